From an optimization exercise on the open Yosys and OpenROAD flow, aimed at small area and a short achievable clock period; shortcuts taken in it are not production practice.
Where RTL was checked, it was by simulation tests only, not by an equivalence proof against the original.
Runs are listed by start time; runs that overlapped did not see each other's results, and the first one shown may already differ from the original design.
Some runs may be left out. An edit can pass the tests and still lose a function that they never use.
For runs 3 to 11, 14, 15, 21, 22, 26 to 29, 32, 33, 39, 45, 48 and 53, only the layout was checked, not whether the RTL still works.

==> flow/design.v <==
module PE#(
    parameter d_width = 32,
    parameter a_width = 8,
    parameter iact_size =  5,
    parameter kernel_size = 3
)
(
    input start,
    input clk, rst_n,
    input [d_width -1 : 0] weight,
    input [d_width -1 : 0] iact,
    output reg load_weight,
    output reg load_iact,
    output reg done,
    output reg [d_width -1 : 0] pe_out
);
    reg [2:0] state, next_state;
    parameter S0 = 3'd0;
    parameter S1 = 3'd1;
    parameter S2 = 3'd2;
    parameter S3 = 3'd3;
    parameter S4 = 3'd4;
    reg [d_width -1 : 0] buffer_iact [0:4];
    reg [d_width -1 : 0] buffer_weight[0:4];
    reg [d_width -1 : 0] buffer_out[0:2];
    reg [2:0] cnt_load_iact, cnt_load_weight;
    reg [2:0] cnt_com_iact, cnt_com_weight, index_out;
    integer i;
    always@(posedge clk, negedge rst_n) begin
        if(!rst_n) begin
            state <= S0;
            cnt_com_iact <= 0;
            cnt_com_weight <= 0;
            cnt_load_iact <= 0;
            cnt_load_weight <= 0;
            index_out <= 0;
            load_iact <= 0;
            load_weight <= 0;
            done <= 0;
            pe_out <= 0;
            for (i = 0; i < 3; i = i + 1) begin
              buffer_out[i] <= 0;
            end
        end
        else begin
            case(state) 
                S0: begin 
                    done <= 0;
                    if(start) state <= S1;
                    else state <= S0;
                    cnt_com_iact <= 0;
                    cnt_com_weight <= 0;
                    cnt_load_iact <= 0;
                    cnt_load_weight <= 0;
                    index_out <= 0;
                    load_iact <= 0;
                    load_weight <= 0;
                    pe_out <= 0;
                    for (i = 0; i < 3; i = i + 1) begin
                        buffer_out[i] <= 0;
                    end
                end
                S1: begin
                    if(cnt_load_iact < iact_size) begin
                        buffer_iact[cnt_load_iact] <= iact;
                        cnt_load_iact <= cnt_load_iact + 1;
                        state <= S1;
                    end
                    else begin
                        state <= S2;
                        load_iact <= 1;
                        cnt_load_iact <= 0;
                    end
                end
                S2: begin
                    if(cnt_load_weight < kernel_size) begin
                        buffer_weight[cnt_load_weight] <= weight;
                        cnt_load_weight <= cnt_load_weight + 1;
                        state <= S2;
                    end
                    else begin
                        state <= S3;
                        load_weight <= 1;
                        cnt_load_weight <= 0;
                    end
                end
                S3: begin
                    if(cnt_com_weight < kernel_size) begin
                        buffer_out[index_out] <= buffer_out[index_out] + buffer_iact[cnt_com_iact] * buffer_weight[cnt_com_weight];                        
                        cnt_com_iact <= cnt_com_iact + 1;
                        cnt_com_weight <= cnt_com_weight +1;
                        state <= S3;
                        done <= 0;
                    end
                    else begin
                        if(index_out < (iact_size - kernel_size + 1)) begin
                            index_out <= index_out + 1;
                            cnt_com_weight <= 0;
                            cnt_com_iact <= index_out + 1;
                            done <= 1;
                            pe_out <= buffer_out[index_out];
                            state <= S3;
                        end
                        else begin
                            cnt_com_iact <= 0;
                            cnt_com_weight <= 0;
                            index_out <= 0;
                            state <= S4;
                        end
                    end
                end
                S4: begin 
                    state <= S0;
                end
                default: state <= S0;
            endcase
        end
    end
endmodule
==> flow/run.sh <==
#!/bin/bash
# synth_recipe.tcl (not shown) runs the flow's synth.tcl, then flattens the netlist and writes it again
# the make line also repeats each setting of config.mk as NAME=value (left out here)
make -C /OpenROAD-flow-scripts/flow DESIGN_CONFIG=/design/flow/config.mk WORK_HOME=/design/flow/orfs CLKGATE_MAP_FILE= SYNTH_SCRIPT=/design/flow/synth_recipe.tcl finish
==> flow/config.mk <==
export PLATFORM = sky130hd
export DESIGN_NAME = PE
export DESIGN_NICKNAME = PE
export VERILOG_FILES = /design/flow/design.v
export SDC_FILE = /design/flow/constraint.sdc
export NUM_CORES = 4
export LEC_CHECK = 0
export CAP_MARGIN = 20
export CORE_MARGIN = 2
export CORE_UTILIZATION = 40
export SLEW_MARGIN = 20
==> flow/constraint.sdc <==
create_clock -name core_clock -period 10.0 [get_ports {clk}]
set_input_delay 2.0000 -clock core_clock [delete_from_list [all_inputs] [get_ports {clk}]]
set_output_delay 2.0000 -clock core_clock [all_outputs]
set_load 0.01 [all_outputs]
==> summary.txt, run 1 <==
Run status
  • Status: no timing/DRC/antenna violations

Critical path
  • Worst Reg2Reg Path Length in Cells: 34
  • Worst setup EP type: flip-flop
  • R2r endpoint: buffer_out[1][31]$_DFFE_PN0P_
  • Crit-path max FO: 25
  • Reg2reg start: cnt_com_iact[0]$_DFFE_PN0N_
  • Worst R2R Setup Slack: 710 ps
  • Critical path's largest stage delay: 670 ps
  • Startpoint Class: flip-flop
  • CP arrival: 9770 ps
  • Critical Path RT: 10,480 ps
  • Worst path slowest cell: o21bai_4
  • Setup CP Type: reg2reg

STA
  • Final period util: 92.9%
  • Fin Setup TNS: 0 ps
  • Slew HR: 29.9%
  • Clock skew: 55.5 ps
  • Hold Vio Cnt, Final: 0
  • Unrepaired setup endpoints after global routing: false
  • Final min period: 9290 ps
  • Maximum clock rate: 0.108 GHz
  • Max-slew violations: 0
  • Worst-Margin Slew: 1050 ps
  • Setup violators final: 0

Cells and area
  • Most frequent cells in the layout: 532 x inv_1, 438 x fa_1, 436 x nor2_1
  • Synthesis-to-finish area growth: 13.2%
  • Multi-input logic area: 0.0194 mm2
  • Finished Layout Cells: 4,648
  • Design area: 0.0397 mm2
  • Area of all sequential standard cells: 0.0133 mm2
  • ANT cells: 0
  • Most common cell after layout, fill and taps aside: inv_1
  • Layout net count: 4,107
  • Fin util: 45.7%
  • Fillers: 8,164
  • Share of cells above drive strength 1: 9.25%

Min path
  • Worst Hold Depth: 2
  • Min-delay worst type: reg2reg
  • Worst Hold End: buffer_out[1][4]$_DFFE_PN0P_
  • Worst Hold Launch: buffer_out[1][4]$_DFFE_PN0P_

Route
  • Routed WL per cell: 20.1 um
  • Drt total wl: 93,200 um
  • DR vias/cell: 5.10
  • Initial DRC count: 1,644
  • Routed via count: 23,700
  • Initial DRT Pass Iterations: 7
  • Routed Antenna Nets: 0
  • DRC viols: 0

Logic synthesis
  • Yosys Warn Count: 4
  • Synthesized area: 0.0351 mm2
  • Cells after synthesis: 3,288
  • Seq/Total Area, Yosys: 38.0%
  • Avg Synthesized Cell Area: 10.7 um2
  • Main synth FF type: edfxtp_1
  • Async set-reset flop share out of synthesis: 31.8%
  • Post-synth EDFFs: 320
  • Synth unique cells: 61
  • Number of synthesized register bits: 469

CTS
  • Post-CTS Setup Bufs: 0
  • Clock Latency Late Sink: 620 ps
  • CTS clock-pin slew for the worst setup and hold paths: 60 ps
  • CTS tree: yes
  • Clk buf depth: 3
  • H-tree levels: 2
  • Root Driver: clkbuf_16
  • Cts hold-fix bufs: 0
  • CTS Buf Count: 50
  • Post-CTS Resized: 0
  • Clk sinks: 469

GRT
  • Initial antenna violation count: 1
  • Number of global-route vias before repair: 24,300
  • First-pass GRT wire length: 143,000 um
  • Largest net degree at the start of global routing: 84
  • GRT Total Usage: 21.0%
  • GRT overflow: 0

Floorplan
  • I/O Pins: 102
  • Die span in x: 300 um
  • Die area: 0.0901 mm2
  • Die Height: 300 um
  • Row count: 108
  • Initial core utilization: 40.4%
  • CORE AREA: 0.0869 mm2

Place
  • DP Wirelength: 70,100 um
  • IO buf count: 101
  • Placed cell count: 4,557
  • Post-placement cell area: 0.0381 mm2
  • Gpl congestion: 0.880

Flow run
  • Max Cap Viol: 0
[worst max-delay path: cells and delay by family (launching register included)]
family / cells / cell delay [ps]
fa+ha+maj: 10 / 4100
compound gates: 10 / 2830
buf+inv: 10 / 1200
flops: 1 / 430
xor+xnor: 1 / 280
simple gates: 3 / 260
[registers in the layout (all words and copies together), names as in the netlist, 32 cells and up]
name / cells
buffer_iact: 160
pe_out: 32
buffer_out: 96
buffer_weight: 160
[cell usage after synthesis (3+ instances only)]
| master | instances | area, um2 |
|---|---|---|
| and3_1 | 3 | 18.8 |
| a21oi_1 | 61 | 305 |
| a31o_2 | 8 | 70.1 |
| o211ai_1 | 3 | 22.5 |
| ha_1 | 147 | 1840 |
| and2_1 | 4 | 25.0 |
| a21o_1 | 10 | 75.1 |
| xor2_1 | 18 | 158 |
| nor2b_1 | 9 | 56.3 |
| buf_2 | 16 | 80.1 |
| mux2i_1 | 42 | 420 |
| nand2_1 | 267 | 1000 |
| mux2i_2 | 3 | 41.3 |
| nor3_1 | 6 | 30.0 |
| clkbuf_1 | 128 | 480 |
| o21a_1 | 4 | 30.0 |
| fa_1 | 438 | 8770 |
| mux2_2 | 11 | 124 |
| nand2b_1 | 33 | 206 |
| or3_1 | 6 | 37.5 |
| a22oi_1 | 84 | 631 |
| buf_4 | 4 | 30.0 |
| o21ai_1 | 6 | 30.0 |
| dfrtp_1 | 149 | 3730 |
| a31oi_1 | 7 | 43.8 |
| nor2_1 | 440 | 1650 |
| a22o_1 | 22 | 193 |
| nand4_1 | 42 | 263 |
| or2_2 | 76 | 475 |
| buf_6 | 6 | 67.6 |
| o31ai_1 | 15 | 113 |
| nand3b_1 | 80 | 601 |
| xnor2_1 | 63 | 552 |
| edfxtp_1 | 320 | 9610 |
| buf_1 | 10 | 37.5 |
| nand3_1 | 56 | 280 |
| inv_1 | 532 | 2000 |
| o21ai_0 | 123 | 616 |
| a31oi_2 | 3 | 37.5 |
| o21bai_1 | 5 | 37.5 |
[stage by stage]
step | setup WS [ps] | hold WS, ps
3_5_place_dp | 622 | 467
2_1_floorplan | 1240 | 449
5_1_grt | 103 | 502
6_report | 709 | 477
3_3_place_gp | 674 | 461
4_1_cts | 570 | 480
[layer usage]
layer	track usage, %	wire length [um]
met3	3.55	5590
met1	26.4	37000
met4	10.5	5070
met2	35.2	45500
met5	0	0
[final cells by class]
class | count | share of cell area [%]
repair buffers | 216 | 4.76
flip-flops and latches | 469 | 33.6
well taps | 1155 | 3.64
clock buffers | 68 | 3.50
inverters | 532 | 5.03
multi-input cells | 2186 | 48.9
clock inverters | 22 | 0.554
[cells by family after synthesis]
family | after synthesis | synth area share, %
and+or+nand+nor | 1029 | 13.4
AOI/OAI and AO/OA | 369 | 6.82
DFF | 469 | 38.0
buffers and inverters | 696 | 7.68
other | 1 | 0.0107
xor gates and xnor gates | 83 | 2.15
adders and majority gates | 585 | 30.2
muxes | 56 | 1.67
[how the worst max path moves through the flow]
| stage | endpoint | from | slack, ps |
|---|---|---|---|
| 2_1_floorplan | buffer_out[1][31]$_DFFE_PN0P_ | cnt_com_weight[2]$_DFFE_PN0N_ | 1240 |
| 6_report | buffer_out[1][31]$_DFFE_PN0P_ | cnt_com_iact[0]$_DFFE_PN0N_ | 710 |
| 3_5_place_dp | buffer_out[1][31]$_DFFE_PN0P_ | cnt_com_iact[0]$_DFFE_PN0N_ | 620 |
| 3_3_place_gp | buffer_out[1][31]$_DFFE_PN0P_ | cnt_com_iact[0]$_DFFE_PN0N_ | 670 |
| 4_1_cts | buffer_out[1][31]$_DFFE_PN0P_ | cnt_com_iact[0]$_DFFE_PN0N_ | 570 |
| 5_1_grt | buffer_out[1][31]$_DFFE_PN0P_ | cnt_com_iact[0]$_DFFE_PN0N_ | 100 |
Power of run 1 is not shown: default switching activity piles up to over one toggle a cycle in this logic, so the estimate is an artifact.
--- run 2: outline of the changes from run 1 ---
flow/design.v: 119 -> 991 lines; modules unchanged: 0
  PE: edited, 119 -> 991 lines, shown in part
==> module PE as of run 2, first 51 of 991 lines <==
module PE#(
    parameter d_width = 32,
    parameter a_width = 8,
    parameter iact_size =  5,
    parameter kernel_size = 3
)
(
    input start,
    input clk, rst_n,
    input [d_width -1 : 0] weight,
    input [d_width -1 : 0] iact,
    output reg load_weight,
    output reg load_iact,
    output reg done,
    output reg [d_width -1 : 0] pe_out
);
    reg [4:0] cnt;
    wire [4:0] nc = (cnt == 5'd0) ? (start ? 5'd1 : 5'd0) :
                    (cnt == 5'd27) ? 5'd0 : cnt + 5'd1;
    always @(posedge clk or negedge rst_n)
        if (!rst_n) cnt <= 5'd0;
        else cnt <= nc;
    reg ld_i;    
    reg ld_w;    
    reg clr;     
    reg tap4;    
    reg hold;    
    reg outp;    
    always @(posedge clk or negedge rst_n)
        if (!rst_n) begin
            ld_i <= 1'b0; ld_w <= 1'b0; clr <= 1'b0; tap4 <= 1'b0; hold <= 1'b0; outp <= 1'b0;
        end else begin
            ld_i <= (nc >= 5'd1) && (nc <= 5'd5);
            ld_w <= (nc >= 5'd7) && (nc <= 5'd9);
            clr  <= (nc == 5'd10) || (nc == 5'd15) || (nc == 5'd19);
            tap4 <= (nc == 5'd14) || (nc == 5'd18) || (nc == 5'd19) || (nc == 5'd20);
            hold <= (nc == 5'd12);
            outp <= (nc == 5'd14) || (nc == 5'd18) || (nc == 5'd22);
        end
    reg [31:0] r0, r1, r2, r3, r4;
    reg [31:0] w0, w1, w2;
    reg [31:0] a;           
    always @(posedge clk) begin
        r0 <= r1; r1 <= r2; r2 <= r3; r3 <= r4; r4 <= ld_i ? iact : r0;
        w0 <= w1; w1 <= w2; w2 <= ld_w ? weight : w0;
        a <= tap4 ? r0 : r2;
    end
    wire [32:0] bx = {w1, 1'b0};
    reg [15:0] one, two, neg;
    integer k;
    always @(posedge clk)
==> run 2 against run 1 <==
Against the previous run: still clean; via count shrank 27%; design area shrank 24%; synthesized area shrank 24%; largest cell class unchanged.
==> summary.txt, run 2 <==
Run status
  • Status: no timing/DRC/antenna violations

Place
  • Post-placement cell area: 0.0285 mm2
  • IO buf count: 101
  • Dpl ws: 5780 ps
  • Gpl congestion: 0.899
  • Placed cell count: 3,277
  • DP Wirelength: 46,000 um

GRT
  • Number of global-route vias before repair: 18,500
  • GRT overflow: 0
  • First-pass GRT wire length: 105,000 um
  • Largest net degree at the start of global routing: 55
  • GRT Total Usage: 19.1%
  • Initial antenna violation count: 0

Cells and area
  • Layout net count: 2,892
  • Share of cells above drive strength 1: 9.81%
  • Finished Layout Cells: 3,371
  • Most frequent cells in the layout: 426 x dfxtp_1, 296 x inv_1, 284 x fa_1
  • Most common cell after layout, fill and taps aside: dfxtp_1
  • Design area: 0.0302 mm2
  • Fillers: 6,039
  • ANT cells: 0
  • Synthesis-to-finish area growth: 13.0%

Route
  • DR vias/cell: 5.11
  • Drt total wl: 65,000 um
  • Routed Antenna Nets: 0
  • DRC viols: 0
  • Routed via count: 17,200
  • Initial DRC count: 1,177
  • Initial DRT Pass Iterations: 7
  • Routed WL per cell: 19.3 um

STA
  • Final worst slack: 5790 ps
  • Fin Setup TNS: 0 ps
  • Final period util: 42.1%
  • Slew HR: 23.9%
  • Clock skew: 44.8 ps
  • Setup violators final: 0
  • Unrepaired setup endpoints after global routing: false
  • Hold Vio Cnt, Final: 0
  • Final min period: 4210 ps
  • Max-slew violations: 0
  • Worst-Margin Slew: 1140 ps
  • Maximum clock rate: 0.237 GHz

Critical path
  • Worst path top cell family by delay: adder cells
  • Worst Reg2Reg Path Length in Cells: 9
  • Worst path cell trace: buf_4, nor2b_1, fa_1, inv_1, fa_1, fa_1, fa_1, inv_1, fa_1
  • R2r endpoint: acc0_c[15]$_DFF_P_
  • CP Buf/Inv Count: 3
  • CP arrival: 4690 ps
  • Setup CP Type: reg2reg
  • Startpoint Class: flip-flop
  • Reg2reg start: clr$_DFF_PN0_
  • Worst R2R Setup Slack: 5790 ps
  • Critical Path RT: 10,480 ps
  • Top cell by count, worst path: fa_1
  • CP startpoint: clr$_DFF_PN0_
  • Crit-path max FO: 54
  • Worst path slowest cell: dfrtp_2
  • Critical path's largest stage delay: 780 ps
  • Worst setup EP type: flip-flop
  • WP depth: 9

Floorplan
  • CORE AREA: 0.0660 mm2
  • Die area: 0.0690 mm2
  • Die Height: 263 um
  • Die span in x: 263 um
  • Initial core utilization: 40.6%
  • I/O Pins: 102
  • Row count: 94

Logic synthesis
  • Number of synthesized register bits: 476
  • Synthesized area: 0.0268 mm2
  • Synth unique cells: 52
  • List of most frequent post-synthesis cells: 430 x dfxtp_1, 296 x inv_1, 284 x fa_1, 257 x a22oi_1, 171 x xnor2_1
  • Yosys Warn Count: 1
  • Post-synth EDFFs: 0
  • Synth area leader: dfxtp_1
  • Seq/Total Area, Yosys: 36.5%
  • Main synth FF type: dfxtp_1
  • Top-area cell type share of the netlist area: 32.2%
  • Count leader, synth: dfxtp_1
  • Avg Synthesized Cell Area: 10.9 um2
  • Top cells by area, synth: dfxtp_1 32%, fa_1 21%, a22oi_1 7.2%, xnor2_1 5.6%, xor2_1 5.3%
  • Async set-reset flop share out of synthesis: 9.66%
  • Cells after synthesis: 2,449

Min path
  • Worst Hold Depth: 0
  • Min-delay worst type: reg2reg
  • Worst Hold End: r0[16]$_DFF_P_
  • Worst Hold Launch: r1[16]$_DFF_P_

CTS
  • CTS tree: yes
  • H-tree levels: 2
  • Cts hold-fix bufs: 0
  • Clock Latency Late Sink: 620 ps
  • Post-CTS Setup Bufs: 0
  • Clk sinks: 476
  • Clk buf depth: 3
  • CTS Buf Count: 50
  • Root Driver: clkbuf_16
  • Post-CTS Resized: 0
  • CTS clock-pin slew for the worst setup and hold paths: 60 ps

Flow run
  • Max Cap Viol: 0
==> run 2: cell count changes in the layout (fill, tap and decap cells not counted), moves of 108 or more <==
| cell | change |
|---|---|
| nor2_1 | -359 |
| xor2_1 | +145 |
| a22oi_1 | +173 |
| dfxtp_1 | +426 |
| fa_1 | -154 |
| xnor2_1 | +108 |
| inv_1 | -236 |
| nand2_1 | -214 |
| edfxtp_1 | -320 |
==> run 2: worst max path at each step <==
stage	endpoint	slack [ps]
finish	acc0_c[15]$_DFF_P_	5790
global placement	acc0_c[15]$_DFF_P_	5820
global route	acc0_c[15]$_DFF_P_	5540
CTS	acc0_c[15]$_DFF_P_	5730
detailed placement	acc0_c[15]$_DFF_P_	5780
floorplan	acc0_c[17]$_DFF_P_	6110
==> run 2: metal layers <==
layer  GRT usage [%]  up-vias  wire, um
li1                -     7948         -
met1            26.6     8631     29100
met2            30.8      552     30200
met3            3.19       94      4230
met4            5.50        0      1430
met5               0        -         0
==> run 2: cells by family (layout without fill, tap and decap cells) <==
kind of cell	count (synthesis)	count (layout)	synth area share, %
simple gates	309	309	6.17
fa+ha+maj	360	360	24.8
buf+inv	470	528	6.62
xor+xnor	334	334	10.9
mux	120	120	4.95
flops	476	476	36.5
compound gates	380	380	10.1
==> run 2: per-stage QoR <==
step / hold WS (ps) / util, %
6_report: 320 / 45.8
5_1_grt: 319 / 45.8
4_1_cts: 317 / 45.8
3_5_place_dp: 312 / 43.1
3_3_place_gp: 310 / 43.1
2_1_floorplan: 310 / -
==> run 2: layout make-up <==
type | instances | area, um2 | area share, %
timing repair buffer | 136 | 1270 | 4.20
inverter | 298 | 1120 | 3.70
clock inverter | 30 | 387 | 1.28
sequential | 476 | 9770 | 32.3
tap | 864 | 1080 | 3.58
multi-input combinational | 1503 | 15200 | 50.4
clock buffer | 64 | 1380 | 4.58
Power of run 2 is left out for the same reason.
==> run 3: too many edits to list; what changed since run 2 <==
flow/design.v: 991 -> 1041 lines; modules unchanged: 0
  PE: edited, 991 -> 1041 lines, shown in part
==> module PE as of run 3, first 51 of 1041 lines <==
module PE#(
    parameter d_width = 32,
    parameter a_width = 8,
    parameter iact_size =  5,
    parameter kernel_size = 3
)
(
    input start,
    input clk, rst_n,
    input [d_width -1 : 0] weight,
    input [d_width -1 : 0] iact,
    output reg load_weight,
    output reg load_iact,
    output reg done,
    output reg [d_width -1 : 0] pe_out
);
    reg [4:0] cnt;
    wire [4:0] nc = (cnt == 5'd0) ? (start ? 5'd1 : 5'd0) :
                    (cnt == 5'd27) ? 5'd0 : cnt + 5'd1;
    always @(posedge clk or negedge rst_n)
        if (!rst_n) cnt <= 5'd0;
        else cnt <= nc;
    reg ld_i;    
    reg ld_w;    
    reg clr;     
    reg tap4;    
    reg hold;    
    reg outp;    
    always @(posedge clk or negedge rst_n)
        if (!rst_n) begin
            ld_i <= 1'b0; ld_w <= 1'b0; clr <= 1'b0; tap4 <= 1'b0; hold <= 1'b0; outp <= 1'b0;
        end else begin
            ld_i <= (nc >= 5'd1) && (nc <= 5'd5);
            ld_w <= (nc >= 5'd7) && (nc <= 5'd9);
            clr  <= (nc == 5'd9) || (nc == 5'd14) || (nc == 5'd18);
            tap4 <= (nc == 5'd14) || (nc == 5'd18) || (nc == 5'd19) || (nc == 5'd20);
            hold <= (nc == 5'd12);
            outp <= (nc == 5'd14) || (nc == 5'd18) || (nc == 5'd22);
        end
    reg [31:0] r0, r1, r2, r3, r4;
    reg [31:0] w0, w1, w2;
    reg [31:0] a;           
    always @(posedge clk) begin
        r0 <= r1; r1 <= r2; r2 <= r3; r3 <= r4; r4 <= ld_i ? iact : r0;
        w0 <= w1; w1 <= w2; w2 <= ld_w ? weight : w0;
        a <= tap4 ? r0 : r2;
    end
    wire [32:0] bx = {w1, 1'b0};
    reg [15:0] one, two, neg;
    integer k;
    always @(posedge clk)
==> run 3 against run 2 <==
Against the previous run: register-to-register slack improved by 320 ps; sequential share of layout area about the same; global-route usage fell by 0.15 points; flip-flop and latch count rose by 35; core utilization shrank 0.47 points; still clean on timing, DRC and antenna; clock skew fell by 7.4 ps.
==> summary.txt, run 3 <==
STA
  • Maximum clock rate: 0.257 GHz
  • Clock skew: 37.4 ps
  • Final worst slack: 6110 ps
  • Setup violators final: 0
  • Final min period: 3890 ps
  • Slew HR: 23.3%
  • Hold slack: 317 ps
  • Final period util: 38.9%
  • Worst-Margin Slew: 1150 ps
  • Hold Vio Cnt, Final: 0
  • Fin Setup TNS: 0 ps
  • Max-slew violations: 0
  • Unrepaired setup endpoints after global routing: false

Logic synthesis
  • List of most frequent post-synthesis cells: 465 x dfxtp_1, 397 x inv_1, 315 x fa_1, 256 x a22oi_1, 181 x xnor2_1
  • Post-synth EDFFs: 0
  • Avg Synthesized Cell Area: 10.7 um2
  • Yosys Warn Count: 1
  • Top cells by area, synth: dfxtp_1 32%, fa_1 22%, a22oi_1 6.7%, xnor2_1 5.5%, inv_1 5.2%
  • Synth area leader: dfxtp_1
  • Seq/Total Area, Yosys: 36.4%
  • Cells after synthesis: 2,684
  • Count leader, synth: dfxtp_1
  • Main synth FF type: dfxtp_1
  • Synthesized area: 0.0288 mm2
  • Synth unique cells: 55
  • Top-area cell type share of the netlist area: 32.4%
  • Number of synthesized register bits: 511
  • Async set-reset flop share out of synthesis: 9.00%

GRT
  • First-pass GRT wire length: 112,000 um
  • Largest net degree at the start of global routing: 68
  • GRT overflow: 0
  • Number of global-route vias before repair: 20,100
  • Initial antenna violation count: 0
  • GRT Total Usage: 19.0%

CTS
  • Clk buf depth: 3
  • H-tree levels: 2
  • Post-CTS Setup Bufs: 0
  • Cts hold-fix bufs: 0
  • Clk sinks: 511
  • Post-CTS Resized: 0
  • CTS tree: yes
  • Clock Latency Late Sink: 630 ps
  • CTS clock-pin slew for the worst setup and hold paths: 70 ps
  • Root Driver: clkbuf_16
  • CTS Buf Count: 54

Cells and area
  • ANT cells: 0
  • Layout net count: 3,161
  • Design area: 0.0324 mm2
  • Most common cell after layout, fill and taps aside: dfxtp_1
  • Multi-input logic area: 0.0161 mm2
  • Most frequent cells in the layout: 461 x dfxtp_1, 397 x inv_1, 315 x fa_1
  • Fillers: 6,603
  • Finished Layout Cells: 3,688
  • Fin util: 45.4%
  • Share of cells above drive strength 1: 8.47%
  • Synthesis-to-finish area growth: 12.5%
  • Area of all sequential standard cells: 0.0105 mm2

Route
  • DRC viols: 0
  • Routed via count: 18,400
  • Routed WL per cell: 18.5 um
  • Initial DRT Pass Iterations: 6
  • Routed Antenna Nets: 0
  • Drt total wl: 68,200 um
  • DR vias/cell: 4.99
  • Initial DRC count: 1,156

Floorplan
  • CORE AREA: 0.0714 mm2
  • Initial core utilization: 40.3%
  • Die Height: 272 um
  • I/O Pins: 102
  • Die area: 0.0741 mm2
  • Row count: 98
  • Die span in x: 272 um

Min path
  • Worst Hold Launch: r4[8]$_DFF_P_
  • Min-delay worst type: reg2reg
  • Worst Hold Depth: 0
  • Worst Hold End: r3[8]$_DFF_P_

Critical path
  • Setup CP Type: reg2reg
  • Worst setup EP type: flip-flop
  • Worst Reg2Reg Path Length in Cells: 15
  • Top cell by count, worst path: inv_1
  • CP arrival: 4360 ps
  • Startpoint Class: flip-flop
  • Worst path cell trace: inv_1, fa_1, inv_1, fa_1, inv_1, fa_1, inv_1, ha_1, a21oi_1, o21ai_0, a211oi_1, o21ai_0, a21o_1, nor4b_1, nor3_1
  • Worst R2R Setup Slack: 6110 ps
  • Worst path slowest cell: fa_1
  • Critical Path RT: 10,470 ps
  • R2r endpoint: pe_out[30]$_DFFE_PN0P_
  • Reg2reg start: acc1_c[23]$_SDFF_PP0_
  • Critical path's largest stage delay: 540 ps
  • Crit-path max FO: 6

Place
  • DP Wirelength: 48,800 um
  • Gpl congestion: 0.875
  • IO buf count: 101
  • Placed cell count: 3,591
  • Post-placement cell area: 0.0306 mm2
  • Dpl ws: 6120 ps

Flow run
  • Max Cap Viol: 0

Run status
  • Status: no timing/DRC/antenna violations
run 3: cell count changes after synthesis, moves of 26 or more:
cell	delta
fa_1	+31
nand2b_1	-69
nor2b_1	+104
nor2_1	+26
inv_1	+101
dfxtp_1	+35
run 3: worst max-delay path, delay by kind of cell, from the launching register on:
family                     cells  cell delay (ps)
adders and majority gates      4             1930
AOI/OAI and AO/OA              5              930
and+or+nand+nor                2              340
DFF                            1              320
buffers and inverters          4              250
run 3: worst max-delay path by stage:
stage,startpoint,to,slack (ps),depth (start not counted)
finish,acc1_c[23]$_SDFF_PP0_,pe_out[30]$_DFFE_PN0P_,6110,15
global route,acc1_c[23]$_SDFF_PP0_,pe_out[30]$_DFFE_PN0P_,5770,15
CTS,acc1_c[23]$_SDFF_PP0_,pe_out[30]$_DFFE_PN0P_,6090,15
detailed placement,acc1_c[23]$_SDFF_PP0_,pe_out[30]$_DFFE_PN0P_,6120,15
global placement,acc1_c[23]$_SDFF_PP0_,pe_out[30]$_DFFE_PN0P_,6120,15
floorplan,neg[6]$_DFF_P_,acc1_c[20]$_SDFF_PP0_,6400,9
run 3: cells by family after synthesis:
| kind of cell | share of synthesized area [%] |
|---|---|
| flops | 36.4 |
| mux | 4.38 |
| compound gates | 9.35 |
| simple gates | 6.67 |
| xor+xnor | 10.2 |
| fa+ha+maj | 25.5 |
| buf+inv | 7.53 |
run 3: routing by layer:
| layer | share of wire (%) | track usage (%) | vias up |
|---|---|---|---|
| li1 | - | - | 8527 |
| met1 | 44 | 25.6 | 9222 |
| met2 | 47 | 31.1 | 546 |
| met3 | 6.6 | 3.53 | 115 |
| met4 | 2.5 | 5.74 | 0 |
| met5 | 0 | 0 | - |
run 3: final cells by class:
type,instances,area share [%]
multi-input cells,1597,49.9
well taps,950,3.67
inverters,399,4.63
clock inverters,24,0.947
repair buffers,134,3.88
clock buffers,73,4.65
flip-flops and latches,511,32.3
Power of run 3 is left out for the same reason.
==> run 4: too many edits to list; what changed since run 3 <==
flow/design.v: 1041 -> 997 lines; modules unchanged: 0
  PE: edited, 1041 -> 997 lines, shown in part
==> module PE, changes in run 4, first 25 of 1327 lines <==
@@ -198,4 +198,64 @@
     wire pp4_30 = ((one[4] & a[22]) | (two[4] & a[21])) ^ neg[4];
     wire pp4_31 = ((one[4] & a[23]) | (two[4] & a[22])) ^ neg[4];
+    wire pp5_10 = ((one[5] & a[0]) | (two[5] & 1'b0)) ^ neg[5];
+    wire pp5_11 = ((one[5] & a[1]) | (two[5] & a[0])) ^ neg[5];
+    wire pp5_12 = ((one[5] & a[2]) | (two[5] & a[1])) ^ neg[5];
+    wire pp5_13 = ((one[5] & a[3]) | (two[5] & a[2])) ^ neg[5];
+    wire pp5_14 = ((one[5] & a[4]) | (two[5] & a[3])) ^ neg[5];
+    wire pp5_15 = ((one[5] & a[5]) | (two[5] & a[4])) ^ neg[5];
+    wire pp5_16 = ((one[5] & a[6]) | (two[5] & a[5])) ^ neg[5];
+    wire pp5_17 = ((one[5] & a[7]) | (two[5] & a[6])) ^ neg[5];
+    wire pp5_18 = ((one[5] & a[8]) | (two[5] & a[7])) ^ neg[5];
+    wire pp5_19 = ((one[5] & a[9]) | (two[5] & a[8])) ^ neg[5];
+    wire pp5_20 = ((one[5] & a[10]) | (two[5] & a[9])) ^ neg[5];
+    wire pp5_21 = ((one[5] & a[11]) | (two[5] & a[10])) ^ neg[5];
+    wire pp5_22 = ((one[5] & a[12]) | (two[5] & a[11])) ^ neg[5];
+    wire pp5_23 = ((one[5] & a[13]) | (two[5] & a[12])) ^ neg[5];
+    wire pp5_24 = ((one[5] & a[14]) | (two[5] & a[13])) ^ neg[5];
+    wire pp5_25 = ((one[5] & a[15]) | (two[5] & a[14])) ^ neg[5];
+    wire pp5_26 = ((one[5] & a[16]) | (two[5] & a[15])) ^ neg[5];
+    wire pp5_27 = ((one[5] & a[17]) | (two[5] & a[16])) ^ neg[5];
+    wire pp5_28 = ((one[5] & a[18]) | (two[5] & a[17])) ^ neg[5];
+    wire pp5_29 = ((one[5] & a[19]) | (two[5] & a[18])) ^ neg[5];
+    wire pp5_30 = ((one[5] & a[20]) | (two[5] & a[19])) ^ neg[5];
+    wire pp5_31 = ((one[5] & a[21]) | (two[5] & a[20])) ^ neg[5];
==> run 4 against run 3 <==
Against the previous run: clock skew rose by 38 ps; synthesized cell count fell by 8.9%; core utilization increased by 0.43 points; die area shrank 6.9%; synthesized area down 7.0%; final cell count down 8.7%; global-route usage increased by 0.19 points; still clean on timing, DRC and antenna; design area down 6.7%; first-iteration DRC count increased by 18%.
==> summary.txt, run 4 <==
Run status
  • Status: no timing/DRC/antenna violations

GRT
  • GRT overflow: 0
  • First-pass GRT wire length: 106,000 um
  • Largest net degree at the start of global routing: 83
  • GRT Total Usage: 19.2%
  • Number of global-route vias before repair: 18,900
  • Initial antenna violation count: 0

Floorplan
  • I/O Pins: 102
  • Die Height: 263 um
  • Die area: 0.0690 mm2
  • CORE AREA: 0.0660 mm2
  • Initial core utilization: 40.6%
  • Row count: 94
  • Die span in x: 263 um

Route
  • Routed WL per cell: 19.2 um
  • DR vias/cell: 5.10
  • Routed via count: 17,200
  • Initial DRC count: 1,366
  • Initial DRT Pass Iterations: 7
  • Drt total wl: 64,800 um
  • Routed Antenna Nets: 0
  • DRC viols: 0

CTS
  • Root Driver: clkbuf_16
  • CTS clock-pin slew for the worst setup and hold paths: 70 ps
  • H-tree levels: 2
  • Post-CTS Resized: 0
  • Clk sinks: 476
  • CTS Buf Count: 50
  • Post-CTS Setup Bufs: 0
  • CTS tree: yes
  • Clock Latency Late Sink: 620 ps
  • Cts hold-fix bufs: 0
  • Clk buf depth: 3

Critical path
  • Setup CP Type: reg2reg
  • R2r endpoint: acc0_c[18]$_SDFF_PP0_
  • Worst Reg2Reg Path Length in Cells: 11
  • Reg2reg start: a[15]$_DFF_P_
  • Critical Path RT: 10,400 ps
  • Worst setup EP type: flip-flop
  • Crit-path max FO: 17
  • Startpoint Class: flip-flop
  • Worst R2R Setup Slack: 5890 ps
  • CP arrival: 4520 ps

Logic synthesis
  • Post-synthesis compound-gate area fraction: 10.2%
  • Avg Synthesized Cell Area: 10.9 um2
  • Seq/Total Area, Yosys: 36.5%
  • Post-Synth Adder-Cell Area: 24.8%
  • XOR/XNOR Fraction of Synth Area: 10.7%
  • Top cells by area, synth: dfxtp_1 32%, fa_1 21%, a22oi_1 7.2%, xnor2_1 6.3%, xor2_1 4.5%
  • Post-synth EDFFs: 0
  • Number of synthesized register bits: 476
  • Yosys Warn Count: 1
  • Combinational family with the most area after synthesis: adder cells
  • Async set-reset flop share out of synthesis: 9.66%
  • Synth area leader: dfxtp_1
  • Cells after synthesis: 2,446
  • Count leader, synth: dfxtp_1
  • Synth unique cells: 60
  • Simple-Gate Fraction of Synth Area: 6.14%
  • Mux cell area share after synthesis: 4.79%
  • List of most frequent post-synthesis cells: 430 x dfxtp_1, 317 x inv_1, 284 x fa_1, 257 x a22oi_1, 191 x xnor2_1
  • Synthesized area: 0.0268 mm2
  • Main synth FF type: dfxtp_1
  • Top-area cell type share of the netlist area: 32.2%

STA
  • Setup violators final: 0
  • Hold slack: 318 ps
  • Slew HR: 30.1%
  • Unrepaired setup endpoints after global routing: false
  • Max-slew violations: 0
  • Fin Setup TNS: 0 ps
  • Final min period: 4110 ps
  • Hold Vio Cnt, Final: 0
  • Maximum clock rate: 0.243 GHz
  • Final period util: 41.1%
  • Clock skew: 75.3 ps
  • Worst-Margin Slew: 1050 ps

Cells and area
  • Fillers: 6,036
  • Fin util: 45.8%
  • Synthesis-to-finish area growth: 12.9%
  • Most common cell after layout, fill and taps aside: dfxtp_1
  • ANT cells: 0
  • Share of cells above drive strength 1: 10.1%
  • Most frequent cells in the layout: 425 x dfxtp_1, 317 x inv_1, 284 x fa_1
  • Layout net count: 2,893

Min path
  • Min-delay worst type: reg2reg
  • Worst Hold Depth: 0
  • Worst Hold End: r0[19]$_DFF_P_
  • Worst Hold Launch: r1[19]$_DFF_P_

Place
  • IO buf count: 101
  • DP Wirelength: 45,400 um
  • Gpl congestion: 0.846

Flow run
  • Max Cap Viol: 0
## run 4: logic make-up after synthesis
logic type,after synthesis
AO/OA/AOI/OAI,384
XOR/XNOR,327
adder cells (fa/ha/maj),360
buffers and inverters,490
flip-flops,476
multiplexers,116
AND/OR/NAND/NOR,293
## run 4: routing by layer
layer | vias up | part of all wire [%] | track usage, % | wire length, um
met5 | - | 0 | 0 | 0
met4 | 0 | 2.6 | 6.06 | 1660
met3 | 123 | 6.3 | 3.63 | 4110
met2 | 606 | 46 | 31.2 | 30000
met1 | 8540 | 45 | 25.9 | 29000
li1 | 7922 | - | - | -
## run 4: how the worst max path moves through the flow
stage	to	slack [ps]	from	cells after the start
after CTS	acc0_c[18]$_SDFF_PP0_	5710	two[2]$_DFF_P_	11
after floorplan	acc0_c[17]$_SDFF_PP0_	6150	neg[1]$_DFF_P_	13
after detailed placement	acc0_c[18]$_SDFF_PP0_	5780	two[2]$_DFF_P_	11
after global routing	acc0_c[18]$_SDFF_PP0_	5670	a[15]$_DFF_P_	11
final	acc0_c[18]$_SDFF_PP0_	5890	a[15]$_DFF_P_	11
after global placement	acc0_c[18]$_SDFF_PP0_	5870	two[2]$_DFF_P_	11
## run 4: worst max-delay path, stage by stage (launching register included)
cell,delay (ps)
dfxtp_1,900
a22oi_1,320
xor2_1,260
fa_1,510
fa_1,420
inv_1,90
fa_1,170
inv_1,60
fa_1,530
inv_1,60
fa_1,450
nor2b_1,130
## run 4: area by class of cell
type / instances / area, um2 / area share, %
multi-input cells: 1480 / 15200 / 50.2
flip-flops and latches: 476 / 9770 / 32.3
clock buffers: 64 / 1400 / 4.62
repair buffers: 139 / 1290 / 4.28
inverters: 319 / 1200 / 3.96
well taps: 864 / 1080 / 3.58
clock inverters: 26 / 320 / 1.06
## run 4: per-stage QoR
stage                     setup WS [ps]  area, um2  std cells
final                              5890      30200       3368
after global routing               5670      30200       3368
after CTS                          5710      30200       3368
after detailed placement           5780      28500       3278
after global placement             5870      28500       3278
after floorplan                    6150      26800       2446
Power of run 4 is left out for the same reason.
==> run 5: changes to the inputs <==
--- a/flow/config.mk
+++ b/flow/config.mk
@@ -9,3 +9,4 @@
 export CORE_MARGIN = 2
 export CORE_UTILIZATION = 40
+export CTS_BUF_LIST = sky130_fd_sc_hd__clkbuf_8
 export SLEW_MARGIN = 20
==> run 5 against run 4 <==
Against the previous run: die area unchanged; synthesized area unchanged; worst hold slack got worse by 20 ps; clock skew decreased by 42 ps; routed wire length increased by 0.48%; flip-flop and latch count unchanged; register-to-register slack improved by 30 ps; setup slack improved by 34 ps; clock-buffer cell count increased by 40; critical endpoint unchanged.
==> summary.txt, run 5 <==
Route
  • Initial DRC count: 1,294
  • DR vias/cell: 5.09
  • DRC viols: 0
  • Drt total wl: 65,100 um
  • Met2 routed WL: 29,800 um
  • Routed via count: 17,500
  • Routed WL per cell: 19.0 um
  • Top layer used by detailed routing: met4
  • Met1 WL: 28,700 um
  • Routed Antenna Nets: 0
  • Met3 WL post-DR: 4730 um
  • Initial DRT Pass Iterations: 6

Logic synthesis
  • Avg Synthesized Cell Area: 10.9 um2
  • XOR/XNOR Fraction of Synth Area: 10.7%
  • Synth area leader: dfxtp_1
  • Main synth FF type: dfxtp_1
  • Count leader, synth: dfxtp_1
  • Post-Synth Adder-Cell Area: 24.8%
  • Seq/Total Area, Yosys: 36.5%
  • Synthesized area: 0.0268 mm2
  • Top cells by area, synth: dfxtp_1 32%, fa_1 21%, a22oi_1 7.2%, xnor2_1 6.3%, xor2_1 4.5%
  • Post-synth EDFFs: 0
  • Mux cell area share after synthesis: 4.79%
  • List of most frequent post-synthesis cells: 430 x dfxtp_1, 317 x inv_1, 284 x fa_1, 257 x a22oi_1, 191 x xnor2_1
  • Top-area cell type share of the netlist area: 32.2%
  • Cells after synthesis: 2,446
  • Combinational family with the most area after synthesis: adder cells
  • Yosys Warn Count: 1
  • Number of synthesized register bits: 476
  • Simple-Gate Fraction of Synth Area: 6.14%
  • Synth unique cells: 60
  • Async set-reset flop share out of synthesis: 9.66%
  • Post-synthesis compound-gate area fraction: 10.2%

Floorplan
  • Die area: 0.0690 mm2
  • I/O Pins: 102
  • Row count: 94
  • Initial core utilization: 40.6%
  • CORE AREA: 0.0660 mm2
  • Die span in x: 263 um
  • Die Height: 263 um

Critical path
  • Startpoint Class: flip-flop
  • Setup CP Type: reg2reg
  • CP arrival: 4610 ps
  • Crit-path max FO: 17
  • Worst setup EP type: flip-flop
  • Critical Path RT: 10,530 ps

Cells and area
  • Share of cells above drive strength 1: 11.3%
  • Fin util: 45.9%
  • Synthesis-to-finish area growth: 13.1%
  • Most common cell after layout, fill and taps aside: dfxtp_1
  • Finished Layout Cells: 3,426
  • Most frequent cells in the layout: 425 x dfxtp_1, 343 x inv_1, 284 x fa_1
  • Layout net count: 2,925

STA
  • Clock skew: 33.3 ps
  • Slew HR: 31.3%
  • Final period util: 40.8%
  • Hold slack: 298 ps
  • Fin Setup TNS: 0 ps
  • Final min period: 4080 ps
  • Worst-Margin Slew: 1030 ps
  • Maximum clock rate: 0.245 GHz
  • Hold Vio Cnt, Final: 0
  • Unrepaired setup endpoints after global routing: false
  • Setup violators final: 0
  • Max-slew violations: 0

CTS
  • Root Driver: clkbuf_8
  • H-tree levels: 3
  • Post-CTS Setup Bufs: 0
  • CTS Buf Count: 82
  • Cts hold-fix bufs: 0
  • CTS clock-pin slew for the worst setup and hold paths: 60 ps
  • Post-CTS Resized: 0
  • Clk buf depth: 3
  • CTS tree: yes
  • Clock Latency Late Sink: 710 ps
  • Clk sinks: 476

Flow run
  • Max Cap Viol: 0

Place
  • DP Wirelength: 45,400 um
  • Placed cell count: 3,278
  • IO buf count: 101
  • Gpl congestion: 0.846

GRT
  • GRT overflow: 0
  • GRT Total Usage: 19.5%
  • First-pass GRT wire length: 107,000 um
  • Largest net degree at the start of global routing: 83
  • Number of global-route vias before repair: 19,200
  • Initial antenna violation count: 1

Min path
  • Min-delay worst type: reg2reg

Run status
  • Status: no timing/DRC/antenna violations
run 5: path summary, 6_finish.rpt:
check | from | to | slack (ps) | cells past startpoint
max | a[15]$_DFF_P_ | acc0_c[18]$_SDFF_PP0_ | 5920 | 11
min | r1[6]$_DFF_P_ | r0[6]$_DFF_P_ | 300 | 0
max reg2reg | a[15]$_DFF_P_ | acc0_c[18]$_SDFF_PP0_ | 5920 | 11
min reg2reg | r1[6]$_DFF_P_ | r0[6]$_DFF_P_ | 300 | 0
max in group asynchronous | rst_n | pe_out[19]$_DFFE_PN0P_ | 8290 | 1
min in group asynchronous | rst_n | ld_w$_DFF_PN0_ | 1300 | 1
run 5: cells by family after synthesis:
| kind of cell | count (synthesis) |
|---|---|
| AOI/OAI and AO/OA | 384 |
| xor gates and xnor gates | 327 |
| DFF | 476 |
| muxes | 116 |
| buffers and inverters | 490 |
| and+or+nand+nor | 293 |
| adders and majority gates | 360 |
run 5: final cells by class:
| class | count | area (um2) |
|---|---|---|
| flip-flops and latches | 476 | 9770 |
| multi-input cells | 1480 | 15200 |
| well taps | 864 | 1080 |
| diodes | 2 | 5.00 |
| fillers | 6053 | 35700 |
| clock inverters | 42 | 345 |
| inverters | 319 | 1200 |
| clock buffers | 104 | 1430 |
| repair buffers | 139 | 1290 |
run 5: worst max-delay path, stage by stage (launching register included):
cell and delay, ps:
dfxtp_1 910, a22oi_1 320, xor2_1 260, fa_1 510, fa_1 420, inv_1 90, fa_1 170, inv_1 60
fa_1 530, inv_1 60, fa_1 450, nor2b_1 130
run 5: through the flow:
step                      instance area (um2)  setup WS [ps]
after floorplan                         26800           6150
after detailed placement                28500           5780
after CTS                               30300           5760
after global routing                    30300           5740
final                                   30300           5920
after global placement                  28500           5870
run 5: per-layer routing:
| layer | track usage, % | vias to the layer above |
|---|---|---|
| met5 | 0 | - |
| met4 | 7.30 | 0 |
| met3 | 4.04 | 142 |
| met2 | 31.4 | 645 |
| met1 | 25.9 | 8655 |
| li1 | - | 8011 |
Power of run 5 is left out for the same reason.
==> run 6: changes to the inputs <==
--- a/flow/config.mk
+++ b/flow/config.mk
@@ -8,5 +8,5 @@
 export CAP_MARGIN = 20
 export CORE_MARGIN = 2
-export CORE_UTILIZATION = 40
-export CTS_BUF_LIST = sky130_fd_sc_hd__clkbuf_8
+export CORE_UTILIZATION = 60
+export CTS_BUF_LIST = sky130_fd_sc_hd__clkbuf_4
 export SLEW_MARGIN = 20
==> run 6 against run 5 <==
Against the previous run: still clean on timing, DRC and antenna; global-route usage is 9.1 points higher; worst hold slack better by 10 ps; die area is 33% lower.
==> summary.txt, run 6 <==
Critical path
  • CP startpoint: a[13]$_DFF_P_
  • Startpoint Class: flip-flop
  • Setup crit end: acc0_c[22]$_SDFF_PP0_
  • Top cell by count, worst path: fa_1
  • Worst Reg2Reg Path Length in Cells: 11
  • Crit-path max FO: 19
  • WP depth: 11
  • CP arrival: 4770 ps
  • Critical path's largest stage delay: 940 ps
  • Setup CP Type: reg2reg
  • Worst path cell trace: a22oi_1, xor2_1, fa_1, fa_1, inv_1, fa_1, inv_1, fa_1, inv_1, fa_1, nor2b_1
  • CP Buf/Inv Count: 3
  • R2r endpoint: acc0_c[22]$_SDFF_PP0_
  • Worst setup EP type: flip-flop
  • Worst path top cell family by delay: adder cells
  • Worst R2R Setup Slack: 5960 ps
  • Reg2reg start: a[13]$_DFF_P_
  • Critical Path RT: 10,730 ps
  • Worst path slowest cell: dfxtp_1

Cells and area
  • Share of cells above drive strength 1: 13.4%
  • Most common cell after layout, fill and taps aside: dfxtp_1
  • Multi-input logic area: 0.0152 mm2
  • Fillers: 3,560
  • Area of all sequential standard cells: 0.00977 mm2
  • Layout net count: 2,962
  • Synthesis-to-finish area growth: 11.1%
  • Most frequent cells in the layout: 427 x dfxtp_1, 317 x inv_1, 284 x fa_1

Place
  • DP Wirelength: 44,000 um
  • Gpl congestion: 0.900
  • IO buf count: 101

Logic synthesis
  • Cells after synthesis: 2,446
  • Number of synthesized register bits: 476
  • Synth unique cells: 60
  • Seq/Total Area, Yosys: 36.5%
  • Synth area leader: dfxtp_1
  • Avg Synthesized Cell Area: 10.9 um2
  • Main synth FF type: dfxtp_1
  • Async set-reset flop share out of synthesis: 9.66%
  • Yosys Warn Count: 1
  • Synthesized area: 0.0268 mm2
  • Post-synth EDFFs: 0
  • List of most frequent post-synthesis cells: 430 x dfxtp_1, 317 x inv_1, 284 x fa_1, 257 x a22oi_1, 191 x xnor2_1
  • Top cells by area, synth: dfxtp_1 32%, fa_1 21%, a22oi_1 7.2%, xnor2_1 6.3%, xor2_1 4.5%
  • Top-area cell type share of the netlist area: 32.2%
  • Count leader, synth: dfxtp_1

STA
  • Unrepaired setup endpoints after global routing: false
  • Slew HR: 25.7%
  • Final min period: 4040 ps
  • Final period util: 40.4%
  • Hold Vio Cnt, Final: 0
  • Max-slew violations: 0
  • Maximum clock rate: 0.248 GHz
  • Worst-Margin Slew: 1110 ps
  • Setup violators final: 0
  • Fin Setup TNS: 0 ps
  • Clock skew: 45.5 ps

Floorplan
  • Die area: 0.0463 mm2
  • Die span in x: 215 um
  • I/O Pins: 102
  • Initial core utilization: 60.7%
  • Die Height: 215 um
  • CORE AREA: 0.0441 mm2
  • Row count: 77

CTS
  • CTS tree: yes
  • Post-CTS Resized: 0
  • CTS clock-pin slew for the worst setup and hold paths: 70 ps
  • Root Driver: clkbuf_4
  • H-tree levels: 3
  • Clock Latency Late Sink: 890 ps
  • CTS Buf Count: 119
  • Cts hold-fix bufs: 0
  • Clk sinks: 476
  • Clk buf depth: 3
  • Post-CTS Setup Bufs: 0

Min path
  • Min-delay worst type: reg2reg
  • Worst Hold Depth: 0
  • Worst Hold End: r3[2]$_DFF_P_
  • Worst Hold Launch: r4[2]$_DFF_P_

Route
  • DRC viols: 0
  • Routed Antenna Nets: 0
  • DR vias/cell: 5.52
  • Drt total wl: 63,600 um
  • Initial DRT Pass Iterations: 7
  • Routed via count: 17,800
  • Initial DRC count: 1,207
  • Routed WL per cell: 19.7 um

GRT
  • Initial antenna violation count: 2
  • GRT Total Usage: 28.6%
  • Largest net degree at the start of global routing: 93
  • First-pass GRT wire length: 103,000 um
  • GRT overflow: 0
  • Number of global-route vias before repair: 19,000

Flow run
  • Max Cap Viol: 0

Run status
  • Status: no timing/DRC/antenna violations
## run 6: changes by cell type in the layout (fill, tap and decap cells not counted), sizes merged
| cell | delta |
|---|---|
| clkinv | +42 |
| diode | +2 |
| clkinvlp | +1 |
| clkbuf | +62 |
| inv | -27 |
| bufinv | -1 |
## run 6: final cells by class
cell class / instances / share of cell area [%]
diodes: 4 / 0.0337
clock inverters: 57 / 1.08
well taps: 592 / 2.49
flip-flops and latches: 476 / 32.8
clock buffers: 166 / 4.19
repair buffers: 139 / 4.35
inverters: 319 / 4.03
multi-input cells: 1480 / 51.0
## run 6: metal layers
layer / vias to the layer above / GRT usage, % / part of all wire [%]
li1: 8149 / - / -
met1: 8801 / 38.0 / 42
met2: 733 / 44.5 / 46
met3: 154 / 7.39 / 8.0
met4: 0 / 12.3 / 3.7
met5: - / 0 / 0
## run 6: logic make-up (layout without fill, tap and decap cells)
group,count (synthesis),in the layout,share of synthesized area (%)
buf+inv,490,681,6.89
fa+ha+maj,360,360,24.8
flops,476,476,36.5
xor+xnor,327,327,10.7
compound gates,384,384,10.2
other cells,0,4,0
simple gates,293,293,6.14
mux,116,116,4.79
## run 6: through the flow
stage / instances / hold slack, ps / util, % / instance area [um2] / worst slack (ps)
final: 3233 / 308 / 67.4 / 29700 / 5960
after global routing: 3233 / 319 / 67.4 / 29700 / 5750
after CTS: 3229 / 320 / 67.4 / 29700 / 6020
after detailed placement: 3006 / 312 / 63.8 / 28200 / 6030
after global placement: 3006 / 310 / 63.8 / 28200 / 6090
after floorplan: 2446 / 310 / - / 26800 / 6150
Power of run 6 is left out for the same reason.
## Run 7: large edit since run 6, in outline
flow/design.v: 997 -> 1006 lines; modules unchanged: 0
  PE: edited, 997 -> 1006 lines, shown in part
==> module PE, changes in run 7, first 33 of 418 lines <==
@@ -41,13 +41,16 @@
     reg [31:0] w0, w1, w2;
     reg [31:0] a;           
+    reg [15:0] an;          
     always @(posedge clk) begin
         r0 <= r1; r1 <= r2; r2 <= r3; r3 <= r4; r4 <= ld_i ? iact : r0;
         w0 <= w1; w1 <= w2; w2 <= ld_w ? weight : w0;
         a <= tap4 ? r0 : r2;
+        an <= ~(tap4 ? r0[15:0] : r2[15:0]);
     end
     wire [32:0] bx = {w1, 1'b0};
     reg [15:0] one, two, neg;
+    reg [7:0] onen, twon, negn;
     integer k;
-    always @(posedge clk)
+    always @(posedge clk) begin
         for (k = 0; k < 16; k = k + 1) begin
             one[k] <= ~hold & (bx[2*k+1] ^ bx[2*k]);
@@ -55,4 +58,10 @@
             neg[k] <= ~hold & bx[2*k+2] & ~(bx[2*k+1] & bx[2*k]);
         end
+        for (k = 0; k < 8; k = k + 1) begin
+            onen[k] <= ~(~hold & (bx[2*k+1] ^ bx[2*k]));
+            twon[k] <= ~(~hold & ((bx[2*k+2] & ~bx[2*k+1] & ~bx[2*k]) | (~bx[2*k+2] & bx[2*k+1] & bx[2*k])));
+            negn[k] <= ~(~hold & bx[2*k+2] & ~(bx[2*k+1] & bx[2*k]));
+        end
+    end
     reg [31:0] acc0_s, acc0_c;
     wire [31:0] f0_s = acc0_s;
@@ -74,20 +83,20 @@
     wire pp0_14 = ((one[0] & a[14]) | (two[0] & a[13])) ^ neg[0];
     wire pp0_15 = ((one[0] & a[15]) | (two[0] & a[14])) ^ neg[0];
-    wire pp0_16 = ((one[0] & a[16]) | (two[0] & a[15])) ^ neg[0];
--- a/flow/config.mk
+++ b/flow/config.mk
@@ -9,4 +9,6 @@
 export CORE_MARGIN = 2
 export CORE_UTILIZATION = 60
-export CTS_BUF_LIST = sky130_fd_sc_hd__clkbuf_4
+export CTS_BUF_LIST = sky130_fd_sc_hd__clkbuf_16
+export CTS_CLUSTER_DIAMETER = 60
+export CTS_CLUSTER_SIZE = 30
 export SLEW_MARGIN = 20
==> run 7 against run 6 <==
Against the previous run: final cell count down 1.8%; die area increased by 3.2%; non-clock buffer count fell by 30; critical path depth stayed put; flip-flop and latch count up 40; fmax rose by 5.8%; clock-buffer cell count shrank 128; critical path type unchanged; largest cell class unchanged.
==> summary.txt, run 7 <==
Run status
  • Status: no timing/DRC/antenna violations

STA
  • Slew HR: 27.7%
  • Final period util: 38.2%
  • Setup violators final: 0
  • Final min period: 3820 ps
  • Max-slew violations: 0
  • Unrepaired setup endpoints after global routing: false
  • Fin Setup TNS: 0 ps
  • Hold slack: 321 ps
  • Hold Vio Cnt, Final: 0

Place
  • DP Wirelength: 47,800 um
  • Dpl ws: 6180 ps
  • Gpl congestion: 0.902

Logic synthesis
  • Synth unique cells: 64
  • XOR/XNOR Fraction of Synth Area: 10.4%
  • Synth area leader: dfxtp_1
  • Main synth FF type: dfxtp_1
  • Post-synth EDFFs: 0
  • Post-synthesis compound-gate area fraction: 9.03%
  • Synthesized area: 0.0276 mm2
  • Mux cell area share after synthesis: 4.67%
  • Count leader, synth: dfxtp_1
  • Top-area cell type share of the netlist area: 34.0%
  • Combinational family with the most area after synthesis: adder cells
  • Top cells by area, synth: dfxtp_1 34%, fa_1 21%, xnor2_1 5.7%, inv_1 5.3%, xor2_1 4.8%

Cells and area
  • ANT cells: 0
  • Most common cell after layout, fill and taps aside: dfxtp_1
  • Fillers: 3,686
  • Layout net count: 2,975
  • Most frequent cells in the layout: 470 x dfxtp_1, 392 x inv_1, 284 x fa_1
  • Share of cells above drive strength 1: 7.15%

Critical path
  • CP Buf/Inv Count: 3
  • Worst setup EP type: flip-flop
  • CP arrival: 4250 ps
  • CP startpoint: a[8]$_DFF_P_
  • WP depth: 11
  • Crit-path max FO: 16
  • Setup CP Type: reg2reg
  • Worst Reg2Reg Path Length in Cells: 11
  • Worst path cell trace: a22oi_1, xor2_1, fa_1, fa_1, inv_1, fa_1, inv_1, fa_1, inv_1, fa_1, nor2b_1
  • Top cell by count, worst path: fa_1
  • Startpoint Class: flip-flop
  • R2r endpoint: acc0_c[17]$_SDFF_PP0_
  • Critical path's largest stage delay: 810 ps
  • Worst R2R Setup Slack: 6180 ps
  • Setup crit end: acc0_c[17]$_SDFF_PP0_

GRT
  • GRT Total Usage: 26.6%
  • Largest net degree at the start of global routing: 67
  • GRT overflow: 0

Floorplan
  • CORE AREA: 0.0455 mm2
  • Die span in x: 219 um
  • Die area: 0.0478 mm2
  • Row count: 78
  • Die Height: 219 um

Min path
  • Worst Hold Launch: r3[2]$_DFF_P_

Route
  • Routed Antenna Nets: 0
  • Routed via count: 17,300
  • Drt total wl: 61,500 um
  • Routed WL per cell: 19.4 um
  • DR vias/cell: 5.46
  • Initial DRT Pass Iterations: 6
  • DRC viols: 0
  • Initial DRC count: 1,289

CTS
  • CTS Buf Count: 37
  • Clock Latency Late Sink: 600 ps
  • Root Driver: clkbuf_16
  • Post-CTS Resized: 0
  • Clk sinks: 516
  • CTS tree: yes
  • CTS clock-pin slew for the worst setup and hold paths: 110 ps
  • Clk buf depth: 3
==> run 7: changes by cell type in the layout (fill, tap and decap cells not counted), sizes merged, moves of 13 or more <==
cell,change
a21o,+16
clkbuf,-128
xor2,+14
o22ai,+163
buf,-30
inv,+85
a22oi,-166
nor2b,-13
mux2,-17
mux2i,+20
clkinv,-35
dfxtp,+40
nand2b,+19
nor2,+13
==> run 7: cell families (layout without fill, tap and decap cells) <==
kind of cell	after synthesis	count (layout)
buffers and inverters	551	572
DFF	516	516
AOI/OAI and AO/OA	373	373
adders and majority gates	360	360
xor gates and xnor gates	329	329
and+or+nand+nor	306	306
muxes	119	119
==> run 7: worst min-delay path by stage <==
stage                endpoint  slack (ps)
3_5_place_dp   r2[16]$_DFF_P_         310
4_1_cts        w1[27]$_DFF_P_         330
3_3_place_gp   r2[18]$_DFF_P_         310
5_1_grt        r0[13]$_DFF_P_         320
6_report        r2[2]$_DFF_P_         320
2_1_floorplan   r0[0]$_DFF_P_         310
==> run 7: through the flow <==
step	cells	util (%)
floorplan	2554	-
global placement	3109	63.4
detailed placement	3109	63.4
CTS	3175	66.4
global route	3175	66.4
finish	3175	66.4
==> run 7: area by class of cell <==
cell class	count	area [um2]	share of cell area [%]
clock buffer	38	951	3.15
sequential	516	10600	35.0
multi-input combinational	1487	15000	49.6
timing repair buffer	109	1070	3.54
inverter	397	1490	4.94
tap	600	751	2.49
clock inverter	28	388	1.28
==> run 7: worst register-to-register path, delay by kind of cell, from the launching register on <==
kind                       cells  cell delay, ps
adders and majority gates      5            2130
DFF                            1             810
xor gates and xnor gates       1             200
buffers and inverters          3             200
AOI/OAI and AO/OA              1             180
and+or+nand+nor                1             140
==> run 7: layer usage <==
metal / global-route usage, % / wire (um) / vias to the layer above
li1: - / - / 8128
met4: 10.2 / 2390 / 0
met3: 3.20 / 2850 / 119
met1: 37.7 / 27800 / 8590
met5: 0 / 0 / -
met2: 42.0 / 28400 / 509
Power of run 7 is left out for the same reason.
==> run 8: changes to the inputs <==
--- a/flow/config.mk
+++ b/flow/config.mk
@@ -9,6 +9,3 @@
 export CORE_MARGIN = 2
 export CORE_UTILIZATION = 60
-export CTS_BUF_LIST = sky130_fd_sc_hd__clkbuf_16
-export CTS_CLUSTER_DIAMETER = 60
-export CTS_CLUSTER_SIZE = 30
 export SLEW_MARGIN = 20
==> run 8 against run 7 <==
Against the previous run: still clean on timing, DRC and antenna; synthesized cell count did not move; register-to-register slack barely moved; synthesized area did not move; routed wire length rose by 2.0%; global-route usage rose by 0.44 points; die area did not move; critical path depth fell by 1; clock-buffer cell count rose by 27.
==> summary.txt, run 8 <==
CTS
  • Clk sinks: 516
  • H-tree levels: 2
  • Cts hold-fix bufs: 0
  • Clk buf depth: 3
  • CTS clock-pin slew for the worst setup and hold paths: 70 ps
  • Post-CTS Setup Bufs: 0
  • Root Driver: clkbuf_16
  • CTS tree: yes
  • Clock Latency Late Sink: 610 ps
  • CTS Buf Count: 52
  • Post-CTS Resized: 0

Route
  • Initial DRC count: 1,416
  • Initial DRT Pass Iterations: 6
  • Routed via count: 17,400
  • Drt total wl: 62,700 um
  • Routed Antenna Nets: 0
  • DRC viols: 0
  • DR vias/cell: 5.45
  • Routed WL per cell: 19.6 um

STA
  • Final period util: 38.1%
  • Hold Vio Cnt, Final: 0
  • Unrepaired setup endpoints after global routing: false
  • Maximum clock rate: 0.262 GHz
  • Final min period: 3810 ps
  • Slew HR: 27.6%
  • Fin Setup TNS: 0 ps
  • Worst-Margin Slew: 1080 ps
  • Setup violators final: 0
  • Max-slew violations: 0
  • Clock skew: 18.0 ps

Logic synthesis
  • Synth area leader: dfxtp_1
  • Top-area cell type share of the netlist area: 34.0%
  • Synth unique cells: 64
  • Number of synthesized register bits: 516
  • List of most frequent post-synthesis cells: 470 x dfxtp_1, 390 x inv_1, 284 x fa_1, 179 x xnor2_1, 164 x o22ai_1
  • Async set-reset flop share out of synthesis: 8.91%
  • Post-synth EDFFs: 0
  • Yosys Warn Count: 1
  • Count leader, synth: dfxtp_1
  • Avg Synthesized Cell Area: 10.8 um2
  • Cells after synthesis: 2,554
  • Seq/Total Area, Yosys: 38.2%
  • Top cells by area, synth: dfxtp_1 34%, fa_1 21%, xnor2_1 5.7%, inv_1 5.3%, xor2_1 4.8%
  • Main synth FF type: dfxtp_1
  • Synthesized area: 0.0276 mm2

Critical path
  • Worst path cell trace: xor2_1, fa_1, fa_1, inv_1, fa_1, inv_1, fa_1, inv_1, fa_1, nor2b_1
  • CP arrival: 4280 ps
  • Setup CP Type: reg2reg
  • Reg2reg start: neg[1]$_DFF_P_
  • Crit-path max FO: 16
  • Critical path's largest stage delay: 1000 ps
  • Startpoint Class: flip-flop
  • Worst path top cell family by delay: adder cells
  • WP depth: 10
  • Worst setup EP type: flip-flop
  • Worst path slowest cell: dfxtp_1
  • CP startpoint: neg[1]$_DFF_P_
  • Worst Reg2Reg Path Length in Cells: 10
  • Critical Path RT: 10,470 ps
  • Top cell by count, worst path: fa_1
  • CP Buf/Inv Count: 3

Place
  • Post-placement cell area: 0.0289 mm2
  • IO buf count: 101
  • DP Wirelength: 47,800 um
  • Gpl congestion: 0.902

GRT
  • Number of global-route vias before repair: 18,100
  • Largest net degree at the start of global routing: 67
  • GRT overflow: 0
  • First-pass GRT wire length: 100,000 um
  • Initial antenna violation count: 0
  • GRT Total Usage: 27.1%

Floorplan
  • CORE AREA: 0.0455 mm2
  • Row count: 78
  • Die Height: 219 um
  • I/O Pins: 102
  • Initial core utilization: 60.8%
  • Die area: 0.0478 mm2
  • Die span in x: 219 um

Flow run
  • Max Cap Viol: 0

Cells and area
  • Most common cell after layout, fill and taps aside: dfxtp_1
  • Most frequent cells in the layout: 470 x dfxtp_1, 390 x inv_1, 284 x fa_1
  • Share of cells above drive strength 1: 7.85%
  • Synthesis-to-finish area growth: 10.7%
  • Layout net count: 2,990
  • Design area: 0.0306 mm2
  • ANT cells: 0

Run status
  • Status: no timing/DRC/antenna violations

Min path
  • Min-delay worst type: reg2reg
  • Worst Hold Launch: r3[2]$_DFF_P_
  • Worst Hold Depth: 0
==> run 8: cell count changes in the layout (fill, tap and decap cells not counted), sizes merged <==
cell | before | now
inv | 408 | 392
clkbuf | 38 | 65
clkinvlp | 1 | 6
bufinv | 1 | 4
clkinv | 15 | 21
==> run 8: cells by family after synthesis <==
family          share of synthesized area, %
fa+ha+maj                               24.0
simple gates                            6.07
flops                                   38.2
compound gates                          9.03
mux                                     4.67
buf+inv                                 7.61
xor+xnor                                10.4
==> run 8: per-layer routing <==
metal	global-route usage [%]	wire, um
met5	0	0
met3	3.81	3080
met1	37.9	28200
met2	43.3	29400
met4	9.17	2000
==> run 8: per-stage QoR <==
stage | hold slack, ps | setup slack, ps | std cells | util [%]
2_1_floorplan | 310 | 6350 | 2554 | -
3_3_place_gp | 310 | 6250 | 3109 | 63.4
3_5_place_dp | 312 | 6180 | 3109 | 63.4
4_1_cts | 315 | 6170 | 3200 | 67.3
5_1_grt | 320 | 5940 | 3200 | 67.3
6_report | 320 | 6190 | 3200 | 67.3
==> run 8: path summary, 6_finish.rpt <==
kind	to	slack [ps]
worst max-delay path	acc0_c[17]$_SDFF_PP0_	6190
worst max register to register	acc0_c[17]$_SDFF_PP0_	6190
max in group asynchronous	outp$_DFF_PN0_	8190
min in group asynchronous	load_weight$_DFFE_PN0P_	1400
worst min register to register	r2[2]$_DFF_P_	320
worst min-delay path	r2[2]$_DFF_P_	320
==> run 8: area by class of cell <==
class / instances / area, um2
Sequential cell: 516 / 10600
Multi-Input combinational cell: 1487 / 15000
Inverter: 397 / 1490
Clock buffer: 65 / 1430
Fill cell: 3626 / 14900
Tap cell: 600 / 751
Clock inverter: 26 / 310
Timing Repair Buffer: 109 / 1070
Power of run 8 is left out for the same reason.
--- run 9: outline of the changes from run 8 ---
flow/design.v: 1006 -> 1222 lines; modules unchanged: 0
  PE: edited, 1006 -> 1222 lines, shown in part
==> module PE as of run 9, first 43 of 1222 lines <==
module PE#(
    parameter d_width = 32,
    parameter a_width = 8,
    parameter iact_size =  5,
    parameter kernel_size = 3
)
(
    input start,
    input clk, rst_n,
    input [d_width -1 : 0] weight,
    input [d_width -1 : 0] iact,
    output reg load_weight,
    output reg load_iact,
    output reg done,
    output reg [d_width -1 : 0] pe_out
);
    reg [4:0] cnt;
    wire [4:0] nc = (cnt == 5'd0) ? (start ? 5'd1 : 5'd0) :
                    (cnt == 5'd27) ? 5'd0 : cnt + 5'd1;
    always @(posedge clk or negedge rst_n)
        if (!rst_n) cnt <= 5'd0;
        else cnt <= nc;
    reg ld_i;    
    reg ld_w;    
    reg clr;     
    reg tap4;    
    reg hold;    
    reg outp;    
    always @(posedge clk or negedge rst_n)
        if (!rst_n) begin
            ld_i <= 1'b0; ld_w <= 1'b0; clr <= 1'b0; tap4 <= 1'b0; hold <= 1'b0; outp <= 1'b0;
        end else begin
            ld_i <= (nc >= 5'd1) && (nc <= 5'd5);
            ld_w <= (nc >= 5'd7) && (nc <= 5'd9);
            clr  <= (nc == 5'd9) || (nc == 5'd14) || (nc == 5'd18);
            tap4 <= (nc == 5'd14) || (nc == 5'd18) || (nc == 5'd19) || (nc == 5'd20);
            hold <= (nc == 5'd12);
            outp <= (nc == 5'd14) || (nc == 5'd18) || (nc == 5'd22);
        end
    reg [31:0] r0, r1, r2, r3, r4;
    reg [31:0] w0, w1, w2;
    reg [31:0] a;           
    reg [15:0] an;          
--- a/flow/config.mk
+++ b/flow/config.mk
@@ -9,3 +9,6 @@
 export CORE_MARGIN = 2
 export CORE_UTILIZATION = 60
+export CTS_BUF_LIST = sky130_fd_sc_hd__clkbuf_16
+export CTS_CLUSTER_DIAMETER = 60
+export CTS_CLUSTER_SIZE = 30
 export SLEW_MARGIN = 20
==> run 9 against run 8 <==
Against the previous run: still clean on timing, DRC and antenna; sequential share of layout area is 0.52 points lower; register-to-register slack better by 20 ps; routed wire length rose by 7.0%; clock skew up 14 ps; die area down 2.4%; critical endpoint is now pe_out[30]$_DFFE_PN0P_; highest routed layer unchanged.
==> summary.txt, run 9 <==
Run status
  • Status: no timing/DRC/antenna violations

CTS
  • Root Driver: clkbuf_16
  • H-tree levels: 2
  • CTS tree: yes
  • CTS Buf Count: 37
  • CTS clock-pin slew for the worst setup and hold paths: 100 ps
  • Post-CTS Resized: 0
  • Clock Latency Late Sink: 600 ps
  • Clk sinks: 485
  • Cts hold-fix bufs: 0
  • Clk buf depth: 3
  • Post-CTS Setup Bufs: 0

STA
  • Fin Setup TNS: 0 ps
  • Final min period: 3790 ps
  • Unrepaired setup endpoints after global routing: false
  • Slew HR: 27.0%
  • Maximum clock rate: 0.264 GHz
  • Hold Vio Cnt, Final: 0
  • Final period util: 37.9%
  • Clock skew: 31.7 ps
  • Setup violators final: 0
  • Max-slew violations: 0
  • Worst-Margin Slew: 1090 ps

Cells and area
  • Most frequent cells in the layout: 481 x xnor2_1, 438 x dfxtp_1, 228 x xor2_1
  • Fin util: 66.0%
  • ANT cells: 0
  • Synthesis-to-finish area growth: 8.46%
  • Layout net count: 2,836
  • Share of cells above drive strength 1: 8.75%
  • Most common cell after layout, fill and taps aside: xnor2_1

Flow run
  • Max Cap Viol: 0

Critical path
  • Setup crit end: pe_out[30]$_DFFE_PN0P_
  • Worst path slowest cell: a221o_1
  • Reg2reg start: acc0_s[2]$_SDFF_PP0_
  • Critical path's largest stage delay: 440 ps
  • Worst path cell trace: ha_1, a21o_1, a21oi_1, o21ai_1, a31o_2, a31oi_1, o21ai_1, a221o_1, a21oi_1, o31a_1, o21ai_0, xnor2_1, a21oi_1
  • Top cell by count, worst path: a21oi_1
  • Critical Path RT: 10,420 ps
  • CP arrival: 4210 ps
  • Setup CP Type: reg2reg
  • R2r endpoint: pe_out[30]$_DFFE_PN0P_
  • Worst setup EP type: flip-flop
  • Startpoint Class: flip-flop
  • Worst R2R Setup Slack: 6210 ps
  • Crit-path max FO: 5
  • CP startpoint: acc0_s[2]$_SDFF_PP0_
  • Worst Reg2Reg Path Length in Cells: 13

Route
  • Routed WL per cell: 20.1 um
  • Routed via count: 19,100
  • DR vias/cell: 5.72
  • DRC viols: 0
  • Initial DRC count: 1,523
  • Drt total wl: 67,200 um
  • Routed Antenna Nets: 0
  • Initial DRT Pass Iterations: 5

Floorplan
  • Die area: 0.0466 mm2
  • Initial core utilization: 60.8%
  • Row count: 77
  • Die span in x: 216 um
  • CORE AREA: 0.0443 mm2
  • Die Height: 216 um
  • I/O Pins: 102

Logic synthesis
  • Seq/Total Area, Yosys: 36.9%
  • Post-synth EDFFs: 0
  • Cells after synthesis: 2,739
  • Number of synthesized register bits: 485
  • Synth unique cells: 64
  • Synth area leader: dfxtp_1
  • Count leader, synth: xnor2_1
  • Top cells by area, synth: dfxtp_1 33%, xnor2_1 16%, xor2_1 7.4%, maj3_1 5.4%, dfrtp_1 4.3%
  • List of most frequent post-synthesis cells: 481 x xnor2_1, 439 x dfxtp_1, 228 x xor2_1, 184 x nor2_1, 158 x o22ai_1
  • Synthesized area: 0.0270 mm2
  • Async set-reset flop share out of synthesis: 9.48%
  • Main synth FF type: dfxtp_1
  • Top-area cell type share of the netlist area: 32.6%
  • Yosys Warn Count: 1
  • Avg Synthesized Cell Area: 9.84 um2

Min path
  • Worst Hold End: r2[1]$_DFF_P_
  • Worst Hold Depth: 0
  • Worst Hold Launch: r3[1]$_DFF_P_
  • Min-delay worst type: reg2reg

Place
  • IO buf count: 101
  • Gpl congestion: 0.975
  • DP Wirelength: 51,800 um

GRT
  • GRT overflow: 0
  • Initial antenna violation count: 0
  • Largest net degree at the start of global routing: 64
  • Number of global-route vias before repair: 18,500
  • GRT Total Usage: 28.7%
  • First-pass GRT wire length: 105,000 um
run 9: cell types whose count changed after synthesis, sizes merged, moves of 26 or more:
cell    change
a21oi      +40
buf        +55
clkbuf     -36
dfxtp      -31
fa        -283
inv       -272
maj3      +169
nand2      +69
nor2      +114
nor2b      -73
xnor2     +309
xnor3      +26
xor2       +78
run 9: through the flow:
stage                     std cells  worst slack (ps)  hold slack (ps)  cell area [um2]
after floorplan                2739              6800              310            27000
after global placement         3268              6260              310            28000
after detailed placement       3268              6160              312            28000
after CTS                      3336              6130              326            29200
after global routing           3336              5980              330            29200
final                          3336              6210              319            29200
run 9: cell type report:
type / count / area [um2]
repair buffers: 110 / 1080
flip-flops and latches: 485 / 9940
multi-input cells: 1961 / 15800
inverters: 120 / 453
well taps: 592 / 741
clock inverters: 31 / 337
clock buffers: 37 / 926
fillers: 3655 / 15100
run 9: worst max-delay path, delay by kind of cell, from the launching register on:
| kind | cells | cell delay [ps] |
|---|---|---|
| XOR/XNOR | 1 | 220 |
| AO/OA/AOI/OAI | 11 | 2660 |
| flip-flops | 1 | 350 |
| adder cells (fa/ha/maj) | 1 | 390 |
run 9: logic make-up (layout without fill, tap and decap cells):
group | after synthesis | in the layout | synth area share [%]
AOI/OAI and AO/OA | 442 | 442 | 10.6
xor gates and xnor gates | 753 | 753 | 26.6
adders and majority gates | 223 | 223 | 8.92
buffers and inverters | 293 | 298 | 4.68
DFF | 485 | 485 | 36.9
muxes | 142 | 142 | 5.66
and+or+nand+nor | 401 | 401 | 6.67
run 9: layer usage:
layer	vias up	global-route usage, %	wire [um]
met3	161	5.88	4440
met4	0	10.5	2590
met2	617	45.4	30100
li1	9179	-	-
met1	9124	38.8	30100
met5	-	0	0
Power of run 9 is left out for the same reason.
==> run 10: too many edits to list; what changed since run 9 <==
flow/design.v: 1222 -> 1572 lines; modules unchanged: 0
  PE: edited, 1222 -> 1572 lines, shown in part
==> module PE as of run 10, first 43 of 1572 lines <==
module PE#(
    parameter d_width = 32,
    parameter a_width = 8,
    parameter iact_size =  5,
    parameter kernel_size = 3
)
(
    input start,
    input clk, rst_n,
    input [d_width -1 : 0] weight,
    input [d_width -1 : 0] iact,
    output reg load_weight,
    output reg load_iact,
    output reg done,
    output reg [d_width -1 : 0] pe_out
);
    reg [4:0] cnt;
    wire [4:0] nc = (cnt == 5'd0) ? (start ? 5'd1 : 5'd0) :
                    (cnt == 5'd27) ? 5'd0 : cnt + 5'd1;
    always @(posedge clk or negedge rst_n)
        if (!rst_n) cnt <= 5'd0;
        else cnt <= nc;
    reg ld_i;    
    reg ld_w;    
    reg clr;     
    reg tap4;    
    reg hold;    
    reg outp;    
    always @(posedge clk or negedge rst_n)
        if (!rst_n) begin
            ld_i <= 1'b0; ld_w <= 1'b0; clr <= 1'b0; tap4 <= 1'b0; hold <= 1'b0; outp <= 1'b0;
        end else begin
            ld_i <= (nc >= 5'd1) && (nc <= 5'd5);
            ld_w <= (nc >= 5'd7) && (nc <= 5'd9);
            clr  <= (nc == 5'd9) || (nc == 5'd14) || (nc == 5'd18);
            tap4 <= (nc == 5'd14) || (nc == 5'd18) || (nc == 5'd19) || (nc == 5'd20);
            hold <= (nc == 5'd12);
            outp <= (nc == 5'd14) || (nc == 5'd18) || (nc == 5'd22);
        end
    reg [31:0] r0, r1, r2, r3, r4;
    reg [31:0] w0, w1, w2;
    reg [31:0] a;           
    reg [15:0] an;          
--- a/flow/config.mk
+++ b/flow/config.mk
@@ -8,5 +8,5 @@
 export CAP_MARGIN = 20
 export CORE_MARGIN = 2
-export CORE_UTILIZATION = 60
+export CORE_UTILIZATION = 80
 export CTS_BUF_LIST = sky130_fd_sc_hd__clkbuf_16
 export CTS_CLUSTER_DIAMETER = 60
==> run 10 against run 9 <==
Against the previous run: worst hold slack improved by 10 ps; via count rose by 14%; first-iteration DRC count rose by 55%; setup slack got worse by 33 ps.
==> summary.txt, run 10 <==
Run status
  • Status: no timing/DRC/antenna violations

Logic synthesis
  • Yosys Warn Count: 1
  • List of most frequent post-synthesis cells: 517 x xnor2_1, 470 x dfxtp_1, 260 x xor2_1, 216 x nor2_1, 175 x maj3_1
  • Top cells by area, synth: dfxtp_1 33%, xnor2_1 16%, xor2_1 8.0%, maj3_1 6.2%, dfrtp_1 4.1%
  • Synth area leader: dfxtp_1
  • Seq/Total Area, Yosys: 37.3%
  • Synth unique cells: 68
  • Cells after synthesis: 2,912
  • Main synth FF type: dfxtp_1
  • Async set-reset flop share out of synthesis: 8.91%
  • Synthesized area: 0.0283 mm2
  • Avg Synthesized Cell Area: 9.72 um2
  • Top-area cell type share of the netlist area: 33.3%
  • Number of synthesized register bits: 516
  • Count leader, synth: xnor2_1
  • Post-synth EDFFs: 0

Place
  • Dpl ws: 6380 ps
  • IO buf count: 101
  • Gpl congestion: 0.965
  • DP Wirelength: 52,900 um

STA
  • Final min period: 3820 ps
  • Final period util: 38.2%
  • Maximum clock rate: 0.262 GHz
  • Setup violators final: 0
  • Max-slew violations: 0
  • Final worst slack: 6180 ps
  • Worst-Margin Slew: 1060 ps
  • Fin Setup TNS: 0 ps
  • Hold Vio Cnt, Final: 0
  • Hold slack: 330 ps
  • Unrepaired setup endpoints after global routing: false
  • Slew HR: 29.0%
  • Clock skew: 53.2 ps

Critical path
  • Worst path slowest cell: xnor2_1
  • Worst path top cell family by delay: XOR/XNOR gates
  • Worst setup EP type: flip-flop
  • Startpoint Class: flip-flop
  • Crit-path max FO: 3
  • Worst path cell trace: xnor2_1, xnor3_1, xor2_1, xnor2_1, xnor2_1, xnor2_1, xnor2_1, xnor2_1, ha_1, a21oi_1, nor2_1
  • CP Buf/Inv Count: 0
  • Top cell by count, worst path: xnor2_1
  • Setup CP Type: reg2reg
  • Critical Path RT: 10,470 ps
  • Critical path's largest stage delay: 660 ps
  • CP arrival: 4290 ps

Cells and area
  • ANT cells: 0
  • Clk_buf instances: 36
  • Count of non-CTS buffers in the layout: 110
  • Most common cell after layout, fill and taps aside: xnor2_1
  • Share of cells above drive strength 1: 6.02%
  • Layout net count: 3,031
  • Clock network area share: 3.89%
  • Most frequent cells in the layout: 517 x xnor2_1, 470 x dfxtp_1, 260 x xor2_1
  • Seq/total area: 34.6%
  • Dominant kind of cell: multi-input combinational cells
  • Fillers: 1,733
  • Synthesis-to-finish area growth: 7.76%
  • Data buffer area share: 3.53%
  • Area of all sequential standard cells: 0.0106 mm2
  • Multi-input logic area: 0.0165 mm2
  • Multi-input logic portion of the cell area: 54.2%
  • Multi-input gates: 2,091
  • Seq_cells: 516
  • Fin util: 87.8%
  • Invs w/o clock: 148

GRT
  • Number of global-route vias before repair: 21,900
  • Initial antenna violation count: 0
  • GRT overflow: 0
  • GRT Total Usage: 41.7%
  • Largest net degree at the start of global routing: 55
  • First-pass GRT wire length: 119,000 um

Route
  • Met2 routed WL: 36,100 um
  • Initial DRC count: 2,359
  • DR vias/cell: 6.45
  • Routed via count: 21,800
  • DRC viols: 0
  • Met1 WL: 29,500 um
  • Routed Antenna Nets: 0
  • Top layer used by detailed routing: met4
  • Drt total wl: 76,700 um
  • Initial DRT Pass Iterations: 9
  • Routed WL per cell: 22.7 um
  • Met3 WL post-DR: 7140 um

CTS
  • Clock Latency Late Sink: 610 ps
  • Cts hold-fix bufs: 0
  • Post-CTS Resized: 0
  • H-tree levels: 2
  • CTS Buf Count: 34
  • CTS clock-pin slew for the worst setup and hold paths: 110 ps
  • Root Driver: clkbuf_16
  • Clk sinks: 516
  • CTS tree: yes
  • Post-CTS Setup Bufs: 0
  • Clk buf depth: 3

Flow run
  • Max Cap Viol: 0

Floorplan
  • Die Height: 192 um
  • Die span in x: 192 um
  • I/O Pins: 102
  • Die area: 0.0369 mm2
  • TAP cells: 455
  • CORE AREA: 0.0347 mm2
  • Row count: 68
  • Initial core utilization: 81.5%

Min path
  • Min-delay worst type: reg2reg
-- run 10: kinds of logic (layout without fill, tap and decap cells) --
kind of cell | after synthesis | in the layout | share of synthesized area, %
fa+ha+maj | 239 | 239 | 9.10
buf+inv | 305 | 318 | 4.25
compound gates | 452 | 452 | 10.3
simple gates | 455 | 455 | 7.24
flops | 516 | 516 | 37.3
mux | 136 | 136 | 5.18
xor+xnor | 809 | 809 | 26.6
-- run 10: through the flow --
| step | std cells | cell area [um2] |
|---|---|---|
| 3_3_place_gp | 3320 | 29300 |
| 4_1_cts | 3380 | 30500 |
| 2_1_floorplan | 2912 | 28300 |
| 3_5_place_dp | 3320 | 29300 |
| 5_1_grt | 3380 | 30500 |
| 6_report | 3380 | 30500 |
-- run 10: worst register-to-register path, cell delays in order, from the launching register on --
cell,delay (ps)
dfxtp_1,390
xnor2_1,660
xnor3_1,540
xor2_1,300
xnor2_1,230
xnor2_1,140
xnor2_1,180
xnor2_1,480
xnor2_1,140
ha_1,260
a21oi_1,280
nor2_1,90
-- run 10: worst paths after layout --
path                            slack, ps  cells past startpoint                  start                endpoint
worst max-delay path                 6180                     11  acc0_c[29]$_SDFF_PP0_   acc0_c[30]$_SDFF_PP0_
worst min-delay path                  330                      0         r3[10]$_DFF_P_          r2[10]$_DFF_P_
worst max register to register       6180                     11  acc0_c[29]$_SDFF_PP0_   acc0_c[30]$_SDFF_PP0_
worst min register to register        330                      0         r3[10]$_DFF_P_          r2[10]$_DFF_P_
max in group asynchronous            8150                      1                  rst_n  pe_out[27]$_DFFE_PN0P_
min in group asynchronous            1400                      1                  rst_n          outp$_DFF_PN0_
-- run 10: per-layer routing --
layer	track usage (%)	vias to the layer above
li1	-	9736
met1	52.4	10300
met2	69.9	1378
met3	6.92	333
met4	20.0	0
met5	0	-
Power of run 10 is left out for the same reason.
--- run 11: outline of the changes from run 10 ---
flow/design.v: 1572 -> 1376 lines; modules unchanged: 0
  PE: edited, 1572 -> 1376 lines, not shown
==> run 11 against run 10 <==
Against the previous run: clock-buffer cell count down 7; core utilization up 0.12 points; critical path depth up 1; critical endpoint is now pe_out[17]$_DFFE_PN0P_; sequential share of layout area down 0.077 points.
==> summary.txt, run 11 <==
GRT
  • Initial antenna violation count: 2
  • Largest net degree at the start of global routing: 64
  • GRT overflow: 0
  • Number of global-route vias before repair: 20,900
  • First-pass GRT wire length: 120,000 um

Cells and area
  • Most frequent cells in the layout: 462 x xnor2_1, 439 x dfxtp_1, 237 x xor2_1
  • Layout net count: 2,794
  • Design area: 0.0288 mm2
  • Most common cell after layout, fill and taps aside: xnor2_1
  • Synthesis-to-finish area growth: 7.46%

Logic synthesis
  • Top-area cell type share of the netlist area: 32.8%
  • Cells after synthesis: 2,690
  • Combinational family with the most area after synthesis: XOR/XNOR gates
  • Simple-Gate Fraction of Synth Area: 6.50%
  • Synth area leader: dfxtp_1
  • Post-Synth Adder-Cell Area: 9.08%
  • Seq/Total Area, Yosys: 37.1%
  • Synth unique cells: 57
  • List of most frequent post-synthesis cells: 462 x xnor2_1, 439 x dfxtp_1, 237 x xor2_1, 177 x nor2_1, 165 x o22ai_1
  • Yosys Warn Count: 1
  • Top cells by area, synth: dfxtp_1 33%, xnor2_1 15%, xor2_1 7.8%, maj3_1 5.8%, dfrtp_1 4.3%
  • XOR/XNOR Fraction of Synth Area: 26.9%
  • Post-synth EDFFs: 0
  • Async set-reset flop share out of synthesis: 9.48%
  • Number of synthesized register bits: 485
  • Post-synthesis compound-gate area fraction: 10.1%

CTS
  • Cts hold-fix bufs: 0
  • Clk buf depth: 3
  • CTS Buf Count: 29
  • CTS clock-pin slew for the worst setup and hold paths: 120 ps
  • Root Driver: clkbuf_16
  • Post-CTS Setup Bufs: 0
  • Clock Latency Late Sink: 650 ps
  • CTS tree: yes

Floorplan
  • Row count: 66
  • Initial core utilization: 81.8%
  • Die span in x: 187 um
  • Die Height: 187 um
  • Die area: 0.0349 mm2
  • I/O Pins: 102

STA
  • Slew HR: 18.4%
  • Final worst slack: 5900 ps
  • Setup violators final: 0
  • Maximum clock rate: 0.244 GHz
  • Unrepaired setup endpoints after global routing: false
  • Hold slack: 324 ps
  • Fin Setup TNS: 0 ps
  • Final min period: 4100 ps
  • Max-slew violations: 0

Route
  • Initial DRT Pass Iterations: 7
  • Met1 WL: 28,400 um
  • Routed Antenna Nets: 0
  • DRC viols: 0
  • Top layer used by detailed routing: met5
  • Routed WL per cell: 24.8 um
  • Routed via count: 20,800
  • Met3 WL post-DR: 8080 um
  • Initial DRC count: 2,758

Critical path
  • Setup CP Type: reg2reg
  • R2r endpoint: pe_out[17]$_DFFE_PN0P_
  • Worst setup EP type: flip-flop
  • Critical Path RT: 10,490 ps

Place
  • Dpl ws: 6220 ps
  • IO buf count: 101
  • DP Wirelength: 52,800 um
  • Gpl congestion: 1.03

Run status
  • Status: no timing/DRC/antenna violations

Min path
  • Worst Hold Launch: r3[1]$_DFF_P_
  • Min-delay worst type: reg2reg
  • Worst Hold End: r2[1]$_DFF_P_

Flow run
  • Max Cap Viol: 0
-- run 11: cell types whose count changed in the layout (fill, tap and decap cells not counted), moves of 21 or more --
| cell | delta |
|---|---|
| a21oi_1 | -27 |
| dfxtp_1 | -31 |
| inv_1 | -24 |
| maj3_1 | -21 |
| nor2_1 | -40 |
| xnor2_1 | -55 |
| xor2_1 | -23 |
-- run 11: worst max path at each step --
stage	from	endpoint	slack, ps	depth (start not counted)
4_1_cts	acc0_s[2]$_SDFF_PP0_	pe_out[17]$_DFFE_PN0P_	6100	12
3_3_place_gp	neg[9]$_DFF_P_	acc0_s[28]$_SDFF_PP0_	6250	10
2_1_floorplan	acc0_s[28]$_SDFF_PP0_	acc0_s[31]$_SDFF_PP0_	6690	14
6_report	acc0_s[2]$_SDFF_PP0_	pe_out[17]$_DFFE_PN0P_	5900	12
3_5_place_dp	neg[9]$_DFF_P_	acc0_s[28]$_SDFF_PP0_	6220	10
5_1_grt	acc0_s[2]$_SDFF_PP0_	pe_out[17]$_DFFE_PN0P_	5790	12
-- run 11: through the flow --
| step | std cells | utilization (%) |
|---|---|---|
| finish | 3132 | 87.9 |
| global route | 3132 | 87.9 |
| CTS | 3132 | 87.9 |
| detailed placement | 3081 | 84.5 |
| global placement | 3081 | 84.5 |
| floorplan | 2690 | - |
-- run 11: routing by layer --
layer / vias to the layer above / track usage (%)
met3: 408 / 7.67
met1: 9827 / 53.5
li1: 8964 / -
met4: 4 / 24.9
met2: 1563 / 72.1
met5: - / 0
-- run 11: final cells by class --
type | instances | area [um2]
multi-input combinational | 1911 | 15600
inverter | 132 | 495
fill | 1551 | 3940
timing repair buffer | 111 | 1080
sequential | 485 | 9940
clock buffer | 29 | 726
tap | 442 | 553
clock inverter | 22 | 388
-- run 11: critical path, stage by stage, from the launching register on --
cell,delay (ps)
dfxtp_1,360
ha_1,390
a21o_1,230
a21oi_1,290
o21bai_1,100
a21o_1,210
a21oi_1,300
o21ai_0,310
a21oi_1,630
inv_1,180
fa_1,440
xnor2_1,140
a211oi_1,380
Power of run 11 is left out for the same reason.
==> run 12: too many edits to list; what changed since run 11 <==
flow/design.v: 1376 -> 1418 lines; modules unchanged: 0
  PE: edited, 1376 -> 1418 lines, shown in part
==> module PE as of run 12, first 43 of 1418 lines <==
module PE#(
    parameter d_width = 32,
    parameter a_width = 8,
    parameter iact_size =  5,
    parameter kernel_size = 3
)
(
    input start,
    input clk, rst_n,
    input [d_width -1 : 0] weight,
    input [d_width -1 : 0] iact,
    output reg load_weight,
    output reg load_iact,
    output reg done,
    output reg [d_width -1 : 0] pe_out
);
    reg [4:0] cnt;
    wire [4:0] nc = (cnt == 5'd0) ? (start ? 5'd1 : 5'd0) :
                    (cnt == 5'd27) ? 5'd0 : cnt + 5'd1;
    always @(posedge clk or negedge rst_n)
        if (!rst_n) cnt <= 5'd0;
        else cnt <= nc;
    reg ld_i;    
    reg ld_w;    
    reg clr;     
    reg tap4;    
    reg hold;    
    reg outp;    
    always @(posedge clk or negedge rst_n)
        if (!rst_n) begin
            ld_i <= 1'b0; ld_w <= 1'b0; clr <= 1'b0; tap4 <= 1'b0; hold <= 1'b0; outp <= 1'b0;
        end else begin
            ld_i <= (nc >= 5'd1) && (nc <= 5'd5);
            ld_w <= (nc >= 5'd7) && (nc <= 5'd9);
            clr  <= (nc == 5'd9) || (nc == 5'd14) || (nc == 5'd18);
            tap4 <= (nc == 5'd14) || (nc == 5'd18) || (nc == 5'd19) || (nc == 5'd20);
            hold <= (nc == 5'd12);
            outp <= (nc == 5'd14) || (nc == 5'd18) || (nc == 5'd22);
        end
    reg [31:0] r0, r1, r2, r3, r4;
    reg [31:0] w0, w1, w2;
    reg [31:0] a;           
    reg [15:0] an;          
--- a/flow/config.mk
+++ b/flow/config.mk
@@ -8,5 +8,5 @@
 export CAP_MARGIN = 20
 export CORE_MARGIN = 2
-export CORE_UTILIZATION = 80
+export CORE_UTILIZATION = 60
 export CTS_BUF_LIST = sky130_fd_sc_hd__clkbuf_16
 export CTS_CLUSTER_DIAMETER = 60
==> run 12 against run 11 <==
Against the previous run: first-iteration DRC count fell by 49%; global-route usage fell by 15 points; largest cell class unchanged; highest routed layer is now met4; design area rose by 8.5%; fmax rose by 17%; sequential share of layout area fell by 0.72 points; final cell count rose by 15%.
==> summary.txt, run 12 <==
Cells and area
  • Count of non-CTS buffers in the layout: 115
  • ANT cells: 0
  • Most frequent cells in the layout: 510 x xnor2_1, 469 x dfxtp_1, 265 x xor2_1
  • Fin util: 65.8%
  • Design area: 0.0312 mm2
  • Finished Layout Cells: 3,610
  • Data buffer area share: 3.57%
  • Seq/total area: 33.8%
  • Synthesis-to-finish area growth: 8.98%
  • Clock network area share: 4.45%
  • Fillers: 3,899

STA
  • Unrepaired setup endpoints after global routing: false
  • Slew HR: 30.5%
  • Fin Setup TNS: 0 ps
  • Worst-Margin Slew: 1040 ps
  • Max-slew violations: 0
  • Setup violators final: 0
  • Final worst slack: 6500 ps
  • Maximum clock rate: 0.285 GHz
  • Final min period: 3500 ps
  • Hold Vio Cnt, Final: 0

CTS
  • H-tree levels: 2
  • CTS clock-pin slew for the worst setup and hold paths: 100 ps
  • CTS Buf Count: 39
  • Root Driver: clkbuf_16
  • Cts hold-fix bufs: 0

Logic synthesis
  • Combinational family with the most area after synthesis: XOR/XNOR gates
  • Synth unique cells: 67
  • Top cells by area, synth: dfxtp_1 33%, xnor2_1 16%, xor2_1 8.1%, maj3_1 6.1%, dfrtp_1 4.0%
  • Top-area cell type share of the netlist area: 32.8%
  • XOR/XNOR Fraction of Synth Area: 26.3%
  • Yosys Warn Count: 1
  • Mux cell area share after synthesis: 4.98%
  • Number of synthesized register bits: 516
  • Post-Synth Adder-Cell Area: 8.80%
  • List of most frequent post-synthesis cells: 510 x xnor2_1, 470 x dfxtp_1, 265 x xor2_1, 211 x nor2_1, 175 x maj3_1

Critical path
  • Startpoint Class: flip-flop
  • Worst R2R Setup Slack: 6520 ps
  • Worst setup EP type: primary output
  • Crit-path max FO: 3
  • Setup CP Type: reg2out
  • CP arrival: 1500 ps
  • Worst Reg2Reg Path Length in Cells: 11
  • R2r endpoint: acc0_s[18]$_SDFF_PP0_
  • Critical path's largest stage delay: 550 ps
  • Critical Path RT: 8000 ps
  • CP Buf/Inv Count: 1

GRT
  • Largest net degree at the start of global routing: 80
  • Number of global-route vias before repair: 20,000
  • Initial antenna violation count: 2
  • GRT overflow: 0
  • GRT Total Usage: 28.4%
  • First-pass GRT wire length: 111,000 um

Place
  • Placed cell count: 3,540
  • Dpl ws: 6640 ps

Run status
  • Status: no timing/DRC/antenna violations

Route
  • Drt total wl: 71,400 um
  • DR vias/cell: 5.66
  • Initial DRT Pass Iterations: 6
  • Initial DRC count: 1,396
  • Routed WL per cell: 19.8 um
  • Routed via count: 20,500

Floorplan
  • Die area: 0.0495 mm2
  • I/O Pins: 102
  • Die span in x: 222 um
  • CORE AREA: 0.0474 mm2
  • Die Height: 222 um
  • Initial core utilization: 60.4%

Min path
  • Min-delay worst type: reg2reg
  • Worst Hold Launch: r1[21]$_DFF_P_

Flow run
  • Max Cap Viol: 0
==> run 12: cell types whose count changed in the layout (fill, tap and decap cells not counted), moves of 12 or more <==
cell / delta
xnor2_1: +48
a21oi_1: +46
nor2_1: +34
dfxtp_1: +30
inv_1: +29
xor2_1: +28
maj3_1: +21
o21a_1: +14
inv_2: -13
nand2_1: +13
nor2b_1: +13
maj3_2: -12
==> run 12: how the worst max path moves through the flow <==
stage,start,endpoint,slack [ps],cells after the start
2_1_floorplan,acc0_s[18]$_SDFF_PP0_,pe_out[31]$_DFFE_PN0P_,7060,12
3_3_place_gp,acc0_s[18]$_SDFF_PP0_,pe_out[31]$_DFFE_PN0P_,6690,12
3_5_place_dp,acc0_s[18]$_SDFF_PP0_,pe_out[31]$_DFFE_PN0P_,6640,12
4_1_cts,pe_out[2]$_DFFE_PN0P_,pe_out[2],6470,1
5_1_grt,a[15]$_DFF_P_,acc0_s[18]$_SDFF_PP0_,6300,11
6_report,load_weight$_DFFE_PN0P_,load_weight,6500,1
==> run 12: cell families (layout without fill, tap and decap cells) <==
family                     Yosys count  after routing
buffers and inverters              321            338
adders and majority gates          236            236
AOI/OAI and AO/OA                  498            498
DFF                                516            516
and+or+nand+nor                    467            467
muxes                              132            132
xor gates and xnor gates           808            808
==> run 12: worst register-to-register path: stages, from the launching register on <==
cell     delay (ps)
dfxtp_1         330
inv_1           370
o22ai_1         210
xor2_1          230
maj3_1          410
o21ai_0         290
xor2_1          220
xnor2_1         180
xnor3_1         480
xor2_1          160
ha_1            280
nor2b_1         130
==> run 12: routing by layer <==
| metal | share of wire [%] | track usage (%) | vias to the layer above |
|---|---|---|---|
| li1 | - | - | 9988 |
| met2 | 45 | 45.7 | 584 |
| met1 | 45 | 38.4 | 9741 |
| met4 | 3.9 | 11.8 | 0 |
| met3 | 5.9 | 4.21 | 137 |
| met5 | 0 | 0 | - |
Power of run 12 is left out for the same reason.
==> run 13: changes to the inputs <==
==> flow/flow/run.sh (new file) <==
#!/bin/bash
# Layout flow: the standard layout (standard.sh) with two changes:
#  - the port buffers are buf_2 cells instead of the cell buffer_ports picks;
#  - timing repair aims at 6.9 ns of setup slack at the 10 ns clock.
set -euo pipefail
cat >> config.mk <<'EOC'
export BUFFER_PORTS_ARGS = -buffer_cell sky130_fd_sc_hd__buf_2
export SETUP_SLACK_MARGIN = 6.9
EOC
bash standard.sh > standard.log 2>&1
==> flow/standard.sh (new file) <==
#!/bin/bash
# synth_recipe.tcl (not shown) runs the flow's synth.tcl, then flattens the netlist and writes it again
# the make line also repeats each setting of config.mk as NAME=value (left out here)
make -C /OpenROAD-flow-scripts/flow DESIGN_CONFIG=/design/flow/config.mk WORK_HOME=/design/flow/orfs CLKGATE_MAP_FILE= SYNTH_SCRIPT=/design/flow/synth_recipe.tcl "${@:-finish}"
--- a/flow/config.mk
+++ b/flow/config.mk
@@ -13,2 +13,4 @@
 export CTS_CLUSTER_SIZE = 30
 export SLEW_MARGIN = 20
+export BUFFER_PORTS_ARGS = -buffer_cell sky130_fd_sc_hd__buf_2
+export SETUP_SLACK_MARGIN = 6.9
removed: flow/run.sh
==> run 13 against run 12 <==
Against the previous run: synthesized cell count unchanged; via count up 4.6%; still clean; flip-flop and latch count unchanged; setup slack better by 300 ps; routed wire length up 4.8%; critical path type is now reg2reg; global-route usage up 0.33 points.
==> summary.txt, run 13 <==
STA
  • Setup violators final: 0
  • Unrepaired setup endpoints after global routing: true
  • Hold slack: 326 ps
  • Clock skew: 59.2 ps
  • Hold Vio Cnt, Final: 0
  • Maximum clock rate: 0.313 GHz
  • Max-slew violations: 0
  • Final min period: 3200 ps
  • Fin Setup TNS: 0 ps
  • Slew HR: 35.5%
  • Worst-Margin Slew: 968 ps
  • Final period util: 32.0%

GRT
  • Number of global-route vias before repair: 20,200
  • GRT Total Usage: 28.8%
  • First-pass GRT wire length: 112,000 um
  • Largest net degree at the start of global routing: 80
  • GRT overflow: 0
  • Initial antenna violation count: 1

Critical path
  • Worst path slowest cell: xnor3_2
  • Setup CP Type: reg2reg
  • CP arrival: 3620 ps
  • Worst Reg2Reg Path Length in Cells: 12
  • Crit-path max FO: 5
  • Worst path top cell family by delay: XOR/XNOR gates
  • Critical Path RT: 10,420 ps
  • Worst setup EP type: flip-flop
  • Reg2reg start: a[15]$_DFF_P_
  • Critical path's largest stage delay: 450 ps
  • CP Buf/Inv Count: 2
  • Worst path cell trace: buf_4, clkinvlp_4, o22ai_1, xor2_1, xnor3_2, xnor2_2, xnor2_2, xor2_1, xnor2_1, xor2_1, ha_1, nor2b_1
  • Worst R2R Setup Slack: 6800 ps
  • R2r endpoint: acc0_s[19]$_SDFF_PP0_
  • Top cell by count, worst path: xor2_1
  • Startpoint Class: flip-flop

Cells and area
  • Share of cells above drive strength 1: 21.2%
  • Most frequent cells in the layout: 458 x xnor2_1, 403 x dfxtp_1, 238 x xor2_1
  • Most common cell after layout, fill and taps aside: xnor2_1
  • Multi-input logic area: 0.0178 mm2
  • Layout net count: 3,214
  • Fillers: 3,685
  • Synthesis-to-finish area growth: 14.8%
  • Finished Layout Cells: 3,729
  • ANT cells: 0
  • Design area: 0.0329 mm2
  • Area of all sequential standard cells: 0.0107 mm2

Run status
  • Status: no timing/DRC/antenna violations

Place
  • Gpl congestion: 0.927
  • Post-placement cell area: 0.0293 mm2
  • Placed cell count: 3,543
  • IO buf count: 101
  • DP Wirelength: 53,700 um

Min path
  • Worst Hold Launch: w2[0]$_DFF_P_
  • Min-delay worst type: reg2reg
  • Worst Hold Depth: 0
  • Worst Hold End: w1[0]$_DFF_P_

CTS
  • Root Driver: clkbuf_16
  • CTS tree: yes
  • CTS clock-pin slew for the worst setup and hold paths: 110 ps
  • CTS Buf Count: 39
  • Clock Latency Late Sink: 610 ps
  • Cts hold-fix bufs: 0
  • Clk sinks: 516
  • H-tree levels: 2
  • Clk buf depth: 3

Route
  • Routed Antenna Nets: 0
  • Initial DRC count: 1,550
  • Routed WL per cell: 20.0 um
  • Drt total wl: 74,800 um
  • Initial DRT Pass Iterations: 6
  • DRC viols: 0
  • Routed via count: 21,400
  • DR vias/cell: 5.74

Floorplan
  • I/O Pins: 102
  • Initial core utilization: 60.4%
  • CORE AREA: 0.0474 mm2
  • Die Height: 222 um
  • Row count: 80
  • Die area: 0.0495 mm2
  • Die span in x: 222 um

Logic synthesis
  • Cells after synthesis: 2,978
  • List of most frequent post-synthesis cells: 510 x xnor2_1, 470 x dfxtp_1, 265 x xor2_1, 211 x nor2_1, 175 x maj3_1
  • Synth unique cells: 67
  • Post-synth EDFFs: 0
  • Avg Synthesized Cell Area: 9.62 um2
  • Async set-reset flop share out of synthesis: 8.91%
  • Synth area leader: dfxtp_1
  • Synthesized area: 0.0286 mm2
  • Top cells by area, synth: dfxtp_1 33%, xnor2_1 16%, xor2_1 8.1%, maj3_1 6.1%, dfrtp_1 4.0%
  • Seq/Total Area, Yosys: 36.9%
  • Top-area cell type share of the netlist area: 32.8%
  • Count leader, synth: xnor2_1
  • Main synth FF type: dfxtp_1
  • Yosys Warn Count: 1
  • Number of synthesized register bits: 516

Flow run
  • Max Cap Viol: 0
[run 13: how the worst max path moves through the flow]
stage	cells after the start	slack, ps	startpoint	to
final	12	6800	a[15]$_DFF_P_	acc0_s[19]$_SDFF_PP0_
after global routing	12	6740	a[15]$_DFF_P_	acc0_s[19]$_SDFF_PP0_
after CTS	10	6860	one[3]$_DFF_P_	acc0_s[18]$_SDFF_PP0_
after detailed placement	11	6650	a[8]$_DFF_P_	acc0_s[21]$_SDFF_PP0_
after global placement	12	6680	acc0_s[18]$_SDFF_PP0_	pe_out[30]$_DFFE_PN0P_
after floorplan	12	7060	acc0_s[18]$_SDFF_PP0_	pe_out[31]$_DFFE_PN0P_
[run 13: area by class of cell]
| type | instances | area share [%] |
|---|---|---|
| repair inverters | 2 | 0.0381 |
| clock inverters | 27 | 1.12 |
| repair buffers | 234 | 4.77 |
| multi-input cells | 2141 | 54.2 |
| flip-flops and latches | 516 | 32.5 |
| inverters | 153 | 1.89 |
| well taps | 615 | 2.34 |
| clock buffers | 41 | 3.12 |
[run 13: metrics by stage]
step | worst slack, ps | util (%)
floorplan | 7060 | -
detailed placement | 6650 | 61.8
global route | 6740 | 69.3
global placement | 6680 | 61.8
finish | 6800 | 69.3
CTS | 6860 | 66.3
[run 13: kinds of logic (layout without fill, tap and decap cells)]
group	count (synthesis)	count (layout)	synth area share [%]
AND/OR/NAND/NOR	467	467	7.40
XOR/XNOR	808	808	26.3
flip-flops	516	516	36.9
AO/OA/AOI/OAI	498	498	11.2
multiplexers	132	132	4.98
adder cells (fa/ha/maj)	236	236	8.80
buffers and inverters	321	457	4.48
[run 13: per-layer routing]
metal	wire length, um	track usage (%)	vias to the layer above
li1	-	-	10200
met1	32800	39.0	10200
met2	32900	45.0	822
met3	5000	4.35	187
met4	4060	13.9	0
met5	0	0	-
[run 13: timing repair]
action	4_1_cts	5_1_grt
buffers inserted	53	63
pin swaps	26	89
resized for setup	102	193
setup endpoints to repair	65	70
cloned	1	1
Power of run 13 is left out for the same reason.
--- run 14: outline of the changes from run 13 ---
flow/design.v: 1418 -> 1572 lines; modules unchanged: 0
  PE: edited, 1418 -> 1572 lines, shown in part
==> module PE, changes in run 14, first 29 of 522 lines <==
@@ -41,14 +41,14 @@
     reg [31:0] w0, w1, w2;
     reg [31:0] a;           
-    reg [15:0] an;          
+    reg [31:0] an;          
     always @(posedge clk) begin
         r0 <= r1; r1 <= r2; r2 <= r3; r3 <= r4; r4 <= ld_i ? iact : r0;
         w0 <= w1; w1 <= w2; w2 <= ld_w ? weight : w0;
         a <= tap4 ? r0 : r2;
-        an <= ~(tap4 ? r0[15:0] : r2[15:0]);
+        an <= ~(tap4 ? r0 : r2);
     end
     wire [32:0] bx = {w1, 1'b0};
     reg [15:0] one, two, neg;
-    reg [7:0] onen, twon, negn;
+    reg [11:0] onen, twon, negn;
     integer k;
     always @(posedge clk) begin
@@ -58,5 +58,5 @@
             neg[k] <= ~hold & bx[2*k+2] & ~(bx[2*k+1] & bx[2*k]);
         end
-        for (k = 0; k < 8; k = k + 1) begin
+        for (k = 0; k < 12; k = k + 1) begin
             onen[k] <= ~(~hold & (bx[2*k+1] ^ bx[2*k]));
             twon[k] <= ~(~hold & ((bx[2*k+2] & ~bx[2*k+1] & ~bx[2*k]) | (~bx[2*k+2] & bx[2*k+1] & bx[2*k])));
@@ -99,34 +99,34 @@
     wire pp0_30 = ((~onen[0] & a[30]) | (~twon[0] & a[29])) ^ ~negn[0];
     wire pp0_31 = ((~onen[0] & a[31]) | (~twon[0] & a[30])) ^ ~negn[0];
-    wire pp1_2 = ((one[1] & a[0]) | (two[1] & 1'b0)) ^ neg[1];
==> flow/flow/run.sh (replaced) <==
#!/bin/bash
# Layout flow: the standard layout (standard.sh), with the port buffers
# made as buf_2 cells instead of the cell buffer_ports picks by default.
set -euo pipefail
cat >> config.mk <<'EOC'
export BUFFER_PORTS_ARGS = -buffer_cell sky130_fd_sc_hd__buf_2
EOC
bash standard.sh > standard.log 2>&1
--- a/flow/config.mk
+++ b/flow/config.mk
@@ -14,3 +14,2 @@
 export SLEW_MARGIN = 20
 export BUFFER_PORTS_ARGS = -buffer_cell sky130_fd_sc_hd__buf_2
-export SETUP_SLACK_MARGIN = 6.9
==> run 14 against run 13 <==
Against the previous run: design area down 5.4%; synthesized cell count decreased by 1.6%; still clean; final cell count down 3.9%; worst hold slack is essentially flat; routed wire length grew 0.35%; clock skew shrank 15 ps; first-iteration DRC count is 2.9% higher; non-clock buffer count is 121 lower; core utilization down 4.1 points.
==> summary.txt, run 14 <==
Run status
  • Status: no timing/DRC/antenna violations

CTS
  • Clock Latency Late Sink: 610 ps
  • Clk buf depth: 3
  • Clk sinks: 542
  • Post-CTS Resized: 0
  • Cts hold-fix bufs: 0
  • CTS clock-pin slew for the worst setup and hold paths: 100 ps
  • Post-CTS Setup Bufs: 0
  • CTS tree: yes
  • Root Driver: clkbuf_16
  • H-tree levels: 2
  • CTS Buf Count: 39

STA
  • Worst-Margin Slew: 1170 ps
  • Fin Setup TNS: 0 ps
  • Max-slew violations: 0
  • Setup violators final: 0
  • Hold Vio Cnt, Final: 0
  • Final min period: 3570 ps
  • Clock skew: 43.9 ps
  • Final period util: 35.7%
  • Maximum clock rate: 0.280 GHz
  • Unrepaired setup endpoints after global routing: false
  • Slew HR: 22.1%
  • Final worst slack: 6430 ps

Min path
  • Worst Hold Depth: 0
  • Min-delay worst type: reg2reg

Route
  • Top layer used by detailed routing: met4
  • Met3 WL post-DR: 5590 um
  • Drt total wl: 75,000 um
  • Initial DRT Pass Iterations: 6
  • DRC viols: 0
  • Initial DRC count: 1,595
  • Routed via count: 20,500
  • DR vias/cell: 5.71
  • Met1 WL: 34,600 um
  • Routed Antenna Nets: 0
  • Routed WL per cell: 20.9 um
  • Met2 routed WL: 32,500 um

GRT
  • Initial antenna violation count: 1
  • Largest net degree at the start of global routing: 52
  • Met2 Usage GRT: 46.5%
  • GRT overflow: 0
  • Number of global-route vias before repair: 20,000
  • GRT Total Usage: 29.9%
  • Met1 Track Usage GR: 41.8%
  • First-pass GRT wire length: 116,000 um
  • Met3 Use GR: 5.46%
  • Most used routing layer: met2

Logic synthesis
  • Yosys Warn Count: 1
  • Async set-reset flop share out of synthesis: 8.49%
  • Avg Synthesized Cell Area: 9.90 um2
  • Number of synthesized register bits: 542
  • Synthesized area: 0.0290 mm2
  • Seq/Total Area, Yosys: 38.2%
  • Post-synth EDFFs: 0
  • Cells after synthesis: 2,930
  • Main synth FF type: dfxtp_1
  • List of most frequent post-synthesis cells: 496 x dfxtp_1, 483 x xnor2_1, 278 x xor2_1, 192 x nor2_1, 181 x o22ai_1
  • Top cells by area, synth: dfxtp_1 34%, xnor2_1 15%, xor2_1 8.4%, maj3_1 6.2%, dfrtp_1 4.0%
  • Count leader, synth: dfxtp_1
  • Top-area cell type share of the netlist area: 34.2%
  • Synth area leader: dfxtp_1
  • Synth unique cells: 74

Floorplan
  • I/O Pins: 102
  • CORE AREA: 0.0477 mm2
  • Initial core utilization: 60.7%
  • Die area: 0.0501 mm2
  • Die span in x: 224 um
  • Die Height: 224 um
  • Row count: 80

Critical path
  • R2r endpoint: acc0_s[25]$_SDFF_PP0_
  • Crit-path max FO: 11
  • Setup CP Type: reg2reg
  • Startpoint Class: flip-flop
  • Worst Reg2Reg Path Length in Cells: 11
  • Worst R2R Setup Slack: 6430 ps
  • CP arrival: 4010 ps
  • Reg2reg start: twon[0]$_DFF_P_
  • Critical Path RT: 10,440 ps
  • Worst setup EP type: flip-flop
  • Setup crit end: acc0_s[25]$_SDFF_PP0_
  • CP startpoint: twon[0]$_DFF_P_

Cells and area
  • Synthesis-to-finish area growth: 7.22%
  • Most common cell after layout, fill and taps aside: dfxtp_1
  • Share of cells above drive strength 1: 10.3%
  • Most frequent cells in the layout: 496 x dfxtp_1, 483 x xnor2_1, 278 x xor2_1
  • ANT cells: 0
  • Layout net count: 3,072

Flow run
  • Max Cap Viol: 0

Place
  • Dpl ws: 6480 ps
  • DP Wirelength: 56,700 um
  • IO buf count: 101
  • Gpl congestion: 0.977
run 14: cells by family (layout without fill, tap and decap cells):
family / count (synthesis) / count (layout) / share of synthesized area, %
XOR/XNOR: 804 / 804 / 26.3
flip-flops: 542 / 542 / 38.2
AO/OA/AOI/OAI: 452 / 452 / 10.1
AND/OR/NAND/NOR: 420 / 420 / 6.64
buffers and inverters: 331 / 371 / 4.65
adder cells (fa/ha/maj): 247 / 247 / 9.18
multiplexers: 134 / 134 / 4.91
run 14: worst min-delay path by stage:
stage	to	slack, ps	startpoint
6_report	w1[4]$_DFF_P_	330	w2[4]$_DFF_P_
5_1_grt	r3[28]$_DFF_P_	340	r4[28]$_DFF_P_
4_1_cts	w1[4]$_DFF_P_	330	w2[4]$_DFF_P_
3_5_place_dp	r2[14]$_DFF_P_	310	r3[14]$_DFF_P_
3_3_place_gp	w1[22]$_DFF_P_	310	w2[22]$_DFF_P_
2_1_floorplan	r0[0]$_DFF_P_	310	r1[0]$_DFF_P_
run 14: cell type report:
class | count | area (um2)
multi-input cells | 2057 | 16600
well taps | 615 | 769
clock buffers | 41 | 1030
inverters | 189 | 712
flip-flops and latches | 542 | 11100
clock inverters | 28 | 330
fillers | 3930 | 16600
repair buffers | 113 | 598
run 14: worst max-delay path, cell delays in order (launching register included):
cell and delay, ps:
dfxtp_1 560, inv_2 130, a22oi_1 430, xnor2_1 170, maj3_1 460, maj3_1 420
xor2_1 200, xnor2_1 260, xnor2_1 190, xor2_1 200, ha_1 260, nor2b_1 120
run 14: per-stage QoR:
step	hold slack (ps)	cells	area [um2]	util (%)
3_3_place_gp	310	3516	29700	62.3
5_1_grt	340	3585	31100	65.1
4_1_cts	325	3585	31100	65.1
2_1_floorplan	310	2930	29000	-
6_report	327	3585	31100	65.1
3_5_place_dp	312	3516	29700	62.3
Power of run 14 is left out for the same reason.
==> run 15: changes to the inputs <==
--- a/flow/config.mk
+++ b/flow/config.mk
@@ -6,4 +6,5 @@
 export NUM_CORES = 4
 export LEC_CHECK = 0
+export ABC_AREA = 1
 export CAP_MARGIN = 20
 export CORE_MARGIN = 2
==> run 15 against run 14 <==
Against the previous run: still clean on timing, DRC and antenna; non-clock buffer count decreased by 1; register-to-register slack improved by 150 ps; synthesized area increased by 11%; via count increased by 51%; global-route usage increased by 4.1 points; setup slack improved by 150 ps; critical path type unchanged.
==> summary.txt, run 15 <==
GRT
  • Largest net degree at the start of global routing: 65
  • GRT overflow: 0
  • Initial antenna violation count: 3
  • Number of global-route vias before repair: 26,800
  • GRT Total Usage: 34.0%
  • First-pass GRT wire length: 147,000 um

CTS
  • Cts hold-fix bufs: 0
  • Root Driver: clkbuf_16
  • CTS tree: yes
  • Post-CTS Resized: 0
  • Clk sinks: 542
  • Clk buf depth: 3
  • CTS clock-pin slew for the worst setup and hold paths: 100 ps
  • Post-CTS Setup Bufs: 0
  • CTS Buf Count: 39
  • H-tree levels: 2
  • Clock Latency Late Sink: 610 ps

Logic synthesis
  • Avg Synthesized Cell Area: 6.46 um2
  • Top cells by area, synth: dfxtp_1 31%, nand2_1 22%, nand3_1 7.9%, inv_1 7.6%, xor2_1 6.5%
  • Count leader, synth: nand2_1
  • Number of synthesized register bits: 542
  • List of most frequent post-synthesis cells: 1,926 x nand2_1, 653 x inv_1, 507 x nand3_1, 496 x dfxtp_1, 239 x xor2_1
  • Yosys Warn Count: 1
  • Main synth FF type: dfxtp_1
  • Synth unique cells: 54
  • Async set-reset flop share out of synthesis: 8.49%
  • Cells after synthesis: 4,996
  • Top-area cell type share of the netlist area: 30.8%
  • Synthesized area: 0.0323 mm2
  • Post-synth EDFFs: 0
  • Synth area leader: dfxtp_1
  • Seq/Total Area, Yosys: 34.3%

Min path
  • Worst Hold Depth: 0
  • Worst Hold Launch: r4[19]$_DFF_P_
  • Worst Hold End: r3[19]$_DFF_P_
  • Min-delay worst type: reg2reg

Place
  • IO buf count: 101
  • DP Wirelength: 75,800 um
  • Gpl congestion: 1.00
  • Dpl ws: 6690 ps
  • Post-placement cell area: 0.0332 mm2

Cells and area
  • Most frequent cells in the layout: 1,926 x nand2_1, 652 x inv_1, 507 x nand3_1
  • Synthesis-to-finish area growth: 7.21%
  • Most common cell after layout, fill and taps aside: nand2_1
  • Layout net count: 5,167
  • Design area: 0.0346 mm2
  • Share of cells above drive strength 1: 6.14%
  • Fin util: 64.7%

Floorplan
  • Row count: 85
  • Initial core utilization: 60.3%
  • Die span in x: 236 um
  • Die area: 0.0557 mm2
  • I/O Pins: 102
  • Die Height: 236 um
  • CORE AREA: 0.0535 mm2

Route
  • Routed Antenna Nets: 0
  • Routed via count: 30,800
  • DRC viols: 0
  • Initial DRT Pass Iterations: 7
  • Routed WL per cell: 16.6 um
  • Initial DRC count: 3,087
  • DR vias/cell: 5.35
  • Drt total wl: 95,700 um

Flow run
  • Max Cap Viol: 0

STA
  • Final period util: 34.2%
  • Setup violators final: 0
  • Clock skew: 29.1 ps
  • Maximum clock rate: 0.293 GHz
  • Worst-Margin Slew: 1020 ps
  • Fin Setup TNS: 0 ps
  • Max-slew violations: 0
  • Unrepaired setup endpoints after global routing: false
  • Final min period: 3420 ps
  • Hold Vio Cnt, Final: 0
  • Slew HR: 31.1%
  • Final worst slack: 6580 ps

Critical path
  • Reg2reg start: negn[4]$_DFF_P_
  • Worst R2R Setup Slack: 6580 ps
  • CP arrival: 3870 ps
  • Startpoint Class: flip-flop
  • Critical Path RT: 10,450 ps
  • Setup CP Type: reg2reg
  • Worst Reg2Reg Path Length in Cells: 16
  • Crit-path max FO: 16
  • Worst setup EP type: flip-flop
  • R2r endpoint: acc0_s[25]$_SDFF_PP0_

Run status
  • Status: no timing/DRC/antenna violations
[run 15: worst max path at each step]
stage / from / end / slack [ps]
floorplan: start / ld_w$_DFF_PN0_ / 7270
global placement: neg[2]$_DFF_P_ / acc0_c[17]$_SDFF_PP0_ / 6730
detailed placement: neg[2]$_DFF_P_ / acc0_c[17]$_SDFF_PP0_ / 6690
CTS: neg[2]$_DFF_P_ / acc0_c[17]$_SDFF_PP0_ / 6660
global route: neg[2]$_DFF_P_ / acc0_c[17]$_SDFF_PP0_ / 6280
finish: negn[4]$_DFF_P_ / acc0_s[25]$_SDFF_PP0_ / 6580
[run 15: area by class of cell]
| class | count | area (um2) |
|---|---|---|
| fill | 5106 | 18900 |
| multi-input combinational | 3643 | 18000 |
| sequential | 542 | 11100 |
| inverter | 699 | 2630 |
| clock buffer | 41 | 1030 |
| tap | 696 | 871 |
| timing repair buffer | 112 | 588 |
| clock inverter | 27 | 392 |
| antenna | 1 | 2.50 |
[run 15: kinds of logic (layout without fill, tap and decap cells)]
family,after synthesis,after routing,synth area share (%)
adder cells (fa/ha/maj),65,65,2.57
other,0,1,0
flip-flops,542,542,34.3
buffers and inverters,811,879,9.86
AND/OR/NAND/NOR,2751,2751,35.0
XOR/XNOR,281,281,7.69
multiplexers,34,34,1.18
AO/OA/AOI/OAI,512,512,9.33
[run 15: through the flow]
step                std cells  hold slack, ps
global placement         5692             310
floorplan                4996             310
finish                   5761             322
CTS                      5760             325
global route             5760             323
detailed placement       5692             312
[run 15: critical path, cell delays in order (launching register included)]
cell and delay, ps:
dfxtp_1 780, inv_1 530, xor2_1 280, nand2_1 100, a21boi_0 450, nand2_1 190
nand3b_1 160, nand2_1 90, inv_1 60, nand2_1 60, nand2_1 50, nand2_1 60
nand2_1 60, inv_1 40, ha_1 280, inv_1 50, nor2_1 30
[run 15: metal layers]
metal,GRT usage [%],wire length [um]
met4,11.1,3320
met3,5.82,10500
met5,0,26
met2,48.4,37400
met1,51.4,44500
Power of run 15 is left out for the same reason.
==> run 16: changes to the inputs <==
==> flow/design.v: back to that of run 12 <==
--- a/flow/config.mk
+++ b/flow/config.mk
@@ -6,5 +6,4 @@
 export NUM_CORES = 4
 export LEC_CHECK = 0
-export ABC_AREA = 1
 export CAP_MARGIN = 20
 export CORE_MARGIN = 2
==> run 16 against run 15 <==
Against the previous run: final cell count down 37%; clock skew up 35 ps; global-route usage down 5.6 points; register-to-register slack about the same; synthesized cell count down 40%; critical path depth down 5; flip-flop and latch count down 26; routed wire length down 26%; setup slack worse by 6.5 ps; design area down 11%.
==> summary.txt, run 16 <==
Critical path
  • Startpoint Class: flip-flop
  • Crit-path max FO: 16
  • Setup CP Type: reg2reg
  • Worst setup EP type: flip-flop
  • Critical Path RT: 10,410 ps
  • CP arrival: 3840 ps

Route
  • Routed via count: 20,500
  • Initial DRC count: 1,460
  • DRC viols: 0
  • Routed WL per cell: 19.7 um
  • Drt total wl: 71,100 um
  • Initial DRT Pass Iterations: 6
  • DR vias/cell: 5.67
  • Routed Antenna Nets: 0

Cells and area
  • Fillers: 3,960
  • Multi-input logic area: 0.0168 mm2
  • Synthesis-to-finish area growth: 7.32%
  • Fin util: 64.8%
  • Area of all sequential standard cells: 0.0106 mm2
  • Most common cell after layout, fill and taps aside: xnor2_1
  • Share of cells above drive strength 1: 9.88%
  • Most frequent cells in the layout: 510 x xnor2_1, 470 x dfxtp_1, 265 x xor2_1
  • ANT cells: 0
  • Layout net count: 3,096

STA
  • Final period util: 34.2%
  • Clock skew: 63.7 ps
  • Maximum clock rate: 0.292 GHz
  • Setup violators final: 0
  • Fin Setup TNS: 0 ps
  • Hold Vio Cnt, Final: 0
  • Final min period: 3420 ps
  • Worst-Margin Slew: 1030 ps
  • Slew HR: 31.4%
  • Unrepaired setup endpoints after global routing: false
  • Max-slew violations: 0

Place
  • Gpl congestion: 0.927
  • IO buf count: 101
  • DP Wirelength: 53,700 um

GRT
  • Number of global-route vias before repair: 19,800
  • Most used routing layer: met2
  • Met1 Track Usage GR: 39.0%
  • First-pass GRT wire length: 111,000 um
  • Largest net degree at the start of global routing: 80
  • Met3 Use GR: 3.91%
  • GRT overflow: 0
  • Met2 Usage GRT: 43.8%
  • Initial antenna violation count: 0
  • GRT Total Usage: 28.3%

Logic synthesis
  • Number of synthesized register bits: 516
  • XOR/XNOR Fraction of Synth Area: 26.3%
  • Count leader, synth: xnor2_1
  • Synth unique cells: 67
  • Main synth FF type: dfxtp_1
  • Post-synth EDFFs: 0
  • Avg Synthesized Cell Area: 9.62 um2
  • Cells after synthesis: 2,978
  • Synthesized area: 0.0286 mm2
  • List of most frequent post-synthesis cells: 510 x xnor2_1, 470 x dfxtp_1, 265 x xor2_1, 211 x nor2_1, 175 x maj3_1
  • Combinational family with the most area after synthesis: XOR/XNOR gates
  • Seq/Total Area, Yosys: 36.9%
  • Post-synthesis compound-gate area fraction: 11.2%
  • Synth area leader: dfxtp_1
  • Async set-reset flop share out of synthesis: 8.91%
  • Yosys Warn Count: 1
  • Mux cell area share after synthesis: 4.98%
  • Top-area cell type share of the netlist area: 32.8%
  • Simple-Gate Fraction of Synth Area: 7.40%
  • Top cells by area, synth: dfxtp_1 33%, xnor2_1 16%, xor2_1 8.1%, maj3_1 6.1%, dfrtp_1 4.0%
  • Post-Synth Adder-Cell Area: 8.80%

CTS
  • Post-CTS Setup Bufs: 0
  • Post-CTS Resized: 0
  • CTS tree: yes
  • Clk buf depth: 3
  • CTS clock-pin slew for the worst setup and hold paths: 100 ps
  • CTS Buf Count: 39
  • Root Driver: clkbuf_16
  • Clk sinks: 516
  • Clock Latency Late Sink: 620 ps
  • H-tree levels: 2
  • Cts hold-fix bufs: 0

Floorplan
  • Die area: 0.0495 mm2
  • Initial core utilization: 60.4%
  • I/O Pins: 102
  • CORE AREA: 0.0474 mm2
  • Row count: 80
  • Die span in x: 222 um
  • Die Height: 222 um

Min path
  • Min-delay worst type: reg2reg

Run status
  • Status: no timing/DRC/antenna violations

Flow run
  • Max Cap Viol: 0
## run 16: metrics by stage
step / instances / setup slack [ps] / cell area, um2 / hold slack [ps]
finish: 3611 / 6580 / 30700 / 326
global route: 3611 / 6340 / 30700 / 339
CTS: 3611 / 6600 / 30700 / 332
detailed placement: 3543 / 6650 / 29300 / 312
global placement: 3543 / 6680 / 29300 / 310
floorplan: 2978 / 7060 / 28600 / 310
## run 16: metal layers
metal	wire length [um]	vias up
met5	0	-
met4	3470	0
met3	3810	132
met2	30900	616
met1	32900	9740
li1	-	9989
## run 16: layout make-up
type | count | area share, %
clock buffer | 41 | 3.34
sequential | 516 | 34.4
multi-input combinational | 2141 | 54.7
timing repair buffer | 118 | 2.07
inverter | 153 | 1.87
tap | 615 | 2.50
clock inverter | 27 | 1.20
## run 16: path summary, 6_finish.rpt
path,from,endpoint,slack (ps),cells past startpoint
worst max register to register,a[7]$_DFF_P_,acc0_s[21]$_SDFF_PP0_,6580,11
min in group asynchronous,rst_n,done$_DFF_PN0_,1430,1
max in group asynchronous,rst_n,outp$_DFF_PN0_,8170,1
worst min register to register,w2[0]$_DFF_P_,w1[0]$_DFF_P_,330,0
worst min-delay path,w2[0]$_DFF_P_,w1[0]$_DFF_P_,330,0
worst max-delay path,a[7]$_DFF_P_,acc0_s[21]$_SDFF_PP0_,6580,11
## run 16: cells by family after synthesis
group	count (synthesis)
xor+xnor	808
flops	516
compound gates	498
simple gates	467
buf+inv	321
fa+ha+maj	236
mux	132
## run 16: critical path, cell delays in order (launching register included)
cell     delay [ps]
dfxtp_1         870
a22oi_1         190
xnor2_1         330
xor2_1          130
xnor2_1         290
nor2_1           60
o21ai_0         390
xor2_1          150
xnor2_1         280
xnor2_1         160
ha_1            250
nor2b_1         120
Power of run 16 is left out for the same reason.
==> run 17: changes to the inputs <==
==> flow/flow/run.sh (replaced) <==
#!/bin/bash
# Layout flow: the standard layout (standard.sh) with two changes:
#  - the port buffers are buf_2 cells instead of the cell buffer_ports picks;
#  - timing repair aims at 6.6 ns of setup slack at the 10 ns clock.
set -euo pipefail
cat >> config.mk <<'EOC'
export BUFFER_PORTS_ARGS = -buffer_cell sky130_fd_sc_hd__buf_2
export SETUP_SLACK_MARGIN = 6.6
EOC
bash standard.sh > standard.log 2>&1
--- a/flow/config.mk
+++ b/flow/config.mk
@@ -14,2 +14,3 @@
 export SLEW_MARGIN = 20
 export BUFFER_PORTS_ARGS = -buffer_cell sky130_fd_sc_hd__buf_2
+export SETUP_SLACK_MARGIN = 6.6
==> run 17 against run 16 <==
Against the previous run: global-route usage about the same; first-iteration DRC count grew 1.4%; flip-flop and latch count unchanged; register-to-register slack gained 120 ps; sequential share of layout area down 0.24 points; highest routed layer unchanged; clock-buffer cell count is the same; synthesized cell count did not move; critical path depth is 2 lower; non-clock buffer count rose by 18; synthesized area unchanged; routed wire length grew 0.55%; final cell count grew 0.53%.
==> summary.txt, run 17 <==
Critical path
  • Worst setup EP type: flip-flop
  • CP Buf/Inv Count: 0
  • Critical path's largest stage delay: 760 ps
  • Setup CP Type: reg2reg
  • Worst path cell trace: a22oi_1, xnor2_1, maj3_1, xor2_1, xnor2_1, xnor3_1, xor2_1, ha_1, nor2b_1
  • Worst path slowest cell: dfxtp_1
  • Crit-path max FO: 12
  • CP arrival: 3730 ps
  • Startpoint Class: flip-flop
  • Worst path top cell family by delay: XOR/XNOR gates
  • Critical Path RT: 10,420 ps

Min path
  • Min-delay worst type: reg2reg

STA
  • Fin Setup TNS: 0 ps
  • Final min period: 3300 ps
  • Hold Vio Cnt, Final: 0
  • Worst-Margin Slew: 1000 ps
  • Max-slew violations: 0
  • Final worst slack: 6700 ps
  • Setup violators final: 0
  • Final period util: 33.0%
  • Unrepaired setup endpoints after global routing: true
  • Clock skew: 63.3 ps
  • Maximum clock rate: 0.303 GHz
  • Slew HR: 33.2%

Run status
  • Status: no timing/DRC/antenna violations

Cells and area
  • Count of non-CTS buffers in the layout: 136
  • Clock network area share: 4.50%
  • Synthesis-to-finish area growth: 8.27%
  • Multi-input logic area: 0.0169 mm2
  • Clk_buf instances: 41
  • ANT cells: 0
  • Invs w/o clock: 154
  • Area of all sequential standard cells: 0.0106 mm2
  • Dominant kind of cell: multi-input combinational cells
  • Seq_cells: 516
  • Multi-input logic portion of the cell area: 54.4%
  • Fillers: 3,946
  • Share of cells above drive strength 1: 11.6%
  • Most frequent cells in the layout: 506 x xnor2_1, 455 x dfxtp_1, 265 x xor2_1
  • Data buffer area share: 2.53%
  • Most common cell after layout, fill and taps aside: xnor2_1
  • Layout net count: 3,115
  • Multi-input gates: 2,141
  • Fin util: 65.4%
  • Seq/total area: 34.1%

GRT
  • Number of global-route vias before repair: 19,800
  • GRT overflow: 0
  • GRT Total Usage: 28.3%
  • Largest net degree at the start of global routing: 80
  • Initial antenna violation count: 0
  • First-pass GRT wire length: 111,000 um

Route
  • Initial DRT Pass Iterations: 8
  • DRC viols: 0
  • Initial DRC count: 1,480
  • DR vias/cell: 5.69
  • Routed via count: 20,700
  • Drt total wl: 71,500 um
  • Routed WL per cell: 19.7 um
  • Routed Antenna Nets: 0

CTS
  • Clock Latency Late Sink: 620 ps
  • H-tree levels: 2
  • Clk buf depth: 3
  • Root Driver: clkbuf_16
  • CTS clock-pin slew for the worst setup and hold paths: 100 ps
  • CTS Buf Count: 39
  • Clk sinks: 516
  • CTS tree: yes

Logic synthesis
  • Synthesized area: 0.0286 mm2
  • Count leader, synth: xnor2_1
  • Avg Synthesized Cell Area: 9.62 um2
  • Number of synthesized register bits: 516
  • Post-synth EDFFs: 0
  • Top cells by area, synth: dfxtp_1 33%, xnor2_1 16%, xor2_1 8.1%, maj3_1 6.1%, dfrtp_1 4.0%
  • List of most frequent post-synthesis cells: 510 x xnor2_1, 470 x dfxtp_1, 265 x xor2_1, 211 x nor2_1, 175 x maj3_1
  • Synth unique cells: 67
  • Main synth FF type: dfxtp_1
  • Async set-reset flop share out of synthesis: 8.91%
  • Top-area cell type share of the netlist area: 32.8%
  • Synth area leader: dfxtp_1
  • Yosys Warn Count: 1
  • Cells after synthesis: 2,978
  • Seq/Total Area, Yosys: 36.9%

Floorplan
  • Initial core utilization: 60.4%
  • Row count: 80
  • Die span in x: 222 um
  • TAP cells: 615
  • I/O Pins: 102
  • CORE AREA: 0.0474 mm2
  • Die Height: 222 um
  • Die area: 0.0495 mm2

Place
  • Dpl ws: 6650 ps
  • Gpl congestion: 0.927
  • DP Wirelength: 53,700 um
  • IO buf count: 101

Flow run
  • Max Cap Viol: 0
-- run 17: cell counts after synthesis --
No cell type changed its count.
-- run 17: final timing paths --
| path | from | end | slack (ps) | depth (start not counted) |
|---|---|---|---|---|
| worst max register to register | one[4]$_DFF_P_ | acc0_s[18]$_SDFF_PP0_ | 6700 | 9 |
| min in group asynchronous | rst_n | done$_DFF_PN0_ | 1420 | 1 |
| worst max-delay path | one[4]$_DFF_P_ | acc0_s[18]$_SDFF_PP0_ | 6700 | 9 |
| max in group asynchronous | rst_n | outp$_DFF_PN0_ | 8160 | 1 |
| worst min-delay path | w2[0]$_DFF_P_ | w1[0]$_DFF_P_ | 330 | 0 |
| worst min register to register | w2[0]$_DFF_P_ | w1[0]$_DFF_P_ | 330 | 0 |
-- run 17: what timing repair did --
item | CTS | global route
cloned | 0 | 1
hold buffers | 0 | 0
resized for setup | 1 | 35
buffers inserted | 0 | 18
endpoints found under the setup margin | 1 | 25
pin swaps | 0 | 1
-- run 17: layer usage --
metal  global-route usage [%]  up-vias  routed length (um)
met2                     43.8      681               31100
met1                     39.0     9787               32700
met5                        0        -                   0
met3                     3.91      143                4230
li1                         -    10000                   -
met4                     13.8        0                3530
-- run 17: kinds of logic after synthesis --
family,count (synthesis),share of synthesized area [%]
flops,516,36.9
mux,132,4.98
fa+ha+maj,236,8.80
xor+xnor,808,26.3
simple gates,467,7.40
compound gates,498,11.2
buf+inv,321,4.48
-- run 17: per-stage QoR --
stage | hold slack [ps] | cell area (um2) | instances
6_report | 327 | 31000 | 3630
5_1_grt | 339 | 31000 | 3630
4_1_cts | 332 | 30700 | 3611
3_5_place_dp | 312 | 29300 | 3543
3_3_place_gp | 310 | 29300 | 3543
2_1_floorplan | 310 | 28600 | 2978
-- run 17: worst reg2reg max path: stages, from the launching register on --
cell and delay, ps:
dfxtp_1 760, a22oi_1 230, xnor2_1 210, maj3_1 480, xor2_1 180, xnor2_1 220, xnor3_1 480, xor2_1 160
ha_1 290, nor2b_1 130
Power of run 17 is left out for the same reason.
==> run 18: changes to the inputs <==
==> flow/flow/run.sh (replaced) <==
#!/bin/bash
# Layout flow: the standard layout (standard.sh) with these changes:
#  - the port buffers are buf_2 cells instead of the cell buffer_ports picks;
#  - timing repair aims at 6.8 ns of setup slack at the 10 ns clock, and
#    may only resize cells and swap pins (no buffers, no cloning).
set -euo pipefail
cat >> config.mk <<'EOC'
export BUFFER_PORTS_ARGS = -buffer_cell sky130_fd_sc_hd__buf_2
export SETUP_SLACK_MARGIN = 6.8
export SETUP_MOVE_SEQUENCE = sizeup,swap
EOC
bash standard.sh > standard.log 2>&1
--- a/flow/config.mk
+++ b/flow/config.mk
@@ -14,3 +14,4 @@
 export SLEW_MARGIN = 20
 export BUFFER_PORTS_ARGS = -buffer_cell sky130_fd_sc_hd__buf_2
-export SETUP_SLACK_MARGIN = 6.6
+export SETUP_SLACK_MARGIN = 6.8
+export SETUP_MOVE_SEQUENCE = sizeup,swap
==> run 18 against run 17 <==
Against the previous run: synthesized area is the same; die area is the same; non-clock buffer count shrank 18; design area grew 1.7%; routed wire length grew 0.75%; first-iteration DRC count grew 5.5%; highest routed layer unchanged.
==> summary.txt, run 18 <==
Run status
  • Status: no timing/DRC/antenna violations

Cells and area
  • Share of cells above drive strength 1: 15.4%
  • ANT cells: 0
  • Finished Layout Cells: 3,611
  • Fin util: 66.5%
  • Fillers: 3,852
  • Multi-input logic area: 0.0175 mm2
  • Most frequent cells in the layout: 481 x xnor2_1, 422 x dfxtp_1, 247 x xor2_1
  • Design area: 0.0316 mm2
  • Most common cell after layout, fill and taps aside: xnor2_1
  • Area of all sequential standard cells: 0.0106 mm2
  • Synthesis-to-finish area growth: 10.2%
  • Layout net count: 3,096

CTS
  • CTS tree: yes
  • CTS clock-pin slew for the worst setup and hold paths: 100 ps
  • CTS Buf Count: 39
  • Clk sinks: 516
  • Clock Latency Late Sink: 620 ps
  • Post-CTS Setup Bufs: 0
  • Clk buf depth: 3
  • Root Driver: clkbuf_16
  • H-tree levels: 2
  • Cts hold-fix bufs: 0

Logic synthesis
  • Synth unique cells: 67
  • Cells after synthesis: 2,978
  • Synthesized area: 0.0286 mm2
  • Synth area leader: dfxtp_1
  • Post-synth EDFFs: 0
  • Count leader, synth: xnor2_1
  • Yosys Warn Count: 1
  • Number of synthesized register bits: 516
  • Avg Synthesized Cell Area: 9.62 um2
  • Top-area cell type share of the netlist area: 32.8%
  • Main synth FF type: dfxtp_1
  • Seq/Total Area, Yosys: 36.9%
  • List of most frequent post-synthesis cells: 510 x xnor2_1, 470 x dfxtp_1, 265 x xor2_1, 211 x nor2_1, 175 x maj3_1
  • Top cells by area, synth: dfxtp_1 33%, xnor2_1 16%, xor2_1 8.1%, maj3_1 6.1%, dfrtp_1 4.0%
  • Async set-reset flop share out of synthesis: 8.91%

Critical path
  • Crit-path max FO: 15
  • Setup CP Type: reg2reg
  • Critical path's largest stage delay: 430 ps
  • CP startpoint: a[17]$_DFF_P_
  • Critical Path RT: 10,420 ps
  • Startpoint Class: flip-flop
  • Reg2reg start: a[17]$_DFF_P_
  • Top cell by count, worst path: xnor2_1
  • Worst path cell trace: inv_1, o22ai_2, xnor2_1, maj3_1, maj3_1, xnor2_1, xnor2_1, xnor2_1, xor2_1, ha_1, nor2b_1
  • Worst setup EP type: flip-flop
  • Worst path slowest cell: inv_1
  • CP arrival: 3640 ps

Route
  • DR vias/cell: 5.71
  • DRC viols: 0
  • Initial DRC count: 1,561
  • Routed Antenna Nets: 0
  • Drt total wl: 72,100 um
  • Initial DRT Pass Iterations: 8
  • Routed via count: 20,600
  • Routed WL per cell: 20.0 um

STA
  • Unrepaired setup endpoints after global routing: true
  • Setup violators final: 0
  • Fin Setup TNS: 0 ps
  • Max-slew violations: 0
  • Maximum clock rate: 0.311 GHz
  • Final min period: 3210 ps
  • Hold slack: 327 ps
  • Final period util: 32.1%
  • Clock skew: 57.7 ps
  • Worst-Margin Slew: 1030 ps
  • Hold Vio Cnt, Final: 0
  • Slew HR: 30.9%
  • Final worst slack: 6790 ps

Place
  • Placed cell count: 3,543
  • Dpl ws: 6650 ps
  • Gpl congestion: 0.927
  • IO buf count: 101
  • Post-placement cell area: 0.0293 mm2
  • DP Wirelength: 53,700 um

GRT
  • GRT overflow: 0
  • Largest net degree at the start of global routing: 80
  • Initial antenna violation count: 1
  • Most used routing layer: met2
  • GRT Total Usage: 28.4%
  • Met1 Track Usage GR: 38.8%
  • Met3 Use GR: 4.24%
  • Met2 Usage GRT: 44.1%
  • Number of global-route vias before repair: 19,800
  • First-pass GRT wire length: 111,000 um

Floorplan
  • Initial core utilization: 60.4%
  • CORE AREA: 0.0474 mm2
  • Row count: 80
  • I/O Pins: 102
  • Die span in x: 222 um
  • Die area: 0.0495 mm2
  • Die Height: 222 um

Flow run
  • Max Cap Viol: 0

Min path
  • Min-delay worst type: reg2reg
  • Worst Hold Launch: w2[0]$_DFF_P_
run 18: cell types whose count changed in the layout (fill, tap and decap cells not counted), moves of 6 or more:
cell     change
xnor2_1     -25
o22ai_4      +6
xnor2_2     +23
o22ai_2     +20
xor2_1      -18
buf_4       -17
maj3_2      +14
dfxtp_2     +25
dfxtp_4      +8
maj3_1      -14
o22ai_1     -26
xor2_2      +18
dfxtp_1     -33
run 18: cells by family after synthesis:
kind of cell | share of synthesized area (%)
AOI/OAI and AO/OA | 11.2
xor gates and xnor gates | 26.3
adders and majority gates | 8.80
buffers and inverters | 4.48
DFF | 36.9
muxes | 4.98
and+or+nand+nor | 7.40
run 18: routing by layer:
layer / share of wire (%) / up-vias
li1: - / 9984
met1: 45 / 9785
met2: 44 / 719
met3: 6.4 / 147
met4: 4.9 / 0
met5: 0 / -
run 18: final cells by class:
class	instances	area share [%]
repair buffers	118	2.01
clock inverters	27	1.17
flip-flops and latches	516	33.7
well taps	615	2.44
clock buffers	41	3.25
inverters	153	1.93
multi-input cells	2141	55.5
run 18: timing repair:
action	4_1_cts	5_1_grt
resized for setup	49	139
gates cloned	0	0
pin swaps	7	45
setup endpoints to repair	28	40
run 18: worst paths after layout:
check	endpoint	slack (ps)	cells after the start
setup / recovery	acc0_s[19]$_SDFF_PP0_	6790	11
hold / removal	w1[0]$_DFF_P_	330	0
setup reg to reg	acc0_s[19]$_SDFF_PP0_	6790	11
max in group asynchronous	tap4$_DFF_PN0_	8160	1
min in group asynchronous	done$_DFF_PN0_	1430	1
hold reg to reg	w1[0]$_DFF_P_	330	0
run 18: critical path: cells and delay by family, from the launching register on:
family	cells	cell delay, ps
simple gates	1	130
xor+xnor	5	930
buf+inv	1	430
flops	1	300
compound gates	1	220
fa+ha+maj	3	1030
Power of run 18 is left out for the same reason.
--- run 19: outline of the changes from run 18 ---
flow/design.v: 1418 -> 1572 lines; modules unchanged: 0
  PE: edited, 1418 -> 1572 lines, shown in part
==> module PE, changes in run 19, first 27 of 575 lines <==
@@ -41,14 +41,14 @@
     reg [31:0] w0, w1, w2;
     reg [31:0] a;           
-    reg [15:0] an;          
+    reg [31:0] an;          
     always @(posedge clk) begin
         r0 <= r1; r1 <= r2; r2 <= r3; r3 <= r4; r4 <= ld_i ? iact : r0;
         w0 <= w1; w1 <= w2; w2 <= ld_w ? weight : w0;
         a <= tap4 ? r0 : r2;
-        an <= ~(tap4 ? r0[15:0] : r2[15:0]);
+        an <= ~(tap4 ? r0 : r2);
     end
     wire [32:0] bx = {w1, 1'b0};
     reg [15:0] one, two, neg;
-    reg [7:0] onen, twon, negn;
+    reg [11:0] onen, twon, negn;
     integer k;
     always @(posedge clk) begin
@@ -58,5 +58,5 @@
             neg[k] <= ~hold & bx[2*k+2] & ~(bx[2*k+1] & bx[2*k]);
         end
-        for (k = 0; k < 8; k = k + 1) begin
+        for (k = 0; k < 12; k = k + 1) begin
             onen[k] <= ~(~hold & (bx[2*k+1] ^ bx[2*k]));
             twon[k] <= ~(~hold & ((bx[2*k+2] & ~bx[2*k+1] & ~bx[2*k]) | (~bx[2*k+2] & bx[2*k+1] & bx[2*k])));
@@ -83,20 +83,20 @@
     wire pp0_14 = ((one[0] & a[14]) | (two[0] & a[13])) ^ neg[0];
==> flow/flow/run.sh (replaced) <==
#!/bin/bash
# Layout flow: the standard layout (standard.sh) with two changes:
#  - the port buffers are buf_2 cells instead of the cell buffer_ports picks;
#  - timing repair aims at 6.6 ns of setup slack at the 10 ns clock.
set -euo pipefail
cat >> config.mk <<'EOC'
export BUFFER_PORTS_ARGS = -buffer_cell sky130_fd_sc_hd__buf_2
export SETUP_SLACK_MARGIN = 6.6
EOC
bash standard.sh > standard.log 2>&1
--- a/flow/config.mk
+++ b/flow/config.mk
@@ -14,4 +14,3 @@
 export SLEW_MARGIN = 20
 export BUFFER_PORTS_ARGS = -buffer_cell sky130_fd_sc_hd__buf_2
-export SETUP_SLACK_MARGIN = 6.8
-export SETUP_MOVE_SEQUENCE = sizeup,swap
+export SETUP_SLACK_MARGIN = 6.6
==> run 19 against run 18 <==
Against the previous run: setup slack improved by 25 ps; still clean; non-clock buffer count grew 18; largest cell class unchanged; core utilization fell by 1.3 points; flip-flop and latch count down 40; critical path depth shrank 2; critical path type unchanged; clock-buffer cell count decreased by 2.
==> summary.txt, run 19 <==
GRT
  • Largest net degree at the start of global routing: 94
  • GRT overflow: 0
  • Number of global-route vias before repair: 19,700
  • GRT Total Usage: 28.3%
  • Initial antenna violation count: 0
  • First-pass GRT wire length: 107,000 um

Run status
  • Status: no timing/DRC/antenna violations

Place
  • DP Wirelength: 47,000 um
  • Dpl ws: 6530 ps
  • IO buf count: 101
  • Post-placement cell area: 0.0282 mm2
  • Placed cell count: 3,377
  • Gpl congestion: 0.874

Logic synthesis
  • Main synth FF type: dfxtp_1
  • Number of synthesized register bits: 476
  • Synthesized area: 0.0276 mm2
  • Count leader, synth: xnor2_1
  • Avg Synthesized Cell Area: 9.80 um2
  • List of most frequent post-synthesis cells: 633 x xnor2_1, 430 x dfxtp_1, 248 x a22oi_1, 221 x nor2_1, 159 x maj3_1
  • Async set-reset flop share out of synthesis: 9.66%
  • Yosys Warn Count: 1
  • Seq/Total Area, Yosys: 35.3%
  • Top-area cell type share of the netlist area: 31.1%
  • Post-synth EDFFs: 0
  • Synth area leader: dfxtp_1
  • Synth unique cells: 70
  • Top cells by area, synth: dfxtp_1 31%, xnor2_1 20%, a22oi_1 6.7%, maj3_1 5.8%, xor2_1 5.0%
  • Cells after synthesis: 2,822

CTS
  • CTS tree: yes
  • Clock Latency Late Sink: 590 ps
  • Clk sinks: 476
  • Cts hold-fix bufs: 0
  • H-tree levels: 2
  • Post-CTS Resized: 7
  • CTS clock-pin slew for the worst setup and hold paths: 100 ps
  • CTS Buf Count: 36
  • Clk buf depth: 3
  • Root Driver: clkbuf_16
  • Post-CTS Setup Bufs: 0

STA
  • Final worst slack: 6810 ps
  • Fin Setup TNS: 0 ps
  • Worst-Margin Slew: 1110 ps
  • Setup violators final: 0
  • Maximum clock rate: 0.314 GHz
  • Clock skew: 49.4 ps
  • Hold Vio Cnt, Final: 0
  • Final period util: 31.9%
  • Slew HR: 25.8%
  • Max-slew violations: 0
  • Final min period: 3190 ps
  • Unrepaired setup endpoints after global routing: true

Cells and area
  • Most frequent cells in the layout: 631 x xnor2_1, 407 x dfxtp_1, 248 x a22oi_1
  • ANT cells: 0
  • Share of cells above drive strength 1: 13.5%
  • Layout net count: 2,947
  • Most common cell after layout, fill and taps aside: xnor2_1
  • Fillers: 3,818
  • Synthesis-to-finish area growth: 7.11%
  • Finished Layout Cells: 3,444
  • Design area: 0.0296 mm2

Route
  • DR vias/cell: 5.74
  • Routed WL per cell: 19.6 um
  • Initial DRC count: 1,384
  • Initial DRT Pass Iterations: 6
  • Routed via count: 19,800
  • Routed Antenna Nets: 0
  • DRC viols: 0
  • Drt total wl: 67,600 um

Critical path
  • Setup crit end: acc0_s[26]$_SDFF_PP0_
  • Worst path cell trace: a22oi_1, xnor2_1, xnor3_1, xnor2_1, xnor2_1, xnor2_1, xor2_1, ha_1, nor2b_1
  • Critical Path RT: 10,400 ps
  • Crit-path max FO: 17
  • Setup CP Type: reg2reg
  • Worst Reg2Reg Path Length in Cells: 9
  • Top cell by count, worst path: xnor2_1
  • Worst R2R Setup Slack: 6810 ps
  • CP startpoint: two[7]$_DFF_P_
  • WP depth: 9
  • Critical path's largest stage delay: 920 ps
  • Worst path slowest cell: dfxtp_1
  • CP arrival: 3590 ps
  • Reg2reg start: two[7]$_DFF_P_
  • CP Buf/Inv Count: 0
  • Startpoint Class: flip-flop
  • Worst setup EP type: flip-flop
  • Worst path top cell family by delay: XOR/XNOR gates
  • R2r endpoint: acc0_s[26]$_SDFF_PP0_

Min path
  • Min-delay worst type: reg2reg

Floorplan
  • I/O Pins: 102
  • Row count: 78
  • Die Height: 219 um
  • Initial core utilization: 60.9%
  • CORE AREA: 0.0454 mm2
  • Die area: 0.0478 mm2
  • Die span in x: 219 um

Flow run
  • Max Cap Viol: 0
run 19: changes by cell type after synthesis, sizes merged, moves of 19 or more:
cell / delta
a21oi: -19
a22oi: +161
buf: +63
clkbuf: -52
dfxtp: -40
inv: -104
o22ai: -162
xnor2: +136
xor2: -106
run 19: worst min-delay path by stage:
stage	startpoint	end	slack [ps]	cells after the start
after floorplan	r1[0]$_DFF_P_	r0[0]$_DFF_P_	310	0
after global placement	w2[5]$_DFF_P_	w1[5]$_DFF_P_	310	0
after detailed placement	w2[11]$_DFF_P_	w1[11]$_DFF_P_	310	0
after CTS	r4[16]$_DFF_P_	r3[16]$_DFF_P_	310	0
after global routing	r4[16]$_DFF_P_	r3[16]$_DFF_P_	320	0
final	r4[16]$_DFF_P_	r3[16]$_DFF_P_	300	0
run 19: through the flow:
stage               hold slack [ps]  utilization (%)
floorplan                       310                -
global placement                310             62.2
detailed placement              312             62.2
CTS                             310             65.1
global route                    318             65.3
finish                          301             65.3
run 19: logic make-up (layout without fill, tap and decap cells):
kind of cell / count (synthesis) / in the layout / share of synthesized area, %
AO/OA/AOI/OAI: 452 / 452 / 11.4
flip-flops: 476 / 476 / 35.3
buffers and inverters: 223 / 245 / 3.98
multiplexers: 136 / 136 / 5.37
adder cells (fa/ha/maj): 242 / 242 / 9.50
AND/OR/NAND/NOR: 476 / 476 / 7.62
XOR/XNOR: 817 / 817 / 26.8
run 19: layout make-up:
cell class / count / area, um2 / area share [%]
clock inverters: 26 / 313 / 1.06
well taps: 600 / 751 / 2.54
clock buffers: 39 / 976 / 3.30
inverters: 44 / 165 / 0.558
repair buffers: 136 / 782 / 2.64
multi-input cells: 2123 / 16800 / 56.8
flip-flops and latches: 476 / 9800 / 33.1
run 19: per-layer routing:
metal / share of wire [%] / track usage, % / vias to the layer above
li1: - / - / 9530
met1: 44 / 37.9 / 9496
met2: 46 / 46.9 / 618
met3: 6.3 / 3.22 / 129
met4: 3.2 / 10.6 / 0
met5: 0 / 0 / -
Power of run 19 is left out for the same reason.
==> run 20: changes to the inputs <==
==> flow/flow/run.sh (replaced) <==
#!/bin/bash
# Layout flow: the standard layout (standard.sh) with these changes:
#  - the port buffers are buf_2 cells instead of the cell buffer_ports picks;
#  - timing repair aims at 6.8 ns of setup slack at the 10 ns clock, and
#    may only resize cells and swap pins (no buffers, no cloning).
set -euo pipefail
cat >> config.mk <<'EOC'
export BUFFER_PORTS_ARGS = -buffer_cell sky130_fd_sc_hd__buf_2
export SETUP_SLACK_MARGIN = 6.8
export SETUP_MOVE_SEQUENCE = sizeup,swap
EOC
bash standard.sh > standard.log 2>&1
--- a/flow/config.mk
+++ b/flow/config.mk
@@ -14,3 +14,4 @@
 export SLEW_MARGIN = 20
 export BUFFER_PORTS_ARGS = -buffer_cell sky130_fd_sc_hd__buf_2
-export SETUP_SLACK_MARGIN = 6.6
+export SETUP_SLACK_MARGIN = 6.8
+export SETUP_MOVE_SEQUENCE = sizeup,swap
==> run 20 against run 19 <==
Against the previous run: non-clock buffer count is 2 lower; core utilization grew 0.62 points; critical path depth decreased by 8; routed wire length about the same; setup slack improved by 41 ps; global-route usage about the same; synthesized cell count unchanged; first-iteration DRC count down 1.2%.
==> summary.txt, run 20 <==
Critical path
  • CP Buf/Inv Count: 1
  • Worst path slowest cell: dfrtp_2
  • Crit-path max FO: 2
  • Reg2reg start: neg[2]$_DFF_P_
  • Worst R2R Setup Slack: 6920 ps
  • R2r endpoint: acc0_s[25]$_SDFF_PP0_
  • Setup CP Type: reg2out
  • Startpoint Class: flip-flop
  • CP arrival: 1150 ps
  • Critical Path RT: 8000 ps

STA
  • Max-slew violations: 0
  • Unrepaired setup endpoints after global routing: true
  • Final worst slack: 6850 ps
  • Worst-Margin Slew: 1110 ps
  • Final min period: 3150 ps
  • Slew HR: 26.0%
  • Maximum clock rate: 0.318 GHz
  • Clock skew: 43.9 ps
  • Final period util: 31.5%
  • Fin Setup TNS: 0 ps

Cells and area
  • Most frequent cells in the layout: 617 x xnor2_1, 383 x dfxtp_1, 247 x a22oi_1
  • Area of all sequential standard cells: 0.00986 mm2
  • Multi-input logic area: 0.0170 mm2
  • Finished Layout Cells: 3,442
  • Most common cell after layout, fill and taps aside: xnor2_1

Route
  • Met3 WL post-DR: 3680 um
  • Met1 WL: 30,500 um
  • Met2 routed WL: 31,000 um
  • DRC viols: 0
  • Initial DRT Pass Iterations: 6
  • Drt total wl: 67,600 um

Logic synthesis
  • Cells after synthesis: 2,822
  • List of most frequent post-synthesis cells: 633 x xnor2_1, 430 x dfxtp_1, 248 x a22oi_1, 221 x nor2_1, 159 x maj3_1
  • Top-area cell type share of the netlist area: 31.1%
  • Mux cell area share after synthesis: 5.37%
  • Synthesized area: 0.0276 mm2
  • Post-synth EDFFs: 0
  • Count leader, synth: xnor2_1
  • Simple-Gate Fraction of Synth Area: 7.62%
  • Async set-reset flop share out of synthesis: 9.66%
  • Synth unique cells: 70
  • Combinational family with the most area after synthesis: XOR/XNOR gates
  • Number of synthesized register bits: 476
  • Post-synthesis compound-gate area fraction: 11.4%
  • Main synth FF type: dfxtp_1
  • Yosys Warn Count: 1
  • Post-Synth Adder-Cell Area: 9.50%
  • Seq/Total Area, Yosys: 35.3%
  • Synth area leader: dfxtp_1

GRT
  • First-pass GRT wire length: 107,000 um
  • Largest net degree at the start of global routing: 94
  • GRT Total Usage: 28.3%
  • Met3 Use GR: 3.20%
  • Met1 Track Usage GR: 37.9%
  • GRT overflow: 0

Floorplan
  • Die span in x: 219 um
  • Initial core utilization: 60.9%
  • Die Height: 219 um
  • CORE AREA: 0.0454 mm2
  • Row count: 78

Min path
  • Worst Hold End: r3[16]$_DFF_P_
  • Worst Hold Depth: 0

CTS
  • CTS Buf Count: 36
  • Clk sinks: 476
  • CTS clock-pin slew for the worst setup and hold paths: 100 ps
  • H-tree levels: 2
  • CTS tree: yes

Place
  • IO buf count: 101
  • DP Wirelength: 47,000 um

Flow run
  • Max Cap Viol: 0

Run status
  • Status: no timing/DRC/antenna violations
## run 20: changes by cell type in the layout (fill, tap and decap cells not counted), moves of 3 or more
| cell | delta |
|---|---|
| dfxtp_1 | -24 |
| dfxtp_4 | +15 |
| xnor2_1 | -14 |
| xnor2_2 | +13 |
| buf_4 | -11 |
| dfxtp_2 | +9 |
| buf_6 | +6 |
| xor2_1 | -3 |
| xor2_2 | +3 |
## run 20: worst max-delay path by stage
stage | endpoint | from | depth (start not counted)
detailed placement | pe_out[31]$_DFFE_PN0P_ | acc0_s[20]$_SDFF_PP0_ | 13
global route | pe_out[31]$_DFFE_PN0P_ | acc0_c[20]$_SDFF_PP0_ | 13
floorplan | pe_out[31]$_DFFE_PN0P_ | acc0_s[20]$_SDFF_PP0_ | 13
CTS | pe_out[31]$_DFFE_PN0P_ | acc1_s[20]$_SDFF_PP0_ | 13
global placement | acc0_c[17]$_SDFF_PP0_ | one[3]$_DFF_P_ | 11
finish | pe_out[23] | pe_out[23]$_DFFE_PN0P_ | 1
## run 20: cell families after synthesis
family | Yosys count
xor gates and xnor gates | 817
AOI/OAI and AO/OA | 452
and+or+nand+nor | 476
muxes | 136
buffers and inverters | 223
adders and majority gates | 242
DFF | 476
## run 20: area by class of cell
cell class / count / area share, %
Inverter: 44 / 0.553
Sequential cell: 476 / 33.0
Clock inverter: 26 / 1.05
Tap cell: 600 / 2.51
Clock buffer: 39 / 3.26
Timing Repair Buffer: 134 / 2.75
Multi-Input combinational cell: 2123 / 56.9
## run 20: timing repair
item                       CTS  global route
hold endpoints to repair     0             0
setup endpoints to repair   38            41
pin swaps                    1            22
resized for setup           30            88
buffers inserted             0             0
hold buffers                 0             0
## run 20: per-stage QoR
stage          util [%]  area, um2  hold slack (ps)
2_1_floorplan         -      27600              310
4_1_cts            65.2      29600              310
3_5_place_dp       62.2      28200              312
3_3_place_gp       62.2      28200              310
6_report           65.9      29900              300
5_1_grt            65.9      29900              318
Power of run 20 is left out for the same reason.
==> run 21: changes to the inputs <==
--- a/flow/design.v
+++ b/flow/design.v
@@ -26,15 +26,19 @@
     reg tap4;    
     reg hold;    
+    always @(posedge clk) begin
+        ld_i <= (nc >= 5'd1) && (nc <= 5'd5);
+        ld_w <= (nc >= 5'd7) && (nc <= 5'd9);
+        clr  <= (nc == 5'd9) || (nc == 5'd14) || (nc == 5'd18);
+        tap4 <= (nc == 5'd14) || (nc == 5'd18) || (nc == 5'd19) || (nc == 5'd20);
+        hold <= (nc == 5'd12);
+    end
     reg outp;    
+    reg keep;    
     always @(posedge clk or negedge rst_n)
         if (!rst_n) begin
-            ld_i <= 1'b0; ld_w <= 1'b0; clr <= 1'b0; tap4 <= 1'b0; hold <= 1'b0; outp <= 1'b0;
+            outp <= 1'b0; keep <= 1'b0;
         end else begin
-            ld_i <= (nc >= 5'd1) && (nc <= 5'd5);
-            ld_w <= (nc >= 5'd7) && (nc <= 5'd9);
-            clr  <= (nc == 5'd9) || (nc == 5'd14) || (nc == 5'd18);
-            tap4 <= (nc == 5'd14) || (nc == 5'd18) || (nc == 5'd19) || (nc == 5'd20);
-            hold <= (nc == 5'd12);
             outp <= (nc == 5'd14) || (nc == 5'd18) || (nc == 5'd22);
+            keep <= (nc != 5'd0) && (nc != 5'd14) && (nc != 5'd18) && (nc != 5'd22);
         end
     reg [31:0] r0, r1, r2, r3, r4;
@@ -1562,11 +1566,9 @@
         if (!rst_n) begin
             load_iact <= 1'b0; load_weight <= 1'b0; done <= 1'b0; pe_out <= 32'd0;
-        end else if (cnt == 5'd0) begin
-            load_iact <= 1'b0; load_weight <= 1'b0; done <= 1'b0; pe_out <= 32'd0;
         end else begin
-            if (cnt == 5'd6) load_iact <= 1'b1;
-            if (cnt == 5'd10) load_weight <= 1'b1;
+            load_iact <= (cnt != 5'd0) && (load_iact || cnt == 5'd6);
+            load_weight <= (cnt != 5'd0) && (load_weight || cnt == 5'd10);
             done <= outp;
-            if (outp) pe_out <= sum;
+            pe_out <= ({32{outp}} & sum) | ({32{keep}} & pe_out);
         end
 endmodule
==> run 21 against run 20 <==
Against the previous run: register-to-register slack worse by 170 ps; sequential share of layout area is 0.82 points lower; flip-flop and latch count is 1 higher; critical path depth is 11 higher; core utilization is 0.066 points higher; synthesized area is 0.97% higher; die area is 0.95% higher; non-clock buffer count is 8 higher; first-iteration DRC count is 8.1% higher; final cell count is 1.7% lower; largest cell class unchanged.
==> summary.txt, run 21 <==
Run status
  • Status: no timing/DRC/antenna violations

CTS
  • Root Driver: clkbuf_16
  • H-tree levels: 2
  • Post-CTS Setup Bufs: 0
  • Cts hold-fix bufs: 0
  • Clk buf depth: 3
  • CTS clock-pin slew for the worst setup and hold paths: 90 ps
  • CTS Buf Count: 38
  • CTS tree: yes
  • Clk sinks: 477
  • Clock Latency Late Sink: 610 ps

Cells and area
  • Most common cell after layout, fill and taps aside: xnor2_1
  • ANT cells: 0
  • Finished Layout Cells: 3,382
  • Layout net count: 2,865
  • Fillers: 3,743
  • Synthesis-to-finish area growth: 9.27%
  • Multi-input logic area: 0.0173 mm2
  • Most frequent cells in the layout: 519 x xnor2_1, 403 x dfxtp_1, 244 x a22oi_1
  • Share of cells above drive strength 1: 15.1%
  • Area of all sequential standard cells: 0.00981 mm2
  • Design area: 0.0305 mm2
  • Fin util: 65.9%

Route
  • Met3 WL post-DR: 4740 um
  • Met1 WL: 30,900 um
  • Top layer used by detailed routing: met4
  • DRC viols: 0
  • Drt total wl: 69,500 um
  • Routed WL per cell: 20.6 um
  • Initial DRC count: 1,478
  • Met2 routed WL: 31,400 um
  • Routed Antenna Nets: 0
  • Routed via count: 19,600
  • DR vias/cell: 5.80
  • Initial DRT Pass Iterations: 6

Logic synthesis
  • Count leader, synth: xnor2_1
  • Synth area leader: dfxtp_1
  • Top-area cell type share of the netlist area: 31.2%
  • Post-synth EDFFs: 0
  • Synth unique cells: 65
  • Main synth FF type: dfxtp_1
  • Async set-reset flop share out of synthesis: 8.81%
  • Cells after synthesis: 2,746
  • Synthesized area: 0.0279 mm2
  • Yosys Warn Count: 1
  • Top cells by area, synth: dfxtp_1 31%, xnor2_1 17%, maj3_1 7.0%, a22oi_1 6.7%, xor2_1 4.9%
  • Avg Synthesized Cell Area: 10.2 um2
  • Number of synthesized register bits: 477
  • List of most frequent post-synthesis cells: 539 x xnor2_1, 435 x dfxtp_1, 248 x a22oi_1, 195 x maj3_1, 183 x nor2_1
  • Seq/Total Area, Yosys: 35.0%

GRT
  • Initial antenna violation count: 0
  • Met3 Use GR: 3.74%
  • Most used routing layer: met2
  • GRT Total Usage: 28.9%
  • Met1 Track Usage GR: 39.5%
  • GRT overflow: 0
  • Number of global-route vias before repair: 19,500
  • Met2 Usage GRT: 46.6%
  • Largest net degree at the start of global routing: 79
  • First-pass GRT wire length: 109,000 um

Floorplan
  • CORE AREA: 0.0463 mm2
  • Die area: 0.0483 mm2
  • I/O Pins: 102
  • Die Height: 220 um
  • Initial core utilization: 60.3%
  • Row count: 79
  • Die span in x: 220 um

STA
  • Slew HR: 30.4%
  • Worst-Margin Slew: 1040 ps
  • Unrepaired setup endpoints after global routing: true
  • Maximum clock rate: 0.308 GHz
  • Hold slack: 326 ps
  • Setup violators final: 0
  • Final min period: 3250 ps
  • Max-slew violations: 0
  • Fin Setup TNS: 0 ps
  • Final period util: 32.5%
  • Hold Vio Cnt, Final: 0
  • Final worst slack: 6750 ps
  • Clock skew: 54.0 ps

Critical path
  • Startpoint Class: flip-flop
  • CP arrival: 3700 ps
  • Reg2reg start: acc0_c[19]$_SDFF_PP0_
  • Crit-path max FO: 6
  • CP startpoint: acc0_c[19]$_SDFF_PP0_
  • Worst setup EP type: flip-flop
  • Setup CP Type: reg2reg
  • Critical Path RT: 10,450 ps

Min path
  • Worst Hold Launch: r3[21]$_DFF_P_
  • Min-delay worst type: reg2reg

Place
  • Placed cell count: 3,315
  • DP Wirelength: 47,400 um
  • IO buf count: 101
  • Dpl ws: 6470 ps
  • Gpl congestion: 0.900
  • Post-placement cell area: 0.0286 mm2

Flow run
  • Max Cap Viol: 0
==> run 21: changes by cell type in the layout (fill, tap and decap cells not counted), sizes merged, moves of 8 or more <==
cell / before / now
inv: 53 / 69
xnor3: 5 / 46
xor3: 4 / 33
buf: 134 / 142
o21ai: 38 / 58
maj3: 179 / 214
xnor2: 649 / 543
nor2: 221 / 183
ha: 60 / 47
mux2i: 37 / 12
nor2b: 39 / 25
a21oi: 87 / 69
==> run 21: kinds of logic after synthesis <==
kind of cell	Yosys count	synth area share, %
flip-flops	477	35.0
adder cells (fa/ha/maj)	264	10.1
buffers and inverters	238	3.92
XOR/XNOR	780	28.7
AND/OR/NAND/NOR	418	6.54
AO/OA/AOI/OAI	460	11.5
multiplexers	109	4.34
==> run 21: critical path: stages, from the launching register on <==
cell      delay (ps)
dfxtp_4          380
maj3_2           340
maj3_2           330
ha_4             260
a21o_1           200
a21oi_2          180
o21ai_1          110
a21oi_1          210
or2_4            140
o31a_1           240
a211oi_4         110
or3_1            390
a32o_1           240
==> run 21: area by class of cell <==
cell class | instances | share of cell area (%)
clock inverter | 28 | 1.62
tap | 607 | 2.49
timing repair buffer | 142 | 2.96
inverter | 58 | 0.714
sequential | 477 | 32.2
multi-input combinational | 2031 | 56.8
clock buffer | 39 | 3.20
==> run 21: timing repair <==
item,4_1_cts,5_1_grt
pin swaps,3,7
resized for setup,34,70
endpoints found under the setup margin,36,31
==> run 21: path summary, 6_finish.rpt <==
kind                       cells past startpoint                   end  slack (ps)
max                                           12  pe_out[30]$_DFF_PN0_        6750
min                                            0        r2[21]$_DFF_P_         330
max reg2reg                                   12  pe_out[30]$_DFF_PN0_        6750
min reg2reg                                    0        r2[21]$_DFF_P_         330
max in group asynchronous                      1  pe_out[21]$_DFF_PN0_        7820
min in group asynchronous                      1      cnt[3]$_DFF_PN0_        1550
Power of run 21 is left out for the same reason.
--- run 22: outline of the changes from run 21 ---
flow/design.v: 1574 -> 1378 lines; modules unchanged: 0
  PE: edited, 1574 -> 1378 lines, shown in part
==> module PE, changes in run 22, first 25 of 1892 lines <==
@@ -271,4 +271,76 @@
     wire pp7_30 = ((one[7] & a[16]) | (two[7] & a[15])) ^ neg[7];
     wire pp7_31 = ((one[7] & a[17]) | (two[7] & a[16])) ^ neg[7];
+    wire pp8_16 = ((one[8] & a[0]) | (two[8] & 1'b0)) ^ neg[8];
+    wire pp8_17 = ((one[8] & a[1]) | (two[8] & a[0])) ^ neg[8];
+    wire pp8_18 = ((one[8] & a[2]) | (two[8] & a[1])) ^ neg[8];
+    wire pp8_19 = ((one[8] & a[3]) | (two[8] & a[2])) ^ neg[8];
+    wire pp8_20 = ((one[8] & a[4]) | (two[8] & a[3])) ^ neg[8];
+    wire pp8_21 = ((one[8] & a[5]) | (two[8] & a[4])) ^ neg[8];
+    wire pp8_22 = ((one[8] & a[6]) | (two[8] & a[5])) ^ neg[8];
+    wire pp8_23 = ((one[8] & a[7]) | (two[8] & a[6])) ^ neg[8];
+    wire pp8_24 = ((one[8] & a[8]) | (two[8] & a[7])) ^ neg[8];
+    wire pp8_25 = ((one[8] & a[9]) | (two[8] & a[8])) ^ neg[8];
+    wire pp8_26 = ((one[8] & a[10]) | (two[8] & a[9])) ^ neg[8];
+    wire pp8_27 = ((one[8] & a[11]) | (two[8] & a[10])) ^ neg[8];
+    wire pp8_28 = ((one[8] & a[12]) | (two[8] & a[11])) ^ neg[8];
+    wire pp8_29 = ((one[8] & a[13]) | (two[8] & a[12])) ^ neg[8];
+    wire pp8_30 = ((one[8] & a[14]) | (two[8] & a[13])) ^ neg[8];
+    wire pp8_31 = ((one[8] & a[15]) | (two[8] & a[14])) ^ neg[8];
+    wire pp9_18 = ((one[9] & a[0]) | (two[9] & 1'b0)) ^ neg[9];
+    wire pp9_19 = ((one[9] & a[1]) | (two[9] & a[0])) ^ neg[9];
+    wire pp9_20 = ((one[9] & a[2]) | (two[9] & a[1])) ^ neg[9];
+    wire pp9_21 = ((one[9] & a[3]) | (two[9] & a[2])) ^ neg[9];
+    wire pp9_22 = ((one[9] & a[4]) | (two[9] & a[3])) ^ neg[9];
+    wire pp9_23 = ((one[9] & a[5]) | (two[9] & a[4])) ^ neg[9];
==> run 22 against run 21 <==
Against the previous run: sequential share of layout area is essentially flat; clock-buffer cell count shrank 11; worst hold slack lost 51 ps; register-to-register slack lost 130 ps; critical path type unchanged; via count shrank 5.7%; first-iteration DRC count shrank 22%.
==> summary.txt, run 22 <==
Logic synthesis
  • Number of synthesized register bits: 446
  • Async set-reset flop share out of synthesis: 9.42%
  • Top cells by area, synth: dfxtp_1 31%, xnor2_1 17%, a22oi_1 6.7%, xor2_1 5.2%, maj3_1 4.9%
  • Post-synth EDFFs: 0
  • Top-area cell type share of the netlist area: 30.6%
  • Seq/Total Area, Yosys: 34.6%
  • List of most frequent post-synthesis cells: 524 x xnor2_1, 404 x dfxtp_1, 237 x a22oi_1, 164 x nor2_1, 158 x xor2_1
  • Synthesized area: 0.0264 mm2
  • Main synth FF type: dfxtp_1
  • Yosys Warn Count: 1
  • Synth unique cells: 68
  • Synth area leader: dfxtp_1
  • Avg Synthesized Cell Area: 10.0 um2
  • Cells after synthesis: 2,639
  • Count leader, synth: xnor2_1

Cells and area
  • ANT cells: 0
  • Layout net count: 2,735
  • Fin util: 66.8%
  • Finished Layout Cells: 3,217
  • Most frequent cells in the layout: 483 x xnor2_1, 349 x dfxtp_1, 223 x a22oi_1
  • Synthesis-to-finish area growth: 9.35%
  • Most common cell after layout, fill and taps aside: xnor2_1
  • Design area: 0.0289 mm2
  • Share of cells above drive strength 1: 20.1%

Place
  • Gpl congestion: 0.920
  • IO buf count: 101
  • DP Wirelength: 46,300 um
  • Dpl ws: 5910 ps
  • Post-placement cell area: 0.0268 mm2
  • Placed cell count: 3,166

Critical path
  • Worst path slowest cell: xnor3_2
  • Startpoint Class: flip-flop
  • Top cell by count, worst path: xnor2_2
  • Worst path top cell family by delay: XOR/XNOR gates
  • Worst setup EP type: flip-flop
  • CP Buf/Inv Count: 1
  • Critical Path RT: 10,500 ps
  • Critical path's largest stage delay: 490 ps
  • Crit-path max FO: 28
  • Setup CP Type: reg2reg
  • Worst path cell trace: buf_12, a22oi_2, xnor2_2, xnor3_2, xnor3_2, xor2_2, xnor2_2, and2_4, nor2_2, xnor2_2, xor2_1, ha_2, nor2b_1
  • CP arrival: 3870 ps

STA
  • Final period util: 33.7%
  • Fin Setup TNS: 0 ps
  • Final worst slack: 6630 ps
  • Hold Vio Cnt, Final: 0
  • Slew HR: 44.5%
  • Max-slew violations: 0
  • Worst-Margin Slew: 831 ps
  • Final min period: 3370 ps
  • Clock skew: 61.8 ps
  • Maximum clock rate: 0.296 GHz
  • Setup violators final: 0
  • Hold slack: 274 ps
  • Unrepaired setup endpoints after global routing: true

Route
  • DRC viols: 0
  • Initial DRT Pass Iterations: 6
  • Routed via count: 18,500
  • Routed WL per cell: 19.9 um
  • DR vias/cell: 5.75
  • Initial DRC count: 1,152
  • Routed Antenna Nets: 0
  • Drt total wl: 64,200 um

Floorplan
  • Die Height: 214 um
  • I/O Pins: 102
  • Row count: 76
  • Initial core utilization: 61.0%
  • Die area: 0.0457 mm2
  • Die span in x: 214 um
  • CORE AREA: 0.0433 mm2

CTS
  • H-tree levels: 1
  • Clk sinks: 446
  • Clock Latency Late Sink: 640 ps
  • CTS clock-pin slew for the worst setup and hold paths: 100 ps
  • CTS Buf Count: 28
  • CTS tree: yes
  • Root Driver: clkbuf_16
  • Clk buf depth: 3
  • Cts hold-fix bufs: 0

GRT
  • Number of global-route vias before repair: 18,200
  • GRT overflow: 0
  • Largest net degree at the start of global routing: 64
  • Initial antenna violation count: 0
  • GRT Total Usage: 28.4%
  • First-pass GRT wire length: 101,000 um

Run status
  • Status: no timing/DRC/antenna violations

Flow run
  • Max Cap Viol: 0

Min path
  • Min-delay worst type: reg2reg
-- run 22: cell count changes in the layout (fill, tap and decap cells not counted), sizes merged, moves of 11 or more --
cell,before,now
a21oi,69,87
buf,142,129
clkbuf,39,28
dfxtp,435,404
maj3,214,161
nor2,183,164
o21a,15,3
xnor3,46,35
xor3,33,10
-- run 22: what timing repair did --
action                     4_1_cts  5_1_grt
gates cloned                     0        0
pin swaps                       50       48
resized for setup              209       65
setup endpoints to repair       44       34
buffers inserted                 0        0
-- run 22: cell type report --
cell class                 instances  area [um2]
inverter                          50         188
multi-input combinational       1956       16800
tap                              585         732
clock inverter                    23         298
timing repair buffer             129         898
sequential                       446        9300
fill                            3470       14400
clock buffer                      28         701
-- run 22: logic make-up (layout without fill, tap and decap cells) --
logic type | Yosys count | in the layout | share of synthesized area [%]
adder cells (fa/ha/maj) | 218 | 218 | 9.06
AO/OA/AOI/OAI | 473 | 473 | 12.6
XOR/XNOR | 742 | 742 | 27.4
buffers and inverters | 237 | 230 | 4.64
multiplexers | 119 | 119 | 4.97
AND/OR/NAND/NOR | 404 | 404 | 6.73
flip-flops | 446 | 446 | 34.6
-- run 22: worst paths after layout --
kind | slack [ps] | cells past startpoint | from | endpoint
worst max-delay path | 6630 | 13 | a[4]$_DFF_P_ | acc0_c[29]$_SDFF_PP0_
worst min-delay path | 270 | 0 | r3[5]$_DFF_P_ | r2[5]$_DFF_P_
worst max register to register | 6630 | 13 | a[4]$_DFF_P_ | acc0_c[29]$_SDFF_PP0_
worst min register to register | 270 | 0 | r3[5]$_DFF_P_ | r2[5]$_DFF_P_
max in group asynchronous | 8200 | 1 | rst_n | pe_out[20]$_DFF_PN0_
min in group asynchronous | 1400 | 1 | rst_n | cnt[3]$_DFF_PN0_
-- run 22: routing by layer --
layer	wire, um	global-route usage (%)	vias up	part of all wire [%]
met2	30100	47.6	490	47
met1	28600	37.7	8945	45
met5	0	0	-	0
met3	3020	3.35	130	4.7
li1	-	-	8924	-
met4	2470	10.3	0	3.9
Power of run 22 is left out for the same reason.
==> run 23: changes to the inputs <==
==> flow/design.v: back to that of run 19 <==
==> flow/flow/run.sh (replaced) <==
#!/bin/bash
# Layout flow: the standard layout (standard.sh) with these changes:
#  - the port buffers are buf_2 cells instead of the cell buffer_ports picks;
#  - timing repair aims at 7.0 ns of setup slack at the 10 ns clock, and
#    may only resize cells and swap pins (no buffers, no cloning).
set -euo pipefail
cat >> config.mk <<'EOC'
export BUFFER_PORTS_ARGS = -buffer_cell sky130_fd_sc_hd__buf_2
export SETUP_SLACK_MARGIN = 7.0
export SETUP_MOVE_SEQUENCE = sizeup,swap
EOC
bash standard.sh > standard.log 2>&1
--- a/flow/config.mk
+++ b/flow/config.mk
@@ -14,4 +14,4 @@
 export SLEW_MARGIN = 20
 export BUFFER_PORTS_ARGS = -buffer_cell sky130_fd_sc_hd__buf_2
-export SETUP_SLACK_MARGIN = 6.8
+export SETUP_SLACK_MARGIN = 7.0
 export SETUP_MOVE_SEQUENCE = sizeup,swap
==> run 23 against run 22 <==
Against the previous run: sequential share of layout area is essentially flat; non-clock buffer count grew 6; critical path depth shrank 12; via count grew 7.9%; die area grew 4.6%; global-route usage grew 0.28 points; highest routed layer unchanged; synthesized cell count grew 6.9%; routed wire length grew 6.9%; worst hold slack gained 45 ps; final cell count grew 7.0%.
==> summary.txt, run 23 <==
GRT
  • First-pass GRT wire length: 108,000 um
  • Largest net degree at the start of global routing: 69
  • GRT overflow: 0
  • Initial antenna violation count: 1
  • GRT Total Usage: 28.6%

Route
  • Routed Antenna Nets: 0
  • DRC viols: 0
  • Routed via count: 19,900
  • Initial DRT Pass Iterations: 6
  • DR vias/cell: 5.79
  • Routed WL per cell: 19.9 um
  • Initial DRC count: 1,500
  • Drt total wl: 68,600 um

Place
  • IO buf count: 101
  • Gpl congestion: 0.883
  • Post-placement cell area: 0.0283 mm2
  • Dpl ws: 6490 ps

Logic synthesis
  • Post-synth EDFFs: 0
  • Async set-reset flop share out of synthesis: 9.66%
  • Synth unique cells: 70
  • Avg Synthesized Cell Area: 9.80 um2
  • Cells after synthesis: 2,822
  • Synth area leader: dfxtp_1
  • Count leader, synth: xnor2_1
  • Seq/Total Area, Yosys: 35.3%
  • Yosys Warn Count: 1
  • Number of synthesized register bits: 476
  • Synthesized area: 0.0276 mm2
  • Main synth FF type: dfxtp_1
  • Top-area cell type share of the netlist area: 31.1%
  • List of most frequent post-synthesis cells: 633 x xnor2_1, 430 x dfxtp_1, 248 x a22oi_1, 221 x nor2_1, 159 x maj3_1
  • Top cells by area, synth: dfxtp_1 31%, xnor2_1 20%, a22oi_1 6.7%, maj3_1 5.8%, xor2_1 5.0%

CTS
  • CTS tree: yes
  • CTS clock-pin slew for the worst setup and hold paths: 100 ps
  • H-tree levels: 2
  • Clk buf depth: 3
  • Cts hold-fix bufs: 0
  • Clock Latency Late Sink: 590 ps
  • Root Driver: clkbuf_16
  • Post-CTS Setup Bufs: 0
  • CTS Buf Count: 37
  • Clk sinks: 476

Critical path
  • R2r endpoint: acc0_c[17]$_SDFF_PP0_
  • Setup CP Type: reg2out
  • CP arrival: 1150 ps
  • Reg2reg start: neg[2]$_DFF_P_
  • Critical path's largest stage delay: 440 ps
  • Startpoint Class: flip-flop
  • Crit-path max FO: 2
  • CP Buf/Inv Count: 1
  • Worst setup EP type: primary output
  • Worst path top cell family by delay: flip-flops
  • Critical Path RT: 8000 ps
  • WP depth: 1
  • Worst R2R Setup Slack: 6960 ps
  • Worst path cell trace: buf_6
  • Worst Reg2Reg Path Length in Cells: 8
  • CP startpoint: pe_out[23]$_DFFE_PN0P_
  • Setup crit end: pe_out[23]
  • Worst path slowest cell: dfrtp_2

Cells and area
  • Most common cell after layout, fill and taps aside: xnor2_1
  • Multi-input logic portion of the cell area: 57.3%
  • Clk_buf instances: 38
  • Clock network area share: 4.36%
  • Layout net count: 2,947
  • Dominant kind of cell: multi-input combinational cells
  • Fillers: 3,636
  • Seq_cells: 476
  • Most frequent cells in the layout: 577 x xnor2_1, 377 x dfxtp_1, 235 x a22oi_1
  • Invs w/o clock: 44
  • Share of cells above drive strength 1: 18.5%
  • Seq/total area: 32.2%
  • Multi-input gates: 2,123
  • Area of all sequential standard cells: 0.00989 mm2
  • Design area: 0.0307 mm2
  • ANT cells: 0
  • Synthesis-to-finish area growth: 11.2%
  • Multi-input logic area: 0.0176 mm2
  • Count of non-CTS buffers in the layout: 135
  • Data buffer area share: 3.19%
  • Fin util: 67.8%

STA
  • Final min period: 3150 ps
  • Maximum clock rate: 0.317 GHz
  • Max-slew violations: 0
  • Hold Vio Cnt, Final: 0
  • Clock skew: 31.1 ps
  • Fin Setup TNS: 0 ps
  • Slew HR: 38.4%
  • Unrepaired setup endpoints after global routing: true
  • Worst-Margin Slew: 912 ps
  • Final period util: 31.5%
  • Setup violators final: 0
  • Final worst slack: 6850 ps

Floorplan
  • TAP cells: 600
  • Initial core utilization: 60.9%
  • Die span in x: 219 um
  • Die Height: 219 um
  • Die area: 0.0478 mm2
  • CORE AREA: 0.0454 mm2

Min path
  • Min-delay worst type: reg2reg

Flow run
  • Max Cap Viol: 0

Run status
  • Status: no timing/DRC/antenna violations
-- run 23: changes by cell type in the layout (fill, tap and decap cells not counted), sizes merged, moves of 16 or more --
cell,change
xnor2,+112
nor2,+57
mux2i,+16
maj3,+18
dfxtp,+26
o21ai,-26
xnor3,-30
o21a,+17
-- run 23: how the worst min path moves through the flow --
stage	start	endpoint	slack, ps	cells after the start
3_3_place_gp	w2[4]$_DFF_P_	w1[4]$_DFF_P_	310	0
3_5_place_dp	r3[0]$_DFF_P_	r2[0]$_DFF_P_	310	0
2_1_floorplan	r1[0]$_DFF_P_	r0[0]$_DFF_P_	310	0
4_1_cts	r4[16]$_DFF_P_	r3[16]$_DFF_P_	330	0
6_report	r4[16]$_DFF_P_	r3[16]$_DFF_P_	320	0
5_1_grt	r4[16]$_DFF_P_	r3[16]$_DFF_P_	320	0
-- run 23: stage by stage --
step | hold WS [ps] | instances
final | 319 | 3443
after global routing | 318 | 3443
after CTS | 327 | 3443
after detailed placement | 312 | 3378
after global placement | 310 | 3378
after floorplan | 310 | 2822
-- run 23: kinds of logic after synthesis --
logic type                 count (synthesis)  synth area share (%)
xor gates and xnor gates                 817                  26.8
and+or+nand+nor                          476                  7.62
DFF                                      476                  35.3
AOI/OAI and AO/OA                        452                  11.4
adders and majority gates                242                  9.50
buffers and inverters                    223                  3.98
muxes                                    136                  5.37
-- run 23: repair_timing --
item	CTS	global route
endpoints found under the hold margin	0	0
pin swaps	30	46
endpoints found under the setup margin	86	80
gates resized for setup	133	130
-- run 23: layer usage --
metal / vias to the layer above / part of all wire, % / global-route usage [%]
met5: - / 0 / 0
met4: 0 / 3.2 / 10.7
li1: 9545 / - / -
met1: 9613 / 44 / 38.8
met2: 648 / 47 / 47.0
met3: 137 / 6.1 / 3.28
Power of run 23 is left out for the same reason.
==> run 24: changes to the inputs <==
==> flow/flow/run.sh (replaced) <==
#!/bin/bash
# Layout flow: the standard layout (standard.sh) with these changes:
#  - the port buffers are buf_2 cells instead of the cell buffer_ports picks;
#  - timing repair aims at 6.8 ns of setup slack at the 10 ns clock, and
#    may only resize cells and swap pins (no buffers, no cloning).
set -euo pipefail
cat >> config.mk <<'EOC'
export BUFFER_PORTS_ARGS = -buffer_cell sky130_fd_sc_hd__buf_2
export SETUP_SLACK_MARGIN = 6.8
export SETUP_MOVE_SEQUENCE = sizeup,swap
EOC
bash standard.sh > standard.log 2>&1
--- a/flow/config.mk
+++ b/flow/config.mk
@@ -8,5 +8,5 @@
 export CAP_MARGIN = 20
 export CORE_MARGIN = 2
-export CORE_UTILIZATION = 60
+export CORE_UTILIZATION = 70
 export CTS_BUF_LIST = sky130_fd_sc_hd__clkbuf_16
 export CTS_CLUSTER_DIAMETER = 60
@@ -14,4 +14,4 @@
 export SLEW_MARGIN = 20
 export BUFFER_PORTS_ARGS = -buffer_cell sky130_fd_sc_hd__buf_2
-export SETUP_SLACK_MARGIN = 7.0
+export SETUP_SLACK_MARGIN = 6.8
 export SETUP_MOVE_SEQUENCE = sizeup,swap
==> run 24 against run 23 <==
Against the previous run: critical path depth stayed put; clock-buffer cell count is 6 lower; global-route usage is 4.0 points higher; final cell count is 2.8% lower; sequential share of layout area is 1.1 points higher; register-to-register slack worse by 100 ps; flip-flop and latch count stayed put; die area is 14% lower; critical endpoint is now load_iact.
==> summary.txt, run 24 <==
Logic synthesis
  • Yosys Warn Count: 1
  • Cells after synthesis: 2,822
  • Synthesized area: 0.0276 mm2
  • List of most frequent post-synthesis cells: 633 x xnor2_1, 430 x dfxtp_1, 248 x a22oi_1, 221 x nor2_1, 159 x maj3_1
  • Avg Synthesized Cell Area: 9.80 um2
  • Synth area leader: dfxtp_1
  • Seq/Total Area, Yosys: 35.3%
  • Number of synthesized register bits: 476
  • Top cells by area, synth: dfxtp_1 31%, xnor2_1 20%, a22oi_1 6.7%, maj3_1 5.8%, xor2_1 5.0%
  • Main synth FF type: dfxtp_1
  • Post-synth EDFFs: 0
  • Top-area cell type share of the netlist area: 31.1%
  • Count leader, synth: xnor2_1
  • Async set-reset flop share out of synthesis: 9.66%
  • Synth unique cells: 70

Critical path
  • Startpoint Class: flip-flop
  • CP Buf/Inv Count: 1
  • WP depth: 1
  • CP startpoint: load_iact$_DFFE_PN0P_
  • Worst path slowest cell: dfrtp_1
  • Worst path cell trace: buf_2
  • Worst R2R Setup Slack: 6860 ps
  • Reg2reg start: acc1_s[20]$_SDFF_PP0_
  • Worst path top cell family by delay: flip-flops
  • CP arrival: 1170 ps
  • Worst Reg2Reg Path Length in Cells: 13
  • Critical path's largest stage delay: 410 ps
  • Crit-path max FO: 3
  • R2r endpoint: pe_out[31]$_DFFE_PN0P_
  • Setup crit end: load_iact
  • Setup CP Type: reg2out
  • Critical Path RT: 8000 ps
  • Worst setup EP type: primary output

Flow run
  • Max Cap Viol: 0

Floorplan
  • Die Height: 203 um
  • CORE AREA: 0.0388 mm2
  • Die area: 0.0411 mm2
  • Initial core utilization: 71.2%
  • I/O Pins: 102
  • Row count: 72
  • Die span in x: 203 um

Route
  • Routed Antenna Nets: 0
  • Initial DRT Pass Iterations: 6
  • DRC viols: 0
  • Drt total wl: 66,900 um
  • Routed WL per cell: 20.0 um
  • Routed via count: 20,100
  • DR vias/cell: 6.02
  • Initial DRC count: 1,589

Min path
  • Min-delay worst type: reg2reg
  • Worst Hold Depth: 0
  • Worst Hold Launch: r3[6]$_DFF_P_
  • Worst Hold End: r2[6]$_DFF_P_

GRT
  • First-pass GRT wire length: 108,000 um
  • Largest net degree at the start of global routing: 82
  • GRT Total Usage: 32.6%
  • Number of global-route vias before repair: 20,600
  • GRT overflow: 0
  • Initial antenna violation count: 0

CTS
  • CTS Buf Count: 31
  • Cts hold-fix bufs: 0
  • Clk buf depth: 3
  • Root Driver: clkbuf_16
  • Clock Latency Late Sink: 630 ps
  • H-tree levels: 1
  • Clk sinks: 476
  • CTS tree: yes
  • CTS clock-pin slew for the worst setup and hold paths: 100 ps

Place
  • DP Wirelength: 46,800 um
  • Post-placement cell area: 0.0281 mm2
  • Dpl ws: 6570 ps
  • IO buf count: 101
  • Gpl congestion: 0.916

STA
  • Fin Setup TNS: 0 ps
  • Slew HR: 36.3%
  • Clock skew: 25.0 ps
  • Hold Vio Cnt, Final: 0
  • Hold slack: 322 ps
  • Max-slew violations: 0
  • Final min period: 3170 ps
  • Worst-Margin Slew: 956 ps
  • Final worst slack: 6830 ps
  • Unrepaired setup endpoints after global routing: true
  • Maximum clock rate: 0.316 GHz
  • Setup violators final: 0
  • Final period util: 31.7%

Cells and area
  • Design area: 0.0295 mm2
  • Most frequent cells in the layout: 627 x xnor2_1, 389 x dfxtp_1, 248 x a22oi_1
  • Synthesis-to-finish area growth: 6.86%
  • Layout net count: 2,938
  • Most common cell after layout, fill and taps aside: xnor2_1
  • ANT cells: 0
  • Fillers: 2,768
  • Share of cells above drive strength 1: 14.2%

Run status
  • Status: no timing/DRC/antenna violations
-- run 24: metal layers --
metal  vias to the layer above  track usage (%)  part of all wire [%]
met5                         -                0                     0
met4                         0             13.3                   4.3
met3                       191             4.09                   7.0
met2                       781             55.1                    47
met1                      9668             42.4                    42
li1                       9500                -                     -
-- run 24: cell families (layout without fill, tap and decap cells) --
| group | count (synthesis) | count (layout) | share of synthesized area (%) |
|---|---|---|---|
| XOR/XNOR | 817 | 817 | 26.8 |
| flip-flops | 476 | 476 | 35.3 |
| AND/OR/NAND/NOR | 476 | 476 | 7.62 |
| AO/OA/AOI/OAI | 452 | 452 | 11.4 |
| adder cells (fa/ha/maj) | 242 | 242 | 9.50 |
| buffers and inverters | 223 | 230 | 3.98 |
| multiplexers | 136 | 136 | 5.37 |
-- run 24: timing repair --
| action | CTS | global route |
|---|---|---|
| gates cloned | 0 | 0 |
| buffers inserted | 0 | 0 |
| resized for setup | 26 | 60 |
| pin swaps | 3 | 14 |
| setup endpoints to repair | 35 | 44 |
-- run 24: layout make-up --
type | instances | area, um2 | share of cell area, %
multi-input cells | 2123 | 16900 | 57.2
clock inverters | 22 | 389 | 1.32
clock buffers | 32 | 801 | 2.71
well taps | 518 | 648 | 2.19
flip-flops and latches | 476 | 9840 | 33.3
inverters | 44 | 165 | 0.559
repair buffers | 132 | 802 | 2.71
-- run 24: stage by stage --
step / utilization, % / std cells
global placement: 72.4 / 3293
detailed placement: 72.4 / 3293
finish: 76.1 / 3347
CTS: 75.6 / 3347
global route: 76.1 / 3347
floorplan: - / 2822
-- run 24: worst reg2reg max path: stages (launching register included) --
cell and delay, ps:
dfxtp_2 360, maj3_2 330, xnor2_1 140, xnor2_1 260
ha_4 270, a21o_1 190, a21oi_2 160, o21ai_1 110
a21oi_2 170, a2bb2oi_1 170, o21a_1 220, a21oi_2 100
or4_1 490, nand3_1 110
Power of run 24 is left out for the same reason.
==> run 25: too many edits to list; what changed since run 24 <==
flow/design.v: 1572 -> 1558 lines; modules unchanged: 0
  PE: edited, 1572 -> 1558 lines, shown in part
==> module PE, changes in run 25, first 36 of 450 lines <==
@@ -40,17 +40,13 @@
     reg [31:0] r0, r1, r2, r3, r4;
     reg [31:0] w0, w1, w2;
-    reg [31:0] a;           
-    reg [31:0] an;          
     always @(posedge clk) begin
         r0 <= r1; r1 <= r2; r2 <= r3; r3 <= r4; r4 <= ld_i ? iact : r0;
         w0 <= w1; w1 <= w2; w2 <= ld_w ? weight : w0;
-        a <= tap4 ? r0 : r2;
-        an <= ~(tap4 ? r0 : r2);
     end
-    wire [32:0] bx = {w1, 1'b0};
+    wire [31:0] a = w0;
+    wire [32:0] bx = {tap4 ? r0 : r2, 1'b0};
     reg [15:0] one, two, neg;
-    reg [11:0] onen, twon, negn;
     integer k;
-    always @(posedge clk) begin
+    always @(posedge clk)
         for (k = 0; k < 16; k = k + 1) begin
             one[k] <= ~hold & (bx[2*k+1] ^ bx[2*k]);
@@ -58,13 +54,5 @@
             neg[k] <= ~hold & bx[2*k+2] & ~(bx[2*k+1] & bx[2*k]);
         end
-        for (k = 0; k < 12; k = k + 1) begin
-            onen[k] <= ~(~hold & (bx[2*k+1] ^ bx[2*k]));
-            twon[k] <= ~(~hold & ((bx[2*k+2] & ~bx[2*k+1] & ~bx[2*k]) | (~bx[2*k+2] & bx[2*k+1] & bx[2*k])));
-            negn[k] <= ~(~hold & bx[2*k+2] & ~(bx[2*k+1] & bx[2*k]));
-        end
-    end
     reg [31:0] acc0_s, acc0_c;
-    wire [31:0] f0_s = acc0_s;
-    wire [31:0] f0_c = acc0_c;
     wire pp0_0 = ((one[0] & a[0]) | (two[0] & 1'b0)) ^ neg[0];
     wire pp0_1 = ((one[0] & a[1]) | (two[0] & a[0])) ^ neg[0];
@@ -267,24 +255,24 @@
--- a/flow/config.mk
+++ b/flow/config.mk
@@ -8,5 +8,5 @@
 export CAP_MARGIN = 20
 export CORE_MARGIN = 2
-export CORE_UTILIZATION = 70
+export CORE_UTILIZATION = 60
 export CTS_BUF_LIST = sky130_fd_sc_hd__clkbuf_16
 export CTS_CLUSTER_DIAMETER = 60
==> run 25 against run 24 <==
Against the previous run: still clean; worst hold slack better by 4.5 ps; register-to-register slack worse by 80 ps; non-clock buffer count up 8; critical path type is now reg2reg; critical endpoint is now pe_out[31]$_DFFE_PN0P_; largest cell class unchanged; highest routed layer unchanged.
==> summary.txt, run 25 <==
Critical path
  • Crit-path max FO: 4
  • Worst R2R Setup Slack: 6780 ps
  • Reg2reg start: acc0_c[18]$_SDFF_PP0_
  • Setup CP Type: reg2reg
  • CP arrival: 3720 ps
  • Worst Reg2Reg Path Length in Cells: 14

Logic synthesis
  • Post-synthesis compound-gate area fraction: 11.6%
  • Count leader, synth: xnor2_1
  • Synth unique cells: 61
  • Synthesized area: 0.0267 mm2
  • Cells after synthesis: 2,764
  • Number of synthesized register bits: 444
  • Yosys Warn Count: 1
  • Combinational family with the most area after synthesis: XOR/XNOR gates
  • Post-Synth Adder-Cell Area: 9.90%
  • Top cells by area, synth: dfxtp_1 30%, xnor2_1 22%, a22oi_1 7.1%, maj3_1 6.6%, xor2_1 5.2%
  • Seq/Total Area, Yosys: 34.2%
  • Main synth FF type: dfxtp_1
  • List of most frequent post-synthesis cells: 656 x xnor2_1, 398 x dfxtp_1, 252 x a22oi_1, 181 x nor2_1, 175 x maj3_1
  • Top-area cell type share of the netlist area: 29.9%
  • Simple-Gate Fraction of Synth Area: 7.05%

Route
  • Drt total wl: 66,900 um
  • Routed Antenna Nets: 0
  • Top layer used by detailed routing: met4
  • DR vias/cell: 5.80
  • Met3 WL post-DR: 4720 um
  • DRC viols: 0

Cells and area
  • Most frequent cells in the layout: 628 x xnor2_1, 362 x dfxtp_1, 246 x a22oi_1
  • Clk_buf instances: 31
  • Synthesis-to-finish area growth: 9.74%
  • Fillers: 3,662
  • Invs w/o clock: 60
  • Count of non-CTS buffers in the layout: 140
  • Layout net count: 2,883
  • Fin util: 66.5%
  • Data buffer area share: 3.16%
  • Share of cells above drive strength 1: 14.3%
  • Seq/total area: 31.4%
  • Multi-input gates: 2,076
  • Clock network area share: 4.38%
  • ANT cells: 0
  • Seq_cells: 444
  • Finished Layout Cells: 3,367
  • Dominant kind of cell: multi-input combinational cells

STA
  • Hold Vio Cnt, Final: 0
  • Max-slew violations: 0
  • Final min period: 3220 ps
  • Maximum clock rate: 0.311 GHz
  • Final period util: 32.2%
  • Worst-Margin Slew: 1080 ps
  • Setup violators final: 0
  • Clock skew: 40.4 ps

CTS
  • Root Driver: clkbuf_16
  • H-tree levels: 1
  • CTS tree: yes
  • Post-CTS Setup Bufs: 0
  • Post-CTS Resized: 64
  • Cts hold-fix bufs: 0
  • Clk buf depth: 3

GRT
  • Met1 Track Usage GR: 39.7%
  • Number of global-route vias before repair: 19,300
  • Initial antenna violation count: 0
  • GRT Total Usage: 28.6%
  • Largest net degree at the start of global routing: 65
  • GRT overflow: 0

Floorplan
  • TAP cells: 592
  • Die span in x: 215 um
  • I/O Pins: 102

Flow run
  • Max Cap Viol: 0

Run status
  • Status: no timing/DRC/antenna violations

Min path
  • Min-delay worst type: reg2reg
[run 25: cell types whose count changed in the layout (fill, tap and decap cells not counted), sizes merged, moves of 10 or more]
cell / previous run / this run
dfxtp: 430 / 398
mux2i: 37 / 51
mux2: 99 / 82
nor2: 221 / 181
nor3b: 22 / 7
nor3: 10 / 20
or3: 3 / 16
nand2: 134 / 113
xnor2: 649 / 660
[run 25: cells by family (layout without fill, tap and decap cells)]
group	Yosys count	after routing
AO/OA/AOI/OAI	447	447
XOR/XNOR	827	827
adder cells (fa/ha/maj)	245	245
buffers and inverters	244	255
flip-flops	444	444
multiplexers	133	133
AND/OR/NAND/NOR	424	424
[run 25: worst max-delay path, cell delays in order, from the launching register on]
cell and delay [ps]:
dfxtp_4 380, maj3_2 350, xnor2_2 160, xnor2_2 230, ha_4 250, a21o_1 180
a21o_1 190, a21oi_2 170, o21ai_2 80, a221oi_2 250, a21bo_4 280, a31oi_4 190
o21ai_2 80, xnor2_1 120, a211oi_1 220
[run 25: per-stage QoR]
stage	cell area (um2)	hold WS (ps)	worst slack [ps]
6_report	29300	326	6780
5_1_grt	29300	313	6600
4_1_cts	28900	319	6780
3_5_place_dp	27400	312	6510
3_3_place_gp	27400	310	6540
2_1_floorplan	26700	310	6830
[run 25: how the worst min path moves through the flow]
| stage | startpoint | endpoint | slack [ps] | depth (start not counted) |
|---|---|---|---|---|
| after CTS | w1[27]$_DFF_P_ | w0[27]$_DFF_P_ | 320 | 0 |
| after global placement | w2[1]$_DFF_P_ | w1[1]$_DFF_P_ | 310 | 0 |
| after floorplan | r1[0]$_DFF_P_ | r0[0]$_DFF_P_ | 310 | 0 |
| after detailed placement | r1[5]$_DFF_P_ | r0[5]$_DFF_P_ | 310 | 0 |
| final | r4[25]$_DFF_P_ | r3[25]$_DFF_P_ | 330 | 0 |
| after global routing | w1[27]$_DFF_P_ | w0[27]$_DFF_P_ | 310 | 0 |
Power of run 25 is left out for the same reason.
==> run 26: changes to the inputs <==
--- a/flow/design.v
+++ b/flow/design.v
@@ -27,15 +27,14 @@
     reg hold;    
     reg outp;    
+    always @(posedge clk) begin
+        ld_i <= (nc >= 5'd1) && (nc <= 5'd5);
+        ld_w <= (nc >= 5'd7) && (nc <= 5'd9);
+        clr  <= (nc == 5'd9) || (nc == 5'd14) || (nc == 5'd18);
+        tap4 <= (nc == 5'd14) || (nc == 5'd18) || (nc == 5'd19) || (nc == 5'd20);
+        hold <= (nc == 5'd12);
+    end
     always @(posedge clk or negedge rst_n)
-        if (!rst_n) begin
-            ld_i <= 1'b0; ld_w <= 1'b0; clr <= 1'b0; tap4 <= 1'b0; hold <= 1'b0; outp <= 1'b0;
-        end else begin
-            ld_i <= (nc >= 5'd1) && (nc <= 5'd5);
-            ld_w <= (nc >= 5'd7) && (nc <= 5'd9);
-            clr  <= (nc == 5'd9) || (nc == 5'd14) || (nc == 5'd18);
-            tap4 <= (nc == 5'd14) || (nc == 5'd18) || (nc == 5'd19) || (nc == 5'd20);
-            hold <= (nc == 5'd12);
-            outp <= (nc == 5'd14) || (nc == 5'd18) || (nc == 5'd22);
-        end
+        if (!rst_n) outp <= 1'b0;
+        else outp <= (nc == 5'd14) || (nc == 5'd18) || (nc == 5'd22);
     reg [31:0] r0, r1, r2, r3, r4;
     reg [31:0] w0, w1, w2;
==> run 26 against run 25 <==
Against the previous run: global-route usage is 0.19 points lower; final cell count is 0.24% higher; clock-buffer cell count is 7 higher; design area is 0.74% lower; critical path depth is 5 lower; setup slack worse by 42 ps; worst hold slack worse by 12 ps; synthesized area hardly changed; via count is 0.26% lower; first-iteration DRC count is 5.2% lower; critical endpoint is now acc0_s[28]$_SDFF_PP0_; largest cell class unchanged.
==> summary.txt, run 26 <==
STA
  • Clock skew: 48.9 ps
  • Slew HR: 23.4%
  • Hold slack: 314 ps
  • Hold Vio Cnt, Final: 0
  • Max-slew violations: 0
  • Final min period: 3260 ps
  • Fin Setup TNS: 0 ps
  • Setup violators final: 0
  • Unrepaired setup endpoints after global routing: true
  • Worst-Margin Slew: 1150 ps
  • Maximum clock rate: 0.307 GHz
  • Final period util: 32.6%

Route
  • Routed via count: 19,500
  • Drt total wl: 66,400 um
  • Routed WL per cell: 19.7 um
  • DRC viols: 0
  • Initial DRT Pass Iterations: 6
  • Initial DRC count: 1,337
  • DR vias/cell: 5.77
  • Routed Antenna Nets: 0

Cells and area
  • ANT cells: 0
  • Layout net count: 2,886
  • Most frequent cells in the layout: 634 x xnor2_1, 367 x dfxtp_1, 251 x a22oi_1
  • Fillers: 3,709
  • Multi-input logic area: 0.0168 mm2
  • Finished Layout Cells: 3,375
  • Synthesis-to-finish area growth: 9.03%
  • Most common cell after layout, fill and taps aside: xnor2_1
  • Share of cells above drive strength 1: 13.6%
  • Area of all sequential standard cells: 0.00915 mm2
  • Fin util: 66.0%

CTS
  • CTS tree: yes
  • H-tree levels: 2
  • CTS Buf Count: 36
  • CTS clock-pin slew for the worst setup and hold paths: 100 ps
  • Clk sinks: 444
  • Root Driver: clkbuf_16
  • Post-CTS Setup Bufs: 0
  • Clk buf depth: 3
  • Clock Latency Late Sink: 590 ps

Floorplan
  • Die area: 0.0461 mm2
  • CORE AREA: 0.0440 mm2
  • Die span in x: 215 um
  • Row count: 77
  • I/O Pins: 102
  • Initial core utilization: 60.5%
  • Die Height: 215 um

Critical path
  • Critical path's largest stage delay: 800 ps
  • CP arrival: 3700 ps
  • Setup CP Type: reg2reg
  • Top cell by count, worst path: xnor2_1
  • CP Buf/Inv Count: 0
  • Worst path cell trace: xnor2_1, maj3_1, maj3_1, xnor2_1, xnor2_1, xnor2_1, xor2_1, ha_1, nor2b_1
  • Worst path slowest cell: dfxtp_4
  • Critical Path RT: 10,440 ps
  • Worst setup EP type: flip-flop
  • Reg2reg start: neg[0]$_DFF_P_
  • CP startpoint: neg[0]$_DFF_P_
  • Startpoint Class: flip-flop
  • Worst path top cell family by delay: adder cells
  • Crit-path max FO: 32

Logic synthesis
  • List of most frequent post-synthesis cells: 656 x xnor2_1, 403 x dfxtp_1, 252 x a22oi_1, 181 x nor2_1, 175 x maj3_1
  • Seq/Total Area, Yosys: 34.1%
  • Avg Synthesized Cell Area: 9.64 um2
  • Main synth FF type: dfxtp_1
  • Synth unique cells: 61
  • Cells after synthesis: 2,764
  • Post-synth EDFFs: 0
  • Count leader, synth: xnor2_1
  • Top cells by area, synth: dfxtp_1 30%, xnor2_1 22%, a22oi_1 7.1%, maj3_1 6.6%, xor2_1 5.2%
  • Yosys Warn Count: 1
  • Async set-reset flop share out of synthesis: 9.23%
  • Number of synthesized register bits: 444
  • Top-area cell type share of the netlist area: 30.3%
  • Synthesized area: 0.0267 mm2
  • Synth area leader: dfxtp_1

GRT
  • GRT Total Usage: 28.4%
  • First-pass GRT wire length: 105,000 um
  • Number of global-route vias before repair: 19,400
  • Met3 Use GR: 4.50%
  • GRT overflow: 0
  • Met1 Track Usage GR: 38.7%
  • Largest net degree at the start of global routing: 66
  • Met2 Usage GRT: 45.9%
  • Most used routing layer: met2
  • Initial antenna violation count: 1

Run status
  • Status: no timing/DRC/antenna violations

Flow run
  • Max Cap Viol: 0

Min path
  • Min-delay worst type: reg2reg
  • Worst Hold Launch: r4[9]$_DFF_P_

Place
  • IO buf count: 101
  • Gpl congestion: 0.899
  • DP Wirelength: 46,200 um
  • Placed cell count: 3,310
## run 26: changes by cell type in the layout (fill, tap and decap cells not counted), moves of 4 or more
cell / delta
dfxtp_2: +9
dfxtp_4: -9
a22oi_1: +5
xnor2_1: +6
inv_16: -6
clkbuf_16: +7
xnor2_2: -5
buf_6: -10
inv_1: +5
buf_2: +6
dfxtp_1: +5
a22oi_2: -5
buf_4: +4
## run 26: final timing paths
check | end | slack, ps | depth (start not counted)
max reg2reg | acc0_s[28]$_SDFF_PP0_ | 6740 | 9
max | acc0_s[28]$_SDFF_PP0_ | 6740 | 9
max in group asynchronous | outp$_DFF_PN0_ | 7780 | 1
min | r3[9]$_DFF_P_ | 310 | 0
min in group asynchronous | load_iact$_DFFE_PN0P_ | 1570 | 1
min reg2reg | r3[9]$_DFF_P_ | 310 | 0
## run 26: cell families (layout without fill, tap and decap cells)
logic type	after synthesis	in the layout	synth area share [%]
compound gates	447	447	11.6
mux	133	133	5.38
buf+inv	244	263	4.14
fa+ha+maj	245	245	9.91
flops	444	444	34.1
xor+xnor	827	827	27.8
simple gates	424	424	7.05
## run 26: cell type report
cell class / count / share of cell area, %
clock buffers: 38 / 3.27
inverters: 60 / 0.775
repair buffers: 138 / 2.85
well taps: 592 / 2.55
clock inverters: 27 / 1.26
multi-input cells: 2076 / 57.8
flip-flops and latches: 444 / 31.5
## run 26: per-layer routing
| layer | up-vias | part of all wire (%) |
|---|---|---|
| met2 | 616 | 46 |
| met3 | 137 | 6.6 |
| li1 | 9327 | - |
| met4 | 0 | 2.8 |
| met5 | - | 0 |
| met1 | 9387 | 45 |
## run 26: metrics by stage
step / worst slack (ps) / area (um2)
global placement: 6440 / 27400
floorplan: 6830 / 26700
global route: 6590 / 29100
detailed placement: 6450 / 27400
finish: 6740 / 29100
CTS: 6760 / 28800
## run 26: what timing repair did
item	in CTS	in global routing
gates resized for setup	51	44
hold buffers	0	0
endpoints found under the setup margin	35	40
cloned	0	0
pin swaps	15	12
Power of run 26 is left out for the same reason.
==> run 27: changes to the inputs <==
--- a/flow/design.v
+++ b/flow/design.v
@@ -27,14 +27,15 @@
     reg hold;    
     reg outp;    
-    always @(posedge clk) begin
-        ld_i <= (nc >= 5'd1) && (nc <= 5'd5);
-        ld_w <= (nc >= 5'd7) && (nc <= 5'd9);
-        clr  <= (nc == 5'd9) || (nc == 5'd14) || (nc == 5'd18);
-        tap4 <= (nc == 5'd14) || (nc == 5'd18) || (nc == 5'd19) || (nc == 5'd20);
-        hold <= (nc == 5'd12);
-    end
     always @(posedge clk or negedge rst_n)
-        if (!rst_n) outp <= 1'b0;
-        else outp <= (nc == 5'd14) || (nc == 5'd18) || (nc == 5'd22);
+        if (!rst_n) begin
+            ld_i <= 1'b0; ld_w <= 1'b0; clr <= 1'b0; tap4 <= 1'b0; hold <= 1'b0; outp <= 1'b0;
+        end else begin
+            ld_i <= (nc >= 5'd1) && (nc <= 5'd5);
+            ld_w <= (nc >= 5'd7) && (nc <= 5'd9);
+            clr  <= (nc == 5'd9) || (nc == 5'd14) || (nc == 5'd18);
+            tap4 <= (nc == 5'd14) || (nc == 5'd18) || (nc == 5'd19) || (nc == 5'd20);
+            hold <= (nc == 5'd12);
+            outp <= (nc == 5'd14) || (nc == 5'd18) || (nc == 5'd22);
+        end
     reg [31:0] r0, r1, r2, r3, r4;
     reg [31:0] w0, w1, w2;
@@ -254,10 +255,10 @@
     wire pp7_30 = ((one[7] & a[16]) | (two[7] & a[15])) ^ neg[7];
     wire pp7_31 = ((one[7] & a[17]) | (two[7] & a[16])) ^ neg[7];
-    wire u1 = acc0_s[0] ^ neg[0];
-    wire c2 = u1 ? pp0_0 : acc0_s[0];
-    wire s3 = u1 ^ pp0_0;
+    wire u1 = acc0_s[0] ^ acc0_c[0];
+    wire c2 = u1 ? neg[0] : acc0_s[0];
+    wire s3 = u1 ^ neg[0];
     wire u4 = acc0_s[1] ^ acc0_c[1];
-    wire c5 = u4 ? pp0_1 : acc0_s[1];
-    wire s6 = u4 ^ pp0_1;
+    wire c5 = u4 ? c2 : acc0_s[1];
+    wire s6 = u4 ^ c2;
     wire u7 = acc0_s[2] ^ acc0_c[2];
     wire c8 = u7 ? neg[1] : acc0_s[2];
@@ -848,7 +849,7 @@
     wire [31:0] n0_s, n0_c;
     assign n0_s[0] = s3;
-    assign n0_c[0] = 1'b0;
-    assign n0_s[1] = s6;
-    assign n0_c[1] = c2;
+    assign n0_c[0] = pp0_0;
+    assign n0_s[1] = pp0_1;
+    assign n0_c[1] = s6;
     assign n0_s[2] = c5;
     assign n0_c[2] = s12;
@@ -988,10 +989,10 @@
     wire pp15_30 = ((one[15] & a[0]) | (two[15] & 1'b0)) ^ neg[15];
     wire pp15_31 = ((one[15] & a[1]) | (two[15] & a[0])) ^ neg[15];
-    wire u593 = acc1_s[16] ^ neg[8];
-    wire c594 = u593 ? pp8_16 : acc1_s[16];
-    wire s595 = u593 ^ pp8_16;
+    wire u593 = acc1_s[16] ^ acc1_c[16];
+    wire c594 = u593 ? neg[8] : acc1_s[16];
+    wire s595 = u593 ^ neg[8];
     wire u596 = acc1_s[17] ^ acc1_c[17];
-    wire c597 = u596 ? pp8_17 : acc1_s[17];
-    wire s598 = u596 ^ pp8_17;
+    wire c597 = u596 ? c594 : acc1_s[17];
+    wire s598 = u596 ^ c594;
     wire u599 = acc1_s[18] ^ acc1_c[18];
     wire c600 = u599 ? neg[9] : acc1_s[18];
@@ -1198,7 +1199,7 @@
     wire [31:16] n1_s, n1_c;
     assign n1_s[16] = s595;
-    assign n1_c[16] = 1'b0;
-    assign n1_s[17] = s598;
-    assign n1_c[17] = c594;
+    assign n1_c[16] = pp8_16;
+    assign n1_s[17] = pp8_17;
+    assign n1_c[17] = s598;
     assign n1_s[18] = c597;
     assign n1_c[18] = s604;
@@ -1326,5 +1327,5 @@
     wire [31:0] m_s, m_c;
     assign m_s[0] = acc0_s[0];
-    assign m_c[0] = 1'b0;
+    assign m_c[0] = acc0_c[0];
     assign m_s[1] = acc0_s[1];
     assign m_c[1] = acc0_c[1];
@@ -1357,6 +1358,6 @@
     assign m_s[15] = acc0_s[15];
     assign m_c[15] = acc0_c[15];
-    assign m_s[16] = s803;
-    assign m_c[16] = 1'b0;
+    assign m_s[16] = acc1_c[16];
+    assign m_c[16] = s803;
     assign m_s[17] = s809;
     assign m_c[17] = 1'b0;
@@ -1390,158 +1391,157 @@
     assign m_c[31] = c886;
     wire [31:0] sum_p = m_s ^ m_c;
-    wire [31:0] sum_g = m_s & m_c;
-    wire G892 = sum_g[1] | (sum_p[1] & sum_g[0]);
-    wire G894 = sum_g[3] | (sum_p[3] & sum_g[2]);
+    wire V892 = sum_p[1] ? (m_s[0] & m_c[0]) : m_s[1];
+    wire V894 = sum_p[3] ? m_s[2] : m_s[3];
     wire P895 = sum_p[3] & sum_p[2];
-    wire G896 = sum_g[5] | (sum_p[5] & sum_g[4]);
+    wire V896 = sum_p[5] ? m_s[4] : m_s[5];
     wire P897 = sum_p[5] & sum_p[4];
-    wire G898 = sum_g[7] | (sum_p[7] & sum_g[6]);
+    wire V898 = sum_p[7] ? m_s[6] : m_s[7];
     wire P899 = sum_p[7] & sum_p[6];
-    wire G900 = sum_g[9] | (sum_p[9] & sum_g[8]);
+    wire V900 = sum_p[9] ? m_s[8] : m_s[9];
     wire P901 = sum_p[9] & sum_p[8];
-    wire G902 = sum_g[11] | (sum_p[11] & sum_g[10]);
+    wire V902 = sum_p[11] ? m_s[10] : m_s[11];
     wire P903 = sum_p[11] & sum_p[10];
-    wire G904 = sum_g[13] | (sum_p[13] & sum_g[12]);
+    wire V904 = sum_p[13] ? m_s[12] : m_s[13];
     wire P905 = sum_p[13] & sum_p[12];
-    wire G906 = sum_g[15] | (sum_p[15] & sum_g[14]);
+    wire V906 = sum_p[15] ? m_s[14] : m_s[15];
     wire P907 = sum_p[15] & sum_p[14];
-    wire G908 = sum_g[17] | (sum_p[17] & sum_g[16]);
+    wire V908 = sum_p[17] ? m_s[16] : m_s[17];
     wire P909 = sum_p[17] & sum_p[16];
-    wire G910 = sum_g[19] | (sum_p[19] & sum_g[18]);
+    wire V910 = sum_p[19] ? m_s[18] : m_s[19];
     wire P911 = sum_p[19] & sum_p[18];
-    wire G912 = sum_g[21] | (sum_p[21] & sum_g[20]);
+    wire V912 = sum_p[21] ? m_s[20] : m_s[21];
     wire P913 = sum_p[21] & sum_p[20];
-    wire G914 = sum_g[23] | (sum_p[23] & sum_g[22]);
+    wire V914 = sum_p[23] ? m_s[22] : m_s[23];
     wire P915 = sum_p[23] & sum_p[22];
-    wire G916 = sum_g[25] | (sum_p[25] & sum_g[24]);
+    wire V916 = sum_p[25] ? m_s[24] : m_s[25];
     wire P917 = sum_p[25] & sum_p[24];
-    wire G918 = sum_g[27] | (sum_p[27] & sum_g[26]);
+    wire V918 = sum_p[27] ? m_s[26] : m_s[27];
     wire P919 = sum_p[27] & sum_p[26];
-    wire G920 = sum_g[29] | (sum_p[29] & sum_g[28]);
+    wire V920 = sum_p[29] ? m_s[28] : m_s[29];
     wire P921 = sum_p[29] & sum_p[28];
-    wire G922 = sum_g[2] | (sum_p[2] & G892);
-    wire G924 = G894 | (P895 & G892);
-    wire G926 = sum_g[6] | (sum_p[6] & G896);
+    wire V922 = sum_p[2] ? V892 : m_s[2];
+    wire V924 = P895 ? V892 : V894;
+    wire V926 = sum_p[6] ? V896 : m_s[6];
     wire P927 = sum_p[6] & P897;
-    wire G928 = G898 | (P899 & G896);
+    wire V928 = P899 ? V896 : V898;
     wire P929 = P899 & P897;
-    wire G930 = sum_g[10] | (sum_p[10] & G900);
+    wire V930 = sum_p[10] ? V900 : m_s[10];
     wire P931 = sum_p[10] & P901;
-    wire G932 = G902 | (P903 & G900);
+    wire V932 = P903 ? V900 : V902;
     wire P933 = P903 & P901;
-    wire G934 = sum_g[14] | (sum_p[14] & G904);
+    wire V934 = sum_p[14] ? V904 : m_s[14];
     wire P935 = sum_p[14] & P905;
-    wire G936 = G906 | (P907 & G904);
+    wire V936 = P907 ? V904 : V906;
     wire P937 = P907 & P905;
-    wire G938 = sum_g[18] | (sum_p[18] & G908);
+    wire V938 = sum_p[18] ? V908 : m_s[18];
     wire P939 = sum_p[18] & P909;
-    wire G940 = G910 | (P911 & G908);
+    wire V940 = P911 ? V908 : V910;
     wire P941 = P911 & P909;
-    wire G942 = sum_g[22] | (sum_p[22] & G912);
+    wire V942 = sum_p[22] ? V912 : m_s[22];
     wire P943 = sum_p[22] & P913;
-    wire G944 = G914 | (P915 & G912);
+    wire V944 = P915 ? V912 : V914;
     wire P945 = P915 & P913;
-    wire G946 = sum_g[26] | (sum_p[26] & G916);
+    wire V946 = sum_p[26] ? V916 : m_s[26];
     wire P947 = sum_p[26] & P917;
-    wire G948 = G918 | (P919 & G916);
+    wire V948 = P919 ? V916 : V918;
     wire P949 = P919 & P917;
-    wire G950 = sum_g[30] | (sum_p[30] & G920);
+    wire V950 = sum_p[30] ? V920 : m_s[30];
     wire P951 = sum_p[30] & P921;
-    wire G952 = sum_g[4] | (sum_p[4] & G924);
-    wire G954 = G896 | (P897 & G924);
-    wire G956 = G926 | (P927 & G924);
-    wire G958 = G928 | (P929 & G924);
-    wire G960 = sum_g[12] | (sum_p[12] & G932);
+    wire V952 = sum_p[4] ? V924 : m_s[4];
+    wire V954 = P897 ? V924 : V896;
+    wire V956 = P927 ? V924 : V926;
+    wire V958 = P929 ? V924 : V928;
+    wire V960 = sum_p[12] ? V932 : m_s[12];
     wire P961 = sum_p[12] & P933;
-    wire G962 = G904 | (P905 & G932);
+    wire V962 = P905 ? V932 : V904;
     wire P963 = P905 & P933;
-    wire G964 = G934 | (P935 & G932);
+    wire V964 = P935 ? V932 : V934;
     wire P965 = P935 & P933;
-    wire G966 = G936 | (P937 & G932);
+    wire V966 = P937 ? V932 : V936;
     wire P967 = P937 & P933;
-    wire G968 = sum_g[20] | (sum_p[20] & G940);
+    wire V968 = sum_p[20] ? V940 : m_s[20];
     wire P969 = sum_p[20] & P941;
-    wire G970 = G912 | (P913 & G940);
+    wire V970 = P913 ? V940 : V912;
     wire P971 = P913 & P941;
-    wire G972 = G942 | (P943 & G940);
+    wire V972 = P943 ? V940 : V942;
     wire P973 = P943 & P941;
-    wire G974 = G944 | (P945 & G940);
+    wire V974 = P945 ? V940 : V944;
     wire P975 = P945 & P941;
-    wire G976 = sum_g[28] | (sum_p[28] & G948);
+    wire V976 = sum_p[28] ? V948 : m_s[28];
     wire P977 = sum_p[28] & P949;
-    wire G978 = G920 | (P921 & G948);
+    wire V978 = P921 ? V948 : V920;
     wire P979 = P921 & P949;
-    wire G980 = G950 | (P951 & G948);
+    wire V980 = P951 ? V948 : V950;
     wire P981 = P951 & P949;
-    wire G982 = sum_g[8] | (sum_p[8] & G958);
-    wire G984 = G900 | (P901 & G958);
-    wire G986 = G930 | (P931 & G958);
-    wire G988 = G932 | (P933 & G958);
-    wire G990 = G960 | (P961 & G958);
-    wire G992 = G962 | (P963 & G958);
-    wire G994 = G964 | (P965 & G958);
-    wire G996 = G966 | (P967 & G958);
-    wire G998 = sum_g[24] | (sum_p[24] & G974);
+    wire V982 = sum_p[8] ? V958 : m_s[8];
+    wire V984 = P901 ? V958 : V900;
+    wire V986 = P931 ? V958 : V930;
+    wire V988 = P933 ? V958 : V932;
+    wire V990 = P961 ? V958 : V960;
+    wire V992 = P963 ? V958 : V962;
+    wire V994 = P965 ? V958 : V964;
+    wire V996 = P967 ? V958 : V966;
+    wire V998 = sum_p[24] ? V974 : m_s[24];
     wire P999 = sum_p[24] & P975;
-    wire G1000 = G916 | (P917 & G974);
+    wire V1000 = P917 ? V974 : V916;
     wire P1001 = P917 & P975;
-    wire G1002 = G946 | (P947 & G974);
+    wire V1002 = P947 ? V974 : V946;
     wire P1003 = P947 & P975;
-    wire G1004 = G948 | (P949 & G974);
+    wire V1004 = P949 ? V974 : V948;
     wire P1005 = P949 & P975;
-    wire G1006 = G976 | (P977 & G974);
+    wire V1006 = P977 ? V974 : V976;
     wire P1007 = P977 & P975;
-    wire G1008 = G978 | (P979 & G974);
+    wire V1008 = P979 ? V974 : V978;
     wire P1009 = P979 & P975;
-    wire G1010 = G980 | (P981 & G974);
+    wire V1010 = P981 ? V974 : V980;
     wire P1011 = P981 & P975;
-    wire G1012 = sum_g[16] | (sum_p[16] & G996);
-    wire G1014 = G908 | (P909 & G996);
-    wire G1016 = G938 | (P939 & G996);
-    wire G1018 = G940 | (P941 & G996);
-    wire G1020 = G968 | (P969 & G996);
-    wire G1022 = G970 | (P971 & G996);
-    wire G1024 = G972 | (P973 & G996);
-    wire G1026 = G974 | (P975 & G996);
-    wire G1028 = G998 | (P999 & G996);
-    wire G1030 = G1000 | (P1001 & G996);
-    wire G1032 = G1002 | (P1003 & G996);
-    wire G1034 = G1004 | (P1005 & G996);
-    wire G1036 = G1006 | (P1007 & G996);
-    wire G1038 = G1008 | (P1009 & G996);
-    wire G1040 = G1010 | (P1011 & G996);
+    wire V1012 = sum_p[16] ? V996 : m_s[16];
+    wire V1014 = P909 ? V996 : V908;
+    wire V1016 = P939 ? V996 : V938;
+    wire V1018 = P941 ? V996 : V940;
+    wire V1020 = P969 ? V996 : V968;
+    wire V1022 = P971 ? V996 : V970;
+    wire V1024 = P973 ? V996 : V972;
+    wire V1026 = P975 ? V996 : V974;
+    wire V1028 = P999 ? V996 : V998;
+    wire V1030 = P1001 ? V996 : V1000;
+    wire V1032 = P1003 ? V996 : V1002;
+    wire V1034 = P1005 ? V996 : V1004;
+    wire V1036 = P1007 ? V996 : V1006;
+    wire V1038 = P1009 ? V996 : V1008;
+    wire V1040 = P1011 ? V996 : V1010;
     wire [31:0] sum;
     assign sum[0] = sum_p[0];
-    assign sum[1] = sum_p[1] ^ sum_g[0];
-    assign sum[2] = sum_p[2] ^ G892;
-    assign sum[3] = sum_p[3] ^ G922;
-    assign sum[4] = sum_p[4] ^ G924;
-    assign sum[5] = sum_p[5] ^ G952;
-    assign sum[6] = sum_p[6] ^ G954;
-    assign sum[7] = sum_p[7] ^ G956;
-    assign sum[8] = sum_p[8] ^ G958;
-    assign sum[9] = sum_p[9] ^ G982;
-    assign sum[10] = sum_p[10] ^ G984;
-    assign sum[11] = sum_p[11] ^ G986;
-    assign sum[12] = sum_p[12] ^ G988;
-    assign sum[13] = sum_p[13] ^ G990;
-    assign sum[14] = sum_p[14] ^ G992;
-    assign sum[15] = sum_p[15] ^ G994;
-    assign sum[16] = sum_p[16] ^ G996;
-    assign sum[17] = sum_p[17] ^ G1012;
-    assign sum[18] = sum_p[18] ^ G1014;
-    assign sum[19] = sum_p[19] ^ G1016;
-    assign sum[20] = sum_p[20] ^ G1018;
-    assign sum[21] = sum_p[21] ^ G1020;
-    assign sum[22] = sum_p[22] ^ G1022;
-    assign sum[23] = sum_p[23] ^ G1024;
-    assign sum[24] = sum_p[24] ^ G1026;
-    assign sum[25] = sum_p[25] ^ G1028;
-    assign sum[26] = sum_p[26] ^ G1030;
-    assign sum[27] = sum_p[27] ^ G1032;
-    assign sum[28] = sum_p[28] ^ G1034;
-    assign sum[29] = sum_p[29] ^ G1036;
-    assign sum[30] = sum_p[30] ^ G1038;
-    assign sum[31] = sum_p[31] ^ G1040;
+    assign sum[1] = sum_p[1] ^ (m_s[0] & m_c[0]);
+    assign sum[2] = sum_p[2] ^ V892;
+    assign sum[3] = sum_p[3] ^ V922;
+    assign sum[4] = sum_p[4] ^ V924;
+    assign sum[5] = sum_p[5] ^ V952;
+    assign sum[6] = sum_p[6] ^ V954;
+    assign sum[7] = sum_p[7] ^ V956;
+    assign sum[8] = sum_p[8] ^ V958;
+    assign sum[9] = sum_p[9] ^ V982;
+    assign sum[10] = sum_p[10] ^ V984;
+    assign sum[11] = sum_p[11] ^ V986;
+    assign sum[12] = sum_p[12] ^ V988;
+    assign sum[13] = sum_p[13] ^ V990;
+    assign sum[14] = sum_p[14] ^ V992;
+    assign sum[15] = sum_p[15] ^ V994;
+    assign sum[16] = sum_p[16] ^ V996;
+    assign sum[17] = sum_p[17] ^ V1012;
+    assign sum[18] = sum_p[18] ^ V1014;
+    assign sum[19] = sum_p[19] ^ V1016;
+    assign sum[20] = sum_p[20] ^ V1018;
+    assign sum[21] = sum_p[21] ^ V1020;
+    assign sum[22] = sum_p[22] ^ V1022;
+    assign sum[23] = sum_p[23] ^ V1024;
+    assign sum[24] = sum_p[24] ^ V1026;
+    assign sum[25] = sum_p[25] ^ V1028;
+    assign sum[26] = sum_p[26] ^ V1030;
+    assign sum[27] = sum_p[27] ^ V1032;
+    assign sum[28] = sum_p[28] ^ V1034;
+    assign sum[29] = sum_p[29] ^ V1036;
+    assign sum[30] = sum_p[30] ^ V1038;
+    assign sum[31] = sum_p[31] ^ V1040;
     always @(posedge clk or negedge rst_n)
         if (!rst_n) begin
==> run 27 against run 26 <==
Against the previous run: still clean; core utilization increased by 0.93 points; non-clock buffer count up 3; register-to-register slack got worse by 40 ps; largest cell class unchanged.
==> summary.txt, run 27 <==
Floorplan
  • Die span in x: 219 um
  • CORE AREA: 0.0454 mm2
  • Initial core utilization: 60.9%
  • Die area: 0.0478 mm2
  • I/O Pins: 102

GRT
  • Most used routing layer: met2
  • Met1 Track Usage GR: 40.4%
  • GRT Total Usage: 29.7%
  • Met3 Use GR: 4.27%
  • Largest net degree at the start of global routing: 77
  • GRT overflow: 0
  • Number of global-route vias before repair: 20,700
  • Met2 Usage GRT: 48.3%

Logic synthesis
  • Synth unique cells: 68
  • Synthesized area: 0.0276 mm2
  • Top cells by area, synth: dfxtp_1 29%, xnor2_1 21%, maj3_1 7.2%, a22oi_1 7.0%, xor2_1 5.7%
  • XOR/XNOR Fraction of Synth Area: 28.0%
  • Cells after synthesis: 2,960
  • Avg Synthesized Cell Area: 9.34 um2
  • Combinational family with the most area after synthesis: XOR/XNOR gates
  • Simple-Gate Fraction of Synth Area: 8.12%
  • Main synth FF type: dfxtp_1
  • Yosys Warn Count: 1
  • Seq/Total Area, Yosys: 33.1%
  • Top-area cell type share of the netlist area: 29.0%
  • Post-Synth Adder-Cell Area: 8.54%
  • List of most frequent post-synthesis cells: 667 x xnor2_1, 400 x dfxtp_1, 258 x a22oi_1, 205 x nor2_1, 199 x maj3_1
  • Number of synthesized register bits: 446
  • Mux cell area share after synthesis: 5.26%
  • Post-synth EDFFs: 0

CTS
  • Clk buf depth: 3
  • H-tree levels: 2
  • CTS clock-pin slew for the worst setup and hold paths: 90 ps
  • Cts hold-fix bufs: 0

Min path
  • Min-delay worst type: reg2reg

Cells and area
  • Area of all sequential standard cells: 0.00928 mm2
  • Share of cells above drive strength 1: 14.6%
  • Multi-input logic area: 0.0179 mm2
  • Synthesis-to-finish area growth: 9.89%
  • ANT cells: 0
  • Fillers: 3,705
  • Fin util: 66.9%

Place
  • Gpl congestion: 0.903
  • IO buf count: 101

Critical path
  • Worst path cell trace: xnor2_4, or4_4, o31a_1, nor4_4, o21ai_2, a31o_4, o221ai_1, o221ai_4, nor4_4, nor3b_2
  • Critical path's largest stage delay: 550 ps
  • Worst Reg2Reg Path Length in Cells: 10
  • Startpoint Class: flip-flop
  • Reg2reg start: acc0_s[11]$_SDFF_PP0_
  • CP arrival: 3740 ps
  • Top cell by count, worst path: nor4_4
  • R2r endpoint: pe_out[29]$_DFFE_PN0P_
  • Crit-path max FO: 8
  • Critical Path RT: 10,440 ps

STA
  • Slew HR: 36.1%
  • Unrepaired setup endpoints after global routing: true
  • Fin Setup TNS: 0 ps
  • Max-slew violations: 0
  • Worst-Margin Slew: 958 ps
  • Clock skew: 43.0 ps
  • Setup violators final: 0
  • Hold Vio Cnt, Final: 0
  • Hold slack: 330 ps
  • Final min period: 3300 ps
  • Maximum clock rate: 0.303 GHz

Route
  • Routed WL per cell: 20.1 um
  • Top layer used by detailed routing: met4
  • Met2 routed WL: 32,600 um
  • Routed via count: 21,200
  • Met3 WL post-DR: 5100 um

Run status
  • Status: no timing/DRC/antenna violations
run 27: worst max path at each step:
stage	from	end	slack, ps	cells past startpoint
3_5_place_dp	acc0_s[0]$_SDFF_PP0_	pe_out[29]$_DFFE_PN0P_	6310	12
5_1_grt	acc0_s[5]$_SDFF_PP0_	pe_out[29]$_DFFE_PN0P_	6510	11
3_3_place_gp	acc0_s[0]$_SDFF_PP0_	pe_out[29]$_DFFE_PN0P_	6390	12
4_1_cts	acc0_s[19]$_SDFF_PP0_	pe_out[29]$_DFFE_PN0P_	6750	11
6_report	acc0_s[11]$_SDFF_PP0_	pe_out[29]$_DFFE_PN0P_	6700	10
2_1_floorplan	acc0_c[19]$_SDFF_PP0_	pe_out[29]$_DFFE_PN0P_	6800	13
run 27: layout make-up:
type                       instances  share of cell area, %
clock buffer                      36                   2.97
sequential                       446                   30.5
tap                              600                   2.47
clock inverter                    27                   1.35
multi-input combinational       2246                   58.9
inverter                          56                  0.692
timing repair buffer             141                   3.09
run 27: logic make-up after synthesis:
logic type,count (synthesis)
simple gates,493
mux,135
xor+xnor,861
fa+ha+maj,229
flops,446
buf+inv,268
compound gates,528
run 27: worst register-to-register path: stages, from the launching register on:
cell and delay (ps):
dfxtp_4 380, xnor2_4 160, or4_4 550, o31a_1 350
nor4_4 430, o21ai_2 160, a31o_4 320, o221ai_1 300
o221ai_4 180, nor4_4 290, nor3b_2 70
run 27: through the flow:
step           worst slack [ps]  area (um2)  cells
6_report                   6700       30400   3552
2_1_floorplan              6800       27600   2960
3_5_place_dp               6310       28400   3489
5_1_grt                    6510       30400   3552
3_3_place_gp               6390       28400   3489
4_1_cts                    6750       29900   3552
run 27: repair_timing:
| item | 4_1_cts | 5_1_grt |
|---|---|---|
| buffers inserted | 0 | 0 |
| resized for setup | 83 | 106 |
| pin swaps | 22 | 38 |
| endpoints found under the setup margin | 46 | 44 |
Power of run 27 is left out for the same reason.
==> run 28: changes to the inputs <==
--- a/flow/design.v
+++ b/flow/design.v
@@ -1325,4 +1325,329 @@
     wire x890 = x888 ^ x889;
     wire x891 = x890 ^ c883;
+    wire p892 = acc0_s[0] ^ acc0_c[0];
+    wire g893 = acc0_s[0] & acc0_c[0];
+    wire p894 = acc0_s[1] ^ acc0_c[1];
+    wire g895 = acc0_s[1] & acc0_c[1];
+    wire p896 = acc0_s[2] ^ acc0_c[2];
+    wire g897 = acc0_s[2] & acc0_c[2];
+    wire p898 = acc0_s[3] ^ acc0_c[3];
+    wire g899 = acc0_s[3] & acc0_c[3];
+    wire p900 = acc0_s[4] ^ acc0_c[4];
+    wire g901 = acc0_s[4] & acc0_c[4];
+    wire p902 = acc0_s[5] ^ acc0_c[5];
+    wire g903 = acc0_s[5] & acc0_c[5];
+    wire p904 = acc0_s[6] ^ acc0_c[6];
+    wire g905 = acc0_s[6] & acc0_c[6];
+    wire p906 = acc0_s[7] ^ acc0_c[7];
+    wire g907 = acc0_s[7] & acc0_c[7];
+    wire p908 = acc0_s[8] ^ acc0_c[8];
+    wire g909 = acc0_s[8] & acc0_c[8];
+    wire p910 = acc0_s[9] ^ acc0_c[9];
+    wire g911 = acc0_s[9] & acc0_c[9];
+    wire p912 = acc0_s[10] ^ acc0_c[10];
+    wire g913 = acc0_s[10] & acc0_c[10];
+    wire p914 = acc0_s[11] ^ acc0_c[11];
+    wire g915 = acc0_s[11] & acc0_c[11];
+    wire p916 = acc0_s[12] ^ acc0_c[12];
+    wire g917 = acc0_s[12] & acc0_c[12];
+    wire p918 = acc0_s[13] ^ acc0_c[13];
+    wire g919 = acc0_s[13] & acc0_c[13];
+    wire p920 = acc0_s[14] ^ acc0_c[14];
+    wire g921 = acc0_s[14] & acc0_c[14];
+    wire p922 = acc0_s[15] ^ acc0_c[15];
+    wire g923 = acc0_s[15] & acc0_c[15];
+    wire G924 = g895 | (p894 & g893);
+    wire G925 = g899 | (p898 & g897);
+    wire P926 = p898 & p896;
+    wire G927 = g903 | (p902 & g901);
+    wire P928 = p902 & p900;
+    wire G929 = g907 | (p906 & g905);
+    wire P930 = p906 & p904;
+    wire G931 = g911 | (p910 & g909);
+    wire P932 = p910 & p908;
+    wire G933 = g915 | (p914 & g913);
+    wire P934 = p914 & p912;
+    wire G935 = g919 | (p918 & g917);
+    wire P936 = p918 & p916;
+    wire G937 = g923 | (p922 & g921);
+    wire P938 = p922 & p920;
+    wire G939 = g897 | (p896 & G924);
+    wire G940 = G925 | (P926 & G924);
+    wire G941 = g905 | (p904 & G927);
+    wire P942 = p904 & P928;
+    wire G943 = G929 | (P930 & G927);
+    wire P944 = P930 & P928;
+    wire G945 = g913 | (p912 & G931);
+    wire P946 = p912 & P932;
+    wire G947 = G933 | (P934 & G931);
+    wire P948 = P934 & P932;
+    wire G949 = g921 | (p920 & G935);
+    wire P950 = p920 & P936;
+    wire G951 = G937 | (P938 & G935);
+    wire P952 = P938 & P936;
+    wire G953 = g901 | (p900 & G940);
+    wire G954 = G927 | (P928 & G940);
+    wire G955 = G941 | (P942 & G940);
+    wire G956 = G943 | (P944 & G940);
+    wire G957 = g917 | (p916 & G947);
+    wire P958 = p916 & P948;
+    wire G959 = G935 | (P936 & G947);
+    wire P960 = P936 & P948;
+    wire G961 = G949 | (P950 & G947);
+    wire P962 = P950 & P948;
+    wire G963 = G951 | (P952 & G947);
+    wire P964 = P952 & P948;
+    wire G965 = g909 | (p908 & G956);
+    wire G966 = G931 | (P932 & G956);
+    wire G967 = G945 | (P946 & G956);
+    wire G968 = G947 | (P948 & G956);
+    wire G969 = G957 | (P958 & G956);
+    wire G970 = G959 | (P960 & G956);
+    wire G971 = G961 | (P962 & G956);
+    wire G972 = G963 | (P964 & G956);
+    wire S973 = p892;
+    wire S974 = p894 ^ g893;
+    wire S975 = p896 ^ G924;
+    wire S976 = p898 ^ G939;
+    wire S977 = p900 ^ G940;
+    wire S978 = p902 ^ G953;
+    wire S979 = p904 ^ G954;
+    wire S980 = p906 ^ G955;
+    wire S981 = p908 ^ G956;
+    wire S982 = p910 ^ G965;
+    wire S983 = p912 ^ G966;
+    wire S984 = p914 ^ G967;
+    wire S985 = p916 ^ G968;
+    wire S986 = p918 ^ G969;
+    wire S987 = p920 ^ G970;
+    wire S988 = p922 ^ G971;
+    wire p989 = acc1_c[16] ^ s803;
+    wire g990 = acc1_c[16] & s803;
+    wire p991 = s809 ^ 1'b0;
+    wire g992 = s809 & 1'b0;
+    wire p993 = s815 ^ c808;
+    wire g994 = s815 & c808;
+    wire p995 = s821 ^ c814;
+    wire g996 = s821 & c814;
+    wire p997 = s827 ^ c820;
+    wire g998 = s827 & c820;
+    wire p999 = s833 ^ c826;
+    wire g1000 = s833 & c826;
+    wire p1001 = s839 ^ c832;
+    wire g1002 = s839 & c832;
+    wire p1003 = s845 ^ c838;
+    wire g1004 = s845 & c838;
+    wire p1005 = s851 ^ c844;
+    wire g1006 = s851 & c844;
+    wire p1007 = s857 ^ c850;
+    wire g1008 = s857 & c850;
+    wire p1009 = s863 ^ c856;
+    wire g1010 = s863 & c856;
+    wire p1011 = s869 ^ c862;
+    wire g1012 = s869 & c862;
+    wire p1013 = s875 ^ c868;
+    wire g1014 = s875 & c868;
+    wire p1015 = s881 ^ c874;
+    wire g1016 = s881 & c874;
+    wire p1017 = s887 ^ c880;
+    wire g1018 = s887 & c880;
+    wire p1019 = x891 ^ c886;
+    wire g1020 = x891 & c886;
+    wire G1021 = g992 | (p991 & g990);
+    wire G1022 = g996 | (p995 & g994);
+    wire P1023 = p995 & p993;
+    wire G1024 = g1000 | (p999 & g998);
+    wire P1025 = p999 & p997;
+    wire G1026 = g1004 | (p1003 & g1002);
+    wire P1027 = p1003 & p1001;
+    wire G1028 = g1008 | (p1007 & g1006);
+    wire P1029 = p1007 & p1005;
+    wire G1030 = g1012 | (p1011 & g1010);
+    wire P1031 = p1011 & p1009;
+    wire G1032 = g1016 | (p1015 & g1014);
+    wire P1033 = p1015 & p1013;
+    wire G1034 = g1020 | (p1019 & g1018);
+    wire P1035 = p1019 & p1017;
+    wire G1036 = g994 | (p993 & G1021);
+    wire G1037 = G1022 | (P1023 & G1021);
+    wire G1038 = g1002 | (p1001 & G1024);
+    wire P1039 = p1001 & P1025;
+    wire G1040 = G1026 | (P1027 & G1024);
+    wire P1041 = P1027 & P1025;
+    wire G1042 = g1010 | (p1009 & G1028);
+    wire P1043 = p1009 & P1029;
+    wire G1044 = G1030 | (P1031 & G1028);
+    wire P1045 = P1031 & P1029;
+    wire G1046 = g1018 | (p1017 & G1032);
+    wire P1047 = p1017 & P1033;
+    wire G1048 = G1034 | (P1035 & G1032);
+    wire P1049 = P1035 & P1033;
+    wire G1050 = g998 | (p997 & G1037);
+    wire G1051 = G1024 | (P1025 & G1037);
+    wire G1052 = G1038 | (P1039 & G1037);
+    wire G1053 = G1040 | (P1041 & G1037);
+    wire G1054 = g1014 | (p1013 & G1044);
+    wire P1055 = p1013 & P1045;
+    wire G1056 = G1032 | (P1033 & G1044);
+    wire P1057 = P1033 & P1045;
+    wire G1058 = G1046 | (P1047 & G1044);
+    wire P1059 = P1047 & P1045;
+    wire G1060 = G1048 | (P1049 & G1044);
+    wire P1061 = P1049 & P1045;
+    wire G1062 = g1006 | (p1005 & G1053);
+    wire G1063 = G1028 | (P1029 & G1053);
+    wire G1064 = G1042 | (P1043 & G1053);
+    wire G1065 = G1044 | (P1045 & G1053);
+    wire G1066 = G1054 | (P1055 & G1053);
+    wire G1067 = G1056 | (P1057 & G1053);
+    wire G1068 = G1058 | (P1059 & G1053);
+    wire G1069 = G1060 | (P1061 & G1053);
+    wire S1070 = p989;
+    wire S1071 = p991 ^ g990;
+    wire S1072 = p993 ^ G1021;
+    wire S1073 = p995 ^ G1036;
+    wire S1074 = p997 ^ G1037;
+    wire S1075 = p999 ^ G1050;
+    wire S1076 = p1001 ^ G1051;
+    wire S1077 = p1003 ^ G1052;
+    wire S1078 = p1005 ^ G1053;
+    wire S1079 = p1007 ^ G1062;
+    wire S1080 = p1009 ^ G1063;
+    wire S1081 = p1011 ^ G1064;
+    wire S1082 = p1013 ^ G1065;
+    wire S1083 = p1015 ^ G1066;
+    wire S1084 = p1017 ^ G1067;
+    wire S1085 = p1019 ^ G1068;
+    wire p1086 = acc1_c[16] ^ s803;
+    wire g1087 = acc1_c[16] & s803;
+    wire p1088 = s809 ^ 1'b0;
+    wire g1089 = s809 & 1'b0;
+    wire p1090 = s815 ^ c808;
+    wire g1091 = s815 & c808;
+    wire p1092 = s821 ^ c814;
+    wire g1093 = s821 & c814;
+    wire p1094 = s827 ^ c820;
+    wire g1095 = s827 & c820;
+    wire p1096 = s833 ^ c826;
+    wire g1097 = s833 & c826;
+    wire p1098 = s839 ^ c832;
+    wire g1099 = s839 & c832;
+    wire p1100 = s845 ^ c838;
+    wire g1101 = s845 & c838;
+    wire p1102 = s851 ^ c844;
+    wire g1103 = s851 & c844;
+    wire p1104 = s857 ^ c850;
+    wire g1105 = s857 & c850;
+    wire p1106 = s863 ^ c856;
+    wire g1107 = s863 & c856;
+    wire p1108 = s869 ^ c862;
+    wire g1109 = s869 & c862;
+    wire p1110 = s875 ^ c868;
+    wire g1111 = s875 & c868;
+    wire p1112 = s881 ^ c874;
+    wire g1113 = s881 & c874;
+    wire p1114 = s887 ^ c880;
+    wire g1115 = s887 & c880;
+    wire p1116 = x891 ^ c886;
+    wire g1117 = x891 & c886;
+    wire g1118 = g1087 | (p1086 & 1'b1);
+    wire G1119 = g1089 | (p1088 & g1118);
+    wire G1120 = g1093 | (p1092 & g1091);
+    wire P1121 = p1092 & p1090;
+    wire G1122 = g1097 | (p1096 & g1095);
+    wire P1123 = p1096 & p1094;
+    wire G1124 = g1101 | (p1100 & g1099);
+    wire P1125 = p1100 & p1098;
+    wire G1126 = g1105 | (p1104 & g1103);
+    wire P1127 = p1104 & p1102;
+    wire G1128 = g1109 | (p1108 & g1107);
+    wire P1129 = p1108 & p1106;
+    wire G1130 = g1113 | (p1112 & g1111);
+    wire P1131 = p1112 & p1110;
+    wire G1132 = g1117 | (p1116 & g1115);
+    wire P1133 = p1116 & p1114;
+    wire G1134 = g1091 | (p1090 & G1119);
+    wire G1135 = G1120 | (P1121 & G1119);
+    wire G1136 = g1099 | (p1098 & G1122);
+    wire P1137 = p1098 & P1123;
+    wire G1138 = G1124 | (P1125 & G1122);
+    wire P1139 = P1125 & P1123;
+    wire G1140 = g1107 | (p1106 & G1126);
+    wire P1141 = p1106 & P1127;
+    wire G1142 = G1128 | (P1129 & G1126);
+    wire P1143 = P1129 & P1127;
+    wire G1144 = g1115 | (p1114 & G1130);
+    wire P1145 = p1114 & P1131;
+    wire G1146 = G1132 | (P1133 & G1130);
+    wire P1147 = P1133 & P1131;
+    wire G1148 = g1095 | (p1094 & G1135);
+    wire G1149 = G1122 | (P1123 & G1135);
+    wire G1150 = G1136 | (P1137 & G1135);
+    wire G1151 = G1138 | (P1139 & G1135);
+    wire G1152 = g1111 | (p1110 & G1142);
+    wire P1153 = p1110 & P1143;
+    wire G1154 = G1130 | (P1131 & G1142);
+    wire P1155 = P1131 & P1143;
+    wire G1156 = G1144 | (P1145 & G1142);
+    wire P1157 = P1145 & P1143;
+    wire G1158 = G1146 | (P1147 & G1142);
+    wire P1159 = P1147 & P1143;
+    wire G1160 = g1103 | (p1102 & G1151);
+    wire G1161 = G1126 | (P1127 & G1151);
+    wire G1162 = G1140 | (P1141 & G1151);
+    wire G1163 = G1142 | (P1143 & G1151);
+    wire G1164 = G1152 | (P1153 & G1151);
+    wire G1165 = G1154 | (P1155 & G1151);
+    wire G1166 = G1156 | (P1157 & G1151);
+    wire G1167 = G1158 | (P1159 & G1151);
+    wire S1168 = p1086 ^ 1'b1;
+    wire S1169 = p1088 ^ g1118;
+    wire S1170 = p1090 ^ G1119;
+    wire S1171 = p1092 ^ G1134;
+    wire S1172 = p1094 ^ G1135;
+    wire S1173 = p1096 ^ G1148;
+    wire S1174 = p1098 ^ G1149;
+    wire S1175 = p1100 ^ G1150;
+    wire S1176 = p1102 ^ G1151;
+    wire S1177 = p1104 ^ G1160;
+    wire S1178 = p1106 ^ G1161;
+    wire S1179 = p1108 ^ G1162;
+    wire S1180 = p1110 ^ G1163;
+    wire S1181 = p1112 ^ G1164;
+    wire S1182 = p1114 ^ G1165;
+    wire S1183 = p1116 ^ G1166;
+    wire [31:0] sum;
+    assign sum[0] = S973;
+    assign sum[1] = S974;
+    assign sum[2] = S975;
+    assign sum[3] = S976;
+    assign sum[4] = S977;
+    assign sum[5] = S978;
+    assign sum[6] = S979;
+    assign sum[7] = S980;
+    assign sum[8] = S981;
+    assign sum[9] = S982;
+    assign sum[10] = S983;
+    assign sum[11] = S984;
+    assign sum[12] = S985;
+    assign sum[13] = S986;
+    assign sum[14] = S987;
+    assign sum[15] = S988;
+    assign sum[16] = G972 ? S1168 : S1070;
+    assign sum[17] = G972 ? S1169 : S1071;
+    assign sum[18] = G972 ? S1170 : S1072;
+    assign sum[19] = G972 ? S1171 : S1073;
+    assign sum[20] = G972 ? S1172 : S1074;
+    assign sum[21] = G972 ? S1173 : S1075;
+    assign sum[22] = G972 ? S1174 : S1076;
+    assign sum[23] = G972 ? S1175 : S1077;
+    assign sum[24] = G972 ? S1176 : S1078;
+    assign sum[25] = G972 ? S1177 : S1079;
+    assign sum[26] = G972 ? S1178 : S1080;
+    assign sum[27] = G972 ? S1179 : S1081;
+    assign sum[28] = G972 ? S1180 : S1082;
+    assign sum[29] = G972 ? S1181 : S1083;
+    assign sum[30] = G972 ? S1182 : S1084;
+    assign sum[31] = G972 ? S1183 : S1085;
     wire [31:0] m_s, m_c;
     assign m_s[0] = acc0_s[0];
@@ -1390,158 +1715,4 @@
     assign m_s[31] = x891;
     assign m_c[31] = c886;
-    wire [31:0] sum_p = m_s ^ m_c;
-    wire V892 = sum_p[1] ? (m_s[0] & m_c[0]) : m_s[1];
-    wire V894 = sum_p[3] ? m_s[2] : m_s[3];
-    wire P895 = sum_p[3] & sum_p[2];
-    wire V896 = sum_p[5] ? m_s[4] : m_s[5];
-    wire P897 = sum_p[5] & sum_p[4];
-    wire V898 = sum_p[7] ? m_s[6] : m_s[7];
-    wire P899 = sum_p[7] & sum_p[6];
-    wire V900 = sum_p[9] ? m_s[8] : m_s[9];
-    wire P901 = sum_p[9] & sum_p[8];
-    wire V902 = sum_p[11] ? m_s[10] : m_s[11];
-    wire P903 = sum_p[11] & sum_p[10];
-    wire V904 = sum_p[13] ? m_s[12] : m_s[13];
-    wire P905 = sum_p[13] & sum_p[12];
-    wire V906 = sum_p[15] ? m_s[14] : m_s[15];
-    wire P907 = sum_p[15] & sum_p[14];
-    wire V908 = sum_p[17] ? m_s[16] : m_s[17];
-    wire P909 = sum_p[17] & sum_p[16];
-    wire V910 = sum_p[19] ? m_s[18] : m_s[19];
-    wire P911 = sum_p[19] & sum_p[18];
-    wire V912 = sum_p[21] ? m_s[20] : m_s[21];
-    wire P913 = sum_p[21] & sum_p[20];
-    wire V914 = sum_p[23] ? m_s[22] : m_s[23];
-    wire P915 = sum_p[23] & sum_p[22];
-    wire V916 = sum_p[25] ? m_s[24] : m_s[25];
-    wire P917 = sum_p[25] & sum_p[24];
-    wire V918 = sum_p[27] ? m_s[26] : m_s[27];
-    wire P919 = sum_p[27] & sum_p[26];
-    wire V920 = sum_p[29] ? m_s[28] : m_s[29];
-    wire P921 = sum_p[29] & sum_p[28];
-    wire V922 = sum_p[2] ? V892 : m_s[2];
-    wire V924 = P895 ? V892 : V894;
-    wire V926 = sum_p[6] ? V896 : m_s[6];
-    wire P927 = sum_p[6] & P897;
-    wire V928 = P899 ? V896 : V898;
-    wire P929 = P899 & P897;
-    wire V930 = sum_p[10] ? V900 : m_s[10];
-    wire P931 = sum_p[10] & P901;
-    wire V932 = P903 ? V900 : V902;
-    wire P933 = P903 & P901;
-    wire V934 = sum_p[14] ? V904 : m_s[14];
-    wire P935 = sum_p[14] & P905;
-    wire V936 = P907 ? V904 : V906;
-    wire P937 = P907 & P905;
-    wire V938 = sum_p[18] ? V908 : m_s[18];
-    wire P939 = sum_p[18] & P909;
-    wire V940 = P911 ? V908 : V910;
-    wire P941 = P911 & P909;
-    wire V942 = sum_p[22] ? V912 : m_s[22];
-    wire P943 = sum_p[22] & P913;
-    wire V944 = P915 ? V912 : V914;
-    wire P945 = P915 & P913;
-    wire V946 = sum_p[26] ? V916 : m_s[26];
-    wire P947 = sum_p[26] & P917;
-    wire V948 = P919 ? V916 : V918;
-    wire P949 = P919 & P917;
-    wire V950 = sum_p[30] ? V920 : m_s[30];
-    wire P951 = sum_p[30] & P921;
-    wire V952 = sum_p[4] ? V924 : m_s[4];
-    wire V954 = P897 ? V924 : V896;
-    wire V956 = P927 ? V924 : V926;
-    wire V958 = P929 ? V924 : V928;
-    wire V960 = sum_p[12] ? V932 : m_s[12];
-    wire P961 = sum_p[12] & P933;
-    wire V962 = P905 ? V932 : V904;
-    wire P963 = P905 & P933;
-    wire V964 = P935 ? V932 : V934;
-    wire P965 = P935 & P933;
-    wire V966 = P937 ? V932 : V936;
-    wire P967 = P937 & P933;
-    wire V968 = sum_p[20] ? V940 : m_s[20];
-    wire P969 = sum_p[20] & P941;
-    wire V970 = P913 ? V940 : V912;
-    wire P971 = P913 & P941;
-    wire V972 = P943 ? V940 : V942;
-    wire P973 = P943 & P941;
-    wire V974 = P945 ? V940 : V944;
-    wire P975 = P945 & P941;
-    wire V976 = sum_p[28] ? V948 : m_s[28];
-    wire P977 = sum_p[28] & P949;
-    wire V978 = P921 ? V948 : V920;
-    wire P979 = P921 & P949;
-    wire V980 = P951 ? V948 : V950;
-    wire P981 = P951 & P949;
-    wire V982 = sum_p[8] ? V958 : m_s[8];
-    wire V984 = P901 ? V958 : V900;
-    wire V986 = P931 ? V958 : V930;
-    wire V988 = P933 ? V958 : V932;
-    wire V990 = P961 ? V958 : V960;
-    wire V992 = P963 ? V958 : V962;
-    wire V994 = P965 ? V958 : V964;
-    wire V996 = P967 ? V958 : V966;
-    wire V998 = sum_p[24] ? V974 : m_s[24];
-    wire P999 = sum_p[24] & P975;
-    wire V1000 = P917 ? V974 : V916;
-    wire P1001 = P917 & P975;
-    wire V1002 = P947 ? V974 : V946;
-    wire P1003 = P947 & P975;
-    wire V1004 = P949 ? V974 : V948;
-    wire P1005 = P949 & P975;
-    wire V1006 = P977 ? V974 : V976;
-    wire P1007 = P977 & P975;
-    wire V1008 = P979 ? V974 : V978;
-    wire P1009 = P979 & P975;
-    wire V1010 = P981 ? V974 : V980;
-    wire P1011 = P981 & P975;
-    wire V1012 = sum_p[16] ? V996 : m_s[16];
-    wire V1014 = P909 ? V996 : V908;
-    wire V1016 = P939 ? V996 : V938;
-    wire V1018 = P941 ? V996 : V940;
-    wire V1020 = P969 ? V996 : V968;
-    wire V1022 = P971 ? V996 : V970;
-    wire V1024 = P973 ? V996 : V972;
-    wire V1026 = P975 ? V996 : V974;
-    wire V1028 = P999 ? V996 : V998;
-    wire V1030 = P1001 ? V996 : V1000;
-    wire V1032 = P1003 ? V996 : V1002;
-    wire V1034 = P1005 ? V996 : V1004;
-    wire V1036 = P1007 ? V996 : V1006;
-    wire V1038 = P1009 ? V996 : V1008;
-    wire V1040 = P1011 ? V996 : V1010;
-    wire [31:0] sum;
-    assign sum[0] = sum_p[0];
-    assign sum[1] = sum_p[1] ^ (m_s[0] & m_c[0]);
-    assign sum[2] = sum_p[2] ^ V892;
-    assign sum[3] = sum_p[3] ^ V922;
-    assign sum[4] = sum_p[4] ^ V924;
-    assign sum[5] = sum_p[5] ^ V952;
-    assign sum[6] = sum_p[6] ^ V954;
-    assign sum[7] = sum_p[7] ^ V956;
-    assign sum[8] = sum_p[8] ^ V958;
-    assign sum[9] = sum_p[9] ^ V982;
-    assign sum[10] = sum_p[10] ^ V984;
-    assign sum[11] = sum_p[11] ^ V986;
-    assign sum[12] = sum_p[12] ^ V988;
-    assign sum[13] = sum_p[13] ^ V990;
-    assign sum[14] = sum_p[14] ^ V992;
-    assign sum[15] = sum_p[15] ^ V994;
-    assign sum[16] = sum_p[16] ^ V996;
-    assign sum[17] = sum_p[17] ^ V1012;
-    assign sum[18] = sum_p[18] ^ V1014;
-    assign sum[19] = sum_p[19] ^ V1016;
-    assign sum[20] = sum_p[20] ^ V1018;
-    assign sum[21] = sum_p[21] ^ V1020;
-    assign sum[22] = sum_p[22] ^ V1022;
-    assign sum[23] = sum_p[23] ^ V1024;
-    assign sum[24] = sum_p[24] ^ V1026;
-    assign sum[25] = sum_p[25] ^ V1028;
-    assign sum[26] = sum_p[26] ^ V1030;
-    assign sum[27] = sum_p[27] ^ V1032;
-    assign sum[28] = sum_p[28] ^ V1034;
-    assign sum[29] = sum_p[29] ^ V1036;
-    assign sum[30] = sum_p[30] ^ V1038;
-    assign sum[31] = sum_p[31] ^ V1040;
     always @(posedge clk or negedge rst_n)
         if (!rst_n) begin
==> run 28 against run 27 <==
Against the previous run: fmax down 29%; via count down 7.0%; critical path type unchanged; global-route usage decreased by 0.68 points; synthesized area is 2.5% lower; critical path depth increased by 14; clock-buffer cell count is 1 higher; worst hold slack lost 26 ps; highest routed layer unchanged; final cell count shrank 4.5%; sequential share of layout area grew 0.97 points; die area decreased by 2.4%.
==> summary.txt, run 28 <==
Critical path
  • Worst R2R Setup Slack: 5370 ps
  • Reg2reg start: acc0_c[0]$_SDFF_PP0_
  • Worst setup EP type: flip-flop
  • CP startpoint: acc0_c[0]$_SDFF_PP0_
  • Startpoint Class: flip-flop
  • Setup CP Type: reg2reg
  • Critical Path RT: 10,470 ps

Floorplan
  • Die span in x: 216 um
  • Row count: 77
  • Die Height: 216 um
  • TAP cells: 592
  • I/O Pins: 102
  • CORE AREA: 0.0443 mm2
  • Initial core utilization: 60.8%

STA
  • Unrepaired setup endpoints after global routing: true
  • Maximum clock rate: 0.216 GHz
  • Final period util: 46.3%
  • Fin Setup TNS: 0 ps
  • Slew HR: 27.4%
  • Clock skew: 38.3 ps
  • Max-slew violations: 0

Logic synthesis
  • Cells after synthesis: 2,773
  • Synth area leader: dfxtp_1
  • Synthesized area: 0.0270 mm2
  • List of most frequent post-synthesis cells: 628 x xnor2_1, 400 x dfxtp_1, 251 x a22oi_1, 200 x nor2_1, 174 x maj3_1
  • Top cells by area, synth: dfxtp_1 30%, xnor2_1 20%, a22oi_1 7.0%, maj3_1 6.5%, xor2_1 5.1%
  • Async set-reset flop share out of synthesis: 10.3%
  • Synth unique cells: 60
  • Top-area cell type share of the netlist area: 29.7%

CTS
  • Cts hold-fix bufs: 0
  • Post-CTS Setup Bufs: 0
  • Clock Latency Late Sink: 570 ps
  • CTS Buf Count: 36
  • Post-CTS Resized: 26
  • Clk buf depth: 3
  • CTS tree: yes
  • CTS clock-pin slew for the worst setup and hold paths: 100 ps
  • H-tree levels: 2

GRT
  • Number of global-route vias before repair: 20,300
  • Largest net degree at the start of global routing: 82
  • Met2 Usage GRT: 50.5%
  • Met1 Track Usage GR: 37.3%
  • First-pass GRT wire length: 108,000 um

Cells and area
  • Count of non-CTS buffers in the layout: 143
  • Fillers: 3,675
  • Most common cell after layout, fill and taps aside: xnor2_1
  • Synthesis-to-finish area growth: 8.47%
  • ANT cells: 0
  • Design area: 0.0292 mm2
  • Clock network area share: 4.47%
  • Multi-input logic portion of the cell area: 57.6%
  • Area of all sequential standard cells: 0.00921 mm2
  • Clk_buf instances: 37
  • Share of cells above drive strength 1: 13.7%
  • Seq/total area: 31.5%
  • Invs w/o clock: 69
  • Multi-input gates: 2,080

Place
  • Gpl congestion: 0.858
  • DP Wirelength: 47,500 um
  • Post-placement cell area: 0.0277 mm2

Run status
  • Status: no timing/DRC/antenna violations

Route
  • Routed via count: 19,800
  • Initial DRC count: 1,405
  • Met1 WL: 29,400 um
  • Met2 routed WL: 32,300 um
  • DR vias/cell: 5.83
  • Met3 WL post-DR: 4120 um
  • Initial DRT Pass Iterations: 8

Min path
  • Min-delay worst type: reg2reg
  • Worst Hold Launch: w2[7]$_DFF_P_
  • Worst Hold End: w1[7]$_DFF_P_
[run 28: cell types whose count changed after synthesis, moves of 13 or more]
cell,change
a21oi_1,-21
buf_1,-16
buf_2,+58
buf_4,+17
clkbuf_1,-94
ha_1,+25
inv_1,+13
maj3_1,-25
maj3_2,+16
o21ai_0,-21
xnor2_1,-39
xor2_1,-24
[run 28: worst max path at each step]
stage,to,slack (ps),depth (start not counted)
after global routing,pe_out[25]$_DFFE_PN0P_,5080,24
after global placement,pe_out[25]$_DFFE_PN0P_,5300,23
after detailed placement,pe_out[25]$_DFFE_PN0P_,5170,24
after floorplan,pe_out[25]$_DFFE_PN0P_,5720,23
after CTS,pe_out[25]$_DFFE_PN0P_,5190,23
final,pe_out[25]$_DFFE_PN0P_,5370,24
[run 28: per-stage QoR]
stage	instances	hold slack, ps	utilization (%)	worst slack, ps
floorplan	2773	310	-	5720
detailed placement	3330	312	62.6	5170
CTS	3392	310	65.7	5190
finish	3392	304	66.0	5370
global route	3392	308	66.0	5080
global placement	3330	309	62.6	5300
[run 28: cells by family (layout without fill, tap and decap cells)]
| family | Yosys count | after routing | synth area share [%] |
|---|---|---|---|
| flip-flops | 446 | 446 | 34.0 |
| AND/OR/NAND/NOR | 444 | 444 | 7.16 |
| buffers and inverters | 247 | 274 | 4.12 |
| adder cells (fa/ha/maj) | 252 | 252 | 10.2 |
| AO/OA/AOI/OAI | 440 | 440 | 11.3 |
| multiplexers | 125 | 125 | 5.01 |
| XOR/XNOR | 819 | 819 | 28.2 |
[run 28: worst max-delay path, stage by stage, from the launching register on]
cell and delay (ps):
dfxtp_2 340, ha_4 130, inv_2 30, fa_2 340, nor2b_1 120, o21a_1 160
o21a_1 150, o21ai_2 70, a21boi_2 220, o211ai_1 230, a211oi_2 350, o31a_1 240
o21ai_1 80, o31a_1 110, ha_2 190, a21o_1 150, a21o_1 210, a21o_1 170
a21o_1 190, a21oi_4 170, nand2b_4 170, nand2b_4 60, fa_2 370, xnor2_2 150
a211oi_2 180
Power of run 28 is left out for the same reason.
==> run 29: changes to the inputs <==
--- a/flow/design.v
+++ b/flow/design.v
@@ -40,10 +40,11 @@
     reg [31:0] r0, r1, r2, r3, r4;
     reg [31:0] w0, w1, w2;
+    reg [31:0] a;           
     always @(posedge clk) begin
         r0 <= r1; r1 <= r2; r2 <= r3; r3 <= r4; r4 <= ld_i ? iact : r0;
         w0 <= w1; w1 <= w2; w2 <= ld_w ? weight : w0;
+        a <= tap4 ? r0 : r2;
     end
-    wire [31:0] a = w0;
-    wire [32:0] bx = {tap4 ? r0 : r2, 1'b0};
+    wire [32:0] bx = {w1, 1'b0};
     reg [15:0] one, two, neg;
     integer k;
==> run 29 against run 28 <==
Against the previous run: non-clock buffer count shrank 1; worst hold slack better by 8.7 ps; register-to-register slack worse by 60 ps; first-iteration DRC count shrank 8.0%; die area up 3.0%; fmax decreased by 1.2%; synthesized cell count up 2.1%; final cell count increased by 2.0%; setup slack worse by 56 ps; global-route usage decreased by 0.11 points; via count grew 0.33%; highest routed layer is now met5.
==> summary.txt, run 29 <==
Cells and area
  • Finished Layout Cells: 3,461
  • Most frequent cells in the layout: 633 x xnor2_1, 407 x dfxtp_1, 244 x a22oi_1
  • Design area: 0.0301 mm2
  • Synthesis-to-finish area growth: 8.26%
  • ANT cells: 0
  • Layout net count: 2,958

Critical path
  • Worst path slowest cell: a211oi_2
  • Worst path cell trace: ha_4, inv_2, fa_2, nor2b_1, o21a_1, o21a_1, o21ai_2, a21boi_2, o211ai_1, a211oi_2, o31a_1, o21ai_1, o31a_1, ha_2, a21o_1, a21o_1, a21o_1, a21o_1, a21oi_4, nand2b_4, nand2b_4, fa_2, xnor2_1, a211oi_1
  • Startpoint Class: flip-flop
  • Setup CP Type: reg2reg
  • CP Buf/Inv Count: 1
  • Crit-path max FO: 4
  • Critical path's largest stage delay: 370 ps
  • Worst path top cell family by delay: compound AO/OA/AOI/OAI gates

Floorplan
  • I/O Pins: 102
  • CORE AREA: 0.0456 mm2
  • Row count: 78
  • Die span in x: 219 um
  • Initial core utilization: 61.0%

GRT
  • GRT Total Usage: 29.0%
  • Initial antenna violation count: 1
  • Met2 Usage GRT: 47.1%
  • Most used routing layer: met2
  • GRT overflow: 0

Logic synthesis
  • Synth unique cells: 62
  • Cells after synthesis: 2,832
  • List of most frequent post-synthesis cells: 636 x xnor2_1, 432 x dfxtp_1, 244 x a22oi_1, 235 x nor2_1, 169 x maj3_1
  • Synth area leader: dfxtp_1
  • Top-area cell type share of the netlist area: 31.1%
  • Avg Synthesized Cell Area: 9.81 um2
  • Main synth FF type: dfxtp_1
  • Count leader, synth: xnor2_1
  • Seq/Total Area, Yosys: 35.3%
  • Post-synth EDFFs: 0
  • Top cells by area, synth: dfxtp_1 31%, xnor2_1 20%, a22oi_1 6.6%, maj3_1 6.1%, xor2_1 4.9%
  • Number of synthesized register bits: 478
  • Yosys Warn Count: 1
  • Async set-reset flop share out of synthesis: 9.62%

STA
  • Final period util: 46.9%
  • Setup violators final: 0
  • Hold slack: 313 ps
  • Maximum clock rate: 0.213 GHz
  • Slew HR: 39.5%
  • Unrepaired setup endpoints after global routing: true
  • Clock skew: 61.7 ps
  • Max-slew violations: 0
  • Final worst slack: 5310 ps
  • Final min period: 4690 ps

Place
  • Dpl ws: 5290 ps
  • Placed cell count: 3,395
  • IO buf count: 101
  • Gpl congestion: 0.847
  • Post-placement cell area: 0.0285 mm2
  • DP Wirelength: 47,100 um

CTS
  • Clock Latency Late Sink: 600 ps
  • Cts hold-fix bufs: 0
  • Clk buf depth: 3
  • CTS clock-pin slew for the worst setup and hold paths: 100 ps
  • CTS Buf Count: 36
  • H-tree levels: 2
  • CTS tree: yes
  • Clk sinks: 478

Route
  • DRC viols: 0
  • DR vias/cell: 5.73
  • Initial DRC count: 1,292
  • Routed WL per cell: 19.9 um
  • Routed Antenna Nets: 0
  • Routed via count: 19,800
  • Initial DRT Pass Iterations: 6

Run status
  • Status: no timing/DRC/antenna violations

Min path
  • Min-delay worst type: reg2reg
run 29: cell types whose count changed after synthesis, sizes merged, moves of 12 or more:
cell	previous run	this run
mux2i	45	28
mux2	80	96
nor3b	6	26
nor3	30	14
buf	114	126
nand3	24	10
nor2	200	235
dfxtp	400	432
or3	17	1
clkbuf	64	52
run 29: kinds of logic (layout without fill, tap and decap cells):
kind of cell / count (synthesis) / after routing / synth area share [%]
AO/OA/AOI/OAI: 433 / 433 / 10.9
adder cells (fa/ha/maj): 256 / 256 / 10.1
buffers and inverters: 248 / 277 / 4.14
multiplexers: 124 / 124 / 4.90
XOR/XNOR: 824 / 824 / 27.4
flip-flops: 478 / 478 / 35.3
AND/OR/NAND/NOR: 469 / 469 / 7.31
run 29: routing by layer:
metal	wire, um	up-vias	part of all wire (%)
met5	10	-	0.015
met4	1700	2	2.5
met3	4530	114	6.6
met2	31300	640	45
met1	31400	9548	46
li1	-	9525	-
run 29: timing repair:
| item | CTS | global route |
|---|---|---|
| gates resized for setup | 14 | 30 |
| hold endpoints to repair | 0 | 0 |
| endpoints found under the setup margin | 50 | 45 |
| pin swaps | 14 | 14 |
| setup buffers | 0 | 0 |
run 29: worst paths after layout:
path,from,end,slack [ps],cells after the start
max in group asynchronous,rst_n,pe_out[25]$_DFFE_PN0P_,8140,1
max reg2reg,acc0_c[0]$_SDFF_PP0_,pe_out[25]$_DFFE_PN0P_,5310,24
min in group asynchronous,rst_n,pe_out[13]$_DFFE_PN0P_,1410,1
min,r4[7]$_DFF_P_,r3[7]$_DFF_P_,310,0
min reg2reg,r4[7]$_DFF_P_,r3[7]$_DFF_P_,310,0
max,acc0_c[0]$_SDFF_PP0_,pe_out[25]$_DFFE_PN0P_,5310,24
run 29: area by class of cell:
class / instances / area (um2)
Timing Repair Buffer: 142 / 867
Tap cell: 600 / 751
Multi-Input combinational cell: 2106 / 17000
Clock inverter: 28 / 469
Inverter: 70 / 268
Clock buffer: 37 / 926
Fill cell: 3696 / 15500
Sequential cell: 478 / 9840
Power of run 29 is left out for the same reason.
==> run 30: changes to the inputs <==
==> flow/design.v: back to that of run 19 <==
--- a/flow/config.mk
+++ b/flow/config.mk
@@ -12,4 +12,5 @@
 export CTS_CLUSTER_DIAMETER = 60
 export CTS_CLUSTER_SIZE = 30
+export GPL_TIMING_DRIVEN = 1
 export SLEW_MARGIN = 20
 export BUFFER_PORTS_ARGS = -buffer_cell sky130_fd_sc_hd__buf_2
==> run 30 against run 29 <==
Against the previous run: still clean on timing, DRC and antenna; flip-flop and latch count is 2 lower; critical path depth is 23 lower; worst hold slack worse by 13 ps; sequential share of layout area is 0.29 points higher; synthesized cell count is 0.35% lower; fmax is 49% higher; clock skew is 18 ps lower; core utilization is 0.12 points lower.
==> summary.txt, run 30 <==
Route
  • Initial DRT Pass Iterations: 6
  • DRC viols: 0
  • Initial DRC count: 1,367
  • Routed Antenna Nets: 0
  • Drt total wl: 67,600 um
  • Routed WL per cell: 19.6 um
  • DR vias/cell: 5.74
  • Routed via count: 19,800

CTS
  • CTS clock-pin slew for the worst setup and hold paths: 100 ps
  • Cts hold-fix bufs: 0
  • Clock Latency Late Sink: 590 ps
  • Root Driver: clkbuf_16
  • CTS Buf Count: 36
  • H-tree levels: 2
  • CTS tree: yes
  • Clk buf depth: 3
  • Post-CTS Setup Bufs: 0
  • Clk sinks: 476

Critical path
  • Setup crit end: pe_out[23]
  • CP arrival: 1150 ps
  • CP Buf/Inv Count: 1
  • Critical path's largest stage delay: 440 ps
  • Worst setup EP type: primary output
  • Critical Path RT: 8000 ps
  • WP depth: 1
  • R2r endpoint: acc0_s[25]$_SDFF_PP0_
  • Crit-path max FO: 2
  • CP startpoint: pe_out[23]$_DFFE_PN0P_
  • Worst R2R Setup Slack: 6920 ps
  • Worst path cell trace: buf_2
  • Reg2reg start: neg[2]$_DFF_P_
  • Worst Reg2Reg Path Length in Cells: 8
  • Setup CP Type: reg2out
  • Startpoint Class: flip-flop
  • Worst path slowest cell: dfrtp_2
  • Worst path top cell family by delay: flip-flops

STA
  • Maximum clock rate: 0.318 GHz
  • Final min period: 3150 ps
  • Unrepaired setup endpoints after global routing: true
  • Final period util: 31.5%
  • Fin Setup TNS: 0 ps
  • Max-slew violations: 0
  • Worst-Margin Slew: 1110 ps
  • Clock skew: 43.9 ps
  • Hold Vio Cnt, Final: 0
  • Slew HR: 26.0%
  • Setup violators final: 0

Logic synthesis
  • Top-area cell type share of the netlist area: 31.1%
  • Synthesized area: 0.0276 mm2
  • Avg Synthesized Cell Area: 9.80 um2
  • Yosys Warn Count: 1
  • Count leader, synth: xnor2_1
  • Post-synth EDFFs: 0
  • Main synth FF type: dfxtp_1
  • Number of synthesized register bits: 476
  • Synth area leader: dfxtp_1
  • Synth unique cells: 70
  • Async set-reset flop share out of synthesis: 9.66%
  • Cells after synthesis: 2,822
  • Seq/Total Area, Yosys: 35.3%
  • List of most frequent post-synthesis cells: 633 x xnor2_1, 430 x dfxtp_1, 248 x a22oi_1, 221 x nor2_1, 159 x maj3_1
  • Top cells by area, synth: dfxtp_1 31%, xnor2_1 20%, a22oi_1 6.7%, maj3_1 5.8%, xor2_1 5.0%

Cells and area
  • Share of cells above drive strength 1: 15.2%
  • Most frequent cells in the layout: 617 x xnor2_1, 383 x dfxtp_1, 247 x a22oi_1
  • Design area: 0.0299 mm2
  • Fillers: 3,782
  • Synthesis-to-finish area growth: 8.12%
  • Layout net count: 2,945
  • Most common cell after layout, fill and taps aside: xnor2_1
  • ANT cells: 0

Floorplan
  • Initial core utilization: 60.9%
  • Die area: 0.0478 mm2
  • I/O Pins: 102
  • Die Height: 219 um
  • Row count: 78
  • Die span in x: 219 um
  • CORE AREA: 0.0454 mm2

GRT
  • Largest net degree at the start of global routing: 94
  • First-pass GRT wire length: 107,000 um
  • GRT overflow: 0
  • Number of global-route vias before repair: 19,700
  • Initial antenna violation count: 0
  • GRT Total Usage: 28.3%

Place
  • DP Wirelength: 47,000 um
  • Gpl congestion: 0.874
  • Post-placement cell area: 0.0282 mm2
  • IO buf count: 101

Min path
  • Min-delay worst type: reg2reg
  • Worst Hold Launch: r4[16]$_DFF_P_

Run status
  • Status: no timing/DRC/antenna violations

Flow run
  • Max Cap Viol: 0
[run 30: cell types whose count changed after synthesis, moves of 12 or more]
| cell | previous run | this run |
|---|---|---|
| nor2b_1 | 27 | 39 |
| nor2_1 | 235 | 221 |
| inv_1 | 68 | 44 |
| xnor3_1 | 19 | 5 |
[run 30: cell type report]
cell class	count	area, um2	share of cell area (%)
clock buffer	39	976	3.26
clock inverter	26	313	1.05
inverter	44	165	0.553
multi-input combinational	2123	17000	56.9
sequential	476	9860	33.0
tap	600	751	2.51
timing repair buffer	134	822	2.75
[run 30: how the worst min path moves through the flow]
| stage | to | slack (ps) | cells past startpoint |
|---|---|---|---|
| 4_1_cts | r3[16]$_DFF_P_ | 310 | 0 |
| 5_1_grt | r3[16]$_DFF_P_ | 320 | 0 |
| 6_report | r3[16]$_DFF_P_ | 300 | 0 |
| 2_1_floorplan | r0[0]$_DFF_P_ | 310 | 0 |
| 3_5_place_dp | w1[11]$_DFF_P_ | 310 | 0 |
| 3_3_place_gp | w1[5]$_DFF_P_ | 310 | 0 |
[run 30: cell families after synthesis]
family | synth area share (%)
xor+xnor | 26.8
fa+ha+maj | 9.50
mux | 5.37
compound gates | 11.4
simple gates | 7.62
buf+inv | 3.98
flops | 35.3
[run 30: through the flow]
step	worst slack [ps]	utilization, %	std cells	hold slack, ps
after floorplan	6880	-	2822	310
after global placement	6590	62.2	3377	310
after detailed placement	6530	62.2	3377	312
after CTS	6730	65.2	3442	310
after global routing	6750	65.9	3442	318
final	6850	65.9	3442	300
[run 30: layer usage]
layer  track usage [%]  share of wire, %  vias up
met4              11.4               3.6        0
li1                  -                 -     9528
met1              37.9                45     9482
met5                 0                 0        -
met3              3.20               5.4      147
met2              46.6                46      609
[run 30: repair_timing]
| item | in CTS | in global routing |
|---|---|---|
| gates resized for setup | 30 | 88 |
| endpoints found under the setup margin | 38 | 41 |
| pin swaps | 1 | 22 |
Power of run 30 is left out for the same reason.
==> run 31: changes to the inputs <==
--- a/flow/config.mk
+++ b/flow/config.mk
@@ -11,6 +11,5 @@
 export CTS_BUF_LIST = sky130_fd_sc_hd__clkbuf_16
 export CTS_CLUSTER_DIAMETER = 60
-export CTS_CLUSTER_SIZE = 30
-export GPL_TIMING_DRIVEN = 1
+export CTS_CLUSTER_SIZE = 40
 export SLEW_MARGIN = 20
 export BUFFER_PORTS_ARGS = -buffer_cell sky130_fd_sc_hd__buf_2
==> run 31 against run 30 <==
Against the previous run: non-clock buffer count unchanged; setup slack got worse by 1.9 ps; synthesized area did not move; still clean; first-iteration DRC count is 1.0% lower; worst hold slack better by 2.1 ps; core utilization barely moved; highest routed layer unchanged; fmax barely moved; final cell count hardly changed; clock-buffer cell count is 3 lower; design area about the same; critical path depth stayed put.
==> summary.txt, run 31 <==
Logic synthesis
  • Avg Synthesized Cell Area: 9.80 um2
  • Synth unique cells: 70
  • Count leader, synth: xnor2_1
  • Synthesized area: 0.0276 mm2
  • Simple-Gate Fraction of Synth Area: 7.62%
  • Cells after synthesis: 2,822
  • Seq/Total Area, Yosys: 35.3%
  • Top-area cell type share of the netlist area: 31.1%
  • Post-synth EDFFs: 0
  • Post-Synth Adder-Cell Area: 9.50%
  • List of most frequent post-synthesis cells: 633 x xnor2_1, 430 x dfxtp_1, 248 x a22oi_1, 221 x nor2_1, 159 x maj3_1
  • Synth area leader: dfxtp_1
  • Mux cell area share after synthesis: 5.37%
  • Async set-reset flop share out of synthesis: 9.66%
  • Yosys Warn Count: 1
  • Number of synthesized register bits: 476
  • Top cells by area, synth: dfxtp_1 31%, xnor2_1 20%, a22oi_1 6.7%, maj3_1 5.8%, xor2_1 5.0%

Cells and area
  • Multi-input logic area: 0.0170 mm2
  • Share of cells above drive strength 1: 15.2%
  • Most frequent cells in the layout: 614 x xnor2_1, 383 x dfxtp_1, 247 x a22oi_1
  • Synthesis-to-finish area growth: 8.10%
  • Layout net count: 2,944
  • Area of all sequential standard cells: 0.00986 mm2
  • Most common cell after layout, fill and taps aside: xnor2_1
  • ANT cells: 0

Route
  • DRC viols: 0
  • Routed via count: 19,800
  • Drt total wl: 67,400 um
  • DR vias/cell: 5.75

Critical path
  • CP Buf/Inv Count: 1
  • Worst Reg2Reg Path Length in Cells: 8
  • Worst path top cell family by delay: flip-flops
  • Reg2reg start: neg[2]$_DFF_P_
  • Crit-path max FO: 2
  • Startpoint Class: flip-flop
  • CP arrival: 1150 ps
  • Worst R2R Setup Slack: 6920 ps
  • Setup CP Type: reg2out

GRT
  • Number of global-route vias before repair: 19,600
  • First-pass GRT wire length: 107,000 um
  • GRT overflow: 0
  • GRT Total Usage: 28.2%
  • Largest net degree at the start of global routing: 94

CTS
  • Cts hold-fix bufs: 0
  • Clock Latency Late Sink: 590 ps
  • CTS Buf Count: 35
  • Clk sinks: 476
  • H-tree levels: 2
  • CTS tree: yes
  • Root Driver: clkbuf_16
  • Post-CTS Setup Bufs: 0
  • Clk buf depth: 3

STA
  • Hold Vio Cnt, Final: 0
  • Maximum clock rate: 0.318 GHz
  • Worst-Margin Slew: 1110 ps
  • Final period util: 31.5%
  • Final min period: 3150 ps
  • Fin Setup TNS: 0 ps
  • Unrepaired setup endpoints after global routing: true
  • Slew HR: 26.0%

Place
  • IO buf count: 101
  • Post-placement cell area: 0.0282 mm2

Min path
  • Worst Hold Launch: r4[16]$_DFF_P_
  • Worst Hold End: r3[16]$_DFF_P_

Floorplan
  • I/O Pins: 102
  • Initial core utilization: 60.9%
  • CORE AREA: 0.0454 mm2
  • Die area: 0.0478 mm2
  • Die Height: 219 um

Run status
  • Status: no timing/DRC/antenna violations

Flow run
  • Max Cap Viol: 0
run 31: cell types whose count changed in the layout (fill, tap and decap cells not counted), sizes merged:
cell      change
clkbuf        -3
clkinvlp      -1
inv           +1
run 31: timing repair:
action / CTS / global route
endpoints found under the setup margin: 39 / 42
pin swaps: 3 / 20
gates resized for setup: 31 / 90
run 31: final cells by class:
type                            count  share of cell area (%)
Clock buffer                       36                    3.01
Clock inverter                     26                    1.18
Inverter                           44                   0.553
Multi-Input combinational cell   2123                    57.0
Sequential cell                   476                    33.0
Tap cell                          600                    2.51
Timing Repair Buffer              134                    2.79
run 31: worst reg2reg max path: cells and delay by family, from the launching register on:
kind	cells	cell delay, ps
adder cells (fa/ha/maj)	3	1120
XOR/XNOR	4	890
flip-flops	1	760
AND/OR/NAND/NOR	1	130
run 31: worst max path at each step:
stage / from / end / slack, ps / cells past startpoint
finish: pe_out[23]$_DFFE_PN0P_ / pe_out[23] / 6850 / 1
floorplan: acc0_s[20]$_SDFF_PP0_ / pe_out[31]$_DFFE_PN0P_ / 6880 / 13
global route: acc1_s[18]$_SDFF_PP0_ / pe_out[31]$_DFFE_PN0P_ / 6750 / 12
global placement: one[3]$_DFF_P_ / acc0_c[17]$_SDFF_PP0_ / 6590 / 11
CTS: acc0_c[19]$_SDFF_PP0_ / pe_out[31]$_DFFE_PN0P_ / 6760 / 12
detailed placement: acc0_s[20]$_SDFF_PP0_ / pe_out[31]$_DFFE_PN0P_ / 6530 / 13
run 31: through the flow:
step                std cells  hold WS, ps  setup WS [ps]  util, %
floorplan                2822          310           6880        -
global placement         3377          310           6590     62.2
detailed placement       3377          312           6530     62.2
CTS                      3439          313           6760     65.1
global route             3439          317           6750     65.9
finish                   3439          302           6850     65.9
run 31: layer usage:
metal / up-vias / GRT usage [%] / share of wire [%]
li1: 9517 / - / -
met1: 9492 / 37.8 / 45
met2: 611 / 46.5 / 46
met3: 150 / 3.17 / 5.4
met4: 0 / 11.3 / 3.5
met5: - / 0 / 0
Power of run 31 is left out for the same reason.
## Run 32: large edit since run 31, in outline
flow/design.v: 1572 -> 1502 lines; modules unchanged: 0
  PE: edited, 1572 -> 1502 lines, shown in part
==> module PE as of run 32, first 42 of 1502 lines <==
module PE#(
    parameter d_width = 32,
    parameter a_width = 8,
    parameter iact_size =  5,
    parameter kernel_size = 3
)
(
    input start,
    input clk, rst_n,
    input [d_width -1 : 0] weight,
    input [d_width -1 : 0] iact,
    output reg load_weight,
    output reg load_iact,
    output reg done,
    output reg [d_width -1 : 0] pe_out
);
    reg [4:0] cnt;
    wire [4:0] nc = (cnt == 5'd0) ? (start ? 5'd1 : 5'd0) :
                    (cnt == 5'd27) ? 5'd0 : cnt + 5'd1;
    always @(posedge clk or negedge rst_n)
        if (!rst_n) cnt <= 5'd0;
        else cnt <= nc;
    reg ld_i;    
    reg ld_w;    
    reg clr;     
    reg tap4;    
    reg hold;    
    reg outp;    
    always @(posedge clk or negedge rst_n)
        if (!rst_n) begin
            ld_i <= 1'b0; ld_w <= 1'b0; clr <= 1'b0; tap4 <= 1'b0; hold <= 1'b0; outp <= 1'b0;
        end else begin
            ld_i <= (nc >= 5'd1) && (nc <= 5'd5);
            ld_w <= (nc >= 5'd7) && (nc <= 5'd9);
            clr  <= (nc == 5'd9) || (nc == 5'd14) || (nc == 5'd18);
            tap4 <= (nc == 5'd14) || (nc == 5'd18) || (nc == 5'd19) || (nc == 5'd20);
            hold <= (nc == 5'd12);
            outp <= (nc == 5'd14) || (nc == 5'd18) || (nc == 5'd22);
        end
    reg [31:0] r0, r1, r2, r3, r4;
    reg [31:0] w0, w1, w2;
    always @(posedge clk) begin
--- a/flow/config.mk
+++ b/flow/config.mk
@@ -11,5 +11,5 @@
 export CTS_BUF_LIST = sky130_fd_sc_hd__clkbuf_16
 export CTS_CLUSTER_DIAMETER = 60
-export CTS_CLUSTER_SIZE = 40
+export CTS_CLUSTER_SIZE = 30
 export SLEW_MARGIN = 20
 export BUFFER_PORTS_ARGS = -buffer_cell sky130_fd_sc_hd__buf_2
==> run 32 against run 31 <==
Against the previous run: still clean; synthesized area fell by 3.2%; synthesized cell count fell by 5.9%; design area fell by 1.9%; worst hold slack got worse by 13 ps; highest routed layer unchanged.
==> summary.txt, run 32 <==
GRT
  • Met1 Track Usage GR: 37.7%
  • Initial antenna violation count: 0
  • Largest net degree at the start of global routing: 97
  • GRT overflow: 0
  • Met3 Use GR: 3.81%
  • GRT Total Usage: 27.3%
  • Most used routing layer: met2
  • Met2 Usage GRT: 44.5%

Floorplan
  • I/O Pins: 102
  • Die area: 0.0463 mm2
  • CORE AREA: 0.0441 mm2
  • Die Height: 215 um

Cells and area
  • ANT cells: 0
  • Synthesis-to-finish area growth: 9.58%
  • Layout net count: 2,831
  • Share of cells above drive strength 1: 14.5%
  • Most common cell after layout, fill and taps aside: xnor2_1

CTS
  • Root Driver: clkbuf_16
  • Clock Latency Late Sink: 570 ps
  • Post-CTS Setup Bufs: 0
  • CTS clock-pin slew for the worst setup and hold paths: 100 ps
  • Cts hold-fix bufs: 0
  • H-tree levels: 2
  • CTS Buf Count: 35
  • Post-CTS Resized: 97
  • CTS tree: yes

Run status
  • Status: no timing/DRC/antenna violations

Critical path
  • CP Buf/Inv Count: 0
  • Worst R2R Setup Slack: 6840 ps
  • Reg2reg start: acc1_s[19]$_SDFF_PP0_
  • Worst setup EP type: flip-flop
  • WP depth: 10
  • CP arrival: 3590 ps
  • Worst path top cell family by delay: compound AO/OA/AOI/OAI gates
  • Worst path slowest cell: maj3_1
  • Critical path's largest stage delay: 410 ps
  • Critical Path RT: 10,430 ps
  • Top cell by count, worst path: a21o_1
  • CP startpoint: acc1_s[19]$_SDFF_PP0_
  • R2r endpoint: pe_out[26]$_DFFE_PN0P_
  • Worst Reg2Reg Path Length in Cells: 10
  • Worst path cell trace: maj3_1, maj3_1, ha_4, a21o_1, a21o_1, a221o_1, a21o_4, a21o_1, a2111oi_4, nor3_1

Route
  • Routed Antenna Nets: 0
  • Routed WL per cell: 19.2 um
  • Initial DRT Pass Iterations: 6
  • Met2 routed WL: 29,200 um

Min path
  • Min-delay worst type: reg2reg

Logic synthesis
  • Combinational family with the most area after synthesis: XOR/XNOR gates
  • Async set-reset flop share out of synthesis: 10.3%
  • Synth unique cells: 59
  • Mux cell area share after synthesis: 4.53%
  • Post-synthesis compound-gate area fraction: 10.9%
  • Yosys Warn Count: 1
  • XOR/XNOR Fraction of Synth Area: 25.8%
  • Top-area cell type share of the netlist area: 29.9%
  • Cells after synthesis: 2,656
  • Synthesized area: 0.0268 mm2
  • Post-synth EDFFs: 0
  • Post-Synth Adder-Cell Area: 13.7%

STA
  • Setup violators final: 0
  • Final period util: 31.6%
  • Slew HR: 35.8%
  • Hold Vio Cnt, Final: 0
  • Fin Setup TNS: 0 ps
  • Maximum clock rate: 0.317 GHz
  • Unrepaired setup endpoints after global routing: true
  • Worst-Margin Slew: 962 ps
  • Max-slew violations: 0
  • Clock skew: 41.0 ps

Flow run
  • Max Cap Viol: 0

Place
  • IO buf count: 101
## run 32: cell count changes in the layout (fill, tap and decap cells not counted), sizes merged, moves of 14 or more
cell | before | now
xnor2 | 649 | 551
nor2 | 221 | 136
inv | 54 | 128
fa | 3 | 61
nand2 | 134 | 77
dfxtp | 430 | 400
nor3 | 10 | 30
mux2 | 99 | 80
nor3b | 22 | 4
nand3 | 14 | 31
a21oi | 87 | 73
or3 | 3 | 17
## run 32: through the flow
stage	utilization, %	hold WS (ps)	worst slack, ps	instances	area, um2
after floorplan	-	310	6750	2656	26900
after global placement	62.3	310	6380	3210	27500
after detailed placement	62.3	312	6290	3210	27500
after CTS	65.9	293	6760	3272	29100
after global routing	66.5	282	6730	3273	29300
final	66.5	290	6840	3273	29300
## run 32: how the worst min path moves through the flow
| stage | start | end | slack, ps | cells past startpoint |
|---|---|---|---|---|
| 2_1_floorplan | w1[1]$_DFF_P_ | w0[1]$_DFF_P_ | 310 | 0 |
| 3_3_place_gp | w1[2]$_DFF_P_ | w0[2]$_DFF_P_ | 310 | 0 |
| 3_5_place_dp | r3[0]$_DFF_P_ | r2[0]$_DFF_P_ | 310 | 0 |
| 4_1_cts | w2[5]$_DFF_P_ | w1[5]$_DFF_P_ | 290 | 0 |
| 5_1_grt | w2[5]$_DFF_P_ | w1[5]$_DFF_P_ | 280 | 0 |
| 6_report | w2[5]$_DFF_P_ | w1[5]$_DFF_P_ | 290 | 0 |
## run 32: kinds of logic after synthesis
family          Yosys count
compound gates          419
xor+xnor                732
fa+ha+maj               291
buf+inv                 295
flops                   446
mux                     111
simple gates            362
## run 32: cell type report
class / count / area [um2]
Tap cell: 592 / 741
Clock buffer: 35 / 876
Multi-Input combinational cell: 1915 / 16600
Sequential cell: 446 / 9230
Fill cell: 3576 / 14800
Timing Repair Buffer: 140 / 1090
Inverter: 118 / 450
Clock inverter: 27 / 338
Power of run 32 is left out for the same reason.
==> run 33: changes to the inputs <==
--- a/flow/design.v
+++ b/flow/design.v
@@ -40,10 +40,11 @@
     reg [31:0] r0, r1, r2, r3, r4;
     reg [31:0] w0, w1, w2;
+    reg [31:0] a;           
     always @(posedge clk) begin
         r0 <= r1; r1 <= r2; r2 <= r3; r3 <= r4; r4 <= ld_i ? iact : r0;
         w0 <= w1; w1 <= w2; w2 <= ld_w ? weight : w0;
+        a <= tap4 ? r0 : r2;
     end
-    wire [31:0] a = w0;
-    wire [32:0] bx = {tap4 ? r0 : r2, 1'b0};
+    wire [32:0] bx = {w1, 1'b0};
     reg [15:0] one, two, neg;
     integer k;
==> run 33 against run 32 <==
Against the previous run: first-iteration DRC count hardly changed; critical path type unchanged; register-to-register slack about the same; core utilization increased by 0.52 points; clock-buffer cell count up 2; synthesized cell count up 2.1%.
==> summary.txt, run 33 <==
CTS
  • Root Driver: clkbuf_16
  • Clock Latency Late Sink: 590 ps
  • H-tree levels: 2
  • CTS Buf Count: 36
  • CTS clock-pin slew for the worst setup and hold paths: 100 ps
  • CTS tree: yes
  • Clk sinks: 478
  • Clk buf depth: 3

Critical path
  • Worst setup EP type: flip-flop
  • Setup crit end: acc0_c[13]$_SDFF_PP0_
  • Worst Reg2Reg Path Length in Cells: 9
  • Worst R2R Setup Slack: 6830 ps
  • Worst path top cell family by delay: adder cells
  • Setup CP Type: reg2reg
  • Top cell by count, worst path: fa_1
  • Reg2reg start: a[1]$_DFF_P_
  • CP startpoint: a[1]$_DFF_P_
  • R2r endpoint: acc0_c[13]$_SDFF_PP0_
  • Worst path slowest cell: dfxtp_4
  • CP Buf/Inv Count: 2
  • Critical path's largest stage delay: 550 ps
  • WP depth: 9
  • Critical Path RT: 10,410 ps
  • Worst path cell trace: buf_12, a22oi_2, xnor2_2, fa_2, fa_1, inv_1, fa_1, fa_1, nor2b_1
  • Startpoint Class: flip-flop
  • CP arrival: 3580 ps
  • Crit-path max FO: 17

Cells and area
  • Synthesis-to-finish area growth: 9.98%
  • ANT cells: 0
  • Most frequent cells in the layout: 511 x xnor2_1, 398 x dfxtp_1, 244 x a22oi_1
  • Area of all sequential standard cells: 0.00987 mm2
  • Fillers: 3,638
  • Most common cell after layout, fill and taps aside: xnor2_1
  • Share of cells above drive strength 1: 15.7%
  • Layout net count: 2,894
  • Multi-input logic area: 0.0170 mm2

STA
  • Setup violators final: 0
  • Slew HR: 42.9%
  • Fin Setup TNS: 0 ps
  • Final min period: 3170 ps
  • Maximum clock rate: 0.316 GHz
  • Clock skew: 51.3 ps
  • Max-slew violations: 0
  • Hold Vio Cnt, Final: 0
  • Unrepaired setup endpoints after global routing: true
  • Final period util: 31.7%
  • Worst-Margin Slew: 856 ps

GRT
  • GRT Total Usage: 28.2%
  • First-pass GRT wire length: 106,000 um
  • Number of global-route vias before repair: 18,900
  • Initial antenna violation count: 0
  • GRT overflow: 0
  • Largest net degree at the start of global routing: 72

Logic synthesis
  • Top-area cell type share of the netlist area: 31.2%
  • Post-synth EDFFs: 0
  • Top cells by area, synth: dfxtp_1 31%, xnor2_1 17%, a22oi_1 6.8%, maj3_1 6.0%, xor2_1 4.7%
  • Synthesized area: 0.0277 mm2
  • Main synth FF type: dfxtp_1
  • Synth unique cells: 58
  • Avg Synthesized Cell Area: 10.2 um2
  • Async set-reset flop share out of synthesis: 9.62%
  • Count leader, synth: xnor2_1
  • Number of synthesized register bits: 478
  • Synth area leader: dfxtp_1
  • Seq/Total Area, Yosys: 35.4%
  • Yosys Warn Count: 1
  • Cells after synthesis: 2,713
  • List of most frequent post-synthesis cells: 527 x xnor2_1, 432 x dfxtp_1, 251 x a22oi_1, 186 x nor2_1, 167 x maj3_1

Flow run
  • Max Cap Viol: 0

Route
  • Met1 WL: 30,800 um
  • Top layer used by detailed routing: met4
  • DR vias/cell: 5.69
  • Drt total wl: 67,300 um
  • Met2 routed WL: 30,800 um
  • Initial DRT Pass Iterations: 6
  • DRC viols: 0
  • Met3 WL post-DR: 4150 um
  • Routed Antenna Nets: 0
  • Routed via count: 19,000
  • Initial DRC count: 1,320
  • Routed WL per cell: 20.1 um

Floorplan
  • Die Height: 219 um
  • Die area: 0.0479 mm2
  • I/O Pins: 102
  • Initial core utilization: 60.9%
  • Row count: 78
  • Die span in x: 219 um
  • CORE AREA: 0.0455 mm2

Min path
  • Worst Hold Depth: 0
  • Worst Hold End: r2[16]$_DFF_P_
  • Worst Hold Launch: r3[16]$_DFF_P_
  • Min-delay worst type: reg2reg

Place
  • DP Wirelength: 47,700 um
  • IO buf count: 101
  • Gpl congestion: 0.875

Run status
  • Status: no timing/DRC/antenna violations
## run 33: worst register-to-register path, stage by stage, from the launching register on
cell and delay, ps:
dfxtp_4 550, buf_12 210, a22oi_2 90, xnor2_2 160, fa_2 360, fa_1 490, inv_1 50, fa_1 480
fa_1 470, nor2b_1 130
## run 33: layout make-up
| type | instances | share of cell area [%] |
|---|---|---|
| Sequential cell | 478 | 32.4 |
| Clock inverter | 28 | 1.39 |
| Clock buffer | 37 | 3.04 |
| Tap cell | 600 | 2.46 |
| Multi-Input combinational cell | 1954 | 55.9 |
| Inverter | 107 | 1.34 |
| Timing Repair Buffer | 142 | 3.48 |
## run 33: through the flow
step	instance area [um2]	util (%)	setup slack [ps]	hold WS, ps	std cells
5_1_grt	30500	67.0	6720	303	3346
4_1_cts	30100	66.2	6780	312	3346
3_3_place_gp	28400	62.5	6280	310	3281
2_1_floorplan	27800	-	6750	310	2713
6_report	30500	67.0	6830	306	3346
3_5_place_dp	28400	62.5	6180	312	3281
## run 33: kinds of logic after synthesis
family / share of synthesized area, %
xor+xnor: 25.3
fa+ha+maj: 13.2
mux: 4.52
flops: 35.4
simple gates: 6.48
compound gates: 10.7
buf+inv: 4.53
## run 33: repair_timing
action / CTS / global route
gates cloned: 0 / 0
setup buffers: 0 / 0
resized for setup: 89 / 83
hold endpoints to repair: 0 / 0
hold buffers: 0 / 0
setup endpoints to repair: 59 / 35
pin swaps: 12 / 25
## run 33: routing by layer
| layer | vias up | GRT usage, % |
|---|---|---|
| met5 | - | 0 |
| met4 | 0 | 7.23 |
| met3 | 81 | 4.37 |
| met2 | 579 | 45.5 |
| met1 | 9264 | 39.5 |
| li1 | 9121 | - |
Power of run 33 is left out for the same reason.
==> run 34: changes to the inputs <==
==> flow/design.v: back to that of run 19 <==
--- a/flow/config.mk
+++ b/flow/config.mk
@@ -10,6 +10,6 @@
 export CORE_UTILIZATION = 60
 export CTS_BUF_LIST = sky130_fd_sc_hd__clkbuf_16
-export CTS_CLUSTER_DIAMETER = 60
-export CTS_CLUSTER_SIZE = 30
+export CTS_CLUSTER_DIAMETER = 80
+export CTS_CLUSTER_SIZE = 36
 export SLEW_MARGIN = 20
 export BUFFER_PORTS_ARGS = -buffer_cell sky130_fd_sc_hd__buf_2
==> run 34 against run 33 <==
Against the previous run: critical path depth down 8; routed wire length shrank 0.15%; die area shrank 0.18%; fmax shrank 0.68%; final cell count grew 2.2%; clock-buffer cell count decreased by 13; register-to-register slack about the same; critical path type is now reg2out.
==> summary.txt, run 34 <==
STA
  • Final min period: 3190 ps
  • Fin Setup TNS: 0 ps
  • Worst-Margin Slew: 1120 ps
  • Slew HR: 25.2%
  • Hold Vio Cnt, Final: 0
  • Unrepaired setup endpoints after global routing: true
  • Setup violators final: 0
  • Clock skew: 41.4 ps
  • Max-slew violations: 0
  • Maximum clock rate: 0.314 GHz
  • Final period util: 31.9%

Logic synthesis
  • Cells after synthesis: 2,822
  • Async set-reset flop share out of synthesis: 9.66%
  • Top cells by area, synth: dfxtp_1 31%, xnor2_1 20%, a22oi_1 6.7%, maj3_1 5.8%, xor2_1 5.0%
  • Post-synth EDFFs: 0
  • Synth area leader: dfxtp_1
  • Number of synthesized register bits: 476
  • Top-area cell type share of the netlist area: 31.1%
  • Yosys Warn Count: 1
  • Avg Synthesized Cell Area: 9.80 um2
  • List of most frequent post-synthesis cells: 633 x xnor2_1, 430 x dfxtp_1, 248 x a22oi_1, 221 x nor2_1, 159 x maj3_1
  • Count leader, synth: xnor2_1
  • Main synth FF type: dfxtp_1
  • Synth unique cells: 70
  • Seq/Total Area, Yosys: 35.3%
  • Synthesized area: 0.0276 mm2

Run status
  • Status: no timing/DRC/antenna violations

Cells and area
  • Most frequent cells in the layout: 625 x xnor2_1, 391 x dfxtp_1, 248 x a22oi_1
  • Most common cell after layout, fill and taps aside: xnor2_1
  • ANT cells: 0
  • Fillers: 3,822
  • Share of cells above drive strength 1: 14.1%
  • Fin util: 65.0%
  • Layout net count: 2,933
  • Synthesis-to-finish area growth: 6.63%
  • Finished Layout Cells: 3,418

GRT
  • Initial antenna violation count: 0
  • Met3 Use GR: 2.81%
  • Largest net degree at the start of global routing: 94
  • GRT overflow: 0
  • First-pass GRT wire length: 106,000 um
  • GRT Total Usage: 27.9%
  • Met1 Track Usage GR: 37.8%
  • Number of global-route vias before repair: 19,600
  • Met2 Usage GRT: 46.6%
  • Most used routing layer: met2

Place
  • Gpl congestion: 0.874
  • IO buf count: 101
  • Placed cell count: 3,377
  • DP Wirelength: 47,000 um

CTS
  • Post-CTS Resized: 29
  • Root Driver: clkbuf_16
  • Post-CTS Setup Bufs: 0
  • CTS clock-pin slew for the worst setup and hold paths: 120 ps
  • Cts hold-fix bufs: 0
  • Clk buf depth: 3
  • Clk sinks: 476
  • Clock Latency Late Sink: 610 ps
  • CTS tree: yes
  • H-tree levels: 1
  • CTS Buf Count: 24

Critical path
  • Worst path cell trace: buf_6
  • Worst Reg2Reg Path Length in Cells: 12
  • Critical Path RT: 8000 ps
  • Worst path top cell family by delay: flip-flops
  • CP Buf/Inv Count: 1
  • Startpoint Class: flip-flop
  • Setup CP Type: reg2out
  • Worst path slowest cell: dfrtp_2
  • Worst setup EP type: primary output
  • R2r endpoint: pe_out[31]$_DFFE_PN0P_
  • Reg2reg start: acc1_s[19]$_SDFF_PP0_
  • Worst R2R Setup Slack: 6830 ps
  • Critical path's largest stage delay: 460 ps
  • Crit-path max FO: 2
  • CP arrival: 1190 ps

Route
  • Initial DRT Pass Iterations: 7
  • Routed WL per cell: 19.7 um
  • Routed Antenna Nets: 0
  • Routed via count: 19,700
  • Drt total wl: 67,200 um
  • DR vias/cell: 5.77
  • DRC viols: 0
  • Initial DRC count: 1,374

Floorplan
  • CORE AREA: 0.0454 mm2
  • Row count: 78
  • Initial core utilization: 60.9%
  • Die area: 0.0478 mm2
  • I/O Pins: 102
  • Die Height: 219 um
  • Die span in x: 219 um

Min path
  • Worst Hold Depth: 0
  • Worst Hold Launch: r3[6]$_DFF_P_
  • Worst Hold End: r2[6]$_DFF_P_
  • Min-delay worst type: reg2reg

Flow run
  • Max Cap Viol: 0
==> run 34: kinds of logic (layout without fill, tap and decap cells) <==
group	Yosys count	in the layout	synth area share, %
multiplexers	136	136	5.37
AO/OA/AOI/OAI	452	452	11.4
adder cells (fa/ha/maj)	242	242	9.50
buffers and inverters	223	219	3.98
AND/OR/NAND/NOR	476	476	7.62
flip-flops	476	476	35.3
XOR/XNOR	817	817	26.8
==> run 34: area by class of cell <==
class / instances / area (um2) / area share [%]
Sequential cell: 476 / 9850 / 33.4
Timing Repair Buffer: 134 / 828 / 2.81
Clock buffer: 24 / 601 / 2.04
Tap cell: 600 / 751 / 2.55
Inverter: 44 / 165 / 0.560
Multi-Input combinational cell: 2123 / 16900 / 57.4
Clock inverter: 17 / 359 / 1.22
==> run 34: metrics by stage <==
stage / area, um2 / setup WS, ps / hold slack (ps)
floorplan: 27600 / 6880 / 310
global placement: 28200 / 6590 / 310
detailed placement: 28200 / 6530 / 312
CTS: 29300 / 6750 / 331
global route: 29500 / 6680 / 340
finish: 29500 / 6810 / 322
==> run 34: how the worst max path moves through the flow <==
| stage | depth (start not counted) | start | slack (ps) | endpoint |
|---|---|---|---|---|
| after floorplan | 13 | acc0_s[20]$_SDFF_PP0_ | 6880 | pe_out[31]$_DFFE_PN0P_ |
| after global placement | 11 | one[3]$_DFF_P_ | 6590 | acc0_c[17]$_SDFF_PP0_ |
| after detailed placement | 13 | acc0_s[20]$_SDFF_PP0_ | 6530 | pe_out[31]$_DFFE_PN0P_ |
| after CTS | 13 | acc1_s[20]$_SDFF_PP0_ | 6750 | pe_out[31]$_DFFE_PN0P_ |
| after global routing | 13 | acc1_s[20]$_SDFF_PP0_ | 6680 | pe_out[31]$_DFFE_PN0P_ |
| final | 1 | pe_out[23]$_DFFE_PN0P_ | 6810 | pe_out[23] |
==> run 34: per-layer routing <==
metal  vias to the layer above  wire, um
met5                         -         0
met3                       136      3720
li1                       9481         -
met4                         0      2210
met2                       587     31100
met1                      9505     30300
Power of run 34 is left out for the same reason.
==> run 35: changes to the inputs <==
--- a/flow/config.mk
+++ b/flow/config.mk
@@ -10,6 +10,6 @@
 export CORE_UTILIZATION = 60
 export CTS_BUF_LIST = sky130_fd_sc_hd__clkbuf_16
-export CTS_CLUSTER_DIAMETER = 80
-export CTS_CLUSTER_SIZE = 36
+export CTS_CLUSTER_DIAMETER = 100
+export CTS_CLUSTER_SIZE = 32
 export SLEW_MARGIN = 20
 export BUFFER_PORTS_ARGS = -buffer_cell sky130_fd_sc_hd__buf_2
==> run 35 against run 34 <==
Against the previous run: clock skew shrank 12 ps; core utilization decreased by 0.66 points; setup slack gained 28 ps; first-iteration DRC count increased by 0.36%; final cell count decreased by 0.41%; register-to-register slack improved by 60 ps; fmax is 0.89% higher; synthesized area stayed put; largest cell class unchanged; sequential share of layout area is 0.43 points higher; non-clock buffer count stayed put.
==> summary.txt, run 35 <==
CTS
  • Post-CTS Setup Bufs: 0
  • H-tree levels: 1
  • Cts hold-fix bufs: 0
  • Clk sinks: 476
  • Clk buf depth: 3
  • CTS clock-pin slew for the worst setup and hold paths: 120 ps
  • Root Driver: clkbuf_16
  • CTS Buf Count: 19
  • Clock Latency Late Sink: 580 ps
  • CTS tree: yes

Floorplan
  • I/O Pins: 102
  • Initial core utilization: 60.9%
  • Row count: 78
  • CORE AREA: 0.0454 mm2
  • Die span in x: 219 um
  • Die area: 0.0478 mm2
  • Die Height: 219 um

Cells and area
  • Layout net count: 2,928
  • Fin util: 64.3%
  • ANT cells: 0
  • Design area: 0.0292 mm2
  • Finished Layout Cells: 3,404
  • Most common cell after layout, fill and taps aside: xnor2_1
  • Share of cells above drive strength 1: 14.0%
  • Most frequent cells in the layout: 622 x xnor2_1, 384 x dfxtp_1, 248 x a22oi_1
  • Synthesis-to-finish area growth: 5.54%

Place
  • Placed cell count: 3,377
  • Dpl ws: 6530 ps
  • Gpl congestion: 0.874
  • Post-placement cell area: 0.0282 mm2
  • IO buf count: 101
  • DP Wirelength: 47,000 um

Critical path
  • Crit-path max FO: 2
  • Worst path slowest cell: dfrtp_2
  • CP Buf/Inv Count: 1
  • Startpoint Class: flip-flop
  • CP arrival: 1160 ps
  • Worst setup EP type: primary output
  • Worst path cell trace: buf_6
  • Worst path top cell family by delay: flip-flops
  • Critical path's largest stage delay: 470 ps
  • Setup CP Type: reg2out
  • Critical Path RT: 8000 ps

Logic synthesis
  • Post-synth EDFFs: 0
  • Top-area cell type share of the netlist area: 31.1%
  • Avg Synthesized Cell Area: 9.80 um2
  • Seq/Total Area, Yosys: 35.3%
  • Yosys Warn Count: 1
  • List of most frequent post-synthesis cells: 633 x xnor2_1, 430 x dfxtp_1, 248 x a22oi_1, 221 x nor2_1, 159 x maj3_1
  • Cells after synthesis: 2,822
  • Synth area leader: dfxtp_1
  • Top cells by area, synth: dfxtp_1 31%, xnor2_1 20%, a22oi_1 6.7%, maj3_1 5.8%, xor2_1 5.0%
  • Synthesized area: 0.0276 mm2
  • Number of synthesized register bits: 476
  • Count leader, synth: xnor2_1
  • Synth unique cells: 70
  • Main synth FF type: dfxtp_1
  • Async set-reset flop share out of synthesis: 9.66%

STA
  • Hold slack: 320 ps
  • Clock skew: 29.5 ps
  • Final worst slack: 6840 ps
  • Final period util: 31.6%
  • Worst-Margin Slew: 1110 ps
  • Max-slew violations: 0
  • Setup violators final: 0
  • Unrepaired setup endpoints after global routing: true
  • Fin Setup TNS: 0 ps
  • Final min period: 3160 ps
  • Maximum clock rate: 0.316 GHz
  • Hold Vio Cnt, Final: 0
  • Slew HR: 25.9%

Route
  • Routed via count: 19,700
  • Routed WL per cell: 19.6 um
  • Initial DRC count: 1,379
  • DR vias/cell: 5.79
  • Initial DRT Pass Iterations: 6
  • Drt total wl: 66,900 um
  • Routed Antenna Nets: 0
  • DRC viols: 0

GRT
  • Largest net degree at the start of global routing: 94
  • Number of global-route vias before repair: 19,500
  • GRT Total Usage: 27.8%
  • GRT overflow: 0
  • Initial antenna violation count: 0
  • First-pass GRT wire length: 106,000 um

Run status
  • Status: no timing/DRC/antenna violations

Flow run
  • Max Cap Viol: 0

Min path
  • Min-delay worst type: reg2reg
run 35: cell counts after synthesis:
Identical to the previous run, type by type.
run 35: cells by family (layout without fill, tap and decap cells):
logic type / after synthesis / after routing / share of synthesized area, %
XOR/XNOR: 817 / 817 / 26.8
flip-flops: 476 / 476 / 35.3
AND/OR/NAND/NOR: 476 / 476 / 7.62
AO/OA/AOI/OAI: 452 / 452 / 11.4
adder cells (fa/ha/maj): 242 / 242 / 9.50
buffers and inverters: 223 / 205 / 3.98
multiplexers: 136 / 136 / 5.37
run 35: repair_timing:
action	4_1_cts	5_1_grt
pin swaps	3	20
cloned	0	0
gates resized for setup	33	81
endpoints found under the setup margin	38	38
run 35: per-layer routing:
| layer | track usage (%) | wire (um) | share of wire (%) | vias up |
|---|---|---|---|---|
| li1 | - | - | - | 9470 |
| met2 | 46.3 | 31000 | 46 | 641 |
| met5 | 0 | 0 | 0 | - |
| met4 | 9.17 | 1880 | 2.8 | 0 |
| met1 | 37.7 | 30000 | 45 | 9476 |
| met3 | 2.77 | 3990 | 6.0 | 112 |
run 35: cell type report:
cell class / instances / area, um2
fill: 3866 / 16200
inverter: 44 / 165
clock buffer: 19 / 475
clock inverter: 8 / 113
tap: 600 / 751
multi-input combinational: 2123 / 17000
timing repair buffer: 134 / 810
sequential: 476 / 9880
run 35: final timing paths:
check                                  startpoint  slack, ps                     end  depth (start not counted)
min in group asynchronous                   rst_n       1400          tap4$_DFF_PN0_                          1
max in group asynchronous                   rst_n       8140  pe_out[23]$_DFFE_PN0P_                          1
max                        pe_out[23]$_DFFE_PN0P_       6840              pe_out[23]                          1
max reg2reg                 acc0_c[20]$_SDFF_PP0_       6890  pe_out[31]$_DFFE_PN0P_                         13
min                                 w2[7]$_DFF_P_        320           w1[7]$_DFF_P_                          0
min reg2reg                         w2[7]$_DFF_P_        320           w1[7]$_DFF_P_                          0
Power of run 35 is left out for the same reason.
==> run 36: changes to the inputs <==
--- a/flow/config.mk
+++ b/flow/config.mk
@@ -8,5 +8,5 @@
 export CAP_MARGIN = 20
 export CORE_MARGIN = 2
-export CORE_UTILIZATION = 60
+export CORE_UTILIZATION = 70
 export CTS_BUF_LIST = sky130_fd_sc_hd__clkbuf_16
 export CTS_CLUSTER_DIAMETER = 100
==> run 36 against run 35 <==
Against the previous run: still clean on timing, DRC and antenna; via count is 1.6% higher; setup slack gained 4.9 ps; synthesized cell count stayed put; core utilization is 10 points higher; flip-flop and latch count did not move; first-iteration DRC count grew 12%; routed wire length fell by 1.4%; largest cell class unchanged.
==> summary.txt, run 36 <==
Critical path
  • CP arrival: 1160 ps
  • Worst path top cell family by delay: flip-flops
  • Critical path's largest stage delay: 420 ps
  • CP Buf/Inv Count: 1
  • Crit-path max FO: 3
  • Worst setup EP type: primary output
  • Startpoint Class: flip-flop
  • R2r endpoint: pe_out[31]$_DFFE_PN0P_
  • Setup CP Type: reg2out
  • WP depth: 1
  • CP startpoint: load_iact$_DFFE_PN0P_
  • Worst R2R Setup Slack: 6870 ps
  • Worst path slowest cell: dfrtp_1
  • Setup crit end: load_iact
  • Critical Path RT: 8000 ps
  • Worst Reg2Reg Path Length in Cells: 10
  • Reg2reg start: acc0_s[9]$_SDFF_PP0_
  • Worst path cell trace: buf_2

GRT
  • GRT overflow: 0
  • First-pass GRT wire length: 106,000 um
  • Largest net degree at the start of global routing: 82
  • Initial antenna violation count: 0
  • Number of global-route vias before repair: 20,300
  • GRT Total Usage: 32.1%

Floorplan
  • I/O Pins: 102
  • Die Height: 203 um
  • Die span in x: 203 um
  • Initial core utilization: 71.2%
  • Die area: 0.0411 mm2
  • CORE AREA: 0.0388 mm2
  • Row count: 72

Cells and area
  • Most frequent cells in the layout: 624 x xnor2_1, 385 x dfxtp_1, 248 x a22oi_1
  • Synthesis-to-finish area growth: 4.62%
  • Share of cells above drive strength 1: 13.7%
  • Area of all sequential standard cells: 0.00985 mm2
  • ANT cells: 0
  • Fillers: 2,854
  • Most common cell after layout, fill and taps aside: xnor2_1
  • Fin util: 74.5%
  • Multi-input logic area: 0.0169 mm2
  • Layout net count: 2,926

STA
  • Setup violators final: 0
  • Max-slew violations: 0
  • Final worst slack: 6840 ps
  • Maximum clock rate: 0.317 GHz
  • Final period util: 31.6%
  • Final min period: 3160 ps
  • Unrepaired setup endpoints after global routing: true
  • Worst-Margin Slew: 943 ps
  • Clock skew: 53.8 ps
  • Slew HR: 37.1%
  • Hold Vio Cnt, Final: 0
  • Fin Setup TNS: 0 ps

Flow run
  • Max Cap Viol: 0

Run status
  • Status: no timing/DRC/antenna violations

Route
  • DR vias/cell: 6.03
  • Met1 WL: 27,900 um
  • Top layer used by detailed routing: met4
  • Initial DRT Pass Iterations: 6
  • Initial DRC count: 1,543
  • Routed Antenna Nets: 0
  • Met3 WL post-DR: 4440 um
  • Routed WL per cell: 19.8 um
  • Routed via count: 20,000
  • DRC viols: 0
  • Drt total wl: 65,900 um
  • Met2 routed WL: 31,000 um

Logic synthesis
  • Avg Synthesized Cell Area: 9.80 um2
  • List of most frequent post-synthesis cells: 633 x xnor2_1, 430 x dfxtp_1, 248 x a22oi_1, 221 x nor2_1, 159 x maj3_1
  • Seq/Total Area, Yosys: 35.3%
  • Synth area leader: dfxtp_1
  • Synthesized area: 0.0276 mm2
  • Yosys Warn Count: 1
  • Count leader, synth: xnor2_1
  • Top-area cell type share of the netlist area: 31.1%
  • Number of synthesized register bits: 476
  • Async set-reset flop share out of synthesis: 9.66%
  • Synth unique cells: 70
  • Top cells by area, synth: dfxtp_1 31%, xnor2_1 20%, a22oi_1 6.7%, maj3_1 5.8%, xor2_1 5.0%
  • Cells after synthesis: 2,822
  • Main synth FF type: dfxtp_1
  • Post-synth EDFFs: 0

Place
  • Gpl congestion: 0.916
  • DP Wirelength: 46,800 um
  • Dpl ws: 6570 ps
  • IO buf count: 101

CTS
  • Root Driver: clkbuf_16
  • H-tree levels: 1
  • Clk sinks: 476
  • CTS Buf Count: 19
  • Cts hold-fix bufs: 0
  • Clock Latency Late Sink: 590 ps
  • CTS clock-pin slew for the worst setup and hold paths: 120 ps
  • CTS tree: yes
  • Clk buf depth: 3

Min path
  • Min-delay worst type: reg2reg
## run 36: worst min path at each step
stage,cells past startpoint,from,slack [ps],end
floorplan,0,r1[0]$_DFF_P_,310,r0[0]$_DFF_P_
global placement,0,w2[25]$_DFF_P_,310,w1[25]$_DFF_P_
detailed placement,0,r4[10]$_DFF_P_,310,r3[10]$_DFF_P_
CTS,0,r4[16]$_DFF_P_,320,r3[16]$_DFF_P_
global route,0,r3[14]$_DFF_P_,310,r2[14]$_DFF_P_
finish,0,r3[14]$_DFF_P_,310,r2[14]$_DFF_P_
## run 36: kinds of logic after synthesis
kind of cell | after synthesis | share of synthesized area [%]
AO/OA/AOI/OAI | 452 | 11.4
XOR/XNOR | 817 | 26.8
adder cells (fa/ha/maj) | 242 | 9.50
buffers and inverters | 223 | 3.98
flip-flops | 476 | 35.3
multiplexers | 136 | 5.37
AND/OR/NAND/NOR | 476 | 7.62
## run 36: metal layers
layer | vias up | global-route usage (%)
met5 | - | 0
met4 | 0 | 11.8
met3 | 161 | 4.03
met2 | 725 | 54.4
met1 | 9679 | 41.9
li1 | 9454 | -
## run 36: final cells by class
type	instances	share of cell area (%)
multi-input cells	2123	58.6
clock buffers	19	1.64
inverters	44	0.571
flip-flops and latches	476	34.1
repair buffers	132	2.69
clock inverters	8	0.208
well taps	518	2.24
## run 36: worst reg2reg max path, stage by stage, from the launching register on
cell,delay [ps]
dfxtp_1,360
ha_2,320
a21o_1,230
a21o_1,230
a21o_1,200
a221o_1,400
o211ai_1,330
o21a_1,250
a21oi_2,100
or4_1,560
nand3_1,100
## run 36: stage by stage
stage	area (um2)	cells	hold slack (ps)
2_1_floorplan	27600	2822	310
6_report	28900	3320	310
3_5_place_dp	28100	3293	312
4_1_cts	28700	3320	319
5_1_grt	28900	3320	310
3_3_place_gp	28100	3293	310
## run 36: repair_timing
action,in CTS,in global routing
pin swaps,5,22
endpoints found under the hold margin,0,0
resized for setup,26,67
endpoints found under the setup margin,36,37
buffers inserted,0,0
Power of run 36 is left out for the same reason.
==> run 37: changes to the inputs <==
==> flow/design.v: back to that of run 25 <==
--- a/flow/config.mk
+++ b/flow/config.mk
@@ -8,5 +8,5 @@
 export CAP_MARGIN = 20
 export CORE_MARGIN = 2
-export CORE_UTILIZATION = 70
+export CORE_UTILIZATION = 60
 export CTS_BUF_LIST = sky130_fd_sc_hd__clkbuf_16
 export CTS_CLUSTER_DIAMETER = 100
==> run 37 against run 36 <==
Against the previous run: first-iteration DRC count fell by 12%; worst hold slack got worse by 20 ps; die area rose by 12%; clock-buffer cell count did not move; flip-flop and latch count fell by 32; design area fell by 1.4%; critical endpoint is now pe_out[30]$_DFFE_PN0P_; largest cell class unchanged.
==> summary.txt, run 37 <==
Run status
  • Status: no timing/DRC/antenna violations

Route
  • DR vias/cell: 5.84
  • DRC viols: 0
  • Routed WL per cell: 19.8 um
  • Routed Antenna Nets: 0
  • Met3 WL post-DR: 4380 um
  • Top layer used by detailed routing: met4
  • Routed via count: 19,500
  • Drt total wl: 66,100 um
  • Met2 routed WL: 30,200 um
  • Initial DRC count: 1,353
  • Met1 WL: 29,600 um
  • Initial DRT Pass Iterations: 6

Place
  • Dpl ws: 6510 ps
  • DP Wirelength: 46,500 um
  • Gpl congestion: 0.891
  • Post-placement cell area: 0.0274 mm2
  • IO buf count: 101
  • Placed cell count: 3,312

Floorplan
  • Die span in x: 215 um
  • Initial core utilization: 60.6%
  • Die area: 0.0462 mm2
  • CORE AREA: 0.0440 mm2
  • I/O Pins: 102
  • Row count: 77
  • Die Height: 215 um

Logic synthesis
  • Seq/Total Area, Yosys: 34.2%
  • Async set-reset flop share out of synthesis: 10.4%
  • Post-synth EDFFs: 0
  • Synth unique cells: 61
  • Synth area leader: dfxtp_1
  • Cells after synthesis: 2,764
  • Synthesized area: 0.0267 mm2
  • Count leader, synth: xnor2_1
  • Main synth FF type: dfxtp_1
  • List of most frequent post-synthesis cells: 656 x xnor2_1, 398 x dfxtp_1, 252 x a22oi_1, 181 x nor2_1, 175 x maj3_1
  • Top-area cell type share of the netlist area: 29.9%
  • Number of synthesized register bits: 444
  • Yosys Warn Count: 1
  • Top cells by area, synth: dfxtp_1 30%, xnor2_1 22%, a22oi_1 7.1%, maj3_1 6.6%, xor2_1 5.2%
  • Avg Synthesized Cell Area: 9.65 um2

Cells and area
  • Synthesis-to-finish area growth: 6.85%
  • Finished Layout Cells: 3,340
  • Layout net count: 2,871
  • Design area: 0.0285 mm2
  • Most frequent cells in the layout: 627 x xnor2_1, 361 x dfxtp_1, 247 x a22oi_1
  • Most common cell after layout, fill and taps aside: xnor2_1
  • ANT cells: 0
  • Share of cells above drive strength 1: 13.3%
  • Fin util: 64.8%

CTS
  • CTS Buf Count: 19
  • CTS tree: yes
  • Clock Latency Late Sink: 580 ps
  • Root Driver: clkbuf_16
  • Clk buf depth: 3
  • CTS clock-pin slew for the worst setup and hold paths: 120 ps
  • Post-CTS Setup Bufs: 0
  • Clk sinks: 444
  • Cts hold-fix bufs: 0
  • H-tree levels: 1

STA
  • Slew HR: 30.6%
  • Maximum clock rate: 0.315 GHz
  • Fin Setup TNS: 0 ps
  • Final min period: 3170 ps
  • Unrepaired setup endpoints after global routing: true
  • Worst-Margin Slew: 1040 ps
  • Hold slack: 290 ps
  • Hold Vio Cnt, Final: 0
  • Clock skew: 42.2 ps
  • Final worst slack: 6830 ps
  • Max-slew violations: 0
  • Setup violators final: 0
  • Final period util: 31.7%

Critical path
  • Startpoint Class: flip-flop
  • Setup CP Type: reg2reg
  • CP arrival: 3660 ps
  • Worst R2R Setup Slack: 6830 ps
  • Critical Path RT: 10,490 ps
  • Crit-path max FO: 4
  • Worst setup EP type: flip-flop
  • Worst Reg2Reg Path Length in Cells: 14

GRT
  • GRT overflow: 0
  • Largest net degree at the start of global routing: 65
  • First-pass GRT wire length: 105,000 um
  • GRT Total Usage: 28.1%
  • Number of global-route vias before repair: 19,000
  • Initial antenna violation count: 0

Min path
  • Min-delay worst type: reg2reg
  • Worst Hold Depth: 0

Flow run
  • Max Cap Viol: 0
run 37: changes by cell type after synthesis, sizes merged, moves of 14 or more:
cell   change
nor3b     -15
mux2      -17
dfxtp     -32
inv       +16
nor2      -40
mux2i     +14
nand2     -21
run 37: final timing paths:
kind / startpoint / to
worst max-delay path: acc1_s[18]$_SDFF_PP0_ / pe_out[30]$_DFFE_PN0P_
worst min-delay path: w1[19]$_DFF_P_ / w0[19]$_DFF_P_
worst max register to register: acc1_s[18]$_SDFF_PP0_ / pe_out[30]$_DFFE_PN0P_
worst min register to register: w1[19]$_DFF_P_ / w0[19]$_DFF_P_
max in group asynchronous: rst_n / outp$_DFF_PN0_
min in group asynchronous: rst_n / load_iact$_DFFE_PN0P_
run 37: metal layers:
metal / track usage (%) / vias up
li1: - / 9288
met5: 0 / -
met2: 45.4 / 675
met1: 39.3 / 9405
met4: 9.00 / 0
met3: 3.28 / 123
run 37: area by class of cell:
class	instances	area [um2]
multi-input cells	2076	16900
clock buffers	19	475
clock inverters	9	93.8
well taps	592	741
flip-flops and latches	444	9200
inverters	60	225
fillers	3751	15500
repair buffers	140	875
run 37: cells by family after synthesis:
kind of cell             after synthesis  synth area share [%]
flip-flops                           444                  34.2
buffers and inverters                244                  4.14
AO/OA/AOI/OAI                        447                  11.6
XOR/XNOR                             827                  27.8
adder cells (fa/ha/maj)              245                  9.90
AND/OR/NAND/NOR                      424                  7.05
multiplexers                         133                  5.37
run 37: worst max-delay path, cell delays in order (launching register included):
cell and delay [ps]:
dfxtp_4 380, maj3_2 340, xnor2_2 160, xnor2_2 220, ha_4 250, a21o_1 160
a21o_1 170, a21oi_2 130, o21ai_2 90, a221oi_2 250, a21bo_4 280, a31oi_4 180
o21bai_2 110, and3_1 150, nor4_1 220
run 37: timing repair:
action | in CTS | in global routing
resized for setup | 52 | 76
pin swaps | 9 | 36
setup endpoints to repair | 36 | 37
Power of run 37 is left out for the same reason.
==> run 38: changes to the inputs <==
--- a/flow/config.mk
+++ b/flow/config.mk
@@ -8,5 +8,5 @@
 export CAP_MARGIN = 20
 export CORE_MARGIN = 2
-export CORE_UTILIZATION = 60
+export CORE_UTILIZATION = 70
 export CTS_BUF_LIST = sky130_fd_sc_hd__clkbuf_16
 export CTS_CLUSTER_DIAMETER = 100
==> run 38 against run 37 <==
Against the previous run: worst hold slack gained 34 ps; global-route usage is 4.5 points higher; sequential share of layout area rose by 0.20 points; still clean; setup slack got worse by 22 ps; fmax decreased by 0.69%; core utilization is 11 points higher; clock skew down 16 ps; highest routed layer unchanged; flip-flop and latch count did not move.
==> summary.txt, run 38 <==
Run status
  • Status: no timing/DRC/antenna violations

STA
  • Setup violators final: 0
  • Maximum clock rate: 0.313 GHz
  • Final period util: 31.9%
  • Clock skew: 26.4 ps
  • Max-slew violations: 0
  • Hold Vio Cnt, Final: 0
  • Final worst slack: 6810 ps
  • Final min period: 3190 ps
  • Unrepaired setup endpoints after global routing: true
  • Fin Setup TNS: 0 ps
  • Slew HR: 32.8%
  • Worst-Margin Slew: 1010 ps

Logic synthesis
  • Post-synth EDFFs: 0
  • List of most frequent post-synthesis cells: 656 x xnor2_1, 398 x dfxtp_1, 252 x a22oi_1, 181 x nor2_1, 175 x maj3_1
  • Async set-reset flop share out of synthesis: 10.4%
  • Synth unique cells: 61
  • Number of synthesized register bits: 444
  • Cells after synthesis: 2,764
  • Seq/Total Area, Yosys: 34.2%
  • Synth area leader: dfxtp_1
  • Top cells by area, synth: dfxtp_1 30%, xnor2_1 22%, a22oi_1 7.1%, maj3_1 6.6%, xor2_1 5.2%
  • Avg Synthesized Cell Area: 9.65 um2
  • Yosys Warn Count: 1
  • Main synth FF type: dfxtp_1
  • Count leader, synth: xnor2_1
  • Synthesized area: 0.0267 mm2
  • Top-area cell type share of the netlist area: 29.9%

Floorplan
  • I/O Pins: 102
  • Row count: 71
  • CORE AREA: 0.0376 mm2
  • Initial core utilization: 71.0%
  • Die area: 0.0397 mm2
  • Die Height: 199 um
  • Die span in x: 199 um

Route
  • Drt total wl: 65,200 um
  • Initial DRC count: 1,433
  • DRC viols: 0
  • Routed via count: 19,700
  • Routed WL per cell: 20.0 um
  • Routed Antenna Nets: 0
  • DR vias/cell: 6.07
  • Initial DRT Pass Iterations: 7

Cells and area
  • Most frequent cells in the layout: 634 x xnor2_1, 361 x dfxtp_1, 249 x a22oi_1
  • Multi-input logic area: 0.0168 mm2
  • Share of cells above drive strength 1: 12.5%
  • Fillers: 2,828
  • Layout net count: 2,868
  • Synthesis-to-finish area growth: 6.07%
  • Area of all sequential standard cells: 0.00919 mm2
  • Most common cell after layout, fill and taps aside: xnor2_1
  • ANT cells: 0

GRT
  • GRT overflow: 0
  • Initial antenna violation count: 0
  • GRT Total Usage: 32.6%
  • Number of global-route vias before repair: 19,800
  • First-pass GRT wire length: 103,000 um
  • Largest net degree at the start of global routing: 64

Critical path
  • Startpoint Class: flip-flop
  • Worst path cell trace: xor2_4, xor2_2, maj3_2, ha_4, a21o_1, a21o_1, a21oi_1, o21ai_1, a221oi_1, a21bo_2, a31oi_4, o21ai_2, xnor2_1, a211oi_1
  • Setup CP Type: reg2reg
  • CP arrival: 3660 ps
  • Worst path slowest cell: dfxtp_4
  • Crit-path max FO: 4
  • Worst setup EP type: flip-flop
  • Top cell by count, worst path: a21o_1
  • Worst path top cell family by delay: compound AO/OA/AOI/OAI gates
  • Critical Path RT: 10,460 ps
  • CP Buf/Inv Count: 0
  • Critical path's largest stage delay: 380 ps

CTS
  • Post-CTS Resized: 49
  • H-tree levels: 1
  • CTS tree: yes
  • Clk buf depth: 3
  • CTS Buf Count: 18
  • Root Driver: clkbuf_16
  • CTS clock-pin slew for the worst setup and hold paths: 120 ps
  • Cts hold-fix bufs: 0
  • Post-CTS Setup Bufs: 0
  • Clk sinks: 444
  • Clock Latency Late Sink: 570 ps

Place
  • Gpl congestion: 0.893
  • Dpl ws: 6550 ps
  • IO buf count: 101
  • DP Wirelength: 45,500 um

Flow run
  • Max Cap Viol: 0

Min path
  • Min-delay worst type: reg2reg
run 38: final timing paths:
path | start | endpoint | slack, ps | cells past startpoint
setup / recovery | acc0_s[18]$_SDFF_PP0_ | pe_out[31]$_DFFE_PN0P_ | 6810 | 14
hold / removal | w1[5]$_DFF_P_ | w0[5]$_DFF_P_ | 320 | 0
setup reg to reg | acc0_s[18]$_SDFF_PP0_ | pe_out[31]$_DFFE_PN0P_ | 6810 | 14
hold reg to reg | w1[5]$_DFF_P_ | w0[5]$_DFF_P_ | 320 | 0
max in group asynchronous | rst_n | pe_out[31]$_DFFE_PN0P_ | 8170 | 1
min in group asynchronous | rst_n | load_weight$_DFFE_PN0P_ | 1410 | 1
run 38: area by class of cell:
type / count / area share [%]
clock buffer: 19 / 1.68
sequential: 444 / 32.5
clock inverter: 6 / 0.261
multi-input combinational: 2076 / 59.3
timing repair buffer: 138 / 3.19
tap: 511 / 2.26
inverter: 60 / 0.796
run 38: cell families after synthesis:
group                      Yosys count  share of synthesized area, %
xor gates and xnor gates           827                          27.8
AOI/OAI and AO/OA                  447                          11.6
DFF                                444                          34.2
and+or+nand+nor                    424                          7.05
adders and majority gates          245                          9.90
buffers and inverters              244                          4.14
muxes                              133                          5.37
run 38: layer usage:
| layer | wire length [um] | share of wire, % | track usage, % |
|---|---|---|---|
| met5 | 0 | 0 | 0 |
| met4 | 2070 | 3.2 | 12.3 |
| met3 | 5320 | 8.2 | 4.34 |
| met2 | 30000 | 46 | 53.9 |
| met1 | 27800 | 43 | 43.6 |
run 38: stage by stage:
stage / std cells / util, % / area [um2] / hold WS (ps)
floorplan: 2764 / - / 26700 / 310
global placement: 3229 / 72.6 / 27300 / 310
detailed placement: 3229 / 72.6 / 27300 / 312
CTS: 3254 / 74.6 / 28000 / 319
global route: 3254 / 75.3 / 28300 / 332
finish: 3254 / 75.3 / 28300 / 324
Power of run 38 is left out for the same reason.
==> run 39: changes to the inputs <==
--- a/flow/design.v
+++ b/flow/design.v
@@ -27,15 +27,14 @@
     reg hold;    
     reg outp;    
+    always @(posedge clk) begin
+        ld_i <= (nc >= 5'd1) && (nc <= 5'd5);
+        ld_w <= (nc >= 5'd7) && (nc <= 5'd9);
+        clr  <= (nc == 5'd9) || (nc == 5'd14) || (nc == 5'd18);
+        tap4 <= (nc == 5'd14) || (nc == 5'd18) || (nc == 5'd19) || (nc == 5'd20);
+        hold <= (nc == 5'd12);
+    end
     always @(posedge clk or negedge rst_n)
-        if (!rst_n) begin
-            ld_i <= 1'b0; ld_w <= 1'b0; clr <= 1'b0; tap4 <= 1'b0; hold <= 1'b0; outp <= 1'b0;
-        end else begin
-            ld_i <= (nc >= 5'd1) && (nc <= 5'd5);
-            ld_w <= (nc >= 5'd7) && (nc <= 5'd9);
-            clr  <= (nc == 5'd9) || (nc == 5'd14) || (nc == 5'd18);
-            tap4 <= (nc == 5'd14) || (nc == 5'd18) || (nc == 5'd19) || (nc == 5'd20);
-            hold <= (nc == 5'd12);
-            outp <= (nc == 5'd14) || (nc == 5'd18) || (nc == 5'd22);
-        end
+        if (!rst_n) outp <= 1'b0;
+        else outp <= (nc == 5'd14) || (nc == 5'd18) || (nc == 5'd22);
     reg [31:0] r0, r1, r2, r3, r4;
     reg [31:0] w0, w1, w2;
--- a/flow/config.mk
+++ b/flow/config.mk
@@ -8,5 +8,5 @@
 export CAP_MARGIN = 20
 export CORE_MARGIN = 2
-export CORE_UTILIZATION = 70
+export CORE_UTILIZATION = 60
 export CTS_BUF_LIST = sky130_fd_sc_hd__clkbuf_16
 export CTS_CLUSTER_DIAMETER = 100
==> run 39 against run 38 <==
Against the previous run: critical path type unchanged; critical endpoint is now acc0_s[29]$_SDFF_PP0_; fmax fell by 1.3%; global-route usage fell by 4.6 points; clock skew fell by 0.66 ps; sequential share of layout area fell by 0.18 points; register-to-register slack got worse by 40 ps; still clean on timing, DRC and antenna; critical path depth fell by 4; clock-buffer cell count rose by 1; core utilization fell by 11 points; setup slack got worse by 41 ps; flip-flop and latch count did not move; worst hold slack got worse by 14 ps; largest cell class unchanged; non-clock buffer count did not move.
==> summary.txt, run 39 <==
Critical path
  • Critical path's largest stage delay: 830 ps
  • Worst path slowest cell: dfxtp_4
  • Worst R2R Setup Slack: 6760 ps
  • CP arrival: 3670 ps
  • Setup crit end: acc0_s[29]$_SDFF_PP0_
  • Top cell by count, worst path: xnor2_2
  • CP startpoint: neg[0]$_DFF_P_
  • Worst path cell trace: xnor2_4, xor2_2, xnor2_2, xnor2_2, xnor3_2, xor2_2, xnor2_2, xor2_1, ha_2, nor2b_1
  • Worst Reg2Reg Path Length in Cells: 10
  • Startpoint Class: flip-flop
  • Setup CP Type: reg2reg
  • Reg2reg start: neg[0]$_DFF_P_
  • Worst setup EP type: flip-flop
  • R2r endpoint: acc0_s[29]$_SDFF_PP0_
  • Critical Path RT: 10,440 ps
  • Crit-path max FO: 32

Cells and area
  • Area of all sequential standard cells: 0.00915 mm2
  • Multi-input logic area: 0.0168 mm2
  • Design area: 0.0283 mm2
  • Fillers: 3,779
  • Most frequent cells in the layout: 635 x xnor2_1, 368 x dfxtp_1, 250 x a22oi_1
  • Synthesis-to-finish area growth: 6.32%
  • Share of cells above drive strength 1: 12.7%
  • Most common cell after layout, fill and taps aside: xnor2_1
  • ANT cells: 0
  • Layout net count: 2,868
  • Finished Layout Cells: 3,336

GRT
  • GRT overflow: 0
  • Number of global-route vias before repair: 19,100
  • Initial antenna violation count: 1
  • First-pass GRT wire length: 104,000 um
  • Largest net degree at the start of global routing: 66
  • GRT Total Usage: 28.0%

Logic synthesis
  • Count leader, synth: xnor2_1
  • Async set-reset flop share out of synthesis: 9.23%
  • Seq/Total Area, Yosys: 34.1%
  • Post-synth EDFFs: 0
  • Synthesized area: 0.0267 mm2
  • Cells after synthesis: 2,764
  • Number of synthesized register bits: 444
  • Avg Synthesized Cell Area: 9.64 um2
  • Yosys Warn Count: 1
  • List of most frequent post-synthesis cells: 656 x xnor2_1, 403 x dfxtp_1, 252 x a22oi_1, 181 x nor2_1, 175 x maj3_1
  • Main synth FF type: dfxtp_1
  • Top cells by area, synth: dfxtp_1 30%, xnor2_1 22%, a22oi_1 7.1%, maj3_1 6.6%, xor2_1 5.2%
  • Top-area cell type share of the netlist area: 30.3%
  • Synth unique cells: 61
  • Synth area leader: dfxtp_1

Min path
  • Min-delay worst type: reg2reg
  • Worst Hold Depth: 0
  • Worst Hold Launch: w1[19]$_DFF_P_
  • Worst Hold End: w0[19]$_DFF_P_

Route
  • Initial DRC count: 1,390
  • Drt total wl: 65,900 um
  • Routed Antenna Nets: 0
  • Met2 routed WL: 30,700 um
  • Met3 WL post-DR: 4130 um
  • Routed WL per cell: 19.8 um
  • Initial DRT Pass Iterations: 6
  • Met1 WL: 29,500 um
  • Routed via count: 19,300
  • DRC viols: 0
  • Top layer used by detailed routing: met4
  • DR vias/cell: 5.80

STA
  • Hold Vio Cnt, Final: 0
  • Worst-Margin Slew: 1140 ps
  • Final worst slack: 6760 ps
  • Final min period: 3240 ps
  • Maximum clock rate: 0.309 GHz
  • Final period util: 32.4%
  • Slew HR: 24.3%
  • Setup violators final: 0
  • Unrepaired setup endpoints after global routing: true
  • Max-slew violations: 0
  • Fin Setup TNS: 0 ps
  • Clock skew: 25.7 ps

CTS
  • Clk buf depth: 3
  • Root Driver: clkbuf_16
  • Clk sinks: 444
  • Clock Latency Late Sink: 570 ps
  • H-tree levels: 1
  • CTS Buf Count: 18
  • Post-CTS Setup Bufs: 0
  • CTS tree: yes
  • CTS clock-pin slew for the worst setup and hold paths: 120 ps

Place
  • Post-placement cell area: 0.0274 mm2
  • Gpl congestion: 0.899
  • Dpl ws: 6450 ps
  • DP Wirelength: 46,200 um
  • IO buf count: 101
  • Placed cell count: 3,310

Flow run
  • Max Cap Viol: 0

Floorplan
  • Die Height: 215 um
  • I/O Pins: 102
  • CORE AREA: 0.0440 mm2
  • Initial core utilization: 60.5%
  • Die span in x: 215 um
  • Die area: 0.0461 mm2
  • Row count: 77

Run status
  • Status: no timing/DRC/antenna violations
run 39: cell count changes after synthesis, sizes merged:
| cell | delta |
|---|---|
| dfxtp | +5 |
| dfrtp | -5 |
run 39: final cells by class:
type | count | area share (%)
sequential | 444 | 32.3
clock inverter | 6 | 0.243
timing repair buffer | 138 | 2.89
tap | 592 | 2.61
inverter | 60 | 0.795
clock buffer | 20 | 1.77
multi-input combinational | 2076 | 59.4
run 39: worst max-delay path: cells and delay by family (launching register included):
kind                     cells  cell delay (ps)
XOR/XNOR                     8             1850
adder cells (fa/ha/maj)      1              310
flip-flops                   1              830
AND/OR/NAND/NOR              1              120
run 39: cell families (layout without fill, tap and decap cells):
logic type,count (synthesis),in the layout,synth area share [%]
simple gates,424,424,7.05
xor+xnor,827,827,27.8
flops,444,444,34.1
mux,133,133,5.38
buf+inv,244,224,4.14
compound gates,447,447,11.6
fa+ha+maj,245,245,9.91
run 39: per-layer routing:
layer  GRT usage (%)  vias to the layer above
li1                -                     9273
met1            38.8                     9337
met3            2.93                      111
met2            46.3                      622
met4            8.29                        0
met5               0                        -
run 39: repair_timing:
| item | in CTS | in global routing |
|---|---|---|
| resized for setup | 45 | 53 |
| pin swaps | 12 | 13 |
| cloned | 0 | 0 |
| hold buffers | 0 | 0 |
| setup endpoints to repair | 31 | 39 |
run 39: through the flow:
step	hold WS (ps)	util, %
detailed placement	312	62.2
CTS	301	63.7
global route	320	64.4
floorplan	310	-
finish	310	64.4
global placement	309	62.2
Power of run 39 is left out for the same reason.
==> run 40: changes to the inputs <==
--- a/flow/design.v
+++ b/flow/design.v
@@ -27,14 +27,15 @@
     reg hold;    
     reg outp;    
-    always @(posedge clk) begin
-        ld_i <= (nc >= 5'd1) && (nc <= 5'd5);
-        ld_w <= (nc >= 5'd7) && (nc <= 5'd9);
-        clr  <= (nc == 5'd9) || (nc == 5'd14) || (nc == 5'd18);
-        tap4 <= (nc == 5'd14) || (nc == 5'd18) || (nc == 5'd19) || (nc == 5'd20);
-        hold <= (nc == 5'd12);
-    end
     always @(posedge clk or negedge rst_n)
-        if (!rst_n) outp <= 1'b0;
-        else outp <= (nc == 5'd14) || (nc == 5'd18) || (nc == 5'd22);
+        if (!rst_n) begin
+            ld_i <= 1'b0; ld_w <= 1'b0; clr <= 1'b0; tap4 <= 1'b0; hold <= 1'b0; outp <= 1'b0;
+        end else begin
+            ld_i <= (nc >= 5'd1) && (nc <= 5'd5);
+            ld_w <= (nc >= 5'd7) && (nc <= 5'd9);
+            clr  <= (nc == 5'd9) || (nc == 5'd14) || (nc == 5'd18);
+            tap4 <= (nc == 5'd14) || (nc == 5'd18) || (nc == 5'd19) || (nc == 5'd20);
+            hold <= (nc == 5'd12);
+            outp <= (nc == 5'd14) || (nc == 5'd18) || (nc == 5'd22);
+        end
     reg [31:0] r0, r1, r2, r3, r4;
     reg [31:0] w0, w1, w2;
--- a/flow/config.mk
+++ b/flow/config.mk
@@ -12,4 +12,5 @@
 export CTS_CLUSTER_DIAMETER = 100
 export CTS_CLUSTER_SIZE = 32
+export PLACE_DENSITY = 0.75
 export SLEW_MARGIN = 20
 export BUFFER_PORTS_ARGS = -buffer_cell sky130_fd_sc_hd__buf_2
==> run 40 against run 39 <==
Against the previous run: routed wire length decreased by 3.3%; register-to-register slack improved by 70 ps; setup slack improved by 74 ps; critical endpoint is now pe_out[30]$_DFFE_PN0P_; via count increased by 0.75%; synthesized area about the same; still clean; critical path type unchanged; highest routed layer unchanged; flip-flop and latch count unchanged; sequential share of layout area increased by 0.17 points; core utilization increased by 0.063 points; first-iteration DRC count increased by 3.1%.
==> summary.txt, run 40 <==
CTS
  • Clk sinks: 444
  • H-tree levels: 1
  • Post-CTS Setup Bufs: 0
  • CTS Buf Count: 19
  • Cts hold-fix bufs: 0
  • Clock Latency Late Sink: 590 ps
  • Root Driver: clkbuf_16
  • CTS clock-pin slew for the worst setup and hold paths: 130 ps
  • Clk buf depth: 3
  • CTS tree: yes

Min path
  • Worst Hold Depth: 0
  • Min-delay worst type: reg2reg

Critical path
  • Crit-path max FO: 4
  • Startpoint Class: flip-flop
  • CP Buf/Inv Count: 0
  • Critical Path RT: 10,490 ps
  • Setup CP Type: reg2reg
  • CP arrival: 3650 ps
  • Worst path top cell family by delay: compound AO/OA/AOI/OAI gates
  • Critical path's largest stage delay: 390 ps
  • Worst path slowest cell: dfxtp_4
  • Worst Reg2Reg Path Length in Cells: 14
  • Worst path cell trace: maj3_2, xnor2_2, xnor2_2, ha_4, a21o_1, a21o_1, a21oi_2, o21ai_2, a221oi_2, a21bo_2, a31oi_4, o21bai_2, and3_1, nor4_1
  • Worst setup EP type: flip-flop
  • WP depth: 14

GRT
  • Largest net degree at the start of global routing: 95
  • Initial antenna violation count: 0
  • GRT Total Usage: 27.2%
  • GRT overflow: 0
  • Number of global-route vias before repair: 19,800
  • First-pass GRT wire length: 103,000 um

STA
  • Worst-Margin Slew: 1130 ps
  • Hold Vio Cnt, Final: 0
  • Unrepaired setup endpoints after global routing: true
  • Setup violators final: 0
  • Final period util: 31.6%
  • Maximum clock rate: 0.316 GHz
  • Clock skew: 57.1 ps
  • Slew HR: 24.3%
  • Final min period: 3160 ps
  • Fin Setup TNS: 0 ps
  • Max-slew violations: 0

Place
  • IO buf count: 101
  • DP Wirelength: 45,000 um
  • Placed cell count: 3,307
  • Gpl congestion: 0.907

Logic synthesis
  • Async set-reset flop share out of synthesis: 10.4%
  • Yosys Warn Count: 1
  • Synthesized area: 0.0267 mm2
  • Avg Synthesized Cell Area: 9.65 um2
  • Post-synth EDFFs: 0
  • Main synth FF type: dfxtp_1
  • Synth unique cells: 61
  • Synth area leader: dfxtp_1
  • Cells after synthesis: 2,764
  • List of most frequent post-synthesis cells: 656 x xnor2_1, 398 x dfxtp_1, 252 x a22oi_1, 181 x nor2_1, 175 x maj3_1
  • Top-area cell type share of the netlist area: 29.9%
  • Top cells by area, synth: dfxtp_1 30%, xnor2_1 22%, a22oi_1 7.1%, maj3_1 6.6%, xor2_1 5.2%
  • Number of synthesized register bits: 444
  • Count leader, synth: xnor2_1
  • Seq/Total Area, Yosys: 34.2%

Route
  • DRC viols: 0
  • Routed Antenna Nets: 0
  • Initial DRT Pass Iterations: 6
  • Routed via count: 19,500
  • Initial DRC count: 1,433
  • DR vias/cell: 5.84
  • Top layer used by detailed routing: met4
  • Met3 WL post-DR: 4200 um
  • Routed WL per cell: 19.1 um
  • Drt total wl: 63,700 um
  • Met2 routed WL: 29,600 um
  • Met1 WL: 28,200 um

Floorplan
  • Die span in x: 215 um
  • I/O Pins: 102
  • Die Height: 215 um
  • Initial core utilization: 60.6%
  • CORE AREA: 0.0440 mm2
  • Die area: 0.0462 mm2
  • Row count: 77

Cells and area
  • Most frequent cells in the layout: 638 x xnor2_1, 356 x dfxtp_1, 249 x a22oi_1
  • Fillers: 3,598
  • Synthesis-to-finish area growth: 6.33%
  • Layout net count: 2,866
  • Most common cell after layout, fill and taps aside: xnor2_1
  • Finished Layout Cells: 3,335
  • Share of cells above drive strength 1: 12.7%
  • ANT cells: 0

Flow run
  • Max Cap Viol: 0

Run status
  • Status: no timing/DRC/antenna violations
run 40: changes by cell type after synthesis:
cell     change
dfrtp_1      +5
dfxtp_1      -5
run 40: path summary, 6_finish.rpt:
kind                                            start                     end  slack (ps)
worst max-delay path            acc1_s[18]$_SDFF_PP0_  pe_out[30]$_DFFE_PN0P_        6840
worst min-delay path                   w1[12]$_DFF_P_          w0[12]$_DFF_P_         280
worst max register to register  acc1_s[18]$_SDFF_PP0_  pe_out[30]$_DFFE_PN0P_        6840
worst min register to register         w1[12]$_DFF_P_          w0[12]$_DFF_P_         280
max in group asynchronous                       rst_n          outp$_DFF_PN0_        8190
min in group asynchronous                       rst_n   pe_out[3]$_DFFE_PN0P_        1390
run 40: routing by layer:
layer	global-route usage, %	vias up
li1	-	9276
met1	36.9	9449
met2	44.7	644
met3	3.82	120
met4	8.82	0
met5	0	-
run 40: metrics by stage:
stage / area, um2 / setup slack [ps] / hold WS [ps] / util, %
6_report: 28400 / 6840 / 285 / 64.4
5_1_grt: 28400 / 6700 / 303 / 64.4
4_1_cts: 28100 / 6800 / 288 / 63.8
3_5_place_dp: 27400 / 6550 / 312 / 62.2
3_3_place_gp: 27400 / 6680 / 310 / 62.2
2_1_floorplan: 26700 / 6830 / 310 / -
run 40: cell families (layout without fill, tap and decap cells):
group	Yosys count	count (layout)	share of synthesized area, %
compound gates	447	447	11.6
xor+xnor	827	827	27.8
fa+ha+maj	245	245	9.90
mux	133	133	5.37
flops	444	444	34.2
simple gates	424	424	7.05
buf+inv	244	223	4.14
run 40: layout make-up:
class,count,area [um2],share of cell area (%)
clock buffer,19,475,1.68
inverter,60,225,0.794
timing repair buffer,135,843,2.97
tap,592,741,2.61
sequential,444,9210,32.5
multi-input combinational,2076,16800,59.1
clock inverter,9,98.8,0.348
run 40: timing repair:
action | CTS | global route
endpoints found under the setup margin | 34 | 35
pin swaps | 14 | 22
gates resized for setup | 53 | 68
Power of run 40 is left out for the same reason.
==> run 41: changes to the inputs <==
==> flow/flow/run.sh (replaced) <==
#!/bin/bash
# Layout flow: the standard layout (standard.sh) with these changes:
#  - the port buffers are buf_2 cells instead of the cell buffer_ports picks;
#  - timing repair aims at 6.85 ns of setup slack at the 10 ns clock, and
#    may resize cells, swap pins and add buffers (no cloning).
set -euo pipefail
cat >> config.mk <<'EOC'
export BUFFER_PORTS_ARGS = -buffer_cell sky130_fd_sc_hd__buf_2
export SETUP_SLACK_MARGIN = 6.85
export SETUP_MOVE_SEQUENCE = sizeup,swap,buffer
EOC
bash standard.sh > standard.log 2>&1
--- a/flow/config.mk
+++ b/flow/config.mk
@@ -12,7 +12,6 @@
 export CTS_CLUSTER_DIAMETER = 100
 export CTS_CLUSTER_SIZE = 32
-export PLACE_DENSITY = 0.75
 export SLEW_MARGIN = 20
 export BUFFER_PORTS_ARGS = -buffer_cell sky130_fd_sc_hd__buf_2
-export SETUP_SLACK_MARGIN = 6.8
-export SETUP_MOVE_SEQUENCE = sizeup,swap
+export SETUP_SLACK_MARGIN = 6.85
+export SETUP_MOVE_SEQUENCE = sizeup,swap,buffer
==> run 41 against run 40 <==
Against the previous run: non-clock buffer count rose by 44; clock skew fell by 41 ps; final cell count rose by 1.3%; setup slack got worse by 65 ps; via count rose by 0.35%; clock-buffer cell count did not move; synthesized area did not move; synthesized cell count did not move; design area rose by 1.9%; routed wire length rose by 4.7%; worst hold slack improved by 38 ps; core utilization rose by 1.2 points.
==> summary.txt, run 41 <==
Floorplan
  • CORE AREA: 0.0440 mm2
  • I/O Pins: 102
  • Die span in x: 215 um
  • Die area: 0.0462 mm2
  • Initial core utilization: 60.6%

GRT
  • First-pass GRT wire length: 106,000 um
  • Number of global-route vias before repair: 19,500
  • GRT Total Usage: 28.5%
  • GRT overflow: 0
  • Initial antenna violation count: 1

Critical path
  • Critical path's largest stage delay: 470 ps
  • Critical Path RT: 10,450 ps
  • Crit-path max FO: 33
  • Worst path slowest cell: xnor3_1
  • Worst setup EP type: flip-flop
  • Worst path cell trace: buf_12, a22oi_2, xnor2_2, maj3_1, xnor2_2, xnor3_1, xor2_1, xnor2_1, xor2_1, ha_2, nor2b_1
  • Worst R2R Setup Slack: 6770 ps
  • Setup CP Type: reg2reg

STA
  • Final min period: 3230 ps
  • Final period util: 32.3%
  • Worst-Margin Slew: 1050 ps
  • Max-slew violations: 0
  • Maximum clock rate: 0.310 GHz
  • Slew HR: 29.3%

CTS
  • CTS clock-pin slew for the worst setup and hold paths: 120 ps
  • Post-CTS Resized: 58
  • Clk sinks: 444
  • Cts hold-fix bufs: 0
  • CTS Buf Count: 19
  • Post-CTS Setup Bufs: 17
  • Clock Latency Late Sink: 570 ps
  • Root Driver: clkbuf_16
  • Clk buf depth: 3

Logic synthesis
  • Cells after synthesis: 2,764
  • Post-synth EDFFs: 0
  • Yosys Warn Count: 1
  • Combinational family with the most area after synthesis: XOR/XNOR gates
  • Synth area leader: dfxtp_1
  • Async set-reset flop share out of synthesis: 10.4%
  • Avg Synthesized Cell Area: 9.65 um2
  • Seq/Total Area, Yosys: 34.2%
  • Count leader, synth: xnor2_1
  • Top-area cell type share of the netlist area: 29.9%
  • Top cells by area, synth: dfxtp_1 30%, xnor2_1 22%, a22oi_1 7.1%, maj3_1 6.6%, xor2_1 5.2%
  • Mux cell area share after synthesis: 5.37%
  • Simple-Gate Fraction of Synth Area: 7.05%
  • Synth unique cells: 61
  • Synthesized area: 0.0267 mm2
  • Main synth FF type: dfxtp_1
  • Post-Synth Adder-Cell Area: 9.90%

Cells and area
  • Multi-input logic area: 0.0170 mm2
  • ANT cells: 0
  • Finished Layout Cells: 3,377
  • Area of all sequential standard cells: 0.00920 mm2
  • Most frequent cells in the layout: 620 x xnor2_1, 362 x dfxtp_1, 246 x a22oi_1
  • Design area: 0.0289 mm2
  • Synthesis-to-finish area growth: 8.33%
  • Most common cell after layout, fill and taps aside: xnor2_1

Route
  • Routed via count: 19,600
  • Routed Antenna Nets: 0
  • Drt total wl: 66,700 um
  • Initial DRT Pass Iterations: 6
  • Initial DRC count: 1,438
  • DRC viols: 0
  • Routed WL per cell: 19.8 um

Run status
  • Status: no timing/DRC/antenna violations

Place
  • Gpl congestion: 0.856
  • Dpl ws: 6500 ps
  • Post-placement cell area: 0.0274 mm2

Min path
  • Min-delay worst type: reg2reg

Flow run
  • Max Cap Viol: 0
## run 41: cell count changes in the layout (fill, tap and decap cells not counted), moves of 3 or more
cell	previous run	this run
buf_4	20	58
xnor2_2	19	38
a22oi_2	6	9
a21oi_2	2	5
dfxtp_1	356	362
dfxtp_2	27	23
xnor2_1	638	620
a21oi_1	85	82
a22oi_1	249	246
buf_6	11	19
buf_2	100	97
## run 41: path summary, 6_finish.rpt
| check | start | end | depth (start not counted) |
|---|---|---|---|
| hold reg to reg | w2[19]$_DFF_P_ | w1[19]$_DFF_P_ | 0 |
| min in group asynchronous | rst_n | pe_out[12]$_DFFE_PN0P_ | 1 |
| hold / removal | w2[19]$_DFF_P_ | w1[19]$_DFF_P_ | 0 |
| max in group asynchronous | rst_n | outp$_DFF_PN0_ | 1 |
| setup / recovery | one[0]$_DFF_P_ | acc0_s[29]$_SDFF_PP0_ | 11 |
| setup reg to reg | one[0]$_DFF_P_ | acc0_s[29]$_SDFF_PP0_ | 11 |
## run 41: area by class of cell
cell class              count  share of cell area (%)
repair buffers            179                    4.25
multi-input cells        2076                    58.7
clock inverters             7                   0.273
clock buffers              19                    1.64
flip-flops and latches    444                    31.8
inverters                  60                   0.779
well taps                 592                    2.56
## run 41: kinds of logic (layout without fill, tap and decap cells)
family                     count (synthesis)  in the layout
xor gates and xnor gates                 827            827
AOI/OAI and AO/OA                        447            447
DFF                                      444            444
and+or+nand+nor                          424            424
adders and majority gates                245            245
buffers and inverters                    244            265
muxes                                    133            133
## run 41: metal layers
metal | wire [um] | track usage [%] | part of all wire [%]
met2 | 30700 | 47.1 | 46
met4 | 2230 | 8.66 | 3.3
met5 | 0 | 0 | 0
met1 | 29600 | 38.8 | 44
met3 | 4190 | 3.64 | 6.3
## run 41: critical path: cells and delay by family (launching register included)
kind / cells / cell delay (ps)
flip-flops: 1 / 350
AND/OR/NAND/NOR: 1 / 120
buffers and inverters: 1 / 160
AO/OA/AOI/OAI: 1 / 270
adder cells (fa/ha/maj): 2 / 740
XOR/XNOR: 6 / 1450
Power of run 41 is left out for the same reason.
==> run 42: changes to the inputs <==
==> flow/flow/run.sh (replaced) <==
#!/bin/bash
# Layout flow: the standard layout (standard.sh) with these changes:
#  - the port buffers are buf_2 cells instead of the cell buffer_ports picks;
#  - timing repair aims at 7.0 ns of setup slack at the 10 ns clock, and
#    may only resize cells and swap pins (no buffers, no cloning).
set -euo pipefail
cat >> config.mk <<'EOC'
export BUFFER_PORTS_ARGS = -buffer_cell sky130_fd_sc_hd__buf_2
export SETUP_SLACK_MARGIN = 7.0
export SETUP_MOVE_SEQUENCE = sizeup,swap
EOC
bash standard.sh > standard.log 2>&1
--- a/flow/config.mk
+++ b/flow/config.mk
@@ -14,4 +14,4 @@
 export SLEW_MARGIN = 20
 export BUFFER_PORTS_ARGS = -buffer_cell sky130_fd_sc_hd__buf_2
-export SETUP_SLACK_MARGIN = 6.85
-export SETUP_MOVE_SEQUENCE = sizeup,swap,buffer
+export SETUP_SLACK_MARGIN = 7.0
+export SETUP_MOVE_SEQUENCE = sizeup,swap
==> run 42 against run 41 <==
Against the previous run: still clean; design area rose by 0.74%; first-iteration DRC count fell by 15%; setup slack improved by 65 ps; global-route usage fell by 0.16 points; clock skew rose by 21 ps; critical endpoint is now pe_out[29]; largest cell class unchanged.
==> summary.txt, run 42 <==
Run status
  • Status: no timing/DRC/antenna violations

Route
  • Routed WL per cell: 19.8 um
  • Initial DRC count: 1,217
  • DRC viols: 0
  • Initial DRT Pass Iterations: 6
  • DR vias/cell: 5.78
  • Drt total wl: 66,100 um
  • Routed via count: 19,300
  • Routed Antenna Nets: 0

Min path
  • Min-delay worst type: reg2reg
  • Worst Hold Depth: 0
  • Worst Hold Launch: w1[25]$_DFF_P_
  • Worst Hold End: w0[25]$_DFF_P_

Critical path
  • Worst R2R Setup Slack: 6840 ps
  • R2r endpoint: pe_out[31]$_DFFE_PN0P_
  • Worst path top cell family by delay: flip-flops
  • Crit-path max FO: 2
  • Worst setup EP type: primary output
  • Worst path cell trace: buf_2
  • Setup CP Type: reg2out
  • Critical Path RT: 8000 ps
  • Worst path slowest cell: dfrtp_1
  • CP arrival: 1160 ps
  • Startpoint Class: flip-flop
  • Reg2reg start: acc0_c[18]$_SDFF_PP0_
  • Worst Reg2Reg Path Length in Cells: 14
  • Critical path's largest stage delay: 430 ps
  • CP Buf/Inv Count: 1

Cells and area
  • Fillers: 3,687
  • Synthesis-to-finish area growth: 9.13%
  • Share of cells above drive strength 1: 15.7%
  • Most common cell after layout, fill and taps aside: xnor2_1
  • Area of all sequential standard cells: 0.00923 mm2
  • Finished Layout Cells: 3,341
  • Multi-input logic area: 0.0172 mm2
  • ANT cells: 0
  • Layout net count: 2,873
  • Most frequent cells in the layout: 614 x xnor2_1, 349 x dfxtp_1, 234 x a22oi_1

Logic synthesis
  • Synth unique cells: 61
  • Simple-Gate Fraction of Synth Area: 7.05%
  • Synth area leader: dfxtp_1
  • Top cells by area, synth: dfxtp_1 30%, xnor2_1 22%, a22oi_1 7.1%, maj3_1 6.6%, xor2_1 5.2%
  • Seq/Total Area, Yosys: 34.2%
  • Cells after synthesis: 2,764
  • Yosys Warn Count: 1
  • Post-synthesis compound-gate area fraction: 11.6%
  • Post-synth EDFFs: 0
  • Post-Synth Adder-Cell Area: 9.90%
  • Count leader, synth: xnor2_1
  • Async set-reset flop share out of synthesis: 10.4%
  • Synthesized area: 0.0267 mm2
  • Number of synthesized register bits: 444
  • Mux cell area share after synthesis: 5.37%
  • Main synth FF type: dfxtp_1
  • List of most frequent post-synthesis cells: 656 x xnor2_1, 398 x dfxtp_1, 252 x a22oi_1, 181 x nor2_1, 175 x maj3_1
  • Top-area cell type share of the netlist area: 29.9%
  • Combinational family with the most area after synthesis: XOR/XNOR gates
  • XOR/XNOR Fraction of Synth Area: 27.8%
  • Avg Synthesized Cell Area: 9.65 um2

Floorplan
  • I/O Pins: 102
  • Initial core utilization: 60.6%
  • CORE AREA: 0.0440 mm2
  • Die span in x: 215 um
  • Die Height: 215 um
  • Die area: 0.0462 mm2
  • Row count: 77

Place
  • IO buf count: 101
  • Gpl congestion: 0.847
  • Placed cell count: 3,314
  • DP Wirelength: 46,000 um

GRT
  • Initial antenna violation count: 0
  • GRT overflow: 0
  • Largest net degree at the start of global routing: 66
  • Number of global-route vias before repair: 19,300
  • First-pass GRT wire length: 105,000 um
  • GRT Total Usage: 28.3%

STA
  • Fin Setup TNS: 0 ps
  • Maximum clock rate: 0.316 GHz
  • Setup violators final: 0
  • Slew HR: 26.2%
  • Clock skew: 36.3 ps
  • Hold Vio Cnt, Final: 0
  • Final period util: 31.6%
  • Final min period: 3160 ps
  • Unrepaired setup endpoints after global routing: true
  • Max-slew violations: 0
  • Hold slack: 314 ps
  • Worst-Margin Slew: 1100 ps

CTS
  • Cts hold-fix bufs: 0
  • CTS Buf Count: 19
  • CTS tree: yes
  • Clk sinks: 444
  • Clock Latency Late Sink: 590 ps
  • Clk buf depth: 3
  • Root Driver: clkbuf_16
  • H-tree levels: 1
  • CTS clock-pin slew for the worst setup and hold paths: 110 ps

Flow run
  • Max Cap Viol: 0
[run 42: what timing repair did]
| action | CTS | global route |
|---|---|---|
| pin swaps | 33 | 76 |
| setup buffers | 0 | 0 |
| endpoints found under the setup margin | 82 | 84 |
| gates resized for setup | 112 | 151 |
[run 42: through the flow]
step / instance area, um2 / utilization [%] / setup WS [ps]
floorplan: 26700 / - / 7000
global placement: 27400 / 62.3 / 6550
detailed placement: 27400 / 62.3 / 6530
CTS: 28500 / 64.7 / 6800
global route: 29100 / 66.1 / 6700
finish: 29100 / 66.1 / 6840
[run 42: per-layer routing]
metal / wire length (um) / GRT usage (%) / up-vias
li1: - / - / 9283
met1: 29400 / 37.7 / 9377
met2: 30800 / 47.2 / 547
met3: 3970 / 4.12 / 103
met4: 1880 / 9.40 / 0
met5: 0 / 0 / -
[run 42: how the worst max path moves through the flow]
stage,start,to,depth (start not counted)
4_1_cts,acc0_c[18]$_SDFF_PP0_,pe_out[31]$_DFFE_PN0P_,14
5_1_grt,one[0]$_DFF_P_,acc0_s[29]$_SDFF_PP0_,12
3_3_place_gp,one[0]$_DFF_P_,acc0_s[29]$_SDFF_PP0_,11
2_1_floorplan,acc0_c[18]$_SDFF_PP0_,pe_out[30]$_DFFE_PN0P_,14
3_5_place_dp,one[0]$_DFF_P_,acc0_s[29]$_SDFF_PP0_,11
6_report,pe_out[29]$_DFFE_PN0P_,pe_out[29],1
[run 42: worst register-to-register path, delay by kind of cell, from the launching register on]
family	cells	cell delay (ps)
compound gates	9	1570
fa+ha+maj	2	600
xor+xnor	3	520
flops	1	380
[run 42: layout make-up]
cell class                 count  area share (%)
clock buffer                  19            1.63
multi-input combinational   2076            59.1
clock inverter                 8           0.357
timing repair buffer         142            3.92
tap                          592            2.54
inverter                      60           0.773
sequential                   444            31.7
Power of run 42 is left out for the same reason.
==> run 43: changes to the inputs <==
==> flow/flow/run.sh (replaced) <==
#!/bin/bash
# Layout flow: the standard layout (standard.sh) with these changes:
#  - the port buffers are buf_2 cells instead of the cell buffer_ports picks;
#  - timing repair aims at 6.9 ns of setup slack at the 10 ns clock, and
#    may only resize cells and swap pins (no buffers, no cloning).
set -euo pipefail
cat >> config.mk <<'EOC'
export BUFFER_PORTS_ARGS = -buffer_cell sky130_fd_sc_hd__buf_2
export SETUP_SLACK_MARGIN = 6.9
export SETUP_MOVE_SEQUENCE = sizeup,swap
EOC
bash standard.sh > standard.log 2>&1
--- a/flow/config.mk
+++ b/flow/config.mk
@@ -10,8 +10,8 @@
 export CORE_UTILIZATION = 60
 export CTS_BUF_LIST = sky130_fd_sc_hd__clkbuf_16
-export CTS_CLUSTER_DIAMETER = 100
-export CTS_CLUSTER_SIZE = 32
+export CTS_CLUSTER_DIAMETER = 80
+export CTS_CLUSTER_SIZE = 30
 export SLEW_MARGIN = 20
 export BUFFER_PORTS_ARGS = -buffer_cell sky130_fd_sc_hd__buf_2
-export SETUP_SLACK_MARGIN = 7.0
+export SETUP_SLACK_MARGIN = 6.9
 export SETUP_MOVE_SEQUENCE = sizeup,swap
==> run 43 against run 42 <==
Against the previous run: clock skew about the same; critical endpoint is now pe_out[6]; still clean on timing, DRC and antenna; global-route usage down 0.25 points; worst hold slack better by 10 ps; clock-buffer cell count up 8; fmax down 0.46%; synthesized area unchanged; routed wire length down 1.2%; sequential share of layout area down 0.33 points; largest cell class unchanged; final cell count up 0.60%.
==> summary.txt, run 43 <==
Run status
  • Status: no timing/DRC/antenna violations

Logic synthesis
  • Count leader, synth: xnor2_1
  • Synth area leader: dfxtp_1
  • Avg Synthesized Cell Area: 9.65 um2
  • Synth unique cells: 61
  • List of most frequent post-synthesis cells: 656 x xnor2_1, 398 x dfxtp_1, 252 x a22oi_1, 181 x nor2_1, 175 x maj3_1
  • Async set-reset flop share out of synthesis: 10.4%
  • Synthesized area: 0.0267 mm2
  • Yosys Warn Count: 1
  • Post-synth EDFFs: 0

CTS
  • Clk sinks: 444
  • Post-CTS Resized: 70
  • CTS clock-pin slew for the worst setup and hold paths: 110 ps
  • Root Driver: clkbuf_16
  • H-tree levels: 1
  • Post-CTS Setup Bufs: 0
  • CTS tree: yes

Critical path
  • Crit-path max FO: 2
  • Worst Reg2Reg Path Length in Cells: 13
  • Reg2reg start: acc0_c[17]$_SDFF_PP0_
  • Critical path's largest stage delay: 420 ps
  • Worst path cell trace: buf_2
  • CP Buf/Inv Count: 1
  • Critical Path RT: 8000 ps
  • Worst path top cell family by delay: flip-flops
  • Setup CP Type: reg2out
  • R2r endpoint: pe_out[31]$_DFFE_PN0P_

Place
  • Gpl congestion: 0.869
  • Placed cell count: 3,314
  • IO buf count: 101
  • Post-placement cell area: 0.0274 mm2
  • DP Wirelength: 46,500 um

STA
  • Clock skew: 35.9 ps
  • Final min period: 3180 ps
  • Setup violators final: 0
  • Unrepaired setup endpoints after global routing: true
  • Max-slew violations: 0
  • Fin Setup TNS: 0 ps
  • Worst-Margin Slew: 1080 ps
  • Hold Vio Cnt, Final: 0

Cells and area
  • Most common cell after layout, fill and taps aside: xnor2_1
  • Data buffer area share: 3.36%
  • Clock network area share: 3.56%
  • Multi-input logic area: 0.0172 mm2
  • Finished Layout Cells: 3,361
  • Seq/total area: 31.4%
  • Count of non-CTS buffers in the layout: 142
  • Synthesis-to-finish area growth: 9.99%
  • Most frequent cells in the layout: 608 x xnor2_1, 358 x dfxtp_1, 247 x a22oi_1
  • Multi-input logic portion of the cell area: 58.4%
  • Share of cells above drive strength 1: 15.3%
  • Seq_cells: 444
  • Clk_buf instances: 27
  • Dominant kind of cell: multi-input combinational cells

Route
  • DR vias/cell: 5.75
  • Initial DRT Pass Iterations: 7
  • Routed WL per cell: 19.4 um
  • Drt total wl: 65,300 um

Floorplan
  • Initial core utilization: 60.6%
  • TAP cells: 592
  • Die Height: 215 um
  • Die area: 0.0462 mm2
  • Die span in x: 215 um
  • Row count: 77

Min path
  • Worst Hold Depth: 0
  • Min-delay worst type: reg2reg
  • Worst Hold Launch: r3[7]$_DFF_P_

Flow run
  • Max Cap Viol: 0

GRT
  • First-pass GRT wire length: 105,000 um
  • GRT Total Usage: 28.0%
  • Initial antenna violation count: 0
run 43: changes by cell type in the layout (fill, tap and decap cells not counted), moves of 5 or more:
cell | before | now
buf_6 | 11 | 22
dfxtp_1 | 349 | 358
xnor2_1 | 614 | 608
dfxtp_4 | 17 | 12
xnor2_2 | 40 | 47
buf_12 | 18 | 4
clkbuf_16 | 19 | 27
buf_4 | 10 | 16
a22oi_1 | 234 | 247
clkinv_16 | 0 | 6
a22oi_2 | 21 | 8
run 43: layer usage:
| metal | global-route usage [%] | up-vias | routed length (um) | part of all wire [%] |
|---|---|---|---|---|
| met1 | 38.8 | 9258 | 29100 | 45 |
| met3 | 2.89 | 94 | 4300 | 6.6 |
| met4 | 7.18 | 0 | 1600 | 2.5 |
| met5 | 0 | - | 0 | 0 |
| li1 | - | 9314 | - | - |
| met2 | 47.0 | 648 | 30200 | 46 |
run 43: worst max-delay path by stage:
stage                            from                     end  slack, ps  cells after the start
2_1_floorplan   acc0_s[18]$_SDFF_PP0_  pe_out[30]$_DFFE_PN0P_       6910                     14
3_3_place_gp           one[0]$_DFF_P_   acc0_s[25]$_SDFF_PP0_       6590                     12
3_5_place_dp           w0[21]$_DFF_P_   acc0_s[22]$_SDFF_PP0_       6550                     11
4_1_cts        pe_out[28]$_DFFE_PN0P_              pe_out[28]       6800                      1
5_1_grt                w0[18]$_DFF_P_   acc0_s[20]$_SDFF_PP0_       6750                     11
6_report        pe_out[6]$_DFFE_PN0P_               pe_out[6]       6820                      1
run 43: per-stage QoR:
stage / hold slack (ps) / setup slack (ps)
floorplan: 310 / 6910
finish: 324 / 6820
detailed placement: 312 / 6550
CTS: 329 / 6800
global route: 334 / 6750
global placement: 310 / 6590
run 43: kinds of logic after synthesis:
kind of cell | share of synthesized area [%]
xor gates and xnor gates | 27.8
adders and majority gates | 9.90
and+or+nand+nor | 7.05
DFF | 34.2
muxes | 5.37
buffers and inverters | 4.14
AOI/OAI and AO/OA | 11.6
Power of run 43 is left out for the same reason.
==> run 44: changes to the inputs <==
--- a/flow/config.mk
+++ b/flow/config.mk
@@ -10,6 +10,6 @@
 export CORE_UTILIZATION = 60
 export CTS_BUF_LIST = sky130_fd_sc_hd__clkbuf_16
-export CTS_CLUSTER_DIAMETER = 80
-export CTS_CLUSTER_SIZE = 30
+export CTS_CLUSTER_DIAMETER = 100
+export CTS_CLUSTER_SIZE = 32
 export SLEW_MARGIN = 20
 export BUFFER_PORTS_ARGS = -buffer_cell sky130_fd_sc_hd__buf_2
==> run 44 against run 43 <==
Against the previous run: still clean; clock skew increased by 1.3 ps; global-route usage decreased by 0.26 points; die area unchanged; synthesized cell count stayed put; setup slack gained 28 ps; first-iteration DRC count down 4.3%; final cell count fell by 0.57%; critical endpoint is now pe_out[28]; largest cell class unchanged; highest routed layer unchanged.
==> summary.txt, run 44 <==
Flow run
  • Max Cap Viol: 0

Route
  • Routed WL per cell: 19.4 um
  • Drt total wl: 65,000 um
  • DRC viols: 0
  • Met1 WL: 29,700 um
  • Initial DRT Pass Iterations: 6
  • Routed Antenna Nets: 0
  • Initial DRC count: 1,364
  • Met3 WL post-DR: 3790 um
  • Met2 routed WL: 29,900 um
  • Top layer used by detailed routing: met4
  • Routed via count: 19,200
  • DR vias/cell: 5.74

CTS
  • Cts hold-fix bufs: 0
  • CTS clock-pin slew for the worst setup and hold paths: 120 ps
  • Clk sinks: 444
  • Clk buf depth: 3
  • Root Driver: clkbuf_16
  • Post-CTS Setup Bufs: 0
  • H-tree levels: 1
  • Clock Latency Late Sink: 580 ps

Cells and area
  • Most common cell after layout, fill and taps aside: xnor2_1
  • Fillers: 3,680
  • Area of all sequential standard cells: 0.00921 mm2
  • ANT cells: 0
  • Clock network area share: 2.00%
  • Synthesis-to-finish area growth: 7.63%
  • Seq_cells: 444
  • Clk_buf instances: 19
  • Layout net count: 2,873
  • Share of cells above drive strength 1: 14.1%
  • Multi-input logic area: 0.0170 mm2
  • Multi-input gates: 2,076
  • Multi-input logic portion of the cell area: 59.2%
  • Data buffer area share: 3.41%
  • Dominant kind of cell: multi-input combinational cells
  • Most frequent cells in the layout: 623 x xnor2_1, 359 x dfxtp_1, 246 x a22oi_1
  • Seq/total area: 32.1%
  • Count of non-CTS buffers in the layout: 142

Logic synthesis
  • Synth unique cells: 61
  • Top cells by area, synth: dfxtp_1 30%, xnor2_1 22%, a22oi_1 7.1%, maj3_1 6.6%, xor2_1 5.2%
  • List of most frequent post-synthesis cells: 656 x xnor2_1, 398 x dfxtp_1, 252 x a22oi_1, 181 x nor2_1, 175 x maj3_1
  • Synth area leader: dfxtp_1
  • Avg Synthesized Cell Area: 9.65 um2
  • Number of synthesized register bits: 444
  • Seq/Total Area, Yosys: 34.2%
  • Main synth FF type: dfxtp_1
  • Async set-reset flop share out of synthesis: 10.4%
  • Count leader, synth: xnor2_1
  • Top-area cell type share of the netlist area: 29.9%
  • Synthesized area: 0.0267 mm2

GRT
  • Most used routing layer: met2
  • Initial antenna violation count: 0
  • Largest net degree at the start of global routing: 65
  • Met2 Usage GRT: 45.8%
  • Met1 Track Usage GR: 39.0%
  • GRT Total Usage: 27.8%
  • Met3 Use GR: 2.68%
  • GRT overflow: 0
  • First-pass GRT wire length: 104,000 um
  • Number of global-route vias before repair: 19,000

Critical path
  • Worst R2R Setup Slack: 6910 ps
  • Worst Reg2Reg Path Length in Cells: 11
  • WP depth: 1
  • Startpoint Class: flip-flop
  • Worst setup EP type: primary output
  • Critical Path RT: 8000 ps
  • Worst path top cell family by delay: flip-flops
  • CP Buf/Inv Count: 1
  • Crit-path max FO: 2
  • CP arrival: 1150 ps
  • Worst path slowest cell: dfrtp_1
  • Setup CP Type: reg2out
  • Worst path cell trace: buf_2
  • Critical path's largest stage delay: 430 ps
  • CP startpoint: pe_out[28]$_DFFE_PN0P_
  • Reg2reg start: one[0]$_DFF_P_
  • Setup crit end: pe_out[28]
  • R2r endpoint: acc0_s[24]$_SDFF_PP0_

STA
  • Worst-Margin Slew: 1090 ps
  • Max-slew violations: 0
  • Fin Setup TNS: 0 ps
  • Final period util: 31.5%
  • Hold Vio Cnt, Final: 0
  • Setup violators final: 0
  • Slew HR: 26.7%
  • Unrepaired setup endpoints after global routing: true
  • Clock skew: 37.2 ps
  • Maximum clock rate: 0.318 GHz

Floorplan
  • Die Height: 215 um
  • I/O Pins: 102
  • Die span in x: 215 um
  • TAP cells: 592
  • CORE AREA: 0.0440 mm2
  • Row count: 77
  • Die area: 0.0462 mm2
  • Initial core utilization: 60.6%

Run status
  • Status: no timing/DRC/antenna violations

Place
  • IO buf count: 101
  • Gpl congestion: 0.869
  • DP Wirelength: 46,500 um

Min path
  • Min-delay worst type: reg2reg
-- run 44: cell count changes in the layout (fill, tap and decap cells not counted), sizes merged --
cell,before,now
bufinv,1,0
clkinv,9,1
buf,141,142
clkbuf,28,19
inv,70,68
-- run 44: logic make-up (layout without fill, tap and decap cells) --
| logic type | after synthesis | count (layout) | share of synthesized area [%] |
|---|---|---|---|
| xor+xnor | 827 | 827 | 27.8 |
| simple gates | 424 | 424 | 7.05 |
| buf+inv | 244 | 230 | 4.14 |
| mux | 133 | 133 | 5.37 |
| compound gates | 447 | 447 | 11.6 |
| flops | 444 | 444 | 34.2 |
| fa+ha+maj | 245 | 245 | 9.90 |
-- run 44: repair_timing --
action	CTS	global route
pin swaps	21	51
resized for setup	65	106
endpoints found under the setup margin	73	76
hold endpoints to repair	0	0
-- run 44: worst min path at each step --
| stage | slack, ps | startpoint | end |
|---|---|---|---|
| finish | 310 | w2[18]$_DFF_P_ | w1[18]$_DFF_P_ |
| global route | 310 | w2[19]$_DFF_P_ | w1[19]$_DFF_P_ |
| CTS | 300 | w2[18]$_DFF_P_ | w1[18]$_DFF_P_ |
| detailed placement | 310 | r4[28]$_DFF_P_ | r3[28]$_DFF_P_ |
| global placement | 310 | w2[29]$_DFF_P_ | w1[29]$_DFF_P_ |
| floorplan | 310 | r1[0]$_DFF_P_ | r0[0]$_DFF_P_ |
-- run 44: metrics by stage --
stage | utilization [%] | setup slack (ps) | instances | hold slack, ps | instance area [um2]
3_5_place_dp | 62.3 | 6550 | 3314 | 312 | 27400
4_1_cts | 64.2 | 6810 | 3342 | 297 | 28300
2_1_floorplan | - | 6910 | 2764 | 310 | 26700
6_report | 65.2 | 6850 | 3342 | 312 | 28700
5_1_grt | 65.2 | 6740 | 3342 | 313 | 28700
3_3_place_gp | 62.3 | 6590 | 3314 | 310 | 27400
Power of run 44 is left out for the same reason.
--- run 45: outline of the changes from run 44 ---
flow/design.v: 1558 -> 1574 lines; modules unchanged: 0
  PE: edited, 1558 -> 1574 lines, not shown
==> run 45 against run 44 <==
Against the previous run: design area increased by 1.5%; setup slack is essentially flat; flip-flop and latch count up 6; worst hold slack got worse by 11 ps.
==> summary.txt, run 45 <==
Place
  • IO buf count: 101
  • DP Wirelength: 47,500 um
  • Gpl congestion: 0.846
  • Post-placement cell area: 0.0282 mm2

Cells and area
  • Layout net count: 2,881
  • Fin util: 64.1%
  • Synthesis-to-finish area growth: 5.17%
  • ANT cells: 0
  • Share of cells above drive strength 1: 15.4%
  • Most frequent cells in the layout: 570 x xnor2_1, 359 x dfxtp_1, 242 x a22oi_1
  • Most common cell after layout, fill and taps aside: xnor2_1
  • Design area: 0.0292 mm2

Logic synthesis
  • Post-synth EDFFs: 0
  • Mux cell area share after synthesis: 5.06%
  • Yosys Warn Count: 1
  • Synth area leader: dfxtp_1
  • Top-area cell type share of the netlist area: 29.2%
  • Cells after synthesis: 2,784
  • Post-synthesis compound-gate area fraction: 11.1%
  • Simple-Gate Fraction of Synth Area: 6.94%
  • Seq/Total Area, Yosys: 33.3%
  • Avg Synthesized Cell Area: 9.96 um2
  • XOR/XNOR Fraction of Synth Area: 28.0%
  • Main synth FF type: dfxtp_1
  • Async set-reset flop share out of synthesis: 10.2%
  • Synthesized area: 0.0277 mm2
  • Top cells by area, synth: dfxtp_1 29%, xnor2_1 18%, a22oi_1 6.6%, xor2_1 5.8%, maj3_1 5.5%
  • Number of synthesized register bits: 450
  • Combinational family with the most area after synthesis: XOR/XNOR gates
  • Synth unique cells: 61
  • Post-Synth Adder-Cell Area: 10.5%
  • List of most frequent post-synthesis cells: 580 x xnor2_1, 404 x dfxtp_1, 242 x a22oi_1, 185 x xor2_1, 162 x nor2_1
  • Count leader, synth: xnor2_1

Route
  • Drt total wl: 66,500 um
  • Routed WL per cell: 19.7 um
  • Initial DRC count: 1,375
  • DRC viols: 0
  • Routed via count: 19,700
  • Routed Antenna Nets: 0
  • DR vias/cell: 5.84
  • Initial DRT Pass Iterations: 6

Critical path
  • Worst Reg2Reg Path Length in Cells: 11
  • Worst path top cell family by delay: flip-flops
  • Critical Path RT: 8000 ps
  • CP arrival: 1150 ps
  • Worst path slowest cell: dfrtp_1
  • Worst R2R Setup Slack: 6930 ps
  • CP Buf/Inv Count: 1
  • Crit-path max FO: 3
  • Worst setup EP type: primary output
  • R2r endpoint: pe_out[29]$_DFFE_PN0P_
  • Reg2reg start: acc0_c[23]$_SDFF_PP0_
  • Setup CP Type: reg2out
  • Worst path cell trace: buf_2
  • Startpoint Class: flip-flop
  • Critical path's largest stage delay: 420 ps

GRT
  • Number of global-route vias before repair: 19,700
  • Largest net degree at the start of global routing: 78
  • First-pass GRT wire length: 106,000 um
  • GRT overflow: 0
  • Initial antenna violation count: 0
  • GRT Total Usage: 27.8%

Min path
  • Worst Hold End: r0[11]$_DFF_P_
  • Worst Hold Depth: 0
  • Min-delay worst type: reg2reg
  • Worst Hold Launch: r1[11]$_DFF_P_

CTS
  • CTS tree: yes
  • Root Driver: clkbuf_16
  • Clock Latency Late Sink: 590 ps
  • H-tree levels: 1
  • CTS clock-pin slew for the worst setup and hold paths: 120 ps
  • Clk sinks: 450
  • CTS Buf Count: 19
  • Clk buf depth: 3

STA
  • Setup violators final: 0
  • Final min period: 3150 ps
  • Unrepaired setup endpoints after global routing: true
  • Max-slew violations: 0
  • Final period util: 31.5%
  • Fin Setup TNS: 0 ps
  • Clock skew: 42.9 ps
  • Worst-Margin Slew: 1020 ps
  • Maximum clock rate: 0.318 GHz
  • Slew HR: 31.7%
  • Hold Vio Cnt, Final: 0
  • Hold slack: 301 ps

Floorplan
  • I/O Pins: 102
  • Initial core utilization: 60.9%
  • Die area: 0.0479 mm2
  • Row count: 78
  • Die Height: 219 um
  • CORE AREA: 0.0455 mm2
  • Die span in x: 219 um

Run status
  • Status: no timing/DRC/antenna violations

Flow run
  • Max Cap Viol: 0
run 45: cell count changes after synthesis, moves of 19 or more:
cell     change
maj3_1      -23
xor2_1      +28
buf_6       +25
inv_1       +19
maj3_2      +55
xnor2_1     -76
xnor3_1     +19
a21oi_1     -21
nor2_1      -19
run 45: routing by layer:
layer | vias to the layer above | global-route usage (%) | part of all wire, %
li1 | 9396 | - | -
met1 | 9538 | 38.1 | 46
met2 | 592 | 45.9 | 46
met3 | 126 | 3.04 | 5.2
met4 | 0 | 9.28 | 3.3
met5 | - | 0 | 0
run 45: how the worst max path moves through the flow:
stage,from,endpoint,slack [ps],depth (start not counted)
2_1_floorplan,acc0_s[16]$_SDFF_PP0_,pe_out[28]$_DFFE_PN0P_,6880,14
3_3_place_gp,acc0_s[16]$_SDFF_PP0_,pe_out[28]$_DFFE_PN0P_,6590,14
3_5_place_dp,acc0_s[16]$_SDFF_PP0_,pe_out[28]$_DFFE_PN0P_,6490,14
4_1_cts,load_weight$_DFFE_PN0P_,load_weight,6830,1
5_1_grt,load_iact$_DFFE_PN0P_,load_iact,6800,1
6_report,load_weight$_DFFE_PN0P_,load_weight,6850,1
run 45: metrics by stage:
step	instances	setup WS (ps)
floorplan	2784	6880
global placement	3340	6590
detailed placement	3340	6490
CTS	3367	6830
global route	3367	6800
finish	3367	6850
run 45: what timing repair did:
item | in CTS | in global routing
hold buffers | 0 | 0
cloned | 0 | 0
buffers inserted | 0 | 0
setup endpoints to repair | 75 | 82
pin swaps | 10 | 19
gates resized for setup | 49 | 59
run 45: worst register-to-register path: cells and delay by family, from the launching register on:
| family | cells | cell delay (ps) |
|---|---|---|
| flops | 1 | 390 |
| fa+ha+maj | 3 | 950 |
| compound gates | 4 | 610 |
| simple gates | 4 | 1000 |
run 45: cell type report:
type	instances	area [um2]
clock buffers	19	475
well taps	600	751
repair buffers	140	848
multi-input cells	2071	17400
flip-flops and latches	450	9310
clock inverters	8	97.6
inverters	79	297
fillers	3832	16300
Power of run 45 is left out for the same reason.
==> run 46: changes to the inputs <==
==> flow/design.v: back to that of run 25 <==
--- a/flow/config.mk
+++ b/flow/config.mk
@@ -8,5 +8,5 @@
 export CAP_MARGIN = 20
 export CORE_MARGIN = 2
-export CORE_UTILIZATION = 60
+export CORE_UTILIZATION = 65
 export CTS_BUF_LIST = sky130_fd_sc_hd__clkbuf_16
 export CTS_CLUSTER_DIAMETER = 100
==> run 46 against run 45 <==
Against the previous run: still clean; die area fell by 11%; worst hold slack better by 3.3 ps; critical path depth stayed put; synthesized cell count is 0.72% lower; setup slack worse by 36 ps; via count is 0.16% lower; design area fell by 1.3%; final cell count is 2.6% lower; register-to-register slack worse by 90 ps; global-route usage is 2.8 points higher; fmax shrank 1.1%; critical path type unchanged.
==> summary.txt, run 46 <==
Logic synthesis
  • Count leader, synth: xnor2_1
  • Synth unique cells: 61
  • Main synth FF type: dfxtp_1
  • Top-area cell type share of the netlist area: 29.9%
  • Synth area leader: dfxtp_1
  • Synthesized area: 0.0267 mm2
  • Seq/Total Area, Yosys: 34.2%
  • List of most frequent post-synthesis cells: 656 x xnor2_1, 398 x dfxtp_1, 252 x a22oi_1, 181 x nor2_1, 175 x maj3_1
  • Yosys Warn Count: 1
  • Avg Synthesized Cell Area: 9.65 um2
  • Top cells by area, synth: dfxtp_1 30%, xnor2_1 22%, a22oi_1 7.1%, maj3_1 6.6%, xor2_1 5.2%
  • Async set-reset flop share out of synthesis: 10.4%
  • Cells after synthesis: 2,764
  • Number of synthesized register bits: 444
  • Post-synth EDFFs: 0

Cells and area
  • Most common cell after layout, fill and taps aside: xnor2_1
  • Fin util: 70.8%
  • Fillers: 3,176
  • Share of cells above drive strength 1: 14.2%
  • Most frequent cells in the layout: 620 x xnor2_1, 357 x dfxtp_1, 245 x a22oi_1
  • Synthesis-to-finish area growth: 7.78%
  • Layout net count: 2,870

GRT
  • Met1 Track Usage GR: 41.7%
  • First-pass GRT wire length: 104,000 um
  • Initial antenna violation count: 1
  • Met2 Usage GRT: 49.9%
  • Met3 Use GR: 3.91%
  • GRT overflow: 0
  • Most used routing layer: met2
  • GRT Total Usage: 30.6%
  • Number of global-route vias before repair: 19,300
  • Largest net degree at the start of global routing: 66

Route
  • Top layer used by detailed routing: met4
  • Drt total wl: 66,100 um
  • Routed Antenna Nets: 0
  • Initial DRT Pass Iterations: 6
  • Initial DRC count: 1,512
  • Met2 routed WL: 30,200 um
  • DRC viols: 0
  • Met3 WL post-DR: 4860 um
  • Routed via count: 19,600
  • DR vias/cell: 5.98
  • Met1 WL: 28,700 um
  • Routed WL per cell: 20.2 um

Floorplan
  • Die span in x: 207 um
  • Die area: 0.0427 mm2
  • Initial core utilization: 65.6%
  • Row count: 74
  • I/O Pins: 102
  • Die Height: 207 um
  • CORE AREA: 0.0406 mm2

CTS
  • Cts hold-fix bufs: 0
  • CTS tree: yes
  • Clock Latency Late Sink: 570 ps
  • Clk sinks: 444
  • CTS Buf Count: 19
  • Clk buf depth: 3
  • CTS clock-pin slew for the worst setup and hold paths: 120 ps
  • H-tree levels: 1
  • Root Driver: clkbuf_16

STA
  • Setup violators final: 0
  • Max-slew violations: 0
  • Unrepaired setup endpoints after global routing: true
  • Final min period: 3180 ps
  • Hold Vio Cnt, Final: 0
  • Clock skew: 31.8 ps
  • Maximum clock rate: 0.314 GHz
  • Final period util: 31.8%
  • Fin Setup TNS: 0 ps
  • Worst-Margin Slew: 944 ps
  • Slew HR: 36.4%

Critical path
  • Worst path slowest cell: dfrtp_1
  • Worst setup EP type: primary output
  • CP Buf/Inv Count: 1
  • Startpoint Class: flip-flop
  • CP arrival: 1180 ps
  • Setup CP Type: reg2out
  • Worst path cell trace: buf_2
  • Worst path top cell family by delay: flip-flops
  • Critical path's largest stage delay: 450 ps
  • Crit-path max FO: 2
  • Critical Path RT: 8000 ps

Min path
  • Min-delay worst type: reg2reg

Place
  • Gpl congestion: 0.880
  • DP Wirelength: 46,100 um
  • IO buf count: 101

Run status
  • Status: no timing/DRC/antenna violations

Flow run
  • Max Cap Viol: 0
## run 46: changes by cell type after synthesis, moves of 11 or more
cell / delta
nor2_1: +19
buf_6: -25
maj3_1: +23
a21oi_1: +21
xnor2_1: +76
buf_1: +13
xnor3_1: -19
xor2_1: -28
inv_1: -19
ha_1: +12
maj3_2: -55
o21ai_0: -11
## run 46: area by class of cell
class / instances / area, um2 / share of cell area (%)
Clock inverter: 9 / 93.8 / 0.326
Multi-Input combinational cell: 2076 / 17000 / 59.1
Clock buffer: 19 / 475 / 1.65
Sequential cell: 444 / 9210 / 32.0
Inverter: 60 / 225 / 0.783
Antenna cell: 1 / 2.50 / 0.00870
Tap cell: 532 / 666 / 2.31
Timing Repair Buffer: 139 / 1090 / 3.81
## run 46: cells by family after synthesis
logic type	share of synthesized area (%)
adder cells (fa/ha/maj)	9.90
multiplexers	5.37
XOR/XNOR	27.8
AND/OR/NAND/NOR	7.05
flip-flops	34.2
buffers and inverters	4.14
AO/OA/AOI/OAI	11.6
## run 46: per-stage QoR
step                cells  instance area, um2  hold WS (ps)  worst slack [ps]
finish               3280               28800           304              6820
global route         3280               28800           312              6710
CTS                  3279               28200           289              6790
detailed placement   3251               27300           312              6490
global placement     3251               27300           310              6560
floorplan            2764               26700           310              6910
## run 46: timing repair
item | in CTS | in global routing
setup buffers | 0 | 0
endpoints found under the setup margin | 73 | 77
pin swaps | 23 | 37
gates resized for setup | 75 | 123
## run 46: final timing paths
path / start / end / slack (ps) / cells past startpoint
min in group asynchronous: rst_n / load_iact$_DFFE_PN0P_ / 1430 / 1
max: pe_out[30]$_DFFE_PN0P_ / pe_out[30] / 6820 / 1
max reg2reg: one[0]$_DFF_P_ / acc0_s[29]$_SDFF_PP0_ / 6840 / 11
min: w1[16]$_DFF_P_ / w0[16]$_DFF_P_ / 300 / 0
max in group asynchronous: rst_n / clr$_DFF_PN0_ / 8140 / 1
min reg2reg: w1[16]$_DFF_P_ / w0[16]$_DFF_P_ / 300 / 0
Power of run 46 is left out for the same reason.
==> run 47: changes to the inputs <==
--- a/flow/config.mk
+++ b/flow/config.mk
@@ -8,5 +8,5 @@
 export CAP_MARGIN = 20
 export CORE_MARGIN = 2
-export CORE_UTILIZATION = 65
+export CORE_UTILIZATION = 55
 export CTS_BUF_LIST = sky130_fd_sc_hd__clkbuf_16
 export CTS_CLUSTER_DIAMETER = 100
==> run 47 against run 46 <==
Against the previous run: largest cell class unchanged; routed wire length up 0.80%; sequential share of layout area down 0.31 points; flip-flop and latch count unchanged; final cell count up 2.8%; synthesized area unchanged; fmax up 1.2%; non-clock buffer count up 5; die area up 18%; clock skew up 9.3 ps; global-route usage down 4.2 points; still clean on timing, DRC and antenna.
==> summary.txt, run 47 <==
Run status
  • Status: no timing/DRC/antenna violations

STA
  • Hold Vio Cnt, Final: 0
  • Unrepaired setup endpoints after global routing: true
  • Final period util: 31.5%
  • Slew HR: 26.7%
  • Max-slew violations: 0
  • Fin Setup TNS: 0 ps
  • Hold slack: 325 ps
  • Maximum clock rate: 0.318 GHz
  • Worst-Margin Slew: 1100 ps
  • Final worst slack: 6850 ps
  • Setup violators final: 0
  • Clock skew: 41.1 ps
  • Final min period: 3150 ps

Logic synthesis
  • Yosys Warn Count: 1
  • Cells after synthesis: 2,764
  • Avg Synthesized Cell Area: 9.65 um2
  • List of most frequent post-synthesis cells: 656 x xnor2_1, 398 x dfxtp_1, 252 x a22oi_1, 181 x nor2_1, 175 x maj3_1
  • Main synth FF type: dfxtp_1
  • Count leader, synth: xnor2_1
  • Number of synthesized register bits: 444
  • Top cells by area, synth: dfxtp_1 30%, xnor2_1 22%, a22oi_1 7.1%, maj3_1 6.6%, xor2_1 5.2%
  • Synth unique cells: 61
  • Top-area cell type share of the netlist area: 29.9%
  • Synth area leader: dfxtp_1
  • Synthesized area: 0.0267 mm2
  • Async set-reset flop share out of synthesis: 10.4%
  • Post-synth EDFFs: 0
  • Seq/Total Area, Yosys: 34.2%

Critical path
  • Worst path cell trace: buf_2
  • Worst path top cell family by delay: flip-flops
  • Critical Path RT: 8000 ps
  • Worst setup EP type: primary output
  • CP arrival: 1150 ps
  • R2r endpoint: pe_out[30]$_DFFE_PN0P_
  • Reg2reg start: acc0_s[18]$_SDFF_PP0_
  • Worst Reg2Reg Path Length in Cells: 14
  • Worst R2R Setup Slack: 6860 ps
  • Crit-path max FO: 2
  • Worst path slowest cell: dfrtp_1
  • Setup CP Type: reg2out
  • Startpoint Class: flip-flop
  • CP Buf/Inv Count: 1
  • Critical path's largest stage delay: 420 ps

GRT
  • GRT overflow: 0
  • Largest net degree at the start of global routing: 80
  • Initial antenna violation count: 0
  • Number of global-route vias before repair: 19,100
  • GRT Total Usage: 26.4%
  • First-pass GRT wire length: 106,000 um

Floorplan
  • Row count: 80
  • Die span in x: 224 um
  • Initial core utilization: 55.8%
  • Die Height: 224 um
  • I/O Pins: 102
  • Die area: 0.0503 mm2
  • CORE AREA: 0.0478 mm2

CTS
  • CTS Buf Count: 21
  • Clk sinks: 444
  • Clock Latency Late Sink: 580 ps
  • Root Driver: clkbuf_16
  • Clk buf depth: 3
  • H-tree levels: 1
  • CTS clock-pin slew for the worst setup and hold paths: 120 ps
  • CTS tree: yes

Place
  • Post-placement cell area: 0.0275 mm2
  • Placed cell count: 3,339
  • IO buf count: 101
  • Gpl congestion: 0.845
  • Dpl ws: 6480 ps
  • DP Wirelength: 47,000 um

Route
  • Met1 WL: 30,600 um
  • Initial DRC count: 1,431
  • Routed WL per cell: 19.8 um
  • DR vias/cell: 5.74
  • DRC viols: 0
  • Top layer used by detailed routing: met4
  • Routed via count: 19,400
  • Initial DRT Pass Iterations: 6
  • Drt total wl: 66,700 um
  • Met3 WL post-DR: 4000 um
  • Routed Antenna Nets: 0
  • Met2 routed WL: 30,500 um

Cells and area
  • Layout net count: 2,877
  • Fin util: 60.6%
  • ANT cells: 0
  • Area of all sequential standard cells: 0.00920 mm2
  • Synthesis-to-finish area growth: 8.75%
  • Most frequent cells in the layout: 608 x xnor2_1, 358 x dfxtp_1, 246 x a22oi_1
  • Multi-input logic area: 0.0171 mm2
  • Design area: 0.0290 mm2
  • Fillers: 4,214
  • Finished Layout Cells: 3,372
  • Most common cell after layout, fill and taps aside: xnor2_1
  • Share of cells above drive strength 1: 14.9%

Min path
  • Worst Hold Launch: w1[24]$_DFF_P_
  • Min-delay worst type: reg2reg
  • Worst Hold End: w0[24]$_DFF_P_
  • Worst Hold Depth: 0

Flow run
  • Max Cap Viol: 0
[run 47: how the worst max path moves through the flow]
stage / slack (ps) / startpoint / endpoint / cells past startpoint
2_1_floorplan: 6910 / acc0_s[18]$_SDFF_PP0_ / pe_out[30]$_DFFE_PN0P_ / 14
3_3_place_gp: 6510 / one[0]$_DFF_P_ / acc0_s[27]$_SDFF_PP0_ / 12
3_5_place_dp: 6480 / one[0]$_DFF_P_ / acc0_s[27]$_SDFF_PP0_ / 12
4_1_cts: 6820 / pe_out[29]$_DFFE_PN0P_ / pe_out[29] / 1
5_1_grt: 6700 / acc0_s[18]$_SDFF_PP0_ / pe_out[31]$_DFFE_PN0P_ / 14
6_report: 6850 / pe_out[8]$_DFFE_PN0P_ / pe_out[8] / 1
[run 47: layout make-up]
| cell class | count | share of cell area [%] |
|---|---|---|
| Multi-Input combinational cell | 2076 | 58.9 |
| Clock buffer | 21 | 1.81 |
| Tap cell | 615 | 2.65 |
| Clock inverter | 12 | 0.573 |
| Inverter | 60 | 0.776 |
| Sequential cell | 444 | 31.7 |
| Timing Repair Buffer | 144 | 3.56 |
[run 47: timing repair]
item,in CTS,in global routing
setup buffers,0,0
gates cloned,0,0
hold buffers,0,0
setup endpoints to repair,74,74
gates resized for setup,84,108
pin swaps,26,37
[run 47: layer usage]
layer  GRT usage (%)  vias up
li1                -     9300
met1            37.0     9403
met2            43.7      554
met3            2.90      102
met4            6.64        0
met5               0        -
[run 47: logic make-up (layout without fill, tap and decap cells)]
group | after synthesis | in the layout | synth area share, %
AO/OA/AOI/OAI | 447 | 447 | 11.6
XOR/XNOR | 827 | 827 | 27.8
adder cells (fa/ha/maj) | 245 | 245 | 9.90
buffers and inverters | 244 | 237 | 4.14
flip-flops | 444 | 444 | 34.2
multiplexers | 133 | 133 | 5.37
AND/OR/NAND/NOR | 424 | 424 | 7.05
Power of run 47 is left out for the same reason.
==> run 48: changes to the inputs <==
--- a/flow/design.v
+++ b/flow/design.v
@@ -255,10 +255,10 @@
     wire pp7_30 = ((one[7] & a[16]) | (two[7] & a[15])) ^ neg[7];
     wire pp7_31 = ((one[7] & a[17]) | (two[7] & a[16])) ^ neg[7];
-    wire u1 = acc0_s[0] ^ neg[0];
-    wire c2 = u1 ? pp0_0 : acc0_s[0];
-    wire s3 = u1 ^ pp0_0;
+    wire u1 = acc0_s[0] ^ acc0_c[0];
+    wire c2 = u1 ? neg[0] : acc0_s[0];
+    wire s3 = u1 ^ neg[0];
     wire u4 = acc0_s[1] ^ acc0_c[1];
-    wire c5 = u4 ? pp0_1 : acc0_s[1];
-    wire s6 = u4 ^ pp0_1;
+    wire c5 = u4 ? c2 : acc0_s[1];
+    wire s6 = u4 ^ c2;
     wire u7 = acc0_s[2] ^ acc0_c[2];
     wire c8 = u7 ? neg[1] : acc0_s[2];
@@ -849,7 +849,7 @@
     wire [31:0] n0_s, n0_c;
     assign n0_s[0] = s3;
-    assign n0_c[0] = 1'b0;
-    assign n0_s[1] = s6;
-    assign n0_c[1] = c2;
+    assign n0_c[0] = pp0_0;
+    assign n0_s[1] = pp0_1;
+    assign n0_c[1] = s6;
     assign n0_s[2] = c5;
     assign n0_c[2] = s12;
@@ -989,10 +989,10 @@
     wire pp15_30 = ((one[15] & a[0]) | (two[15] & 1'b0)) ^ neg[15];
     wire pp15_31 = ((one[15] & a[1]) | (two[15] & a[0])) ^ neg[15];
-    wire u593 = acc1_s[16] ^ neg[8];
-    wire c594 = u593 ? pp8_16 : acc1_s[16];
-    wire s595 = u593 ^ pp8_16;
+    wire u593 = acc1_s[16] ^ acc1_c[16];
+    wire c594 = u593 ? neg[8] : acc1_s[16];
+    wire s595 = u593 ^ neg[8];
     wire u596 = acc1_s[17] ^ acc1_c[17];
-    wire c597 = u596 ? pp8_17 : acc1_s[17];
-    wire s598 = u596 ^ pp8_17;
+    wire c597 = u596 ? c594 : acc1_s[17];
+    wire s598 = u596 ^ c594;
     wire u599 = acc1_s[18] ^ acc1_c[18];
     wire c600 = u599 ? neg[9] : acc1_s[18];
@@ -1199,7 +1199,7 @@
     wire [31:16] n1_s, n1_c;
     assign n1_s[16] = s595;
-    assign n1_c[16] = 1'b0;
-    assign n1_s[17] = s598;
-    assign n1_c[17] = c594;
+    assign n1_c[16] = pp8_16;
+    assign n1_s[17] = pp8_17;
+    assign n1_c[17] = s598;
     assign n1_s[18] = c597;
     assign n1_c[18] = s604;
@@ -1327,5 +1327,5 @@
     wire [31:0] m_s, m_c;
     assign m_s[0] = acc0_s[0];
-    assign m_c[0] = 1'b0;
+    assign m_c[0] = acc0_c[0];
     assign m_s[1] = acc0_s[1];
     assign m_c[1] = acc0_c[1];
@@ -1358,6 +1358,6 @@
     assign m_s[15] = acc0_s[15];
     assign m_c[15] = acc0_c[15];
-    assign m_s[16] = s803;
-    assign m_c[16] = 1'b0;
+    assign m_s[16] = acc1_c[16];
+    assign m_c[16] = s803;
     assign m_s[17] = s809;
     assign m_c[17] = 1'b0;
--- a/flow/config.mk
+++ b/flow/config.mk
@@ -8,5 +8,5 @@
 export CAP_MARGIN = 20
 export CORE_MARGIN = 2
-export CORE_UTILIZATION = 55
+export CORE_UTILIZATION = 60
 export CTS_BUF_LIST = sky130_fd_sc_hd__clkbuf_16
 export CTS_CLUSTER_DIAMETER = 100
==> run 48 against run 47 <==
Against the previous run: non-clock buffer count down 1; design area fell by 0.26%; synthesized area rose by 0.89%; sequential share of layout area up 0.21 points; critical endpoint is now pe_out[31]$_DFFE_PN0P_; highest routed layer unchanged.
==> summary.txt, run 48 <==
Run status
  • Status: no timing/DRC/antenna violations

Cells and area
  • Finished Layout Cells: 3,379
  • Area of all sequential standard cells: 0.00924 mm2
  • Most frequent cells in the layout: 634 x xnor2_1, 367 x dfxtp_1, 241 x a22oi_1
  • Layout net count: 2,909
  • Most common cell after layout, fill and taps aside: xnor2_1
  • Fin util: 65.4%
  • Fillers: 3,634
  • Synthesis-to-finish area growth: 7.51%
  • ANT cells: 0
  • Share of cells above drive strength 1: 13.6%
  • Multi-input logic area: 0.0170 mm2

Route
  • Drt total wl: 68,100 um
  • DRC viols: 0
  • Initial DRT Pass Iterations: 6
  • DR vias/cell: 5.85
  • Routed WL per cell: 20.2 um
  • Routed via count: 19,800
  • Initial DRC count: 1,567
  • Routed Antenna Nets: 0

STA
  • Final period util: 32.1%
  • Maximum clock rate: 0.312 GHz
  • Final min period: 3210 ps
  • Worst-Margin Slew: 898 ps
  • Slew HR: 40.1%
  • Fin Setup TNS: 0 ps
  • Final worst slack: 6790 ps
  • Hold Vio Cnt, Final: 0
  • Unrepaired setup endpoints after global routing: true
  • Clock skew: 21.9 ps
  • Max-slew violations: 0
  • Setup violators final: 0

Floorplan
  • Die span in x: 216 um
  • I/O Pins: 102
  • Die area: 0.0466 mm2
  • Die Height: 216 um
  • CORE AREA: 0.0442 mm2
  • Row count: 77
  • Initial core utilization: 60.9%

Critical path
  • Worst path slowest cell: dfxtp_1
  • Worst path cell trace: xnor2_2, xnor2_1, maj3_1, ha_1, a21o_1, a21o_1, a21oi_1, nor2b_1, nor2_1, o31ai_4, o31ai_4, xnor2_1, a211oi_2
  • Worst setup EP type: flip-flop
  • Crit-path max FO: 5
  • Critical path's largest stage delay: 400 ps
  • Critical Path RT: 10,450 ps
  • Reg2reg start: acc0_c[24]$_SDFF_PP0_
  • Worst R2R Setup Slack: 6790 ps
  • CP arrival: 3660 ps
  • Startpoint Class: flip-flop
  • Worst Reg2Reg Path Length in Cells: 13
  • R2r endpoint: pe_out[31]$_DFFE_PN0P_
  • Setup CP Type: reg2reg

Logic synthesis
  • Number of synthesized register bits: 446
  • Yosys Warn Count: 1
  • Synthesized area: 0.0269 mm2
  • Count leader, synth: xnor2_1
  • Top-area cell type share of the netlist area: 29.7%
  • List of most frequent post-synthesis cells: 655 x xnor2_1, 400 x dfxtp_1, 251 x a22oi_1, 193 x nor2_1, 174 x maj3_1
  • Top cells by area, synth: dfxtp_1 30%, xnor2_1 21%, a22oi_1 7.0%, maj3_1 6.5%, xor2_1 5.4%
  • Synth area leader: dfxtp_1
  • Post-synth EDFFs: 0
  • Seq/Total Area, Yosys: 34.0%
  • Async set-reset flop share out of synthesis: 10.3%
  • Cells after synthesis: 2,798
  • Synth unique cells: 65
  • Avg Synthesized Cell Area: 9.62 um2
  • Main synth FF type: dfxtp_1

Place
  • Gpl congestion: 0.877
  • IO buf count: 101
  • Dpl ws: 6570 ps
  • DP Wirelength: 47,500 um
  • Placed cell count: 3,345

CTS
  • Clock Latency Late Sink: 580 ps
  • CTS Buf Count: 21
  • Cts hold-fix bufs: 0
  • H-tree levels: 1
  • Clk sinks: 446
  • Clk buf depth: 3
  • Post-CTS Setup Bufs: 0
  • CTS tree: yes
  • CTS clock-pin slew for the worst setup and hold paths: 120 ps
  • Root Driver: clkbuf_16

GRT
  • First-pass GRT wire length: 108,000 um
  • GRT Total Usage: 28.9%
  • Number of global-route vias before repair: 19,600
  • Largest net degree at the start of global routing: 97
  • GRT overflow: 0
  • Initial antenna violation count: 0

Min path
  • Worst Hold End: w0[18]$_DFF_P_
  • Worst Hold Launch: w1[18]$_DFF_P_
  • Min-delay worst type: reg2reg
  • Worst Hold Depth: 0

Flow run
  • Max Cap Viol: 0
-- run 48: worst max-delay path, delay by kind of cell, from the launching register on --
kind	cells	cell delay [ps]
compound gates	6	1080
xor+xnor	3	620
fa+ha+maj	2	760
flops	1	400
simple gates	2	250
-- run 48: logic make-up after synthesis --
logic type                 synth area share [%]
AOI/OAI and AO/OA                          11.7
adders and majority gates                  9.89
and+or+nand+nor                            7.25
buffers and inverters                      4.34
xor gates and xnor gates                   27.6
DFF                                        34.0
muxes                                      5.25
-- run 48: final cells by class --
type / count / share of cell area [%]
clock inverter: 13 / 0.636
sequential: 446 / 31.9
multi-input combinational: 2104 / 58.6
timing repair buffer: 143 / 3.69
tap: 592 / 2.56
inverter: 60 / 0.778
clock buffer: 21 / 1.82
-- run 48: how the worst max path moves through the flow --
| stage | start | to | slack (ps) | cells after the start |
|---|---|---|---|---|
| final | acc0_c[24]$_SDFF_PP0_ | pe_out[31]$_DFFE_PN0P_ | 6790 | 13 |
| after CTS | pe_out[30]$_DFFE_PN0P_ | pe_out[30] | 6770 | 1 |
| after detailed placement | acc0_s[0]$_SDFF_PP0_ | pe_out[30]$_DFFE_PN0P_ | 6570 | 14 |
| after global placement | acc0_s[0]$_SDFF_PP0_ | pe_out[30]$_DFFE_PN0P_ | 6620 | 14 |
| after floorplan | acc0_s[0]$_SDFF_PP0_ | pe_out[30]$_DFFE_PN0P_ | 7010 | 14 |
| after global routing | acc0_c[0]$_SDFF_PP0_ | pe_out[29]$_DFFE_PN0P_ | 6600 | 14 |
-- run 48: layer usage --
layer,global-route usage (%),share of wire [%]
met1,38.4,44
met2,48.2,46
met3,4.26,7.4
met4,9.72,3.1
met5,0,0
-- run 48: per-stage QoR --
step	hold slack [ps]	instance area, um2
after CTS	325	28500
after global routing	321	28900
after detailed placement	312	27500
after floorplan	310	26900
after global placement	310	27500
final	317	28900
-- run 48: timing repair --
item,CTS,global route
resized for setup,67,111
pin swaps,22,56
cloned,0,0
setup endpoints to repair,80,81
Power of run 48 is left out for the same reason.
==> run 49: changes to the inputs <==
--- a/flow/design.v
+++ b/flow/design.v
@@ -255,10 +255,10 @@
     wire pp7_30 = ((one[7] & a[16]) | (two[7] & a[15])) ^ neg[7];
     wire pp7_31 = ((one[7] & a[17]) | (two[7] & a[16])) ^ neg[7];
-    wire u1 = acc0_s[0] ^ acc0_c[0];
-    wire c2 = u1 ? neg[0] : acc0_s[0];
-    wire s3 = u1 ^ neg[0];
+    wire u1 = acc0_s[0] ^ neg[0];
+    wire c2 = u1 ? pp0_0 : acc0_s[0];
+    wire s3 = u1 ^ pp0_0;
     wire u4 = acc0_s[1] ^ acc0_c[1];
-    wire c5 = u4 ? c2 : acc0_s[1];
-    wire s6 = u4 ^ c2;
+    wire c5 = u4 ? pp0_1 : acc0_s[1];
+    wire s6 = u4 ^ pp0_1;
     wire u7 = acc0_s[2] ^ acc0_c[2];
     wire c8 = u7 ? neg[1] : acc0_s[2];
@@ -849,7 +849,7 @@
     wire [31:0] n0_s, n0_c;
     assign n0_s[0] = s3;
-    assign n0_c[0] = pp0_0;
-    assign n0_s[1] = pp0_1;
-    assign n0_c[1] = s6;
+    assign n0_c[0] = 1'b0;
+    assign n0_s[1] = s6;
+    assign n0_c[1] = c2;
     assign n0_s[2] = c5;
     assign n0_c[2] = s12;
@@ -989,10 +989,10 @@
     wire pp15_30 = ((one[15] & a[0]) | (two[15] & 1'b0)) ^ neg[15];
     wire pp15_31 = ((one[15] & a[1]) | (two[15] & a[0])) ^ neg[15];
-    wire u593 = acc1_s[16] ^ acc1_c[16];
-    wire c594 = u593 ? neg[8] : acc1_s[16];
-    wire s595 = u593 ^ neg[8];
+    wire u593 = acc1_s[16] ^ neg[8];
+    wire c594 = u593 ? pp8_16 : acc1_s[16];
+    wire s595 = u593 ^ pp8_16;
     wire u596 = acc1_s[17] ^ acc1_c[17];
-    wire c597 = u596 ? c594 : acc1_s[17];
-    wire s598 = u596 ^ c594;
+    wire c597 = u596 ? pp8_17 : acc1_s[17];
+    wire s598 = u596 ^ pp8_17;
     wire u599 = acc1_s[18] ^ acc1_c[18];
     wire c600 = u599 ? neg[9] : acc1_s[18];
@@ -1199,7 +1199,7 @@
     wire [31:16] n1_s, n1_c;
     assign n1_s[16] = s595;
-    assign n1_c[16] = pp8_16;
-    assign n1_s[17] = pp8_17;
-    assign n1_c[17] = s598;
+    assign n1_c[16] = 1'b0;
+    assign n1_s[17] = s598;
+    assign n1_c[17] = c594;
     assign n1_s[18] = c597;
     assign n1_c[18] = s604;
@@ -1327,5 +1327,5 @@
     wire [31:0] m_s, m_c;
     assign m_s[0] = acc0_s[0];
-    assign m_c[0] = acc0_c[0];
+    assign m_c[0] = 1'b0;
     assign m_s[1] = acc0_s[1];
     assign m_c[1] = acc0_c[1];
@@ -1358,6 +1358,6 @@
     assign m_s[15] = acc0_s[15];
     assign m_c[15] = acc0_c[15];
-    assign m_s[16] = acc1_c[16];
-    assign m_c[16] = s803;
+    assign m_s[16] = s803;
+    assign m_c[16] = 1'b0;
     assign m_s[17] = s809;
     assign m_c[17] = 1'b0;
--- a/flow/config.mk
+++ b/flow/config.mk
@@ -13,4 +13,5 @@
 export CTS_CLUSTER_SIZE = 32
 export SLEW_MARGIN = 20
+export TNS_END_PERCENT = 60
 export BUFFER_PORTS_ARGS = -buffer_cell sky130_fd_sc_hd__buf_2
 export SETUP_SLACK_MARGIN = 6.9
==> run 49 against run 48 <==
Against the previous run: routed wire length fell by 4.7%; design area is 0.83% lower; sequential share of layout area increased by 0.17 points; worst hold slack worse by 1.5 ps; clock-buffer cell count down 2; first-iteration DRC count decreased by 3.1%; critical path depth down 12; clock skew rose by 13 ps; fmax grew 1.9%; register-to-register slack better by 140 ps; critical endpoint is now pe_out[28].
==> summary.txt, run 49 <==
Run status
  • Status: no timing/DRC/antenna violations

Critical path
  • Worst setup EP type: primary output
  • CP Buf/Inv Count: 1
  • R2r endpoint: acc0_s[24]$_SDFF_PP0_
  • Worst R2R Setup Slack: 6930 ps
  • Setup crit end: pe_out[28]
  • Setup CP Type: reg2out
  • Worst path cell trace: buf_2
  • Critical path's largest stage delay: 430 ps
  • CP startpoint: pe_out[28]$_DFFE_PN0P_
  • Crit-path max FO: 2
  • Critical Path RT: 8000 ps
  • Worst path top cell family by delay: flip-flops
  • Reg2reg start: one[0]$_DFF_P_
  • Startpoint Class: flip-flop
  • Worst path slowest cell: dfrtp_1
  • CP arrival: 1150 ps
  • WP depth: 1
  • Worst Reg2Reg Path Length in Cells: 11

STA
  • Max-slew violations: 0
  • Worst-Margin Slew: 1090 ps
  • Clock skew: 35.1 ps
  • Slew HR: 26.9%
  • Unrepaired setup endpoints after global routing: true
  • Hold Vio Cnt, Final: 0
  • Maximum clock rate: 0.318 GHz
  • Final period util: 31.5%
  • Final min period: 3150 ps
  • Final worst slack: 6850 ps
  • Fin Setup TNS: 0 ps
  • Setup violators final: 0

Logic synthesis
  • Count leader, synth: xnor2_1
  • List of most frequent post-synthesis cells: 656 x xnor2_1, 398 x dfxtp_1, 252 x a22oi_1, 181 x nor2_1, 175 x maj3_1
  • Yosys Warn Count: 1
  • Synth unique cells: 61
  • Cells after synthesis: 2,764
  • Seq/Total Area, Yosys: 34.2%
  • Top cells by area, synth: dfxtp_1 30%, xnor2_1 22%, a22oi_1 7.1%, maj3_1 6.6%, xor2_1 5.2%
  • Main synth FF type: dfxtp_1
  • Synth area leader: dfxtp_1
  • Async set-reset flop share out of synthesis: 10.4%
  • Top-area cell type share of the netlist area: 29.9%
  • Synthesized area: 0.0267 mm2
  • Post-synth EDFFs: 0
  • Number of synthesized register bits: 444
  • Avg Synthesized Cell Area: 9.65 um2

Route
  • Routed Antenna Nets: 0
  • Initial DRT Pass Iterations: 6
  • DRC viols: 0
  • DR vias/cell: 5.75
  • Routed WL per cell: 19.4 um
  • Drt total wl: 64,900 um
  • Routed via count: 19,200
  • Initial DRC count: 1,518

GRT
  • Initial antenna violation count: 0
  • GRT Total Usage: 27.8%
  • First-pass GRT wire length: 104,000 um
  • Number of global-route vias before repair: 19,000
  • Met1 Track Usage GR: 39.0%
  • Largest net degree at the start of global routing: 65
  • GRT overflow: 0
  • Met2 Usage GRT: 45.8%
  • Most used routing layer: met2
  • Met3 Use GR: 2.68%

Cells and area
  • Area of all sequential standard cells: 0.00921 mm2
  • Fin util: 65.2%
  • Most common cell after layout, fill and taps aside: xnor2_1
  • Layout net count: 2,873
  • Finished Layout Cells: 3,342
  • Share of cells above drive strength 1: 14.1%
  • Multi-input logic area: 0.0170 mm2
  • Fillers: 3,682
  • Synthesis-to-finish area growth: 7.56%
  • Most frequent cells in the layout: 623 x xnor2_1, 359 x dfxtp_1, 246 x a22oi_1
  • ANT cells: 0

CTS
  • Clk buf depth: 3
  • CTS Buf Count: 19
  • Post-CTS Setup Bufs: 0
  • Clock Latency Late Sink: 580 ps
  • H-tree levels: 1
  • CTS clock-pin slew for the worst setup and hold paths: 120 ps
  • CTS tree: yes
  • Clk sinks: 444
  • Root Driver: clkbuf_16

Min path
  • Worst Hold Depth: 0
  • Worst Hold End: w1[18]$_DFF_P_
  • Worst Hold Launch: w2[18]$_DFF_P_
  • Min-delay worst type: reg2reg

Floorplan
  • Row count: 77
  • Die span in x: 215 um
  • Die Height: 215 um
  • Initial core utilization: 60.6%
  • Die area: 0.0462 mm2
  • CORE AREA: 0.0440 mm2
  • I/O Pins: 102

Place
  • Dpl ws: 6550 ps
  • DP Wirelength: 46,500 um
  • Gpl congestion: 0.869
  • IO buf count: 101
  • Placed cell count: 3,314

Flow run
  • Max Cap Viol: 0
[run 49: per-stage QoR]
stage | hold slack (ps) | instance area (um2)
final | 315 | 28700
after global routing | 313 | 28700
after CTS | 297 | 28200
after detailed placement | 312 | 27400
after global placement | 310 | 27400
after floorplan | 310 | 26700
[run 49: layout make-up]
cell class / instances / share of cell area, %
multi-input combinational: 2076 / 59.2
timing repair buffer: 142 / 3.35
inverter: 60 / 0.785
sequential: 444 / 32.1
clock buffer: 19 / 1.66
tap: 592 / 2.58
clock inverter: 9 / 0.340
[run 49: kinds of logic (layout without fill, tap and decap cells)]
group | count (synthesis) | count (layout) | synth area share (%)
and+or+nand+nor | 424 | 424 | 7.05
xor gates and xnor gates | 827 | 827 | 27.8
AOI/OAI and AO/OA | 447 | 447 | 11.6
muxes | 133 | 133 | 5.37
DFF | 444 | 444 | 34.2
adders and majority gates | 245 | 245 | 9.90
buffers and inverters | 244 | 230 | 4.14
[run 49: layer usage]
| layer | vias to the layer above | wire length, um |
|---|---|---|
| met2 | 545 | 29800 |
| met4 | 0 | 1560 |
| met5 | - | 0 |
| li1 | 9283 | - |
| met3 | 93 | 3620 |
| met1 | 9285 | 29900 |
[run 49: worst register-to-register path: cells and delay by family, from the launching register on]
| family | cells | cell delay, ps |
|---|---|---|
| flip-flops | 1 | 360 |
| AND/OR/NAND/NOR | 1 | 130 |
| XOR/XNOR | 7 | 1800 |
| AO/OA/AOI/OAI | 1 | 210 |
| adder cells (fa/ha/maj) | 1 | 260 |
| buffers and inverters | 1 | 200 |
[run 49: repair_timing]
| action | in CTS | in global routing |
|---|---|---|
| pin swaps | 21 | 51 |
| hold buffers | 0 | 0 |
| cloned | 0 | 0 |
| endpoints found under the setup margin | 73 | 79 |
| gates resized for setup | 61 | 107 |
| endpoints found under the hold margin | 0 | 0 |
Power of run 49 is left out for the same reason.
==> run 50: changes to the inputs <==
--- a/flow/config.mk
+++ b/flow/config.mk
@@ -13,5 +13,5 @@
 export CTS_CLUSTER_SIZE = 32
 export SLEW_MARGIN = 20
-export TNS_END_PERCENT = 60
+export TNS_END_PERCENT = 10
 export BUFFER_PORTS_ARGS = -buffer_cell sky130_fd_sc_hd__buf_2
 export SETUP_SLACK_MARGIN = 6.9
==> run 50 against run 49 <==
Against the previous run: highest routed layer unchanged; setup slack improved by 5.1 ps; synthesized cell count did not move; critical path depth did not move; non-clock buffer count did not move; sequential share of layout area rose by 0.17 points; synthesized area did not move; core utilization fell by 0.42 points; clock-buffer cell count did not move; die area did not move; still clean.
==> summary.txt, run 50 <==
CTS
  • CTS tree: yes
  • Post-CTS Setup Bufs: 0
  • CTS Buf Count: 19
  • Clk sinks: 444
  • Clk buf depth: 3
  • Cts hold-fix bufs: 0
  • Clock Latency Late Sink: 570 ps
  • CTS clock-pin slew for the worst setup and hold paths: 120 ps
  • H-tree levels: 1
  • Root Driver: clkbuf_16

Cells and area
  • Fillers: 3,711
  • Most common cell after layout, fill and taps aside: xnor2_1
  • Synthesis-to-finish area growth: 6.87%
  • Design area: 0.0285 mm2
  • Most frequent cells in the layout: 635 x xnor2_1, 364 x dfxtp_1, 247 x a22oi_1
  • Layout net count: 2,873
  • ANT cells: 0
  • Share of cells above drive strength 1: 13.0%
  • Fin util: 64.8%

Floorplan
  • Die Height: 215 um
  • Initial core utilization: 60.6%
  • Row count: 77
  • I/O Pins: 102
  • Die area: 0.0462 mm2
  • Die span in x: 215 um
  • CORE AREA: 0.0440 mm2

Route
  • DR vias/cell: 5.76
  • Initial DRT Pass Iterations: 6
  • Initial DRC count: 1,411
  • DRC viols: 0
  • Routed WL per cell: 19.4 um
  • Routed Antenna Nets: 0
  • Drt total wl: 65,000 um
  • Routed via count: 19,300

Critical path
  • Worst path cell trace: buf_2
  • Crit-path max FO: 2
  • Worst path top cell family by delay: flip-flops
  • Worst path slowest cell: dfrtp_1
  • Worst setup EP type: primary output
  • Critical Path RT: 8000 ps
  • CP Buf/Inv Count: 1
  • CP arrival: 1140 ps
  • Worst R2R Setup Slack: 6860 ps
  • Startpoint Class: flip-flop
  • Critical path's largest stage delay: 420 ps
  • Setup CP Type: reg2out

STA
  • Hold slack: 311 ps
  • Worst-Margin Slew: 1070 ps
  • Setup violators final: 0
  • Unrepaired setup endpoints after global routing: true
  • Hold Vio Cnt, Final: 0
  • Maximum clock rate: 0.318 GHz
  • Slew HR: 27.8%
  • Max-slew violations: 0
  • Final period util: 31.4%
  • Clock skew: 36.4 ps
  • Final min period: 3140 ps
  • Fin Setup TNS: 0 ps

Logic synthesis
  • Seq/Total Area, Yosys: 34.2%
  • List of most frequent post-synthesis cells: 656 x xnor2_1, 398 x dfxtp_1, 252 x a22oi_1, 181 x nor2_1, 175 x maj3_1
  • Async set-reset flop share out of synthesis: 10.4%
  • Synth area leader: dfxtp_1
  • Post-synth EDFFs: 0
  • Mux cell area share after synthesis: 5.37%
  • Top cells by area, synth: dfxtp_1 30%, xnor2_1 22%, a22oi_1 7.1%, maj3_1 6.6%, xor2_1 5.2%
  • Yosys Warn Count: 1
  • Count leader, synth: xnor2_1
  • Main synth FF type: dfxtp_1
  • Post-Synth Adder-Cell Area: 9.90%
  • Synthesized area: 0.0267 mm2
  • XOR/XNOR Fraction of Synth Area: 27.8%
  • Number of synthesized register bits: 444
  • Avg Synthesized Cell Area: 9.65 um2
  • Post-synthesis compound-gate area fraction: 11.6%
  • Top-area cell type share of the netlist area: 29.9%
  • Combinational family with the most area after synthesis: XOR/XNOR gates
  • Simple-Gate Fraction of Synth Area: 7.05%
  • Cells after synthesis: 2,764
  • Synth unique cells: 61

Place
  • Post-placement cell area: 0.0274 mm2
  • IO buf count: 101
  • DP Wirelength: 46,500 um
  • Gpl congestion: 0.869

GRT
  • GRT Total Usage: 27.8%
  • First-pass GRT wire length: 104,000 um
  • Largest net degree at the start of global routing: 65
  • GRT overflow: 0
  • Initial antenna violation count: 0
  • Number of global-route vias before repair: 19,000

Min path
  • Min-delay worst type: reg2reg

Run status
  • Status: no timing/DRC/antenna violations

Flow run
  • Max Cap Viol: 0
-- run 50: through the flow --
stage          worst slack (ps)  cells
3_3_place_gp               6590   3314
6_report                   6860   3342
5_1_grt                    6720   3342
3_5_place_dp               6550   3314
2_1_floorplan              6910   2764
4_1_cts                    6810   3342
-- run 50: cell type report --
type | count | area [um2] | share of cell area, %
Multi-Input combinational cell | 2076 | 16900 | 59.1
Sequential cell | 444 | 9200 | 32.3
Timing Repair Buffer | 142 | 923 | 3.24
Tap cell | 592 | 741 | 2.60
Clock buffer | 19 | 475 | 1.67
Inverter | 60 | 225 | 0.790
Clock inverter | 9 | 97.6 | 0.342
-- run 50: cells by family after synthesis --
| family | count (synthesis) |
|---|---|
| AND/OR/NAND/NOR | 424 |
| AO/OA/AOI/OAI | 447 |
| buffers and inverters | 244 |
| XOR/XNOR | 827 |
| adder cells (fa/ha/maj) | 245 |
| flip-flops | 444 |
| multiplexers | 133 |
-- run 50: routing by layer --
layer	part of all wire, %	track usage, %
met5	0	0
met4	2.3	7.50
met3	5.7	2.68
met2	46	45.8
met1	46	39.0
-- run 50: worst paths after layout --
kind | startpoint | end | cells after the start
worst max-delay path | pe_out[28]$_DFFE_PN0P_ | pe_out[28] | 1
worst min-delay path | w2[18]$_DFF_P_ | w1[18]$_DFF_P_ | 0
worst max register to register | two[4]$_DFF_P_ | acc0_s[29]$_SDFF_PP0_ | 10
worst min register to register | w2[18]$_DFF_P_ | w1[18]$_DFF_P_ | 0
max in group asynchronous | rst_n | tap4$_DFF_PN0_ | 1
min in group asynchronous | rst_n | load_iact$_DFFE_PN0P_ | 1
-- run 50: repair_timing --
action / 4_1_cts / 5_1_grt
pin swaps: 19 / 35
gates resized for setup: 59 / 67
endpoints found under the setup margin: 73 / 82
Power of run 50 is left out for the same reason.
==> run 51: changes to the inputs <==
==> flow/flow/run.sh (replaced) <==
#!/bin/bash
# Layout flow: the standard layout (standard.sh) with these changes:
#  - the port buffers are buf_2 cells instead of the cell buffer_ports picks;
#  - timing repair aims at 7.0 ns of setup slack at the 10 ns clock, and
#    may only resize cells and swap pins (no buffers, no cloning).
set -euo pipefail
cat >> config.mk <<'EOC'
export BUFFER_PORTS_ARGS = -buffer_cell sky130_fd_sc_hd__buf_2
export SETUP_SLACK_MARGIN = 7.0
export SETUP_MOVE_SEQUENCE = sizeup,swap
EOC
bash standard.sh > standard.log 2>&1
--- a/flow/config.mk
+++ b/flow/config.mk
@@ -13,6 +13,6 @@
 export CTS_CLUSTER_SIZE = 32
 export SLEW_MARGIN = 20
-export TNS_END_PERCENT = 10
+export TNS_END_PERCENT = 30
 export BUFFER_PORTS_ARGS = -buffer_cell sky130_fd_sc_hd__buf_2
-export SETUP_SLACK_MARGIN = 6.9
+export SETUP_SLACK_MARGIN = 7.0
 export SETUP_MOVE_SEQUENCE = sizeup,swap
==> run 51 against run 50 <==
Against the previous run: fmax decreased by 0.74%; still clean on timing, DRC and antenna; core utilization increased by 0.95 points; non-clock buffer count unchanged; routed wire length increased by 1.9%; final cell count about the same; die area unchanged; critical path type unchanged.
==> summary.txt, run 51 <==
Critical path
  • Worst Reg2Reg Path Length in Cells: 14
  • Crit-path max FO: 2
  • Worst R2R Setup Slack: 6850 ps
  • CP arrival: 1160 ps
  • Critical Path RT: 8000 ps
  • Worst path cell trace: buf_2
  • WP depth: 1
  • CP Buf/Inv Count: 1
  • Startpoint Class: flip-flop
  • Setup CP Type: reg2out
  • Worst path slowest cell: dfrtp_1
  • Worst setup EP type: primary output
  • Critical path's largest stage delay: 430 ps
  • Worst path top cell family by delay: flip-flops

STA
  • Hold slack: 316 ps
  • Setup violators final: 0
  • Clock skew: 35.1 ps
  • Fin Setup TNS: 0 ps
  • Final min period: 3160 ps
  • Maximum clock rate: 0.316 GHz
  • Final period util: 31.6%
  • Unrepaired setup endpoints after global routing: true
  • Worst-Margin Slew: 1090 ps
  • Hold Vio Cnt, Final: 0
  • Max-slew violations: 0
  • Slew HR: 26.8%

Min path
  • Worst Hold Depth: 0
  • Min-delay worst type: reg2reg

GRT
  • First-pass GRT wire length: 105,000 um
  • Largest net degree at the start of global routing: 66
  • GRT overflow: 0
  • Number of global-route vias before repair: 19,300
  • GRT Total Usage: 28.2%
  • Initial antenna violation count: 0

Logic synthesis
  • List of most frequent post-synthesis cells: 656 x xnor2_1, 398 x dfxtp_1, 252 x a22oi_1, 181 x nor2_1, 175 x maj3_1
  • Yosys Warn Count: 1
  • Avg Synthesized Cell Area: 9.65 um2
  • Post-synthesis compound-gate area fraction: 11.6%
  • Synthesized area: 0.0267 mm2
  • Top-area cell type share of the netlist area: 29.9%
  • Async set-reset flop share out of synthesis: 10.4%
  • Cells after synthesis: 2,764
  • Mux cell area share after synthesis: 5.37%
  • Main synth FF type: dfxtp_1
  • Combinational family with the most area after synthesis: XOR/XNOR gates
  • Simple-Gate Fraction of Synth Area: 7.05%
  • Count leader, synth: xnor2_1
  • Synth area leader: dfxtp_1
  • Number of synthesized register bits: 444
  • Synth unique cells: 61
  • Top cells by area, synth: dfxtp_1 30%, xnor2_1 22%, a22oi_1 7.1%, maj3_1 6.6%, xor2_1 5.2%
  • Seq/Total Area, Yosys: 34.2%
  • Post-synth EDFFs: 0
  • Post-Synth Adder-Cell Area: 9.90%
  • XOR/XNOR Fraction of Synth Area: 27.8%

Route
  • Routed via count: 19,300
  • Met2 routed WL: 30,800 um
  • Routed WL per cell: 19.8 um
  • Met1 WL: 29,700 um
  • DRC viols: 0
  • DR vias/cell: 5.77
  • Met3 WL post-DR: 3860 um
  • Routed Antenna Nets: 0
  • Drt total wl: 66,200 um
  • Top layer used by detailed routing: met4
  • Initial DRC count: 1,283
  • Initial DRT Pass Iterations: 6

CTS
  • CTS tree: yes
  • Post-CTS Setup Bufs: 0
  • Clk buf depth: 3
  • Clk sinks: 444
  • CTS Buf Count: 19
  • CTS clock-pin slew for the worst setup and hold paths: 110 ps
  • H-tree levels: 1
  • Root Driver: clkbuf_16
  • Clock Latency Late Sink: 580 ps

Floorplan
  • CORE AREA: 0.0440 mm2
  • I/O Pins: 102
  • Initial core utilization: 60.6%
  • Row count: 77
  • Die area: 0.0462 mm2
  • Die span in x: 215 um
  • Die Height: 215 um

Cells and area
  • Fillers: 3,710
  • Most frequent cells in the layout: 623 x xnor2_1, 354 x dfxtp_1, 239 x a22oi_1
  • Layout net count: 2,873
  • Most common cell after layout, fill and taps aside: xnor2_1
  • Share of cells above drive strength 1: 14.9%
  • ANT cells: 0
  • Synthesis-to-finish area growth: 8.44%
  • Design area: 0.0289 mm2

Place
  • IO buf count: 101
  • Gpl congestion: 0.847
  • Post-placement cell area: 0.0274 mm2
  • DP Wirelength: 46,000 um

Flow run
  • Max Cap Viol: 0

Run status
  • Status: no timing/DRC/antenna violations
## run 51: cell counts after synthesis
No cell type changed its count.
## run 51: timing repair
action | CTS | global route
gates resized for setup | 98 | 128
cloned | 0 | 0
pin swaps | 31 | 51
endpoints found under the setup margin | 82 | 92
hold buffers | 0 | 0
## run 51: worst paths after layout
path	start	to
max	pe_out[29]$_DFFE_PN0P_	pe_out[29]
min	w1[25]$_DFF_P_	w0[25]$_DFF_P_
max reg2reg	acc0_c[18]$_SDFF_PP0_	pe_out[31]$_DFFE_PN0P_
min reg2reg	w1[25]$_DFF_P_	w0[25]$_DFF_P_
max in group asynchronous	rst_n	pe_out[27]$_DFFE_PN0P_
min in group asynchronous	rst_n	pe_out[5]$_DFFE_PN0P_
## run 51: kinds of logic after synthesis
| group | count (synthesis) |
|---|---|
| xor+xnor | 827 |
| fa+ha+maj | 245 |
| flops | 444 |
| mux | 133 |
| compound gates | 447 |
| simple gates | 424 |
| buf+inv | 244 |
## run 51: layout make-up
type / count / area, um2 / share of cell area, %
Clock buffer: 19 / 475 / 1.64
Clock inverter: 8 / 104 / 0.359
Inverter: 60 / 225 / 0.778
Multi-Input combinational cell: 2076 / 17100 / 59.1
Sequential cell: 444 / 9220 / 31.9
Tap cell: 592 / 741 / 2.56
Timing Repair Buffer: 142 / 1070 / 3.71
## run 51: stage by stage
stage	std cells	util (%)	setup slack (ps)
after floorplan	2764	-	7000
after global routing	3341	65.7	6680
after detailed placement	3314	62.3	6530
after global placement	3314	62.3	6550
after CTS	3341	64.5	6800
final	3341	65.7	6840
## run 51: per-layer routing
| metal | up-vias | global-route usage [%] |
|---|---|---|
| met2 | 529 | 47.1 |
| met1 | 9365 | 37.6 |
| met5 | - | 0 |
| li1 | 9285 | - |
| met3 | 98 | 4.13 |
| met4 | 0 | 9.49 |
Power of run 51 is left out for the same reason.
==> run 52: changes to the inputs <==
==> flow/flow/run.sh (replaced) <==
#!/bin/bash
# Layout flow: the standard layout (standard.sh) with these changes:
#  - the port buffers are buf_2 cells instead of the cell buffer_ports picks;
#  - timing repair aims at 6.9 ns of setup slack at the 10 ns clock, and
#    may only resize cells and swap pins (no buffers, no cloning).
set -euo pipefail
cat >> config.mk <<'EOC'
export BUFFER_PORTS_ARGS = -buffer_cell sky130_fd_sc_hd__buf_2
export SETUP_SLACK_MARGIN = 6.9
export SETUP_MOVE_SEQUENCE = sizeup,swap
EOC
bash standard.sh > standard.log 2>&1
--- a/flow/config.mk
+++ b/flow/config.mk
@@ -15,4 +15,4 @@
 export TNS_END_PERCENT = 30
 export BUFFER_PORTS_ARGS = -buffer_cell sky130_fd_sc_hd__buf_2
-export SETUP_SLACK_MARGIN = 7.0
+export SETUP_SLACK_MARGIN = 6.9
 export SETUP_MOVE_SEQUENCE = sizeup,swap
==> run 52 against run 51 <==
Against the previous run: final cell count about the same; highest routed layer unchanged; synthesized area unchanged; critical path type unchanged; die area unchanged; first-iteration DRC count up 13%; global-route usage is 0.45 points lower.
==> summary.txt, run 52 <==
Logic synthesis
  • Yosys Warn Count: 1
  • Combinational family with the most area after synthesis: XOR/XNOR gates
  • Top cells by area, synth: dfxtp_1 30%, xnor2_1 22%, a22oi_1 7.1%, maj3_1 6.6%, xor2_1 5.2%
  • Synthesized area: 0.0267 mm2
  • Count leader, synth: xnor2_1
  • Avg Synthesized Cell Area: 9.65 um2
  • Synth area leader: dfxtp_1
  • Simple-Gate Fraction of Synth Area: 7.05%
  • Post-Synth Adder-Cell Area: 9.90%
  • XOR/XNOR Fraction of Synth Area: 27.8%
  • Number of synthesized register bits: 444
  • Seq/Total Area, Yosys: 34.2%
  • Cells after synthesis: 2,764
  • List of most frequent post-synthesis cells: 656 x xnor2_1, 398 x dfxtp_1, 252 x a22oi_1, 181 x nor2_1, 175 x maj3_1
  • Post-synth EDFFs: 0
  • Mux cell area share after synthesis: 5.37%
  • Post-synthesis compound-gate area fraction: 11.6%
  • Top-area cell type share of the netlist area: 29.9%
  • Main synth FF type: dfxtp_1
  • Async set-reset flop share out of synthesis: 10.4%
  • Synth unique cells: 61

Critical path
  • CP startpoint: pe_out[28]$_DFFE_PN0P_
  • Worst path top cell family by delay: flip-flops
  • Crit-path max FO: 2
  • Worst path slowest cell: dfrtp_1
  • Setup CP Type: reg2out
  • Reg2reg start: acc1_c[17]$_SDFF_PP0_
  • Worst path cell trace: buf_2
  • Critical Path RT: 8000 ps
  • CP Buf/Inv Count: 1
  • Startpoint Class: flip-flop
  • Critical path's largest stage delay: 420 ps
  • CP arrival: 1140 ps
  • Worst setup EP type: primary output

GRT
  • Initial antenna violation count: 0
  • Largest net degree at the start of global routing: 65
  • GRT Total Usage: 27.8%
  • GRT overflow: 0
  • Number of global-route vias before repair: 19,000
  • First-pass GRT wire length: 104,000 um

Cells and area
  • Area of all sequential standard cells: 0.00921 mm2
  • Fillers: 3,694
  • Share of cells above drive strength 1: 13.9%
  • ANT cells: 0
  • Layout net count: 2,873
  • Fin util: 65.1%
  • Synthesis-to-finish area growth: 7.39%
  • Most frequent cells in the layout: 624 x xnor2_1, 359 x dfxtp_1, 246 x a22oi_1
  • Most common cell after layout, fill and taps aside: xnor2_1
  • Multi-input logic area: 0.0170 mm2

Min path
  • Worst Hold Launch: w2[18]$_DFF_P_
  • Min-delay worst type: reg2reg

CTS
  • Root Driver: clkbuf_16
  • CTS tree: yes
  • CTS Buf Count: 19
  • Cts hold-fix bufs: 0
  • Clk buf depth: 3
  • CTS clock-pin slew for the worst setup and hold paths: 120 ps
  • H-tree levels: 1
  • Clk sinks: 444
  • Clock Latency Late Sink: 580 ps

STA
  • Fin Setup TNS: 0 ps
  • Maximum clock rate: 0.318 GHz
  • Setup violators final: 0
  • Final period util: 31.4%
  • Final min period: 3140 ps
  • Unrepaired setup endpoints after global routing: true
  • Slew HR: 27.2%
  • Max-slew violations: 0
  • Clock skew: 37.8 ps
  • Hold Vio Cnt, Final: 0
  • Worst-Margin Slew: 1080 ps

Route
  • Routed via count: 19,200
  • Routed Antenna Nets: 0
  • DR vias/cell: 5.76
  • Initial DRT Pass Iterations: 6
  • Routed WL per cell: 19.5 um
  • Initial DRC count: 1,444
  • Drt total wl: 65,000 um
  • DRC viols: 0

Flow run
  • Max Cap Viol: 0

Floorplan
  • CORE AREA: 0.0440 mm2
  • Die span in x: 215 um
  • Row count: 77
  • I/O Pins: 102
  • Die area: 0.0462 mm2
  • Die Height: 215 um
  • Initial core utilization: 60.6%

Run status
  • Status: no timing/DRC/antenna violations

Place
  • IO buf count: 101
  • Gpl congestion: 0.869
  • DP Wirelength: 46,500 um
-- run 52: cell type report --
type / count / share of cell area [%]
Multi-Input combinational cell: 2076 / 59.2
Sequential cell: 444 / 32.1
Clock inverter: 9 / 0.341
Timing Repair Buffer: 142 / 3.27
Clock buffer: 19 / 1.66
Tap cell: 592 / 2.58
Inverter: 60 / 0.786
-- run 52: per-stage QoR --
step,setup WS [ps],instance area [um2],hold WS [ps],instances
floorplan,6910,26700,310,2764
global placement,6590,27400,310,3314
detailed placement,6550,27400,312,3314
CTS,6810,28200,297,3342
global route,6740,28700,313,3342
finish,6860,28700,313,3342
-- run 52: logic make-up (layout without fill, tap and decap cells) --
family                   Yosys count  count (layout)
AO/OA/AOI/OAI                    447             447
multiplexers                     133             133
adder cells (fa/ha/maj)          245             245
AND/OR/NAND/NOR                  424             424
flip-flops                       444             444
XOR/XNOR                         827             827
buffers and inverters            244             230
-- run 52: what timing repair did --
action | in CTS | in global routing
buffers inserted | 0 | 0
resized for setup | 59 | 99
endpoints found under the setup margin | 73 | 82
pin swaps | 20 | 51
-- run 52: per-layer routing --
layer  GRT usage, %  share of wire [%]  up-vias
met1           39.0                 46     9266
met5              0                  0        -
met3           2.68                5.8      100
met4           7.50                2.6        0
met2           45.8                 46      589
li1               -                  -     9281
-- run 52: final timing paths --
kind / endpoint / slack (ps) / depth (start not counted)
hold reg to reg: w1[18]$_DFF_P_ / 310 / 0
setup / recovery: pe_out[28] / 6860 / 1
setup reg to reg: pe_out[31]$_DFFE_PN0P_ / 6930 / 14
hold / removal: w1[18]$_DFF_P_ / 310 / 0
min in group asynchronous: load_iact$_DFFE_PN0P_ / 1430 / 1
max in group asynchronous: tap4$_DFF_PN0_ / 8140 / 1
Power of run 52 is left out for the same reason.
==> run 53: changes to the inputs <==
==> flow/design.v: back to that of run 45 <==
==> run 53 against run 52 <==
Against the previous run: via count rose by 1.7%; setup slack got worse by 11 ps; flip-flop and latch count rose by 6; final cell count rose by 0.75%; die area rose by 3.8%; critical path depth did not move; non-clock buffer count fell by 2; fmax fell by 0.35%.
==> summary.txt, run 53 <==
Place
  • Placed cell count: 3,340
  • Dpl ws: 6490 ps
  • Gpl congestion: 0.846
  • Post-placement cell area: 0.0282 mm2
  • IO buf count: 101
  • DP Wirelength: 47,500 um

STA
  • Hold Vio Cnt, Final: 0
  • Final period util: 31.5%
  • Setup violators final: 0
  • Clock skew: 44.4 ps
  • Worst-Margin Slew: 1010 ps
  • Final min period: 3150 ps
  • Max-slew violations: 0
  • Maximum clock rate: 0.317 GHz
  • Fin Setup TNS: 0 ps
  • Final worst slack: 6850 ps
  • Slew HR: 32.1%
  • Unrepaired setup endpoints after global routing: true
  • Hold slack: 296 ps

Route
  • Initial DRC count: 1,395
  • Initial DRT Pass Iterations: 6
  • DR vias/cell: 5.81
  • Routed Antenna Nets: 0
  • Routed via count: 19,600
  • DRC viols: 0
  • Drt total wl: 66,400 um
  • Routed WL per cell: 19.7 um

Critical path
  • CP arrival: 1150 ps
  • Worst Reg2Reg Path Length in Cells: 11
  • Crit-path max FO: 3
  • Worst path top cell family by delay: flip-flops
  • CP Buf/Inv Count: 1
  • Worst R2R Setup Slack: 6940 ps
  • Worst path slowest cell: dfrtp_1
  • WP depth: 1
  • Worst setup EP type: primary output
  • Critical path's largest stage delay: 420 ps
  • Startpoint Class: flip-flop
  • Setup CP Type: reg2out
  • Worst path cell trace: buf_2
  • Critical Path RT: 8000 ps

Logic synthesis
  • Avg Synthesized Cell Area: 9.96 um2
  • Synth unique cells: 61
  • List of most frequent post-synthesis cells: 580 x xnor2_1, 404 x dfxtp_1, 242 x a22oi_1, 185 x xor2_1, 162 x nor2_1
  • Async set-reset flop share out of synthesis: 10.2%
  • Top-area cell type share of the netlist area: 29.2%
  • Cells after synthesis: 2,784
  • Synth area leader: dfxtp_1
  • Synthesized area: 0.0277 mm2
  • Seq/Total Area, Yosys: 33.3%
  • Post-synth EDFFs: 0
  • Number of synthesized register bits: 450
  • Yosys Warn Count: 1
  • Main synth FF type: dfxtp_1
  • Count leader, synth: xnor2_1
  • Top cells by area, synth: dfxtp_1 29%, xnor2_1 18%, a22oi_1 6.6%, xor2_1 5.8%, maj3_1 5.5%

Cells and area
  • Design area: 0.0291 mm2
  • Finished Layout Cells: 3,367
  • Synthesis-to-finish area growth: 5.07%
  • Most frequent cells in the layout: 570 x xnor2_1, 362 x dfxtp_1, 242 x a22oi_1
  • Fillers: 3,839
  • Layout net count: 2,881
  • Share of cells above drive strength 1: 15.3%
  • ANT cells: 0
  • Most common cell after layout, fill and taps aside: xnor2_1
  • Fin util: 64.0%

Floorplan
  • I/O Pins: 102
  • Die span in x: 219 um
  • CORE AREA: 0.0455 mm2
  • Initial core utilization: 60.9%
  • Die area: 0.0479 mm2
  • Die Height: 219 um
  • Row count: 78

CTS
  • Clk buf depth: 3
  • Post-CTS Setup Bufs: 0
  • CTS Buf Count: 19
  • CTS clock-pin slew for the worst setup and hold paths: 120 ps
  • Clk sinks: 450
  • H-tree levels: 1
  • CTS tree: yes
  • Clock Latency Late Sink: 590 ps
  • Root Driver: clkbuf_16
  • Cts hold-fix bufs: 0

GRT
  • First-pass GRT wire length: 106,000 um
  • Number of global-route vias before repair: 19,600
  • Initial antenna violation count: 0
  • Largest net degree at the start of global routing: 78
  • GRT overflow: 0
  • GRT Total Usage: 27.8%

Flow run
  • Max Cap Viol: 0

Run status
  • Status: no timing/DRC/antenna violations

Min path
  • Worst Hold Depth: 0
  • Min-delay worst type: reg2reg
## run 53: worst paths after layout
check	from	to
max in group asynchronous	rst_n	clr$_DFF_PN0_
hold / removal	r1[11]$_DFF_P_	r0[11]$_DFF_P_
min in group asynchronous	rst_n	load_weight$_DFFE_PN0P_
setup reg to reg	acc0_c[23]$_SDFF_PP0_	pe_out[29]$_DFFE_PN0P_
hold reg to reg	r1[11]$_DFF_P_	r0[11]$_DFF_P_
setup / recovery	load_weight$_DFFE_PN0P_	load_weight
## run 53: final cells by class
type / count / area [um2] / area share, %
timing repair buffer: 140 / 823 / 2.83
multi-input combinational: 2071 / 17400 / 59.6
clock buffer: 19 / 475 / 1.63
tap: 600 / 751 / 2.58
clock inverter: 8 / 97.6 / 0.335
inverter: 79 / 297 / 1.02
sequential: 450 / 9310 / 32.0
## run 53: layer usage
| layer | global-route usage (%) | vias to the layer above | share of wire, % |
|---|---|---|---|
| met5 | 0 | - | 0 |
| met4 | 9.32 | 0 | 3.2 |
| met3 | 3.04 | 119 | 4.9 |
| met2 | 45.8 | 552 | 46 |
| met1 | 38.0 | 9487 | 46 |
| li1 | - | 9404 | - |
## run 53: cell families (layout without fill, tap and decap cells)
family                     after synthesis  in the layout  synth area share, %
DFF                                    450            450                 33.3
muxes                                  130            130                 5.06
and+or+nand+nor                        421            421                 6.94
AOI/OAI and AO/OA                      438            438                 11.1
adders and majority gates              267            267                 10.5
xor gates and xnor gates               815            815                 28.0
buffers and inverters                  263            246                 4.99
## run 53: timing repair
item	CTS	global route
resized for setup	44	55
endpoints found under the setup margin	75	88
pin swaps	10	19
Power of run 53 is left out for the same reason.
==> run 54: changes to the inputs <==
==> flow/design.v: back to that of run 25 <==
--- a/flow/config.mk
+++ b/flow/config.mk
@@ -13,5 +13,5 @@
 export CTS_CLUSTER_SIZE = 32
 export SLEW_MARGIN = 20
-export TNS_END_PERCENT = 30
+export TNS_END_PERCENT = 20
 export BUFFER_PORTS_ARGS = -buffer_cell sky130_fd_sc_hd__buf_2
 export SETUP_SLACK_MARGIN = 6.9
==> run 54 against run 53 <==
Against the previous run: fmax up 0.39%; global-route usage is essentially flat; design area is 1.7% lower; routed wire length fell by 2.4%; clock-buffer cell count stayed put; die area down 3.7%; core utilization grew 0.99 points; synthesized cell count fell by 0.72%; via count fell by 2.1%; worst hold slack better by 14 ps; largest cell class unchanged; highest routed layer unchanged.
==> summary.txt, run 54 <==
Route
  • Top layer used by detailed routing: met4
  • Routed Antenna Nets: 0
  • Met1 WL: 29,800 um
  • Initial DRT Pass Iterations: 5
  • DRC viols: 0
  • Routed WL per cell: 19.4 um
  • Routed via count: 19,200
  • Initial DRC count: 1,416
  • DR vias/cell: 5.73
  • Drt total wl: 64,900 um
  • Met2 routed WL: 29,900 um
  • Met3 WL post-DR: 3690 um

STA
  • Unrepaired setup endpoints after global routing: true
  • Worst-Margin Slew: 1080 ps
  • Final period util: 31.4%
  • Fin Setup TNS: 0 ps
  • Max-slew violations: 0
  • Hold Vio Cnt, Final: 0
  • Slew HR: 27.4%
  • Setup violators final: 0
  • Final min period: 3140 ps
  • Clock skew: 39.3 ps
  • Maximum clock rate: 0.318 GHz

Critical path
  • Critical path's largest stage delay: 420 ps
  • Worst Reg2Reg Path Length in Cells: 11
  • R2r endpoint: acc0_s[26]$_SDFF_PP0_
  • Worst path cell trace: buf_2
  • Startpoint Class: flip-flop
  • Critical Path RT: 8000 ps
  • Worst setup EP type: primary output
  • Reg2reg start: w0[25]$_DFF_P_
  • CP Buf/Inv Count: 1
  • Worst path top cell family by delay: flip-flops
  • WP depth: 1
  • Worst R2R Setup Slack: 6920 ps
  • CP arrival: 1140 ps
  • CP startpoint: pe_out[28]$_DFFE_PN0P_
  • Crit-path max FO: 2
  • Setup CP Type: reg2out
  • Setup crit end: pe_out[28]
  • Worst path slowest cell: dfrtp_1

CTS
  • Clk sinks: 444
  • Root Driver: clkbuf_16
  • H-tree levels: 1
  • CTS Buf Count: 19
  • CTS clock-pin slew for the worst setup and hold paths: 120 ps
  • Cts hold-fix bufs: 0
  • CTS tree: yes
  • Post-CTS Setup Bufs: 0
  • Clk buf depth: 3
  • Clock Latency Late Sink: 580 ps

Logic synthesis
  • Synth area leader: dfxtp_1
  • List of most frequent post-synthesis cells: 656 x xnor2_1, 398 x dfxtp_1, 252 x a22oi_1, 181 x nor2_1, 175 x maj3_1
  • Synthesized area: 0.0267 mm2
  • Synth unique cells: 61
  • Seq/Total Area, Yosys: 34.2%
  • Main synth FF type: dfxtp_1
  • Top-area cell type share of the netlist area: 29.9%
  • Cells after synthesis: 2,764
  • Avg Synthesized Cell Area: 9.65 um2
  • Post-synth EDFFs: 0
  • Top cells by area, synth: dfxtp_1 30%, xnor2_1 22%, a22oi_1 7.1%, maj3_1 6.6%, xor2_1 5.2%
  • Number of synthesized register bits: 444
  • Yosys Warn Count: 1
  • Count leader, synth: xnor2_1
  • Async set-reset flop share out of synthesis: 10.4%

GRT
  • Number of global-route vias before repair: 19,000
  • Met3 Use GR: 2.68%
  • GRT Total Usage: 27.8%
  • Met2 Usage GRT: 45.8%
  • GRT overflow: 0
  • First-pass GRT wire length: 104,000 um
  • Most used routing layer: met2
  • Initial antenna violation count: 0
  • Met1 Track Usage GR: 39.0%
  • Largest net degree at the start of global routing: 65

Min path
  • Min-delay worst type: reg2reg
  • Worst Hold Depth: 0

Cells and area
  • Synthesis-to-finish area growth: 7.30%
  • Most common cell after layout, fill and taps aside: xnor2_1
  • Area of all sequential standard cells: 0.00921 mm2
  • Fillers: 3,698
  • Layout net count: 2,873
  • ANT cells: 0
  • Multi-input logic area: 0.0169 mm2
  • Share of cells above drive strength 1: 13.8%
  • Most frequent cells in the layout: 626 x xnor2_1, 359 x dfxtp_1, 246 x a22oi_1

Place
  • DP Wirelength: 46,500 um
  • Gpl congestion: 0.869
  • IO buf count: 101

Floorplan
  • CORE AREA: 0.0440 mm2
  • Die span in x: 215 um
  • Die Height: 215 um
  • Row count: 77
  • Initial core utilization: 60.6%
  • Die area: 0.0462 mm2
  • I/O Pins: 102

Run status
  • Status: no timing/DRC/antenna violations

Flow run
  • Max Cap Viol: 0
[run 54: what timing repair did]
item,CTS,global route
pin swaps,20,44
hold endpoints to repair,0,0
setup endpoints to repair,73,82
resized for setup,59,94
[run 54: worst min-delay path by stage]
| stage | end | start | slack, ps |
|---|---|---|---|
| 6_report | w1[18]$_DFF_P_ | w2[18]$_DFF_P_ | 310 |
| 5_1_grt | w1[19]$_DFF_P_ | w2[19]$_DFF_P_ | 310 |
| 4_1_cts | w1[18]$_DFF_P_ | w2[18]$_DFF_P_ | 300 |
| 3_5_place_dp | r3[28]$_DFF_P_ | r4[28]$_DFF_P_ | 310 |
| 3_3_place_gp | w1[29]$_DFF_P_ | w2[29]$_DFF_P_ | 310 |
| 2_1_floorplan | r0[0]$_DFF_P_ | r1[0]$_DFF_P_ | 310 |
[run 54: final cells by class]
class / count / share of cell area, %
clock buffer: 19 / 1.66
inverter: 60 / 0.787
clock inverter: 9 / 0.341
multi-input combinational: 2076 / 59.2
timing repair buffer: 142 / 3.25
sequential: 444 / 32.2
tap: 592 / 2.59
[run 54: logic make-up after synthesis]
group,after synthesis,share of synthesized area (%)
adder cells (fa/ha/maj),245,9.90
multiplexers,133,5.37
XOR/XNOR,827,27.8
AND/OR/NAND/NOR,424,7.05
flip-flops,444,34.2
AO/OA/AOI/OAI,447,11.6
buffers and inverters,244,4.14
[run 54: metrics by stage]
| step | setup WS, ps | utilization (%) | std cells | cell area, um2 | hold slack (ps) |
|---|---|---|---|---|---|
| floorplan | 6910 | - | 2764 | 26700 | 310 |
| global placement | 6590 | 62.3 | 3314 | 27400 | 310 |
| detailed placement | 6550 | 62.3 | 3314 | 27400 | 312 |
| CTS | 6810 | 64.1 | 3342 | 28200 | 297 |
| global route | 6740 | 65.0 | 3342 | 28600 | 313 |
| finish | 6860 | 65.0 | 3342 | 28600 | 310 |
Power of run 54 is left out for the same reason.
==> run 55: changes to the inputs <==
--- a/flow/config.mk
+++ b/flow/config.mk
@@ -11,7 +11,7 @@
 export CTS_BUF_LIST = sky130_fd_sc_hd__clkbuf_16
 export CTS_CLUSTER_DIAMETER = 100
-export CTS_CLUSTER_SIZE = 32
+export CTS_CLUSTER_SIZE = 28
 export SLEW_MARGIN = 20
-export TNS_END_PERCENT = 20
+export TNS_END_PERCENT = 30
 export BUFFER_PORTS_ARGS = -buffer_cell sky130_fd_sc_hd__buf_2
 export SETUP_SLACK_MARGIN = 6.9
==> run 55 against run 54 <==
Against the previous run: still clean; via count increased by 0.28%; worst hold slack improved by 2.3 ps; clock skew decreased by 13 ps; global-route usage up 0.14 points; design area increased by 0.83%; synthesized cell count did not move; setup slack lost 18 ps; highest routed layer unchanged.
==> summary.txt, run 55 <==
STA
  • Hold Vio Cnt, Final: 0
  • Unrepaired setup endpoints after global routing: true
  • Final min period: 3160 ps
  • Maximum clock rate: 0.316 GHz
  • Final period util: 31.6%
  • Fin Setup TNS: 0 ps
  • Worst-Margin Slew: 1140 ps
  • Clock skew: 26.5 ps
  • Setup violators final: 0
  • Hold slack: 312 ps
  • Slew HR: 23.1%
  • Max-slew violations: 0

Min path
  • Min-delay worst type: reg2reg

CTS
  • CTS clock-pin slew for the worst setup and hold paths: 110 ps
  • Root Driver: clkbuf_16
  • Clk buf depth: 3
  • Clk sinks: 444
  • H-tree levels: 1
  • Cts hold-fix bufs: 0
  • Post-CTS Setup Bufs: 0
  • CTS tree: yes
  • Clock Latency Late Sink: 580 ps
  • CTS Buf Count: 21

Place
  • IO buf count: 101
  • Gpl congestion: 0.869
  • DP Wirelength: 46,500 um
  • Placed cell count: 3,314

Floorplan
  • Die Height: 215 um
  • CORE AREA: 0.0440 mm2
  • Row count: 77
  • Initial core utilization: 60.6%
  • I/O Pins: 102
  • Die span in x: 215 um
  • Die area: 0.0462 mm2

Critical path
  • Worst path slowest cell: dfrtp_1
  • Critical path's largest stage delay: 420 ps
  • CP arrival: 1160 ps
  • Setup crit end: pe_out[28]
  • Crit-path max FO: 2
  • Worst path top cell family by delay: flip-flops
  • CP Buf/Inv Count: 1
  • Worst setup EP type: primary output
  • Startpoint Class: flip-flop
  • Setup CP Type: reg2out
  • Worst R2R Setup Slack: 6930 ps
  • Worst path cell trace: buf_2
  • Worst Reg2Reg Path Length in Cells: 13
  • Critical Path RT: 8000 ps
  • CP startpoint: pe_out[28]$_DFFE_PN0P_
  • Reg2reg start: acc1_s[17]$_SDFF_PP0_
  • WP depth: 1
  • R2r endpoint: pe_out[31]$_DFFE_PN0P_

Logic synthesis
  • Top-area cell type share of the netlist area: 29.9%
  • Cells after synthesis: 2,764
  • Count leader, synth: xnor2_1
  • Top cells by area, synth: dfxtp_1 30%, xnor2_1 22%, a22oi_1 7.1%, maj3_1 6.6%, xor2_1 5.2%
  • Async set-reset flop share out of synthesis: 10.4%
  • Yosys Warn Count: 1
  • Seq/Total Area, Yosys: 34.2%
  • List of most frequent post-synthesis cells: 656 x xnor2_1, 398 x dfxtp_1, 252 x a22oi_1, 181 x nor2_1, 175 x maj3_1
  • Avg Synthesized Cell Area: 9.65 um2
  • Post-synth EDFFs: 0
  • Synthesized area: 0.0267 mm2
  • Synth area leader: dfxtp_1
  • Main synth FF type: dfxtp_1
  • Number of synthesized register bits: 444
  • Synth unique cells: 61

Route
  • DR vias/cell: 5.74
  • DRC viols: 0
  • Drt total wl: 65,400 um
  • Routed via count: 19,200
  • Initial DRT Pass Iterations: 6
  • Routed Antenna Nets: 0
  • Routed WL per cell: 19.6 um
  • Initial DRC count: 1,517

GRT
  • Largest net degree at the start of global routing: 65
  • Initial antenna violation count: 0
  • Number of global-route vias before repair: 19,200
  • GRT Total Usage: 27.9%
  • First-pass GRT wire length: 104,000 um
  • GRT overflow: 0

Cells and area
  • Most frequent cells in the layout: 614 x xnor2_1, 356 x dfxtp_1, 244 x a22oi_1
  • Share of cells above drive strength 1: 14.6%
  • Synthesis-to-finish area growth: 8.19%
  • Finished Layout Cells: 3,344
  • Layout net count: 2,875
  • Most common cell after layout, fill and taps aside: xnor2_1
  • ANT cells: 0

Flow run
  • Max Cap Viol: 0

Run status
  • Status: no timing/DRC/antenna violations
run 55: area by class of cell:
| class | count | area (um2) |
|---|---|---|
| Multi-Input combinational cell | 2076 | 17100 |
| Fill cell | 3666 | 15200 |
| Sequential cell | 444 | 9210 |
| Timing Repair Buffer | 142 | 956 |
| Tap cell | 592 | 741 |
| Clock buffer | 22 | 551 |
| Inverter | 60 | 225 |
| Clock inverter | 8 | 86.3 |
run 55: cells by family after synthesis:
kind of cell / after synthesis / synth area share (%)
AO/OA/AOI/OAI: 447 / 11.6
XOR/XNOR: 827 / 27.8
adder cells (fa/ha/maj): 245 / 9.90
buffers and inverters: 244 / 4.14
flip-flops: 444 / 34.2
multiplexers: 133 / 5.37
AND/OR/NAND/NOR: 424 / 7.05
run 55: per-layer routing:
layer	track usage, %	wire length, um
met3	2.94	3860
met1	38.7	29700
met5	0	0
met4	7.59	1850
met2	46.4	30000
run 55: per-stage QoR:
stage | setup slack, ps | util (%) | cell area (um2)
after global routing | 6760 | 65.6 | 28900
final | 6840 | 65.6 | 28900
after global placement | 6590 | 62.3 | 27400
after detailed placement | 6550 | 62.3 | 27400
after floorplan | 6910 | - | 26700
after CTS | 6800 | 64.3 | 28300
run 55: worst min path at each step:
stage / startpoint / endpoint / cells past startpoint
CTS: r3[14]$_DFF_P_ / r2[14]$_DFF_P_ / 0
finish: r1[16]$_DFF_P_ / r0[16]$_DFF_P_ / 0
global route: r1[16]$_DFF_P_ / r0[16]$_DFF_P_ / 0
global placement: w2[29]$_DFF_P_ / w1[29]$_DFF_P_ / 0
floorplan: r1[0]$_DFF_P_ / r0[0]$_DFF_P_ / 0
detailed placement: r4[28]$_DFF_P_ / r3[28]$_DFF_P_ / 0
run 55: what timing repair did:
item,4_1_cts,5_1_grt
gates resized for setup,61,121
endpoints found under the hold margin,0,0
pin swaps,24,54
endpoints found under the setup margin,73,82
Power of run 55 is left out for the same reason.
==> run 56: changes to the inputs <==
--- a/flow/config.mk
+++ b/flow/config.mk
@@ -8,8 +8,8 @@
 export CAP_MARGIN = 20
 export CORE_MARGIN = 2
-export CORE_UTILIZATION = 60
+export CORE_UTILIZATION = 65
 export CTS_BUF_LIST = sky130_fd_sc_hd__clkbuf_16
 export CTS_CLUSTER_DIAMETER = 100
-export CTS_CLUSTER_SIZE = 28
+export CTS_CLUSTER_SIZE = 32
 export SLEW_MARGIN = 20
 export TNS_END_PERCENT = 30
==> run 56 against run 55 <==
Against the previous run: final cell count fell by 1.9%; critical endpoint is now pe_out[30]; via count rose by 1.7%; register-to-register slack got worse by 90 ps; setup slack got worse by 30 ps; critical path depth did not move; sequential share of layout area rose by 0.26 points; largest cell class unchanged; flip-flop and latch count did not move; still clean; synthesized area did not move; die area fell by 7.6%.
==> summary.txt, run 56 <==
STA
  • Clock skew: 34.7 ps
  • Max-slew violations: 0
  • Unrepaired setup endpoints after global routing: true
  • Fin Setup TNS: 0 ps
  • Final period util: 31.9%
  • Worst-Margin Slew: 983 ps
  • Setup violators final: 0
  • Hold slack: 301 ps
  • Maximum clock rate: 0.313 GHz
  • Final min period: 3190 ps
  • Slew HR: 34.5%
  • Hold Vio Cnt, Final: 0

Route
  • DR vias/cell: 5.95
  • Initial DRC count: 1,647
  • Drt total wl: 65,900 um
  • Routed WL per cell: 20.1 um
  • Routed Antenna Nets: 0
  • DRC viols: 0
  • Initial DRT Pass Iterations: 6
  • Routed via count: 19,500

Logic synthesis
  • List of most frequent post-synthesis cells: 656 x xnor2_1, 398 x dfxtp_1, 252 x a22oi_1, 181 x nor2_1, 175 x maj3_1
  • Synth unique cells: 61
  • Synth area leader: dfxtp_1
  • Cells after synthesis: 2,764
  • Post-synth EDFFs: 0
  • Yosys Warn Count: 1
  • Synthesized area: 0.0267 mm2
  • Count leader, synth: xnor2_1
  • Main synth FF type: dfxtp_1
  • Async set-reset flop share out of synthesis: 10.4%
  • Seq/Total Area, Yosys: 34.2%
  • Number of synthesized register bits: 444
  • Avg Synthesized Cell Area: 9.65 um2
  • Top cells by area, synth: dfxtp_1 30%, xnor2_1 22%, a22oi_1 7.1%, maj3_1 6.6%, xor2_1 5.2%
  • Top-area cell type share of the netlist area: 29.9%

Critical path
  • Reg2reg start: one[0]$_DFF_P_
  • Worst path top cell family by delay: flip-flops
  • Critical path's largest stage delay: 460 ps
  • CP arrival: 1190 ps
  • Worst path slowest cell: dfrtp_1
  • CP startpoint: pe_out[30]$_DFFE_PN0P_
  • Critical Path RT: 8000 ps
  • Worst setup EP type: primary output
  • Startpoint Class: flip-flop
  • CP Buf/Inv Count: 1
  • Crit-path max FO: 2
  • Worst path cell trace: buf_2
  • Setup CP Type: reg2out

CTS
  • CTS clock-pin slew for the worst setup and hold paths: 110 ps
  • Clk sinks: 444
  • H-tree levels: 1
  • CTS Buf Count: 19
  • Clk buf depth: 3
  • Post-CTS Setup Bufs: 0
  • Clock Latency Late Sink: 570 ps
  • CTS tree: yes
  • Root Driver: clkbuf_16

Cells and area
  • Most frequent cells in the layout: 623 x xnor2_1, 356 x dfxtp_1, 245 x a22oi_1
  • Fillers: 3,197
  • Synthesis-to-finish area growth: 7.26%
  • Most common cell after layout, fill and taps aside: xnor2_1
  • Area of all sequential standard cells: 0.00921 mm2
  • Fin util: 70.4%
  • Finished Layout Cells: 3,280
  • Multi-input logic area: 0.0170 mm2
  • Layout net count: 2,870
  • Share of cells above drive strength 1: 14.1%

Floorplan
  • Die area: 0.0427 mm2
  • I/O Pins: 102
  • CORE AREA: 0.0406 mm2
  • Die span in x: 207 um
  • Initial core utilization: 65.6%
  • Die Height: 207 um
  • Row count: 74

Min path
  • Worst Hold Launch: w1[16]$_DFF_P_
  • Min-delay worst type: reg2reg

GRT
  • First-pass GRT wire length: 104,000 um
  • GRT overflow: 0
  • Initial antenna violation count: 1
  • Number of global-route vias before repair: 19,300
  • GRT Total Usage: 30.6%
  • Largest net degree at the start of global routing: 66

Place
  • Gpl congestion: 0.880
  • Placed cell count: 3,251
  • DP Wirelength: 46,100 um
  • IO buf count: 101

Run status
  • Status: no timing/DRC/antenna violations

Flow run
  • Max Cap Viol: 0
## run 56: cell type report
type	count	share of cell area [%]
Antenna cell	1	0.00874
Clock buffer	19	1.66
Clock inverter	9	0.328
Inverter	60	0.787
Multi-Input combinational cell	2076	59.3
Sequential cell	444	32.2
Tap cell	532	2.33
Timing Repair Buffer	139	3.41
## run 56: worst paths after layout
kind                                         endpoint  cells after the start  slack [ps]
max in group asynchronous               clr$_DFF_PN0_                      1        8140
worst max-delay path                       pe_out[30]                      1        6810
worst max register to register  acc0_s[29]$_SDFF_PP0_                     12        6840
worst min-delay path                   w0[16]$_DFF_P_                      0         300
min in group asynchronous       load_iact$_DFFE_PN0P_                      1        1420
worst min register to register         w0[16]$_DFF_P_                      0         300
## run 56: per-stage QoR
step           area, um2  setup slack (ps)
2_1_floorplan      26700              6910
3_3_place_gp       27300              6560
3_5_place_dp       27300              6490
4_1_cts            28200              6790
5_1_grt            28600              6700
6_report           28600              6810
## run 56: cell families after synthesis
group                    share of synthesized area (%)
XOR/XNOR                                          27.8
multiplexers                                      5.37
AND/OR/NAND/NOR                                   7.05
AO/OA/AOI/OAI                                     11.6
flip-flops                                        34.2
buffers and inverters                             4.14
adder cells (fa/ha/maj)                           9.90
## run 56: routing by layer
| layer | GRT usage (%) | routed length (um) | vias up |
|---|---|---|---|
| met4 | 11.0 | 2260 | 0 |
| met2 | 49.9 | 30300 | 702 |
| met3 | 3.81 | 4650 | 120 |
| met5 | 0 | 0 | - |
| met1 | 41.8 | 28700 | 9425 |
| li1 | - | - | 9282 |
## run 56: repair_timing
action,4_1_cts,5_1_grt
setup endpoints to repair,73,81
resized for setup,65,111
hold buffers,0,0
pin swaps,23,36
Power of run 56 is left out for the same reason.
==> run 57: changes to the inputs <==
--- a/flow/config.mk
+++ b/flow/config.mk
@@ -8,8 +8,9 @@
 export CAP_MARGIN = 20
 export CORE_MARGIN = 2
-export CORE_UTILIZATION = 65
+export CORE_UTILIZATION = 60
 export CTS_BUF_LIST = sky130_fd_sc_hd__clkbuf_16
 export CTS_CLUSTER_DIAMETER = 100
 export CTS_CLUSTER_SIZE = 32
+export GPL_ROUTABILITY_DRIVEN = 0
 export SLEW_MARGIN = 20
 export TNS_END_PERCENT = 30
==> run 57 against run 56 <==
Against the previous run: via count decreased by 1.1%; first-iteration DRC count decreased by 5.3%; setup slack improved by 45 ps; die area increased by 8.2%.
==> summary.txt, run 57 <==
STA
  • Slew HR: 33.1%
  • Final period util: 31.4%
  • Fin Setup TNS: 0 ps
  • Setup violators final: 0
  • Hold Vio Cnt, Final: 0
  • Max-slew violations: 0
  • Worst-Margin Slew: 992 ps
  • Unrepaired setup endpoints after global routing: true
  • Maximum clock rate: 0.318 GHz
  • Final min period: 3140 ps
  • Clock skew: 26.2 ps

Place
  • DP Wirelength: 46,200 um
  • IO buf count: 101
  • Placed cell count: 3,311

Cells and area
  • Finished Layout Cells: 3,341
  • Most frequent cells in the layout: 624 x xnor2_1, 354 x dfxtp_1, 248 x a22oi_1
  • Most common cell after layout, fill and taps aside: xnor2_1
  • Layout net count: 2,871
  • Fillers: 3,645
  • Synthesis-to-finish area growth: 7.73%
  • Share of cells above drive strength 1: 13.8%
  • ANT cells: 0

CTS
  • CTS tree: yes
  • CTS Buf Count: 20
  • Clk sinks: 444
  • Root Driver: clkbuf_16
  • H-tree levels: 1
  • Cts hold-fix bufs: 0
  • Clock Latency Late Sink: 580 ps
  • Clk buf depth: 3
  • Post-CTS Setup Bufs: 0
  • CTS clock-pin slew for the worst setup and hold paths: 120 ps
  • Post-CTS Resized: 77

Critical path
  • CP arrival: 3590 ps
  • Crit-path max FO: 4
  • Reg2reg start: acc1_s[18]$_SDFF_PP0_
  • Worst R2R Setup Slack: 6860 ps
  • Worst Reg2Reg Path Length in Cells: 14
  • Setup CP Type: reg2reg
  • R2r endpoint: pe_out[30]$_DFFE_PN0P_
  • Startpoint Class: flip-flop
  • Critical Path RT: 10,440 ps
  • CP startpoint: acc1_s[18]$_SDFF_PP0_
  • Worst setup EP type: flip-flop

Min path
  • Worst Hold Depth: 0
  • Min-delay worst type: reg2reg
  • Worst Hold Launch: w1[17]$_DFF_P_
  • Worst Hold End: w0[17]$_DFF_P_

Floorplan
  • Row count: 77
  • Die area: 0.0462 mm2
  • Die Height: 215 um
  • CORE AREA: 0.0440 mm2
  • Die span in x: 215 um
  • I/O Pins: 102
  • Initial core utilization: 60.6%

Logic synthesis
  • Main synth FF type: dfxtp_1
  • Synth area leader: dfxtp_1
  • Synthesized area: 0.0267 mm2
  • Yosys Warn Count: 1
  • Async set-reset flop share out of synthesis: 10.4%
  • Synth unique cells: 61
  • Top-area cell type share of the netlist area: 29.9%
  • List of most frequent post-synthesis cells: 656 x xnor2_1, 398 x dfxtp_1, 252 x a22oi_1, 181 x nor2_1, 175 x maj3_1
  • Post-synth EDFFs: 0
  • Cells after synthesis: 2,764
  • Avg Synthesized Cell Area: 9.65 um2
  • Seq/Total Area, Yosys: 34.2%
  • Count leader, synth: xnor2_1
  • Number of synthesized register bits: 444
  • Top cells by area, synth: dfxtp_1 30%, xnor2_1 22%, a22oi_1 7.1%, maj3_1 6.6%, xor2_1 5.2%

Route
  • Routed WL per cell: 19.5 um
  • DR vias/cell: 5.78
  • Drt total wl: 65,100 um
  • DRC viols: 0
  • Initial DRT Pass Iterations: 6
  • Routed via count: 19,300
  • Initial DRC count: 1,559
  • Routed Antenna Nets: 0

GRT
  • Largest net degree at the start of global routing: 66
  • GRT Total Usage: 27.8%
  • GRT overflow: 0
  • Number of global-route vias before repair: 18,900
  • Initial antenna violation count: 0
  • First-pass GRT wire length: 103,000 um

Flow run
  • Max Cap Viol: 0

Run status
  • Status: no timing/DRC/antenna violations
[run 57: cell counts after synthesis]
No cell type changed its count.
[run 57: layout make-up]
cell class	count	area [um2]	area share, %
repair buffers	139	952	3.31
clock buffers	20	500	1.74
clock inverters	10	191	0.666
multi-input cells	2076	16900	58.8
well taps	592	741	2.58
flip-flops and latches	444	9220	32.1
inverters	60	225	0.783
[run 57: worst max-delay path by stage]
stage                     slack, ps                endpoint  cells after the start
after floorplan                6910  pe_out[30]$_DFFE_PN0P_                     14
after global placement         6610   acc0_s[22]$_SDFF_PP0_                     11
after detailed placement       6550   acc0_s[25]$_SDFF_PP0_                     11
after CTS                      6830              pe_out[10]                      1
after global routing           6700  pe_out[31]$_DFFE_PN0P_                     12
final                          6860  pe_out[30]$_DFFE_PN0P_                     14
[run 57: per-layer routing]
metal	up-vias	part of all wire, %	global-route usage, %
met3	91	5.9	2.92
met4	0	2.5	6.11
met5	-	0	0
met1	9361	46	39.3
li1	9270	-	-
met2	600	46	46.0
[run 57: critical path, stage by stage, from the launching register on]
cell and delay, ps:
dfxtp_4 380, maj3_2 350, xnor2_2 160, xnor2_2 180
ha_4 240, a21o_1 170, a21o_1 160, a21oi_2 160
o21ai_2 80, a221oi_2 240, a21bo_4 280, a31oi_4 200
o21bai_1 130, nor3b_1 210, nor4_1 70
[run 57: through the flow]
stage	hold WS (ps)	worst slack (ps)	utilization, %	area (um2)
detailed placement	312	6550	62.2	27400
finish	320	6860	65.3	28700
floorplan	310	6910	-	26700
global placement	310	6610	62.2	27400
global route	320	6700	65.3	28700
CTS	322	6830	64.5	28400
[run 57: kinds of logic (layout without fill, tap and decap cells)]
logic type	after synthesis	in the layout	share of synthesized area [%]
AND/OR/NAND/NOR	424	424	7.05
AO/OA/AOI/OAI	447	447	11.6
adder cells (fa/ha/maj)	245	245	9.90
flip-flops	444	444	34.2
XOR/XNOR	827	827	27.8
multiplexers	133	133	5.37
buffers and inverters	244	229	4.14
Power of run 57 is left out for the same reason.
==> run 58: changes to the inputs <==
--- a/flow/config.mk
+++ b/flow/config.mk
@@ -12,5 +12,5 @@
 export CTS_CLUSTER_DIAMETER = 100
 export CTS_CLUSTER_SIZE = 32
-export GPL_ROUTABILITY_DRIVEN = 0
+export PLACE_DENSITY_LB_ADDON = 0.2
 export SLEW_MARGIN = 20
 export TNS_END_PERCENT = 30
==> run 58 against run 57 <==
Against the previous run: final cell count is 0.15% lower; via count up 0.13%; fmax fell by 0.31%; global-route usage decreased by 0.63 points; critical path depth decreased by 13; register-to-register slack about the same; clock skew shrank 4.4 ps; core utilization shrank 0.55 points; worst hold slack better by 2.5 ps; routed wire length down 1.3%; critical path type is now reg2out.
==> summary.txt, run 58 <==
Floorplan
  • I/O Pins: 102
  • Die Height: 215 um
  • CORE AREA: 0.0440 mm2
  • Initial core utilization: 60.6%
  • Row count: 77
  • Die span in x: 215 um
  • Die area: 0.0462 mm2

GRT
  • Number of global-route vias before repair: 19,200
  • Largest net degree at the start of global routing: 66
  • GRT Total Usage: 27.2%
  • First-pass GRT wire length: 102,000 um
  • GRT overflow: 0
  • Initial antenna violation count: 0

CTS
  • H-tree levels: 1
  • Clock Latency Late Sink: 570 ps
  • Root Driver: clkbuf_16
  • Cts hold-fix bufs: 0
  • Post-CTS Setup Bufs: 0
  • Clk sinks: 444
  • CTS Buf Count: 19
  • Clk buf depth: 3
  • CTS tree: yes
  • CTS clock-pin slew for the worst setup and hold paths: 120 ps

Place
  • Gpl congestion: 0.905
  • IO buf count: 101
  • Placed cell count: 3,309
  • DP Wirelength: 45,400 um
  • Dpl ws: 6560 ps

Min path
  • Worst Hold Launch: w1[18]$_DFF_P_
  • Worst Hold End: w0[18]$_DFF_P_
  • Min-delay worst type: reg2reg
  • Worst Hold Depth: 0

Route
  • DRC viols: 0
  • DR vias/cell: 5.80
  • Initial DRT Pass Iterations: 6
  • Routed via count: 19,300
  • Routed WL per cell: 19.3 um
  • Initial DRC count: 1,493
  • Drt total wl: 64,300 um
  • Routed Antenna Nets: 0

Logic synthesis
  • List of most frequent post-synthesis cells: 656 x xnor2_1, 398 x dfxtp_1, 252 x a22oi_1, 181 x nor2_1, 175 x maj3_1
  • Top cells by area, synth: dfxtp_1 30%, xnor2_1 22%, a22oi_1 7.1%, maj3_1 6.6%, xor2_1 5.2%
  • Synthesized area: 0.0267 mm2
  • Synth unique cells: 61
  • Async set-reset flop share out of synthesis: 10.4%
  • Avg Synthesized Cell Area: 9.65 um2
  • Post-synth EDFFs: 0
  • Number of synthesized register bits: 444
  • Synth area leader: dfxtp_1
  • Count leader, synth: xnor2_1
  • Yosys Warn Count: 1
  • Top-area cell type share of the netlist area: 29.9%
  • Cells after synthesis: 2,764
  • Main synth FF type: dfxtp_1
  • Seq/Total Area, Yosys: 34.2%

STA
  • Unrepaired setup endpoints after global routing: true
  • Slew HR: 36.1%
  • Fin Setup TNS: 0 ps
  • Hold slack: 322 ps
  • Maximum clock rate: 0.317 GHz
  • Final min period: 3150 ps
  • Worst-Margin Slew: 948 ps
  • Setup violators final: 0
  • Max-slew violations: 0
  • Hold Vio Cnt, Final: 0
  • Clock skew: 21.8 ps
  • Final worst slack: 6850 ps
  • Final period util: 31.5%

Critical path
  • Setup CP Type: reg2out
  • Worst Reg2Reg Path Length in Cells: 14
  • Worst path cell trace: buf_2
  • Worst R2R Setup Slack: 6850 ps
  • Worst setup EP type: primary output
  • Worst path top cell family by delay: flip-flops
  • CP Buf/Inv Count: 1
  • CP arrival: 1150 ps
  • Worst path slowest cell: dfrtp_1
  • Critical path's largest stage delay: 430 ps
  • Critical Path RT: 8000 ps
  • Crit-path max FO: 3
  • Reg2reg start: acc0_s[18]$_SDFF_PP0_
  • Startpoint Class: flip-flop
  • R2r endpoint: pe_out[31]$_DFFE_PN0P_

Cells and area
  • Most common cell after layout, fill and taps aside: xnor2_1
  • Synthesis-to-finish area growth: 6.82%
  • Area of all sequential standard cells: 0.00922 mm2
  • Share of cells above drive strength 1: 13.3%
  • Layout net count: 2,868
  • Most frequent cells in the layout: 631 x xnor2_1, 355 x dfxtp_1, 247 x a22oi_1
  • Multi-input logic area: 0.0169 mm2
  • ANT cells: 0
  • Finished Layout Cells: 3,336
  • Fillers: 3,584

Run status
  • Status: no timing/DRC/antenna violations

Flow run
  • Max Cap Viol: 0
[run 58: cell counts after synthesis]
Identical to the previous run, type by type.
[run 58: cells by family (layout without fill, tap and decap cells)]
logic type,count (synthesis),after routing,share of synthesized area (%)
AOI/OAI and AO/OA,447,447,11.6
xor gates and xnor gates,827,827,27.8
adders and majority gates,245,245,9.90
buffers and inverters,244,224,4.14
DFF,444,444,34.2
muxes,133,133,5.37
and+or+nand+nor,424,424,7.05
[run 58: area by class of cell]
cell class / instances / share of cell area, %
flip-flops and latches: 444 / 32.3
inverters: 60 / 0.790
well taps: 592 / 2.60
clock buffers: 19 / 1.67
repair buffers: 137 / 3.16
clock inverters: 8 / 0.303
multi-input cells: 2076 / 59.1
[run 58: per-stage QoR]
step / utilization [%] / area, um2
floorplan: - / 26700
global placement: 62.2 / 27400
detailed placement: 62.2 / 27400
CTS: 64.0 / 28200
global route: 64.7 / 28500
finish: 64.7 / 28500
[run 58: metal layers]
layer / track usage, % / vias to the layer above / routed length (um)
li1: - / 9284 / -
met1: 36.7 / 9307 / 28300
met2: 45.1 / 631 / 30000
met3: 3.50 / 125 / 4200
met4: 8.77 / 0 / 1720
met5: 0 / - / 0
[run 58: worst max path at each step]
| stage | from | end | depth (start not counted) |
|---|---|---|---|
| after floorplan | acc0_s[18]$_SDFF_PP0_ | pe_out[30]$_DFFE_PN0P_ | 14 |
| after global placement | one[0]$_DFF_P_ | acc0_s[29]$_SDFF_PP0_ | 12 |
| after detailed placement | one[0]$_DFF_P_ | acc0_s[29]$_SDFF_PP0_ | 12 |
| after CTS | acc0_s[2]$_SDFF_PP0_ | pe_out[23]$_DFFE_PN0P_ | 11 |
| after global routing | acc0_s[18]$_SDFF_PP0_ | pe_out[31]$_DFFE_PN0P_ | 14 |
| final | load_iact$_DFFE_PN0P_ | load_iact | 1 |
[run 58: timing repair]
item,CTS,global route
pin swaps,23,26
resized for setup,64,81
hold endpoints to repair,0,0
setup endpoints to repair,75,81
Power of run 58 is left out for the same reason.
==> run 59: changes to the inputs <==
==> flow/run.sh (new file) <==
#!/bin/bash
# synth_recipe.tcl (not shown) runs the flow's synth.tcl, then flattens the netlist and writes it again
# the make line also repeats each setting of config.mk as NAME=value (left out here)
make -C /OpenROAD-flow-scripts/flow DESIGN_CONFIG=/design/flow/config.mk WORK_HOME=/design/flow/orfs CLKGATE_MAP_FILE= SYNTH_SCRIPT=/design/flow/synth_recipe.tcl finish
--- a/flow/config.mk
+++ b/flow/config.mk
@@ -12,8 +12,3 @@
 export CTS_CLUSTER_DIAMETER = 100
 export CTS_CLUSTER_SIZE = 32
-export PLACE_DENSITY_LB_ADDON = 0.2
 export SLEW_MARGIN = 20
-export TNS_END_PERCENT = 30
-export BUFFER_PORTS_ARGS = -buffer_cell sky130_fd_sc_hd__buf_2
-export SETUP_SLACK_MARGIN = 6.9
-export SETUP_MOVE_SEQUENCE = sizeup,swap
removed: flow/flow/run.sh
removed: flow/standard.sh
==> run 59 against run 58 <==
Against the previous run: still clean; design area down 0.39%; via count decreased by 0.23%; non-clock buffer count rose by 2.
==> summary.txt, run 59 <==
Place
  • DP Wirelength: 46,700 um
  • IO buf count: 101
  • Post-placement cell area: 0.0278 mm2
  • Placed cell count: 3,311
  • Gpl congestion: 0.910

Min path
  • Min-delay worst type: reg2reg
  • Worst Hold Depth: 0

Logic synthesis
  • List of most frequent post-synthesis cells: 656 x xnor2_1, 398 x dfxtp_1, 252 x a22oi_1, 181 x nor2_1, 175 x maj3_1
  • Top cells by area, synth: dfxtp_1 30%, xnor2_1 22%, a22oi_1 7.1%, maj3_1 6.6%, xor2_1 5.2%
  • Post-Synth Adder-Cell Area: 9.90%
  • Synth unique cells: 61
  • Async set-reset flop share out of synthesis: 10.4%
  • Top-area cell type share of the netlist area: 29.9%
  • Number of synthesized register bits: 444
  • Seq/Total Area, Yosys: 34.2%
  • Main synth FF type: dfxtp_1
  • Combinational family with the most area after synthesis: XOR/XNOR gates
  • Count leader, synth: xnor2_1
  • Cells after synthesis: 2,764
  • Synthesized area: 0.0267 mm2
  • Post-synthesis compound-gate area fraction: 11.6%
  • Simple-Gate Fraction of Synth Area: 7.05%
  • Synth area leader: dfxtp_1
  • XOR/XNOR Fraction of Synth Area: 27.8%
  • Mux cell area share after synthesis: 5.37%
  • Yosys Warn Count: 1
  • Post-synth EDFFs: 0
  • Avg Synthesized Cell Area: 9.65 um2

GRT
  • First-pass GRT wire length: 104,000 um
  • GRT Total Usage: 28.1%
  • Initial antenna violation count: 0
  • Largest net degree at the start of global routing: 63
  • GRT overflow: 0
  • Number of global-route vias before repair: 19,100

Critical path
  • Worst R2R Setup Slack: 6310 ps
  • Startpoint Class: flip-flop
  • CP arrival: 4150 ps
  • Critical Path RT: 10,460 ps
  • Worst setup EP type: flip-flop
  • Crit-path max FO: 4
  • Worst Reg2Reg Path Length in Cells: 14
  • Setup CP Type: reg2reg

STA
  • Unrepaired setup endpoints after global routing: false
  • Clock skew: 35.9 ps
  • Final min period: 3690 ps
  • Fin Setup TNS: 0 ps
  • Final period util: 36.9%
  • Maximum clock rate: 0.271 GHz
  • Setup violators final: 0
  • Hold Vio Cnt, Final: 0
  • Max-slew violations: 0
  • Worst-Margin Slew: 1090 ps
  • Slew HR: 27.4%

Route
  • Routed via count: 19,300
  • Initial DRC count: 1,516
  • Initial DRT Pass Iterations: 5
  • Routed Antenna Nets: 0
  • DRC viols: 0
  • DR vias/cell: 5.78
  • Routed WL per cell: 19.7 um
  • Drt total wl: 65,600 um

CTS
  • Clk sinks: 444
  • H-tree levels: 1
  • CTS clock-pin slew for the worst setup and hold paths: 120 ps
  • Clk buf depth: 3
  • Clock Latency Late Sink: 580 ps
  • Post-CTS Resized: 0
  • CTS tree: yes
  • Root Driver: clkbuf_16
  • CTS Buf Count: 19
  • Post-CTS Setup Bufs: 0
  • Cts hold-fix bufs: 0

Cells and area
  • Most frequent cells in the layout: 656 x xnor2_1, 396 x dfxtp_1, 252 x a22oi_1
  • Finished Layout Cells: 3,337
  • Design area: 0.0284 mm2
  • Fillers: 3,716
  • ANT cells: 0
  • Multi-input logic area: 0.0165 mm2
  • Most common cell after layout, fill and taps aside: xnor2_1
  • Layout net count: 2,870
  • Area of all sequential standard cells: 0.00912 mm2
  • Share of cells above drive strength 1: 6.30%
  • Synthesis-to-finish area growth: 6.41%

Floorplan
  • I/O Pins: 102
  • Die span in x: 215 um
  • Die Height: 215 um
  • Row count: 77
  • Initial core utilization: 60.6%
  • Die area: 0.0462 mm2
  • CORE AREA: 0.0440 mm2

Run status
  • Status: no timing/DRC/antenna violations

Flow run
  • Max Cap Viol: 0
-- run 59: kinds of logic (layout without fill, tap and decap cells) --
kind of cell | after synthesis | after routing
and+or+nand+nor | 424 | 424
DFF | 444 | 444
xor gates and xnor gates | 827 | 827
buffers and inverters | 244 | 225
muxes | 133 | 133
AOI/OAI and AO/OA | 447 | 447
adders and majority gates | 245 | 245
-- run 59: final cells by class --
cell class | instances | share of cell area (%)
multi-input combinational | 2076 | 58.0
tap | 592 | 2.61
inverter | 60 | 0.793
clock buffer | 19 | 1.67
sequential | 444 | 32.1
timing repair buffer | 139 | 4.56
clock inverter | 7 | 0.247
-- run 59: per-stage QoR --
step                      hold slack (ps)  utilization [%]  setup WS, ps
after floorplan                       310                -          6680
after global placement                310             63.2          6470
after detailed placement              312             63.2          6340
after CTS                             322             64.5          6300
after global routing                  328             64.5          6090
final                                 308             64.5          6310
-- run 59: routing by layer --
metal	GRT usage, %	part of all wire [%]	up-vias
met4	10.3	3.8	0
met3	4.71	6.7	126
li1	-	-	9272
met1	37.5	45	9276
met5	0	0	-
met2	45.8	45	628
-- run 59: critical path: stages, from the launching register on --
cell,delay (ps)
dfxtp_1,390
xor2_1,260
xor2_1,140
maj3_1,380
ha_1,360
a21o_1,190
a21o_1,170
a21oi_1,130
o21ai_0,150
a221oi_1,280
a21bo_2,280
a31oi_2,280
o21bai_1,110
and3_1,190
nor4_1,270
-- run 59: final timing paths --
kind / from / to
setup / recovery: acc0_c[18]$_SDFF_PP0_ / pe_out[30]$_DFFE_PN0P_
hold / removal: w1[10]$_DFF_P_ / w0[10]$_DFF_P_
setup reg to reg: acc0_c[18]$_SDFF_PP0_ / pe_out[30]$_DFFE_PN0P_
hold reg to reg: w1[10]$_DFF_P_ / w0[10]$_DFF_P_
max in group asynchronous: rst_n / pe_out[24]$_DFFE_PN0P_
min in group asynchronous: rst_n / load_weight$_DFFE_PN0P_
Power of run 59 is left out for the same reason.
==> run 60: changes to the inputs <==
==> flow/flow/run.sh (new file) <==
#!/bin/bash
# Layout flow: the standard layout (standard.sh), with the port buffers
# made as buf_2 cells instead of the cell buffer_ports picks by default.
set -euo pipefail
cat >> config.mk <<'EOC'
export BUFFER_PORTS_ARGS = -buffer_cell sky130_fd_sc_hd__buf_2
EOC
bash standard.sh > standard.log 2>&1
==> flow/standard.sh (new file) <==
#!/bin/bash
# synth_recipe.tcl (not shown) runs the flow's synth.tcl, then flattens the netlist and writes it again
# the make line also repeats each setting of config.mk as NAME=value (left out here)
make -C /OpenROAD-flow-scripts/flow DESIGN_CONFIG=/design/flow/config.mk WORK_HOME=/design/flow/orfs CLKGATE_MAP_FILE= SYNTH_SCRIPT=/design/flow/synth_recipe.tcl "${@:-finish}"
--- a/flow/config.mk
+++ b/flow/config.mk
@@ -13,2 +13,3 @@
 export CTS_CLUSTER_SIZE = 32
 export SLEW_MARGIN = 20
+export BUFFER_PORTS_ARGS = -buffer_cell sky130_fd_sc_hd__buf_2
removed: flow/run.sh
==> run 60 against run 59 <==
Against the previous run: largest cell class unchanged; core utilization down 1.1 points; via count up 0.15%; non-clock buffer count down 1; critical path type unchanged; fmax up 0.75%; design area down 1.6%; die area unchanged; clock-buffer cell count up 1; synthesized area unchanged; register-to-register slack better by 30 ps; critical path depth unchanged.
==> summary.txt, run 60 <==
Cells and area
  • Most frequent cells in the layout: 656 x xnor2_1, 396 x dfxtp_1, 252 x a22oi_1
  • Most common cell after layout, fill and taps aside: xnor2_1
  • Fin util: 63.4%
  • Synthesis-to-finish area growth: 4.66%
  • Fillers: 3,777
  • Finished Layout Cells: 3,338
  • Share of cells above drive strength 1: 9.94%
  • Design area: 0.0279 mm2
  • Layout net count: 2,869
  • ANT cells: 0

Critical path
  • Worst setup EP type: flip-flop
  • CP arrival: 4150 ps
  • Worst R2R Setup Slack: 6340 ps
  • Critical Path RT: 10,490 ps
  • Worst Reg2Reg Path Length in Cells: 14
  • R2r endpoint: pe_out[30]$_DFFE_PN0P_
  • Startpoint Class: flip-flop
  • Reg2reg start: acc0_c[18]$_SDFF_PP0_
  • Setup CP Type: reg2reg
  • Crit-path max FO: 4

CTS
  • CTS tree: yes
  • Clock Latency Late Sink: 590 ps
  • Post-CTS Setup Bufs: 0
  • CTS clock-pin slew for the worst setup and hold paths: 120 ps
  • Clk sinks: 444
  • H-tree levels: 1
  • Clk buf depth: 3
  • Cts hold-fix bufs: 0
  • CTS Buf Count: 19
  • Root Driver: clkbuf_16
  • Post-CTS Resized: 0

GRT
  • Largest net degree at the start of global routing: 79
  • Initial antenna violation count: 0
  • Met2 Usage GRT: 45.8%
  • GRT Total Usage: 27.9%
  • Most used routing layer: met2
  • Met1 Track Usage GR: 38.6%
  • GRT overflow: 0
  • Number of global-route vias before repair: 19,000
  • First-pass GRT wire length: 104,000 um
  • Met3 Use GR: 3.41%

Route
  • DRC viols: 0
  • Routed WL per cell: 19.5 um
  • Top layer used by detailed routing: met4
  • Initial DRC count: 1,609
  • Met3 WL post-DR: 3560 um
  • Drt total wl: 65,100 um
  • DR vias/cell: 5.79
  • Routed Antenna Nets: 0
  • Routed via count: 19,300
  • Initial DRT Pass Iterations: 6
  • Met2 routed WL: 29,600 um
  • Met1 WL: 29,900 um

STA
  • Maximum clock rate: 0.273 GHz
  • Unrepaired setup endpoints after global routing: false
  • Clock skew: 30.9 ps
  • Final min period: 3660 ps
  • Max-slew violations: 0
  • Fin Setup TNS: 0 ps
  • Final period util: 36.6%
  • Hold slack: 313 ps
  • Worst-Margin Slew: 1130 ps
  • Slew HR: 24.3%
  • Final worst slack: 6340 ps
  • Setup violators final: 0
  • Hold Vio Cnt, Final: 0

Logic synthesis
  • List of most frequent post-synthesis cells: 656 x xnor2_1, 398 x dfxtp_1, 252 x a22oi_1, 181 x nor2_1, 175 x maj3_1
  • Top-area cell type share of the netlist area: 29.9%
  • Main synth FF type: dfxtp_1
  • Post-synth EDFFs: 0
  • Top cells by area, synth: dfxtp_1 30%, xnor2_1 22%, a22oi_1 7.1%, maj3_1 6.6%, xor2_1 5.2%
  • Async set-reset flop share out of synthesis: 10.4%
  • Synth area leader: dfxtp_1
  • Avg Synthesized Cell Area: 9.65 um2
  • Count leader, synth: xnor2_1
  • Cells after synthesis: 2,764
  • Number of synthesized register bits: 444
  • Yosys Warn Count: 1
  • Synthesized area: 0.0267 mm2
  • Seq/Total Area, Yosys: 34.2%
  • Synth unique cells: 61

Place
  • IO buf count: 101
  • Gpl congestion: 0.895
  • Dpl ws: 6340 ps
  • DP Wirelength: 46,400 um
  • Post-placement cell area: 0.0273 mm2
  • Placed cell count: 3,310

Run status
  • Status: no timing/DRC/antenna violations

Flow run
  • Max Cap Viol: 0

Floorplan
  • Die span in x: 215 um
  • Initial core utilization: 60.6%
  • Die Height: 215 um
  • Die area: 0.0462 mm2
  • I/O Pins: 102
  • CORE AREA: 0.0440 mm2
  • Row count: 77

Min path
  • Min-delay worst type: reg2reg
  • Worst Hold End: r0[13]$_DFF_P_
  • Worst Hold Depth: 0
  • Worst Hold Launch: r1[13]$_DFF_P_
-- run 60: cell counts after synthesis --
Identical to the previous run, type by type.
-- run 60: cells by family (layout without fill, tap and decap cells) --
family                     count (synthesis)  count (layout)  share of synthesized area [%]
xor gates and xnor gates                 827             827                           27.8
buffers and inverters                    244             226                           4.14
adders and majority gates                245             245                           9.90
muxes                                    133             133                           5.37
and+or+nand+nor                          424             424                           7.05
DFF                                      444             444                           34.2
AOI/OAI and AO/OA                        447             447                           11.6
-- run 60: worst max path at each step --
stage | from | to | slack, ps | cells after the start
after global routing | acc0_c[18]$_SDFF_PP0_ | pe_out[30]$_DFFE_PN0P_ | 6040 | 14
after detailed placement | acc0_c[18]$_SDFF_PP0_ | pe_out[30]$_DFFE_PN0P_ | 6340 | 14
after floorplan | acc0_c[18]$_SDFF_PP0_ | pe_out[30]$_DFFE_PN0P_ | 6680 | 14
after CTS | acc0_c[18]$_SDFF_PP0_ | pe_out[30]$_DFFE_PN0P_ | 6310 | 14
final | acc0_c[18]$_SDFF_PP0_ | pe_out[30]$_DFFE_PN0P_ | 6340 | 14
after global placement | acc0_c[18]$_SDFF_PP0_ | pe_out[30]$_DFFE_PN0P_ | 6490 | 14
-- run 60: area by class of cell --
cell class | count | area (um2) | area share, %
multi-input cells | 2076 | 16500 | 59.0
clock inverters | 8 | 85.1 | 0.305
inverters | 60 | 225 | 0.806
well taps | 592 | 741 | 2.65
repair buffers | 138 | 786 | 2.81
clock buffers | 20 | 500 | 1.79
flip-flops and latches | 444 | 9130 | 32.7
-- run 60: worst max-delay path, cell delays in order, from the launching register on --
cell and delay [ps]:
dfxtp_1 400, xor2_1 270, xor2_1 140, maj3_1 370, ha_1 350, a21o_1 190
a21o_1 170, a21oi_1 150, o21ai_0 150, a221oi_1 260, a21bo_2 280, a31oi_2 270
o21bai_1 120, and3_1 190, nor4_1 250
Power of run 60 is left out for the same reason.
==> run 61: changes to the inputs <==
==> flow/flow/run.sh (replaced) <==
#!/bin/bash
# Layout flow: the standard layout (standard.sh) with these changes:
#  - the port buffers are buf_2 cells instead of the cell buffer_ports picks;
#  - timing repair aims at 6.95 ns of setup slack at the 10 ns clock, and
#    may only resize cells and swap pins (no buffers, no cloning).
set -euo pipefail
cat >> config.mk <<'EOC'
export BUFFER_PORTS_ARGS = -buffer_cell sky130_fd_sc_hd__buf_2
export SETUP_SLACK_MARGIN = 6.95
export SETUP_MOVE_SEQUENCE = sizeup,swap
EOC
bash standard.sh > standard.log 2>&1
--- a/flow/config.mk
+++ b/flow/config.mk
@@ -13,3 +13,6 @@
 export CTS_CLUSTER_SIZE = 32
 export SLEW_MARGIN = 20
+export TNS_END_PERCENT = 30
 export BUFFER_PORTS_ARGS = -buffer_cell sky130_fd_sc_hd__buf_2
+export SETUP_SLACK_MARGIN = 6.95
+export SETUP_MOVE_SEQUENCE = sizeup,swap
==> run 61 against run 60 <==
Against the previous run: clock skew is 3.2 ps higher; first-iteration DRC count is 13% lower; register-to-register slack better by 520 ps; flip-flop and latch count stayed put; highest routed layer is now met5; final cell count about the same; synthesized cell count is the same; routed wire length grew 0.31%; die area unchanged; non-clock buffer count did not move.
==> summary.txt, run 61 <==
Critical path
  • CP Buf/Inv Count: 1
  • Worst path cell trace: buf_2
  • Worst path top cell family by delay: flip-flops
  • Worst path slowest cell: dfrtp_1
  • Crit-path max FO: 2
  • Critical Path RT: 8000 ps
  • Worst setup EP type: primary output
  • Startpoint Class: flip-flop
  • Critical path's largest stage delay: 430 ps
  • CP arrival: 1160 ps
  • Setup CP Type: reg2out

STA
  • Clock skew: 34.1 ps
  • Final min period: 3160 ps
  • Max-slew violations: 0
  • Hold Vio Cnt, Final: 0
  • Setup violators final: 0
  • Slew HR: 35.1%
  • Worst-Margin Slew: 973 ps
  • Fin Setup TNS: 0 ps
  • Hold slack: 320 ps
  • Maximum clock rate: 0.317 GHz
  • Final period util: 31.6%
  • Unrepaired setup endpoints after global routing: true

Cells and area
  • Share of cells above drive strength 1: 15.5%
  • Most common cell after layout, fill and taps aside: xnor2_1
  • Most frequent cells in the layout: 604 x xnor2_1, 358 x dfxtp_1, 243 x a22oi_1
  • Multi-input logic area: 0.0172 mm2
  • Layout net count: 2,871
  • Area of all sequential standard cells: 0.00921 mm2
  • Fillers: 3,666
  • ANT cells: 0
  • Synthesis-to-finish area growth: 8.79%

Logic synthesis
  • List of most frequent post-synthesis cells: 656 x xnor2_1, 398 x dfxtp_1, 252 x a22oi_1, 181 x nor2_1, 175 x maj3_1
  • Synthesized area: 0.0267 mm2
  • Synth unique cells: 61
  • Synth area leader: dfxtp_1
  • Count leader, synth: xnor2_1
  • Number of synthesized register bits: 444
  • Seq/Total Area, Yosys: 34.2%
  • Avg Synthesized Cell Area: 9.65 um2
  • Top-area cell type share of the netlist area: 29.9%
  • Cells after synthesis: 2,764
  • Top cells by area, synth: dfxtp_1 30%, xnor2_1 22%, a22oi_1 7.1%, maj3_1 6.6%, xor2_1 5.2%
  • Main synth FF type: dfxtp_1
  • Yosys Warn Count: 1
  • Post-synth EDFFs: 0
  • Async set-reset flop share out of synthesis: 10.4%

GRT
  • Number of global-route vias before repair: 19,200
  • GRT overflow: 0
  • Initial antenna violation count: 1
  • Largest net degree at the start of global routing: 65
  • GRT Total Usage: 27.8%
  • First-pass GRT wire length: 104,000 um

CTS
  • Clk buf depth: 3
  • H-tree levels: 1
  • Clk sinks: 444
  • CTS clock-pin slew for the worst setup and hold paths: 110 ps
  • Cts hold-fix bufs: 0
  • Clock Latency Late Sink: 580 ps
  • CTS Buf Count: 21
  • CTS tree: yes
  • Post-CTS Setup Bufs: 0
  • Root Driver: clkbuf_16

Place
  • DP Wirelength: 45,800 um
  • IO buf count: 101
  • Gpl congestion: 0.862

Min path
  • Min-delay worst type: reg2reg

Floorplan
  • CORE AREA: 0.0440 mm2
  • Die area: 0.0462 mm2
  • Row count: 77
  • Initial core utilization: 60.6%
  • I/O Pins: 102
  • Die Height: 215 um
  • Die span in x: 215 um

Run status
  • Status: no timing/DRC/antenna violations

Route
  • Initial DRT Pass Iterations: 6
  • Routed WL per cell: 19.5 um
  • Initial DRC count: 1,401
  • Routed via count: 19,300
  • DR vias/cell: 5.78
  • DRC viols: 0
  • Drt total wl: 65,300 um
  • Routed Antenna Nets: 0

Flow run
  • Max Cap Viol: 0
-- run 61: cell counts after synthesis --
No cell type changed its count.
-- run 61: cells by family (layout without fill, tap and decap cells) --
family / count (synthesis) / count (layout) / share of synthesized area [%]
compound gates: 447 / 447 / 11.6
xor+xnor: 827 / 827 / 27.8
fa+ha+maj: 245 / 245 / 9.90
buf+inv: 244 / 229 / 4.14
flops: 444 / 444 / 34.2
mux: 133 / 133 / 5.37
simple gates: 424 / 424 / 7.05
-- run 61: final timing paths --
check	from	end	slack [ps]	cells after the start
setup / recovery	pe_out[30]$_DFFE_PN0P_	pe_out[30]	6840	1
setup reg to reg	acc1_s[18]$_SDFF_PP0_	pe_out[31]$_DFFE_PN0P_	6860	14
max in group asynchronous	rst_n	clr$_DFF_PN0_	8160	1
hold reg to reg	r3[4]$_DFF_P_	r2[4]$_DFF_P_	320	0
min in group asynchronous	rst_n	load_weight$_DFFE_PN0P_	1400	1
hold / removal	r3[4]$_DFF_P_	r2[4]$_DFF_P_	320	0
-- run 61: stage by stage --
stage | cell area [um2] | setup WS (ps) | std cells | utilization [%]
floorplan | 26700 | 6990 | 2764 | -
global placement | 27400 | 6500 | 3310 | 62.2
detailed placement | 27400 | 6440 | 3310 | 62.2
CTS | 28300 | 6770 | 3341 | 64.2
global route | 29000 | 6720 | 3341 | 65.9
finish | 29000 | 6840 | 3341 | 65.9
-- run 61: layer usage --
layer / GRT usage [%] / part of all wire [%] / up-vias
li1: - / - / 9291
met1: 38.3 / 45 / 9261
met2: 46.0 / 46 / 627
met3: 3.65 / 6.3 / 116
met4: 7.52 / 2.6 / 2
met5: 0 / 0.020 / -
-- run 61: timing repair --
action,in CTS,in global routing
setup endpoints to repair,80,87
pin swaps,23,68
resized for setup,67,161
-- run 61: cell type report --
cell class	count	share of cell area, %
inverter	60	0.776
timing repair buffer	138	3.38
tap	592	2.55
multi-input combinational	2076	59.3
sequential	444	31.7
clock buffer	21	1.81
clock inverter	10	0.427
Power of run 61 is left out for the same reason.
==> run 62: changes to the inputs <==
==> flow/flow/run.sh (replaced) <==
#!/bin/bash
# Layout flow: the standard layout (standard.sh) with these changes:
#  - the port buffers are buf_4 cells instead of the cell buffer_ports picks;
#  - timing repair aims at 6.9 ns of setup slack at the 10 ns clock, and
#    may only resize cells and swap pins (no buffers, no cloning).
set -euo pipefail
cat >> config.mk <<'EOC'
export BUFFER_PORTS_ARGS = -buffer_cell sky130_fd_sc_hd__buf_4
export SETUP_SLACK_MARGIN = 6.9
export SETUP_MOVE_SEQUENCE = sizeup,swap
EOC
bash standard.sh > standard.log 2>&1
--- a/flow/config.mk
+++ b/flow/config.mk
@@ -14,5 +14,5 @@
 export SLEW_MARGIN = 20
 export TNS_END_PERCENT = 30
-export BUFFER_PORTS_ARGS = -buffer_cell sky130_fd_sc_hd__buf_2
-export SETUP_SLACK_MARGIN = 6.95
+export BUFFER_PORTS_ARGS = -buffer_cell sky130_fd_sc_hd__buf_4
+export SETUP_SLACK_MARGIN = 6.9
 export SETUP_MOVE_SEQUENCE = sizeup,swap
==> run 62 against run 61 <==
Against the previous run: still clean; first-iteration DRC count increased by 8.6%; setup slack got worse by 41 ps; worst hold slack got worse by 12 ps; routed wire length decreased by 0.29%; design area decreased by 0.41%; clock-buffer cell count unchanged; critical path depth increased by 13; fmax decreased by 1.3%; register-to-register slack got worse by 60 ps; synthesized cell count unchanged; final cell count about the same; critical path type is now reg2reg.
==> summary.txt, run 62 <==
CTS
  • CTS clock-pin slew for the worst setup and hold paths: 120 ps
  • Clock Latency Late Sink: 580 ps
  • Clk buf depth: 3
  • H-tree levels: 1
  • CTS tree: yes
  • Post-CTS Setup Bufs: 0
  • CTS Buf Count: 20
  • Root Driver: clkbuf_16
  • Clk sinks: 444

Logic synthesis
  • Synth unique cells: 61
  • Top cells by area, synth: dfxtp_1 30%, xnor2_1 22%, a22oi_1 7.1%, maj3_1 6.6%, xor2_1 5.2%
  • Post-synth EDFFs: 0
  • Avg Synthesized Cell Area: 9.65 um2
  • List of most frequent post-synthesis cells: 656 x xnor2_1, 398 x dfxtp_1, 252 x a22oi_1, 181 x nor2_1, 175 x maj3_1
  • Synth area leader: dfxtp_1
  • Count leader, synth: xnor2_1
  • Cells after synthesis: 2,764
  • Synthesized area: 0.0267 mm2
  • Async set-reset flop share out of synthesis: 10.4%
  • Number of synthesized register bits: 444
  • Main synth FF type: dfxtp_1
  • Top-area cell type share of the netlist area: 29.9%
  • Seq/Total Area, Yosys: 34.2%
  • Yosys Warn Count: 1

Critical path
  • Setup CP Type: reg2reg
  • Worst Reg2Reg Path Length in Cells: 14
  • Worst setup EP type: flip-flop
  • CP arrival: 3670 ps
  • Crit-path max FO: 4
  • Startpoint Class: flip-flop
  • Critical Path RT: 10,480 ps

STA
  • Hold slack: 308 ps
  • Clock skew: 31.4 ps
  • Maximum clock rate: 0.313 GHz
  • Fin Setup TNS: 0 ps
  • Slew HR: 30.0%
  • Final period util: 32.0%
  • Final min period: 3200 ps
  • Worst-Margin Slew: 1040 ps
  • Hold Vio Cnt, Final: 0
  • Max-slew violations: 0
  • Unrepaired setup endpoints after global routing: true
  • Final worst slack: 6800 ps
  • Setup violators final: 0

Route
  • Initial DRC count: 1,521
  • DRC viols: 0
  • Initial DRT Pass Iterations: 6
  • Routed Antenna Nets: 0
  • Routed via count: 19,300
  • DR vias/cell: 5.78
  • Drt total wl: 65,100 um
  • Routed WL per cell: 19.5 um

GRT
  • Largest net degree at the start of global routing: 65
  • First-pass GRT wire length: 104,000 um
  • Met3 Use GR: 3.37%
  • GRT overflow: 0
  • Initial antenna violation count: 0
  • GRT Total Usage: 27.9%
  • Met1 Track Usage GR: 39.0%
  • Most used routing layer: met2
  • Number of global-route vias before repair: 19,200
  • Met2 Usage GRT: 45.4%

Place
  • Placed cell count: 3,314
  • DP Wirelength: 46,100 um
  • Gpl congestion: 0.855
  • IO buf count: 101
  • Post-placement cell area: 0.0277 mm2
  • Dpl ws: 6570 ps

Cells and area
  • Design area: 0.0289 mm2
  • Most common cell after layout, fill and taps aside: xnor2_1
  • Fin util: 65.7%
  • Fillers: 3,702
  • Layout net count: 2,874
  • Share of cells above drive strength 1: 13.7%
  • Finished Layout Cells: 3,343
  • ANT cells: 0
  • Most frequent cells in the layout: 626 x xnor2_1, 362 x dfxtp_1, 248 x a22oi_1
  • Synthesis-to-finish area growth: 8.34%

Floorplan
  • CORE AREA: 0.0440 mm2
  • Initial core utilization: 60.6%
  • I/O Pins: 102
  • Row count: 77
  • Die area: 0.0462 mm2
  • Die span in x: 215 um
  • Die Height: 215 um

Min path
  • Worst Hold Depth: 0
  • Min-delay worst type: reg2reg

Run status
  • Status: no timing/DRC/antenna violations

Flow run
  • Max Cap Viol: 0
## run 62: path summary, 6_finish.rpt
| kind | slack [ps] | startpoint | to |
|---|---|---|---|
| setup / recovery | 6800 | acc0_s[17]$_SDFF_PP0_ | pe_out[30]$_DFFE_PN0P_ |
| hold / removal | 310 | w2[18]$_DFF_P_ | w1[18]$_DFF_P_ |
| setup reg to reg | 6800 | acc0_s[17]$_SDFF_PP0_ | pe_out[30]$_DFFE_PN0P_ |
| hold reg to reg | 310 | w2[18]$_DFF_P_ | w1[18]$_DFF_P_ |
| max in group asynchronous | 8150 | rst_n | outp$_DFF_PN0_ |
| min in group asynchronous | 1420 | rst_n | load_iact$_DFFE_PN0P_ |
## run 62: logic make-up after synthesis
logic type | share of synthesized area, %
and+or+nand+nor | 7.05
xor gates and xnor gates | 27.8
AOI/OAI and AO/OA | 11.6
adders and majority gates | 9.90
DFF | 34.2
muxes | 5.37
buffers and inverters | 4.14
## run 62: timing repair
item	4_1_cts	5_1_grt
setup endpoints to repair	74	82
pin swaps	22	27
gates resized for setup	62	80
hold buffers	0	0
## run 62: layout make-up
class                      instances  area (um2)  area share [%]
multi-input combinational       2076       16900            58.5
tap                              592         741            2.56
clock inverter                     8         118           0.407
timing repair buffer             142        1180            4.09
inverter                          60         225           0.779
clock buffer                      21         526            1.82
sequential                       444        9190            31.8
## run 62: metal layers
layer,part of all wire [%],vias to the layer above,wire (um)
li1,-,9304,-
met1,45,9347,29100
met2,46,579,30000
met3,6.6,104,4280
met4,2.7,0,1790
met5,0,-,0
## run 62: worst max-delay path: stages, from the launching register on
cell and delay (ps):
dfxtp_2 370, xnor2_4 250, xnor2_4 180, mux2_4 330, ha_1 220, a21o_1 160, a21o_1 160, a21oi_2 140
o21ai_2 90, a221oi_2 270, a21bo_4 290, a31oi_4 210, o21bai_1 130, and3_1 170, nor4_2 140
Power of run 62 is left out for the same reason.

-- static timing again, ports no longer ideal --
Ports are ideal in the flow. The routed layouts listed here were re-timed in OpenROAD.
Step 1 sets driving cells, clkbuf_16 on the clock port and buf_2 on the other inputs (assumed; they add their load-dependent delay and slew).
Step 2 adds t to the input delays and takes it off the output delays; t is the mean of the earliest and latest rising clock arrival at the registers after step 1. Input paths then give back, and output paths get back, about the clock's delay inside the block.
Three values: ideal, step 1, step 2; two values: the first two.
run	t, ns	setup WS [ns]	worst hold slack (ns)	worst setup path at the end
run 1	0.662	0.709 / 0.709 / 0.709	0.477 / 0.477 / 0.477	register to register
run 2	0.659	5.787 / 5.787 / 5.787	0.320 / 0.320 / 0.320	register to register
run 3	0.667	6.106 / 6.106 / 6.106	0.317 / 0.317 / 0.317	register to register
run 4	0.647	5.885 / 5.885 / 5.885	0.318 / 0.318 / 0.318	register to register
run 5	0.746	5.920 / 5.920 / 5.920	0.298 / 0.298 / 0.298	register to register
run 6	0.926	5.963 / 5.963 / 5.963	0.308 / 0.308 / 0.308	register to register
run 7	0.632	6.185 / 6.185 / 6.185	0.321 / 0.321 / 0.321	register to register
run 8	0.656	6.185 / 6.185 / 6.185	0.320 / 0.320 / 0.320	register to register
run 9	0.646	6.210 / 6.210 / 6.210	0.319 / 0.319 / 0.319	register to register
run 10	0.642	6.176 / 6.176 / 6.176	0.330 / 0.330 / 0.330	register to register
run 11	0.680	5.904 / 5.904 / 5.904	0.324 / 0.324 / 0.324	register to register
run 12	0.645	6.496 / 6.439 / 6.524	0.305 / 0.305 / 0.305	register to register
run 13	0.644	6.801 / 6.801 / 6.801	0.326 / 0.326 / 0.326	register to register
run 14	0.653	6.430 / 6.430 / 6.430	0.327 / 0.327 / 0.327	register to register
run 15	0.655	6.582 / 6.582 / 6.582	0.322 / 0.322 / 0.322	register to register
run 16	0.649	6.576 / 6.576 / 6.576	0.326 / 0.326 / 0.326	register to register
run 17	0.651	6.696 / 6.696 / 6.696	0.327 / 0.327 / 0.327	register to register
run 18	0.649	6.787 / 6.787 / 6.787	0.327 / 0.327 / 0.327	register to register
run 19	0.630	6.812 / 6.784 / 6.709	0.301 / 0.301 / 0.301	input to register
run 20	0.628	6.853 / 6.792 / 6.717	0.300 / 0.300 / 0.300	input to register
run 21	0.640	6.753 / 6.753 / 6.513	0.326 / 0.326 / 0.326	input to register
run 22	0.669	6.625 / 6.625 / 6.307	0.274 / 0.274 / 0.274	input to register
run 23	0.641	6.850 / 6.787 / 6.829	0.319 / 0.319 / 0.319	input to register
run 24	0.675	6.832 / 6.774 / 6.828	0.322 / 0.322 / 0.322	input to register
run 25	0.666	6.783 / 6.763 / 6.745	0.326 / 0.326 / 0.326	input to register
run 26	0.629	6.741 / 6.741 / 6.564	0.314 / 0.314 / 0.314	input to register
run 27	0.631	6.698 / 6.698 / 6.694	0.330 / 0.330 / 0.330	input to register
run 28	0.614	5.366 / 5.366 / 5.366	0.304 / 0.304 / 0.304	register to register
run 29	0.637	5.310 / 5.310 / 5.310	0.313 / 0.313 / 0.313	register to register
run 30	0.628	6.853 / 6.792 / 6.717	0.300 / 0.300 / 0.300	input to register
run 31	0.629	6.851 / 6.791 / 6.696	0.302 / 0.302 / 0.302	input to register
run 32	0.608	6.842 / 6.842 / 6.728	0.290 / 0.290 / 0.290	input to register
run 33	0.619	6.833 / 6.833 / 6.833	0.306 / 0.306 / 0.306	register to register
run 34	0.656	6.811 / 6.750 / 6.736	0.322 / 0.322 / 0.322	input to register
run 35	0.625	6.840 / 6.779 / 6.751	0.320 / 0.320 / 0.320	input to register
run 36	0.627	6.844 / 6.785 / 6.859	0.310 / 0.310 / 0.310	input to register
run 37	0.625	6.828 / 6.819 / 6.696	0.290 / 0.290 / 0.290	input to register
run 38	0.608	6.806 / 6.806 / 6.770	0.324 / 0.324 / 0.324	input to register
run 39	0.617	6.765 / 6.765 / 6.581	0.310 / 0.310 / 0.310	input to register
run 40	0.623	6.839 / 6.786 / 6.839	0.285 / 0.285 / 0.285	register to register
run 41	0.623	6.774 / 6.774 / 6.772	0.322 / 0.322 / 0.322	input to register
run 42	0.628	6.838 / 6.779 / 6.532	0.314 / 0.314 / 0.314	input to register
run 43	0.650	6.824 / 6.764 / 6.834	0.324 / 0.324 / 0.324	input to register
run 44	0.616	6.852 / 6.793 / 6.828	0.312 / 0.312 / 0.312	input to register
run 45	0.624	6.852 / 6.793 / 6.897	0.301 / 0.301 / 0.301	input to register
run 46	0.613	6.817 / 6.759 / 6.654	0.304 / 0.304 / 0.304	input to register
run 47	0.622	6.854 / 6.792 / 6.465	0.325 / 0.325 / 0.325	input to register
run 48	0.633	6.794 / 6.744 / 6.794	0.317 / 0.317 / 0.317	register to register
run 49	0.617	6.853 / 6.795 / 6.829	0.315 / 0.315 / 0.315	input to register
run 50	0.615	6.859 / 6.800 / 6.823	0.311 / 0.311 / 0.311	input to register
run 51	0.625	6.835 / 6.776 / 6.528	0.316 / 0.316 / 0.316	input to register
run 52	0.617	6.857 / 6.798 / 6.826	0.313 / 0.313 / 0.313	input to register
run 53	0.627	6.846 / 6.786 / 6.886	0.296 / 0.296 / 0.296	input to register
run 54	0.615	6.858 / 6.799 / 6.826	0.310 / 0.310 / 0.310	input to register
run 55	0.629	6.840 / 6.782 / 6.843	0.312 / 0.312 / 0.312	input to register
run 56	0.611	6.810 / 6.753 / 6.670	0.301 / 0.301 / 0.301	input to register
run 57	0.624	6.855 / 6.806 / 6.841	0.320 / 0.320 / 0.320	input to register
run 58	0.619	6.845 / 6.785 / 6.750	0.322 / 0.322 / 0.322	input to register
run 59	0.618	6.310 / 6.310 / 6.310	0.308 / 0.308 / 0.308	register to register
run 60	0.627	6.337 / 6.337 / 6.337	0.313 / 0.313 / 0.313	register to register
run 61	0.623	6.843 / 6.786 / 6.727	0.320 / 0.320 / 0.320	input to register
run 62	0.611	6.803 / 6.790 / 6.803	0.308 / 0.308 / 0.308	register to register
After both steps setup and hold are still met in every run listed. The setup slack of run 47, which loses most, moves by -0.062 ns with the drivers and by -0.389 ns with both steps.
